From an optimization exercise on the open Yosys and OpenROAD flow, aimed at small area, a short achievable clock period and few clock cycles; shortcuts taken in it are not production practice. RTL that was checked went through simulation tests only; none was proved equivalent to the original. Order is by start time. A run may have started before the one above it ended, and the first run may already hold edits. Some runs may be left out. An edit can pass the tests and still lose a function that they never use. No functional check of the RTL was part of runs 2 to 9, 23, 24 and 28.

==> design.v <==
module fmul_pipe #(
    parameter EXP_WIDTH    = 5,
    parameter FRAC_WIDTH   = 3,
    parameter CTRL_C_WIDTH = 16,
    parameter DEPTH_WARP   = 4
) (
    input  wire                              clk,
    input  wire                              rst_n,
    input  wire [EXP_WIDTH+FRAC_WIDTH:0]     a_i,
    input  wire [EXP_WIDTH+FRAC_WIDTH:0]     b_i,
    input  wire [2:0]                        rm_i,       
    input  wire [CTRL_C_WIDTH-1:0]           ctrl_c_i,   
    input  wire [2:0]                        ctrl_rm_i,  
    input  wire [7:0]                        ctrl_reg_idxw_i, 
    input  wire [DEPTH_WARP-1:0]             ctrl_warpid_i,   
    input  wire                              in_valid_i, 
    output reg                               in_ready_o, 
    output reg                               out_valid_o,
    input  wire                              out_ready_i, 
    output reg  [EXP_WIDTH+FRAC_WIDTH:0]     result_o,
    output reg  [4:0]                        fflags_o,
    output wire [CTRL_C_WIDTH-1:0]           ctrl_c_o,   
    output wire [2:0]                        ctrl_rm_o, 
    output wire [7:0]                        ctrl_reg_idxw_o, 
    output wire [DEPTH_WARP-1:0]             ctrl_warpid_o
);
    localparam integer MAN_WIDTH      = FRAC_WIDTH + 1;
    localparam integer PROD_WIDTH     = MAN_WIDTH * 2;
    localparam integer EXP_SUM_WIDTH  = EXP_WIDTH + 3;
    localparam integer BIAS           = (1 << (EXP_WIDTH - 1)) - 1;
    localparam signed [EXP_SUM_WIDTH:0] BIAS_VALUE = BIAS[EXP_SUM_WIDTH:0];
    localparam integer EXP_MAX        = (1 << EXP_WIDTH) - 1;
    localparam integer INDEX_MSB      = PROD_WIDTH - 3;
    localparam integer INDEX_LSB      = PROD_WIDTH - FRAC_WIDTH - 2;
    localparam integer GUARD_INDEX    = INDEX_LSB - 1;
    localparam integer ROUND_INDEX    = GUARD_INDEX - 1;
    assign ctrl_c_o        = ctrl_c_i;
    assign ctrl_rm_o       = ctrl_rm_i;
    assign ctrl_reg_idxw_o = ctrl_reg_idxw_i;
    assign ctrl_warpid_o   = ctrl_warpid_i;
    reg                               stage1_valid;
    reg                               stage1_sign_a;
    reg                               stage1_sign_b;
    reg  [EXP_WIDTH-1:0]              stage1_exp_a;
    reg  [EXP_WIDTH-1:0]              stage1_exp_b;
    reg  [MAN_WIDTH-1:0]              stage1_mant_a;
    reg  [MAN_WIDTH-1:0]              stage1_mant_b;
    reg  signed [EXP_SUM_WIDTH:0]     stage1_exp_a_eff;
    reg  signed [EXP_SUM_WIDTH:0]     stage1_exp_b_eff;
    reg                               stage1_is_zero_a;
    reg                               stage1_is_zero_b;
    reg                               stage1_is_inf_a;
    reg                               stage1_is_inf_b;
    reg                               stage1_is_nan_a;
    reg                               stage1_is_nan_b;
    reg                               stage2_valid;
    reg                               stage2_sign;
    reg  [PROD_WIDTH-1:0]             stage2_mant_product;
    reg  signed [EXP_SUM_WIDTH:0]     stage2_exp_sum;
    reg                               stage2_is_nan;
    reg                               stage2_is_inf;
    reg                               stage2_is_zero;
    reg                               stage2_invalid;
    reg                               stage3_valid;
    wire [PROD_WIDTH-1:0]             mant_product_w;
    wire signed [EXP_SUM_WIDTH:0]     exp_sum_w;
    wire                              invalid_w;
    wire                              nan_w;
    wire                              inf_w;
    wire                              zero_w;
    wire [EXP_WIDTH-1:0]              exp_a_w;
    wire [EXP_WIDTH-1:0]              exp_b_w;
    wire [FRAC_WIDTH-1:0]             frac_a_w;
    wire [FRAC_WIDTH-1:0]             frac_b_w;
    wire                              is_zero_a_w;
    wire                              is_zero_b_w;
    wire                              is_inf_a_w;
    wire                              is_inf_b_w;
    wire                              is_nan_a_w;
    wire                              is_nan_b_w;
    wire [MAN_WIDTH-1:0]              mant_a_w;
    wire [MAN_WIDTH-1:0]              mant_b_w;
    wire signed [EXP_SUM_WIDTH:0]     exp_a_eff_w;
    wire signed [EXP_SUM_WIDTH:0]     exp_b_eff_w;
    assign exp_a_w = a_i[EXP_WIDTH+FRAC_WIDTH-1:FRAC_WIDTH];
    assign exp_b_w = b_i[EXP_WIDTH+FRAC_WIDTH-1:FRAC_WIDTH];
    assign frac_a_w = a_i[FRAC_WIDTH-1:0];
    assign frac_b_w = b_i[FRAC_WIDTH-1:0];
    assign is_zero_a_w = (exp_a_w == {EXP_WIDTH{1'b0}}) && (frac_a_w == {FRAC_WIDTH{1'b0}});
    assign is_zero_b_w = (exp_b_w == {EXP_WIDTH{1'b0}}) && (frac_b_w == {FRAC_WIDTH{1'b0}});
    assign is_inf_a_w = (exp_a_w == {EXP_WIDTH{1'b1}}) && (frac_a_w == {FRAC_WIDTH{1'b0}});
    assign is_inf_b_w = (exp_b_w == {EXP_WIDTH{1'b1}}) && (frac_b_w == {FRAC_WIDTH{1'b0}});
    assign is_nan_a_w = (exp_a_w == {EXP_WIDTH{1'b1}}) && (frac_a_w != {FRAC_WIDTH{1'b0}});
    assign is_nan_b_w = (exp_b_w == {EXP_WIDTH{1'b1}}) && (frac_b_w != {FRAC_WIDTH{1'b0}});
    assign mant_a_w = (exp_a_w == {EXP_WIDTH{1'b0}}) ? {1'b0, frac_a_w} :
                                                       {1'b1, frac_a_w};
    assign mant_b_w = (exp_b_w == {EXP_WIDTH{1'b0}}) ? {1'b0, frac_b_w} :
                                                       {1'b1, frac_b_w};
    assign exp_a_eff_w = is_zero_a_w ? {EXP_SUM_WIDTH+1{1'b0}} :
                         ((exp_a_w == {EXP_WIDTH{1'b0}}) ?
                          {{EXP_SUM_WIDTH{1'b0}}, 1'b1} :
                          {{(EXP_SUM_WIDTH+1-EXP_WIDTH){1'b0}}, exp_a_w});
    assign exp_b_eff_w = is_zero_b_w ? {EXP_SUM_WIDTH+1{1'b0}} :
                         ((exp_b_w == {EXP_WIDTH{1'b0}}) ?
                          {{EXP_SUM_WIDTH{1'b0}}, 1'b1} :
                          {{(EXP_SUM_WIDTH+1-EXP_WIDTH){1'b0}}, exp_b_w});
    always @(posedge clk or negedge rst_n) begin
        if (!rst_n) begin
            stage1_valid     <= 1'b0;
            stage1_sign_a    <= 1'b0;
            stage1_sign_b    <= 1'b0;
            stage1_exp_a     <= {EXP_WIDTH{1'b0}};
            stage1_exp_b     <= {EXP_WIDTH{1'b0}};
            stage1_mant_a    <= {MAN_WIDTH{1'b0}};
            stage1_mant_b    <= {MAN_WIDTH{1'b0}};
            stage1_exp_a_eff <= {EXP_SUM_WIDTH+1{1'b0}};
            stage1_exp_b_eff <= {EXP_SUM_WIDTH+1{1'b0}};
            stage1_is_zero_a <= 1'b0;
            stage1_is_zero_b <= 1'b0;
            stage1_is_inf_a  <= 1'b0;
            stage1_is_inf_b  <= 1'b0;
            stage1_is_nan_a  <= 1'b0;
            stage1_is_nan_b  <= 1'b0;
        end else begin
            stage1_valid  <= in_valid_i && in_ready_o;
            if (in_valid_i && in_ready_o) begin
                stage1_sign_a <= a_i[EXP_WIDTH+FRAC_WIDTH];
                stage1_sign_b <= b_i[EXP_WIDTH+FRAC_WIDTH];
                stage1_exp_a  <= exp_a_w;
                stage1_exp_b  <= exp_b_w;
                stage1_mant_a <= mant_a_w;
                stage1_mant_b <= mant_b_w;
                stage1_is_zero_a <= is_zero_a_w;
                stage1_is_zero_b <= is_zero_b_w;
                stage1_is_inf_a  <= is_inf_a_w;
                stage1_is_inf_b  <= is_inf_b_w;
                stage1_is_nan_a  <= is_nan_a_w;
                stage1_is_nan_b  <= is_nan_b_w;
                stage1_exp_a_eff <= exp_a_eff_w;
                stage1_exp_b_eff <= exp_b_eff_w;
            end
        end
    end
    assign invalid_w = (stage1_is_inf_a && stage1_is_zero_b) ||
                       (stage1_is_inf_b && stage1_is_zero_a);
    assign nan_w = stage1_is_nan_a || stage1_is_nan_b || invalid_w;
    assign inf_w = (stage1_is_inf_a || stage1_is_inf_b) && !nan_w;
    assign zero_w = (stage1_is_zero_a || stage1_is_zero_b) && !inf_w && !nan_w;
    naiveMultiplier #(
        .WIDTH(MAN_WIDTH)
    ) mant_mul (
        .in_a(stage1_mant_a),
        .in_b(stage1_mant_b),
        .product(mant_product_w)
    );
    assign exp_sum_w = stage1_exp_a_eff + stage1_exp_b_eff - BIAS_VALUE;
    always @(posedge clk or negedge rst_n) begin
        if (!rst_n) begin
            stage2_valid        <= 1'b0;
            stage2_sign         <= 1'b0;
            stage2_mant_product <= {PROD_WIDTH{1'b0}};
            stage2_exp_sum      <= {EXP_SUM_WIDTH+1{1'b0}};
            stage2_is_nan       <= 1'b0;
            stage2_is_inf       <= 1'b0;
            stage2_is_zero      <= 1'b0;
            stage2_invalid      <= 1'b0;
        end else begin
            stage2_valid        <= stage1_valid;
            if (stage1_valid) begin
                stage2_sign         <= stage1_sign_a ^ stage1_sign_b;
                stage2_mant_product <= mant_product_w;
                stage2_exp_sum      <= exp_sum_w;
                stage2_is_nan       <= nan_w;
                stage2_is_inf       <= inf_w;
                stage2_is_zero      <= zero_w;
                stage2_invalid      <= invalid_w;
            end
        end
    end
    reg [EXP_WIDTH+FRAC_WIDTH:0] result_comb;
    reg                          overflow_comb;
    reg                          underflow_comb;
    reg                          invalid_comb;
    reg [PROD_WIDTH-1:0]         norm_mant;
    reg signed [EXP_SUM_WIDTH:0] norm_exp;
    reg signed [EXP_SUM_WIDTH:0] exp_after_round;
    reg [FRAC_WIDTH-1:0]         mantissa_field;
    reg                          guard_bit;
    reg                          round_bit;
    reg                          sticky_bit;
    reg                          round_up;
    reg [FRAC_WIDTH:0]           mantissa_rounded;
    reg                          found_one;
    integer                      i;
    always @(*) begin
        result_comb    = {EXP_WIDTH+FRAC_WIDTH+1{1'b0}};
        overflow_comb  = 1'b0;
        underflow_comb = 1'b0;
        invalid_comb   = 1'b0;
        norm_mant      = stage2_mant_product;
        norm_exp       = stage2_exp_sum;
        exp_after_round = stage2_exp_sum;
        mantissa_field = {FRAC_WIDTH{1'b0}};
        guard_bit      = 1'b0;
        round_bit      = 1'b0;
        sticky_bit     = 1'b0;
        round_up       = 1'b0;
        mantissa_rounded = {(FRAC_WIDTH+1){1'b0}};
        found_one      = 1'b0;
        if (stage2_is_nan) begin
            result_comb  = {1'b0, {EXP_WIDTH{1'b1}}, {FRAC_WIDTH{1'b0}}};
            if (FRAC_WIDTH > 0) begin
                result_comb[FRAC_WIDTH-1:0] = {1'b1, {FRAC_WIDTH-1{1'b0}}};
            end
            invalid_comb = 1'b1;
        end else if (stage2_is_inf) begin
            result_comb = {stage2_sign, {EXP_WIDTH{1'b1}}, {FRAC_WIDTH{1'b0}}};
        end else if (stage2_is_zero || (stage2_mant_product == {PROD_WIDTH{1'b0}})) begin
            result_comb = {stage2_sign, {EXP_WIDTH{1'b0}}, {FRAC_WIDTH{1'b0}}};
        end else begin
            norm_mant = stage2_mant_product;
            norm_exp  = stage2_exp_sum;
            if (norm_mant[PROD_WIDTH-1]) begin
                norm_mant = norm_mant >> 1;
                norm_exp  = norm_exp + 1'b1;
            end else begin
                found_one = 1'b0;
                for (i = 0; i < PROD_WIDTH-1; i = i + 1) begin
                    if (!found_one) begin
                        if (norm_mant[PROD_WIDTH-2]) begin
                            found_one = 1'b1;
                        end else begin
                            norm_mant = norm_mant << 1;
                            norm_exp  = norm_exp - 1'b1;
                        end
                    end
                end
            end
            mantissa_field = (INDEX_MSB >= INDEX_LSB) ?
                             norm_mant[INDEX_MSB:INDEX_LSB] :
                             {FRAC_WIDTH{1'b0}};
            guard_bit = (GUARD_INDEX >= 0) ? norm_mant[GUARD_INDEX] : 1'b0;
            round_bit = (ROUND_INDEX >= 0) ? norm_mant[ROUND_INDEX] : 1'b0;
            if (ROUND_INDEX > 0) begin
                sticky_bit = |norm_mant[ROUND_INDEX-1:0];
            end else begin
                sticky_bit = 1'b0;
            end
            if (FRAC_WIDTH > 0) begin
                round_up = guard_bit & (round_bit | sticky_bit | mantissa_field[0]);
            end else begin
                round_up = guard_bit & (round_bit | sticky_bit);
            end
            mantissa_rounded = {1'b0, mantissa_field} + { {FRAC_WIDTH{1'b0}}, round_up };
            exp_after_round = norm_exp;
            if (mantissa_rounded[FRAC_WIDTH]) begin
                mantissa_field   = mantissa_rounded[FRAC_WIDTH:1];
                exp_after_round  = norm_exp + 1'b1;
            end else begin
                mantissa_field = mantissa_rounded[FRAC_WIDTH-1:0];
            end
            if ($signed(exp_after_round) >= $signed(EXP_MAX[EXP_SUM_WIDTH:0])) begin
                result_comb   = {stage2_sign, {EXP_WIDTH{1'b1}}, {FRAC_WIDTH{1'b0}}};
                overflow_comb = 1'b1;
            end else if (exp_after_round <= 0) begin
                result_comb    = {stage2_sign, {EXP_WIDTH{1'b0}}, {FRAC_WIDTH{1'b0}}};
                underflow_comb = 1'b1;
            end else begin
                result_comb = {stage2_sign,
                               exp_after_round[EXP_WIDTH-1:0],
                               mantissa_field};
            end
        end
        if (stage2_invalid) begin
            invalid_comb = 1'b1;
        end
    end
    always @(posedge clk or negedge rst_n) begin
        if (!rst_n) begin
            stage3_valid<= 1'b0;
            result_o    <= {EXP_WIDTH+FRAC_WIDTH+1{1'b0}};
            fflags_o    <= 5'b0;
        end else begin
            stage3_valid <= stage2_valid;
            if (stage2_valid) begin
                result_o    <= result_comb;
                fflags_o    <= {1'b0, 1'b0, invalid_comb, underflow_comb, overflow_comb};
            end
        end
    end
    always @(posedge clk or negedge rst_n)begin
        if(!rst_n)
            in_ready_o <= 1'b0;
        else if(~in_ready_o && in_valid_i)
            in_ready_o <= 1'b1;
        else
            in_ready_o <= 1'b0;
    end
    always @(posedge clk or negedge rst_n)begin
        if(!rst_n)
            out_valid_o <= 1'b0;
        else if(stage3_valid)
            out_valid_o <= 1'b1;
        else if(out_ready_i)
            out_valid_o <= 1'b0;
        else
            out_valid_o <= out_valid_o;
    end
endmodule
module naiveMultiplier #(
    parameter WIDTH = 24
) (
    input  wire [WIDTH-1:0]  in_a,
    input  wire [WIDTH-1:0]  in_b,
    output wire [2*WIDTH-1:0] product
);
    assign product = in_a * in_b;
endmodule
module tc_mul #(
    parameter SHAPE_K       = 8,
    parameter ELEMENT_WIDTH = 9,
    parameter CTRL_C_WIDTH  = 16,
    parameter DEPTH_WARP    = 4
) (
    input  wire                              clk,
    input  wire                              rst_n,
    input  wire [SHAPE_K*ELEMENT_WIDTH-1:0]  a_i,
    input  wire [SHAPE_K*ELEMENT_WIDTH-1:0]  b_i,
    input  wire [2:0]                        rm_i,       
    input  wire [CTRL_C_WIDTH-1:0]           ctrl_c_i,   
    input  wire [2:0]                        ctrl_rm_i,  
    input  wire [7:0]                        ctrl_reg_idxw_i, 
    input  wire [DEPTH_WARP-1:0]             ctrl_warpid_i,   
    input  wire                              in_valid_i, 
    output reg                               in_ready_o, 
    output reg                               out_valid_o,
    input  wire                              out_ready_i, 
    output reg  [SHAPE_K*ELEMENT_WIDTH-1:0]  result_o,
    output reg  [4:0]                        fflags_o,
    output wire [CTRL_C_WIDTH-1:0]           ctrl_c_o,   
    output wire [2:0]                        ctrl_rm_o, 
    output wire [7:0]                        ctrl_reg_idxw_o, 
    output wire [DEPTH_WARP-1:0]             ctrl_warpid_o
);
assign ctrl_c_o        = ctrl_c_i;
assign ctrl_rm_o       = ctrl_rm_i;
assign ctrl_reg_idxw_o = ctrl_reg_idxw_i;
assign ctrl_warpid_o   = ctrl_warpid_i;
wire [ELEMENT_WIDTH-1:0] a_lane         [0:SHAPE_K-1];
wire [ELEMENT_WIDTH-1:0] b_lane         [0:SHAPE_K-1];
wire [ELEMENT_WIDTH-1:0] result_lane    [0:SHAPE_K-1];
wire [4:0]               fflags_lane    [0:SHAPE_K-1];
wire                     in_ready_lane  [0:SHAPE_K-1];
wire                     out_valid_lane [0:SHAPE_K-1];
genvar i;
generate
    for (i = 0; i < SHAPE_K; i = i + 1) begin : SPLIT
        assign a_lane[i] = a_i[(i+1)*ELEMENT_WIDTH-1 -: ELEMENT_WIDTH];
        assign b_lane[i] = b_i[(i+1)*ELEMENT_WIDTH-1 -: ELEMENT_WIDTH];
        assign result_o[(i+1)*ELEMENT_WIDTH-1 -: ELEMENT_WIDTH] = result_lane[i];
    end
endgenerate
integer j;
reg [4:0] fflags_r;
reg       in_ready_r;
reg       out_valid_r;
always @(*) begin
    fflags_r    = 5'b0;
    in_ready_r  = 1'b1;
    out_valid_r = 1'b1;
    for (j = 0; j < SHAPE_K; j = j + 1) begin
        fflags_r    = fflags_r    | fflags_lane[j];
        in_ready_r  = in_ready_r  & in_ready_lane[j];
        out_valid_r = out_valid_r & out_valid_lane[j];
    end
end
assign fflags_o    = fflags_r;
assign in_ready_o  = in_ready_r;
assign out_valid_o = out_valid_r;
generate
    for (i = 0; i < SHAPE_K; i = i + 1) begin : MUL_INST
        fmul_pipe u_fmul_pipe (
        .clk(clk),
        .rst_n(rst_n),
        .a_i(a_lane[i]),
        .b_i(b_lane[i]),
        .rm_i(3'b0),       
        .ctrl_c_i({CTRL_C_WIDTH{1'b0}}),   
        .ctrl_rm_i(3'b0),  
        .ctrl_reg_idxw_i(8'b0), 
        .ctrl_warpid_i({DEPTH_WARP{1'b0}}),   
        .in_valid_i(in_valid_i), 
        .in_ready_o(in_ready_lane[i]), 
        .out_valid_o(out_valid_lane[i]),
        .out_ready_i(out_ready_i), 
        .result_o(result_lane[i]),
        .fflags_o(fflags_lane[i]),
        .ctrl_c_o(),   
        .ctrl_rm_o(), 
        .ctrl_reg_idxw_o(), 
        .ctrl_warpid_o()
    );
    end
endgenerate
endmodule
module fadd_pipe #(
    parameter EXPWIDTH    = 5,
    parameter PRECISION   = 3,
    parameter CTRL_C_WIDTH = 16,
    parameter DEPTH_WARP   = 4
)(
    input  wire                              clk,
    input  wire                              rst_n,
    input  wire [EXPWIDTH+PRECISION:0]       a_i,
    input  wire [EXPWIDTH+PRECISION:0]       b_i,
    input  wire [2:0]                        rm_i,       
    input  wire [CTRL_C_WIDTH-1:0]           ctrl_c_i,   
    input  wire [2:0]                        ctrl_rm_i,  
    input  wire [7:0]                        ctrl_reg_idxw_i, 
    input  wire [DEPTH_WARP-1:0]             ctrl_warpid_i,   
    input  wire                              in_valid_i, 
    output reg                               in_ready_o, 
    output reg                               out_valid_o,
    input  wire                              out_ready_i, 
    output reg  [EXPWIDTH+PRECISION:0]       result_o,
    output reg  [4:0]                        fflags_o,
    output wire [CTRL_C_WIDTH-1:0]           ctrl_c_o,   
    output wire [2:0]                        ctrl_rm_o, 
    output wire [7:0]                        ctrl_reg_idxw_o, 
    output wire [DEPTH_WARP-1:0]             ctrl_warpid_o
);
    localparam TOTAL_WIDTH = EXPWIDTH + PRECISION + 1;
    localparam FRAC_WIDTH  = PRECISION + 3;
    localparam SUM_WIDTH   = FRAC_WIDTH + 2;
    assign ctrl_c_o        = ctrl_c_i;
    assign ctrl_rm_o       = ctrl_rm_i;
    assign ctrl_reg_idxw_o = ctrl_reg_idxw_i;
    assign ctrl_warpid_o   = ctrl_warpid_i;
    reg overflow;
    reg underflow;
    reg invalid;
    wire sign_a;
    wire [EXPWIDTH-1:0] E_a;
    wire [EXPWIDTH-1:0] exponent_a;
    wire hidden_a;
    wire [FRAC_WIDTH-1:0] fraction_a;
    wire sign_b;
    wire [EXPWIDTH-1:0] E_b;
    wire [EXPWIDTH-1:0] exponent_b;
    wire hidden_b;
    wire [FRAC_WIDTH-1:0] fraction_b;
    wire sign_large;
    wire [EXPWIDTH-1:0] exponent_large;
    wire [FRAC_WIDTH-1:0] fraction_large;
    wire [FRAC_WIDTH+2:0] FRACTION_LARGE;  
    wire sign_small;
    wire [EXPWIDTH-1:0] exponent_small;
    wire [FRAC_WIDTH-1:0] fraction_small;
    wire [FRAC_WIDTH+2:0] FRACTION_SMALL;  
    wire [FRAC_WIDTH:0] shifted_fraction_small;   
    wire [SUM_WIDTH:0] sum;
    wire [SUM_WIDTH:0] SUM;
    wire [SUM_WIDTH:0] normalizedSum;
    wire [SUM_WIDTH:0] NorSum;
    wire [SUM_WIDTH:0] NorSumm;
    wire [SUM_WIDTH:0] Sum;
    wire [SUM_WIDTH:0] SUMFINAL;
    wire [EXPWIDTH-1:0] Exponent;
    wire [EXPWIDTH-1:0] EXPONENT;
    wire [EXPWIDTH-1:0] EpreFinal;
    wire [EXPWIDTH-1:0] EFinal;
    wire [EXPWIDTH-1:0] EFINAL;
    wire [EXPWIDTH-1:0] subtraction;
    wire [EXPWIDTH-1:0] shift;
    wire [FRAC_WIDTH-1:0] lostBits;
    wire [SUM_WIDTH:0] sticky;
    wire [EXPWIDTH-1:0] k;
    wire carry;
    reg  [TOTAL_WIDTH-1:0] a_reg;
    reg  [TOTAL_WIDTH-1:0] b_reg;
    reg [FRAC_WIDTH+2:0]FRACTION_SMALL_stage2;
    reg [FRAC_WIDTH+2:0]FRACTION_LARGE_stage2;
    reg [EXPWIDTH-1:0] Exponent_stage2;
    reg [TOTAL_WIDTH-1:0] a_stage2;
    reg [TOTAL_WIDTH-1:0] b_stage2;
    reg [SUM_WIDTH:0] sum_stage2;
    reg stage1_valid;
    reg stage2_valid;
    wire[TOTAL_WIDTH-1:0] result;
    assign sign_a = a_i[EXPWIDTH+PRECISION];
    assign sign_b = b_i[EXPWIDTH+PRECISION];
    assign E_a = a_i[EXPWIDTH+PRECISION-1:PRECISION];
    assign E_b = b_i[EXPWIDTH+PRECISION-1:PRECISION];
    assign hidden_a = |E_a;
    assign hidden_b = |E_b;
    assign exponent_a = E_a > 0 ? E_a : {{EXPWIDTH-1{1'b0}}, 1'b1};
    assign exponent_b = E_b > 0 ? E_b : {{EXPWIDTH-1{1'b0}}, 1'b1};
    assign fraction_a = {hidden_a, a_i[PRECISION-1:0], 2'b00};
    assign fraction_b = {hidden_b, b_i[PRECISION-1:0], 2'b00};
    assign {carry, subtraction} = exponent_a - exponent_b;
    assign sign_small = carry == 0 ? sign_b : sign_a;
    assign sign_large = carry == 0 ? sign_a : sign_b;
    assign exponent_small = carry == 0 ? exponent_b : exponent_a;
    assign exponent_large = carry == 0 ? exponent_a : exponent_b;
    assign Exponent = exponent_large;
    assign fraction_small = carry == 0 ? fraction_b : fraction_a;  
    assign fraction_large = carry == 0 ? fraction_a : fraction_b;
    assign shift = carry == 0 ? subtraction : -subtraction;
    assign lostBits = shift <= FRAC_WIDTH ? fraction_small << (FRAC_WIDTH - shift) : fraction_small;
    assign shifted_fraction_small = {fraction_small >> shift, |lostBits};
    assign FRACTION_SMALL = sign_small ? {sign_small, sign_small, -shifted_fraction_small} : {sign_small, sign_small, shifted_fraction_small};
    assign FRACTION_LARGE = sign_large ? {sign_large, sign_large, -fraction_large, 1'b0} : {sign_large, sign_large, fraction_large, 1'b0};
    assign sum = FRACTION_LARGE + FRACTION_SMALL;    
    always @(posedge clk or negedge rst_n) begin
        if (!rst_n) begin
            stage1_valid <= 1'b0;
            FRACTION_LARGE_stage2 <= {FRAC_WIDTH+3{1'b0}};
            FRACTION_SMALL_stage2 <= {FRAC_WIDTH+3{1'b0}};
            Exponent_stage2 <= {EXPWIDTH{1'b0}};
            a_reg <= {TOTAL_WIDTH{1'b0}};
            b_reg <= {TOTAL_WIDTH{1'b0}};
            sum_stage2 <= {SUM_WIDTH+1{1'b0}};
        end else begin
            stage1_valid <= in_valid_i && in_ready_o;
            FRACTION_LARGE_stage2 <= FRACTION_LARGE;
            FRACTION_SMALL_stage2 <= FRACTION_SMALL;
            Exponent_stage2 <= Exponent;
            a_reg <= a_i;
            b_reg <= b_i;
            sum_stage2 <= sum;
        end
    end
    assign SUM = sum_stage2[SUM_WIDTH] ? -sum_stage2 : sum_stage2;
    reg [EXPWIDTH-1:0] k_reg;
    always @(*) begin
        k_reg = {EXPWIDTH{1'b0}};
        for (integer i = 0; i < SUM_WIDTH; i = i + 1) begin
            if (SUM[i]) begin
                k_reg = i[EXPWIDTH-1:0];   
            end
        end
    end
    assign k = k_reg;
    assign normalizedSum = k > (PRECISION + 2) ? SUM >> (k - FRAC_WIDTH) : SUM << (FRAC_WIDTH - k);
    assign EXPONENT      = k > (PRECISION + 2) ? (Exponent_stage2 + k - FRAC_WIDTH) : (Exponent_stage2 - FRAC_WIDTH + k);
    assign EpreFinal = Exponent_stage2 + k > FRAC_WIDTH ? EXPONENT : {EXPWIDTH{1'b0}}; 
    assign NorSum    = Exponent_stage2 + k > FRAC_WIDTH ? normalizedSum : SUM << (Exponent_stage2 - 1);
    assign sticky = (k > (FRAC_WIDTH-1)) ? SUM << (FRAC_WIDTH*2+2 - k) : SUM << SUM_WIDTH;
    assign NorSumm = {NorSum[SUM_WIDTH:1], |sticky};
    assign Sum = NorSumm[2] == 0 ? NorSumm :
                 NorSumm[1] == 1 ? (NorSumm + {{SUM_WIDTH-3{1'b0}}, 4'b1000}) :
                 NorSumm[0] == 1 ? (NorSumm + {{SUM_WIDTH-3{1'b0}}, 4'b1000}) :
                 NorSumm[3] == 0 ? NorSumm : (NorSumm + {{SUM_WIDTH-3{1'b0}}, 4'b1000});
    assign EFinal = |SUM ? EpreFinal : {EXPWIDTH{1'b0}};
    assign SUMFINAL = Sum[SUM_WIDTH-1] ? Sum >> 1 : Sum; 
    assign EFINAL =  Sum[SUM_WIDTH-1] ? EFinal + 1 : EFinal;
    assign result = (a_reg[EXPWIDTH+PRECISION-1:0] == 0) ? b_reg :
                      (b_reg[EXPWIDTH+PRECISION-1:0] == 0) ? a_reg : 
                      (a_reg[EXPWIDTH+PRECISION-1:PRECISION] == {EXPWIDTH{1'b1}}) && (a_reg[PRECISION-1:0] == 0) ? {1'b0, {EXPWIDTH{1'b1}}, {PRECISION{1'b0}}} :
                      (b_reg[EXPWIDTH+PRECISION-1:PRECISION] == {EXPWIDTH{1'b1}}) && (b_reg[PRECISION-1:0] == 0) ? {1'b0, {EXPWIDTH{1'b1}}, {PRECISION{1'b0}}} : 
                      (a_reg[EXPWIDTH+PRECISION-1:PRECISION] == {EXPWIDTH{1'b1}}) && (a_reg[PRECISION-1:0] != 0) ? {1'b0, {EXPWIDTH{1'b1}}, 1'b1, {PRECISION-1{1'b0}}} :
                      (b_reg[EXPWIDTH+PRECISION-1:PRECISION] == {EXPWIDTH{1'b1}}) && (b_reg[PRECISION-1:0] != 0) ? {1'b0, {EXPWIDTH{1'b1}}, 1'b1, {PRECISION-1{1'b0}}} : 
                      {sum_stage2[SUM_WIDTH], EFINAL, SUMFINAL[FRAC_WIDTH-1:3]};
    assign overflow = result[EXPWIDTH+PRECISION-1:PRECISION] == {EXPWIDTH{1'b1}};  
    assign underflow = 1'b0;  
    assign invalid  = (result[EXPWIDTH+PRECISION-1:PRECISION] == {EXPWIDTH{1'b1}}) && (result[PRECISION-1:0] != 0);
    always @(posedge clk or negedge rst_n) begin
        if (!rst_n) begin
            stage2_valid<= 1'b0;
            result_o    <= {EXPWIDTH+PRECISION+1{1'b0}};
            fflags_o    <= 5'b0;
        end else begin
            stage2_valid <= stage1_valid;
            if (stage1_valid) begin
                result_o    <= result;
                fflags_o    <= {1'b0, 1'b0, invalid, underflow, overflow};
            end
        end
    end
    always @(posedge clk or negedge rst_n)begin
        if(!rst_n)
            in_ready_o <= 1'b0;
        else if(~in_ready_o && in_valid_i)
            in_ready_o <= 1'b1;
        else
            in_ready_o <= 1'b0;
    end
    always @(posedge clk or negedge rst_n)begin
        if(!rst_n)
            out_valid_o <= 1'b0;
        else if(stage1_valid)
            out_valid_o <= 1'b1;
        else if(out_ready_i)
            out_valid_o <= 1'b0;
        else
            out_valid_o <= out_valid_o;
    end
endmodule
module fadd_tree #(
    parameter SHAPE_K       = 8,
    parameter ELEMENT_WIDTH = 9,
    parameter CTRL_C_WIDTH  = 16,
    parameter DEPTH_WARP    = 4
)(
    input  wire                              clk,
    input  wire                              rst_n,
    input  wire [SHAPE_K*ELEMENT_WIDTH-1:0]  data_i,
    input  wire [2:0]                        rm_i,       
    input  wire [CTRL_C_WIDTH-1:0]           ctrl_c_i,   
    input  wire [2:0]                        ctrl_rm_i,  
    input  wire [7:0]                        ctrl_reg_idxw_i, 
    input  wire [DEPTH_WARP-1:0]             ctrl_warpid_i,   
    input  wire                              in_valid_i, 
    output reg                               in_ready_o, 
    output reg                               out_valid_o,
    input  wire                              out_ready_i, 
    output reg  [ELEMENT_WIDTH-1:0]          result_o,
    output reg  [4:0]                        fflags_o,
    output wire [CTRL_C_WIDTH-1:0]           ctrl_c_o,   
    output wire [2:0]                        ctrl_rm_o, 
    output wire [7:0]                        ctrl_reg_idxw_o, 
    output wire [DEPTH_WARP-1:0]             ctrl_warpid_o
);
assign ctrl_c_o        = ctrl_c_i;
assign ctrl_rm_o       = ctrl_rm_i;
assign ctrl_reg_idxw_o = ctrl_reg_idxw_i;
assign ctrl_warpid_o   = ctrl_warpid_i;
wire [ELEMENT_WIDTH-1:0] data_lane         [0:SHAPE_K-1];
wire [ELEMENT_WIDTH-1:0] data_min          [0:SHAPE_K/2-1];
wire [ELEMENT_WIDTH-1:0] data_high         [0:SHAPE_K/4-1];
wire                     in_ready_lane_low [0:SHAPE_K/2-1];
wire                     out_valid_lane_low[0:SHAPE_K/2-1];
wire                     in_ready_lane_min [0:SHAPE_K/4-1];
wire                     out_valid_lane_min[0:SHAPE_K/4-1];
wire                     in_ready_high;
genvar i;
generate
    for (i = 0; i < SHAPE_K; i = i + 1) begin : SPLIT
        assign data_lane[i] = data_i[(i+1)*ELEMENT_WIDTH-1 -: ELEMENT_WIDTH];
    end
endgenerate
integer j;
reg       in_ready_r;
reg       out_valid_r;
always @(*) begin
    in_ready_r  = 1'b1;
    out_valid_r = 1'b1;
    for (j = 0; j < SHAPE_K/2; j = j + 1) begin
        in_ready_r  = in_ready_r  & in_ready_lane_low[j];
        out_valid_r = out_valid_r & out_valid_lane_low[j];
    end
end
assign in_ready_o  = in_ready_r;
wire   out_valid_low = out_valid_r;
integer k;
reg       in_ready_r_min;
reg       out_valid_r_min;
always @(*) begin
    in_ready_r_min  = 1'b1;
    out_valid_r_min = 1'b1;
    for (k = 0; k < SHAPE_K/4; k = k + 1) begin
        in_ready_r_min  = in_ready_r_min  & in_ready_lane_min[k];
        out_valid_r_min = out_valid_r_min & out_valid_lane_min[k];
    end
end
wire in_ready_min = in_ready_r_min;
wire out_valid_min = out_valid_r_min;
generate
    for (i = 0; i < SHAPE_K/2; i = i + 1) begin : ADD_INST_LOW
        fadd_pipe u_add_pipe_low(
            .clk(clk),
            .rst_n(rst_n),
            .a_i(data_lane[i]),
            .b_i(data_lane[i+4]),
            .rm_i(3'b0),       
            .ctrl_c_i({CTRL_C_WIDTH{1'b0}}),   
            .ctrl_rm_i(3'b0),  
            .ctrl_reg_idxw_i(8'b0), 
            .ctrl_warpid_i({DEPTH_WARP{1'b0}}),    
            .in_valid_i(in_valid_i), 
            .in_ready_o(in_ready_lane_low[i]), 
            .out_valid_o(out_valid_lane_low[i]),
            .out_ready_i(in_ready_min), 
            .result_o(data_min[i]),
            .fflags_o(),
            .ctrl_c_o(),   
            .ctrl_rm_o(), 
            .ctrl_reg_idxw_o(), 
            .ctrl_warpid_o()
        );
    end
endgenerate
generate
    for (i = 0; i < SHAPE_K/4; i = i + 1) begin : ADD_INST_MIN
        fadd_pipe u_add_pipe_min(
            .clk(clk),
            .rst_n(rst_n),
            .a_i(data_min[i]),
            .b_i(data_min[i+2]),
            .rm_i(3'b0),       
            .ctrl_c_i({CTRL_C_WIDTH{1'b0}}),   
            .ctrl_rm_i(3'b0),  
            .ctrl_reg_idxw_i(8'b0), 
            .ctrl_warpid_i({DEPTH_WARP{1'b0}}),    
            .in_valid_i(out_valid_low), 
            .in_ready_o(in_ready_lane_min[i]), 
            .out_valid_o(out_valid_lane_min[i]),
            .out_ready_i(in_ready_high), 
            .result_o(data_high[i]),
            .fflags_o(),
            .ctrl_c_o(),   
            .ctrl_rm_o(), 
            .ctrl_reg_idxw_o(), 
            .ctrl_warpid_o()
        );
    end
endgenerate
fadd_pipe u_add_pipe_high(
    .clk(clk),
    .rst_n(rst_n),
    .a_i(data_high[0]),
    .b_i(data_high[1]),
    .rm_i(3'b0),       
    .ctrl_c_i({CTRL_C_WIDTH{1'b0}}),   
    .ctrl_rm_i(3'b0),  
    .ctrl_reg_idxw_i(8'b0), 
    .ctrl_warpid_i({DEPTH_WARP{1'b0}}),    
    .in_valid_i(out_valid_min), 
    .in_ready_o(in_ready_high), 
    .out_valid_o(out_valid_o),
    .out_ready_i(out_ready_i), 
    .result_o(result_o),
    .fflags_o(fflags_o),
    .ctrl_c_o(),   
    .ctrl_rm_o(), 
    .ctrl_reg_idxw_o(), 
    .ctrl_warpid_o()
);
endmodule
module tc_add #(
    parameter SHAPE_N       = 8,
    parameter SHAPE_K       = 8,
    parameter ELEMENT_WIDTH = 9,
    parameter CTRL_C_WIDTH  = 16,
    parameter DEPTH_WARP    = 4
)(
    input  wire                              clk,
    input  wire                              rst_n,
    input  wire [SHAPE_N*SHAPE_K*ELEMENT_WIDTH-1:0]  r_v_i,
    input  wire [2:0]                        rm_i,       
    input  wire [CTRL_C_WIDTH-1:0]           ctrl_c_i,   
    input  wire [2:0]                        ctrl_rm_i,  
    input  wire [7:0]                        ctrl_reg_idxw_i, 
    input  wire [DEPTH_WARP-1:0]             ctrl_warpid_i,   
    input  wire                              in_valid_i, 
    output reg                               in_ready_o, 
    output reg                               out_valid_o,
    input  wire                              out_ready_i, 
    output reg  [SHAPE_K*ELEMENT_WIDTH-1:0]  result_o,
    output reg  [4:0]                        fflags_o,
    output wire [CTRL_C_WIDTH-1:0]           ctrl_c_o,   
    output wire [2:0]                        ctrl_rm_o, 
    output wire [7:0]                        ctrl_reg_idxw_o, 
    output wire [DEPTH_WARP-1:0]             ctrl_warpid_o
);
assign ctrl_c_o        = ctrl_c_i;
assign ctrl_rm_o       = ctrl_rm_i;
assign ctrl_reg_idxw_o = ctrl_reg_idxw_i;
assign ctrl_warpid_o   = ctrl_warpid_i;
wire [SHAPE_K*ELEMENT_WIDTH-1:0] data_lane      [0:SHAPE_N-1];
wire [ELEMENT_WIDTH-1:0]         result_lane    [0:SHAPE_N-1];
wire [4:0]                       fflags_lane    [0:SHAPE_N-1];
wire                             in_ready_lane  [0:SHAPE_N-1];
wire                             out_valid_lane [0:SHAPE_N-1];
genvar i;
generate
    for (i = 0; i < SHAPE_N; i = i + 1) begin : SPLIT
        assign data_lane[i] = r_v_i[(i+1)*SHAPE_K*ELEMENT_WIDTH-1 -: SHAPE_K*ELEMENT_WIDTH];
        assign result_o[(i+1)*ELEMENT_WIDTH-1 -: ELEMENT_WIDTH] = result_lane[i];
    end
endgenerate
integer j;
reg [4:0] fflags_r;
reg       in_ready_r;
reg       out_valid_r;
always @(*) begin
    fflags_r    = 5'b0;
    in_ready_r  = 1'b1;
    out_valid_r = 1'b1;
    for (j = 0; j < SHAPE_N; j = j + 1) begin
        fflags_r    = fflags_r    | fflags_lane[j];
        in_ready_r  = in_ready_r  & in_ready_lane[j];
        out_valid_r = out_valid_r & out_valid_lane[j];
    end
end
assign fflags_o    = fflags_r;
assign in_ready_o  = in_ready_r;
assign out_valid_o = out_valid_r;
generate
    for (i = 0; i < SHAPE_N; i = i + 1) begin : FADD_TREE_INST
        fadd_tree u_fadd_tree(
            .clk(clk),
            .rst_n(rst_n),
            .data_i(data_lane[i]),
            .rm_i(3'b0),       
            .ctrl_c_i({CTRL_C_WIDTH{1'b0}}),   
            .ctrl_rm_i(3'b0),  
            .ctrl_reg_idxw_i(8'b0), 
            .ctrl_warpid_i({DEPTH_WARP{1'b0}}),    
            .in_valid_i(in_valid_i), 
            .in_ready_o(in_ready_lane[i]), 
            .out_valid_o(out_valid_lane[i]),
            .out_ready_i(out_ready_i), 
            .result_o(result_lane[i]),
            .fflags_o(fflags_lane[i]),
            .ctrl_c_o(),   
            .ctrl_rm_o(), 
            .ctrl_reg_idxw_o(), 
            .ctrl_warpid_o()
        );
    end
endgenerate
endmodule
module mv_mul #(
    parameter SHAPE_M       = 2,
    parameter SHAPE_N       = 8,
    parameter ELEMENT_WIDTH = 9,
    parameter CTRL_C_WIDTH  = 16,
    parameter DEPTH_WARP    = 4
) (
    input  wire                              clk,
    input  wire                              rst_n,
    input  wire [SHAPE_M*SHAPE_N*ELEMENT_WIDTH-1:0]  a_i,
    input  wire [SHAPE_N*ELEMENT_WIDTH-1:0]  b_i,
    input  wire [2:0]                        rm_i,       
    input  wire [7:0]                        ctrl_reg_idxw_i, 
    input  wire [DEPTH_WARP-1:0]             ctrl_warpid_i,   
    input  wire                              in_valid_i, 
    output reg                               in_ready_o, 
    output reg                               out_valid_o,
    input  wire                              out_ready_i, 
    output reg  [SHAPE_M*ELEMENT_WIDTH-1:0]  result_o,
    output reg  [4:0]                        fflags_o
);
wire [SHAPE_M*SHAPE_N*ELEMENT_WIDTH-1:0] input_tc_add;
wire [SHAPE_N*ELEMENT_WIDTH-1:0] a_lane         [0:SHAPE_M-1];
wire [SHAPE_N*ELEMENT_WIDTH-1:0] result_lane    [0:SHAPE_M-1];
wire [4:0]                       fflags_lane    [0:SHAPE_M-1];
wire                             in_ready_lane  [0:SHAPE_M-1];
wire                             out_valid_lane [0:SHAPE_M-1];
genvar i;
generate
    for (i = 0; i < SHAPE_M; i = i + 1) begin : SPLIT
        assign a_lane[i] = a_i[(i+1)*SHAPE_N*ELEMENT_WIDTH-1 -: SHAPE_N*ELEMENT_WIDTH];
        assign input_tc_add[(i+1)*SHAPE_N*ELEMENT_WIDTH-1 -: SHAPE_N*ELEMENT_WIDTH] = result_lane[i];
    end
endgenerate
integer j;
reg       in_ready_r;
reg       out_valid_r;
always @(*) begin
    in_ready_r  = 1'b1;
    out_valid_r = 1'b1;
    for (j = 0; j < SHAPE_M; j = j + 1) begin
        in_ready_r  = in_ready_r  & in_ready_lane[j];
        out_valid_r = out_valid_r & out_valid_lane[j];
    end
end
assign in_ready_o  = in_ready_r;
wire   out_valid_mv_mul = out_valid_r;
wire   in_ready_tc_add;
generate
    for (i = 0; i < SHAPE_M; i = i + 1) begin : TC_MUL_INST
        tc_mul u_tc_mul (
        .clk(clk),
        .rst_n(rst_n),
        .a_i(a_lane[i]),
        .b_i(b_i),
        .rm_i(3'b0),       
        .ctrl_c_i({CTRL_C_WIDTH{1'b0}}),   
        .ctrl_rm_i(3'b0),  
        .ctrl_reg_idxw_i(8'b0), 
        .ctrl_warpid_i({DEPTH_WARP{1'b0}}),   
        .in_valid_i(in_valid_i), 
        .in_ready_o(in_ready_lane[i]), 
        .out_valid_o(out_valid_lane[i]),
        .out_ready_i(in_ready_tc_add), 
        .result_o(result_lane[i]),
        .fflags_o(fflags_lane[i]),
        .ctrl_c_o(),   
        .ctrl_rm_o(), 
        .ctrl_reg_idxw_o(), 
        .ctrl_warpid_o()
    );
    end
endgenerate
tc_add #(.SHAPE_N(SHAPE_M), .SHAPE_K(SHAPE_N)) u_tc_add(
    .clk(clk),
    .rst_n(rst_n),
    .r_v_i(input_tc_add),
    .rm_i(3'b0),       
    .ctrl_c_i({CTRL_C_WIDTH{1'b0}}),   
    .ctrl_rm_i(3'b0),  
    .ctrl_reg_idxw_i(8'b0), 
    .ctrl_warpid_i({DEPTH_WARP{1'b0}}), 
    .in_valid_i(out_valid_mv_mul), 
    .in_ready_o(in_ready_tc_add), 
    .out_valid_o(out_valid_o),
    .out_ready_i(out_ready_i), 
    .result_o(result_o),
    .fflags_o(fflags_o),
    .ctrl_c_o(),   
    .ctrl_rm_o(), 
    .ctrl_reg_idxw_o(), 
    .ctrl_warpid_o()
);
endmodule
==> run.sh <==
#!/bin/bash
# synth_recipe.tcl (not shown) runs the flow's synth.tcl, then flattens the netlist and writes it again
# the make line also repeats each setting of config.mk as NAME=value (left out here)
make -C /OpenROAD-flow-scripts/flow DESIGN_CONFIG=/design/flow/config.mk WORK_HOME=/design/flow/orfs CLKGATE_MAP_FILE= SYNTH_SCRIPT=/design/flow/synth_recipe.tcl finish
==> config.mk <==
export PLATFORM = sky130hd
export DESIGN_NAME = mv_mul
export DESIGN_NICKNAME = mv_mul
export VERILOG_FILES = /design/flow/design.v
export SDC_FILE = /design/flow/constraint.sdc
export NUM_CORES = 4
export LEC_CHECK = 0
export CAP_MARGIN = 20
export CORE_MARGIN = 2
export CORE_UTILIZATION = 40
export SLEW_MARGIN = 20
==> constraint.sdc <==
create_clock -name core_clock -period 10.0 [get_ports {clk}]
set_input_delay 2.0000 -clock core_clock [delete_from_list [all_inputs] [get_ports {clk}]]
set_output_delay 2.0000 -clock core_clock [all_outputs]
set_load 0.01 [all_outputs]
==> Implementation_results.wiki, run 1 <==
{| class="wikitable"
! Metric !! Value
|-
| Result of the run || timing/DRC/antenna clean
|-
| Finish-stage setup viols || 0
|-
| Detailed-route via count || roughly 120k
|-
| Buffer and inverter count on the worst path || 4
|-
| Global placer's final weighted congestion || just over 0.9
|-
| Number of buffers inserted during clock tree synthesis || around 190
|-
| Number of violations reported at the end of detailed-routing iteration 0 || 8,963
|-
| Post-CTS Hold Fix Bufs || 0
|-
| Max clock buf depth || 4
|-
| Synth area leaders || sky130_fd_sc_hd__dfrtp_1 28%, sky130_fd_sc_hd__ha_1 8.1%, sky130_fd_sc_hd__xnor2_1 6.6%
|-
| Cell with the most instances after synthesis || sky130_fd_sc_hd__nand2_1
|-
| Global-route wire length before repair || roughly 620,000 um
|-
| Area of the mapped netlist || around 140,000 sq um
|-
| Fraction of post-synthesis cell area in the top cell type by area || around 28%
|-
| Warning count from the yosys run || 46
|-
| Die area || about 360,000 sq um
|-
| DIE WIDTH || 603 um
|-
| Max capacitance violation total || 0
|-
| Tightest Pin Transition || around 1.1 ns
|-
| Dominant register cell in the synthesized netlist || sky130_fd_sc_hd__dfrtp_1
|-
| Clock Sink Count || between 1,500 and 2,000
|-
| Count of final max-slew check failures || 0
|-
| Avg Vias per Cell || approximately 5.6
|-
| Critical Path Start Type || register
|-
| Number of setup buffers added after CTS || 0
|-
| Number of unique standard cell types used by synthesis || ~130
|-
| Post-synth EDFFs || 0
|-
| Proportion of layout cells with a drive suffix above 1 || around 6.7%
|-
| Total wire length || between 300,000 and 400,000 um
|-
| Post-route antenna net violation count || 0
|-
| Wire length per cell || approximately 17 um
|-
| Most instantiated cells after synthesis || 1,706 x sky130_fd_sc_hd__nand2_1, 1,596 x sky130_fd_sc_hd__dfrtp_1, 1,475 x sky130_fd_sc_hd__nor2_1, 1,149 x sky130_fd_sc_hd__o21ai_0, 1,085 x sky130_fd_sc_hd__inv_1
|-
| Largest delay share family, worst path || simple AND/OR/NAND/NOR gates
|-
| Cell row count || around 220
|-
| Cts repair resizes || 0
|-
| Arrival time of the worst setup path || between 9 and 10 ns
|-
| Fmax || ~120 MHz
|-
| Worst rel slew slack || approximately a quarter
|-
| Class of the most critical setup path || reg2reg
|-
| Detailed placer's ending HPWL || between 200,000 and 300,000 um
|-
| Post-route fraction of the period consumed by the critical path || ~84%
|-
| Initial Util || between 40% and 50%
|-
| Worst-Skew Late Latency || ~0.9 ns
|-
| Worst-path cell with the longest stage delay || sky130_fd_sc_hd__or4b_2
|-
| I/O Buffers || approximately 240
|-
| Library cell occupying the most area in the post-synthesis netlist || sky130_fd_sc_hd__dfrtp_1
|-
| Via count of the first global-routing pass || 116,000
|-
| Peak fanout along the critical path || 12
|-
| Final Hold Fails || 0
|-
| Global-route usage over all layers || just over 20%
|-
| Post-synthesis sequential element count || ~1,600
|-
| Cell occurring most often along the worst timing path || sky130_fd_sc_hd__inv_1
|-
| Drt pass-1 iters || 8
|-
| Final clock skew || 0.0596 ns
|-
| Floorplan Core Area || ~360,000 sq um
|-
| Seq/Total Area, Yosys || between 20 and 30%
|-
| Residual overflow from global routing || 0
|-
| Die height || roughly 600 um
|-
| Deepest level of the CTS H-tree || 4
|-
| Async set-or-reset flop fraction in the synthesized netlist || 100%
|-
| Synthesized instance count || between 15,000 and 20,000
|-
| CP Capture Type || register
|-
| Setup total negative slack || 0 ns
|-
| Pin count of the biggest net entering global routing || 157
|-
| RSZ-0062 raised after global routing || no
|-
| Clock tree root driver cell || sky130_fd_sc_hd__clkbuf_16
|-
| Required time of the critical path || about 11 ns
|-
| TritonCTS clock tree || built
|-
| Worst Hold Class || reg2reg
|-
| Clock slew at the register clock pins of the worst setup and hold paths || 0.06 ns
|-
| Synth-to-layout area growth || 9.05%
|-
| Number of nets at the end of the flow || between 15,000 and 20,000
|-
| Initial antenna violation count || 30
|-
| Post-route DRC || 0
|-
| Crit path time final || about 8.4 ns
|-
| Synth Area per Inst || 8.24 sq um
|-
| Top-Level Pins || 260
|-
| Maximum cell stage delay along the critical path || between 0.6 and 0.7 ns
|}
## through the flow
step | cells | utilization [%] | worst slack, ns | hold WS (ns) | instance area, sq um
final | 22100 | 43.9 | 1.60 | 0.366 | 156000
after global routing | 22100 | 43.9 | 0.918 | 0.376 | 156000
after CTS | 22100 | 43.9 | 1.75 | 0.362 | 156000
after detailed placement | 21700 | 42.0 | 1.80 | 0.382 | 150000
after global placement | 21700 | 42.0 | 1.86 | 0.379 | 150000
after floorplan | 17400 | - | 2.84 | 0.352 | 143000
## final cells by class
cell class              count  area [sq um]
multi-input cells       13900         96300
diodes                     16          40.0
well taps                4751          5940
flip-flops and latches   1596         39900
fillers                 35400        200000
repair buffers            331          3200
clock inverters           111          1320
clock buffers             245          5360
inverters                1112          4170
## worst paths after layout
kind | startpoint | end | slack (ns) | cells past startpoint
min | register | register | 0.37 | 0
max reg2reg | register | register | 1.60 | 28
max in group asynchronous | rst_n | asynchronous set/reset pin | 6.91 | 3
max | register | register | 1.60 | 28
min in group asynchronous | rst_n | asynchronous set/reset pin | 1.07 | 1
min reg2reg | register | register | 0.37 | 0
## cell families (layout without fill, tap and decap cells)
| family | after synthesis | in the layout | share of synthesized area, % |
|---|---|---|---|
| buf+inv | 1869 | 1799 | 4.95 |
| compound gates | 4362 | 4362 | 19.6 |
| simple gates | 6096 | 6096 | 21.0 |
| fa+ha+maj | 1065 | 1065 | 10.0 |
| xor+xnor | 1579 | 1579 | 10.2 |
| flops | 1596 | 1596 | 27.9 |
| other cells | 1 | 19 | 0.00262 |
| mux | 826 | 826 | 6.43 |
## layout by cell type (no fill, tap or decap), drive strengths merged, types with 62 or more instances in the layout
| cell | n |
|---|---|
| a22oi | 95 |
| nor3b | 96 |
| nand3 | 497 |
| o21ai | 1175 |
| clkdlybuf4s50 | 239 |
| o2111ai | 64 |
| dfrtp | 1596 |
| nand2b | 168 |
| mux2 | 456 |
| a211oi | 173 |
| and2 | 352 |
| a21boi | 62 |
| and3 | 191 |
| a21o | 267 |
| ha | 928 |
| nand3b | 104 |
| o21a | 100 |
| a31oi | 216 |
| or4 | 120 |
| clkinv | 69 |
| or3 | 126 |
| clkbuf | 245 |
| nand2 | 1706 |
| mux2i | 340 |
| xnor2 | 1094 |
| nand4 | 128 |
| a21oi | 992 |
| or2 | 97 |
| nor2b | 172 |
| nor4 | 156 |
| buf | 92 |
| inv | 1108 |
| o211ai | 185 |
| nor2 | 1479 |
| nor3 | 494 |
| o22ai | 183 |
| fa | 136 |
| o31ai | 151 |
| xor2 | 438 |
## layer usage
layer	up-vias	GRT usage [%]	part of all wire (%)
li1	61900	-	-
met1	59200	28.7	48
met2	2651	32.9	45
met3	474	1.63	3.9
met4	0	6.20	3.0
met5	-	0	0
Testbench counts, summed over its fixed seeds: cycles 28,680.
Power of run 1 is left out: the tool's default activity adds up to more than one toggle a clock period on the data nets, which glitch-free logic cannot reach.
==> run 2: changes to the inputs <==
==> design.v (replaced) <==
module fp9_mul(input [8:0] a, input [8:0] b, output [8:0] y);
    wire [4:0] ea = a[7:3], eb = b[7:3];
    wire [2:0] fa = a[2:0], fb = b[2:0];
    wire s = a[8] ^ b[8];
    wire ea0 = (ea == 5'd0), eb0 = (eb == 5'd0);
    wire ea1 = &ea, eb1 = &eb;
    wire fa0 = (fa == 3'd0), fb0 = (fb == 3'd0);
    wire za = ea0 & fa0, zb = eb0 & fb0;
    wire ia = ea1 & fa0, ib = eb1 & fb0;
    wire na = ea1 & ~fa0, nb = eb1 & ~fb0;
    wire nan = na | nb | (ia & zb) | (ib & za);
    wire inf = ia | ib;
    wire zero = za | zb;
    wire [3:0] ma = {~ea0, fa}, mb = {~eb0, fb};
    wire [7:0] P = ma * mb;
    reg [2:0] L;
    always @(*) begin
        casez (P)
            8'b1???????: L = 3'd7;
            8'b01??????: L = 3'd6;
            8'b001?????: L = 3'd5;
            8'b0001????: L = 3'd4;
            8'b00001???: L = 3'd3;
            8'b000001??: L = 3'd2;
            8'b0000001?: L = 3'd1;
            default:     L = 3'd0;
        endcase
    end
    wire [7:0] N = P << (3'd7 - L);
    wire [2:0] fld = N[6:4];
    wire g = N[3], r = N[2], st = N[1] | (~P[7] & N[0]);
    wire rup = g & (r | st | fld[0]);
    wire cy = rup & (&fld);
    wire [2:0] fr = cy ? 3'b100 : fld + {2'b0, rup};
    wire [4:0] xa = ea0 ? 5'd1 : ea, xb = eb0 ? 5'd1 : eb;
    wire [6:0] T = xa + xb + L + cy;    
    wire ovf = (T >= 7'd52);
    wire unf = (T <= 7'd21);
    wire [4:0] ex = T[4:0] + 5'd11;
    assign y = nan  ? 9'b0_11111_100 :
               inf  ? {s, 5'b11111, 3'b000} :
               zero ? {s, 8'd0} :
               ovf  ? {s, 5'b11111, 3'b000} :
               unf  ? {s, 8'd0} :
                      {s, ex, fr};
endmodule
module fp9_add(input [8:0] a, input [8:0] b, output [8:0] y);
    wire [4:0] Ea = a[7:3], Eb = b[7:3];
    wire ha = |Ea, hb = |Eb;
    wire [4:0] xa = ha ? Ea : 5'd1, xb = hb ? Eb : 5'd1;
    wire [5:0] d = {1'b0, xa} - {1'b0, xb};
    wire swp = d[5];                        
    wire [4:0] sh = swp ? -d[4:0] : d[4:0];
    wire [3:0] fl = swp ? {hb, b[2:0]} : {ha, a[2:0]};
    wire [3:0] fs = swp ? {ha, a[2:0]} : {hb, b[2:0]};
    wire sl = swp ? b[8] : a[8];
    wire ss = swp ? a[8] : b[8];
    wire [4:0] E2 = swp ? xb : xa;
    wire [6:0] fs7 = {fs, 3'b000};
    wire [6:0] sa = fs7 >> sh;
    wire stk = (sh >= 5'd7) ? 1'b1 : |(fs7 & ~(7'h7f << sh));
    wire [6:0] S7 = {sa[6:1], sa[0] | stk};
    wire [6:0] L8 = {fl, 3'b000};
    wire [8:0] sum = (sl ? -{2'b0, L8} : {2'b0, L8}) + (ss ? -{2'b0, S7} : {2'b0, S7});
    wire [7:0] SUM = sum[8] ? -sum[7:0] : sum[7:0];
    reg [2:0] k;
    always @(*) begin
        casez (SUM)
            8'b1???????: k = 3'd7;
            8'b01??????: k = 3'd6;
            8'b001?????: k = 3'd5;
            8'b0001????: k = 3'd4;
            8'b00001???: k = 3'd3;
            8'b000001??: k = 3'd2;
            8'b0000001?: k = 3'd1;
            default:     k = 3'd0;
        endcase
    end
    wire [5:0] E2k = E2 + k;
    wire nrm = E2k > 6'd6;
    wire [7:0] NorSum = nrm ? ((k == 3'd7) ? {1'b0, SUM[7:1]} : SUM << (3'd6 - k)) : SUM << (E2 - 5'd1);
    wire stick = SUM[0] | ((k == 3'd7) & SUM[1]);
    wire [7:0] NS = {NorSum[7:1], stick};
    wire rup = NS[2] & (NS[1] | NS[0] | NS[3]);
    wire [7:0] Sm = NS + {4'b0, rup, 3'b000};
    wire [4:0] EF = (nrm && (SUM != 0)) ? (E2k[4:0] - 5'd6) : 5'd0;
    wire [4:0] EFIN = Sm[7] ? EF + 5'd1 : EF;
    wire [2:0] FF = Sm[7] ? Sm[6:4] : Sm[5:3];
    wire az = (a[7:0] == 0), bz = (b[7:0] == 0);
    wire ai = (&Ea) & (a[2:0] == 0), bi = (&Eb) & (b[2:0] == 0);
    wire an = (&Ea) & (a[2:0] != 0), bn = (&Eb) & (b[2:0] != 0);
    assign y = az ? b : bz ? a : (ai | bi) ? 9'b0_11111_000 : (an | bn) ? 9'b0_11111_100 :
               {sum[8], EFIN, FF};
endmodule
module mv_mul #(
    parameter SHAPE_M       = 2,
    parameter SHAPE_N       = 8,
    parameter ELEMENT_WIDTH = 9,
    parameter CTRL_C_WIDTH  = 16,
    parameter DEPTH_WARP    = 4
) (
    input  wire                              clk,
    input  wire                              rst_n,
    input  wire [SHAPE_M*SHAPE_N*ELEMENT_WIDTH-1:0]  a_i,
    input  wire [SHAPE_N*ELEMENT_WIDTH-1:0]  b_i,
    input  wire [2:0]                        rm_i,
    input  wire [7:0]                        ctrl_reg_idxw_i,
    input  wire [DEPTH_WARP-1:0]             ctrl_warpid_i,
    input  wire                              in_valid_i,
    output reg                               in_ready_o,
    output reg                               out_valid_o,
    input  wire                              out_ready_i,
    output reg  [SHAPE_M*ELEMENT_WIDTH-1:0]  result_o,
    output reg  [4:0]                        fflags_o
);
    reg  [3:0] cnt;
    wire       acc = in_valid_i & in_ready_o;
    always @(posedge clk or negedge rst_n) begin
        if (!rst_n) begin
            cnt        <= 4'd0;
            in_ready_o <= 1'b0;
        end else begin
            cnt        <= (in_valid_i && !in_ready_o) ? cnt + 4'd1 : 4'd0;
            in_ready_o <= in_valid_i && !in_ready_o && (cnt == 4'd9);
        end
    end
    always @(posedge clk or negedge rst_n) begin
        if (!rst_n)
            out_valid_o <= 1'b0;
        else if (acc)
            out_valid_o <= 1'b1;
        else if (out_ready_i)
            out_valid_o <= 1'b0;
    end
    wire [1:0] col = {cnt[0], cnt[1]};
    wire       row = cnt[2];
    wire [71:0] a_row = row ? a_i[143:72] : a_i[71:0];
    wire [8:0] ma0 = a_row[col*9 +: 9];
    wire [8:0] ma1 = a_row[(col+4)*9 +: 9];
    wire [8:0] mb0 = b_i[col*9 +: 9];
    wire [8:0] mb1 = b_i[(col+4)*9 +: 9];
    wire [8:0] p0, p1;
    fp9_mul u_mul0 (.a(ma0), .b(mb0), .y(p0));
    fp9_mul u_mul1 (.a(ma1), .b(mb1), .y(p1));
    reg [8:0] pa, pb;        
    reg [8:0] s0, s1;        
    reg [8:0] t0, t1;        
    always @(posedge clk) begin
        pa <= p0;
        pb <= p1;
    end
    wire [8:0] l1;
    fp9_add u_add1 (.a(pa), .b(pb), .y(l1));
    always @(posedge clk) begin
        s0 <= l1;
        s1 <= s0;
    end
    wire       top = (cnt == 4'd6) | (cnt == 4'd10);
    wire [8:0] l2;
    fp9_add u_add2 (.a(top ? t0 : s1), .b(top ? t1 : s0), .y(l2));
    always @(posedge clk) begin
        if (cnt == 4'd3 || cnt == 4'd7) t0 <= l2;
        if (cnt == 4'd5 || cnt == 4'd9) t1 <= l2;
        if (cnt == 4'd6)  result_o[8:0]  <= l2;
        if (cnt == 4'd10) result_o[17:9] <= l2;
    end
    wire ov0 = &result_o[7:3];
    wire ov1 = &result_o[16:12];
    always @(*) begin
        fflags_o = {2'b00, (ov0 & |result_o[2:0]) | (ov1 & |result_o[11:9]), 1'b0, ov0 | ov1};
    end
endmodule
==> run 2 against run 1 <==
Largest cell class unchanged. Flip-flop and latch count shrank 1518. Non-clock buffer count is 114 higher. Still clean on timing, DRC and antenna. Synthesized area fell by 90%. Highest routed layer unchanged.
==> Implementation_results.wiki, run 2 <==
{| class="wikitable"
! Metric !! Value
|-
| Buffer and inverter count on the worst path || 6 (was 4)
|-
| Final Hold Fails || 0 (unchanged)
|-
| Initial antenna violation count || 1 (was 30)
|-
| Placed cell area || 18,000 sq um (was 150,000 sq um)
|-
| Fin area || 19,100 sq um (was 156,000 sq um)
|-
| Pin count of the biggest net entering global routing || 64 (was 157)
|-
| Count of final max-slew check failures || 0 (unchanged)
|-
| Number of buffers inserted during clock tree synthesis || 9 (was 194)
|-
| WP depth || 47 (was 28)
|-
| Number of unique standard cell types used by synthesis || 112 (was 126)
|-
| Cell row count || 68 (was 219)
|-
| I/O Buffers || 241 (unchanged)
|-
| Residual overflow from global routing || 0 (unchanged)
|-
| Post-route antenna net violation count || 0 (unchanged)
|-
| Clock tree root driver cell || sky130_fd_sc_hd__clkbuf_16 (unchanged)
|-
| Synthesized instance count || 1,726 (was 17,400)
|-
| Most instantiated cells after synthesis || 163 x sky130_fd_sc_hd__nand2_1, 161 x sky130_fd_sc_hd__nor2_1, 120 x sky130_fd_sc_hd__a21oi_1, 110 x sky130_fd_sc_hd__inv_1, 93 x sky130_fd_sc_hd__ha_1 (was 1,706 x sky130_fd_sc_hd__nand2_1, 1,596 x sky130_fd_sc_hd__dfrtp_1, 1,475 x sky130_fd_sc_hd__nor2_1, 1,149 x sky130_fd_sc_hd__o21ai_0, 1,085 x sky130_fd_sc_hd__inv_1)
|-
| Post-CTS Hold Fix Bufs || 0 (unchanged)
|-
| Avg Vias per Cell || 5.72 (was 5.62)
|-
| Most frequent cells in the layout || 241 x sky130_fd_sc_hd__clkdlybuf4s50_1, 201 x sky130_fd_sc_hd__buf_4, 156 x sky130_fd_sc_hd__nand2_1 (was 1,706 x sky130_fd_sc_hd__nand2_1, 1,590 x sky130_fd_sc_hd__dfrtp_1, 1,475 x sky130_fd_sc_hd__nor2_1)
|-
| Library cell occupying the most area in the post-synthesis netlist || sky130_fd_sc_hd__mux4_2 (was sky130_fd_sc_hd__dfrtp_1)
|-
| Detailed placer's ending HPWL || 38,200 um (was 294,000 um)
|-
| Worst-path cell with the longest stage delay || sky130_fd_sc_hd__or4_4 (was sky130_fd_sc_hd__or4b_2)
|-
| Number of nets at the end of the flow || 2,457 (was 18,500)
|-
| Die area || 36,100 sq um (was 363,000 sq um)
|-
| Dominant register cell in the synthesized netlist || sky130_fd_sc_hd__edfxtp_1 (was sky130_fd_sc_hd__dfrtp_1)
|-
| Fraction of post-synthesis cell area in the top cell type by area || 9.28% (was 27.9%)
|-
| RSZ-0062 raised after global routing || yes (was no)
|-
| Initial Util || 40.3% (was 40.2%)
|-
| Finish-stage setup viols || 0 (unchanged)
|-
| Crit path time final || 9.86 ns (was 8.40 ns)
|-
| Met2 Resource Use GR || 43.8% (was 32.9%)
|-
| DIE WIDTH || 190 um (was 603 um)
|-
| Synth-to-layout area growth || 37.9% (was 9.05%)
|-
| Warning count from the yosys run || 3 (was 46)
|-
| Seq/Total Area, Yosys || 14.1% (was 27.9%)
|-
| Die height || 190 um (was 603 um)
|-
| Maximum cell stage delay along the critical path || 0.56 ns (was 0.65 ns)
|-
| Global-route wire length before repair || 73,600 um (was 622,000 um)
|-
| Result of the run || timing/DRC/antenna clean (unchanged)
|-
| Tightest Pin Transition || 1.06 ns (was 1.11 ns)
|-
| Class of the most critical setup path || reg2reg (unchanged)
|-
| Post-route DRC || 0 (unchanged)
|-
| Clock slew at the register clock pins of the worst setup and hold paths || 0.07 ns (was 0.06 ns)
|-
| Routing layer with the top usage in global route || met2 (unchanged)
|-
| Final clock skew || 0.0115 ns (was 0.0596 ns)
|-
| TritonCTS clock tree || built (unchanged)
|-
| Number of violations reported at the end of detailed-routing iteration 0 || 947 (was 8,963)
|-
| Drt pass-1 iters || 5 (was 8)
|-
| Post-route fraction of the period consumed by the critical path || 98.6% (was 84.0%)
|-
| Synth Area per Inst || 8.01 sq um (was 8.24 sq um)
|-
| Wire length per cell || 18.1 um (was 17.2 um)
|-
| Critical Path Start Type || register (unchanged)
|-
| Peak fanout along the critical path || 9 (was 12)
|-
| Logic depth of the worst register-to-register path || 47 (was 28)
|-
| Floorplan Core Area || 34,300 sq um (was 356,000 sq um)
|-
| Cell with the most instances after synthesis || sky130_fd_sc_hd__nand2_1 (unchanged)
|-
| Deepest level of the CTS H-tree || 3 (was 4)
|-
| Post-synthesis sequential element count || 78 (was 1,596)
|-
| Cell occurring most often along the worst timing path || sky130_fd_sc_hd__buf_4 (was sky130_fd_sc_hd__inv_1)
|-
| Async set-or-reset flop fraction in the synthesized netlist || 7.69% (was 100%)
|-
| CP Capture Type || register (unchanged)
|-
| Largest register FFs || 18
|-
| Clock Sink Count || 78 (was 1,596)
|-
| Hold Path Cell Cnt || 0 (unchanged)
|-
| Required time of the critical path || 10.05 ns (was 10.81 ns)
|-
| Max capacitance violation total || 0 (unchanged)
|-
| Max clock buf depth || 2 (was 4)
|-
| Met1 track utilization from global routing || 32.1% (was 28.7%)
|-
| Final core area utilization || 55.6% (was 43.9%)
|-
| Register name with the most flops || result_o
|-
| Top-Level Pins || 260 (unchanged)
|-
| Largest delay share family, worst path || simple AND/OR/NAND/NOR gates (unchanged)
|-
| Total wire length || 46,400 um (was 380,000 um)
|-
| Worst-Skew Late Latency || 0.35 ns (was 0.92 ns)
|-
| Global placer's final weighted congestion || 0.924 (was 0.914)
|-
| Post-synth EDFFs || 36 (was 0)
|-
| Number of antenna cells inserted || 0 (was 16)
|-
| Arrival time of the worst setup path || 9.91 ns (was 9.20 ns)
|-
| Met3 Resource Use GR || 4.10% (was 1.63%)
|-
| Detailed-route via count || 14,700 (was 124,000)
|-
| Via count of the first global-routing pass || 14,400 (was 116,000)
|-
| Global-route usage over all layers || 25.2% (was 20.3%)
|-
| Most common library cell in the layout ignoring fill and taps || sky130_fd_sc_hd__clkdlybuf4s50_1 (was sky130_fd_sc_hd__nand2_1)
|-
| Fmax || 101 MHz (was 119 MHz)
|-
| Synth area leaders || sky130_fd_sc_hd__mux4_2 9.3%, sky130_fd_sc_hd__ha_1 8.4%, sky130_fd_sc_hd__edfxtp_1 7.8% (was sky130_fd_sc_hd__dfrtp_1 28%, sky130_fd_sc_hd__ha_1 8.1%, sky130_fd_sc_hd__xnor2_1 6.6%)
|-
| Worst rel slew slack || 29.2% (was 25.0%)
|-
| Area of the mapped netlist || 13,800 sq um (was 143,000 sq um)
|-
| Proportion of layout cells with a drive suffix above 1 || 22.5% (was 6.67%)
|-
| Worst Hold Class || reg2reg (unchanged)
|}
run 2: changes by cell type after synthesis, sizes merged, moves of 436 or more:
cell	previous run	this run
dfrtp	1596	6
nand2	1706	166
nor2	1479	161
o21ai	1175	101
xnor2	1094	60
inv	1088	112
a21oi	992	122
ha	928	93
clkbuf	639	41
nor3	494	46
nand3	497	58
mux2	456	20
run 2: layout make-up:
cell class | instances | area [sq um]
clock inverters | 7 | 67.6
clock buffers | 9 | 225
well taps | 455 | 569
fillers | 3189 | 15200
flip-flops and latches | 78 | 1950
repair buffers | 445 | 3960
inverters | 113 | 424
multi-input cells | 1462 | 11900
run 2: final timing paths:
check	startpoint	endpoint	slack (ns)
setup / recovery	t1[6]	t1[0]	0.14
hold / removal	s0[8]	s1[8]	0.40
setup reg to reg	t1[6]	t1[0]	0.14
hold reg to reg	s0[8]	s1[8]	0.40
max in group asynchronous	rst_n	cnt[1]	7.80
min in group asynchronous	rst_n	out_valid_o	1.93
run 2: what timing repair did:
action	in CTS	in global routing
resized for setup	8	114
setup buffers	2	30
pin swaps	1	57
endpoints found under the setup margin	33	43
run 2: through the flow:
stage	worst slack, ns	hold WS, ns	std cells	TNS [ns]
floorplan	-0.398	0.343	1728	-9.89
global placement	-0.0272	0.386	2521	-0.0272
detailed placement	-0.161	0.385	2521	-3.23
CTS	0.00411	0.389	2539	0
global route	-0.220	0.403	2569	-4.52
finish	0.142	0.398	2569	0
run 2: logic make-up after synthesis:
| group | after synthesis | share of synthesized area (%) |
|---|---|---|
| AO/OA/AOI/OAI | 497 | 25.2 |
| flip-flops | 78 | 14.1 |
| XOR/XNOR | 102 | 6.62 |
| adder cells (fa/ha/maj) | 113 | 11.3 |
| other | 1 | 0.0271 |
| AND/OR/NAND/NOR | 595 | 20.9 |
| multiplexers | 152 | 16.4 |
| buffers and inverters | 188 | 5.44 |
run 2: routing by layer:
layer	vias to the layer above	part of all wire, %
met1	6990	44
met3	77	5.0
met5	-	0
met2	414	49
met4	0	2.6
li1	7219	-
Power of run 2 is left out for the same reason.
==> run 3: changes to the inputs <==
==> design.v (replaced) <==
module fp9_mul(input [8:0] a, input [8:0] b, output [8:0] y);
    wire [4:0] ea = a[7:3], eb = b[7:3];
    wire s = a[8] ^ b[8];
    wire ea0 = ~|ea, eb0 = ~|eb;
    wire ea1 = &ea, eb1 = &eb;
    wire fa0 = ~|a[2:0], fb0 = ~|b[2:0];
    wire za = ea0 & fa0, zb = eb0 & fb0;
    wire ia = ea1 & fa0, ib = eb1 & fb0;
    wire nan = (ea1 & ~fa0) | (eb1 & ~fb0) | (ia & zb) | (ib & za);
    wire inf = ia | ib;
    wire zero = za | zb;
    reg [2:0] na, nb; reg [1:0] la, lb;
    always @(*) begin
        casez (a[2:0])
            3'b1??: begin na = {a[1:0], 1'b0}; la = 2'd1; end
            3'b01?: begin na = {a[0], 2'b0};   la = 2'd2; end
            default: begin na = 3'b0;          la = 2'd3; end
        endcase
        casez (b[2:0])
            3'b1??: begin nb = {b[1:0], 1'b0}; lb = 2'd1; end
            3'b01?: begin nb = {b[0], 2'b0};   lb = 2'd2; end
            default: begin nb = 3'b0;          lb = 2'd3; end
        endcase
    end
    wire [2:0] ma = ea0 ? na : a[2:0];
    wire [2:0] mb = eb0 ? nb : b[2:0];
    reg [1:0] adj; reg [2:0] fr;
    always @(*) begin
        case ({ma, mb})
            6'd0: begin adj = 2'd0; fr = 3'd0; end
            6'd1: begin adj = 2'd0; fr = 3'd1; end
            6'd2: begin adj = 2'd0; fr = 3'd2; end
            6'd3: begin adj = 2'd0; fr = 3'd3; end
            6'd4: begin adj = 2'd0; fr = 3'd4; end
            6'd5: begin adj = 2'd0; fr = 3'd5; end
            6'd6: begin adj = 2'd0; fr = 3'd6; end
            6'd7: begin adj = 2'd0; fr = 3'd7; end
            6'd8: begin adj = 2'd0; fr = 3'd1; end
            6'd9: begin adj = 2'd0; fr = 3'd2; end
            6'd10: begin adj = 2'd0; fr = 3'd3; end
            6'd11: begin adj = 2'd0; fr = 3'd4; end
            6'd12: begin adj = 2'd0; fr = 3'd6; end
            6'd13: begin adj = 2'd0; fr = 3'd7; end
            6'd14: begin adj = 2'd1; fr = 3'd4; end
            6'd15: begin adj = 2'd1; fr = 3'd0; end
            6'd16: begin adj = 2'd0; fr = 3'd2; end
            6'd17: begin adj = 2'd0; fr = 3'd3; end
            6'd18: begin adj = 2'd0; fr = 3'd4; end
            6'd19: begin adj = 2'd0; fr = 3'd6; end
            6'd20: begin adj = 2'd0; fr = 3'd7; end
            6'd21: begin adj = 2'd1; fr = 3'd0; end
            6'd22: begin adj = 2'd1; fr = 3'd1; end
            6'd23: begin adj = 2'd1; fr = 3'd1; end
            6'd24: begin adj = 2'd0; fr = 3'd3; end
            6'd25: begin adj = 2'd0; fr = 3'd4; end
            6'd26: begin adj = 2'd0; fr = 3'd6; end
            6'd27: begin adj = 2'd0; fr = 3'd7; end
            6'd28: begin adj = 2'd1; fr = 3'd0; end
            6'd29: begin adj = 2'd1; fr = 3'd1; end
            6'd30: begin adj = 2'd1; fr = 3'd2; end
            6'd31: begin adj = 2'd1; fr = 3'd2; end
            6'd32: begin adj = 2'd0; fr = 3'd4; end
            6'd33: begin adj = 2'd0; fr = 3'd6; end
            6'd34: begin adj = 2'd0; fr = 3'd7; end
            6'd35: begin adj = 2'd1; fr = 3'd0; end
            6'd36: begin adj = 2'd1; fr = 3'd1; end
            6'd37: begin adj = 2'd1; fr = 3'd2; end
            6'd38: begin adj = 2'd1; fr = 3'd2; end
            6'd39: begin adj = 2'd1; fr = 3'd3; end
            6'd40: begin adj = 2'd0; fr = 3'd5; end
            6'd41: begin adj = 2'd0; fr = 3'd7; end
            6'd42: begin adj = 2'd1; fr = 3'd0; end
            6'd43: begin adj = 2'd1; fr = 3'd1; end
            6'd44: begin adj = 2'd1; fr = 3'd2; end
            6'd45: begin adj = 2'd1; fr = 3'd2; end
            6'd46: begin adj = 2'd1; fr = 3'd3; end
            6'd47: begin adj = 2'd1; fr = 3'd4; end
            6'd48: begin adj = 2'd0; fr = 3'd6; end
            6'd49: begin adj = 2'd1; fr = 3'd4; end
            6'd50: begin adj = 2'd1; fr = 3'd1; end
            6'd51: begin adj = 2'd1; fr = 3'd2; end
            6'd52: begin adj = 2'd1; fr = 3'd2; end
            6'd53: begin adj = 2'd1; fr = 3'd3; end
            6'd54: begin adj = 2'd1; fr = 3'd4; end
            6'd55: begin adj = 2'd1; fr = 3'd5; end
            6'd56: begin adj = 2'd0; fr = 3'd7; end
            6'd57: begin adj = 2'd1; fr = 3'd0; end
            6'd58: begin adj = 2'd1; fr = 3'd1; end
            6'd59: begin adj = 2'd1; fr = 3'd2; end
            6'd60: begin adj = 2'd1; fr = 3'd3; end
            6'd61: begin adj = 2'd1; fr = 3'd4; end
            6'd62: begin adj = 2'd1; fr = 3'd5; end
            6'd63: begin adj = 2'd1; fr = 3'd6; end
            default: begin adj = 2'd0; fr = 3'd0; end
        endcase
    end
    wire [6:0] xa = ea0 ? (7'd1 - {5'd0, la}) : {2'b0, ea};
    wire [6:0] xb = eb0 ? (7'd1 - {5'd0, lb}) : {2'b0, eb};
    wire [6:0] T = xa + xb + {5'd0, adj} - 7'd15;
    wire ovf = ~T[6] & (T[5:0] >= 6'd31);
    wire unf = T[6] | (T[5:0] == 6'd0);
    assign y = nan  ? 9'b0_11111_100 :
               (inf | ovf) ? {s, 5'b11111, 3'b000} :
               (zero | unf) ? {s, 8'd0} :
                      {s, T[4:0], fr};
endmodule
module fp9_add(input [8:0] a, input [8:0] b, output [8:0] y);
    wire [4:0] Ea = a[7:3], Eb = b[7:3];
    wire ha = |Ea, hb = |Eb;
    wire [4:0] xa = ha ? Ea : 5'd1, xb = hb ? Eb : 5'd1;
    wire [5:0] dab = {1'b0, xa} - {1'b0, xb};
    wire [5:0] dba = {1'b0, xb} - {1'b0, xa};
    wire [3:0] ma = {ha, a[2:0]}, mb = {hb, b[2:0]};
    wire swp = {xa, ma} < {xb, mb};           
    wire [4:0] sh = dab[5] ? dba[4:0] : dab[4:0];
    wire [3:0] fl = swp ? mb : ma;
    wire [3:0] fs = swp ? ma : mb;
    wire sl = swp ? b[8] : a[8];
    wire [4:0] E2 = swp ? xb : xa;
    wire sub = a[8] ^ b[8];
    wire [6:0] fs7 = {fs, 3'b000};
    wire [6:0] sa = fs7 >> sh;
    wire stk = (sh >= 5'd7) ? 1'b1 : |(fs7 & ~(7'h7f << sh));
    wire [6:0] S7 = {sa[6:1], sa[0] | stk};
    wire [6:0] L8 = {fl, 3'b000};
    wire [7:0] SUM = {1'b0, L8} + ({8{sub}} ^ {1'b0, S7}) + {7'd0, sub};
    wire sgn = sl;
    reg [3:0] adj; reg [2:0] FFn; reg [2:0] k;
    always @(*) begin
        case (SUM)
            8'd0: begin adj = 4'd10; FFn = 3'd0; k = 3'd0; end
            8'd1: begin adj = 4'd10; FFn = 3'd0; k = 3'd0; end
            8'd2: begin adj = 4'd11; FFn = 3'd0; k = 3'd1; end
            8'd3: begin adj = 4'd11; FFn = 3'd4; k = 3'd1; end
            8'd4: begin adj = 4'd12; FFn = 3'd0; k = 3'd2; end
            8'd5: begin adj = 4'd12; FFn = 3'd2; k = 3'd2; end
            8'd6: begin adj = 4'd12; FFn = 3'd4; k = 3'd2; end
            8'd7: begin adj = 4'd12; FFn = 3'd6; k = 3'd2; end
            8'd8: begin adj = 4'd13; FFn = 3'd0; k = 3'd3; end
            8'd9: begin adj = 4'd13; FFn = 3'd1; k = 3'd3; end
            8'd10: begin adj = 4'd13; FFn = 3'd2; k = 3'd3; end
            8'd11: begin adj = 4'd13; FFn = 3'd3; k = 3'd3; end
            8'd12: begin adj = 4'd13; FFn = 3'd4; k = 3'd3; end
            8'd13: begin adj = 4'd13; FFn = 3'd5; k = 3'd3; end
            8'd14: begin adj = 4'd13; FFn = 3'd6; k = 3'd3; end
            8'd15: begin adj = 4'd13; FFn = 3'd7; k = 3'd3; end
            8'd16: begin adj = 4'd14; FFn = 3'd0; k = 3'd4; end
            8'd17: begin adj = 4'd14; FFn = 3'd1; k = 3'd4; end
            8'd18: begin adj = 4'd14; FFn = 3'd1; k = 3'd4; end
            8'd19: begin adj = 4'd14; FFn = 3'd2; k = 3'd4; end
            8'd20: begin adj = 4'd14; FFn = 3'd2; k = 3'd4; end
            8'd21: begin adj = 4'd14; FFn = 3'd3; k = 3'd4; end
            8'd22: begin adj = 4'd14; FFn = 3'd3; k = 3'd4; end
            8'd23: begin adj = 4'd14; FFn = 3'd4; k = 3'd4; end
            8'd24: begin adj = 4'd14; FFn = 3'd4; k = 3'd4; end
            8'd25: begin adj = 4'd14; FFn = 3'd5; k = 3'd4; end
            8'd26: begin adj = 4'd14; FFn = 3'd5; k = 3'd4; end
            8'd27: begin adj = 4'd14; FFn = 3'd6; k = 3'd4; end
            8'd28: begin adj = 4'd14; FFn = 3'd6; k = 3'd4; end
            8'd29: begin adj = 4'd14; FFn = 3'd7; k = 3'd4; end
            8'd30: begin adj = 4'd14; FFn = 3'd7; k = 3'd4; end
            8'd31: begin adj = 4'd15; FFn = 3'd0; k = 3'd4; end
            8'd32: begin adj = 4'd15; FFn = 3'd0; k = 3'd5; end
            8'd33: begin adj = 4'd15; FFn = 3'd0; k = 3'd5; end
            8'd34: begin adj = 4'd15; FFn = 3'd0; k = 3'd5; end
            8'd35: begin adj = 4'd15; FFn = 3'd1; k = 3'd5; end
            8'd36: begin adj = 4'd15; FFn = 3'd1; k = 3'd5; end
            8'd37: begin adj = 4'd15; FFn = 3'd1; k = 3'd5; end
            8'd38: begin adj = 4'd15; FFn = 3'd2; k = 3'd5; end
            8'd39: begin adj = 4'd15; FFn = 3'd2; k = 3'd5; end
            8'd40: begin adj = 4'd15; FFn = 3'd2; k = 3'd5; end
            8'd41: begin adj = 4'd15; FFn = 3'd2; k = 3'd5; end
            8'd42: begin adj = 4'd15; FFn = 3'd2; k = 3'd5; end
            8'd43: begin adj = 4'd15; FFn = 3'd3; k = 3'd5; end
            8'd44: begin adj = 4'd15; FFn = 3'd3; k = 3'd5; end
            8'd45: begin adj = 4'd15; FFn = 3'd3; k = 3'd5; end
            8'd46: begin adj = 4'd15; FFn = 3'd4; k = 3'd5; end
            8'd47: begin adj = 4'd15; FFn = 3'd4; k = 3'd5; end
            8'd48: begin adj = 4'd15; FFn = 3'd4; k = 3'd5; end
            8'd49: begin adj = 4'd15; FFn = 3'd4; k = 3'd5; end
            8'd50: begin adj = 4'd15; FFn = 3'd4; k = 3'd5; end
            8'd51: begin adj = 4'd15; FFn = 3'd5; k = 3'd5; end
            8'd52: begin adj = 4'd15; FFn = 3'd5; k = 3'd5; end
            8'd53: begin adj = 4'd15; FFn = 3'd5; k = 3'd5; end
            8'd54: begin adj = 4'd15; FFn = 3'd6; k = 3'd5; end
            8'd55: begin adj = 4'd15; FFn = 3'd6; k = 3'd5; end
            8'd56: begin adj = 4'd15; FFn = 3'd6; k = 3'd5; end
            8'd57: begin adj = 4'd15; FFn = 3'd6; k = 3'd5; end
            8'd58: begin adj = 4'd15; FFn = 3'd6; k = 3'd5; end
            8'd59: begin adj = 4'd15; FFn = 3'd7; k = 3'd5; end
            8'd60: begin adj = 4'd15; FFn = 3'd7; k = 3'd5; end
            8'd61: begin adj = 4'd15; FFn = 3'd7; k = 3'd5; end
            8'd62: begin adj = 4'd0; FFn = 3'd0; k = 3'd5; end
            8'd63: begin adj = 4'd0; FFn = 3'd0; k = 3'd5; end
            8'd64: begin adj = 4'd0; FFn = 3'd0; k = 3'd6; end
            8'd65: begin adj = 4'd0; FFn = 3'd0; k = 3'd6; end
            8'd66: begin adj = 4'd0; FFn = 3'd0; k = 3'd6; end
            8'd67: begin adj = 4'd0; FFn = 3'd0; k = 3'd6; end
            8'd68: begin adj = 4'd0; FFn = 3'd0; k = 3'd6; end
            8'd69: begin adj = 4'd0; FFn = 3'd1; k = 3'd6; end
            8'd70: begin adj = 4'd0; FFn = 3'd1; k = 3'd6; end
            8'd71: begin adj = 4'd0; FFn = 3'd1; k = 3'd6; end
            8'd72: begin adj = 4'd0; FFn = 3'd1; k = 3'd6; end
            8'd73: begin adj = 4'd0; FFn = 3'd1; k = 3'd6; end
            8'd74: begin adj = 4'd0; FFn = 3'd1; k = 3'd6; end
            8'd75: begin adj = 4'd0; FFn = 3'd1; k = 3'd6; end
            8'd76: begin adj = 4'd0; FFn = 3'd2; k = 3'd6; end
            8'd77: begin adj = 4'd0; FFn = 3'd2; k = 3'd6; end
            8'd78: begin adj = 4'd0; FFn = 3'd2; k = 3'd6; end
            8'd79: begin adj = 4'd0; FFn = 3'd2; k = 3'd6; end
            8'd80: begin adj = 4'd0; FFn = 3'd2; k = 3'd6; end
            8'd81: begin adj = 4'd0; FFn = 3'd2; k = 3'd6; end
            8'd82: begin adj = 4'd0; FFn = 3'd2; k = 3'd6; end
            8'd83: begin adj = 4'd0; FFn = 3'd2; k = 3'd6; end
            8'd84: begin adj = 4'd0; FFn = 3'd2; k = 3'd6; end
            8'd85: begin adj = 4'd0; FFn = 3'd3; k = 3'd6; end
            8'd86: begin adj = 4'd0; FFn = 3'd3; k = 3'd6; end
            8'd87: begin adj = 4'd0; FFn = 3'd3; k = 3'd6; end
            8'd88: begin adj = 4'd0; FFn = 3'd3; k = 3'd6; end
            8'd89: begin adj = 4'd0; FFn = 3'd3; k = 3'd6; end
            8'd90: begin adj = 4'd0; FFn = 3'd3; k = 3'd6; end
            8'd91: begin adj = 4'd0; FFn = 3'd3; k = 3'd6; end
            8'd92: begin adj = 4'd0; FFn = 3'd4; k = 3'd6; end
            8'd93: begin adj = 4'd0; FFn = 3'd4; k = 3'd6; end
            8'd94: begin adj = 4'd0; FFn = 3'd4; k = 3'd6; end
            8'd95: begin adj = 4'd0; FFn = 3'd4; k = 3'd6; end
            8'd96: begin adj = 4'd0; FFn = 3'd4; k = 3'd6; end
            8'd97: begin adj = 4'd0; FFn = 3'd4; k = 3'd6; end
            8'd98: begin adj = 4'd0; FFn = 3'd4; k = 3'd6; end
            8'd99: begin adj = 4'd0; FFn = 3'd4; k = 3'd6; end
            8'd100: begin adj = 4'd0; FFn = 3'd4; k = 3'd6; end
            8'd101: begin adj = 4'd0; FFn = 3'd5; k = 3'd6; end
            8'd102: begin adj = 4'd0; FFn = 3'd5; k = 3'd6; end
            8'd103: begin adj = 4'd0; FFn = 3'd5; k = 3'd6; end
            8'd104: begin adj = 4'd0; FFn = 3'd5; k = 3'd6; end
            8'd105: begin adj = 4'd0; FFn = 3'd5; k = 3'd6; end
            8'd106: begin adj = 4'd0; FFn = 3'd5; k = 3'd6; end
            8'd107: begin adj = 4'd0; FFn = 3'd5; k = 3'd6; end
            8'd108: begin adj = 4'd0; FFn = 3'd6; k = 3'd6; end
            8'd109: begin adj = 4'd0; FFn = 3'd6; k = 3'd6; end
            8'd110: begin adj = 4'd0; FFn = 3'd6; k = 3'd6; end
            8'd111: begin adj = 4'd0; FFn = 3'd6; k = 3'd6; end
            8'd112: begin adj = 4'd0; FFn = 3'd6; k = 3'd6; end
            8'd113: begin adj = 4'd0; FFn = 3'd6; k = 3'd6; end
            8'd114: begin adj = 4'd0; FFn = 3'd6; k = 3'd6; end
            8'd115: begin adj = 4'd0; FFn = 3'd6; k = 3'd6; end
            8'd116: begin adj = 4'd0; FFn = 3'd6; k = 3'd6; end
            8'd117: begin adj = 4'd0; FFn = 3'd7; k = 3'd6; end
            8'd118: begin adj = 4'd0; FFn = 3'd7; k = 3'd6; end
            8'd119: begin adj = 4'd0; FFn = 3'd7; k = 3'd6; end
            8'd120: begin adj = 4'd0; FFn = 3'd7; k = 3'd6; end
            8'd121: begin adj = 4'd0; FFn = 3'd7; k = 3'd6; end
            8'd122: begin adj = 4'd0; FFn = 3'd7; k = 3'd6; end
            8'd123: begin adj = 4'd0; FFn = 3'd7; k = 3'd6; end
            8'd124: begin adj = 4'd1; FFn = 3'd0; k = 3'd6; end
            8'd125: begin adj = 4'd1; FFn = 3'd0; k = 3'd6; end
            8'd126: begin adj = 4'd1; FFn = 3'd0; k = 3'd6; end
            8'd127: begin adj = 4'd1; FFn = 3'd0; k = 3'd6; end
            8'd128: begin adj = 4'd1; FFn = 3'd0; k = 3'd7; end
            8'd129: begin adj = 4'd1; FFn = 3'd0; k = 3'd7; end
            8'd130: begin adj = 4'd1; FFn = 3'd0; k = 3'd7; end
            8'd131: begin adj = 4'd1; FFn = 3'd0; k = 3'd7; end
            8'd132: begin adj = 4'd1; FFn = 3'd0; k = 3'd7; end
            8'd133: begin adj = 4'd1; FFn = 3'd0; k = 3'd7; end
            8'd134: begin adj = 4'd1; FFn = 3'd0; k = 3'd7; end
            8'd135: begin adj = 4'd1; FFn = 3'd0; k = 3'd7; end
            8'd136: begin adj = 4'd1; FFn = 3'd0; k = 3'd7; end
            8'd137: begin adj = 4'd1; FFn = 3'd1; k = 3'd7; end
            8'd138: begin adj = 4'd1; FFn = 3'd1; k = 3'd7; end
            8'd139: begin adj = 4'd1; FFn = 3'd1; k = 3'd7; end
            8'd140: begin adj = 4'd1; FFn = 3'd1; k = 3'd7; end
            8'd141: begin adj = 4'd1; FFn = 3'd1; k = 3'd7; end
            8'd142: begin adj = 4'd1; FFn = 3'd1; k = 3'd7; end
            8'd143: begin adj = 4'd1; FFn = 3'd1; k = 3'd7; end
            8'd144: begin adj = 4'd1; FFn = 3'd1; k = 3'd7; end
            8'd145: begin adj = 4'd1; FFn = 3'd1; k = 3'd7; end
            8'd146: begin adj = 4'd1; FFn = 3'd1; k = 3'd7; end
            8'd147: begin adj = 4'd1; FFn = 3'd1; k = 3'd7; end
            8'd148: begin adj = 4'd1; FFn = 3'd1; k = 3'd7; end
            8'd149: begin adj = 4'd1; FFn = 3'd1; k = 3'd7; end
            8'd150: begin adj = 4'd1; FFn = 3'd1; k = 3'd7; end
            8'd151: begin adj = 4'd1; FFn = 3'd1; k = 3'd7; end
            8'd152: begin adj = 4'd1; FFn = 3'd2; k = 3'd7; end
            8'd153: begin adj = 4'd1; FFn = 3'd2; k = 3'd7; end
            8'd154: begin adj = 4'd1; FFn = 3'd2; k = 3'd7; end
            8'd155: begin adj = 4'd1; FFn = 3'd2; k = 3'd7; end
            8'd156: begin adj = 4'd1; FFn = 3'd2; k = 3'd7; end
            8'd157: begin adj = 4'd1; FFn = 3'd2; k = 3'd7; end
            8'd158: begin adj = 4'd1; FFn = 3'd2; k = 3'd7; end
            8'd159: begin adj = 4'd1; FFn = 3'd2; k = 3'd7; end
            8'd160: begin adj = 4'd1; FFn = 3'd2; k = 3'd7; end
            8'd161: begin adj = 4'd1; FFn = 3'd2; k = 3'd7; end
            8'd162: begin adj = 4'd1; FFn = 3'd2; k = 3'd7; end
            8'd163: begin adj = 4'd1; FFn = 3'd2; k = 3'd7; end
            8'd164: begin adj = 4'd1; FFn = 3'd2; k = 3'd7; end
            8'd165: begin adj = 4'd1; FFn = 3'd2; k = 3'd7; end
            8'd166: begin adj = 4'd1; FFn = 3'd2; k = 3'd7; end
            8'd167: begin adj = 4'd1; FFn = 3'd2; k = 3'd7; end
            8'd168: begin adj = 4'd1; FFn = 3'd2; k = 3'd7; end
            8'd169: begin adj = 4'd1; FFn = 3'd3; k = 3'd7; end
            8'd170: begin adj = 4'd1; FFn = 3'd3; k = 3'd7; end
            8'd171: begin adj = 4'd1; FFn = 3'd3; k = 3'd7; end
            8'd172: begin adj = 4'd1; FFn = 3'd3; k = 3'd7; end
            8'd173: begin adj = 4'd1; FFn = 3'd3; k = 3'd7; end
            8'd174: begin adj = 4'd1; FFn = 3'd3; k = 3'd7; end
            8'd175: begin adj = 4'd1; FFn = 3'd3; k = 3'd7; end
            8'd176: begin adj = 4'd1; FFn = 3'd3; k = 3'd7; end
            8'd177: begin adj = 4'd1; FFn = 3'd3; k = 3'd7; end
            8'd178: begin adj = 4'd1; FFn = 3'd3; k = 3'd7; end
            8'd179: begin adj = 4'd1; FFn = 3'd3; k = 3'd7; end
            8'd180: begin adj = 4'd1; FFn = 3'd3; k = 3'd7; end
            8'd181: begin adj = 4'd1; FFn = 3'd3; k = 3'd7; end
            8'd182: begin adj = 4'd1; FFn = 3'd3; k = 3'd7; end
            8'd183: begin adj = 4'd1; FFn = 3'd3; k = 3'd7; end
            8'd184: begin adj = 4'd1; FFn = 3'd4; k = 3'd7; end
            8'd185: begin adj = 4'd1; FFn = 3'd4; k = 3'd7; end
            8'd186: begin adj = 4'd1; FFn = 3'd4; k = 3'd7; end
            8'd187: begin adj = 4'd1; FFn = 3'd4; k = 3'd7; end
            8'd188: begin adj = 4'd1; FFn = 3'd4; k = 3'd7; end
            8'd189: begin adj = 4'd1; FFn = 3'd4; k = 3'd7; end
            8'd190: begin adj = 4'd1; FFn = 3'd4; k = 3'd7; end
            8'd191: begin adj = 4'd1; FFn = 3'd4; k = 3'd7; end
            8'd192: begin adj = 4'd1; FFn = 3'd4; k = 3'd7; end
            8'd193: begin adj = 4'd1; FFn = 3'd4; k = 3'd7; end
            8'd194: begin adj = 4'd1; FFn = 3'd4; k = 3'd7; end
            8'd195: begin adj = 4'd1; FFn = 3'd4; k = 3'd7; end
            8'd196: begin adj = 4'd1; FFn = 3'd4; k = 3'd7; end
            8'd197: begin adj = 4'd1; FFn = 3'd4; k = 3'd7; end
            8'd198: begin adj = 4'd1; FFn = 3'd4; k = 3'd7; end
            8'd199: begin adj = 4'd1; FFn = 3'd4; k = 3'd7; end
            8'd200: begin adj = 4'd1; FFn = 3'd4; k = 3'd7; end
            8'd201: begin adj = 4'd1; FFn = 3'd5; k = 3'd7; end
            8'd202: begin adj = 4'd1; FFn = 3'd5; k = 3'd7; end
            8'd203: begin adj = 4'd1; FFn = 3'd5; k = 3'd7; end
            8'd204: begin adj = 4'd1; FFn = 3'd5; k = 3'd7; end
            8'd205: begin adj = 4'd1; FFn = 3'd5; k = 3'd7; end
            8'd206: begin adj = 4'd1; FFn = 3'd5; k = 3'd7; end
            8'd207: begin adj = 4'd1; FFn = 3'd5; k = 3'd7; end
            8'd208: begin adj = 4'd1; FFn = 3'd5; k = 3'd7; end
            8'd209: begin adj = 4'd1; FFn = 3'd5; k = 3'd7; end
            8'd210: begin adj = 4'd1; FFn = 3'd5; k = 3'd7; end
            8'd211: begin adj = 4'd1; FFn = 3'd5; k = 3'd7; end
            8'd212: begin adj = 4'd1; FFn = 3'd5; k = 3'd7; end
            8'd213: begin adj = 4'd1; FFn = 3'd5; k = 3'd7; end
            8'd214: begin adj = 4'd1; FFn = 3'd5; k = 3'd7; end
            8'd215: begin adj = 4'd1; FFn = 3'd5; k = 3'd7; end
            8'd216: begin adj = 4'd1; FFn = 3'd6; k = 3'd7; end
            8'd217: begin adj = 4'd1; FFn = 3'd6; k = 3'd7; end
            8'd218: begin adj = 4'd1; FFn = 3'd6; k = 3'd7; end
            8'd219: begin adj = 4'd1; FFn = 3'd6; k = 3'd7; end
            8'd220: begin adj = 4'd1; FFn = 3'd6; k = 3'd7; end
            8'd221: begin adj = 4'd1; FFn = 3'd6; k = 3'd7; end
            8'd222: begin adj = 4'd1; FFn = 3'd6; k = 3'd7; end
            8'd223: begin adj = 4'd1; FFn = 3'd6; k = 3'd7; end
            8'd224: begin adj = 4'd1; FFn = 3'd6; k = 3'd7; end
            8'd225: begin adj = 4'd1; FFn = 3'd6; k = 3'd7; end
            8'd226: begin adj = 4'd1; FFn = 3'd6; k = 3'd7; end
            8'd227: begin adj = 4'd1; FFn = 3'd6; k = 3'd7; end
            8'd228: begin adj = 4'd1; FFn = 3'd6; k = 3'd7; end
            8'd229: begin adj = 4'd1; FFn = 3'd6; k = 3'd7; end
            8'd230: begin adj = 4'd1; FFn = 3'd6; k = 3'd7; end
            8'd231: begin adj = 4'd1; FFn = 3'd6; k = 3'd7; end
            8'd232: begin adj = 4'd1; FFn = 3'd6; k = 3'd7; end
            8'd233: begin adj = 4'd1; FFn = 3'd7; k = 3'd7; end
            8'd234: begin adj = 4'd1; FFn = 3'd7; k = 3'd7; end
            8'd235: begin adj = 4'd1; FFn = 3'd7; k = 3'd7; end
            8'd236: begin adj = 4'd1; FFn = 3'd7; k = 3'd7; end
            8'd237: begin adj = 4'd1; FFn = 3'd7; k = 3'd7; end
            8'd238: begin adj = 4'd1; FFn = 3'd7; k = 3'd7; end
            8'd239: begin adj = 4'd1; FFn = 3'd7; k = 3'd7; end
            8'd240: begin adj = 4'd1; FFn = 3'd7; k = 3'd7; end
            8'd241: begin adj = 4'd1; FFn = 3'd7; k = 3'd7; end
            8'd242: begin adj = 4'd1; FFn = 3'd7; k = 3'd7; end
            8'd243: begin adj = 4'd1; FFn = 3'd7; k = 3'd7; end
            8'd244: begin adj = 4'd1; FFn = 3'd7; k = 3'd7; end
            8'd245: begin adj = 4'd1; FFn = 3'd7; k = 3'd7; end
            8'd246: begin adj = 4'd1; FFn = 3'd7; k = 3'd7; end
            8'd247: begin adj = 4'd1; FFn = 3'd7; k = 3'd7; end
            8'd248: begin adj = 4'd2; FFn = 3'd0; k = 3'd7; end
            8'd249: begin adj = 4'd2; FFn = 3'd0; k = 3'd7; end
            8'd250: begin adj = 4'd2; FFn = 3'd0; k = 3'd7; end
            8'd251: begin adj = 4'd2; FFn = 3'd0; k = 3'd7; end
            8'd252: begin adj = 4'd2; FFn = 3'd0; k = 3'd7; end
            8'd253: begin adj = 4'd2; FFn = 3'd0; k = 3'd7; end
            8'd254: begin adj = 4'd2; FFn = 3'd0; k = 3'd7; end
            8'd255: begin adj = 4'd2; FFn = 3'd0; k = 3'd7; end
            default: begin adj = 4'd0; FFn = 3'd0; k = 3'd0; end
        endcase
    end
    wire nrm = ({1'b0, E2} + {3'b0, k}) > 6'd6;
    wire [7:0] NSd = (SUM << (E2 - 5'd1)) | {7'd0, SUM[0]};
    wire rupd = NSd[2] & (NSd[1] | NSd[0] | NSd[3]);
    wire [7:0] Smd = NSd + {4'b0, rupd, 3'b000};
    wire [4:0] EFIN = E2 + {adj[3], adj};
    wire az = (a[7:0] == 0), bz = (b[7:0] == 0);
    wire ai = (&Ea) & (a[2:0] == 0), bi = (&Eb) & (b[2:0] == 0);
    wire an = (&Ea) & (a[2:0] != 0), bn = (&Eb) & (b[2:0] != 0);
    assign y = az ? b : bz ? a : (ai | bi) ? 9'b0_11111_000 : (an | bn) ? 9'b0_11111_100 :
               (SUM == 8'd0) ? 9'd0 :
               nrm ? {sgn, EFIN, FFn} : {sgn, 5'd0, Smd[5:3]};
endmodule
module mv_mul #(
    parameter SHAPE_M       = 2,
    parameter SHAPE_N       = 8,
    parameter ELEMENT_WIDTH = 9,
    parameter CTRL_C_WIDTH  = 16,
    parameter DEPTH_WARP    = 4
) (
    input  wire                              clk,
    input  wire                              rst_n,
    input  wire [SHAPE_M*SHAPE_N*ELEMENT_WIDTH-1:0]  a_i,
    input  wire [SHAPE_N*ELEMENT_WIDTH-1:0]  b_i,
    input  wire [2:0]                        rm_i,
    input  wire [7:0]                        ctrl_reg_idxw_i,
    input  wire [DEPTH_WARP-1:0]             ctrl_warpid_i,
    input  wire                              in_valid_i,
    output reg                               in_ready_o,
    output reg                               out_valid_o,
    input  wire                              out_ready_i,
    output reg  [SHAPE_M*ELEMENT_WIDTH-1:0]  result_o,
    output reg  [4:0]                        fflags_o
);
    reg  [3:0] cnt;
    wire       acc = in_valid_i & in_ready_o;
    always @(posedge clk or negedge rst_n) begin
        if (!rst_n) begin
            cnt        <= 4'd0;
            in_ready_o <= 1'b0;
        end else begin
            cnt        <= (in_valid_i && !in_ready_o) ? cnt + 4'd1 : 4'd0;
            in_ready_o <= in_valid_i && !in_ready_o && (cnt == 4'd9);
        end
    end
    always @(posedge clk or negedge rst_n) begin
        if (!rst_n)
            out_valid_o <= 1'b0;
        else if (acc)
            out_valid_o <= 1'b1;
        else if (out_ready_i)
            out_valid_o <= 1'b0;
    end
    wire [1:0] col = {cnt[0], cnt[1]};
    wire       row = cnt[2];
    wire [71:0] a_row = row ? a_i[143:72] : a_i[71:0];
    wire [8:0] ma0 = a_row[col*9 +: 9];
    wire [8:0] ma1 = a_row[(col+4)*9 +: 9];
    wire [8:0] mb0 = b_i[col*9 +: 9];
    wire [8:0] mb1 = b_i[(col+4)*9 +: 9];
    wire [8:0] p0, p1;
    fp9_mul u_mul0 (.a(ma0), .b(mb0), .y(p0));
    fp9_mul u_mul1 (.a(ma1), .b(mb1), .y(p1));
    reg [8:0] pa, pb;        
    reg [8:0] s0, s1;        
    reg [8:0] t0, t1;        
    always @(posedge clk) begin
        pa <= p0;
        pb <= p1;
    end
    wire [8:0] l1;
    fp9_add u_add1 (.a(pa), .b(pb), .y(l1));
    always @(posedge clk) begin
        s0 <= l1;
        s1 <= s0;
    end
    wire       top = (cnt == 4'd6) | (cnt == 4'd10);
    wire [8:0] l2;
    fp9_add u_add2 (.a(top ? t0 : s1), .b(top ? t1 : s0), .y(l2));
    always @(posedge clk) begin
        if (cnt == 4'd3 || cnt == 4'd7) t0 <= l2;
        if (cnt == 4'd5 || cnt == 4'd9) t1 <= l2;
        if (cnt == 4'd6)  result_o[8:0]  <= l2;
        if (cnt == 4'd10) result_o[17:9] <= l2;
    end
    wire ov0 = &result_o[7:3];
    wire ov1 = &result_o[16:12];
    always @(*) begin
        fflags_o = {2'b00, (ov0 & |result_o[2:0]) | (ov1 & |result_o[11:9]), 1'b0, ov0 | ov1};
    end
endmodule
--- a/config.mk
+++ b/config.mk
@@ -5,6 +5,7 @@
 export SDC_FILE = /design/flow/constraint.sdc
 export NUM_CORES = 4
 export LEC_CHECK = 0
+export ABC_AREA = 1
 export CAP_MARGIN = 20
 export CORE_MARGIN = 2
 export CORE_UTILIZATION = 40
==> run 3 against run 2 <==
Still clean. Flip-flop and latch count stayed put. First-iteration DRC count shrank 0.42%. Critical path depth is 2 lower. Design area down 22%. Synthesized cell count increased by 14%. Register-to-register slack improved by 1.5 ns. Non-clock buffer count shrank 192. Via count fell by 8.5%. Core utilization down 5.2 points. Worst setup slack improved by 1.5 ns. Routed wire length down 16%. Hold slack got worse by 0.044 ns.
==> Implementation_results.wiki, run 3 <==
{| class="wikitable"
! Metric !! Value
|-
| Result of the run || timing/DRC/antenna clean (unchanged)
|-
| Clock tree root driver cell || sky130_fd_sc_hd__clkbuf_16 (unchanged)
|-
| Tightest Pin Transition || 1.02 ns (was 1.06 ns)
|-
| Most frequent cells in the layout || 475 x sky130_fd_sc_hd__nand2_1, 248 x sky130_fd_sc_hd__inv_1, 241 x sky130_fd_sc_hd__clkdlybuf4s50_1 (was 241 x sky130_fd_sc_hd__clkdlybuf4s50_1, 201 x sky130_fd_sc_hd__buf_4, 156 x sky130_fd_sc_hd__nand2_1)
|-
| Synth area leaders || sky130_fd_sc_hd__nand2_1 15%, sky130_fd_sc_hd__ha_1 11%, sky130_fd_sc_hd__edfxtp_1 9.0% (was sky130_fd_sc_hd__mux4_2 9.3%, sky130_fd_sc_hd__ha_1 8.4%, sky130_fd_sc_hd__edfxtp_1 7.8%)
|-
| Post-route antenna net violation count || 0 (unchanged)
|-
| Worst-path cell with the longest stage delay || sky130_fd_sc_hd__nor3_1 (was sky130_fd_sc_hd__or4_4)
|-
| Largest register FFs || 18 (unchanged)
|-
| Post-synth EDFFs || 36 (unchanged)
|-
| Finish-stage setup viols || 0 (unchanged)
|-
| Fmax || 119 MHz (was 101 MHz)
|-
| RSZ-0062 raised after global routing || no (was yes)
|-
| Pin count of the biggest net entering global routing || 76 (was 64)
|-
| Layout fillers || 3,061 (was 3,189)
|-
| Area of the multi-input gates || 8680 sq um (was 11,900 sq um)
|-
| Global-route usage over all layers || 24.6% (was 25.2%)
|-
| Class of the most critical setup path || reg2reg (unchanged)
|-
| I/O Buffers || 241 (unchanged)
|-
| Number of unique standard cell types used by synthesis || 66 (was 112)
|-
| Post-synthesis sequential element count || 78 (unchanged)
|-
| Post-route fraction of the period consumed by the critical path || 83.8% (was 98.6%)
|-
| TritonCTS clock tree || built (unchanged)
|-
| Worst-Skew Late Latency || 0.34 ns (was 0.35 ns)
|-
| End of the worst register-to-register path || t0[2] (was t1[0])
|-
| Fraction of post-synthesis cell area in the top cell type by area || 14.9% (was 9.28%)
|-
| Cell row count || 63 (was 68)
|-
| Fin area || 14,900 sq um (was 19,100 sq um)
|-
| Die height || 177 um (was 190 um)
|-
| Max capacitance violation total || 0 (unchanged)
|-
| Clock Sink Count || 78 (unchanged)
|-
| Synth-to-layout area growth || 24.6% (was 37.9%)
|-
| Synthesized instance count || 1,970 (was 1,726)
|-
| Most common library cell in the layout ignoring fill and taps || sky130_fd_sc_hd__nand2_1 (was sky130_fd_sc_hd__clkdlybuf4s50_1)
|-
| Number of nets at the end of the flow || 2,517 (was 2,457)
|-
| Floorplan Core Area || 29,600 sq um (was 34,300 sq um)
|-
| Post-route DRC || 0 (unchanged)
|-
| Crit path time final || 8.38 ns (was 9.86 ns)
|-
| Placed cell area || 14,600 sq um (was 18,000 sq um)
|-
| Deepest level of the CTS H-tree || 3 (unchanged)
|-
| Proportion of layout cells with a drive suffix above 1 || 5.48% (was 22.5%)
|-
| Hold Path Cell Cnt || 0 (unchanged)
|-
| Wire length per cell || 15.3 um (was 18.1 um)
|-
| Setup slack on the worst flop-to-flop path || 1.62 ns (was 0.14 ns)
|-
| Peak fanout along the critical path || 26 (was 9)
|-
| Final clock skew || 0.0123 ns (was 0.0115 ns)
|-
| Final Hold Fails || 0 (unchanged)
|-
| Synth Area per Inst || 6.07 sq um (was 8.01 sq um)
|-
| Max clock buf depth || 2 (unchanged)
|-
| Total area of sequential cells || 1950 sq um (unchanged)
|-
| Cts repair resizes || 0 (was 8)
|-
| Maximum cell stage delay along the critical path || 0.49 ns (was 0.56 ns)
|-
| Die area || 31,300 sq um (was 36,100 sq um)
|-
| Warning count from the yosys run || 3 (unchanged)
|-
| Number of buffers inserted during clock tree synthesis || 9 (unchanged)
|-
| Critical Path Start Type || register (unchanged)
|-
| Post-CTS Hold Fix Bufs || 0 (unchanged)
|-
| Dominant register cell in the synthesized netlist || sky130_fd_sc_hd__edfxtp_1 (unchanged)
|-
| Cell with the most instances after synthesis || sky130_fd_sc_hd__nand2_1 (unchanged)
|-
| Top-Level Pins || 260 (unchanged)
|-
| Global placer's final weighted congestion || 0.899 (was 0.924)
|-
| Drt pass-1 iters || 5 (unchanged)
|-
| Arrival time of the worst setup path || 8.46 ns (was 9.91 ns)
|-
| Global-route wire length before repair || 62,700 um (was 73,600 um)
|-
| Number of antenna cells inserted || 0 (unchanged)
|-
| Area of the mapped netlist || 12,000 sq um (was 13,800 sq um)
|-
| Residual overflow from global routing || 0 (unchanged)
|-
| Minimum hold slack || 0.354 ns (was 0.398 ns)
|-
| Register name with the most flops || result_o (unchanged)
|-
| Total wire length || 39,100 um (was 46,400 um)
|-
| Worst rel slew slack || 32.0% (was 29.2%)
|-
| Initial Util || 40.5% (was 40.3%)
|-
| CP Capture Type || register (unchanged)
|-
| Destination of the worst hold path || s1[5] (was s1[8])
|-
| Count of final max-slew check failures || 0 (unchanged)
|-
| Worst Hold Class || reg2reg (unchanged)
|-
| Initial antenna violation count || 0 (was 1)
|-
| Number of violations reported at the end of detailed-routing iteration 0 || 943 (was 947)
|-
| Setup total negative slack || 0 ns (unchanged)
|-
| Cell occurring most often along the worst timing path || sky130_fd_sc_hd__nand2_1 (was sky130_fd_sc_hd__buf_4)
|-
| Detailed-route via count || 13,500 (was 14,700)
|-
| Async set-or-reset flop fraction in the synthesized netlist || 7.69% (unchanged)
|-
| Most instantiated cells after synthesis || 475 x sky130_fd_sc_hd__nand2_1, 250 x sky130_fd_sc_hd__inv_1, 217 x sky130_fd_sc_hd__nor2_1, 178 x sky130_fd_sc_hd__o21ai_0, 133 x sky130_fd_sc_hd__nand3_1 (was 163 x sky130_fd_sc_hd__nand2_1, 161 x sky130_fd_sc_hd__nor2_1, 120 x sky130_fd_sc_hd__a21oi_1, 110 x sky130_fd_sc_hd__inv_1, 93 x sky130_fd_sc_hd__ha_1)
|-
| Worst hold start || s0[5] (was s0[8])
|-
| DIE WIDTH || 177 um (was 190 um)
|-
| Required time of the critical path || 10.08 ns (was 10.05 ns)
|-
| Library cell occupying the most area in the post-synthesis netlist || sky130_fd_sc_hd__nand2_1 (was sky130_fd_sc_hd__mux4_2)
|-
| Number of setup buffers added after CTS || 0 (was 2)
|-
| Logic depth of the worst register-to-register path || 45 (was 47)
|-
| Via count of the first global-routing pass || 12,700 (was 14,400)
|-
| Clock slew at the register clock pins of the worst setup and hold paths || 0.06 ns (was 0.07 ns)
|-
| Seq/Total Area, Yosys || 16.3% (was 14.1%)
|-
| Detailed placer's ending HPWL || 32,300 um (was 38,200 um)
|-
| Avg Vias per Cell || 5.26 (was 5.72)
|-
| Reg2reg start || cnt[0] (was t1[6])
|}
run 3: changes by cell type in the layout (fill, tap and decap cells not counted), sizes merged, moves of 27 or more:
| cell | previous run | this run |
|---|---|---|
| nand2b | 27 | 0 |
| xnor2 | 60 | 13 |
| mux4 | 57 | 0 |
| a21o | 36 | 3 |
| nand2 | 166 | 507 |
| o22ai | 6 | 44 |
| inv | 114 | 265 |
| nor2 | 161 | 225 |
| o21ai | 101 | 204 |
| buf | 204 | 12 |
| nand3 | 58 | 141 |
| mux2i | 75 | 1 |
run 3: layer usage:
metal	vias up	part of all wire [%]	GRT usage, %
li1	6952	-	-
met1	6087	42	28.5
met2	364	51	47.1
met3	50	4.4	2.49
met4	0	2.6	7.33
met5	-	0	0
run 3: logic make-up after synthesis:
logic type | after synthesis | share of synthesized area (%)
mux | 1 | 0.0837
flops | 78 | 16.3
buf+inv | 336 | 11.2
simple gates | 947 | 34.3
other cells | 1 | 0.0313
compound gates | 448 | 22.0
fa+ha+maj | 117 | 12.9
xor+xnor | 42 | 3.29
run 3: cell type report:
cell class | count | area share (%)
Multi-Input combinational cell | 1558 | 58.3
Timing Repair Buffer | 253 | 16.8
Sequential cell | 78 | 13.1
Inverter | 265 | 6.67
Tap cell | 390 | 3.27
Clock buffer | 9 | 1.51
Clock inverter | 7 | 0.386
run 3: critical path, delay by kind of cell (launching register included):
family                   cells  cell delay (ns)
AO/OA/AOI/OAI                8             1.85
XOR/XNOR                     2             0.34
adder cells (fa/ha/maj)      4             1.25
buffers and inverters        5             0.52
flip-flops                   1             0.38
AND/OR/NAND/NOR             26             3.76
run 3: how the worst max path moves through the flow:
stage	slack (ns)	to	from	cells past startpoint
3_5_place_dp	1.69	result_o[11]	cnt[0]	45
3_3_place_gp	1.82	result_o[2]	cnt[0]	45
4_1_cts	1.62	t0[2]	cnt[0]	45
6_report	1.62	t0[2]	cnt[0]	45
2_1_floorplan	2.50	result_o[11]	cnt[0]	53
5_1_grt	0.74	t0[2]	cnt[0]	45
run 3: through the flow:
stage          instances  util, %  worst slack, ns
2_1_floorplan       1972        -             2.50
3_3_place_gp        2544     49.5             1.82
3_5_place_dp        2544     49.5             1.69
4_1_cts             2560     50.4             1.62
5_1_grt             2560     50.4            0.741
6_report            2560     50.4             1.62
Power of run 3 is left out for the same reason.
==> run 4: changes to the inputs <==
--- a/design.v
+++ b/design.v
@@ -422,13 +422,23 @@
 );
     reg  [3:0] cnt;
     wire       acc = in_valid_i & in_ready_o;
+    reg        top, we_t0, we_t1, we_r0;
+    wire [3:0] cnt_n = (in_valid_i && !in_ready_o) ? cnt + 4'd1 : 4'd0;
     always @(posedge clk or negedge rst_n) begin
         if (!rst_n) begin
             cnt        <= 4'd0;
             in_ready_o <= 1'b0;
+            top        <= 1'b0;
+            we_t0      <= 1'b0;
+            we_t1      <= 1'b0;
+            we_r0      <= 1'b0;
         end else begin
-            cnt        <= (in_valid_i && !in_ready_o) ? cnt + 4'd1 : 4'd0;
+            cnt        <= cnt_n;
             in_ready_o <= in_valid_i && !in_ready_o && (cnt == 4'd9);
+            top        <= (cnt_n == 4'd6) | (cnt_n == 4'd10);
+            we_t0      <= (cnt_n == 4'd3) | (cnt_n == 4'd7);
+            we_t1      <= (cnt_n == 4'd5) | (cnt_n == 4'd9);
+            we_r0      <= (cnt_n == 4'd6);
         end
     end
     always @(posedge clk or negedge rst_n) begin
@@ -462,14 +472,13 @@
         s0 <= l1;
         s1 <= s0;
     end
-    wire       top = (cnt == 4'd6) | (cnt == 4'd10);
     wire [8:0] l2;
     fp9_add u_add2 (.a(top ? t0 : s1), .b(top ? t1 : s0), .y(l2));
     always @(posedge clk) begin
-        if (cnt == 4'd3 || cnt == 4'd7) t0 <= l2;
-        if (cnt == 4'd5 || cnt == 4'd9) t1 <= l2;
-        if (cnt == 4'd6)  result_o[8:0]  <= l2;
-        if (cnt == 4'd10) result_o[17:9] <= l2;
+        if (we_t0) t0 <= l2;
+        if (we_t1) t1 <= l2;
+        if (we_r0) result_o[8:0]  <= l2;
+        if (acc)   result_o[17:9] <= l2;
     end
     wire ov0 = &result_o[7:3];
     wire ov1 = &result_o[16:12];
==> run 4 against run 3 <==
Design area up 1.8%. Worst setup slack better by 0.41 ns. Non-clock buffer count down 2. Register-to-register slack better by 0.41 ns. Routed wire length up 1.7%. First-iteration DRC count down 6.9%. Sequential share of layout area up 0.43 points. Largest cell class unchanged. Highest routed layer unchanged.
==> Implementation_results.wiki, run 4 <==
{| class="wikitable"
! Metric !! Value
|-
| Result of the run || timing/DRC/antenna clean (unchanged)
|-
| Tightest Pin Transition || 0.968 ns (was 1.02 ns)
|-
| Warning count from the yosys run || 3 (unchanged)
|-
| Clock tree root driver cell || sky130_fd_sc_hd__clkbuf_16 (unchanged)
|-
| Max clock buf depth || 2 (unchanged)
|-
| Dominant register cell in the synthesized netlist || sky130_fd_sc_hd__edfxtp_1 (unchanged)
|-
| Clock slew at the register clock pins of the worst setup and hold paths || 0.06 ns (about the same)
|-
| Die area || 31,900 sq um (was 31,300 sq um)
|-
| Destination of the worst hold path || s1[0] (was s1[5])
|-
| M1 wire length || 18,100 um (was 16,300 um)
|-
| Hold Path Cell Cnt || 0 (unchanged)
|-
| Post-CTS Hold Fix Bufs || 0 (unchanged)
|-
| Area of the multi-input gates || 8750 sq um (was 8680 sq um)
|-
| Worst rel slew slack || 35.5% (was 32.0%)
|-
| Largest register FFs || 18 (unchanged)
|-
| Final clock skew || 0.00752 ns (was 0.0123 ns)
|-
| Number of unique standard cell types used by synthesis || 65 (was 66)
|-
| Library cell occupying the most area in the post-synthesis netlist || sky130_fd_sc_hd__nand2_1 (unchanged)
|-
| Max capacitance violation total || 0 (unchanged)
|-
| Count of final max-slew check failures || 0 (unchanged)
|-
| Finish-stage setup viols || 0 (unchanged)
|-
| Total area of sequential cells || 2050 sq um (was 1950 sq um)
|-
| Synth area leaders || sky130_fd_sc_hd__nand2_1 15%, sky130_fd_sc_hd__ha_1 11%, sky130_fd_sc_hd__edfxtp_1 8.9% (was sky130_fd_sc_hd__nand2_1 15%, sky130_fd_sc_hd__ha_1 11%, sky130_fd_sc_hd__edfxtp_1 9.0%)
|-
| Top routing layer in use || met4 (unchanged)
|-
| Most instantiated cells after synthesis || 480 x sky130_fd_sc_hd__nand2_1, 256 x sky130_fd_sc_hd__inv_1, 204 x sky130_fd_sc_hd__nor2_1, 149 x sky130_fd_sc_hd__o21ai_0, 135 x sky130_fd_sc_hd__nand3_1 (was 475 x sky130_fd_sc_hd__nand2_1, 250 x sky130_fd_sc_hd__inv_1, 217 x sky130_fd_sc_hd__nor2_1, 178 x sky130_fd_sc_hd__o21ai_0, 133 x sky130_fd_sc_hd__nand3_1)
|-
| Synthesized instance count || 1,993 (was 1,970)
|-
| Post-synthesis sequential element count || 82 (was 78)
|-
| Post-synth EDFFs || 36 (unchanged)
|-
| Global-route usage over all layers || 25.0% (was 24.6%)
|-
| Critical Path Start Type || register (unchanged)
|-
| Synth Area per Inst || 6.13 sq um (was 6.07 sq um)
|-
| Register name with the most flops || result_o (unchanged)
|-
| Post-route DRC || 0 (unchanged)
|-
| RSZ-0062 raised after global routing || no (unchanged)
|-
| Cts repair resizes || 0 (unchanged)
|-
| Number of nets at the end of the flow || 2,540 (was 2,517)
|-
| Drt pass-1 iters || 5 (unchanged)
|-
| Synth-to-layout area growth || 24.3% (was 24.6%)
|-
| Cell row count || 63 (unchanged)
|-
| DIE WIDTH || 179 um (was 177 um)
|-
| Seq/Total Area, Yosys || 16.8% (was 16.3%)
|-
| Avg Vias per Cell || 5.22 (was 5.26)
|-
| Fmax || 126 MHz (was 119 MHz)
|-
| Top-Level Pins || 260 (unchanged)
|-
| Die height || 179 um (was 177 um)
|-
| Deepest level of the CTS H-tree || 3 (unchanged)
|-
| Worst hold start || s0[0] (was s0[5])
|-
| End of the worst register-to-register path || t1[2] (was t0[2])
|-
| Peak fanout along the critical path || 27 (was 26)
|-
| Detailed-route via count || 13,500 (about the same)
|-
| Async set-or-reset flop fraction in the synthesized netlist || 12.2% (was 7.69%)
|-
| Crit path time final || 7.97 ns (was 8.38 ns)
|-
| Setup slack on the worst flop-to-flop path || 2.03 ns (was 1.62 ns)
|-
| Floorplan Core Area || 29,900 sq um (was 29,600 sq um)
|-
| Pin count of the biggest net entering global routing || 77 (was 76)
|-
| Met3 Routed Length || 1720 um (was 1710 um)
|-
| Maximum cell stage delay along the critical path || 0.59 ns (was 0.49 ns)
|-
| Most common library cell in the layout ignoring fill and taps || sky130_fd_sc_hd__nand2_1 (unchanged)
|-
| Cell occurring most often along the worst timing path || sky130_fd_sc_hd__nand2_1 (unchanged)
|-
| Number of buffers inserted during clock tree synthesis || 9 (unchanged)
|-
| Logic depth of the worst register-to-register path || 39 (was 45)
|-
| Reg2reg start || top (was cnt[0])
|-
| Most frequent cells in the layout || 480 x sky130_fd_sc_hd__nand2_1, 254 x sky130_fd_sc_hd__inv_1, 241 x sky130_fd_sc_hd__clkdlybuf4s50_1 (was 475 x sky130_fd_sc_hd__nand2_1, 248 x sky130_fd_sc_hd__inv_1, 241 x sky130_fd_sc_hd__clkdlybuf4s50_1)
|-
| Non-filler cells in the finished layout || 2,587 (was 2,560)
|-
| Fraction of post-synthesis cell area in the top cell type by area || 14.8% (was 14.9%)
|-
| Total wire length || 39,700 um (was 39,100 um)
|-
| Post-route fraction of the period consumed by the critical path || 79.7% (was 83.8%)
|-
| Class of the most critical setup path || reg2reg (unchanged)
|-
| I/O Buffers || 241 (unchanged)
|-
| Layout fillers || 3,004 (was 3,061)
|-
| Detailed placer's ending HPWL || 32,700 um (was 32,300 um)
|-
| Initial Util || 40.9% (was 40.5%)
|-
| Setup total negative slack || 0 ns (unchanged)
|-
| Residual overflow from global routing || 0 (unchanged)
|-
| Global placer's final weighted congestion || 0.944 (was 0.899)
|-
| Post-route antenna net violation count || 0 (unchanged)
|-
| Initial antenna violation count || 2 (was 0)
|-
| Wire length per cell || 15.4 um (was 15.3 um)
|-
| Via count of the first global-routing pass || 12,800 (was 12,700)
|-
| TritonCTS clock tree || built (unchanged)
|-
| Amount of wire on met2 after detailed routing || 19,000 um (was 20,100 um)
|-
| Worst-Skew Late Latency || 0.34 ns (about the same)
|-
| Number of setup buffers added after CTS || 0 (unchanged)
|-
| Area of the mapped netlist || 12,200 sq um (was 12,000 sq um)
|-
| Clock Sink Count || 82 (was 78)
|-
| Total placed cells including tap cells || 2,568 (was 2,544)
|-
| CP Capture Type || register (unchanged)
|-
| Cell with the most instances after synthesis || sky130_fd_sc_hd__nand2_1 (unchanged)
|-
| Arrival time of the worst setup path || 8.05 ns (was 8.46 ns)
|-
| Proportion of layout cells with a drive suffix above 1 || 6.79% (was 5.48%)
|-
| Worst-path cell with the longest stage delay || sky130_fd_sc_hd__dfrtp_1 (was sky130_fd_sc_hd__nor3_1)
|-
| Worst Hold Class || reg2reg (unchanged)
|-
| Final Hold Fails || 0 (unchanged)
|-
| Global-route wire length before repair || 64,500 um (was 62,700 um)
|-
| Number of violations reported at the end of detailed-routing iteration 0 || 878 (was 943)
|-
| Required time of the critical path || 10.09 ns (was 10.08 ns)
|}
-- run 4: area by class of cell --
class	count	share of cell area, %
clock inverters	7	0.544
well taps	390	3.22
diodes	3	0.0495
repair buffers	251	16.4
clock buffers	9	1.48
inverters	287	7.10
multi-input cells	1558	57.7
flip-flops and latches	82	13.5
-- run 4: layer usage --
metal  global-route usage [%]  vias up
li1                         -     7037
met1                     32.1     6094
met2                     43.4      330
met3                     3.84       54
met4                     6.74        0
met5                        0        -
-- run 4: how the worst max path moves through the flow --
stage	start	endpoint	slack [ns]
2_1_floorplan	top	result_o[16]	3.84
3_3_place_gp	top	result_o[11]	2.17
3_5_place_dp	top	result_o[11]	2.08
4_1_cts	top	t1[2]	2.04
5_1_grt	top	t1[2]	1.25
6_report	top	t1[2]	2.03
-- run 4: per-stage QoR --
step | instance area [sq um] | util (%) | worst slack, ns | hold WS [ns]
detailed placement | 14900 | 49.7 | 2.08 | 0.365
floorplan | 12200 | - | 3.84 | 0.331
CTS | 15200 | 50.8 | 2.04 | 0.374
global placement | 14900 | 49.7 | 2.17 | 0.368
global route | 15200 | 50.8 | 1.25 | 0.384
finish | 15200 | 50.8 | 2.03 | 0.369
-- run 4: critical path, delay by kind of cell (launching register included) --
kind	cells	cell delay, ns
XOR/XNOR	1	0.15
flip-flops	1	0.59
buffers and inverters	4	0.77
AND/OR/NAND/NOR	23	3.33
AO/OA/AOI/OAI	8	1.77
adder cells (fa/ha/maj)	3	1.08
-- run 4: kinds of logic (layout without fill, tap and decap cells) --
family / after synthesis / count (layout) / synth area share (%)
multiplexers: 1 / 1 / 0.184
other: 1 / 6 / 0.0307
AO/OA/AOI/OAI: 447 / 447 / 21.8
adder cells (fa/ha/maj): 116 / 116 / 12.5
AND/OR/NAND/NOR: 952 / 952 / 34.1
flip-flops: 82 / 82 / 16.8
XOR/XNOR: 39 / 39 / 3.01
buffers and inverters: 355 / 554 / 11.6
Power of run 4 is left out for the same reason.
==> run 5: changes to the inputs <==
--- a/config.mk
+++ b/config.mk
@@ -9,4 +9,5 @@
 export CAP_MARGIN = 20
 export CORE_MARGIN = 2
 export CORE_UTILIZATION = 40
+export SETUP_SLACK_MARGIN = 2.5
 export SLEW_MARGIN = 20
==> run 5 against run 4 <==
First-iteration DRC count fell by 3.6%. Design area increased by 1.2%. Maximum frequency rose by 14%. Final cell count rose by 0.27%. Critical path type is now in2reg. Highest routed layer unchanged.
==> Implementation_results.wiki, run 5 <==
{| class="wikitable"
! Metric !! Value
|-
| Critical Path Start Type || input pin (was register)
|-
| Via count of the first global-routing pass || 12,800 (unchanged)
|-
| Most instantiated cells after synthesis || 480 x sky130_fd_sc_hd__nand2_1, 256 x sky130_fd_sc_hd__inv_1, 204 x sky130_fd_sc_hd__nor2_1, 149 x sky130_fd_sc_hd__o21ai_0, 135 x sky130_fd_sc_hd__nand3_1 (unchanged)
|-
| Area of the mapped netlist || 12,200 sq um (unchanged)
|-
| Setup slack at placement || 2.08 ns (unchanged)
|-
| Proportion of layout cells with a drive suffix above 1 || 8.00% (was 6.79%)
|-
| Detailed placer's ending HPWL || 32,700 um (unchanged)
|-
| Peak fanout along the critical path || 14 (was 27)
|-
| Worst-path cell with the longest stage delay || sky130_fd_sc_hd__clkdlybuf4s50_1 (was sky130_fd_sc_hd__dfrtp_1)
|-
| RSZ-0062 raised after global routing || no (unchanged)
|-
| Dominant register cell in the synthesized netlist || sky130_fd_sc_hd__edfxtp_1 (unchanged)
|-
| Library cell occupying the most area in the post-synthesis netlist || sky130_fd_sc_hd__nand2_1 (unchanged)
|-
| Number of buffers inserted during clock tree synthesis || 9 (unchanged)
|-
| Worst-Skew Late Latency || 0.34 ns (about the same)
|-
| Initial antenna violation count || 2 (unchanged)
|-
| Synthesized instance count || 1,993 (unchanged)
|-
| Register name with the most flops || result_o (unchanged)
|-
| Fmax || 143 MHz (was 126 MHz)
|-
| Most common library cell in the layout ignoring fill and taps || sky130_fd_sc_hd__nand2_1 (unchanged)
|-
| CP Capture Type || register (unchanged)
|-
| Logic depth of the worst register-to-register path || 38 (was 39)
|-
| Deepest level of the CTS H-tree || 3 (unchanged)
|-
| Die height || 179 um (unchanged)
|-
| Max clock buf depth || 2 (unchanged)
|-
| Setup slack on the worst flop-to-flop path || 3.05 ns (was 2.03 ns)
|-
| Worst rel slew slack || 45.6% (was 35.5%)
|-
| Global placer's final weighted congestion || 0.944 (unchanged)
|-
| Launching instance or port of the critical path || b_i[49] (was top)
|-
| Clock slew at the register clock pins of the worst setup and hold paths || 0.07 ns (was 0.06 ns)
|-
| Maximum cell stage delay along the critical path || 0.45 ns (was 0.59 ns)
|-
| Synth Area per Inst || 6.13 sq um (unchanged)
|-
| Dominant combinational cell family by area after synthesis || simple AND/OR/NAND/NOR gates (unchanged)
|-
| Seq/Total Area, Yosys || 16.8% (unchanged)
|-
| Worst Hold Class || reg2reg (unchanged)
|-
| Top-Level Pins || 260 (unchanged)
|-
| I/O Buffers || 241 (unchanged)
|-
| Synth-to-layout area growth || 25.8% (was 24.3%)
|-
| Synth Area in Simple Gates || 34.1% (unchanged)
|-
| Reg2reg start || top (unchanged)
|-
| End of the worst register-to-register path || t0[1] (was t1[2])
|-
| Post-Synth Adder-Cell Area || 12.5% (unchanged)
|-
| Global-route usage over all layers || 25.0% (about the same)
|-
| DIE WIDTH || 179 um (unchanged)
|-
| Setup slack of the critical path after layout || 2.99 ns (was 2.03 ns)
|-
| Async set-or-reset flop fraction in the synthesized netlist || 12.2% (unchanged)
|-
| Warning count from the yosys run || 3 (unchanged)
|-
| Avg Vias per Cell || 5.25 (was 5.22)
|-
| Class of the most critical setup path || in2reg (was reg2reg)
|-
| Final Hold Fails || 0 (unchanged)
|-
| Result of the run || timing/DRC/antenna clean (unchanged)
|-
| Post-route fraction of the period consumed by the critical path || 70.1% (was 79.7%)
|-
| Total wire length || 40,200 um (was 39,700 um)
|-
| Finish-stage setup viols || 0 (unchanged)
|-
| Most frequent cells in the layout || 477 x sky130_fd_sc_hd__nand2_1, 254 x sky130_fd_sc_hd__inv_1, 241 x sky130_fd_sc_hd__clkdlybuf4s50_1 (was 480 x sky130_fd_sc_hd__nand2_1, 254 x sky130_fd_sc_hd__inv_1, 241 x sky130_fd_sc_hd__clkdlybuf4s50_1)
|-
| Compound-gate portion of the synthesized area || 21.8% (unchanged)
|-
| Post-CTS Hold Fix Bufs || 0 (unchanged)
|-
| Synth Area in XOR/XNOR || 3.01% (unchanged)
|-
| Pin count of the biggest net entering global routing || 77 (unchanged)
|-
| Largest register FFs || 18 (unchanged)
|-
| Max capacitance violation total || 0 (unchanged)
|-
| Wire length per cell || 15.5 um (was 15.4 um)
|-
| Setup total negative slack || 0 ns (unchanged)
|-
| Cell occurring most often along the worst timing path || sky130_fd_sc_hd__nand2_1 (unchanged)
|-
| Crit path time final || 7.01 ns (was 7.97 ns)
|-
| Number of nets at the end of the flow || 2,547 (was 2,540)
|-
| Post-route DRC || 0 (unchanged)
|-
| Number of violations reported at the end of detailed-routing iteration 0 || 846 (was 878)
|-
| Arrival time of the worst setup path || 7.27 ns (was 8.05 ns)
|-
| Fraction of post-synthesis cell area in the top cell type by area || 14.8% (unchanged)
|-
| Clock tree root driver cell || sky130_fd_sc_hd__clkbuf_16 (unchanged)
|-
| Synth area leaders || sky130_fd_sc_hd__nand2_1 15%, sky130_fd_sc_hd__ha_1 11%, sky130_fd_sc_hd__edfxtp_1 8.9% (unchanged)
|-
| Tightest Pin Transition || 0.807 ns (was 0.968 ns)
|-
| Cell with the most instances after synthesis || sky130_fd_sc_hd__nand2_1 (unchanged)
|-
| Number of unique standard cell types used by synthesis || 65 (unchanged)
|-
| Final clock skew || 0.00732 ns (was 0.00752 ns)
|-
| Die area || 31,900 sq um (unchanged)
|-
| Required time of the critical path || 10.25 ns (was 10.09 ns)
|-
| Drt pass-1 iters || 5 (unchanged)
|-
| Cell row count || 63 (unchanged)
|-
| TritonCTS clock tree || built (unchanged)
|-
| Fraction of synthesized area in multiplexers || 0.184% (unchanged)
|-
| Clock Sink Count || 82 (unchanged)
|-
| Initial Util || 40.9% (unchanged)
|-
| Worst Setup EP || pb[1] (was t1[2])
|-
| Post-synthesis sequential element count || 82 (unchanged)
|-
| Global-route wire length before repair || 64,500 um (about the same)
|-
| Count of final max-slew check failures || 0 (unchanged)
|-
| Floorplan Core Area || 29,900 sq um (unchanged)
|-
| Detailed-route via count || 13,600 (was 13,500)
|-
| Post-route antenna net violation count || 0 (unchanged)
|-
| Post-synth EDFFs || 36 (unchanged)
|-
| Residual overflow from global routing || 0 (unchanged)
|}
-- run 5: cell type report --
class	count	area, sq um
Clock inverter	7	82.6
Inverter	287	1080
Clock buffer	9	225
Fill cell	2987	14500
Sequential cell	82	2060
Multi-Input combinational cell	1560	8890
Tap cell	390	488
Antenna cell	3	7.51
Timing Repair Buffer	256	2530
-- run 5: critical path, delay by kind of cell --
family	cells	cell delay, ns
adder cells (fa/ha/maj)	4	1.21
XOR/XNOR	1	0.23
AO/OA/AOI/OAI	7	1.66
buffers and inverters	5	0.97
AND/OR/NAND/NOR	12	1.16
-- run 5: kinds of logic after synthesis --
family                   count (synthesis)
adder cells (fa/ha/maj)                116
buffers and inverters                  355
XOR/XNOR                                39
multiplexers                             1
AND/OR/NAND/NOR                        952
AO/OA/AOI/OAI                          447
other                                    1
flip-flops                              82
-- run 5: stage by stage --
step / hold WS, ns / util, % / std cells / cell area (sq um)
floorplan: 0.331 / - / 1995 / 12200
global placement: 0.368 / 49.7 / 2568 / 14900
detailed placement: 0.365 / 49.7 / 2568 / 14900
CTS: 0.374 / 50.8 / 2584 / 15200
global route: 0.384 / 51.4 / 2594 / 15400
finish: 0.369 / 51.4 / 2594 / 15400
-- run 5: timing repair --
item / in CTS / in global routing
cloned: 0 / 2
resized for setup: 4 / 24
setup endpoints to repair: 32 / 51
setup buffers: 0 / 5
pin swaps: 0 / 3
-- run 5: worst min path at each step --
stage,cells after the start,startpoint,slack (ns),end
2_1_floorplan,0,s0[0],0.33,s1[0]
3_3_place_gp,0,s0[0],0.37,s1[0]
3_5_place_dp,0,s0[0],0.37,s1[0]
4_1_cts,0,s0[0],0.37,s1[0]
5_1_grt,0,s0[0],0.38,s1[0]
6_report,0,s0[0],0.37,s1[0]
-- run 5: metal layers --
metal / track usage, % / up-vias / wire length, um
li1: - / 7054 / -
met1: 32.1 / 6181 / 18400
met2: 43.4 / 320 / 19200
met3: 3.84 / 51 / 1740
met4: 6.74 / 0 / 882
met5: 0 / - / 0
Power of run 5 is left out for the same reason.
==> run 6: changes to the inputs <==
--- a/design.v
+++ b/design.v
@@ -420,25 +420,21 @@
     output reg  [SHAPE_M*ELEMENT_WIDTH-1:0]  result_o,
     output reg  [4:0]                        fflags_o
 );
-    reg  [3:0] cnt;
+    reg [9:0]  ph;           
+    reg        ph0;
+    reg        top;          
     wire       acc = in_valid_i & in_ready_o;
-    reg        top, we_t0, we_t1, we_r0;
-    wire [3:0] cnt_n = (in_valid_i && !in_ready_o) ? cnt + 4'd1 : 4'd0;
     always @(posedge clk or negedge rst_n) begin
         if (!rst_n) begin
-            cnt        <= 4'd0;
+            ph0        <= 1'b1;
+            ph         <= 10'd0;
             in_ready_o <= 1'b0;
             top        <= 1'b0;
-            we_t0      <= 1'b0;
-            we_t1      <= 1'b0;
-            we_r0      <= 1'b0;
         end else begin
-            cnt        <= cnt_n;
-            in_ready_o <= in_valid_i && !in_ready_o && (cnt == 4'd9);
-            top        <= (cnt_n == 4'd6) | (cnt_n == 4'd10);
-            we_t0      <= (cnt_n == 4'd3) | (cnt_n == 4'd7);
-            we_t1      <= (cnt_n == 4'd5) | (cnt_n == 4'd9);
-            we_r0      <= (cnt_n == 4'd6);
+            ph0        <= !in_valid_i | ph[9];
+            ph         <= in_valid_i ? {ph[8:0], ph0} : 10'd0;
+            in_ready_o <= in_valid_i & ph[8];
+            top        <= in_valid_i & (ph[4] | ph[8]);
         end
     end
     always @(posedge clk or negedge rst_n) begin
@@ -449,13 +445,21 @@
         else if (out_ready_i)
             out_valid_o <= 1'b0;
     end
-    wire [1:0] col = {cnt[0], cnt[1]};
-    wire       row = cnt[2];
-    wire [71:0] a_row = row ? a_i[143:72] : a_i[71:0];
-    wire [8:0] ma0 = a_row[col*9 +: 9];
-    wire [8:0] ma1 = a_row[(col+4)*9 +: 9];
-    wire [8:0] mb0 = b_i[col*9 +: 9];
-    wire [8:0] mb1 = b_i[(col+4)*9 +: 9];
+    wire [7:0] slot = {ph[6:0], ph0};
+    wire [3:0] csel = slot[3:0] | slot[7:4];
+    reg  [8:0] ma0, ma1, mb0, mb1;
+    integer t;
+    always @(*) begin
+        ma0 = 9'd0; ma1 = 9'd0; mb0 = 9'd0; mb1 = 9'd0;
+        for (t = 0; t < 8; t = t + 1) begin
+            ma0 = ma0 | ({9{slot[t]}} & a_i[(t[2]*8 + {t[0], t[1]})*9 +: 9]);
+            ma1 = ma1 | ({9{slot[t]}} & a_i[(t[2]*8 + {t[0], t[1]} + 4)*9 +: 9]);
+        end
+        for (t = 0; t < 4; t = t + 1) begin
+            mb0 = mb0 | ({9{csel[t]}} & b_i[{t[0], t[1]}*9 +: 9]);
+            mb1 = mb1 | ({9{csel[t]}} & b_i[({t[0], t[1]} + 4)*9 +: 9]);
+        end
+    end
     wire [8:0] p0, p1;
     fp9_mul u_mul0 (.a(ma0), .b(mb0), .y(p0));
     fp9_mul u_mul1 (.a(ma1), .b(mb1), .y(p1));
@@ -475,10 +479,10 @@
     wire [8:0] l2;
     fp9_add u_add2 (.a(top ? t0 : s1), .b(top ? t1 : s0), .y(l2));
     always @(posedge clk) begin
-        if (we_t0) t0 <= l2;
-        if (we_t1) t1 <= l2;
-        if (we_r0) result_o[8:0]  <= l2;
-        if (acc)   result_o[17:9] <= l2;
+        if (ph[2] | ph[6]) t0 <= l2;
+        if (ph[4] | ph[8]) t1 <= l2;
+        if (ph[5])         result_o[8:0]  <= l2;
+        if (ph[9])         result_o[17:9] <= l2;
     end
     wire ov0 = &result_o[7:3];
     wire ov1 = &result_o[16:12];
--- a/config.mk
+++ b/config.mk
@@ -9,5 +9,5 @@
 export CAP_MARGIN = 20
 export CORE_MARGIN = 2
 export CORE_UTILIZATION = 40
-export SETUP_SLACK_MARGIN = 2.5
+export SETUP_SLACK_MARGIN = 3.5
 export SLEW_MARGIN = 20
==> run 6 against run 5 <==
Count of clock-buffer cells in the layout did not move. Clock skew increased by 0.0033 ns. Global-route usage down 0.51 points. Synthesized area decreased by 3.6%. Sequential share of layout area fell by 0.82 points. Maximum frequency increased by 9.0%. Critical path type is now reg2reg. Largest cell class unchanged.
==> Implementation_results.wiki, run 6 <==
{| class="wikitable"
! Metric !! Value
|-
| Result of the run || timing/DRC/antenna clean (unchanged)
|-
| Setup total negative slack || 0 ns (unchanged)
|-
| Finish-stage setup viols || 0 (unchanged)
|-
| Critical Path Start Type || register (was input pin)
|-
| Cell with the most instances after synthesis || sky130_fd_sc_hd__nand2_1 (unchanged)
|-
| Global placer's final weighted congestion || 0.908 (was 0.944)
|-
| Residual overflow from global routing || 0 (unchanged)
|-
| Number of buffers inserted during clock tree synthesis || 9 (unchanged)
|-
| Register name with the most flops || result_o (unchanged)
|-
| Post-CTS Hold Fix Bufs || 0 (unchanged)
|-
| Clock tree root driver cell || sky130_fd_sc_hd__clkbuf_16 (unchanged)
|-
| Floorplan Core Area || 28,900 sq um (was 29,900 sq um)
|-
| Post-synthesis sequential element count || 85 (was 82)
|-
| Library cell occupying the most area in the post-synthesis netlist || sky130_fd_sc_hd__nand2_1 (unchanged)
|-
| Worst rel slew slack || 41.1% (was 45.6%)
|-
| Buffer and inverter count on the worst path || 6 (was 5)
|-
| Count of final max-slew check failures || 0 (unchanged)
|-
| Async set-or-reset flop fraction in the synthesized netlist || 15.3% (was 12.2%)
|-
| Post-route fraction of the period consumed by the critical path || 64.4% (was 70.1%)
|-
| Post-route antenna net violation count || 0 (unchanged)
|-
| Warning count from the yosys run || 3 (unchanged)
|-
| Reg2reg start || top (unchanged)
|-
| Detailed-route via count || 13,600 (about the same)
|-
| Met3 Routed Length || 1780 um (was 1740 um)
|-
| Wire length per cell || 15.7 um (was 15.5 um)
|-
| Worst Hold Class || reg2reg (unchanged)
|-
| Initial Util || 40.8% (was 40.9%)
|-
| Total wire length || 40,900 um (was 40,200 um)
|-
| Area of the mapped netlist || 11,800 sq um (was 12,200 sq um)
|-
| Worst-Skew Late Latency || 0.34 ns (about the same)
|-
| Die height || 176 um (was 179 um)
|-
| Fraction of synthesized area in multiplexers || 0.213% (was 0.184%)
|-
| Final Hold Fails || 0 (unchanged)
|-
| Launching instance or port of the critical path || top (was b_i[49])
|-
| Global-route wire length before repair || 61,800 um (was 64,500 um)
|-
| Setup slack at placement || 1.66 ns (was 2.08 ns)
|-
| Tightest Pin Transition || 0.876 ns (was 0.807 ns)
|-
| Class of the most critical setup path || reg2reg (was in2reg)
|-
| DIE WIDTH || 176 um (was 179 um)
|-
| Destination of the worst hold path || s1[5] (was s1[0])
|-
| Post-synth EDFFs || 36 (unchanged)
|-
| Via count of the first global-routing pass || 12,500 (was 12,800)
|-
| Number of unique standard cell types used by synthesis || 63 (was 65)
|-
| Die area || 30,800 sq um (was 31,900 sq um)
|-
| Logic depth of the worst register-to-register path || 41 (was 38)
|-
| Largest register FFs || 18 (unchanged)
|-
| Final clock skew || 0.0107 ns (was 0.00732 ns)
|-
| Compound-gate portion of the synthesized area || 18.9% (was 21.8%)
|-
| Max clock buf depth || 2 (unchanged)
|-
| Global-route usage over all layers || 24.5% (was 25.0%)
|-
| Amount of wire on met2 after detailed routing || 21,000 um (was 19,200 um)
|-
| Dominant register cell in the synthesized netlist || sky130_fd_sc_hd__edfxtp_1 (unchanged)
|-
| Arrival time of the worst setup path || 6.48 ns (was 7.27 ns)
|-
| Number of violations reported at the end of detailed-routing iteration 0 || 1,089 (was 846)
|-
| Hold Path Cell Cnt || 0 (unchanged)
|-
| Fmax || 155 MHz (was 143 MHz)
|-
| Most instantiated cells after synthesis || 504 x sky130_fd_sc_hd__nand2_1, 287 x sky130_fd_sc_hd__inv_1, 138 x sky130_fd_sc_hd__nand3_1, 125 x sky130_fd_sc_hd__nor2_1, 102 x sky130_fd_sc_hd__ha_1 (was 480 x sky130_fd_sc_hd__nand2_1, 256 x sky130_fd_sc_hd__inv_1, 204 x sky130_fd_sc_hd__nor2_1, 149 x sky130_fd_sc_hd__o21ai_0, 135 x sky130_fd_sc_hd__nand3_1)
|-
| Dominant combinational cell family by area after synthesis || simple AND/OR/NAND/NOR gates (unchanged)
|-
| Peak fanout along the critical path || 8 (was 14)
|-
| Cell row count || 62 (was 63)
|-
| Crit path time final || 6.44 ns (was 7.01 ns)
|-
| Clock slew at the register clock pins of the worst setup and hold paths || 0.07 ns (about the same)
|-
| Largest delay share family, worst path || simple AND/OR/NAND/NOR gates (was compound AO/OA/AOI/OAI gates)
|-
| Top routing layer in use || met4 (unchanged)
|-
| End of the worst register-to-register path || t0[7] (was t0[1])
|-
| Required time of the critical path || 10.05 ns (was 10.25 ns)
|-
| Most common library cell in the layout ignoring fill and taps || sky130_fd_sc_hd__nand2_1 (unchanged)
|-
| Synth area leaders || sky130_fd_sc_hd__nand2_1 16%, sky130_fd_sc_hd__ha_1 11%, sky130_fd_sc_hd__edfxtp_1 9.2% (was sky130_fd_sc_hd__nand2_1 15%, sky130_fd_sc_hd__ha_1 11%, sky130_fd_sc_hd__edfxtp_1 8.9%)
|-
| I/O Buffers || 241 (unchanged)
|-
| Initial antenna violation count || 0 (was 2)
|-
| Most frequent cells in the layout || 463 x sky130_fd_sc_hd__nand2_1, 252 x sky130_fd_sc_hd__inv_1, 234 x sky130_fd_sc_hd__clkdlybuf4s50_1 (was 477 x sky130_fd_sc_hd__nand2_1, 254 x sky130_fd_sc_hd__inv_1, 241 x sky130_fd_sc_hd__clkdlybuf4s50_1)
|-
| Top-Level Pins || 260 (unchanged)
|-
| Synth Area in Simple Gates || 35.1% (was 34.1%)
|-
| M1 wire length || 17,000 um (was 18,400 um)
|-
| Detailed placer's ending HPWL || 31,300 um (was 32,700 um)
|-
| Clock Sink Count || 85 (was 82)
|-
| RSZ-0062 raised after global routing || yes (was no)
|-
| CP Capture Type || register (unchanged)
|-
| Number of antenna cells inserted || 0 (was 3)
|-
| Synthesized instance count || 1,876 (was 1,993)
|-
| Setup slack on the worst flop-to-flop path || 3.56 ns (was 3.05 ns)
|-
| Max capacitance violation total || 0 (unchanged)
|-
| Proportion of layout cells with a drive suffix above 1 || 20.7% (was 8.00%)
|-
| Number of nets at the end of the flow || 2,556 (was 2,547)
|-
| Avg Vias per Cell || 5.25 (about the same)
|-
| Layout fillers || 2,760 (was 2,987)
|-
| Fraction of post-synthesis cell area in the top cell type by area || 16.1% (was 14.8%)
|-
| TritonCTS clock tree || built (unchanged)
|-
| Post-Synth Adder-Cell Area || 12.5% (about the same)
|-
| Deepest level of the CTS H-tree || 3 (unchanged)
|-
| Synth Area in XOR/XNOR || 2.94% (was 3.01%)
|-
| Maximum cell stage delay along the critical path || 0.45 ns (about the same)
|-
| Synth Area per Inst || 6.27 sq um (was 6.13 sq um)
|-
| Worst hold start || s0[5] (was s0[0])
|-
| Post-route DRC || 0 (unchanged)
|-
| Pin count of the biggest net entering global routing || 29 (was 77)
|-
| Seq/Total Area, Yosys || 18.1% (was 16.8%)
|-
| Final core area utilization || 58.9% (was 51.4%)
|-
| Setup slack of the critical path after layout || 3.56 ns (was 2.99 ns)
|-
| Worst-path cell with the longest stage delay || sky130_fd_sc_hd__dfrtp_2 (was sky130_fd_sc_hd__clkdlybuf4s50_1)
|-
| Drt pass-1 iters || 7 (was 5)
|-
| Synth-to-layout area growth || 44.3% (was 25.8%)
|}
==> run 6: cell types whose count changed after synthesis, moves of 17 or more <==
cell,previous run,this run
sky130_fd_sc_hd__nor2_1,204,125
sky130_fd_sc_hd__o21ai_0,149,85
sky130_fd_sc_hd__o22ai_1,45,6
sky130_fd_sc_hd__a22o_1,1,33
sky130_fd_sc_hd__inv_1,256,287
sky130_fd_sc_hd__nand2_1,480,504
sky130_fd_sc_hd__nand4_1,27,46
sky130_fd_sc_hd__a21oi_1,98,80
sky130_fd_sc_hd__buf_2,27,10
==> run 6: what timing repair did <==
| action | in CTS | in global routing |
|---|---|---|
| pin swaps | 39 | 124 |
| endpoints found under the hold margin | 0 | 0 |
| resized for setup | 119 | 211 |
| buffers inserted | 44 | 78 |
| gates cloned | 3 | 2 |
| setup endpoints to repair | 56 | 56 |
==> run 6: stage by stage <==
step | hold WS [ns] | cell area [sq um] | std cells
global route | 0.396 | 17000 | 2598
finish | 0.390 | 17000 | 2598
floorplan | 0.330 | 11800 | 1878
CTS | 0.393 | 15600 | 2518
detailed placement | 0.356 | 14400 | 2455
global placement | 0.359 | 14400 | 2455
==> run 6: logic make-up after synthesis <==
kind of cell             count (synthesis)
AND/OR/NAND/NOR                        929
buffers and inverters                  359
AO/OA/AOI/OAI                          351
adder cells (fa/ha/maj)                112
flip-flops                              85
XOR/XNOR                                37
multiplexers                             2
other                                    1
==> run 6: routing by layer <==
metal	up-vias	GRT usage (%)
met1	6215	29.7
met2	424	46.0
met4	0	6.58
met3	78	2.23
li1	6920	-
met5	-	0
==> run 6: area by class of cell <==
cell class | count | area [sq um] | area share, %
well taps | 384 | 480 | 2.83
flip-flops and latches | 85 | 2130 | 12.6
repair buffers | 372 | 3530 | 20.8
inverters | 305 | 1180 | 6.94
clock inverters | 7 | 83.8 | 0.494
multi-input cells | 1436 | 9350 | 55.1
clock buffers | 9 | 225 | 1.33
==> run 6: worst max-delay path by stage <==
stage                   endpoint  slack, ns  cells after the start
finish                     t0[7]       3.56                     41
floorplan                  pa[2]       3.60                     28
CTS                        pa[2]       3.45                     28
detailed placement         pa[2]       1.66                     26
global placement           pa[2]       1.75                     26
global route        result_o[16]       3.19                     43
Power of run 6 is left out for the same reason.
==> run 7: changes to the inputs <==
--- a/config.mk
+++ b/config.mk
@@ -9,5 +9,5 @@
 export CAP_MARGIN = 20
 export CORE_MARGIN = 2
 export CORE_UTILIZATION = 40
-export SETUP_SLACK_MARGIN = 3.5
+export SETUP_SLACK_MARGIN = 5
 export SLEW_MARGIN = 20
==> run 7 against run 6 <==
Die area did not move. Sequential share of layout area fell by 0.98 points. Worst setup slack improved by 0.034 ns. Critical path type unchanged. Register-to-register slack improved by 0.03 ns. Count of clock-buffer cells in the layout did not move. Largest cell class unchanged.
==> Implementation_results.wiki, run 7 <==
{| class="wikitable"
! Metric !! Value
|-
| Global-route usage over all layers || 27.0% (was 24.5%)
|-
| Drt pass-1 iters || 5 (was 7)
|-
| Async set-or-reset flop fraction in the synthesized netlist || 15.3% (unchanged)
|-
| Hold Path Cell Cnt || 0 (unchanged)
|-
| Pin count of the biggest net entering global routing || 28 (was 29)
|-
| Via count of the first global-routing pass || 14,000 (was 12,500)
|-
| Floorplan Core Area || 28,900 sq um (unchanged)
|-
| Total area of sequential cells || 2150 sq um (was 2130 sq um)
|-
| Post-route fraction of the period consumed by the critical path || 64.0% (was 64.4%)
|-
| Seq/Total Area, Yosys || 18.1% (unchanged)
|-
| End of the worst register-to-register path || result_o[7] (was t0[7])
|-
| Post-synthesis sequential element count || 85 (unchanged)
|-
| Worst rel slew slack || 38.3% (was 41.1%)
|-
| Synth-to-layout area growth || 57.6% (was 44.3%)
|-
| Synth Area per Inst || 6.27 sq um (unchanged)
|-
| Result of the run || timing/DRC/antenna clean (unchanged)
|-
| Setup slack on the worst flop-to-flop path || 3.60 ns (was 3.56 ns)
|-
| Clock slew at the register clock pins of the worst setup and hold paths || 0.07 ns (about the same)
|-
| Fraction of post-synthesis cell area in the top cell type by area || 16.1% (unchanged)
|-
| Reg2reg start || top (unchanged)
|-
| Most common library cell in the layout ignoring fill and taps || sky130_fd_sc_hd__nand2_1 (unchanged)
|-
| Die height || 176 um (unchanged)
|-
| Library cell occupying the most area in the post-synthesis netlist || sky130_fd_sc_hd__nand2_1 (unchanged)
|-
| Most instantiated cells after synthesis || 504 x sky130_fd_sc_hd__nand2_1, 287 x sky130_fd_sc_hd__inv_1, 138 x sky130_fd_sc_hd__nand3_1, 125 x sky130_fd_sc_hd__nor2_1, 102 x sky130_fd_sc_hd__ha_1 (unchanged)
|-
| Total placed cells including tap cells || 2,456 (was 2,455)
|-
| Worst-Skew Late Latency || 0.33 ns (was 0.34 ns)
|-
| Initial antenna violation count || 1 (was 0)
|-
| Critical Path Start Type || register (unchanged)
|-
| Register name with the most flops || result_o (unchanged)
|-
| TritonCTS clock tree || built (unchanged)
|-
| Required time of the critical path || 10.04 ns (was 10.05 ns)
|-
| Cell with the most instances after synthesis || sky130_fd_sc_hd__nand2_1 (unchanged)
|-
| Clock Sink Count || 85 (unchanged)
|-
| Peak fanout along the critical path || 6 (was 8)
|-
| Destination of the worst hold path || s1[3] (was s1[5])
|-
| Logic depth of the worst register-to-register path || 44 (was 41)
|-
| Area of the mapped netlist || 11,800 sq um (unchanged)
|-
| Synthesized instance count || 1,876 (unchanged)
|-
| Number of unique standard cell types used by synthesis || 63 (unchanged)
|-
| DIE WIDTH || 176 um (unchanged)
|-
| Clock tree root driver cell || sky130_fd_sc_hd__clkbuf_16 (unchanged)
|-
| Worst hold start || s0[3] (was s0[5])
|-
| Maximum cell stage delay along the critical path || 0.56 ns (was 0.45 ns)
|-
| Non-filler cells in the finished layout || 2,711 (was 2,598)
|-
| Finish-stage setup viols || 0 (unchanged)
|-
| Setup total negative slack || 0 ns (unchanged)
|-
| Proportion of layout cells with a drive suffix above 1 || 31.9% (was 20.7%)
|-
| RSZ-0062 raised after global routing || yes (unchanged)
|-
| Number of buffers inserted during clock tree synthesis || 9 (unchanged)
|-
| Detailed-route via count || 14,400 (was 13,600)
|-
| Layout fillers || 2,583 (was 2,760)
|-
| Avg Vias per Cell || 5.29 (was 5.25)
|-
| Area of the multi-input gates || 10,100 sq um (was 9350 sq um)
|-
| Global placer's final weighted congestion || 0.936 (was 0.908)
|-
| Tightest Pin Transition || 0.917 ns (was 0.876 ns)
|-
| Number of violations reported at the end of detailed-routing iteration 0 || 834 (was 1,089)
|-
| Crit path time final || 6.40 ns (was 6.44 ns)
|-
| Class of the most critical setup path || reg2reg (unchanged)
|-
| Wire length per cell || 16.1 um (was 15.7 um)
|-
| Post-synth EDFFs || 36 (unchanged)
|-
| Synth area leaders || sky130_fd_sc_hd__nand2_1 16%, sky130_fd_sc_hd__ha_1 11%, sky130_fd_sc_hd__edfxtp_1 9.2% (unchanged)
|-
| Largest register FFs || 18 (unchanged)
|-
| Max capacitance violation total || 0 (unchanged)
|-
| Warning count from the yosys run || 3 (unchanged)
|-
| Minimum hold slack || 0.364 ns (was 0.390 ns)
|-
| Cell row count || 62 (unchanged)
|-
| Residual overflow from global routing || 0 (unchanged)
|-
| Post-route antenna net violation count || 0 (unchanged)
|-
| Most frequent cells in the layout || 436 x sky130_fd_sc_hd__nand2_1, 220 x sky130_fd_sc_hd__inv_1, 215 x sky130_fd_sc_hd__buf_4 (was 463 x sky130_fd_sc_hd__nand2_1, 252 x sky130_fd_sc_hd__inv_1, 234 x sky130_fd_sc_hd__clkdlybuf4s50_1)
|-
| I/O Buffers || 241 (unchanged)
|-
| Count of final max-slew check failures || 0 (unchanged)
|-
| Dominant register cell in the synthesized netlist || sky130_fd_sc_hd__edfxtp_1 (unchanged)
|-
| Number of nets at the end of the flow || 2,668 (was 2,556)
|-
| Post-route DRC || 0 (unchanged)
|-
| Top-Level Pins || 260 (unchanged)
|-
| Total wire length || 43,700 um (was 40,900 um)
|-
| Detailed placer's ending HPWL || 31,700 um (was 31,300 um)
|-
| Final clock skew || 0.00646 ns (was 0.0107 ns)
|-
| Initial Util || 40.8% (unchanged)
|-
| Worst Hold Class || reg2reg (unchanged)
|-
| Max clock buf depth || 2 (unchanged)
|-
| Post-CTS Hold Fix Bufs || 0 (unchanged)
|-
| Global-route wire length before repair || 68,100 um (was 61,800 um)
|-
| Fmax || 156 MHz (was 155 MHz)
|-
| Arrival time of the worst setup path || 6.44 ns (was 6.48 ns)
|-
| Final Hold Fails || 0 (unchanged)
|-
| CP Capture Type || register (unchanged)
|-
| Die area || 30,800 sq um (unchanged)
|-
| Deepest level of the CTS H-tree || 3 (unchanged)
|-
| Worst-path cell with the longest stage delay || sky130_fd_sc_hd__dfrtp_4 (was sky130_fd_sc_hd__dfrtp_2)
|}
==> run 7: cell counts after synthesis <==
No cell type changed its count.
==> run 7: kinds of logic after synthesis <==
kind of cell    after synthesis  share of synthesized area, %
xor+xnor                     37                          2.94
mux                           2                         0.213
simple gates                929                          35.1
fa+ha+maj                   112                          12.5
flops                        85                          18.1
other cells                   1                        0.0319
compound gates              351                          18.9
buf+inv                     359                          12.2
==> run 7: how the worst max path moves through the flow <==
stage / slack, ns / to / startpoint / cells after the start
after floorplan: 4.07 / result_o[16] / top / 48
after global placement: 2.13 / t0[7] / top / 39
after detailed placement: 2.10 / t1[7] / top / 37
after CTS: 3.77 / result_o[7] / top / 46
after global routing: 3.29 / result_o[7] / top / 44
final: 3.60 / result_o[7] / top / 44
==> run 7: metrics by stage <==
step	setup slack (ns)	util [%]	instance area, sq um
2_1_floorplan	4.07	-	12100
3_3_place_gp	2.13	51.2	14800
3_5_place_dp	2.10	51.2	14800
4_1_cts	3.77	61.0	17600
5_1_grt	3.29	64.3	18600
6_report	3.60	64.3	18600
==> run 7: cell type report <==
class / count / area share (%)
Timing Repair Buffer: 482 / 23.2
Inverter: 305 / 6.49
Clock buffer: 9 / 1.21
Tap cell: 384 / 2.59
Antenna cell: 1 / 0.0135
Sequential cell: 85 / 11.6
Multi-Input combinational cell: 1438 / 54.5
Clock inverter: 7 / 0.445
==> run 7: metal layers <==
metal / vias to the layer above / track usage (%) / wire [um] / part of all wire (%)
met2: 453 / 50.7 / 22700 / 52
met4: 0 / 11.0 / 1800 / 4.1
met3: 85 / 3.01 / 2020 / 4.6
met1: 6642 / 30.9 / 17200 / 39
met5: - / 0 / 0 / 0
li1: 7173 / - / - / -
==> run 7: critical path: cells and delay by family (launching register included) <==
family	cells	cell delay, ns
AND/OR/NAND/NOR	22	2.17
adder cells (fa/ha/maj)	5	1.39
AO/OA/AOI/OAI	8	1.00
buffers and inverters	7	0.62
flip-flops	1	0.56
XOR/XNOR	2	0.37
==> run 7: repair_timing <==
action | in CTS | in global routing
gates resized for setup | 438 | 163
pin swaps | 198 | 138
endpoints found under the setup margin | 61 | 61
buffers inserted | 180 | 53
gates cloned | 5 | 0
Power of run 7 is left out for the same reason.
==> run 8: changes to the inputs <==
--- a/config.mk
+++ b/config.mk
@@ -9,5 +9,5 @@
 export CAP_MARGIN = 20
 export CORE_MARGIN = 2
 export CORE_UTILIZATION = 40
-export SETUP_SLACK_MARGIN = 5
+export SETUP_SLACK_MARGIN = 3
 export SLEW_MARGIN = 20
==> run 8 against run 7 <==
Die area unchanged. Synthesized cell count unchanged. Register-to-register slack got worse by 0.24 ns. Via count decreased by 7.7%. Critical path type is now in2reg. Critical endpoint is now pa[2]. Largest cell class unchanged.
==> Implementation_results.wiki, run 8 <==
{| class="wikitable"
! Metric !! Value
|-
| Drt pass-1 iters || 6 (was 5)
|-
| Avg Vias per Cell || 5.21 (was 5.29)
|-
| Met3 Routed Length || 1780 um (was 2020 um)
|-
| Residual overflow from global routing || 0 (unchanged)
|-
| Class of the most critical setup path || in2reg (was reg2reg)
|-
| Final clock skew || 0.0116 ns (was 0.00646 ns)
|-
| Die height || 176 um (unchanged)
|-
| Setup slack on the worst flop-to-flop path || 3.36 ns (was 3.60 ns)
|-
| Library cell occupying the most area in the post-synthesis netlist || sky130_fd_sc_hd__nand2_1 (unchanged)
|-
| Area of the multi-input gates || 8750 sq um (was 10,100 sq um)
|-
| Register name with the most flops || result_o (unchanged)
|-
| Synth-to-layout area growth || 34.7% (was 57.6%)
|-
| Most instantiated cells after synthesis || 504 x sky130_fd_sc_hd__nand2_1, 287 x sky130_fd_sc_hd__inv_1, 138 x sky130_fd_sc_hd__nand3_1, 125 x sky130_fd_sc_hd__nor2_1, 102 x sky130_fd_sc_hd__ha_1 (unchanged)
|-
| Total placed cells including tap cells || 2,455 (was 2,456)
|-
| Number of unique standard cell types used by synthesis || 63 (unchanged)
|-
| Finish-stage setup viols || 0 (unchanged)
|-
| Required time of the critical path || 10.24 ns (was 10.04 ns)
|-
| Number of violations reported at the end of detailed-routing iteration 0 || 800 (was 834)
|-
| Total wire length || 39,000 um (was 43,700 um)
|-
| Post-synth EDFFs || 36 (unchanged)
|-
| Initial Util || 40.8% (unchanged)
|-
| Async set-or-reset flop fraction in the synthesized netlist || 15.3% (unchanged)
|-
| Number of buffers inserted during clock tree synthesis || 9 (unchanged)
|-
| Final core area utilization || 54.9% (was 64.3%)
|-
| Fraction of post-synthesis cell area in the top cell type by area || 16.1% (unchanged)
|-
| Worst rel slew slack || 38.3% (about the same)
|-
| Top-Level Pins || 260 (unchanged)
|-
| Reg2reg start || top (unchanged)
|-
| CP Capture Type || register (unchanged)
|-
| Clock Sink Count || 85 (unchanged)
|-
| Peak fanout along the critical path || 7 (was 6)
|-
| Setup slack of the critical path after layout || 3.35 ns (was 3.60 ns)
|-
| DIE WIDTH || 176 um (unchanged)
|-
| Floorplan Core Area || 28,900 sq um (unchanged)
|-
| Result of the run || timing/DRC/antenna clean (unchanged)
|-
| Worst-Skew Late Latency || 0.34 ns (was 0.33 ns)
|-
| Logic depth of the worst register-to-register path || 40 (was 44)
|-
| Proportion of layout cells with a drive suffix above 1 || 13.1% (was 31.9%)
|-
| Warning count from the yosys run || 3 (unchanged)
|-
| Deepest level of the CTS H-tree || 3 (unchanged)
|-
| Top routing layer in use || met4 (unchanged)
|-
| Arrival time of the worst setup path || 6.89 ns (was 6.44 ns)
|-
| Post-route DRC || 0 (unchanged)
|-
| Synth Area per Inst || 6.27 sq um (unchanged)
|-
| Global placer's final weighted congestion || 0.908 (was 0.936)
|-
| Clock tree root driver cell || sky130_fd_sc_hd__clkbuf_16 (unchanged)
|-
| Detailed placer's ending HPWL || 31,300 um (was 31,700 um)
|-
| M1 wire length || 16,600 um (was 17,200 um)
|-
| Area of the mapped netlist || 11,800 sq um (unchanged)
|-
| Setup total negative slack || 0 ns (unchanged)
|-
| Final Hold Fails || 0 (unchanged)
|-
| Non-filler cells in the finished layout || 2,543 (was 2,711)
|-
| Post-route antenna net violation count || 0 (unchanged)
|-
| Setup slack at placement || 1.66 ns (was 2.10 ns)
|-
| Dominant register cell in the synthesized netlist || sky130_fd_sc_hd__edfxtp_1 (unchanged)
|-
| Count of final max-slew check failures || 0 (unchanged)
|-
| Worst Hold Class || reg2reg (unchanged)
|-
| Post-CTS Hold Fix Bufs || 0 (unchanged)
|-
| Global-route usage over all layers || 23.8% (was 27.0%)
|-
| End of the worst register-to-register path || t1[4] (was result_o[7])
|-
| Tightest Pin Transition || 0.916 ns (was 0.917 ns)
|-
| Global-route wire length before repair || 59,900 um (was 68,100 um)
|-
| Initial antenna violation count || 0 (was 1)
|-
| Detailed-route via count || 13,300 (was 14,400)
|-
| Max capacitance violation total || 0 (unchanged)
|-
| Amount of wire on met2 after detailed routing || 19,900 um (was 22,700 um)
|-
| Most frequent cells in the layout || 492 x sky130_fd_sc_hd__nand2_1, 272 x sky130_fd_sc_hd__inv_1, 241 x sky130_fd_sc_hd__clkdlybuf4s50_1 (was 436 x sky130_fd_sc_hd__nand2_1, 220 x sky130_fd_sc_hd__inv_1, 215 x sky130_fd_sc_hd__buf_4)
|-
| TritonCTS clock tree || built (unchanged)
|-
| Worst Setup EP || pa[2] (was result_o[7])
|-
| I/O Buffers || 241 (unchanged)
|-
| Wire length per cell || 15.3 um (was 16.1 um)
|-
| Number of antenna cells inserted || 0 (was 1)
|-
| Die area || 30,800 sq um (unchanged)
|-
| Clock slew at the register clock pins of the worst setup and hold paths || 0.06 ns (was 0.07 ns)
|-
| Launching instance or port of the critical path || a_i[4] (was top)
|-
| Post-synthesis sequential element count || 85 (unchanged)
|-
| Total area of sequential cells || 2130 sq um (was 2150 sq um)
|-
| Critical Path Start Type || input pin (was register)
|-
| Cell row count || 62 (unchanged)
|-
| Post-route fraction of the period consumed by the critical path || 66.5% (was 64.0%)
|-
| Synthesized instance count || 1,876 (unchanged)
|-
| Hold Path Cell Cnt || 0 (unchanged)
|-
| Layout fillers || 2,880 (was 2,583)
|-
| Seq/Total Area, Yosys || 18.1% (unchanged)
|-
| Pin count of the biggest net entering global routing || 29 (was 28)
|-
| Largest register FFs || 18 (unchanged)
|-
| Via count of the first global-routing pass || 12,100 (was 14,000)
|-
| Cell with the most instances after synthesis || sky130_fd_sc_hd__nand2_1 (unchanged)
|-
| Max clock buf depth || 2 (unchanged)
|-
| Fmax || 150 MHz (was 156 MHz)
|-
| Crit path time final || 6.65 ns (was 6.40 ns)
|-
| Number of nets at the end of the flow || 2,501 (was 2,668)
|-
| Most common library cell in the layout ignoring fill and taps || sky130_fd_sc_hd__nand2_1 (unchanged)
|-
| RSZ-0062 raised after global routing || no (was yes)
|-
| Synth area leaders || sky130_fd_sc_hd__nand2_1 16%, sky130_fd_sc_hd__ha_1 11%, sky130_fd_sc_hd__edfxtp_1 9.2% (unchanged)
|}
run 8: changes by cell type in the layout (fill, tap and decap cells not counted), moves of 28 or more:
cell,change
sky130_fd_sc_hd__nand3_1,+29
sky130_fd_sc_hd__nand2_1,+56
sky130_fd_sc_hd__nand2_2,-32
sky130_fd_sc_hd__nand3_2,-28
sky130_fd_sc_hd__dlygate4sd2_1,-40
sky130_fd_sc_hd__clkdlybuf4s50_1,+96
sky130_fd_sc_hd__inv_2,-39
sky130_fd_sc_hd__buf_4,-144
sky130_fd_sc_hd__inv_1,+52
run 8: stage by stage:
step	hold WS, ns	cell area (sq um)
2_1_floorplan	0.330	11800
3_3_place_gp	0.359	14400
3_5_place_dp	0.356	14400
4_1_cts	0.389	15000
5_1_grt	0.393	15900
6_report	0.390	15900
run 8: worst min-delay path by stage:
stage | slack (ns) | end | startpoint
6_report | 0.39 | s1[5] | s0[5]
4_1_cts | 0.39 | s1[5] | s0[5]
3_3_place_gp | 0.36 | s1[5] | s0[5]
5_1_grt | 0.39 | s1[1] | s0[1]
2_1_floorplan | 0.33 | s1[8] | s0[8]
3_5_place_dp | 0.36 | s1[5] | s0[5]
run 8: timing repair:
| item | in CTS | in global routing |
|---|---|---|
| setup buffers | 4 | 62 |
| endpoints found under the setup margin | 51 | 56 |
| pin swaps | 3 | 42 |
| cloned | 1 | 5 |
| hold endpoints to repair | 0 | 0 |
| gates resized for setup | 38 | 96 |
run 8: cell type report:
cell class                      instances  area share (%)
Clock buffer                            9            1.42
Clock inverter                          7           0.529
Inverter                              305            7.30
Multi-Input combinational cell       1436            55.2
Sequential cell                        85            13.4
Tap cell                              384            3.03
Timing Repair Buffer                  316            19.1
Timing Repair inverter                  1          0.0316
run 8: routing by layer:
| metal | up-vias | GRT usage (%) |
|---|---|---|
| met3 | 48 | 2.12 |
| li1 | 6796 | - |
| met1 | 6016 | 29.1 |
| met2 | 394 | 44.7 |
| met4 | 0 | 5.58 |
| met5 | - | 0 |
run 8: critical path, stage by stage:
cell,delay (ns)
sky130_fd_sc_hd__clkdlybuf4s50_1,0.41
sky130_fd_sc_hd__a22o_1,0.23
sky130_fd_sc_hd__a221oi_1,0.23
sky130_fd_sc_hd__nand4_1,0.21
sky130_fd_sc_hd__a21oi_4,0.23
sky130_fd_sc_hd__nand3b_1,0.12
sky130_fd_sc_hd__or2_4,0.29
sky130_fd_sc_hd__nor2_1,0.12
sky130_fd_sc_hd__o21ai_2,0.12
sky130_fd_sc_hd__inv_2,0.10
sky130_fd_sc_hd__buf_4,0.12
sky130_fd_sc_hd__nor2_1,0.03
sky130_fd_sc_hd__o21ai_0,0.19
sky130_fd_sc_hd__nand2_1,0.11
sky130_fd_sc_hd__ha_1,0.28
sky130_fd_sc_hd__inv_1,0.04
sky130_fd_sc_hd__ha_1,0.21
sky130_fd_sc_hd__fa_1,0.40
sky130_fd_sc_hd__a21oi_1,0.15
sky130_fd_sc_hd__o21bai_1,0.10
sky130_fd_sc_hd__a21oi_1,0.14
sky130_fd_sc_hd__o21bai_1,0.09
sky130_fd_sc_hd__xor2_1,0.20
sky130_fd_sc_hd__o21a_1,0.15
sky130_fd_sc_hd__nand3_1,0.10
sky130_fd_sc_hd__inv_1,0.12
sky130_fd_sc_hd__nand2_1,0.12
sky130_fd_sc_hd__o311ai_1,0.28
run 8: kinds of logic (layout without fill, tap and decap cells):
logic type | count (synthesis) | in the layout | synth area share, %
multiplexers | 2 | 2 | 0.213
flip-flops | 85 | 85 | 18.1
XOR/XNOR | 37 | 37 | 2.94
adder cells (fa/ha/maj) | 112 | 112 | 12.5
AO/OA/AOI/OAI | 351 | 351 | 18.9
AND/OR/NAND/NOR | 929 | 931 | 35.1
buffers and inverters | 359 | 638 | 12.2
other | 1 | 3 | 0.0319
Power of run 8 is left out for the same reason.
==> run 9: changes to the inputs <==
--- a/config.mk
+++ b/config.mk
@@ -9,5 +9,5 @@
 export CAP_MARGIN = 20
 export CORE_MARGIN = 2
 export CORE_UTILIZATION = 40
-export SETUP_SLACK_MARGIN = 3
+export SETUP_SLACK_MARGIN = 2.5
 export SLEW_MARGIN = 20
==> run 9 against run 8 <==
Worst setup slack lost 0.42 ns. Maximum frequency decreased by 5.9%. Die area did not move. Flip-flop and latch count stayed put. Critical path type unchanged. Still clean. Hold slack worse by 0.0036 ns. Clock skew is essentially flat.
==> Implementation_results.wiki, run 9 <==
{| class="wikitable"
! Metric !! Value
|-
| Result of the run || timing/DRC/antenna clean (unchanged)
|-
| TritonCTS clock tree || built (unchanged)
|-
| Total wire length || 37,800 um (was 39,000 um)
|-
| Cell row count || 62 (unchanged)
|-
| Post-route DRC || 0 (unchanged)
|-
| Global-route usage over all layers || 23.6% (was 23.8%)
|-
| Fraction of post-synthesis cell area in the top cell type by area || 16.1% (unchanged)
|-
| Via count of the first global-routing pass || 12,000 (was 12,100)
|-
| Warning count from the yosys run || 3 (unchanged)
|-
| Detailed placer's ending HPWL || 31,300 um (unchanged)
|-
| Most frequent cells in the layout || 503 x sky130_fd_sc_hd__nand2_1, 286 x sky130_fd_sc_hd__inv_1, 241 x sky130_fd_sc_hd__clkdlybuf4s50_1 (was 492 x sky130_fd_sc_hd__nand2_1, 272 x sky130_fd_sc_hd__inv_1, 241 x sky130_fd_sc_hd__clkdlybuf4s50_1)
|-
| Fmax || 141 MHz (was 150 MHz)
|-
| Number of antenna cells inserted || 0 (unchanged)
|-
| RSZ-0062 raised after global routing || no (unchanged)
|-
| Worst-Skew Late Latency || 0.34 ns (about the same)
|-
| Area of the mapped netlist || 11,800 sq um (unchanged)
|-
| Clock slew at the register clock pins of the worst setup and hold paths || 0.06 ns (about the same)
|-
| Register name with the most flops || result_o (unchanged)
|-
| Critical Path Start Type || input pin (unchanged)
|-
| Floorplan Core Area || 28,900 sq um (unchanged)
|-
| Synth-to-layout area growth || 28.4% (was 34.7%)
|-
| Pin count of the biggest net entering global routing || 35 (was 29)
|-
| Number of unique standard cell types used by synthesis || 63 (unchanged)
|-
| Clock Sink Count || 85 (unchanged)
|-
| Deepest level of the CTS H-tree || 3 (unchanged)
|-
| Total area of sequential cells || 2130 sq um (unchanged)
|-
| Number of buffers inserted during clock tree synthesis || 9 (unchanged)
|-
| Async set-or-reset flop fraction in the synthesized netlist || 15.3% (unchanged)
|-
| Post-route antenna net violation count || 0 (unchanged)
|-
| DIE WIDTH || 176 um (unchanged)
|-
| Initial Util || 40.8% (unchanged)
|-
| Finish-stage setup viols || 0 (unchanged)
|-
| Cell with the most instances after synthesis || sky130_fd_sc_hd__nand2_1 (unchanged)
|-
| Wire length per cell || 15.2 um (was 15.3 um)
|-
| Required time of the critical path || 10.26 ns (was 10.24 ns)
|-
| Library cell occupying the most area in the post-synthesis netlist || sky130_fd_sc_hd__nand2_1 (unchanged)
|-
| Die area || 30,800 sq um (unchanged)
|-
| Die height || 176 um (unchanged)
|-
| Final Hold Fails || 0 (unchanged)
|-
| Synthesized instance count || 1,876 (unchanged)
|-
| Seq/Total Area, Yosys || 18.1% (unchanged)
|-
| Area of the multi-input gates || 8470 sq um (was 8750 sq um)
|-
| Synth Area per Inst || 6.27 sq um (unchanged)
|-
| Most instantiated cells after synthesis || 504 x sky130_fd_sc_hd__nand2_1, 287 x sky130_fd_sc_hd__inv_1, 138 x sky130_fd_sc_hd__nand3_1, 125 x sky130_fd_sc_hd__nor2_1, 102 x sky130_fd_sc_hd__ha_1 (unchanged)
|-
| Most common library cell in the layout ignoring fill and taps || sky130_fd_sc_hd__nand2_1 (unchanged)
|-
| Crit path time final || 7.07 ns (was 6.65 ns)
|-
| Tightest Pin Transition || 0.823 ns (was 0.916 ns)
|-
| Post-synthesis sequential element count || 85 (unchanged)
|-
| Worst rel slew slack || 45.1% (was 38.3%)
|-
| Setup total negative slack || 0 ns (unchanged)
|-
| Number of nets at the end of the flow || 2,442 (was 2,501)
|-
| Global-route wire length before repair || 59,500 um (was 59,900 um)
|-
| Global placer's final weighted congestion || 0.908 (unchanged)
|-
| Initial antenna violation count || 0 (unchanged)
|-
| Proportion of layout cells with a drive suffix above 1 || 8.14% (was 13.1%)
|-
| Dominant register cell in the synthesized netlist || sky130_fd_sc_hd__edfxtp_1 (unchanged)
|-
| Residual overflow from global routing || 0 (unchanged)
|-
| Post-route fraction of the period consumed by the critical path || 70.7% (was 66.5%)
|-
| Number of violations reported at the end of detailed-routing iteration 0 || 948 (was 800)
|-
| Worst Hold Class || reg2reg (unchanged)
|-
| Final clock skew || 0.0119 ns (was 0.0116 ns)
|-
| Count of final max-slew check failures || 0 (unchanged)
|-
| Setup slack at placement || 1.66 ns (unchanged)
|-
| Clock tree root driver cell || sky130_fd_sc_hd__clkbuf_16 (unchanged)
|-
| Setup slack of the critical path after layout || 2.93 ns (was 3.35 ns)
|-
| Avg Vias per Cell || 5.22 (was 5.21)
|-
| Max clock buf depth || 2 (unchanged)
|-
| Top-Level Pins || 260 (unchanged)
|-
| Drt pass-1 iters || 5 (was 6)
|-
| Largest register FFs || 18 (unchanged)
|-
| Detailed-route via count || 13,000 (was 13,300)
|-
| Layout fillers || 2,974 (was 2,880)
|-
| I/O Buffers || 241 (unchanged)
|-
| Peak fanout along the critical path || 7 (unchanged)
|-
| CP Capture Type || register (unchanged)
|-
| Arrival time of the worst setup path || 7.34 ns (was 6.89 ns)
|-
| Synth area leaders || sky130_fd_sc_hd__nand2_1 16%, sky130_fd_sc_hd__ha_1 11%, sky130_fd_sc_hd__edfxtp_1 9.2% (unchanged)
|-
| Max capacitance violation total || 0 (unchanged)
|-
| Post-synth EDFFs || 36 (unchanged)
|-
| Class of the most critical setup path || in2reg (unchanged)
|}
## run 9: worst paths after layout
path | from | to | slack, ns | cells after the start
setup reg to reg | top | t0[7] | 3.05 | 45
min in group asynchronous | rst_n | ph[1] | 2.03 | 1
max in group asynchronous | rst_n | top | 7.55 | 1
hold / removal | s0[5] | s1[5] | 0.39 | 0
setup / recovery | b_i[42] | pb[1] | 2.93 | 27
hold reg to reg | s0[5] | s1[5] | 0.39 | 0
## run 9: layout make-up
class | instances | area share [%]
Clock buffer | 9 | 1.49
Sequential cell | 85 | 14.1
Inverter | 305 | 7.59
Clock inverter | 7 | 0.554
Multi-Input combinational cell | 1435 | 56.1
Tap cell | 384 | 3.18
Timing Repair Buffer | 259 | 17.0
## run 9: logic make-up after synthesis
logic type	Yosys count	share of synthesized area, %
and+or+nand+nor	929	35.1
adders and majority gates	112	12.5
xor gates and xnor gates	37	2.94
buffers and inverters	359	12.2
AOI/OAI and AO/OA	351	18.9
muxes	2	0.213
DFF	85	18.1
other	1	0.0319
## run 9: worst max-delay path, stage by stage
cell	delay, ns
sky130_fd_sc_hd__clkdlybuf4s50_1	0.40
sky130_fd_sc_hd__a22o_1	0.24
sky130_fd_sc_hd__a221oi_2	0.33
sky130_fd_sc_hd__nand4_1	0.32
sky130_fd_sc_hd__inv_1	0.22
sky130_fd_sc_hd__nor2_1	0.07
sky130_fd_sc_hd__a31oi_2	0.37
sky130_fd_sc_hd__inv_1	0.24
sky130_fd_sc_hd__ha_1	0.25
sky130_fd_sc_hd__or2_2	0.31
sky130_fd_sc_hd__a21oi_1	0.19
sky130_fd_sc_hd__o21ai_0	0.12
sky130_fd_sc_hd__a31oi_1	0.17
sky130_fd_sc_hd__ha_1	0.14
sky130_fd_sc_hd__inv_1	0.04
sky130_fd_sc_hd__ha_1	0.22
sky130_fd_sc_hd__fa_1	0.40
sky130_fd_sc_hd__a21oi_1	0.15
sky130_fd_sc_hd__o21bai_1	0.10
sky130_fd_sc_hd__xor2_1	0.15
sky130_fd_sc_hd__inv_1	0.10
sky130_fd_sc_hd__nor3_1	0.05
sky130_fd_sc_hd__o21ai_0	0.19
sky130_fd_sc_hd__nand3_1	0.12
sky130_fd_sc_hd__nor2_2	0.21
sky130_fd_sc_hd__nand2_1	0.11
sky130_fd_sc_hd__a21oi_1	0.14
## run 9: metal layers
metal / vias to the layer above / part of all wire [%] / global-route usage, % / routed length [um]
li1: 6673 / - / - / -
met4: 0 / 1.7 / 5.37 / 637
met2: 361 / 51 / 44.4 / 19300
met5: - / 0 / 0 / 0
met3: 41 / 3.9 / 2.12 / 1480
met1: 5903 / 43 / 28.9 / 16400
## run 9: timing repair
item                       in CTS  in global routing
gates resized for setup         6                 49
pin swaps                       0                  8
buffers inserted                0                 11
setup endpoints to repair      33                 56
cloned                          0                  2
hold buffers                    0                  0
## run 9: metrics by stage
step / hold slack (ns) / std cells / instance area [sq um] / utilization [%]
after floorplan: 0.330 / 1878 / 11800 / -
after global placement: 0.359 / 2455 / 14400 / 50.0
after detailed placement: 0.356 / 2455 / 14400 / 50.0
after CTS: 0.368 / 2471 / 14800 / 51.2
after global routing: 0.390 / 2484 / 15100 / 52.4
final: 0.386 / 2484 / 15100 / 52.4
Power of run 9 is left out for the same reason.
--- run 10: outline of the changes from run 9 ---
design.v: 492 -> 2028 lines; modules unchanged: 0
  fp9_mul: edited, 106 -> 435 lines, not shown
  fp9_add: edited, 295 -> 777 lines, shown in part
  fp9_add_ns: new, 725 lines, not shown
  mv_mul: edited, 91 -> 91 lines
==> module fp9_add as of run 10, first 126 of 777 lines <==
module fp9_add(a, b, y);
  input [8:0] a;
  wire [8:0] a;
  input [8:0] b;
  wire [8:0] b;
  output [8:0] y;
  wire [8:0] y;
  wire _000_;
  wire _001_;
  wire _002_;
  wire _003_;
  wire _004_;
  wire _005_;
  wire _006_;
  wire _007_;
  wire _008_;
  wire _009_;
  wire _010_;
  wire _011_;
  wire _012_;
  wire _013_;
  wire _014_;
  wire _015_;
  wire _016_;
  wire _017_;
  wire _018_;
  wire _019_;
  wire _020_;
  wire _021_;
  wire _022_;
  wire _023_;
  wire _024_;
  wire _025_;
  wire _026_;
  wire _027_;
  wire _028_;
  wire _029_;
  wire _030_;
  wire _031_;
  wire _032_;
  wire _033_;
  wire _034_;
  wire _035_;
  wire _036_;
  wire _037_;
  wire _038_;
  wire _039_;
  wire _040_;
  wire _041_;
  wire _042_;
  wire _043_;
  wire _044_;
  wire _045_;
  wire _046_;
  wire _047_;
  wire _048_;
  wire _049_;
  wire _050_;
  wire _051_;
  wire _052_;
  wire _053_;
  wire _054_;
  wire _055_;
  wire _056_;
  wire _057_;
  wire _058_;
  wire _059_;
  wire _060_;
  wire _061_;
  wire _062_;
  wire _063_;
  wire _064_;
  wire _065_;
  wire _066_;
  wire _067_;
  wire _068_;
  wire _069_;
  wire _070_;
  wire _071_;
  wire _072_;
  wire _073_;
  wire _074_;
  wire _075_;
  wire _076_;
  wire _077_;
  wire _078_;
  wire _079_;
  wire _080_;
  wire _081_;
  wire _082_;
  wire _083_;
  wire _084_;
  wire _085_;
  wire _086_;
  wire _087_;
  wire _088_;
  wire _089_;
  wire _090_;
  wire _091_;
  wire _092_;
  wire _093_;
  wire _094_;
  wire _095_;
  wire _096_;
  wire _097_;
  wire _098_;
  wire _099_;
  wire _100_;
  wire _101_;
  wire _102_;
  wire _103_;
  wire _104_;
  wire _105_;
  wire _106_;
  wire _107_;
  wire _108_;
  wire _109_;
  wire _110_;
  wire _111_;
  wire _112_;
  wire _113_;
  wire _114_;
  wire _115_;
  wire _116_;
  wire _117_;
  wire _118_;
==> module mv_mul, changes in run 10 <==
@@ -70,7 +70,7 @@
         pb <= p1;
     end
     wire [8:0] l1;
-    fp9_add u_add1 (.a(pa), .b(pb), .y(l1));
+    fp9_add_ns u_add1 (.a(pa), .b(pb), .y(l1));
     always @(posedge clk) begin
         s0 <= l1;
         s1 <= s0;
--- a/config.mk
+++ b/config.mk
@@ -9,5 +9,5 @@
 export CAP_MARGIN = 20
 export CORE_MARGIN = 2
 export CORE_UTILIZATION = 40
-export SETUP_SLACK_MARGIN = 2.5
+export SETUP_SLACK_MARGIN = 2
 export SLEW_MARGIN = 20
==> run 10 against run 9 <==
Non-clock buffer count is 8 lower. Register-to-register slack worse by 0.38 ns. Sequential share of layout area rose by 3.8 points. Clock skew fell by 0.0041 ns. Design area down 21%. First-iteration DRC count fell by 42%. Core utilization is 2.1 points higher. Hold slack lost 0.035 ns. Die area is 24% lower. Synthesized cell count shrank 28%. Count of clock-buffer cells in the layout is 1 higher. Largest cell class unchanged. Highest routed layer unchanged.
==> Implementation_results.wiki, run 10 <==
{| class="wikitable"
! Metric !! Value
|-
| Clock slew at the register clock pins of the worst setup and hold paths || 0.06 ns (about the same)
|-
| Max clock buf depth || 2 (unchanged)
|-
| Seq/Total Area, Yosys || 23.9% (was 18.1%)
|-
| Tightest Pin Transition || 0.857 ns (was 0.823 ns)
|-
| Post-route fraction of the period consumed by the critical path || 73.3% (was 70.7%)
|-
| Max capacitance violation total || 0 (unchanged)
|-
| Residual overflow from global routing || 0 (unchanged)
|-
| Crit path time final || 7.33 ns (was 7.07 ns)
|-
| Global placer's final weighted congestion || 0.897 (was 0.908)
|-
| Clock Sink Count || 85 (unchanged)
|-
| Count of final max-slew check failures || 0 (unchanged)
|-
| Area of the multi-input gates || 5770 sq um (was 8470 sq um)
|-
| Peak fanout along the critical path || 22 (was 7)
|-
| Pin count of the biggest net entering global routing || 29 (was 35)
|-
| Die area || 23,500 sq um (was 30,800 sq um)
|-
| Final Hold Fails || 0 (unchanged)
|-
| Finish-stage setup viols || 0 (unchanged)
|-
| Cell with the most instances after synthesis || sky130_fd_sc_hd__nand2_1 (unchanged)
|-
| Dominant register cell in the synthesized netlist || sky130_fd_sc_hd__edfxtp_1 (unchanged)
|-
| Library cell occupying the most area in the post-synthesis netlist || sky130_fd_sc_hd__nand2_1 (unchanged)
|-
| Via count of the first global-routing pass || 9,440 (was 12,000)
|-
| Required time of the critical path || 10.02 ns (was 10.26 ns)
|-
| Clock tree root driver cell || sky130_fd_sc_hd__clkbuf_16 (unchanged)
|-
| Worst Hold Class || reg2reg (unchanged)
|-
| Number of violations reported at the end of detailed-routing iteration 0 || 553 (was 948)
|-
| Detailed placer's ending HPWL || 25,000 um (was 31,300 um)
|-
| Top-Level Pins || 260 (unchanged)
|-
| Drt pass-1 iters || 5 (unchanged)
|-
| Initial Util || 40.8% (about the same)
|-
| Setup total negative slack || 0 ns (unchanged)
|-
| Total wire length || 29,800 um (was 37,800 um)
|-
| Initial antenna violation count || 0 (unchanged)
|-
| Most common library cell in the layout ignoring fill and taps || sky130_fd_sc_hd__nand2_1 (unchanged)
|-
| RSZ-0062 raised after global routing || no (unchanged)
|-
| Deepest level of the CTS H-tree || 3 (unchanged)
|-
| Post-route antenna net violation count || 0 (unchanged)
|-
| Synth Area per Inst || 6.60 sq um (was 6.27 sq um)
|-
| Cell row count || 54 (was 62)
|-
| Number of antenna cells inserted || 0 (unchanged)
|-
| Global-route wire length before repair || 47,400 um (was 59,500 um)
|-
| Worst rel slew slack || 42.4% (was 45.1%)
|-
| Fraction of post-synthesis cell area in the top cell type by area || 15.1% (was 16.1%)
|-
| Worst-path cell with the longest stage delay || sky130_fd_sc_hd__fa_1 (was sky130_fd_sc_hd__clkdlybuf4s50_1)
|-
| Most frequent cells in the layout || 359 x sky130_fd_sc_hd__nand2_1, 241 x sky130_fd_sc_hd__clkdlybuf4s50_1, 199 x sky130_fd_sc_hd__inv_1 (was 503 x sky130_fd_sc_hd__nand2_1, 286 x sky130_fd_sc_hd__inv_1, 241 x sky130_fd_sc_hd__clkdlybuf4s50_1)
|-
| Final core area utilization || 54.5% (was 52.4%)
|-
| Result of the run || timing/DRC/antenna clean (unchanged)
|-
| Area of the mapped netlist || 8900 sq um (was 11,800 sq um)
|-
| Arrival time of the worst setup path || 7.35 ns (was 7.34 ns)
|-
| Number of setup buffers added after CTS || 0 (unchanged)
|-
| Worst-Skew Late Latency || 0.33 ns (was 0.34 ns)
|-
| Layout fillers || 2,188 (was 2,974)
|-
| Async set-or-reset flop fraction in the synthesized netlist || 15.3% (unchanged)
|-
| DIE WIDTH || 153 um (was 176 um)
|-
| Detailed-route via count || 9,696 (was 13,000)
|-
| I/O Buffers || 241 (unchanged)
|-
| Global-route usage over all layers || 24.9% (was 23.6%)
|-
| Largest register FFs || 18 (unchanged)
|-
| TritonCTS clock tree || built (unchanged)
|-
| Critical Path Start Type || register (was input pin)
|-
| Synthesized instance count || 1,348 (was 1,876)
|-
| Post-synthesis sequential element count || 85 (unchanged)
|-
| Number of buffers inserted during clock tree synthesis || 9 (unchanged)
|-
| Cell occurring most often along the worst timing path || sky130_fd_sc_hd__inv_1 (unchanged)
|-
| Post-synth EDFFs || 36 (unchanged)
|-
| Number of nets at the end of the flow || 1,877 (was 2,442)
|-
| Synth area leaders || sky130_fd_sc_hd__nand2_1 15%, sky130_fd_sc_hd__edfxtp_1 12%, sky130_fd_sc_hd__inv_1 8.4% (was sky130_fd_sc_hd__nand2_1 16%, sky130_fd_sc_hd__ha_1 11%, sky130_fd_sc_hd__edfxtp_1 9.2%)
|-
| Avg Vias per Cell || 5.20 (was 5.22)
|-
| Final clock skew || 0.00785 ns (was 0.0119 ns)
|-
| Number of unique standard cell types used by synthesis || 65 (was 63)
|-
| Wire length per cell || 16.0 um (was 15.2 um)
|-
| Maximum cell stage delay along the critical path || 0.39 ns (was 0.40 ns)
|-
| CP Capture Type || register (unchanged)
|-
| Most instantiated cells after synthesis || 359 x sky130_fd_sc_hd__nand2_1, 199 x sky130_fd_sc_hd__inv_1, 99 x sky130_fd_sc_hd__nor2_1, 80 x sky130_fd_sc_hd__nand3_1, 74 x sky130_fd_sc_hd__o21ai_0 (was 504 x sky130_fd_sc_hd__nand2_1, 287 x sky130_fd_sc_hd__inv_1, 138 x sky130_fd_sc_hd__nand3_1, 125 x sky130_fd_sc_hd__nor2_1, 102 x sky130_fd_sc_hd__ha_1)
|-
| Synth-to-layout area growth || 33.7% (was 28.4%)
|-
| Total area of sequential cells || 2130 sq um (about the same)
|-
| Die height || 153 um (was 176 um)
|-
| Class of the most critical setup path || reg2reg (was in2reg)
|-
| Floorplan Core Area || 21,800 sq um (was 28,900 sq um)
|-
| Proportion of layout cells with a drive suffix above 1 || 7.14% (was 8.14%)
|-
| Warning count from the yosys run || 1 (was 3)
|-
| Placed cell area || 11,600 sq um (was 14,400 sq um)
|-
| Register name with the most flops || result_o (unchanged)
|-
| Fin area || 11,900 sq um (was 15,100 sq um)
|-
| Post-CTS Hold Fix Bufs || 0 (unchanged)
|-
| Fmax || 136 MHz (was 141 MHz)
|-
| Post-route DRC || 0 (unchanged)
|}
[run 10: cell count changes after synthesis, sizes merged, moves of 25 or more]
cell / before / now
nand2: 535 / 376
inv: 301 / 223
nand3: 145 / 87
ha: 102 / 50
a21oi: 81 / 43
nor2: 135 / 110
[run 10: kinds of logic (layout without fill, tap and decap cells)]
kind of cell / Yosys count / in the layout / synth area share (%)
AND/OR/NAND/NOR: 653 / 653 / 32.9
buffers and inverters: 262 / 495 / 11.6
AO/OA/AOI/OAI: 258 / 258 / 18.8
flip-flops: 85 / 85 / 23.9
adder cells (fa/ha/maj): 64 / 64 / 10.2
XOR/XNOR: 22 / 22 / 2.17
multiplexers: 3 / 3 / 0.337
other: 1 / 3 / 0.0421
[run 10: final timing paths]
| path | startpoint | endpoint | slack (ns) | cells past startpoint |
|---|---|---|---|---|
| setup / recovery | top | t0[5] | 2.67 | 38 |
| hold / removal | s0[2] | s1[2] | 0.35 | 0 |
| setup reg to reg | top | t0[5] | 2.67 | 38 |
| hold reg to reg | s0[2] | s1[2] | 0.35 | 0 |
| max in group asynchronous | rst_n | ph[3] | 7.58 | 1 |
| min in group asynchronous | rst_n | ph[7] | 2.04 | 1 |
[run 10: stage by stage]
step / setup WS [ns] / std cells / hold slack [ns]
floorplan: 3.33 / 1350 / 0.326
global placement: 2.07 / 1847 / 0.344
detailed placement: 1.98 / 1847 / 0.342
CTS: 2.21 / 1863 / 0.354
global route: 2.04 / 1863 / 0.359
finish: 2.67 / 1863 / 0.351
[run 10: worst max-delay path, delay by kind of cell (launching register included)]
| kind | cells | cell delay [ns] |
|---|---|---|
| AO/OA/AOI/OAI | 5 | 0.92 |
| XOR/XNOR | 1 | 0.11 |
| adder cells (fa/ha/maj) | 7 | 2.12 |
| buffers and inverters | 10 | 1.03 |
| flip-flops | 1 | 0.32 |
| AND/OR/NAND/NOR | 15 | 2.53 |
[run 10: what timing repair did]
item,4_1_cts,5_1_grt
pin swaps,0,1
endpoints found under the setup margin,28,32
resized for setup,1,3
[run 10: area by class of cell]
| class | instances | share of cell area, % |
|---|---|---|
| Clock buffer | 10 | 2.01 |
| Clock inverter | 6 | 0.526 |
| Inverter | 228 | 7.20 |
| Multi-Input combinational cell | 1003 | 48.5 |
| Sequential cell | 85 | 17.9 |
| Tap cell | 280 | 2.95 |
| Timing Repair Buffer | 251 | 20.9 |
[run 10: layer usage]
metal / wire [um] / up-vias / track usage, %
li1: - / 4923 / -
met1: 12200 / 4427 / 29.2
met2: 15300 / 298 / 46.0
met3: 1390 / 48 / 3.18
met4: 916 / 0 / 9.39
met5: 0 / - / 0
Testbench counts for the RTL of run 10, summed over its fixed seeds: cycles 22,536.
Power of run 10 is left out for the same reason.
==> run 11: changes to the inputs <==
--- a/config.mk
+++ b/config.mk
@@ -9,5 +9,5 @@
 export CAP_MARGIN = 20
 export CORE_MARGIN = 2
 export CORE_UTILIZATION = 40
-export SETUP_SLACK_MARGIN = 2
+export SETUP_SLACK_MARGIN = 3
 export SLEW_MARGIN = 20
==> run 11 against run 10 <==
Count of clock-buffer cells in the layout is the same. Sequential share of layout area shrank 0.33 points. Global-route usage rose by 0.083 points. Maximum frequency up 11%. Flip-flop and latch count unchanged. Core utilization increased by 1.1 points. Highest routed layer unchanged.
==> Implementation_results.wiki, run 11 <==
{| class="wikitable"
! Metric !! Value
|-
| Result of the run || timing/DRC/antenna clean (unchanged)
|-
| Detailed-route via count || 9,779 (was 9,696)
|-
| TritonCTS clock tree || built (unchanged)
|-
| Number of buffers inserted during clock tree synthesis || 9 (unchanged)
|-
| Number of unique standard cell types used by synthesis || 65 (unchanged)
|-
| Required time of the critical path || 10.26 ns (was 10.02 ns)
|-
| Fin area || 12,100 sq um (was 11,900 sq um)
|-
| Post-synthesis sequential element count || 85 (unchanged)
|-
| Count of final max-slew check failures || 0 (unchanged)
|-
| Seq/Total Area, Yosys || 23.9% (unchanged)
|-
| DIE WIDTH || 153 um (unchanged)
|-
| Final clock skew || 0.00741 ns (was 0.00785 ns)
|-
| Global-route wire length before repair || 47,500 um (was 47,400 um)
|-
| Synthesized instance count || 1,348 (unchanged)
|-
| Layout fillers || 2,170 (was 2,188)
|-
| Floorplan Core Area || 21,800 sq um (unchanged)
|-
| Post-route fraction of the period consumed by the critical path || 66.3% (was 73.3%)
|-
| Fraction of post-synthesis cell area in the top cell type by area || 15.1% (unchanged)
|-
| Placed cell area || 11,600 sq um (unchanged)
|-
| Most common library cell in the layout ignoring fill and taps || sky130_fd_sc_hd__nand2_1 (unchanged)
|-
| Dominant register cell in the synthesized netlist || sky130_fd_sc_hd__edfxtp_1 (unchanged)
|-
| Die height || 153 um (unchanged)
|-
| Peak fanout along the critical path || 7 (was 22)
|-
| Synth-to-layout area growth || 36.3% (was 33.7%)
|-
| Tightest Pin Transition || 0.866 ns (was 0.857 ns)
|-
| Worst Setup EP || pa[2] (was t0[5])
|-
| Top-Level Pins || 260 (unchanged)
|-
| Minimum hold slack || 0.351 ns (about the same)
|-
| Library cell occupying the most area in the post-synthesis netlist || sky130_fd_sc_hd__nand2_1 (unchanged)
|-
| Post-synth EDFFs || 36 (unchanged)
|-
| Ordered list of cells on the worst path || clkdlybuf4s50_1 > a22o_1 > nor4_1 > inv_1 > nor2_1 > nand3_1 > inv_1 > nand2_1 > o21ai_0 > ha_1 > fa_1 > inv_1 > fa_1 > inv_1 > fa_1 > fa_1 > inv_1 > a21oi_1 > nor3_1 > nand2_1 > inv_1 > o21ai_0 > o21bai_1
|-
| Class of the most critical setup path || in2reg (was reg2reg)
|-
| Cell occurring most often along the worst timing path || sky130_fd_sc_hd__inv_1 (unchanged)
|-
| Number of nets at the end of the flow || 1,892 (was 1,877)
|-
| Worst-Skew Late Latency || 0.33 ns (about the same)
|-
| RSZ-0062 raised after global routing || no (unchanged)
|-
| End of the worst register-to-register path || result_o[7] (was t0[5])
|-
| Worst Hold Class || reg2reg (unchanged)
|-
| Area of the mapped netlist || 8900 sq um (unchanged)
|-
| Avg Vias per Cell || 5.21 (was 5.20)
|-
| Initial Util || 40.8% (unchanged)
|-
| I/O Buffers || 241 (unchanged)
|-
| Final Hold Fails || 0 (unchanged)
|-
| Async set-or-reset flop fraction in the synthesized netlist || 15.3% (unchanged)
|-
| CP Capture Type || register (unchanged)
|-
| Max capacitance violation total || 0 (unchanged)
|-
| Total wire length || 30,200 um (was 29,800 um)
|-
| Logic depth of the worst register-to-register path || 40 (was 38)
|-
| Max clock buf depth || 2 (unchanged)
|-
| Register name with the most flops || result_o (unchanged)
|-
| Largest register FFs || 18 (unchanged)
|-
| Post-route DRC || 0 (unchanged)
|-
| Area of the multi-input gates || 5860 sq um (was 5770 sq um)
|-
| Global placer's final weighted congestion || 0.897 (unchanged)
|-
| Total placed cells including tap cells || 1,847 (unchanged)
|-
| Total area of sequential cells || 2130 sq um (about the same)
|-
| Crit path time final || 6.63 ns (was 7.33 ns)
|-
| Launching instance or port of the critical path || a_i[103] (was top)
|-
| Worst-path cell with the longest stage delay || sky130_fd_sc_hd__nor4_1 (was sky130_fd_sc_hd__fa_1)
|-
| Most frequent cells in the layout || 355 x sky130_fd_sc_hd__nand2_1, 241 x sky130_fd_sc_hd__clkdlybuf4s50_1, 195 x sky130_fd_sc_hd__inv_1 (was 359 x sky130_fd_sc_hd__nand2_1, 241 x sky130_fd_sc_hd__clkdlybuf4s50_1, 199 x sky130_fd_sc_hd__inv_1)
|-
| Post-route antenna net violation count || 0 (unchanged)
|-
| Proportion of layout cells with a drive suffix above 1 || 9.57% (was 7.14%)
|-
| Via count of the first global-routing pass || 9,479 (was 9,440)
|-
| Clock tree root driver cell || sky130_fd_sc_hd__clkbuf_16 (unchanged)
|-
| Global-route usage over all layers || 25.0% (was 24.9%)
|-
| Initial antenna violation count || 0 (unchanged)
|-
| Synth Area per Inst || 6.60 sq um (unchanged)
|-
| Deepest level of the CTS H-tree || 3 (unchanged)
|-
| Number of violations reported at the end of detailed-routing iteration 0 || 590 (was 553)
|-
| Clock slew at the register clock pins of the worst setup and hold paths || 0.06 ns (about the same)
|-
| Warning count from the yosys run || 1 (unchanged)
|-
| Number of antenna cells inserted || 0 (unchanged)
|-
| Arrival time of the worst setup path || 6.89 ns (was 7.35 ns)
|-
| Worst rel slew slack || 41.8% (was 42.4%)
|-
| Wire length per cell || 16.1 um (was 16.0 um)
|-
| Fmax || 151 MHz (was 136 MHz)
|-
| Drt pass-1 iters || 5 (unchanged)
|-
| Die area || 23,500 sq um (unchanged)
|-
| Post-CTS Hold Fix Bufs || 0 (unchanged)
|-
| Finish-stage setup viols || 0 (unchanged)
|-
| Residual overflow from global routing || 0 (unchanged)
|-
| Cell row count || 54 (unchanged)
|-
| Synth area leaders || sky130_fd_sc_hd__nand2_1 15%, sky130_fd_sc_hd__edfxtp_1 12%, sky130_fd_sc_hd__inv_1 8.4% (unchanged)
|-
| Reg2reg start || top (unchanged)
|-
| Setup slack on the worst flop-to-flop path || 3.40 ns (was 2.67 ns)
|-
| Maximum cell stage delay along the critical path || 0.54 ns (was 0.39 ns)
|-
| Detailed placer's ending HPWL || 25,000 um (unchanged)
|-
| Critical Path Start Type || input pin (was register)
|-
| Setup total negative slack || 0 ns (unchanged)
|-
| Non-filler cells in the finished layout || 1,878 (was 1,863)
|-
| Clock Sink Count || 85 (unchanged)
|-
| Most instantiated cells after synthesis || 359 x sky130_fd_sc_hd__nand2_1, 199 x sky130_fd_sc_hd__inv_1, 99 x sky130_fd_sc_hd__nor2_1, 80 x sky130_fd_sc_hd__nand3_1, 74 x sky130_fd_sc_hd__o21ai_0 (unchanged)
|-
| Cell with the most instances after synthesis || sky130_fd_sc_hd__nand2_1 (unchanged)
|-
| Pin count of the biggest net entering global routing || 29 (unchanged)
|}
==> run 11: cell counts after synthesis <==
Identical to the previous run, type by type.
==> run 11: cell type report <==
| class | count | area share [%] |
|---|---|---|
| clock inverter | 6 | 0.516 |
| clock buffer | 10 | 1.97 |
| sequential | 85 | 17.6 |
| timing repair buffer | 266 | 21.7 |
| tap | 280 | 2.89 |
| multi-input combinational | 1003 | 48.3 |
| inverter | 228 | 7.08 |
==> run 11: worst min path at each step <==
stage,startpoint,to,slack (ns),cells past startpoint
floorplan,s0[0],s1[0],0.33,0
global placement,s0[2],s1[2],0.34,0
detailed placement,s0[2],s1[2],0.34,0
CTS,s0[2],s1[2],0.35,0
global route,s0[2],s1[2],0.36,0
finish,s0[2],s1[2],0.35,0
==> run 11: logic make-up after synthesis <==
family,count (synthesis),synth area share (%)
AND/OR/NAND/NOR,653,32.9
buffers and inverters,262,11.6
AO/OA/AOI/OAI,258,18.8
flip-flops,85,23.9
adder cells (fa/ha/maj),64,10.2
XOR/XNOR,22,2.17
multiplexers,3,0.337
other,1,0.0421
==> run 11: critical path, delay by kind of cell <==
family | cells | cell delay [ns]
adder cells (fa/ha/maj) | 5 | 1.41
AND/OR/NAND/NOR | 6 | 1.61
AO/OA/AOI/OAI | 5 | 0.78
buffers and inverters | 7 | 1.09
==> run 11: stage by stage <==
stage	setup slack, ns	utilization [%]
after floorplan	3.33	-
after global placement	2.07	53.0
after detailed placement	1.98	53.0
after CTS	2.97	54.7
after global routing	2.98	55.6
final	3.37	55.6
==> run 11: per-layer routing <==
layer / track usage, % / part of all wire, % / vias to the layer above
met5: 0 / 0 / -
met4: 9.39 / 3.1 / 0
met3: 3.18 / 4.5 / 50
met2: 46.3 / 51 / 309
met1: 29.1 / 41 / 4463
li1: - / - / 4957
==> run 11: what timing repair did <==
action / 4_1_cts / 5_1_grt
setup endpoints to repair: 36 / 36
gates cloned: 0 / 1
buffers inserted: 2 / 12
pin swaps: 3 / 8
gates resized for setup: 12 / 28
Power of run 11 is left out for the same reason.
==> run 12: changes to the inputs <==
--- a/config.mk
+++ b/config.mk
@@ -9,5 +9,5 @@
 export CAP_MARGIN = 20
 export CORE_MARGIN = 2
 export CORE_UTILIZATION = 40
-export SETUP_SLACK_MARGIN = 3
+export SETUP_SLACK_MARGIN = 4
 export SLEW_MARGIN = 20
==> run 12 against run 11 <==
Clock skew grew 0.0025 ns. Die area unchanged. Register-to-register slack better by 0.26 ns. Via count is 3.0% higher. Highest routed layer unchanged. Critical path depth increased by 16. Design area is 10% higher. Synthesized cell count unchanged. Core utilization increased by 5.6 points. Final cell count is 4.3% higher.
==> Implementation_results.wiki, run 12 <==
{| class="wikitable"
! Metric !! Value
|-
| Synth-to-layout area growth || 50.0% (was 36.3%)
|-
| Synth Area per Inst || 6.60 sq um (unchanged)
|-
| Async set-or-reset flop fraction in the synthesized netlist || 15.3% (unchanged)
|-
| Library cell occupying the most area in the post-synthesis netlist || sky130_fd_sc_hd__nand2_1 (unchanged)
|-
| Peak fanout along the critical path || 7 (unchanged)
|-
| Avg Vias per Cell || 5.14 (was 5.21)
|-
| Clock slew at the register clock pins of the worst setup and hold paths || 0.06 ns (about the same)
|-
| Floorplan Core Area || 21,800 sq um (unchanged)
|-
| Post-route DRC || 0 (unchanged)
|-
| TritonCTS clock tree || built (unchanged)
|-
| CP Capture Type || register (unchanged)
|-
| Number of antenna cells inserted || 0 (unchanged)
|-
| Arrival time of the worst setup path || 6.39 ns (was 6.89 ns)
|-
| Fraction of post-synthesis cell area in the top cell type by area || 15.1% (unchanged)
|-
| Setup total negative slack || 0 ns (unchanged)
|-
| Max capacitance violation total || 0 (unchanged)
|-
| Final Hold Fails || 0 (unchanged)
|-
| Maximum cell stage delay along the critical path || 0.42 ns (was 0.54 ns)
|-
| Reg2reg start || top (unchanged)
|-
| Warning count from the yosys run || 1 (unchanged)
|-
| Worst Hold Class || reg2reg (unchanged)
|-
| Area of the mapped netlist || 8900 sq um (unchanged)
|-
| Total area of sequential cells || 2140 sq um (was 2130 sq um)
|-
| Finish-stage setup viols || 0 (unchanged)
|-
| Die height || 153 um (unchanged)
|-
| Most instantiated cells after synthesis || 359 x sky130_fd_sc_hd__nand2_1, 199 x sky130_fd_sc_hd__inv_1, 99 x sky130_fd_sc_hd__nor2_1, 80 x sky130_fd_sc_hd__nand3_1, 74 x sky130_fd_sc_hd__o21ai_0 (unchanged)
|-
| Register name with the most flops || result_o (unchanged)
|-
| Area of the multi-input gates || 6450 sq um (was 5860 sq um)
|-
| Global-route usage over all layers || 25.9% (was 25.0%)
|-
| Via count of the first global-routing pass || 9,760 (was 9,479)
|-
| Drt pass-1 iters || 5 (unchanged)
|-
| Critical Path Start Type || register (was input pin)
|-
| End of the worst register-to-register path || t0[7] (was result_o[7])
|-
| Crit path time final || 6.34 ns (was 6.63 ns)
|-
| Worst Setup EP || t0[7] (was pa[2])
|-
| Global-route wire length before repair || 49,200 um (was 47,500 um)
|-
| Number of violations reported at the end of detailed-routing iteration 0 || 482 (was 590)
|-
| Setup slack on the worst flop-to-flop path || 3.66 ns (was 3.40 ns)
|-
| Cell with the most instances after synthesis || sky130_fd_sc_hd__nand2_1 (unchanged)
|-
| Launching instance or port of the critical path || top (was a_i[103])
|-
| Count of final max-slew check failures || 0 (unchanged)
|-
| Proportion of layout cells with a drive suffix above 1 || 20.1% (was 9.57%)
|-
| RSZ-0062 raised after global routing || yes (was no)
|-
| Required time of the critical path || 10.05 ns (was 10.26 ns)
|-
| Cell row count || 54 (unchanged)
|-
| Top-Level Pins || 260 (unchanged)
|-
| Die area || 23,500 sq um (unchanged)
|-
| Deepest level of the CTS H-tree || 3 (unchanged)
|-
| Synth area leaders || sky130_fd_sc_hd__nand2_1 15%, sky130_fd_sc_hd__edfxtp_1 12%, sky130_fd_sc_hd__inv_1 8.4% (unchanged)
|-
| Seq/Total Area, Yosys || 23.9% (unchanged)
|-
| I/O Buffers || 241 (unchanged)
|-
| Logic depth of the worst register-to-register path || 39 (was 40)
|-
| Pin count of the biggest net entering global routing || 28 (was 29)
|-
| Residual overflow from global routing || 0 (unchanged)
|-
| Layout fillers || 2,028 (was 2,170)
|-
| Post-synth EDFFs || 36 (unchanged)
|-
| Dominant register cell in the synthesized netlist || sky130_fd_sc_hd__edfxtp_1 (unchanged)
|-
| Initial Util || 40.8% (unchanged)
|-
| Post-route antenna net violation count || 0 (unchanged)
|-
| Worst rel slew slack || 30.5% (was 41.8%)
|-
| Wire length per cell || 16.3 um (was 16.1 um)
|-
| Final clock skew || 0.00993 ns (was 0.00741 ns)
|-
| Fmax || 158 MHz (was 151 MHz)
|-
| Number of nets at the end of the flow || 1,973 (was 1,892)
|-
| Most common library cell in the layout ignoring fill and taps || sky130_fd_sc_hd__nand2_1 (unchanged)
|-
| Synthesized instance count || 1,348 (unchanged)
|-
| Result of the run || timing/DRC/antenna clean (unchanged)
|-
| Post-synthesis sequential element count || 85 (unchanged)
|-
| Most frequent cells in the layout || 337 x sky130_fd_sc_hd__nand2_1, 241 x sky130_fd_sc_hd__clkdlybuf4s50_1, 183 x sky130_fd_sc_hd__inv_1 (was 355 x sky130_fd_sc_hd__nand2_1, 241 x sky130_fd_sc_hd__clkdlybuf4s50_1, 195 x sky130_fd_sc_hd__inv_1)
|-
| Clock tree root driver cell || sky130_fd_sc_hd__clkbuf_16 (unchanged)
|-
| Largest register FFs || 18 (unchanged)
|-
| Worst-path cell with the longest stage delay || sky130_fd_sc_hd__dfrtp_1 (was sky130_fd_sc_hd__nor4_1)
|-
| Class of the most critical setup path || reg2reg (was in2reg)
|-
| Total wire length || 31,900 um (was 30,200 um)
|-
| Worst-Skew Late Latency || 0.34 ns (was 0.33 ns)
|-
| Global placer's final weighted congestion || 0.952 (was 0.897)
|-
| Number of buffers inserted during clock tree synthesis || 9 (unchanged)
|-
| DIE WIDTH || 153 um (unchanged)
|-
| Detailed-route via count || 10,100 (was 9,779)
|-
| Max clock buf depth || 2 (unchanged)
|-
| Cell occurring most often along the worst timing path || sky130_fd_sc_hd__inv_2 (was sky130_fd_sc_hd__inv_1)
|-
| Post-route fraction of the period consumed by the critical path || 63.4% (was 66.3%)
|-
| Detailed placer's ending HPWL || 25,000 um (about the same)
|-
| Post-CTS Hold Fix Bufs || 0 (unchanged)
|-
| Number of unique standard cell types used by synthesis || 65 (unchanged)
|-
| Initial antenna violation count || 0 (unchanged)
|-
| Tightest Pin Transition || 1.04 ns (was 0.866 ns)
|-
| Clock Sink Count || 85 (unchanged)
|}
run 12: cell counts after synthesis:
Identical to the previous run, type by type.
run 12: area by class of cell:
class                   count  share of cell area, %
flip-flops and latches     85                   16.0
well taps                 280                   2.62
clock inverters             4                  0.225
inverters                 228                   6.53
multi-input cells        1004                   48.3
repair buffers            346                   24.4
clock buffers              12                   1.92
run 12: logic make-up after synthesis:
kind of cell	after synthesis	synth area share, %
and+or+nand+nor	653	32.9
buffers and inverters	262	11.6
AOI/OAI and AO/OA	258	18.8
DFF	85	23.9
adders and majority gates	64	10.2
xor gates and xnor gates	22	2.17
muxes	3	0.337
other	1	0.0421
run 12: worst max-delay path: cells and delay by family, from the launching register on:
| family | cells | cell delay [ns] |
|---|---|---|
| XOR/XNOR | 3 | 0.53 |
| buffers and inverters | 10 | 0.65 |
| AND/OR/NAND/NOR | 12 | 1.64 |
| flip-flops | 1 | 0.42 |
| AO/OA/AOI/OAI | 7 | 0.96 |
| adder cells (fa/ha/maj) | 7 | 1.82 |
run 12: worst min-delay path by stage:
stage,slack [ns],cells past startpoint,end,from
CTS,0.36,0,s1[0],s0[0]
global placement,0.34,0,s1[0],s0[0]
detailed placement,0.35,0,s1[0],s0[0]
floorplan,0.33,0,s1[0],s0[0]
finish,0.36,0,s1[0],s0[0]
global route,0.37,0,s1[0],s0[0]
run 12: metrics by stage:
stage / setup slack (ns) / hold slack [ns] / cells / cell area [sq um] / util, %
finish: 3.66 / 0.358 / 1959 / 13300 / 61.2
CTS: 3.83 / 0.362 / 1912 / 12600 / 57.7
global route: 3.36 / 0.372 / 1959 / 13300 / 61.2
global placement: 2.80 / 0.340 / 1841 / 11600 / 53.2
detailed placement: 2.72 / 0.354 / 1841 / 11600 / 53.2
floorplan: 3.89 / 0.326 / 1350 / 9000 / -
run 12: metal layers:
metal	global-route usage, %	wire length, um	up-vias	share of wire, %
met5	0	0	-	0
met4	9.48	1090	0	3.4
met3	3.63	1340	78	4.2
met2	48.6	16700	296	52
met1	29.6	12800	4575	40
li1	-	-	5121	-
run 12: what timing repair did:
action                                  in CTS  in global routing
pin swaps                                   40                 63
gates resized for setup                     71                107
cloned                                       1                  1
endpoints found under the setup margin      52                 60
setup buffers                               54                 46
Power of run 12 is left out for the same reason.
==> run 13: changes to the inputs <==
--- a/config.mk
+++ b/config.mk
@@ -8,6 +8,6 @@
 export ABC_AREA = 1
 export CAP_MARGIN = 20
 export CORE_MARGIN = 2
-export CORE_UTILIZATION = 40
-export SETUP_SLACK_MARGIN = 4
+export CORE_UTILIZATION = 65
+export SETUP_SLACK_MARGIN = 3
 export SLEW_MARGIN = 20
==> run 13 against run 12 <==
The flow now stops in 5_1_grt. Synthesized area unchanged. Synthesized cell count stayed put.
==> Implementation_results.wiki, run 13 <==
{| class="wikitable"
! Metric !! Value
|-
| Dominant register cell in the synthesized netlist || sky130_fd_sc_hd__edfxtp_1 (unchanged)
|-
| Deepest level of the CTS H-tree || 3 (unchanged)
|-
| Seq/Total Area, Yosys || 23.9% (unchanged)
|-
| Post-CTS Hold Fix Bufs || 0 (unchanged)
|-
| Area of the mapped netlist || 8900 sq um (unchanged)
|-
| Clock tree root driver cell || sky130_fd_sc_hd__clkbuf_16 (unchanged)
|-
| Post-synthesis sequential element count || 85 (unchanged)
|-
| Result of the run || did not finish (was timing/DRC/antenna clean)
|-
| Initial Util || 66.9% (was 40.8%)
|-
| DIE WIDTH || 121 um (was 153 um)
|-
| Warning count from the yosys run || 1 (unchanged)
|-
| Residual overflow from global routing || 16
|-
| Clock Sink Count || 85 (unchanged)
|-
| Top-Level Pins || 260 (unchanged)
|-
| Cell row count || 42 (was 54)
|-
| Number of buffers inserted during clock tree synthesis || 9 (unchanged)
|-
| Most instantiated cells after synthesis || 359 x sky130_fd_sc_hd__nand2_1, 199 x sky130_fd_sc_hd__inv_1, 99 x sky130_fd_sc_hd__nor2_1, 80 x sky130_fd_sc_hd__nand3_1, 74 x sky130_fd_sc_hd__o21ai_0 (unchanged)
|-
| Error message || [ERROR GRT-0232] Routing congestion too high. Check the congestion heatmap in the GUI.
|-
| Die height || 121 um (was 153 um)
|-
| I/O Buffers || 241 (unchanged)
|-
| Stage where the run ended || 5_1_grt
|-
| Synth Area per Inst || 6.60 sq um (unchanged)
|-
| Detailed placer's ending HPWL || 25,200 um (was 25,000 um)
|-
| Final worst endpoint reported by repair_timing after global routing || result_o[2]$_DFFE_PP_/D
|-
| Global placer's final weighted congestion || 1.02 (was 0.952)
|-
| Max clock buf depth || 2 (unchanged)
|-
| Cell with the most instances after synthesis || sky130_fd_sc_hd__nand2_1 (unchanged)
|-
| Library cell occupying the most area in the post-synthesis netlist || sky130_fd_sc_hd__nand2_1 (unchanged)
|-
| Async set-or-reset flop fraction in the synthesized netlist || 15.3% (unchanged)
|-
| Fraction of post-synthesis cell area in the top cell type by area || 15.1% (unchanged)
|-
| Post-synth EDFFs || 36 (unchanged)
|-
| Synthesized instance count || 1,348 (unchanged)
|-
| WEP type || sequential cell input
|-
| Pin count of the biggest net entering global routing || 30
|-
| Number of unique standard cell types used by synthesis || 65 (unchanged)
|-
| Synth area leaders || sky130_fd_sc_hd__nand2_1 15%, sky130_fd_sc_hd__edfxtp_1 12%, sky130_fd_sc_hd__inv_1 8.4% (unchanged)
|-
| Global-route usage over all layers || between 70% and 80%
|}
run 13: cell counts after synthesis:
No cell type changed its count.
run 13: repair_timing:
action,CTS
pin swaps,9
setup endpoints to repair,36
buffers inserted,8
resized for setup,22
run 13: per-stage QoR:
step / hold WS, ns / utilization (%) / cells / cell area [sq um] / setup slack (ns)
after floorplan: 0.326 / - / 1350 / 8910 / 3.33
after global placement: 0.365 / 85.6 / 1735 / 11400 / 1.83
after detailed placement: 0.361 / 85.6 / 1735 / 11400 / 1.35
after CTS: 0.369 / 89.2 / 1759 / 11900 / 3.02
run 13: cell families after synthesis:
family / Yosys count / synth area share (%)
simple gates: 653 / 32.9
buf+inv: 262 / 11.6
compound gates: 258 / 18.8
flops: 85 / 23.9
fa+ha+maj: 64 / 10.2
xor+xnor: 22 / 2.17
mux: 3 / 0.337
other cells: 1 / 0.0421
run 13: worst max-delay path by stage:
stage	from	endpoint	depth (start not counted)
CTS	top	t0[7]	38
global placement	top	result_o[2]	38
detailed placement	top	result_o[14]	37
floorplan	top	result_o[11]	37
run 13: per-layer routing:
layer / overflow / global-route usage (%)
met2: 8 / 92.2
met5: 0 / 22.1
met3: 0 / 57.0
met1: 1 / 66.6
met4: 7 / 62.6
==> run 14: changes to the inputs <==
--- a/config.mk
+++ b/config.mk
@@ -8,6 +8,6 @@
 export ABC_AREA = 1
 export CAP_MARGIN = 20
 export CORE_MARGIN = 2
-export CORE_UTILIZATION = 65
+export CORE_UTILIZATION = 50
 export SETUP_SLACK_MARGIN = 3
 export SLEW_MARGIN = 20
==> run 14 against run 13 <==
Now clean on timing, DRC and antenna. Synthesized area did not move. Synthesized cell count did not move.
==> Implementation_results.wiki, run 14 <==
{| class="wikitable"
! Metric !! Value
|-
| Global-route wire length before repair || roughly 46,000 um
|-
| Warning count from the yosys run || 1 (unchanged)
|-
| Pin count of the biggest net entering global routing || 30
|-
| CP Capture Type || register
|-
| Placed cell area || 11,400 sq um (about the same)
|-
| Crit path time final || approximately 6.7 ns
|-
| Finish-stage setup viols || 0
|-
| Tightest Pin Transition || ~1.0 ns
|-
| Post-route DRC || 0
|-
| Non-filler cells in the finished layout || approximately 1,800
|-
| DIE WIDTH || 137 um (was 121 um)
|-
| Die height || 137 um (was 121 um)
|-
| Seq/Total Area, Yosys || 23.9% (unchanged)
|-
| Post-CTS Hold Fix Bufs || 0 (unchanged)
|-
| Fin area || ~12,000 sq um
|-
| Fmax || roughly 150 MHz
|-
| Arrival time of the worst setup path || just under 7 ns
|-
| Post-synthesis sequential element count || 85 (unchanged)
|-
| Largest delay share family, worst path || simple AND/OR/NAND/NOR gates
|-
| Max clock buf depth || 2 (unchanged)
|-
| Dominant register cell in the synthesized netlist || sky130_fd_sc_hd__edfxtp_1 (unchanged)
|-
| Class of the most critical setup path || reg2reg
|-
| Buffer and inverter count on the worst path || 11
|-
| Most frequent cells in the layout || 357 x sky130_fd_sc_hd__nand2_1, 241 x sky130_fd_sc_hd__clkdlybuf4s50_1, 195 x sky130_fd_sc_hd__inv_1
|-
| Async set-or-reset flop fraction in the synthesized netlist || 15.3% (unchanged)
|-
| Post-route fraction of the period consumed by the critical path || 67.1%
|-
| Synth Area per Inst || 6.60 sq um (unchanged)
|-
| Critical Path Start Type || register
|-
| Count of final max-slew check failures || 0
|-
| Maximum cell stage delay along the critical path || around 0.64 ns
|-
| Final core area utilization || approximately 69%
|-
| Synthesized instance count || 1,348 (unchanged)
|-
| Initial antenna violation count || 0
|-
| Global-route usage over all layers || between 30% and 40%
|-
| Synth-to-layout area growth || 34.3%
|-
| Layout fillers || between 1,500 and 2,000
|-
| Most common library cell in the layout ignoring fill and taps || sky130_fd_sc_hd__nand2_1
|-
| Reg2reg start || top
|-
| Synth area leaders || sky130_fd_sc_hd__nand2_1 15%, sky130_fd_sc_hd__edfxtp_1 12%, sky130_fd_sc_hd__inv_1 8.4% (unchanged)
|-
| Final Hold Fails || 0
|-
| Library cell occupying the most area in the post-synthesis netlist || sky130_fd_sc_hd__nand2_1 (unchanged)
|-
| Destination of the worst hold path || s1[2]
|-
| Fraction of post-synthesis cell area in the top cell type by area || 15.1% (unchanged)
|-
| Via count of the first global-routing pass || about 9,300
|-
| Clock slew at the register clock pins of the worst setup and hold paths || roughly 0.060 ns
|-
| Worst rel slew slack || between 30% and 40%
|-
| Number of buffers inserted during clock tree synthesis || 9 (unchanged)
|-
| Clock tree root driver cell || sky130_fd_sc_hd__clkbuf_16 (unchanged)
|-
| Floorplan Core Area || roughly 17,000 sq um
|-
| I/O Buffers || 241 (unchanged)
|-
| Number of nets at the end of the flow || 1,878
|-
| Largest register FFs || 18
|-
| Avg Vias per Cell || ~5.4
|-
| Hold Path Cell Cnt || 0
|-
| Top-Level Pins || 260 (unchanged)
|-
| Cell occurring most often along the worst timing path || sky130_fd_sc_hd__inv_2
|-
| Die area || about 19,000 sq um
|-
| Global placer's final weighted congestion || 0.945 (was 1.02)
|-
| Drt pass-1 iters || 6
|-
| Final clock skew || just over 0.007 ns
|-
| Setup total negative slack || 0 ns
|-
| Worst Hold Class || reg2reg
|-
| TritonCTS clock tree || built
|-
| Worst-path cell with the longest stage delay || sky130_fd_sc_hd__fa_2
|-
| Cell with the most instances after synthesis || sky130_fd_sc_hd__nand2_1 (unchanged)
|-
| Detailed-route via count || ~9,800
|-
| Area of the mapped netlist || 8900 sq um (unchanged)
|-
| Wire length per cell || between 15 and 20 um
|-
| Residual overflow from global routing || 0
|-
| Peak fanout along the critical path || 13
|-
| Cell row count || 48 (was 42)
|-
| Result of the run || timing/DRC/antenna clean (was did not finish)
|-
| Total placed cells including tap cells || 1,784 (was 1,735)
|-
| Worst-Skew Late Latency || 0.33 ns
|-
| Number of unique standard cell types used by synthesis || 65 (unchanged)
|-
| RSZ-0062 raised after global routing || no
|-
| Number of antenna cells inserted || 0
|-
| Clock Sink Count || 85 (unchanged)
|-
| Setup slack on the worst flop-to-flop path || 3.29 ns
|-
| Total wire length || ~30,000 um
|-
| Most instantiated cells after synthesis || 359 x sky130_fd_sc_hd__nand2_1, 199 x sky130_fd_sc_hd__inv_1, 99 x sky130_fd_sc_hd__nor2_1, 80 x sky130_fd_sc_hd__nand3_1, 74 x sky130_fd_sc_hd__o21ai_0 (unchanged)
|-
| Logic depth of the worst register-to-register path || 40
|-
| Proportion of layout cells with a drive suffix above 1 || roughly 8.5%
|-
| Post-route antenna net violation count || 0
|-
| Required time of the critical path || a little over 10 ns
|-
| Deepest level of the CTS H-tree || 3 (unchanged)
|-
| Max capacitance violation total || 0
|-
| Register name with the most flops || result_o
|-
| Number of violations reported at the end of detailed-routing iteration 0 || around 630
|-
| Post-synth EDFFs || 36 (unchanged)
|-
| End of the worst register-to-register path || t1[2]
|-
| Detailed placer's ending HPWL || 24,600 um (was 25,200 um)
|-
| Initial Util || 51.3% (was 66.9%)
|-
| Worst hold start || s0[2]
|}
## run 14: cell counts after synthesis
No cell type changed its count.
## run 14: through the flow
stage / hold slack, ns / setup WS, ns
detailed placement: 0.343 / 1.54
global placement: 0.345 / 1.72
global route: 0.369 / 2.93
floorplan: 0.326 / 3.33
finish: 0.357 / 3.29
CTS: 0.361 / 3.01
## run 14: worst register-to-register path: cells and delay by family, from the launching register on
| family | cells | cell delay, ns |
|---|---|---|
| AO/OA/AOI/OAI | 3 | 0.56 |
| XOR/XNOR | 1 | 0.10 |
| adder cells (fa/ha/maj) | 6 | 2.05 |
| buffers and inverters | 11 | 1.04 |
| flip-flops | 1 | 0.51 |
| AND/OR/NAND/NOR | 19 | 2.21 |
## run 14: worst max path at each step
stage | from | end | slack [ns] | cells after the start
floorplan | top | result_o[11] | 3.33 | 37
global placement | top | result_o[11] | 1.72 | 38
detailed placement | top | t1[0] | 1.54 | 36
CTS | top | result_o[16] | 3.01 | 37
global route | top | t0[2] | 2.93 | 39
finish | top | t1[2] | 3.29 | 40
## run 14: metal layers
layer,wire (um),vias to the layer above,GRT usage [%]
li1,-,4910,-
met1,11700,4436,36.4
met2,15300,373,57.9
met3,1520,81,3.97
met4,1270,0,13.8
met5,0,-,0
## run 14: repair_timing
item / CTS / global route
gates resized for setup: 9 / 29
gates cloned: 0 / 0
setup buffers: 3 / 6
pin swaps: 2 / 9
setup endpoints to repair: 36 / 41
## run 14: cell type report
cell class	count	area (sq um)	area share (%)
flip-flops and latches	85	2130	17.8
clock inverters	3	43.8	0.366
multi-input cells	1003	5870	49.1
inverters	228	861	7.20
well taps	225	282	2.36
repair buffers	252	2500	20.9
clock buffers	13	262	2.19
## run 14: logic make-up after synthesis
family | count (synthesis) | share of synthesized area (%)
compound gates | 258 | 18.8
mux | 3 | 0.337
xor+xnor | 22 | 2.17
simple gates | 653 | 32.9
buf+inv | 262 | 11.6
other cells | 1 | 0.0421
fa+ha+maj | 64 | 10.2
flops | 85 | 23.9
Power of run 14 is left out for the same reason.
==> run 15: changes to the inputs <==
==> flow/run.sh (new file) <==
#!/bin/bash
# The standard layout (standard.sh: standard synthesis, floorplan, power
# grid, placement, CTS, routing), with one change: the buffers that placement
# puts on every input and output port are the plain sky130 buf_1 instead of the
# tool's default pick (a clkdlybuf4s50 delay cell).
set -euo pipefail
bash standard.sh 'BUFFER_PORTS_ARGS=-buffer_cell sky130_fd_sc_hd__buf_1' finish > standard_flow.log 2>&1
==> standard.sh (new file) <==
#!/bin/bash
# synth_recipe.tcl (not shown) runs the flow's synth.tcl, then flattens the netlist and writes it again
# the make line also repeats each setting of config.mk as NAME=value (left out here)
make -C /OpenROAD-flow-scripts/flow DESIGN_CONFIG=/design/flow/config.mk WORK_HOME=/design/flow/orfs CLKGATE_MAP_FILE= SYNTH_SCRIPT=/design/flow/synth_recipe.tcl "${@:-finish}"
--- a/config.mk
+++ b/config.mk
@@ -8,6 +8,6 @@
 export ABC_AREA = 1
 export CAP_MARGIN = 20
 export CORE_MARGIN = 2
-export CORE_UTILIZATION = 50
+export CORE_UTILIZATION = 40
 export SETUP_SLACK_MARGIN = 3
 export SLEW_MARGIN = 20
removed: run.sh
==> run 15 against run 14 <==
Die area grew 24%. Core utilization shrank 20 points. Final cell count grew 3.5%. Design area shrank 12%. Synthesized cell count is the same. First-iteration DRC count shrank 8.3%. Maximum frequency grew 1.5%. Routed wire length shrank 5.0%. Still clean on timing, DRC and antenna. Sequential share of layout area grew 2.3 points.
==> Implementation_results.wiki, run 15 <==
{| class="wikitable"
! Metric !! Value
|-
| Final core area utilization || 48.4% (was 68.9%)
|-
| Compound-gate portion of the synthesized area || 18.8% (unchanged)
|-
| CP Capture Type || register (unchanged)
|-
| Warning count from the yosys run || 1 (unchanged)
|-
| Dominant register cell in the synthesized netlist || sky130_fd_sc_hd__edfxtp_1 (unchanged)
|-
| Detailed placer's ending HPWL || 23,500 um (was 24,600 um)
|-
| Result of the run || timing/DRC/antenna clean (unchanged)
|-
| Number of violations reported at the end of detailed-routing iteration 0 || 576 (was 628)
|-
| Largest delay share family, worst path || simple AND/OR/NAND/NOR gates (unchanged)
|-
| Cell row count || 54 (was 48)
|-
| TritonCTS clock tree || built (unchanged)
|-
| Pin count of the biggest net entering global routing || 29 (was 30)
|-
| Clock Sink Count || 85 (unchanged)
|-
| Most instantiated cells after synthesis || 359 x sky130_fd_sc_hd__nand2_1, 199 x sky130_fd_sc_hd__inv_1, 99 x sky130_fd_sc_hd__nor2_1, 80 x sky130_fd_sc_hd__nand3_1, 74 x sky130_fd_sc_hd__o21ai_0 (unchanged)
|-
| Required time of the critical path || 10.05 ns (was 10.08 ns)
|-
| Synth-to-layout area growth || 18.7% (was 34.3%)
|-
| Maximum cell stage delay along the critical path || 0.60 ns (was 0.64 ns)
|-
| Post-route DRC || 0 (unchanged)
|-
| Buffer and inverter count on the worst path || 10 (was 11)
|-
| Final Hold Fails || 0 (unchanged)
|-
| Post-route fraction of the period consumed by the critical path || 66.1% (was 67.1%)
|-
| Worst hold start || s0[8] (was s0[2])
|-
| Worst rel slew slack || 36.3% (was 31.5%)
|-
| Setup total negative slack || 0 ns (unchanged)
|-
| Area of the mapped netlist || 8900 sq um (unchanged)
|-
| Post-Synth Adder-Cell Area || 10.2% (unchanged)
|-
| Dominant combinational cell family by area after synthesis || simple AND/OR/NAND/NOR gates (unchanged)
|-
| Fraction of post-synthesis cell area in the top cell type by area || 15.1% (unchanged)
|-
| Global placer's final weighted congestion || 0.910 (was 0.945)
|-
| Initial antenna violation count || 0 (unchanged)
|-
| Synth Area in XOR/XNOR || 2.17% (unchanged)
|-
| Drt pass-1 iters || 5 (was 6)
|-
| Deepest level of the CTS H-tree || 3 (unchanged)
|-
| Synth area leaders || sky130_fd_sc_hd__nand2_1 15%, sky130_fd_sc_hd__edfxtp_1 12%, sky130_fd_sc_hd__inv_1 8.4% (unchanged)
|-
| Post-synth EDFFs || 36 (unchanged)
|-
| Minimum hold slack || 0.354 ns (was 0.357 ns)
|-
| Finish-stage setup viols || 0 (unchanged)
|-
| Count of final max-slew check failures || 0 (unchanged)
|-
| Number of antenna cells inserted || 0 (unchanged)
|-
| RSZ-0062 raised after global routing || no (unchanged)
|-
| Clock tree root driver cell || sky130_fd_sc_hd__clkbuf_16 (unchanged)
|-
| Final clock skew || 0.00556 ns (was 0.00714 ns)
|-
| Largest register FFs || 18 (unchanged)
|-
| Cell with the most instances after synthesis || sky130_fd_sc_hd__nand2_1 (unchanged)
|-
| Critical Path Start Type || register (unchanged)
|-
| DIE WIDTH || 153 um (was 137 um)
|-
| Global-route usage over all layers || 23.0% (was 31.5%)
|-
| Max capacitance violation total || 0 (unchanged)
|-
| Post-CTS Hold Fix Bufs || 0 (unchanged)
|-
| Peak fanout along the critical path || 13 (unchanged)
|-
| Detailed-route via count || 9,701 (was 9,800)
|-
| Die area || 23,500 sq um (was 18,900 sq um)
|-
| Most frequent cells in the layout || 358 x sky130_fd_sc_hd__nand2_1, 241 x sky130_fd_sc_hd__buf_1, 196 x sky130_fd_sc_hd__inv_1 (was 357 x sky130_fd_sc_hd__nand2_1, 241 x sky130_fd_sc_hd__clkdlybuf4s50_1, 195 x sky130_fd_sc_hd__inv_1)
|-
| Wire length per cell || 15.1 um (was 16.5 um)
|-
| Post-route antenna net violation count || 0 (unchanged)
|-
| Total wire length || 28,300 um (was 29,800 um)
|-
| Seq/Total Area, Yosys || 23.9% (unchanged)
|-
| Floorplan Core Area || 21,800 sq um (was 17,400 sq um)
|-
| Tightest Pin Transition || 0.947 ns (was 1.02 ns)
|-
| Proportion of layout cells with a drive suffix above 1 || 9.04% (was 8.52%)
|-
| Synthesized instance count || 1,348 (unchanged)
|-
| Register name with the most flops || result_o (unchanged)
|-
| Worst-Skew Late Latency || 0.33 ns (about the same)
|-
| Die height || 153 um (was 137 um)
|-
| Launching instance or port of the critical path || top (unchanged)
|-
| Number of nets at the end of the flow || 1,887 (was 1,878)
|-
| Most common library cell in the layout ignoring fill and taps || sky130_fd_sc_hd__nand2_1 (unchanged)
|-
| Initial Util || 40.8% (was 51.3%)
|-
| Reg2reg start || top (unchanged)
|-
| Global-route wire length before repair || 44,200 um (was 46,300 um)
|-
| Synth Area per Inst || 6.60 sq um (unchanged)
|-
| Fraction of synthesized area in multiplexers || 0.337% (unchanged)
|-
| Arrival time of the worst setup path || 6.66 ns (was 6.78 ns)
|-
| Top-Level Pins || 260 (unchanged)
|-
| I/O Buffers || 241 (unchanged)
|-
| Fmax || 151 MHz (was 149 MHz)
|-
| Synth Area in Simple Gates || 32.9% (unchanged)
|-
| Worst Hold Class || reg2reg (unchanged)
|-
| Post-synthesis sequential element count || 85 (unchanged)
|-
| Clock slew at the register clock pins of the worst setup and hold paths || 0.07 ns (was 0.06 ns)
|-
| Max clock buf depth || 2 (unchanged)
|-
| Crit path time final || 6.61 ns (was 6.71 ns)
|-
| Residual overflow from global routing || 0 (unchanged)
|-
| Cell occurring most often along the worst timing path || sky130_fd_sc_hd__inv_1 (was sky130_fd_sc_hd__inv_2)
|-
| Avg Vias per Cell || 5.18 (was 5.42)
|-
| Worst-path cell with the longest stage delay || sky130_fd_sc_hd__fa_2 (unchanged)
|-
| Number of unique standard cell types used by synthesis || 65 (unchanged)
|-
| Number of buffers inserted during clock tree synthesis || 9 (unchanged)
|-
| Library cell occupying the most area in the post-synthesis netlist || sky130_fd_sc_hd__nand2_1 (unchanged)
|-
| Class of the most critical setup path || reg2reg (unchanged)
|-
| Via count of the first global-routing pass || 9,165 (was 9,337)
|-
| Async set-or-reset flop fraction in the synthesized netlist || 15.3% (unchanged)
|}
-- run 15: stage by stage --
step | worst slack, ns | area [sq um] | instances
final | 3.39 | 10600 | 1873
after global routing | 2.99 | 10600 | 1873
after CTS | 3.03 | 10400 | 1866
after detailed placement | 1.59 | 10000 | 1845
after global placement | 1.69 | 10000 | 1845
after floorplan | 3.33 | 8910 | 1350
-- run 15: area by class of cell --
| cell class | count | area [sq um] |
|---|---|---|
| tap | 280 | 350 |
| sequential | 85 | 2130 |
| fill | 2322 | 11300 |
| inverter | 228 | 861 |
| clock buffer | 9 | 225 |
| multi-input combinational | 1003 | 5840 |
| timing repair buffer | 261 | 1060 |
| clock inverter | 7 | 91.3 |
-- run 15: final timing paths --
path / end / slack [ns] / cells past startpoint
max: t0[1] / 3.39 / 36
min: s1[8] / 0.35 / 0
max reg2reg: t0[1] / 3.39 / 36
min reg2reg: s1[8] / 0.35 / 0
max in group asynchronous: top / 7.74 / 1
min in group asynchronous: out_valid_o / 1.71 / 1
-- run 15: metal layers --
layer  up-vias  share of wire [%]  global-route usage [%]  wire length (um)
met5         -                  0                       0                 0
met4         0                3.6                    9.35              1030
met3        47                3.3                    1.39               925
met2       275                 52                    43.6             14700
met1      4421                 41                    26.7             11600
li1       4958                  -                       -                 -
-- run 15: what timing repair did --
action	in CTS	in global routing
buffers inserted	5	7
resized for setup	7	27
pin swaps	2	7
endpoints found under the setup margin	36	36
-- run 15: kinds of logic after synthesis --
logic type,after synthesis
simple gates,653
buf+inv,262
compound gates,258
flops,85
fa+ha+maj,64
xor+xnor,22
mux,3
other cells,1
-- run 15: worst register-to-register path, delay by kind of cell (launching register included) --
family	cells	cell delay (ns)
compound gates	3	0.52
xor+xnor	1	0.10
fa+ha+maj	6	1.95
buf+inv	10	0.89
flops	1	0.45
simple gates	16	2.41
Power of run 15 is left out for the same reason.
==> run 16: changes to the inputs <==
==> flow/run.sh (replaced) <==
#!/bin/bash
# The standard layout (standard.sh: floorplan, power grid, placement,
# CTS, routing) with two changes:
# - synthesis is the standard one (synth_recipe.tcl, same registers and names)
#   except for the combinational mapping: no full-adder extraction, no
#   Kogge-Stone adder map, and ABC's default liberty-mapping script
#   (flow/my_synth.tcl);
# - the buffers that placement puts on every input and output port are the
#   plain sky130 buf_1 instead of the default clkdlybuf4s50 delay cell.
set -euo pipefail
W=$PWD
FLOW_SYNTH_TCL=$W/synth_recipe.tcl bash standard.sh \
  SYNTH_SCRIPT=$W/flow/my_synth.tcl ADDER_MAP_FILE= SYNTH_OPERATIONS_ARGS=-nofsm \
  'BUFFER_PORTS_ARGS=-buffer_cell sky130_fd_sc_hd__buf_1' finish > standard_flow.log 2>&1
==> flow/my_synth.tcl (new file) <==
# Synthesis script for flow/run.sh: synth_recipe.tcl (the standard synthesis,
# named by FLOW_SYNTH_TCL) with the technology mapping done by ABC's own
# default script for a liberty library.
proc abc {args} {
  set i [lsearch -exact $args -script]
  if {$i >= 0} { set args [lreplace $args $i [expr {$i + 1}]] }
  yosys abc {*}$args
}
source $::env(FLOW_SYNTH_TCL)
==> run 16 against run 15 <==
Global-route usage increased by 2.3 points. Register-to-register slack gained 0.10 ns. Core utilization grew 0.62 points. Synthesized cell count shrank 21%. Via count down 4.6%. Synthesized area decreased by 7.9%. Clock skew is 0.0047 ns higher. Sequential share of layout area up 1.3 points.
==> Implementation_results.wiki, run 16 <==
{| class="wikitable"
! Metric !! Value
|-
| Deepest level of the CTS H-tree || 3 (unchanged)
|-
| Number of unique standard cell types used by synthesis || 96 (was 65)
|-
| Drt pass-1 iters || 9 (was 5)
|-
| Crit path time final || 6.65 ns (was 6.61 ns)
|-
| Detailed placer's ending HPWL || 22,900 um (was 23,500 um)
|-
| Number of violations reported at the end of detailed-routing iteration 0 || 878 (was 576)
|-
| Synth Area per Inst || 7.74 sq um (was 6.60 sq um)
|-
| Result of the run || timing/DRC/antenna clean (unchanged)
|-
| Synth-to-layout area growth || 20.6% (was 18.7%)
|-
| Initial Util || 40.7% (was 40.8%)
|-
| Global placer's final weighted congestion || 0.924 (was 0.910)
|-
| Setup total negative slack || 0 ns (unchanged)
|-
| Clock tree root driver cell || sky130_fd_sc_hd__clkbuf_16 (unchanged)
|-
| Worst rel slew slack || 41.4% (was 36.3%)
|-
| Fraction of post-synthesis cell area in the top cell type by area || 13.2% (was 15.1%)
|-
| RSZ-0062 raised after global routing || no (unchanged)
|-
| Arrival time of the worst setup path || 6.89 ns (was 6.66 ns)
|-
| CP Capture Type || register (unchanged)
|-
| Max clock buf depth || 2 (unchanged)
|-
| I/O Buffers || 241 (unchanged)
|-
| Critical Path Start Type || input pin (was register)
|-
| Cell with the most instances after synthesis || sky130_fd_sc_hd__nand2_1 (unchanged)
|-
| Post-synth EDFFs || 36 (unchanged)
|-
| Area of the multi-input gates || 5940 sq um (was 5840 sq um)
|-
| Most common library cell in the layout ignoring fill and taps || sky130_fd_sc_hd__buf_1 (was sky130_fd_sc_hd__nand2_1)
|-
| Register name with the most flops || result_o (unchanged)
|-
| Required time of the critical path || 10.25 ns (was 10.05 ns)
|-
| Final Hold Fails || 0 (unchanged)
|-
| Count of final max-slew check failures || 0 (unchanged)
|-
| Max capacitance violation total || 0 (unchanged)
|-
| Post-route DRC || 0 (unchanged)
|-
| Fmax || 150 MHz (was 151 MHz)
|-
| Die area || 21,700 sq um (was 23,500 sq um)
|-
| Total area of sequential cells || 2130 sq um (about the same)
|-
| Detailed-route via count || 9,252 (was 9,701)
|-
| Synth area leaders || sky130_fd_sc_hd__edfxtp_1 13%, sky130_fd_sc_hd__dfxtp_1 8.8%, sky130_fd_sc_hd__nand2_1 6.5% (was sky130_fd_sc_hd__nand2_1 15%, sky130_fd_sc_hd__edfxtp_1 12%, sky130_fd_sc_hd__inv_1 8.4%)
|-
| Clock slew at the register clock pins of the worst setup and hold paths || 0.07 ns (about the same)
|-
| Most instantiated cells after synthesis || 141 x sky130_fd_sc_hd__nand2_1, 108 x sky130_fd_sc_hd__nor2_1, 68 x sky130_fd_sc_hd__o21ai_0, 51 x sky130_fd_sc_hd__a21oi_1, 47 x sky130_fd_sc_hd__a222oi_1 (was 359 x sky130_fd_sc_hd__nand2_1, 199 x sky130_fd_sc_hd__inv_1, 99 x sky130_fd_sc_hd__nor2_1, 80 x sky130_fd_sc_hd__nand3_1, 74 x sky130_fd_sc_hd__o21ai_0)
|-
| Number of antenna cells inserted || 0 (unchanged)
|-
| Residual overflow from global routing || 0 (unchanged)
|-
| Number of nets at the end of the flow || 1,527 (was 1,887)
|-
| Dominant register cell in the synthesized netlist || sky130_fd_sc_hd__edfxtp_1 (unchanged)
|-
| Warning count from the yosys run || 1 (unchanged)
|-
| Layout fillers || 2,060 (was 2,322)
|-
| Async set-or-reset flop fraction in the synthesized netlist || 15.3% (unchanged)
|-
| Peak fanout along the critical path || 8 (was 13)
|-
| Via count of the first global-routing pass || 8,497 (was 9,165)
|-
| Total wire length || 28,600 um (was 28,300 um)
|-
| Worst-Skew Late Latency || 0.35 ns (was 0.33 ns)
|-
| Final clock skew || 0.0103 ns (was 0.00556 ns)
|-
| Class of the most critical setup path || in2reg (was reg2reg)
|-
| Finish-stage setup viols || 0 (unchanged)
|-
| Minimum hold slack || 0.351 ns (was 0.354 ns)
|-
| Clock Sink Count || 85 (unchanged)
|-
| Largest register FFs || 18 (unchanged)
|-
| Wire length per cell || 18.3 um (was 15.1 um)
|-
| Post-route fraction of the period consumed by the critical path || 66.5% (was 66.1%)
|-
| Worst Hold Class || reg2reg (unchanged)
|-
| Post-route antenna net violation count || 0 (unchanged)
|-
| Global-route usage over all layers || 25.3% (was 23.0%)
|-
| Avg Vias per Cell || 5.90 (was 5.18)
|-
| Pin count of the biggest net entering global routing || 32 (was 29)
|-
| Global-route wire length before repair || 44,100 um (was 44,200 um)
|-
| Seq/Total Area, Yosys || 26.0% (was 23.9%)
|-
| Floorplan Core Area || 20,200 sq um (was 21,800 sq um)
|-
| Top-Level Pins || 260 (unchanged)
|-
| Number of buffers inserted during clock tree synthesis || 9 (unchanged)
|-
| Initial antenna violation count || 0 (unchanged)
|-
| DIE WIDTH || 147 um (was 153 um)
|-
| Proportion of layout cells with a drive suffix above 1 || 9.10% (was 9.04%)
|-
| Die height || 147 um (was 153 um)
|-
| Library cell occupying the most area in the post-synthesis netlist || sky130_fd_sc_hd__edfxtp_1 (was sky130_fd_sc_hd__nand2_1)
|-
| Post-synthesis sequential element count || 85 (unchanged)
|-
| Synthesized instance count || 1,059 (was 1,348)
|-
| Cell row count || 52 (was 54)
|-
| Area of the mapped netlist || 8200 sq um (was 8900 sq um)
|-
| Most frequent cells in the layout || 241 x sky130_fd_sc_hd__buf_1, 141 x sky130_fd_sc_hd__nand2_1, 107 x sky130_fd_sc_hd__nor2_1 (was 358 x sky130_fd_sc_hd__nand2_1, 241 x sky130_fd_sc_hd__buf_1, 196 x sky130_fd_sc_hd__inv_1)
|-
| Final core area utilization || 49.0% (was 48.4%)
|-
| Tightest Pin Transition || 0.879 ns (was 0.947 ns)
|-
| TritonCTS clock tree || built (unchanged)
|}
==> run 16: cell types whose count changed in the layout (fill, tap and decap cells not counted), sizes merged, moves of 30 or more <==
cell,change
o21ai,-30
nand3,-47
xnor2,+37
inv,-189
ha,-50
a222oi,+47
nand2,-235
==> run 16: critical path, stage by stage <==
cell and delay (ns):
sky130_fd_sc_hd__buf_1 0.08, sky130_fd_sc_hd__a222oi_1 0.43, sky130_fd_sc_hd__nand3_1 0.21, sky130_fd_sc_hd__or4_1 0.56, sky130_fd_sc_hd__nor2_1 0.27, sky130_fd_sc_hd__and2_1 0.33
sky130_fd_sc_hd__nor2_1 0.12, sky130_fd_sc_hd__xor2_1 0.28, sky130_fd_sc_hd__a21oi_1 0.16, sky130_fd_sc_hd__maj3_1 0.40, sky130_fd_sc_hd__maj3_1 0.39, sky130_fd_sc_hd__xnor2_1 0.25
sky130_fd_sc_hd__xnor2_1 0.23, sky130_fd_sc_hd__o21ai_0 0.15, sky130_fd_sc_hd__o21a_1 0.20, sky130_fd_sc_hd__nor3_2 0.34, sky130_fd_sc_hd__nand2_1 0.18, sky130_fd_sc_hd__o21ai_0 0.28
==> run 16: repair_timing <==
action,CTS,global route
pin swaps,0,4
setup buffers,0,9
setup endpoints to repair,8,50
cloned,0,0
hold buffers,0,0
gates resized for setup,1,28
==> run 16: layout make-up <==
class | instances | area share [%]
Multi-Input combinational cell | 903 | 60.0
Sequential cell | 85 | 21.5
Timing Repair Buffer | 260 | 10.6
Tap cell | 270 | 3.42
Clock buffer | 9 | 2.28
Inverter | 33 | 1.25
Clock inverter | 7 | 0.848
==> run 16: cell families (layout without fill, tap and decap cells) <==
group / Yosys count / after routing / share of synthesized area [%]
multiplexers: 39 / 39 / 5.23
XOR/XNOR: 71 / 71 / 8.03
flip-flops: 85 / 85 / 26.0
other: 1 / 3 / 0.0457
AO/OA/AOI/OAI: 335 / 335 / 29.8
adder cells (fa/ha/maj): 9 / 9 / 1.11
AND/OR/NAND/NOR: 446 / 446 / 26.2
buffers and inverters: 73 / 309 / 3.62
==> run 16: per-layer routing <==
layer / vias up / routed length (um) / global-route usage (%)
li1: 4491 / - / -
met1: 4304 / 12600 / 34.9
met2: 412 / 13200 / 40.5
met3: 45 / 1920 / 3.66
met4: 0 / 905 / 9.09
met5: - / 0 / 0
==> run 16: worst paths after layout <==
check	start	endpoint	slack, ns	cells past startpoint
worst max-delay path	a_i[23]	pa[2]	3.35	18
worst min-delay path	s0[3]	s1[3]	0.35	0
worst max register to register	top	t0[5]	3.49	24
worst min register to register	s0[3]	s1[3]	0.35	0
max in group asynchronous	rst_n	ph[1]	7.85	1
min in group asynchronous	rst_n	out_valid_o	1.68	1
==> run 16: stage by stage <==
step           setup WS [ns]  cells  area, sq um
4_1_cts                 3.06   1558         9670
3_5_place_dp            2.69   1542         9360
5_1_grt                 3.01   1567         9890
2_1_floorplan           3.60   1061         8210
6_report                3.35   1567         9890
3_3_place_gp            2.80   1542         9350
Power of run 16 is left out for the same reason.
==> run 17: changes to the inputs <==
--- a/flow/run.sh
+++ b/flow/run.sh
@@ -3,7 +3,7 @@
 # CTS, routing) with two changes:
 # - synthesis is the standard one (synth_recipe.tcl, same registers and names)
 #   except for the combinational mapping: no full-adder extraction, no
-#   Kogge-Stone adder map, and ABC's default liberty-mapping script
+#   Kogge-Stone adder map, and ABC script flow/map.abc (logic rewriting, then area-oriented mapping with upsizing)
 #   (flow/my_synth.tcl);
 # - the buffers that placement puts on every input and output port are the
 #   plain sky130 buf_1 instead of the default clkdlybuf4s50 delay cell.
==> flow/map.abc (new file) <==
strash
dc2
balance
rewrite
refactor
balance
rewrite
rewrite -z
balance
refactor -z
rewrite -z
balance
dc2
balance
rewrite
refactor
balance
rewrite
rewrite -z
balance
refactor -z
rewrite -z
balance
dch -f
map -a {D}
topo
buffer
upsize {D}
dnsize {D}
==> flow/my_synth.tcl (replaced) <==
# Synthesis script for flow/run.sh: synth_recipe.tcl (the standard synthesis,
# named by FLOW_SYNTH_TCL) with the technology mapping done by flow/map.abc
# instead of ORFS's abc_area/abc_speed script. Registers are untouched: ABC
# only maps the combinational logic.
set map_script [file join [file dirname [file normalize [info script]]] map.abc]
proc abc {args} {
  set i [lsearch -exact $args -script]
  if {$i >= 0} { set args [lreplace $args $i [expr {$i + 1}]] }
  yosys abc -script $::map_script {*}$args
}
source $::env(FLOW_SYNTH_TCL)
--- a/config.mk
+++ b/config.mk
@@ -9,5 +9,5 @@
 export CAP_MARGIN = 20
 export CORE_MARGIN = 2
 export CORE_UTILIZATION = 40
-export SETUP_SLACK_MARGIN = 3
+export SETUP_SLACK_MARGIN = 4.5
 export SLEW_MARGIN = 20
==> run 17 against run 16 <==
Synthesized area down 0.43%. Final cell count up 29%. Non-clock buffer count up 182. Global-route usage up 3.0 points.
==> Implementation_results.wiki, run 17 <==
{| class="wikitable"
! Metric !! Value
|-
| Die height || 147 um (about the same)
|-
| Max clock buf depth || 2 (unchanged)
|-
| Number of violations reported at the end of detailed-routing iteration 0 || 1,043 (was 878)
|-
| Detailed-route via count || 11,300 (was 9,252)
|-
| Synth area leaders || sky130_fd_sc_hd__edfxtp_1 13%, sky130_fd_sc_hd__nand2_1 12%, sky130_fd_sc_hd__nor2_1 10% (was sky130_fd_sc_hd__edfxtp_1 13%, sky130_fd_sc_hd__dfxtp_1 8.8%, sky130_fd_sc_hd__nand2_1 6.5%)
|-
| Wire length per cell || 17.6 um (was 18.3 um)
|-
| Fmax || 160 MHz (was 150 MHz)
|-
| Library cell occupying the most area in the post-synthesis netlist || sky130_fd_sc_hd__edfxtp_1 (unchanged)
|-
| Proportion of layout cells with a drive suffix above 1 || 28.3% (was 9.10%)
|-
| Final clock skew || 0.00808 ns (was 0.0103 ns)
|-
| Synth Area per Inst || 6.18 sq um (was 7.74 sq um)
|-
| Cell with the most instances after synthesis || sky130_fd_sc_hd__nand2_1 (unchanged)
|-
| Maximum cell stage delay along the critical path || 0.46 ns (was 0.56 ns)
|-
| Number of unique standard cell types used by synthesis || 60 (was 96)
|-
| Pin count of the biggest net entering global routing || 28 (was 32)
|-
| Worst rel slew slack || 22.9% (was 41.4%)
|-
| I/O Buffers || 241 (unchanged)
|-
| Most common library cell in the layout ignoring fill and taps || sky130_fd_sc_hd__buf_1 (unchanged)
|-
| RSZ-0062 raised after global routing || yes (was no)
|-
| Reg2reg start || pa[5] (was top)
|-
| Arrival time of the worst setup path || 6.51 ns (was 6.89 ns)
|-
| Finish-stage setup viols || 0 (unchanged)
|-
| Post-CTS Hold Fix Bufs || 0 (unchanged)
|-
| Worst-Skew Late Latency || 0.34 ns (was 0.35 ns)
|-
| Via count of the first global-routing pass || 10,200 (was 8,497)
|-
| Residual overflow from global routing || 0 (unchanged)
|-
| Number of buffers inserted during clock tree synthesis || 9 (unchanged)
|-
| DIE WIDTH || 147 um (about the same)
|-
| Register name with the most flops || result_o (unchanged)
|-
| Avg Vias per Cell || 5.59 (was 5.90)
|-
| Area of the multi-input gates || 6360 sq um (was 5940 sq um)
|-
| Hold Path Cell Cnt || 0 (unchanged)
|-
| Cell row count || 52 (unchanged)
|-
| Async set-or-reset flop fraction in the synthesized netlist || 15.3% (unchanged)
|-
| Post-synth EDFFs || 36 (unchanged)
|-
| Global placer's final weighted congestion || 0.970 (was 0.924)
|-
| Synth-to-layout area growth || 54.7% (was 20.6%)
|-
| Floorplan Core Area || 20,100 sq um (was 20,200 sq um)
|-
| Dominant register cell in the synthesized netlist || sky130_fd_sc_hd__edfxtp_1 (unchanged)
|-
| Warning count from the yosys run || 1 (unchanged)
|-
| Worst-path cell with the longest stage delay || sky130_fd_sc_hd__dfxtp_1 (was sky130_fd_sc_hd__or4_1)
|-
| Required time of the critical path || 10.25 ns (about the same)
|-
| CP Capture Type || register (unchanged)
|-
| Global-route usage over all layers || 28.3% (was 25.3%)
|-
| Initial antenna violation count || 1 (was 0)
|-
| Die area || 21,600 sq um (was 21,700 sq um)
|-
| Area of the mapped netlist || 8160 sq um (was 8200 sq um)
|-
| Most frequent cells in the layout || 241 x sky130_fd_sc_hd__buf_1, 224 x sky130_fd_sc_hd__nand2_1, 169 x sky130_fd_sc_hd__inv_1 (was 241 x sky130_fd_sc_hd__buf_1, 141 x sky130_fd_sc_hd__nand2_1, 107 x sky130_fd_sc_hd__nor2_1)
|-
| Fraction of post-synthesis cell area in the top cell type by area || 13.2% (about the same)
|-
| Initial Util || 40.6% (was 40.7%)
|-
| Deepest level of the CTS H-tree || 3 (unchanged)
|-
| Clock tree root driver cell || sky130_fd_sc_hd__clkbuf_16 (unchanged)
|-
| Total area of sequential cells || 2150 sq um (was 2130 sq um)
|-
| Post-route DRC || 0 (unchanged)
|-
| Layout fillers || 1,743 (was 2,060)
|-
| Count of final max-slew check failures || 0 (unchanged)
|-
| Setup total negative slack || 0 ns (unchanged)
|-
| Number of nets at the end of the flow || 1,980 (was 1,527)
|-
| Peak fanout along the critical path || 4 (was 8)
|-
| Clock slew at the register clock pins of the worst setup and hold paths || 0.06 ns (was 0.07 ns)
|-
| Synthesized instance count || 1,320 (was 1,059)
|-
| Post-route antenna net violation count || 0 (unchanged)
|-
| Drt pass-1 iters || 7 (was 9)
|-
| Setup slack on the worst flop-to-flop path || 3.74 ns (was 3.49 ns)
|-
| Worst Hold Class || reg2reg (unchanged)
|-
| Worst hold start || s0[6] (was s0[3])
|-
| Largest register FFs || 18 (unchanged)
|-
| Result of the run || timing/DRC/antenna clean (unchanged)
|-
| Clock Sink Count || 85 (unchanged)
|-
| Post-synthesis sequential element count || 85 (unchanged)
|-
| Max capacitance violation total || 0 (unchanged)
|-
| Top-Level Pins || 260 (unchanged)
|-
| Destination of the worst hold path || s1[6] (was s1[3])
|-
| Crit path time final || 6.26 ns (was 6.65 ns)
|-
| Most instantiated cells after synthesis || 261 x sky130_fd_sc_hd__nand2_1, 222 x sky130_fd_sc_hd__nor2_1, 207 x sky130_fd_sc_hd__inv_1, 92 x sky130_fd_sc_hd__a22oi_1, 77 x sky130_fd_sc_hd__o21ai_0 (was 141 x sky130_fd_sc_hd__nand2_1, 108 x sky130_fd_sc_hd__nor2_1, 68 x sky130_fd_sc_hd__o21ai_0, 51 x sky130_fd_sc_hd__a21oi_1, 47 x sky130_fd_sc_hd__a222oi_1)
|-
| Final Hold Fails || 0 (unchanged)
|-
| End of the worst register-to-register path || s0[7] (was t0[5])
|-
| Logic depth of the worst register-to-register path || 51 (was 24)
|-
| Post-route fraction of the period consumed by the critical path || 62.6% (was 66.5%)
|-
| Global-route wire length before repair || 49,300 um (was 44,100 um)
|-
| Tightest Pin Transition || 1.14 ns (was 0.879 ns)
|-
| Detailed placer's ending HPWL || 22,500 um (was 22,900 um)
|-
| Class of the most critical setup path || reg2reg (was in2reg)
|-
| Seq/Total Area, Yosys || 26.1% (was 26.0%)
|-
| Total wire length || 35,500 um (was 28,600 um)
|-
| TritonCTS clock tree || built (unchanged)
|-
| Critical Path Start Type || register (was input pin)
|}
## run 17: cell types whose count changed after synthesis, moves of 12 or more
| cell | delta |
|---|---|
| sky130_fd_sc_hd__and2_1 | -23 |
| sky130_fd_sc_hd__a22oi_1 | +66 |
| sky130_fd_sc_hd__mux2i_1 | -28 |
| sky130_fd_sc_hd__a222oi_1 | -47 |
| sky130_fd_sc_hd__nor2_1 | +114 |
| sky130_fd_sc_hd__xnor2_1 | -25 |
| sky130_fd_sc_hd__and3_1 | -12 |
| sky130_fd_sc_hd__a21oi_1 | +13 |
| sky130_fd_sc_hd__nand2_1 | +120 |
| sky130_fd_sc_hd__nand2b_1 | -22 |
| sky130_fd_sc_hd__inv_1 | +176 |
## run 17: per-stage QoR
stage / utilization, % / hold slack (ns) / cells / worst slack [ns] / instance area [sq um]
global placement: 46.5 / 0.336 / 1809 / 2.67 / 9350
detailed placement: 46.5 / 0.338 / 1809 / 2.67 / 9350
finish: 62.8 / 0.348 / 2021 / 3.74 / 12600
global route: 62.8 / 0.351 / 2021 / 3.51 / 12600
CTS: 56.9 / 0.351 / 1968 / 4.13 / 11400
floorplan: - / 0.327 / 1322 / 4.50 / 8190
## run 17: logic make-up after synthesis
logic type	Yosys count	synth area share, %
adder cells (fa/ha/maj)	4	0.490
buffers and inverters	248	11.6
AO/OA/AOI/OAI	337	26.7
other	1	0.0459
flip-flops	85	26.1
XOR/XNOR	44	4.72
multiplexers	1	0.138
AND/OR/NAND/NOR	600	30.3
## run 17: worst max-delay path by stage
stage	from	to	cells after the start
detailed placement	top	t1[2]	40
global placement	top	t0[2]	40
CTS	pa[3]	s0[2]	48
floorplan	a_i[50]	pb[2]	21
global route	pa[5]	s0[7]	51
finish	pa[5]	s0[7]	51
## run 17: repair_timing
action	4_1_cts	5_1_grt
hold endpoints to repair	0	0
pin swaps	64	104
cloned	2	1
gates resized for setup	202	208
setup endpoints to repair	61	61
setup buffers	141	51
## run 17: area by class of cell
type / count / share of cell area (%)
diodes: 1 / 0.0198
well taps: 270 / 2.67
inverters: 218 / 6.60
flip-flops and latches: 85 / 17.0
multi-input cells: 989 / 50.4
repair buffers: 442 / 20.7
clock buffers: 9 / 1.78
clock inverters: 7 / 0.773
## run 17: critical path: cells and delay by family, from the launching register on
family | cells | cell delay (ns)
AND/OR/NAND/NOR | 25 | 2.90
buffers and inverters | 17 | 1.79
flip-flops | 1 | 0.46
AO/OA/AOI/OAI | 9 | 1.05
## run 17: per-layer routing
layer / track usage, % / up-vias / routed length, um
li1: - / 5311 / -
met1: 30.6 / 5159 / 12700
met2: 51.0 / 650 / 17900
met3: 2.83 / 183 / 2190
met4: 21.5 / 0 / 2730
met5: 0 / - / 0
Power of run 17 is left out for the same reason.
==> run 18: changes to the inputs <==
--- a/config.mk
+++ b/config.mk
@@ -9,5 +9,5 @@
 export CAP_MARGIN = 20
 export CORE_MARGIN = 2
 export CORE_UTILIZATION = 40
-export SETUP_SLACK_MARGIN = 4.5
+export SETUP_SLACK_MARGIN = 4
 export SLEW_MARGIN = 20
==> run 18 against run 17 <==
Via count decreased by 11%. Count of clock-buffer cells in the layout increased by 1. Register-to-register slack improved by 0.37 ns. Critical path depth unchanged. Final cell count decreased by 5.4%. Worst setup slack improved by 0.37 ns. Non-clock buffer count decreased by 110. Design area decreased by 12%. Critical path type unchanged. Largest cell class unchanged.
==> Implementation_results.wiki, run 18 <==
{| class="wikitable"
! Metric !! Value
|-
| Floorplan Core Area || 20,100 sq um (unchanged)
|-
| Async set-or-reset flop fraction in the synthesized netlist || 15.3% (unchanged)
|-
| Most frequent cells in the layout || 242 x sky130_fd_sc_hd__nand2_1, 241 x sky130_fd_sc_hd__buf_1, 182 x sky130_fd_sc_hd__nor2_1, 182 x sky130_fd_sc_hd__inv_1, 90 x sky130_fd_sc_hd__a22oi_1 (was 241 x sky130_fd_sc_hd__buf_1, 224 x sky130_fd_sc_hd__nand2_1, 169 x sky130_fd_sc_hd__inv_1)
|-
| Deepest level of the CTS H-tree || 3 (unchanged)
|-
| Setup slack at placement || 2.54 ns (was 2.67 ns)
|-
| Drt pass-1 iters || 5 (was 7)
|-
| Amount of wire on met2 after detailed routing || 14,600 um (was 17,900 um)
|-
| Total wire length || 28,700 um (was 35,500 um)
|-
| Post-route fraction of the period consumed by the critical path || 58.9% (was 62.6%)
|-
| Dominant register cell in the synthesized netlist || sky130_fd_sc_hd__edfxtp_1 (unchanged)
|-
| Number of nets at the end of the flow || 1,870 (was 1,980)
|-
| Count of final max-slew check failures || 0 (unchanged)
|-
| Top-Level Pins || 260 (unchanged)
|-
| Residual overflow from global routing || 0 (unchanged)
|-
| Cell row count || 52 (unchanged)
|-
| Detailed-route via count || 10,000 (was 11,300)
|-
| I/O Buffers || 241 (unchanged)
|-
| Top routing layer in use || met4 (unchanged)
|-
| Number of unique standard cell types used by synthesis || 60 (unchanged)
|-
| Final Hold Fails || 0 (unchanged)
|-
| Clock Sink Count || 85 (unchanged)
|-
| Post-route DRC || 0 (unchanged)
|-
| Wire length per cell || 15.0 um (was 17.6 um)
|-
| Post-synthesis sequential element count || 85 (unchanged)
|-
| Met3 Routed Length || 1250 um (was 2190 um)
|-
| Seq/Total Area, Yosys || 26.1% (unchanged)
|-
| Die area || 21,600 sq um (unchanged)
|-
| Post-CTS Hold Fix Bufs || 0 (unchanged)
|-
| Most instantiated cells after synthesis || 261 x sky130_fd_sc_hd__nand2_1, 222 x sky130_fd_sc_hd__nor2_1, 207 x sky130_fd_sc_hd__inv_1, 92 x sky130_fd_sc_hd__a22oi_1, 77 x sky130_fd_sc_hd__o21ai_0 (unchanged)
|-
| Library cell occupying the most area in the post-synthesis netlist || sky130_fd_sc_hd__edfxtp_1 (unchanged)
|-
| Critical Path Start Type || register (unchanged)
|-
| Global-route usage over all layers || 24.4% (was 28.3%)
|-
| Area of the mapped netlist || 8160 sq um (unchanged)
|-
| Clock tree root driver cell || sky130_fd_sc_hd__clkbuf_16 (unchanged)
|-
| Initial Util || 40.6% (unchanged)
|-
| DIE WIDTH || 147 um (unchanged)
|-
| Fmax || 170 MHz (was 160 MHz)
|-
| Arrival time of the worst setup path || 6.14 ns (was 6.51 ns)
|-
| Finish-stage setup viols || 0 (unchanged)
|-
| M1 wire length || 11,600 um (was 12,700 um)
|-
| Worst-Skew Late Latency || 0.34 ns (about the same)
|-
| Max clock buf depth || 2 (unchanged)
|-
| Worst Hold Class || reg2reg (unchanged)
|-
| Required time of the critical path || 10.26 ns (was 10.25 ns)
|-
| Final clock skew || 0.00752 ns (was 0.00808 ns)
|-
| Setup slack of the critical path after layout || 4.11 ns (was 3.74 ns)
|-
| Via count of the first global-routing pass || 8,939 (was 10,200)
|-
| Cell with the most instances after synthesis || sky130_fd_sc_hd__nand2_1 (unchanged)
|-
| Detailed placer's ending HPWL || 21,700 um (was 22,500 um)
|-
| Die height || 147 um (unchanged)
|-
| Post-route antenna net violation count || 0 (unchanged)
|-
| Avg Vias per Cell || 5.25 (was 5.59)
|-
| Worst rel slew slack || 47.2% (was 22.9%)
|-
| Synthesized instance count || 1,320 (unchanged)
|-
| Peak fanout along the critical path || 8 (was 4)
|-
| TritonCTS clock tree || built (unchanged)
|-
| Fraction of post-synthesis cell area in the top cell type by area || 13.2% (unchanged)
|-
| Synth area leaders || sky130_fd_sc_hd__edfxtp_1 13%, sky130_fd_sc_hd__nand2_1 12%, sky130_fd_sc_hd__nor2_1 10% (unchanged)
|-
| Area of the multi-input gates || 5850 sq um (was 6360 sq um)
|-
| Synth Area per Inst || 6.18 sq um (unchanged)
|-
| Post-synth EDFFs || 36 (unchanged)
|-
| Maximum cell stage delay along the critical path || 0.36 ns (was 0.46 ns)
|-
| Warning count from the yosys run || 1 (unchanged)
|-
| Global-route wire length before repair || 42,800 um (was 49,300 um)
|-
| Worst-path cell with the longest stage delay || sky130_fd_sc_hd__dfxtp_4 (was sky130_fd_sc_hd__dfxtp_1)
|-
| Setup total negative slack || 0 ns (unchanged)
|-
| Clock slew at the register clock pins of the worst setup and hold paths || 0.06 ns (about the same)
|-
| Pin count of the biggest net entering global routing || 28 (unchanged)
|-
| Tightest Pin Transition || 0.784 ns (was 1.14 ns)
|-
| Most common library cell in the layout ignoring fill and taps || sky130_fd_sc_hd__nand2_1 (was sky130_fd_sc_hd__buf_1)
|-
| CP Capture Type || register (unchanged)
|-
| Total area of sequential cells || 2150 sq um (about the same)
|-
| Number of violations reported at the end of detailed-routing iteration 0 || 605 (was 1,043)
|-
| Global placer's final weighted congestion || 0.931 (was 0.970)
|-
| Synth-to-layout area growth || 36.8% (was 54.7%)
|-
| Max capacitance violation total || 0 (unchanged)
|-
| Class of the most critical setup path || reg2reg (unchanged)
|-
| Initial antenna violation count || 2 (was 1)
|-
| Layout fillers || 1,931 (was 1,743)
|-
| Result of the run || timing/DRC/antenna clean (unchanged)
|-
| Register name with the most flops || result_o (unchanged)
|-
| Number of buffers inserted during clock tree synthesis || 9 (unchanged)
|-
| Crit path time final || 5.89 ns (was 6.26 ns)
|-
| Proportion of layout cells with a drive suffix above 1 || 18.2% (was 28.3%)
|-
| RSZ-0062 raised after global routing || yes (unchanged)
|-
| Largest register FFs || 18 (unchanged)
|}
## run 18: cell type report
class	count	area share (%)
clock buffer	10	2.24
antenna	2	0.0448
sequential	85	19.2
clock inverter	6	0.840
tap	270	3.02
multi-input combinational	989	52.4
timing repair buffer	332	14.8
inverter	218	7.43
## run 18: timing repair
| item | 4_1_cts | 5_1_grt |
|---|---|---|
| cloned | 0 | 2 |
| endpoints found under the setup margin | 51 | 60 |
| gates resized for setup | 94 | 162 |
| pin swaps | 28 | 78 |
| setup buffers | 30 | 54 |
## run 18: cells by family (layout without fill, tap and decap cells)
family | count (synthesis) | count (layout) | share of synthesized area, %
buf+inv | 248 | 566 | 11.6
simple gates | 600 | 600 | 30.3
mux | 1 | 1 | 0.138
xor+xnor | 44 | 44 | 4.72
other cells | 1 | 5 | 0.0459
compound gates | 337 | 337 | 26.7
fa+ha+maj | 4 | 4 | 0.490
flops | 85 | 85 | 26.1
## run 18: final timing paths
path                            depth (start not counted)  startpoint    endpoint  slack [ns]
worst max-delay path                                   51       pa[4]       s0[7]        4.11
worst min-delay path                                    0       s0[2]       s1[2]        0.35
worst max register to register                         51       pa[4]       s0[7]        4.11
worst min register to register                          0       s0[2]       s1[2]        0.35
max in group asynchronous                               1       rst_n         top        7.84
min in group asynchronous                               1       rst_n  in_ready_o        1.67
## run 18: layer usage
metal / GRT usage, % / vias to the layer above
li1: - / 5084
met1: 28.8 / 4479
met2: 44.3 / 389
met3: 2.86 / 81
met4: 11.2 / 0
met5: 0 / -
## run 18: worst max-delay path, delay by kind of cell (launching register included)
family          cells  cell delay, ns
compound gates     13            1.54
buf+inv             9            0.68
flops               1            0.36
simple gates       29            3.21
## run 18: metrics by stage
| stage | util (%) | instances | cell area, sq um | hold WS (ns) |
|---|---|---|---|---|
| 4_1_cts | 50.6 | 1854 | 10200 | 0.353 |
| 3_3_place_gp | 46.4 | 1808 | 9330 | 0.339 |
| 2_1_floorplan | - | 1322 | 8170 | 0.327 |
| 6_report | 55.6 | 1912 | 11200 | 0.351 |
| 5_1_grt | 55.6 | 1912 | 11200 | 0.364 |
| 3_5_place_dp | 46.4 | 1808 | 9330 | 0.341 |
Power of run 18 is left out for the same reason.
==> run 19: changes to the inputs <==
--- a/config.mk
+++ b/config.mk
@@ -9,5 +9,5 @@
 export CAP_MARGIN = 20
 export CORE_MARGIN = 2
 export CORE_UTILIZATION = 40
-export SETUP_SLACK_MARGIN = 4
+export SETUP_SLACK_MARGIN = 2.5
 export SLEW_MARGIN = 20
==> run 19 against run 18 <==
Register-to-register slack got worse by 0.79 ns. Via count down 5.8%. Final cell count shrank 4.4%. Highest routed layer unchanged. Hold slack about the same. Critical path type unchanged. Critical path depth fell by 8. Routed wire length shrank 8.1%. Core utilization shrank 7.1 points. Flip-flop and latch count unchanged.
==> Implementation_results.wiki, run 19 <==
{| class="wikitable"
! Metric !! Value
|-
| Clock tree root driver cell || sky130_fd_sc_hd__clkbuf_16 (unchanged)
|-
| Global placer's final weighted congestion || 0.931 (unchanged)
|-
| Global-route wire length before repair || 41,400 um (was 42,800 um)
|-
| Pin count of the biggest net entering global routing || 36 (was 28)
|-
| Count of final max-slew check failures || 0 (unchanged)
|-
| Worst hold start || s0[2] (unchanged)
|-
| RSZ-0062 raised after global routing || no (was yes)
|-
| Detailed placer's ending HPWL || 21,700 um (unchanged)
|-
| Cell with the most instances after synthesis || sky130_fd_sc_hd__nand2_1 (unchanged)
|-
| Setup total negative slack || 0 ns (unchanged)
|-
| Most frequent cells in the layout || 259 x sky130_fd_sc_hd__nand2_1, 241 x sky130_fd_sc_hd__buf_1, 218 x sky130_fd_sc_hd__nor2_1 (was 242 x sky130_fd_sc_hd__nand2_1, 241 x sky130_fd_sc_hd__buf_1, 182 x sky130_fd_sc_hd__nor2_1, 182 x sky130_fd_sc_hd__inv_1, 90 x sky130_fd_sc_hd__a22oi_1)
|-
| Via count of the first global-routing pass || 8,739 (was 8,939)
|-
| I/O Buffers || 241 (unchanged)
|-
| Total wire length || 26,400 um (was 28,700 um)
|-
| Number of nets at the end of the flow || 1,785 (was 1,870)
|-
| Seq/Total Area, Yosys || 26.1% (unchanged)
|-
| Layout fillers || 2,116 (was 1,931)
|-
| Most common library cell in the layout ignoring fill and taps || sky130_fd_sc_hd__nand2_1 (unchanged)
|-
| Initial antenna violation count || 2 (unchanged)
|-
| Finish-stage setup viols || 0 (unchanged)
|-
| Cell occurring most often along the worst timing path || sky130_fd_sc_hd__nor2_1
|-
| Launching instance or port of the critical path || top (was pa[4])
|-
| Worst-path cell with the longest stage delay || sky130_fd_sc_hd__dfrtp_4 (was sky130_fd_sc_hd__dfxtp_4)
|-
| Max clock buf depth || 2 (unchanged)
|-
| Global-route usage over all layers || 23.7% (was 24.4%)
|-
| Peak fanout along the critical path || 19 (was 8)
|-
| Destination of the worst hold path || s1[2] (unchanged)
|-
| Final Hold Fails || 0 (unchanged)
|-
| Number of buffers inserted during clock tree synthesis || 9 (unchanged)
|-
| Dominant register cell in the synthesized netlist || sky130_fd_sc_hd__edfxtp_1 (unchanged)
|-
| Die area || 21,600 sq um (unchanged)
|-
| Warning count from the yosys run || 1 (unchanged)
|-
| Arrival time of the worst setup path || 6.73 ns (was 6.14 ns)
|-
| End of the worst register-to-register path || t0[4] (was s0[7])
|-
| Tightest Pin Transition || 0.773 ns (was 0.784 ns)
|-
| Library cell occupying the most area in the post-synthesis netlist || sky130_fd_sc_hd__edfxtp_1 (unchanged)
|-
| Crit path time final || 6.67 ns (was 5.89 ns)
|-
| TritonCTS clock tree || built (unchanged)
|-
| Floorplan Core Area || 20,100 sq um (unchanged)
|-
| Logic depth of the worst register-to-register path || 43 (was 51)
|-
| Area of the multi-input gates || 5160 sq um (was 5850 sq um)
|-
| Number of unique standard cell types used by synthesis || 60 (unchanged)
|-
| Async set-or-reset flop fraction in the synthesized netlist || 15.3% (unchanged)
|-
| Wire length per cell || 14.4 um (was 15.0 um)
|-
| Critical Path Start Type || register (unchanged)
|-
| Maximum cell stage delay along the critical path || 0.58 ns (was 0.36 ns)
|-
| Synthesized instance count || 1,320 (unchanged)
|-
| Total area of sequential cells || 2130 sq um (was 2150 sq um)
|-
| Die height || 147 um (unchanged)
|-
| Fraction of post-synthesis cell area in the top cell type by area || 13.2% (unchanged)
|-
| CP Capture Type || register (unchanged)
|-
| Result of the run || timing/DRC/antenna clean (unchanged)
|-
| Register name with the most flops || result_o (unchanged)
|-
| Post-route antenna net violation count || 0 (unchanged)
|-
| Residual overflow from global routing || 0 (unchanged)
|-
| Hold Path Cell Cnt || 0 (unchanged)
|-
| Deepest level of the CTS H-tree || 3 (unchanged)
|-
| Final core area utilization || 48.5% (was 55.6%)
|-
| Synth-to-layout area growth || 19.4% (was 36.8%)
|-
| Top-Level Pins || 260 (unchanged)
|-
| Synth Area per Inst || 6.18 sq um (unchanged)
|-
| Post-CTS Hold Fix Bufs || 0 (unchanged)
|-
| Max capacitance violation total || 0 (unchanged)
|-
| Reg2reg start || top (was pa[4])
|-
| Fmax || 150 MHz (was 170 MHz)
|-
| Final clock skew || 0.00822 ns (was 0.00752 ns)
|-
| Proportion of layout cells with a drive suffix above 1 || 4.50% (was 18.2%)
|-
| DIE WIDTH || 147 um (unchanged)
|-
| Initial Util || 40.6% (unchanged)
|-
| Clock Sink Count || 85 (unchanged)
|-
| Area of the mapped netlist || 8160 sq um (unchanged)
|-
| Required time of the critical path || 10.05 ns (was 10.26 ns)
|-
| Post-route fraction of the period consumed by the critical path || 66.7% (was 58.9%)
|-
| Drt pass-1 iters || 6 (was 5)
|-
| Cell row count || 52 (unchanged)
|-
| Most instantiated cells after synthesis || 261 x sky130_fd_sc_hd__nand2_1, 222 x sky130_fd_sc_hd__nor2_1, 207 x sky130_fd_sc_hd__inv_1, 92 x sky130_fd_sc_hd__a22oi_1, 77 x sky130_fd_sc_hd__o21ai_0 (unchanged)
|-
| Avg Vias per Cell || 5.18 (was 5.25)
|-
| Clock slew at the register clock pins of the worst setup and hold paths || 0.06 ns (about the same)
|-
| Worst-Skew Late Latency || 0.35 ns (was 0.34 ns)
|-
| Post-synth EDFFs || 36 (unchanged)
|-
| Post-route DRC || 0 (unchanged)
|-
| Worst rel slew slack || 48.5% (was 47.2%)
|-
| Number of violations reported at the end of detailed-routing iteration 0 || 527 (was 605)
|-
| Setup slack on the worst flop-to-flop path || 3.33 ns (was 4.11 ns)
|-
| Synth area leaders || sky130_fd_sc_hd__edfxtp_1 13%, sky130_fd_sc_hd__nand2_1 12%, sky130_fd_sc_hd__nor2_1 10% (unchanged)
|-
| Post-synthesis sequential element count || 85 (unchanged)
|-
| Class of the most critical setup path || reg2reg (unchanged)
|-
| Largest register FFs || 18 (unchanged)
|-
| Worst Hold Class || reg2reg (unchanged)
|-
| Detailed-route via count || 9,455 (was 10,000)
|}
==> run 19: cell type report <==
| cell class | count | share of cell area, % |
|---|---|---|
| Tap cell | 270 | 3.47 |
| Clock inverter | 6 | 0.963 |
| Multi-Input combinational cell | 989 | 52.9 |
| Clock buffer | 10 | 2.57 |
| Inverter | 218 | 8.39 |
| Timing Repair Buffer | 247 | 9.78 |
| Antenna cell | 2 | 0.0513 |
| Sequential cell | 85 | 21.9 |
==> run 19: how the worst max path moves through the flow <==
stage,end,depth (start not counted)
after floorplan,result_o[16],43
after global placement,t0[2],40
after detailed placement,t0[2],40
after CTS,result_o[11],40
after global routing,s0[7],49
final,t0[4],43
==> run 19: stage by stage <==
step	instances	instance area, sq um	hold slack [ns]	worst slack (ns)
2_1_floorplan	1322	8170	0.327	4.39
3_3_place_gp	1808	9330	0.339	2.62
3_5_place_dp	1808	9330	0.341	2.54
4_1_cts	1824	9670	0.353	2.53
5_1_grt	1827	9750	0.364	2.51
6_report	1827	9750	0.351	3.33
==> run 19: repair_timing <==
| item | 4_1_cts | 5_1_grt |
|---|---|---|
| endpoints found under the setup margin | 0 | 39 |
| setup buffers | 0 | 1 |
| gates resized for setup | 0 | 25 |
==> run 19: cells by family (layout without fill, tap and decap cells) <==
| kind of cell | Yosys count | after routing | share of synthesized area [%] |
|---|---|---|---|
| compound gates | 337 | 337 | 26.7 |
| xor+xnor | 44 | 44 | 4.72 |
| fa+ha+maj | 4 | 4 | 0.490 |
| buf+inv | 248 | 481 | 11.6 |
| flops | 85 | 85 | 26.1 |
| mux | 1 | 1 | 0.138 |
| other cells | 1 | 5 | 0.0459 |
| simple gates | 600 | 600 | 30.3 |
==> run 19: critical path, delay by kind of cell (launching register included) <==
family	cells	cell delay, ns
compound gates	7	1.51
buf+inv	11	1.07
flops	1	0.58
xor+xnor	2	0.51
simple gates	23	2.69
==> run 19: layer usage <==
metal / global-route usage (%) / wire length (um)
met5: 0 / 0
met4: 11.4 / 1140
met3: 2.76 / 1160
met2: 42.6 / 13000
met1: 28.0 / 11100
Power of run 19 is left out for the same reason.
==> run 20: changes to the inputs <==
--- a/config.mk
+++ b/config.mk
@@ -9,5 +9,6 @@
 export CAP_MARGIN = 20
 export CORE_MARGIN = 2
 export CORE_UTILIZATION = 40
-export SETUP_SLACK_MARGIN = 2.5
+export PLACE_DENSITY = 0.8
+export SETUP_SLACK_MARGIN = 3
 export SLEW_MARGIN = 20
==> run 20 against run 19 <==
Core utilization rose by 0.52 points. Maximum frequency rose by 2.5%. Final cell count grew 0.44%. Sequential share of layout area fell by 0.22 points. Worst setup slack gained 0.16 ns. Critical path depth increased by 6. Synthesized cell count did not move.
==> Implementation_results.wiki, run 20 <==
{| class="wikitable"
! Metric !! Value
|-
| Launching instance or port of the critical path || pb[5] (was top)
|-
| Number of buffers inserted during clock tree synthesis || 9 (unchanged)
|-
| Required time of the critical path || 10.25 ns (was 10.05 ns)
|-
| Largest register FFs || 18 (unchanged)
|-
| Logic depth of the worst register-to-register path || 49 (was 43)
|-
| Synth area leaders || sky130_fd_sc_hd__edfxtp_1 13%, sky130_fd_sc_hd__nand2_1 12%, sky130_fd_sc_hd__nor2_1 10% (unchanged)
|-
| Worst Setup EP || s0[7] (was t0[4])
|-
| Total wire length || 28,000 um (was 26,400 um)
|-
| Deepest level of the CTS H-tree || 3 (unchanged)
|-
| Warning count from the yosys run || 1 (unchanged)
|-
| Post-synth EDFFs || 36 (unchanged)
|-
| Critical Path Start Type || register (unchanged)
|-
| Max clock buf depth || 2 (unchanged)
|-
| Seq/Total Area, Yosys || 26.1% (unchanged)
|-
| End of the worst register-to-register path || s0[7] (was t0[4])
|-
| Most common library cell in the layout ignoring fill and taps || sky130_fd_sc_hd__nand2_1 (unchanged)
|-
| Minimum hold slack || 0.352 ns (was 0.351 ns)
|-
| Clock Sink Count || 85 (unchanged)
|-
| Worst rel slew slack || 41.8% (was 48.5%)
|-
| Final Hold Fails || 0 (unchanged)
|-
| Synth-to-layout area growth || 20.7% (was 19.4%)
|-
| Crit path time final || 6.51 ns (was 6.67 ns)
|-
| Die height || 147 um (unchanged)
|-
| Maximum cell stage delay along the critical path || 0.44 ns (was 0.58 ns)
|-
| Clock tree root driver cell || sky130_fd_sc_hd__clkbuf_16 (unchanged)
|-
| Arrival time of the worst setup path || 6.76 ns (was 6.73 ns)
|-
| Result of the run || timing/DRC/antenna clean (unchanged)
|-
| Post-route DRC || 0 (unchanged)
|-
| Drt pass-1 iters || 6 (unchanged)
|-
| Final clock skew || 0.0110 ns (was 0.00822 ns)
|-
| Peak fanout along the critical path || 10 (was 19)
|-
| Cell occurring most often along the worst timing path || sky130_fd_sc_hd__nand2_1 (was sky130_fd_sc_hd__nor2_1)
|-
| Layout fillers || 2,037 (was 2,116)
|-
| Cell row count || 52 (unchanged)
|-
| I/O Buffers || 241 (unchanged)
|-
| Class of the most critical setup path || reg2reg (unchanged)
|-
| RSZ-0062 raised after global routing || no (unchanged)
|-
| Residual overflow from global routing || 0 (unchanged)
|-
| Avg Vias per Cell || 5.50 (was 5.18)
|-
| Cell with the most instances after synthesis || sky130_fd_sc_hd__nand2_1 (unchanged)
|-
| Die area || 21,600 sq um (unchanged)
|-
| Worst Hold Class || reg2reg (unchanged)
|-
| Post-route fraction of the period consumed by the critical path || 65.1% (was 66.7%)
|-
| Worst-path cell with the longest stage delay || sky130_fd_sc_hd__dfxtp_1 (was sky130_fd_sc_hd__dfrtp_4)
|-
| Fraction of post-synthesis cell area in the top cell type by area || 13.2% (unchanged)
|-
| Setup slack on the worst flop-to-flop path || 3.49 ns (was 3.33 ns)
|-
| Register name with the most flops || result_o (unchanged)
|-
| Post-synthesis sequential element count || 85 (unchanged)
|-
| Worst-Skew Late Latency || 0.34 ns (was 0.35 ns)
|-
| Async set-or-reset flop fraction in the synthesized netlist || 15.3% (unchanged)
|-
| Synth Area per Inst || 6.18 sq um (unchanged)
|-
| Dominant register cell in the synthesized netlist || sky130_fd_sc_hd__edfxtp_1 (unchanged)
|-
| Setup total negative slack || 0 ns (unchanged)
|-
| Synthesized instance count || 1,320 (unchanged)
|-
| Finish-stage setup viols || 0 (unchanged)
|-
| Most frequent cells in the layout || 259 x sky130_fd_sc_hd__nand2_1, 241 x sky130_fd_sc_hd__buf_1, 216 x sky130_fd_sc_hd__nor2_1 (was 259 x sky130_fd_sc_hd__nand2_1, 241 x sky130_fd_sc_hd__buf_1, 218 x sky130_fd_sc_hd__nor2_1)
|-
| Number of violations reported at the end of detailed-routing iteration 0 || 885 (was 527)
|-
| Area of the multi-input gates || 5240 sq um (was 5160 sq um)
|-
| Top-Level Pins || 260 (unchanged)
|-
| Floorplan Core Area || 20,100 sq um (unchanged)
|-
| Wire length per cell || 15.2 um (was 14.4 um)
|-
| Area of the mapped netlist || 8160 sq um (unchanged)
|-
| Final core area utilization || 49.0% (was 48.5%)
|-
| Fmax || 154 MHz (was 150 MHz)
|-
| Pin count of the biggest net entering global routing || 36 (unchanged)
|-
| Most instantiated cells after synthesis || 261 x sky130_fd_sc_hd__nand2_1, 222 x sky130_fd_sc_hd__nor2_1, 207 x sky130_fd_sc_hd__inv_1, 92 x sky130_fd_sc_hd__a22oi_1, 77 x sky130_fd_sc_hd__o21ai_0 (unchanged)
|-
| Tightest Pin Transition || 0.871 ns (was 0.773 ns)
|-
| Detailed-route via count || 10,100 (was 9,455)
|-
| Global-route wire length before repair || 43,200 um (was 41,400 um)
|-
| Reg2reg start || pb[5] (was top)
|-
| Initial Util || 40.6% (unchanged)
|-
| Initial antenna violation count || 6 (was 2)
|-
| Clock slew at the register clock pins of the worst setup and hold paths || 0.07 ns (was 0.06 ns)
|-
| Count of final max-slew check failures || 0 (unchanged)
|-
| Total area of sequential cells || 2130 sq um (about the same)
|-
| CP Capture Type || register (unchanged)
|-
| Post-route antenna net violation count || 0 (unchanged)
|-
| Detailed placer's ending HPWL || 22,700 um (was 21,700 um)
|-
| Proportion of layout cells with a drive suffix above 1 || 5.58% (was 4.50%)
|-
| Number of nets at the end of the flow || 1,789 (was 1,785)
|-
| TritonCTS clock tree || built (unchanged)
|-
| Global placer's final weighted congestion || 0.982 (was 0.931)
|-
| Max capacitance violation total || 0 (unchanged)
|-
| Number of unique standard cell types used by synthesis || 60 (unchanged)
|-
| DIE WIDTH || 147 um (unchanged)
|-
| Via count of the first global-routing pass || 9,224 (was 8,739)
|-
| Library cell occupying the most area in the post-synthesis netlist || sky130_fd_sc_hd__edfxtp_1 (unchanged)
|-
| Global-route usage over all layers || 24.5% (was 23.7%)
|}
==> run 20: area by class of cell <==
class / instances / area share [%]
clock inverter: 7 / 0.851
timing repair buffer: 251 / 10.2
sequential: 85 / 21.7
clock buffer: 9 / 2.29
tap: 270 / 3.43
inverter: 218 / 8.30
multi-input combinational: 989 / 53.1
antenna: 6 / 0.152
==> run 20: kinds of logic after synthesis <==
logic type | count (synthesis) | synth area share [%]
muxes | 1 | 0.138
xor gates and xnor gates | 44 | 4.72
AOI/OAI and AO/OA | 337 | 26.7
buffers and inverters | 248 | 11.6
other | 1 | 0.0459
adders and majority gates | 4 | 0.490
DFF | 85 | 26.1
and+or+nand+nor | 600 | 30.3
==> run 20: layer usage <==
layer  GRT usage (%)  share of wire [%]  up-vias
li1                -                  -     4922
met1            27.4                 37     4514
met2            44.3                 50      535
met3            1.77                6.2      113
met4            16.8                7.2        0
met5               0                  0        -
==> run 20: worst min path at each step <==
stage	startpoint	end	cells past startpoint
after CTS	s0[7]	s1[7]	0
after global routing	s0[7]	s1[7]	0
after global placement	s0[3]	s1[3]	0
final	s0[7]	s1[7]	0
after detailed placement	s0[1]	s1[1]	0
after floorplan	s0[7]	s1[7]	0
==> run 20: timing repair <==
item | in CTS | in global routing
setup buffers | 0 | 6
hold buffers | 0 | 0
gates resized for setup | 2 | 50
setup endpoints to repair | 32 | 44
pin swaps | 0 | 4
cloned | 0 | 0
==> run 20: critical path, delay by kind of cell (launching register included) <==
family	cells	cell delay (ns)
simple gates	29	3.65
buf+inv	8	0.59
compound gates	12	1.72
flops	1	0.44
==> run 20: through the flow <==
step,cells,cell area [sq um],setup slack (ns)
6_report,1835,9850,3.49
5_1_grt,1835,9850,2.94
4_1_cts,1822,9620,3.06
3_5_place_dp,1806,9310,2.74
3_3_place_gp,1806,9310,2.85
2_1_floorplan,1322,8170,4.39
Power of run 20 is left out for the same reason.
==> run 21: changes to the inputs <==
--- a/config.mk
+++ b/config.mk
@@ -9,6 +9,5 @@
 export CAP_MARGIN = 20
 export CORE_MARGIN = 2
 export CORE_UTILIZATION = 40
-export PLACE_DENSITY = 0.8
 export SETUP_SLACK_MARGIN = 3
 export SLEW_MARGIN = 20
==> run 21 against run 20 <==
Still clean on timing, DRC and antenna. Synthesized area unchanged. Maximum frequency increased by 2.0%. Critical path depth unchanged. Hold slack got worse by 0.00066 ns. Core utilization increased by 0.41 points. Routed wire length decreased by 5.1%. Synthesized cell count unchanged. Register-to-register slack improved by 0.13 ns. Die area unchanged. Global-route usage decreased by 0.81 points. Final cell count decreased by 0.16%. Via count decreased by 5.8%. Critical path type unchanged.
==> Implementation_results.wiki, run 21 <==
{| class="wikitable"
! Metric !! Value
|-
| Result of the run || timing/DRC/antenna clean (unchanged)
|-
| Die height || 147 um (unchanged)
|-
| Seq/Total Area, Yosys || 26.1% (unchanged)
|-
| Max capacitance violation total || 0 (unchanged)
|-
| Proportion of layout cells with a drive suffix above 1 || 6.47% (was 5.58%)
|-
| Setup slack at placement || 2.54 ns (was 2.74 ns)
|-
| Post-CTS Hold Fix Bufs || 0 (unchanged)
|-
| Deepest level of the CTS H-tree || 3 (unchanged)
|-
| Area of the mapped netlist || 8160 sq um (unchanged)
|-
| Worst rel slew slack || 47.2% (was 41.8%)
|-
| Worst-path cell with the longest stage delay || sky130_fd_sc_hd__dfxtp_2 (was sky130_fd_sc_hd__dfxtp_1)
|-
| Fmax || 157 MHz (was 154 MHz)
|-
| DIE WIDTH || 147 um (unchanged)
|-
| Final clock skew || 0.00775 ns (was 0.0110 ns)
|-
| Final Hold Fails || 0 (unchanged)
|-
| Total wire length || 26,500 um (was 28,000 um)
|-
| Number of nets at the end of the flow || 1,790 (was 1,789)
|-
| Cell row count || 52 (unchanged)
|-
| Buffer and inverter count on the worst path || 9 (was 8)
|-
| Class of the most critical setup path || reg2reg (unchanged)
|-
| Synth Area per Inst || 6.18 sq um (unchanged)
|-
| Via count of the first global-routing pass || 8,733 (was 9,224)
|-
| Detailed-route via count || 9,497 (was 10,100)
|-
| Register name with the most flops || result_o (unchanged)
|-
| Detailed placer's ending HPWL || 21,700 um (was 22,700 um)
|-
| Count of final max-slew check failures || 0 (unchanged)
|-
| Die area || 21,600 sq um (unchanged)
|-
| Worst Hold Class || reg2reg (unchanged)
|-
| Largest register FFs || 18 (unchanged)
|-
| Max clock buf depth || 2 (unchanged)
|-
| Launching instance or port of the critical path || pb[3] (was pb[5])
|-
| Post-route fraction of the period consumed by the critical path || 63.8% (was 65.1%)
|-
| Post-route antenna net violation count || 0 (unchanged)
|-
| Global placer's final weighted congestion || 0.931 (was 0.982)
|-
| Global-route usage over all layers || 23.7% (was 24.5%)
|-
| Floorplan Core Area || 20,100 sq um (unchanged)
|-
| I/O Buffers || 241 (unchanged)
|-
| Post-route DRC || 0 (unchanged)
|-
| Fraction of post-synthesis cell area in the top cell type by area || 13.2% (unchanged)
|-
| TritonCTS clock tree || built (unchanged)
|-
| Residual overflow from global routing || 0 (unchanged)
|-
| Tightest Pin Transition || 0.792 ns (was 0.871 ns)
|-
| Critical Path Start Type || register (unchanged)
|-
| Top-Level Pins || 260 (unchanged)
|-
| Global-route wire length before repair || 41,500 um (was 43,200 um)
|-
| Clock Sink Count || 85 (unchanged)
|-
| Worst hold start || s0[2] (was s0[7])
|-
| Async set-or-reset flop fraction in the synthesized netlist || 15.3% (unchanged)
|-
| Placed cell area || 9330 sq um (was 9310 sq um)
|-
| Wire length per cell || 14.5 um (was 15.2 um)
|-
| Avg Vias per Cell || 5.18 (was 5.50)
|-
| Arrival time of the worst setup path || 6.64 ns (was 6.76 ns)
|-
| Synth-to-layout area growth || 21.7% (was 20.7%)
|-
| Number of unique standard cell types used by synthesis || 60 (unchanged)
|-
| Clock tree root driver cell || sky130_fd_sc_hd__clkbuf_16 (unchanged)
|-
| RSZ-0062 raised after global routing || no (unchanged)
|-
| Most common library cell in the layout ignoring fill and taps || sky130_fd_sc_hd__nand2_1 (unchanged)
|-
| Post-synth EDFFs || 36 (unchanged)
|-
| Cell with the most instances after synthesis || sky130_fd_sc_hd__nand2_1 (unchanged)
|-
| Dominant register cell in the synthesized netlist || sky130_fd_sc_hd__edfxtp_1 (unchanged)
|-
| Setup total negative slack || 0 ns (unchanged)
|-
| Crit path time final || 6.38 ns (was 6.51 ns)
|-
| Peak fanout along the critical path || 9 (was 10)
|-
| Synth area leaders || sky130_fd_sc_hd__edfxtp_1 13%, sky130_fd_sc_hd__nand2_1 12%, sky130_fd_sc_hd__nor2_1 10% (unchanged)
|-
| Maximum cell stage delay along the critical path || 0.37 ns (was 0.44 ns)
|-
| Cell occurring most often along the worst timing path || sky130_fd_sc_hd__nand2_1 (unchanged)
|-
| Pin count of the biggest net entering global routing || 36 (unchanged)
|-
| Initial Util || 40.6% (unchanged)
|-
| Fin area || 9940 sq um (was 9850 sq um)
|-
| Required time of the critical path || 10.25 ns (about the same)
|-
| Initial antenna violation count || 2 (was 6)
|-
| Setup slack on the worst flop-to-flop path || 3.62 ns (was 3.49 ns)
|-
| Drt pass-1 iters || 5 (was 6)
|-
| Most frequent cells in the layout || 259 x sky130_fd_sc_hd__nand2_1, 241 x sky130_fd_sc_hd__buf_1, 212 x sky130_fd_sc_hd__nor2_1 (was 259 x sky130_fd_sc_hd__nand2_1, 241 x sky130_fd_sc_hd__buf_1, 216 x sky130_fd_sc_hd__nor2_1)
|-
| Setup slack of the critical path after layout || 3.62 ns (was 3.49 ns)
|-
| Reg2reg start || pb[3] (was pb[5])
|-
| Number of buffers inserted during clock tree synthesis || 9 (unchanged)
|-
| Number of violations reported at the end of detailed-routing iteration 0 || 517 (was 885)
|-
| CP Capture Type || register (unchanged)
|-
| Post-synthesis sequential element count || 85 (unchanged)
|-
| Largest delay share family, worst path || simple AND/OR/NAND/NOR gates (unchanged)
|-
| Finish-stage setup viols || 0 (unchanged)
|-
| Clock slew at the register clock pins of the worst setup and hold paths || 0.06 ns (was 0.07 ns)
|-
| Layout fillers || 2,098 (was 2,037)
|-
| Synthesized instance count || 1,320 (unchanged)
|-
| Library cell occupying the most area in the post-synthesis netlist || sky130_fd_sc_hd__edfxtp_1 (unchanged)
|-
| Worst-Skew Late Latency || 0.35 ns (was 0.34 ns)
|-
| Warning count from the yosys run || 1 (unchanged)
|-
| Most instantiated cells after synthesis || 261 x sky130_fd_sc_hd__nand2_1, 222 x sky130_fd_sc_hd__nor2_1, 207 x sky130_fd_sc_hd__inv_1, 92 x sky130_fd_sc_hd__a22oi_1, 77 x sky130_fd_sc_hd__o21ai_0 (unchanged)
|}
==> run 21: stage by stage <==
step	util [%]	hold slack (ns)	instances
after floorplan	-	0.327	1322
after global placement	46.4	0.339	1808
after detailed placement	46.4	0.341	1808
after CTS	48.2	0.353	1824
after global routing	49.4	0.364	1832
final	49.4	0.351	1832
==> run 21: kinds of logic (layout without fill, tap and decap cells) <==
family,after synthesis,in the layout,synth area share (%)
compound gates,337,337,26.7
xor+xnor,44,44,4.72
fa+ha+maj,4,4,0.490
buf+inv,248,486,11.6
flops,85,85,26.1
mux,1,1,0.138
other cells,1,5,0.0459
simple gates,600,600,30.3
==> run 21: timing repair <==
action                                  CTS  global route
resized for setup                         5            61
pin swaps                                 0             5
endpoints found under the setup margin   32            44
setup buffers                             0             6
==> run 21: final timing paths <==
check | endpoint | cells after the start
worst max-delay path | s0[7] | 49
worst min-delay path | s1[2] | 0
worst max register to register | s0[7] | 49
worst min register to register | s1[2] | 0
max in group asynchronous | top | 1
min in group asynchronous | out_valid_o | 1
==> run 21: cell type report <==
class,count,area (sq um),area share (%)
multi-input combinational,989,5310,53.4
sequential,85,2130,21.5
tap,270,338,3.40
antenna,2,5.00,0.0504
clock inverter,6,93.8,0.944
timing repair buffer,252,991,9.97
inverter,218,818,8.24
clock buffer,10,250,2.52
==> run 21: metal layers <==
metal / global-route usage, % / vias up / wire length, um
met1: 28.1 / 4239 / 11100
met4: 11.4 / 0 / 1160
met5: 0 / - / 0
met2: 42.5 / 289 / 13200
li1: - / 4905 / -
met3: 2.76 / 64 / 1080
Power of run 21 is left out for the same reason.
==> run 22: changes to the inputs <==
--- a/flow/run.sh
+++ b/flow/run.sh
@@ -3,7 +3,7 @@
 # CTS, routing) with two changes:
 # - synthesis is the standard one (synth_recipe.tcl, same registers and names)
 #   except for the combinational mapping: no full-adder extraction, no
-#   Kogge-Stone adder map, and ABC script flow/map.abc (logic rewriting, then area-oriented mapping with upsizing)
+#   Kogge-Stone adder map, and ABC script flow/map.abc (logic rewriting, then mapping with &nf and gate sizing)
 #   (flow/my_synth.tcl);
 # - the buffers that placement puts on every input and output port are the
 #   plain sky130 buf_1 instead of the default clkdlybuf4s50 delay cell.
--- a/flow/map.abc
+++ b/flow/map.abc
@@ -21,9 +21,10 @@
 refactor -z
 rewrite -z
 balance
-dch -f
-map -a {D}
-topo
+&get -n
+&dch -f
+&nf -R 1000 {D}
+&put
 buffer
 upsize {D}
 dnsize {D}
==> run 22 against run 21 <==
Worst setup slack lost 0.40 ns. Final cell count shrank 14%. Via count shrank 6.1%. Highest routed layer unchanged.
==> Implementation_results.wiki, run 22 <==
{| class="wikitable"
! Metric !! Value
|-
| Result of the run || timing/DRC/antenna clean (unchanged)
|-
| Async set-or-reset flop fraction in the synthesized netlist || 15.3% (unchanged)
|-
| Clock slew at the register clock pins of the worst setup and hold paths || 0.06 ns (about the same)
|-
| Cell occurring most often along the worst timing path || sky130_fd_sc_hd__nor2_1 (was sky130_fd_sc_hd__nand2_1)
|-
| Peak fanout along the critical path || 7 (was 9)
|-
| Dominant register cell in the synthesized netlist || sky130_fd_sc_hd__edfxtp_1 (unchanged)
|-
| Setup slack of the critical path after layout || 3.21 ns (was 3.62 ns)
|-
| TritonCTS clock tree || built (unchanged)
|-
| Post-synthesis sequential element count || 85 (unchanged)
|-
| Proportion of layout cells with a drive suffix above 1 || 12.7% (was 6.47%)
|-
| Logic depth of the worst register-to-register path || 31 (was 49)
|-
| Post-synth EDFFs || 36 (unchanged)
|-
| Total wire length || 27,300 um (was 26,500 um)
|-
| Fraction of post-synthesis cell area in the top cell type by area || 13.6% (was 13.2%)
|-
| Die area || 21,000 sq um (was 21,600 sq um)
|-
| RSZ-0062 raised after global routing || no (unchanged)
|-
| Synth-to-layout area growth || 27.1% (was 21.7%)
|-
| Library cell occupying the most area in the post-synthesis netlist || sky130_fd_sc_hd__edfxtp_1 (unchanged)
|-
| End of the worst register-to-register path || result_o[6] (was s0[7])
|-
| Worst-Skew Late Latency || 0.34 ns (was 0.35 ns)
|-
| Critical Path Start Type || register (unchanged)
|-
| Most common library cell in the layout ignoring fill and taps || sky130_fd_sc_hd__buf_1 (was sky130_fd_sc_hd__nand2_1)
|-
| Residual overflow from global routing || 0 (unchanged)
|-
| Warning count from the yosys run || 1 (unchanged)
|-
| Wire length per cell || 17.4 um (was 14.5 um)
|-
| Post-route antenna net violation count || 0 (unchanged)
|-
| Seq/Total Area, Yosys || 26.8% (was 26.1%)
|-
| Number of unique standard cell types used by synthesis || 85 (was 60)
|-
| Drt pass-1 iters || 6 (was 5)
|-
| Max capacitance violation total || 0 (unchanged)
|-
| Global-route usage over all layers || 24.8% (was 23.7%)
|-
| Synthesized instance count || 1,035 (was 1,320)
|-
| Via count of the first global-routing pass || 8,117 (was 8,733)
|-
| Pin count of the biggest net entering global routing || 29 (was 36)
|-
| Final Hold Fails || 0 (unchanged)
|-
| Finish-stage setup viols || 0 (unchanged)
|-
| Global-route wire length before repair || 40,900 um (was 41,500 um)
|-
| Detailed placer's ending HPWL || 21,400 um (was 21,700 um)
|-
| Synth Area per Inst || 7.66 sq um (was 6.18 sq um)
|-
| Max clock buf depth || 2 (unchanged)
|-
| Class of the most critical setup path || reg2reg (unchanged)
|-
| Most instantiated cells after synthesis || 137 x sky130_fd_sc_hd__nor2_1, 136 x sky130_fd_sc_hd__nand2_1, 58 x sky130_fd_sc_hd__a21oi_1, 52 x sky130_fd_sc_hd__o21ai_0, 48 x sky130_fd_sc_hd__a222oi_1 (was 261 x sky130_fd_sc_hd__nand2_1, 222 x sky130_fd_sc_hd__nor2_1, 207 x sky130_fd_sc_hd__inv_1, 92 x sky130_fd_sc_hd__a22oi_1, 77 x sky130_fd_sc_hd__o21ai_0)
|-
| Number of nets at the end of the flow || 1,531 (was 1,790)
|-
| Largest register FFs || 18 (unchanged)
|-
| I/O Buffers || 241 (unchanged)
|-
| Floorplan Core Area || 19,500 sq um (was 20,100 sq um)
|-
| Cell with the most instances after synthesis || sky130_fd_sc_hd__nor2_1 (was sky130_fd_sc_hd__nand2_1)
|-
| Setup slack at placement || 1.90 ns (was 2.54 ns)
|-
| Crit path time final || 6.79 ns (was 6.38 ns)
|-
| CP Capture Type || register (unchanged)
|-
| Worst Setup EP || result_o[6] (was s0[7])
|-
| Launching instance or port of the critical path || top (was pb[3])
|-
| Global placer's final weighted congestion || 0.925 (was 0.931)
|-
| Setup total negative slack || 0 ns (unchanged)
|-
| Number of violations reported at the end of detailed-routing iteration 0 || 677 (was 517)
|-
| Die height || 145 um (was 147 um)
|-
| Required time of the critical path || 10.07 ns (was 10.25 ns)
|-
| Buffer and inverter count on the worst path || 4 (was 9)
|-
| Clock tree root driver cell || sky130_fd_sc_hd__clkbuf_16 (unchanged)
|-
| Number of buffers inserted during clock tree synthesis || 9 (unchanged)
|-
| Largest delay share family, worst path || compound AO/OA/AOI/OAI gates (was simple AND/OR/NAND/NOR gates)
|-
| Initial Util || 40.8% (was 40.6%)
|-
| Setup slack on the worst flop-to-flop path || 3.21 ns (was 3.62 ns)
|-
| Cell row count || 51 (was 52)
|-
| Maximum cell stage delay along the critical path || 0.55 ns (was 0.37 ns)
|-
| Post-CTS Hold Fix Bufs || 0 (unchanged)
|-
| Deepest level of the CTS H-tree || 3 (unchanged)
|-
| DIE WIDTH || 145 um (was 147 um)
|-
| Worst hold start || s0[8] (was s0[2])
|-
| Tightest Pin Transition || 1.10 ns (was 0.792 ns)
|-
| Synth area leaders || sky130_fd_sc_hd__edfxtp_1 14%, sky130_fd_sc_hd__dfxtp_1 9.1%, sky130_fd_sc_hd__nor2_1 6.5% (was sky130_fd_sc_hd__edfxtp_1 13%, sky130_fd_sc_hd__nand2_1 12%, sky130_fd_sc_hd__nor2_1 10%)
|-
| Arrival time of the worst setup path || 6.85 ns (was 6.64 ns)
|-
| Count of final max-slew check failures || 0 (unchanged)
|-
| Worst rel slew slack || 26.7% (was 47.2%)
|-
| Area of the mapped netlist || 7930 sq um (was 8160 sq um)
|-
| Clock Sink Count || 85 (unchanged)
|-
| Avg Vias per Cell || 5.68 (was 5.18)
|-
| Initial antenna violation count || 3 (was 2)
|-
| WP depth || 31 (was 49)
|-
| Post-route fraction of the period consumed by the critical path || 67.9% (was 63.8%)
|-
| Post-route DRC || 0 (unchanged)
|-
| Fmax || 147 MHz (was 157 MHz)
|-
| Worst Hold Class || reg2reg (unchanged)
|-
| Worst-path cell with the longest stage delay || sky130_fd_sc_hd__a2111oi_4 (was sky130_fd_sc_hd__dfxtp_2)
|-
| Register name with the most flops || result_o (unchanged)
|-
| Most frequent cells in the layout || 241 x sky130_fd_sc_hd__buf_1, 135 x sky130_fd_sc_hd__nor2_1, 131 x sky130_fd_sc_hd__nand2_1 (was 259 x sky130_fd_sc_hd__nand2_1, 241 x sky130_fd_sc_hd__buf_1, 212 x sky130_fd_sc_hd__nor2_1)
|-
| Final clock skew || 0.00837 ns (was 0.00775 ns)
|-
| Reg2reg start || top (was pb[3])
|-
| Top-Level Pins || 260 (unchanged)
|-
| Detailed-route via count || 8,913 (was 9,497)
|}
run 22: cell count changes after synthesis, moves of 23 or more:
cell                       previous run  this run
sky130_fd_sc_hd__nand2b_1             0        24
sky130_fd_sc_hd__nor2_1             222       137
sky130_fd_sc_hd__o21ai_0             77        52
sky130_fd_sc_hd__xnor2_1             16        39
sky130_fd_sc_hd__nand2_1            261       136
sky130_fd_sc_hd__inv_1              207        27
sky130_fd_sc_hd__mux2i_1              0        29
sky130_fd_sc_hd__a222oi_1             0        48
sky130_fd_sc_hd__a22oi_1             92        23
run 22: worst min-delay path by stage:
| stage | end | cells past startpoint |
|---|---|---|
| 2_1_floorplan | s1[1] | 0 |
| 3_3_place_gp | s1[8] | 0 |
| 3_5_place_dp | s1[8] | 0 |
| 4_1_cts | s1[8] | 0 |
| 5_1_grt | s1[8] | 0 |
| 6_report | s1[8] | 0 |
run 22: final cells by class:
cell class	count	area, sq um
Timing Repair Buffer	287	1280
Clock inverter	6	87.6
Antenna cell	3	7.51
Fill cell	1889	9380
Tap cell	265	332
Sequential cell	85	2130
Inverter	32	120
Clock buffer	10	229
Multi-Input combinational cell	881	5890
run 22: worst register-to-register path, delay by kind of cell, from the launching register on:
kind / cells / cell delay [ns]
DFF: 1 / 0.51
AOI/OAI and AO/OA: 12 / 2.53
adders and majority gates: 2 / 0.75
muxes: 1 / 0.35
and+or+nand+nor: 9 / 1.15
xor gates and xnor gates: 3 / 0.69
buffers and inverters: 4 / 0.57
run 22: per-stage QoR:
stage / instances / hold slack, ns / utilization, % / instance area [sq um]
after CTS: 1537 / 0.354 / 49.0 / 9530
after global placement: 1510 / 0.341 / 46.5 / 9040
after detailed placement: 1510 / 0.346 / 46.5 / 9040
after floorplan: 1037 / 0.330 / - / 7940
after global routing: 1569 / 0.358 / 51.8 / 10100
final: 1569 / 0.351 / 51.8 / 10100
run 22: logic make-up (layout without fill, tap and decap cells):
kind of cell	count (synthesis)	after routing	synth area share, %
mux	39	39	5.32
fa+ha+maj	10	10	1.34
buf+inv	71	335	3.77
flops	85	85	26.8
xor+xnor	70	70	8.44
compound gates	305	305	27.5
other cells	1	6	0.0473
simple gates	454	454	26.8
run 22: routing by layer:
metal  track usage [%]  up-vias  wire [um]
met3              2.14       63       1260
met4              15.5        0       1560
met5                 0        -          0
met2              43.5      337      13700
li1                  -     4369          -
met1              29.3     4144      10800
run 22: what timing repair did:
action                                  CTS  global route
gates resized for setup                  11            58
endpoints found under the setup margin   37            48
pin swaps                                 3            20
setup buffers                            11            29
Power of run 22 is left out for the same reason.
==> run 23: changes to the inputs <==
--- a/design.v
+++ b/design.v
@@ -1571,369 +1571,429 @@
   wire _351_;
   wire _352_;
   wire _353_;
-  assign _178_ = 4'h8 >> { b[5], b[3] };
-  assign _188_ = 4'h8 >> { b[7], b[4] };
-  assign _197_ = 4'h8 >> { _188_, b[6] };
-  assign _208_ = 4'h8 >> { _197_, _178_ };
-  assign _219_ = 4'h8 >> a[7:6];
-  assign _229_ = 4'h8 >> a[4:3];
-  assign _240_ = 4'h8 >> { _229_, a[5] };
-  assign _251_ = 4'h8 >> { _240_, _219_ };
-  assign _261_ = 4'h1 >> { _251_, _208_ };
-  assign _272_ = 4'h1 >> { b[7], a[7] };
-  assign _282_ = 4'h1 >> { b[8], a[8] };
-  assign _293_ = 4'h8 >> { b[8], a[8] };
-  assign _294_ = 4'h1 >> { _293_, _282_ };
-  assign _295_ = 4'h4 >> { a[4], b[4] };
-  assign _296_ = 4'h2 >> { a[4], b[4] };
-  assign _297_ = 4'h1 >> { _296_, _295_ };
-  assign _298_ = 4'h2 >> { a[3], b[3] };
-  assign _299_ = 4'h4 >> { a[5], b[5] };
-  assign _300_ = 4'h2 >> { a[5], b[5] };
-  assign _301_ = 4'h1 >> { _298_, _296_ };
-  assign _302_ = 4'h1 >> { _301_, _295_ };
-  assign _303_ = 4'h1 >> { _302_, _300_ };
-  assign _304_ = 4'h1 >> { _303_, _299_ };
-  assign _305_ = 4'h2 >> { b[7], a[7] };
-  assign _306_ = 4'h2 >> { b[6], a[6] };
-  assign _307_ = 4'h1 >> { _306_, _305_ };
-  assign _308_ = 4'h8 >> { _307_, _304_ };
-  assign _309_ = 4'h4 >> { b[7], a[7] };
-  assign _310_ = 4'h4 >> { b[6], a[6] };
-  assign _311_ = 4'h1 >> { _310_, _309_ };
-  assign _312_ = 4'h1 >> { _311_, _305_ };
-  assign _313_ = 4'h1 >> { _312_, _308_ };
-  assign _314_ = 4'h4 >> { _313_, _298_ };
-  assign _315_ = 4'h4 >> { a[3], b[3] };
-  assign _316_ = 4'h1 >> { _315_, _313_ };
-  assign _317_ = 4'h1 >> { _316_, _314_ };
-  assign _318_ = 4'h2 >> { _317_, _297_ };
-  assign _319_ = 4'h4 >> { _317_, _297_ };
-  assign _320_ = 4'h1 >> { _319_, _318_ };
-  assign _321_ = 4'h1 >> { _300_, _299_ };
-  assign _322_ = 4'h1 >> { _309_, _307_ };
-  assign _323_ = 4'h4 >> { _322_, _304_ };
-  assign _324_ = 4'h8 >> { _312_, _304_ };
-  assign _325_ = 4'h1 >> { _324_, _323_ };
-  assign _326_ = 4'h4 >> { _325_, _321_ };
-  assign _327_ = 4'h8 >> { _313_, _302_ };
-  assign _328_ = 4'h1 >> { _313_, _296_ };
-  assign _329_ = 4'h4 >> { _328_, _318_ };
-  assign _330_ = 4'h1 >> { _329_, _327_ };
-  assign _331_ = 4'h8 >> { _330_, _326_ };
-  assign _332_ = 4'h1 >> { _310_, _306_ };
-  assign _333_ = 4'h1 >> { _332_, _326_ };
-  assign _334_ = 4'h1 >> { _306_, a[7] };
-  assign _335_ = 4'h1 >> { _310_, b[7] };
-  assign _336_ = 4'h1 >> { _335_, _334_ };
-  assign _337_ = 4'h1 >> { _336_, _272_ };
-  assign _338_ = 4'h1 >> { _337_, _333_ };
-  assign _339_ = 4'h4 >> { _338_, _331_ };
-  assign _340_ = 4'h4 >> { _339_, _320_ };
-  assign _341_ = 4'h1 >> { _315_, _298_ };
-  assign _342_ = 4'h8 >> { _341_, _340_ };
-  assign _343_ = 4'h4 >> { a[2], b[2] };
-  assign _344_ = 4'h2 >> { a[2], b[2] };
-  assign _345_ = 4'h8 >> { a[0], a[1] };
-  assign _346_ = 4'h1 >> { a[0], a[1] };
-  assign _347_ = 4'h1 >> { _346_, b[1] };
-  assign _348_ = 4'h1 >> { _347_, _345_ };
-  assign _349_ = 4'h1 >> { _348_, _344_ };
-  assign _350_ = 4'h1 >> { _349_, _343_ };
-  assign _351_ = 4'h8 >> { _350_, _342_ };
-  assign _352_ = 4'h2 >> { _351_, _313_ };
-  assign _353_ = 4'h2 >> { _352_, a[2] };
-  assign _000_ = 4'h8 >> { _352_, b[2] };
-  assign _001_ = 4'h1 >> { _000_, _353_ };
-  assign _002_ = 4'h8 >> { _001_, _341_ };
-  assign _003_ = 4'h2 >> { _002_, _340_ };
-  assign _004_ = 4'h4 >> { _003_, _294_ };
-  assign _005_ = 4'h2 >> { _003_, _294_ };
-  assign _006_ = 4'h1 >> { _005_, _004_ };
-  assign _007_ = 4'h2 >> { _352_, b[2] };
-  assign _008_ = 4'h8 >> { _352_, a[2] };
-  assign _009_ = 4'h1 >> { _008_, _007_ };
-  assign _010_ = 4'h1 >> { _009_, _006_ };
-  assign _011_ = 4'h8 >> { _009_, _006_ };
-  assign _012_ = 4'h1 >> { _011_, _010_ };
-  assign _013_ = 4'h8 >> { _339_, _320_ };
-  assign _014_ = 4'h8 >> { _013_, _341_ };
-  assign _015_ = 4'h2 >> { _352_, a[1] };
-  assign _016_ = 4'h8 >> { _352_, b[1] };
+  wire _354_;
+  wire _355_;
+  wire _356_;
+  wire _357_;
+  wire _358_;
+  wire _359_;
+  wire _360_;
+  wire _361_;
+  wire _362_;
+  wire _363_;
+  wire _364_;
+  wire _365_;
+  wire _366_;
+  wire _367_;
+  wire _368_;
+  wire _369_;
+  wire _370_;
+  wire _371_;
+  wire _372_;
+  wire _373_;
+  wire _374_;
+  wire _375_;
+  wire _376_;
+  wire _377_;
+  wire _378_;
+  wire _379_;
+  wire _380_;
+  wire _381_;
+  wire _382_;
+  wire _383_;
+  assign _180_ = 4'h8 >> { a[4], a[5] };
+  assign _190_ = 4'h8 >> a[7:6];
+  assign _201_ = 4'h8 >> { _190_, a[3] };
+  assign _212_ = 4'h8 >> { _201_, _180_ };
+  assign _222_ = 4'h8 >> b[4:3];
+  assign _231_ = 4'h8 >> { b[7], b[5] };
+  assign _241_ = 4'h8 >> { _231_, b[6] };
+  assign _252_ = 4'h8 >> { _241_, _222_ };
+  assign _263_ = 4'h1 >> { _252_, _212_ };
+  assign _273_ = 4'h2 >> { b[8], a[8] };
+  assign _284_ = 4'h4 >> { b[8], a[8] };
+  assign _294_ = 4'h1 >> { _284_, _273_ };
+  assign _305_ = 4'h2 >> { b[4], a[4] };
+  assign _316_ = 4'h4 >> { b[4], a[4] };
+  assign _326_ = 4'h2 >> { a[3], b[3] };
+  assign _327_ = 4'h1 >> { _326_, _316_ };
+  assign _328_ = 4'h1 >> { _327_, _305_ };
+  assign _329_ = 4'h1 >> { b[5], a[5] };
+  assign _330_ = 4'h8 >> { b[5], a[5] };
+  assign _331_ = 4'h1 >> { _330_, _329_ };
+  assign _332_ = 4'h2 >> { _331_, _328_ };
+  assign _333_ = 4'h4 >> { _331_, _328_ };
+  assign _334_ = 4'h1 >> { _333_, _332_ };
+  assign _335_ = 4'h4 >> { b[7], a[7] };
+  assign _336_ = 4'h2 >> { b[7], a[7] };
+  assign _337_ = 4'h2 >> { b[6], a[6] };
+  assign _338_ = 4'h1 >> { _337_, _336_ };
+  assign _339_ = 4'h1 >> { _316_, _305_ };
+  assign _340_ = 4'h4 >> { a[3], b[3] };
+  assign _341_ = 4'h1 >> { _340_, _326_ };
+  assign _342_ = 4'h8 >> { _341_, _334_ };
+  assign _343_ = 4'h8 >> { _342_, _339_ };
+  assign _344_ = 4'h4 >> { a[2], b[2] };
+  assign _345_ = 4'h2 >> { a[2], b[2] };
+  assign _346_ = 4'h8 >> { a[0], a[1] };
+  assign _347_ = 4'h1 >> { a[0], a[1] };
+  assign _348_ = 4'h1 >> { _347_, b[1] };
+  assign _349_ = 4'h1 >> { _348_, _346_ };
+  assign _350_ = 4'h1 >> { _349_, _345_ };
+  assign _351_ = 4'h1 >> { _350_, _344_ };
+  assign _352_ = 4'h8 >> { _351_, _343_ };
+  assign _353_ = 4'h4 >> { b[6], a[6] };
+  assign _354_ = 4'h4 >> { b[5], a[5] };
+  assign _355_ = 4'h1 >> { _354_, _332_ };
+  assign _356_ = 4'h4 >> { _355_, _353_ };
+  assign _357_ = 4'h4 >> { _356_, _352_ };
+  assign _358_ = 4'h2 >> { _357_, _338_ };
+  assign _359_ = 4'h1 >> { _358_, _335_ };
+  assign _360_ = 4'h2 >> { _353_, _336_ };
+  assign _361_ = 4'h4 >> { _355_, _338_ };
+  assign _362_ = 4'h1 >> { _361_, _360_ };
+  assign _363_ = 4'h8 >> { _362_, _359_ };
+  assign _364_ = 4'h8 >> { _363_, _334_ };
+  assign _365_ = 4'h1 >> { _339_, _326_ };
+  assign _366_ = 4'h2 >> { _340_, _339_ };
+  assign _367_ = 4'h1 >> { _366_, _365_ };
+  assign _368_ = 4'h8 >> { _367_, b[2] };
+  assign _369_ = 4'h4 >> { _341_, _339_ };
+  assign _370_ = 4'h8 >> { _341_, b[1] };
+  assign _371_ = 4'h1 >> { _370_, _369_ };
+  assign _372_ = 4'h4 >> { _371_, _368_ };
+  assign _373_ = 4'h2 >> { _372_, _364_ };
+  assign _374_ = 4'h1 >> { _336_, _335_ };
+  assign _375_ = 4'h1 >> { _374_, _337_ };
+  assign _376_ = 4'h1 >> b[4:3];
+  assign _377_ = 4'h2 >> { _354_, a[3] };
+  assign _378_ = 4'h8 >> { _377_, _376_ };
+  assign _379_ = 4'h2 >> { b[5], a[5] };
+  assign _380_ = 4'h1 >> { _353_, _337_ };
+  assign _381_ = 4'h1 >> { _380_, _379_ };
+  assign _382_ = 4'h4 >> { _381_, _378_ };
+  assign _383_ = 4'h1 >> { _382_, _375_ };
+  assign _000_ = 4'h4 >> { _383_, _359_ };
+  assign _001_ = 4'h8 >> { _341_, _339_ };
+  assign _002_ = 4'h1 >> { _001_, _334_ };
+  assign _003_ = 4'h1 >> { _002_, _343_ };
+  assign _004_ = 4'h2 >> { _003_, _000_ };
+  assign _005_ = 4'h4 >> { _339_, _326_ };
+  assign _006_ = 4'h4 >> { _005_, a[1] };
+  assign _007_ = 4'h1 >> { _341_, a[2] };
+  assign _008_ = 4'h1 >> { _007_, _367_ };
+  assign _009_ = 4'h4 >> { _008_, _006_ };
+  assign _010_ = 4'h8 >> { _009_, _004_ };
+  assign _011_ = 4'h1 >> { _010_, _373_ };
+  assign _012_ = 4'h8 >> { _011_, _294_ };
+  assign _013_ = 4'h1 >> { _011_, _294_ };
+  assign _014_ = 4'h1 >> { _013_, _012_ };
+  assign _015_ = 4'h2 >> { _359_, b[1] };
+  assign _016_ = 4'h8 >> { _359_, a[1] };
   assign _017_ = 4'h1 >> { _016_, _015_ };
-  assign _018_ = 4'h2 >> { _017_, _341_ };
-  assign _019_ = 4'h1 >> { _001_, _341_ };
+  assign _018_ = 4'h4 >> { _017_, _014_ };
+  assign _019_ = 4'h2 >> { _017_, _014_ };
   assign _020_ = 4'h1 >> { _019_, _018_ };
-  assign _021_ = 4'h2 >> { _020_, _340_ };
-  assign _022_ = 4'h1 >> { _021_, _014_ };
-  assign _023_ = 4'h4 >> { _022_, _294_ };
-  assign _024_ = 4'h2 >> { _022_, _294_ };
-  assign _025_ = 4'h1 >> { _024_, _023_ };
-  assign _026_ = 4'h2 >> { _352_, b[1] };
-  assign _027_ = 4'h8 >> { _352_, a[1] };
-  assign _028_ = 4'h1 >> { _027_, _026_ };
-  assign _029_ = 4'h2 >> { _028_, _025_ };
-  assign _030_ = 4'h4 >> { _028_, _025_ };
+  assign _021_ = 4'h4 >> { _367_, b[1] };
+  assign _022_ = 4'h4 >> { _001_, b[0] };
+  assign _023_ = 4'h4 >> { _369_, b[2] };
+  assign _024_ = 4'h1 >> { _023_, _022_ };
+  assign _025_ = 4'h4 >> { _024_, _021_ };
+  assign _026_ = 4'h8 >> { _025_, _364_ };
+  assign _027_ = 4'h1 >> { _367_, _341_ };
+  assign _028_ = 4'h4 >> { _027_, a[1] };
+  assign _029_ = 4'h4 >> { _001_, a[0] };
+  assign _030_ = 4'h4 >> { _369_, a[2] };
   assign _031_ = 4'h1 >> { _030_, _029_ };
-  assign _032_ = 4'h4 >> { _013_, _002_ };
-  assign _033_ = 4'h1 >> { _017_, _341_ };
-  assign _034_ = 4'h2 >> { _352_, a[0] };
-  assign _035_ = 4'h8 >> { _352_, b[0] };
-  assign _036_ = 4'h1 >> { _035_, _034_ };
-  assign _037_ = 4'h2 >> { _036_, _341_ };
-  assign _038_ = 4'h1 >> { _037_, _033_ };
-  assign _039_ = 4'h2 >> { _038_, _340_ };
-  assign _040_ = 4'h1 >> { _039_, _032_ };
-  assign _041_ = 4'h4 >> { _040_, _294_ };
-  assign _042_ = 4'h2 >> { _352_, b[0] };
-  assign _043_ = 4'h8 >> { _352_, a[0] };
-  assign _044_ = 4'h1 >> { _043_, _042_ };
-  assign _045_ = 4'h2 >> { _044_, _040_ };
-  assign _046_ = 4'h2 >> { _038_, _013_ };
-  assign _047_ = 4'h1 >> { _002_, _321_ };
-  assign _048_ = 4'h2 >> { _047_, _330_ };
-  assign _049_ = 4'h1 >> { _330_, _321_ };
-  assign _050_ = 4'h1 >> { _337_, _320_ };
-  assign _051_ = 4'h4 >> { _050_, _049_ };
-  assign _052_ = 4'h4 >> { _051_, _048_ };
-  assign _053_ = 4'h1 >> { _052_, _046_ };
-  assign _054_ = 4'h1 >> { _036_, _341_ };
-  assign _055_ = 4'h4 >> { _054_, _340_ };
-  assign _056_ = 4'h1 >> { a[0], b[0] };
-  assign _057_ = 4'h8 >> { _056_, _001_ };
-  assign _058_ = 4'h8 >> { _057_, _017_ };
-  assign _059_ = 4'h1 >> { _058_, _339_ };
-  assign _060_ = 4'h1 >> { _059_, _055_ };
-  assign _061_ = 4'h8 >> { _060_, _053_ };
-  assign _062_ = 4'h2 >> { _020_, _013_ };
-  assign _063_ = 4'h8 >> { _054_, _340_ };
-  assign _064_ = 4'h8 >> { _341_, _326_ };
-  assign _065_ = 4'h8 >> { _064_, _050_ };
-  assign _066_ = 4'h1 >> { _065_, _063_ };
-  assign _067_ = 4'h4 >> { _066_, _062_ };
-  assign _068_ = 4'h8 >> { _067_, _061_ };
-  assign _069_ = 4'h2 >> { _068_, _294_ };
-  assign _070_ = 4'h4 >> { _044_, _040_ };
-  assign _071_ = 4'h1 >> { _070_, _045_ };
-  assign _072_ = 4'h4 >> { _071_, _069_ };
-  assign _073_ = 4'h1 >> { _072_, _045_ };
-  assign _074_ = 4'h1 >> { _073_, _041_ };
-  assign _075_ = 4'h8 >> { _074_, _031_ };
-  assign _076_ = 4'h1 >> { _075_, _029_ };
-  assign _077_ = 4'h2 >> { _076_, _012_ };
-  assign _078_ = 4'h1 >> { _077_, _010_ };
-  assign _079_ = 4'h8 >> { _078_, _342_ };
-  assign _080_ = 4'h1 >> { _078_, _342_ };
-  assign _081_ = 4'h1 >> { _080_, _079_ };
-  assign _082_ = 4'h8 >> { _081_, _294_ };
-  assign _083_ = 4'h1 >> { _060_, _053_ };
-  assign _084_ = 4'h2 >> { _083_, _067_ };
-  assign _085_ = 4'h2 >> { _084_, _325_ };
-  assign _086_ = 4'h1 >> { _085_, _061_ };
-  assign _087_ = 4'h1 >> { _074_, _031_ };
-  assign _088_ = 4'h1 >> { _087_, _075_ };
-  assign _089_ = 4'h2 >> { _071_, _069_ };
-  assign _090_ = 4'h1 >> { _089_, _072_ };
-  assign _091_ = 4'h8 >> { _090_, _088_ };
-  assign _092_ = 4'h8 >> { _091_, _086_ };
-  assign _093_ = 4'h2 >> { _092_, _082_ };
-  assign _094_ = 4'h1 >> { a[3], b[3] };
-  assign _095_ = 4'h1 >> { _094_, _317_ };
-  assign _096_ = 4'h4 >> { _076_, _012_ };
-  assign _097_ = 4'h1 >> { _096_, _077_ };
-  assign _098_ = 4'h1 >> { _067_, _061_ };
-  assign _099_ = 4'h2 >> { _098_, _071_ };
-  assign _100_ = 4'h1 >> { _071_, _067_ };
-  assign _101_ = 4'h1 >> { _100_, _099_ };
-  assign _102_ = 4'h2 >> { _101_, _090_ };
-  assign _103_ = 4'h8 >> { _102_, _088_ };
-  assign _104_ = 4'h2 >> { _103_, _097_ };
-  assign _105_ = 4'h4 >> { _090_, _088_ };
+  assign _032_ = 4'h4 >> { _031_, _028_ };
+  assign _033_ = 4'h8 >> { _032_, _004_ };
+  assign _034_ = 4'h1 >> { _033_, _026_ };
+  assign _035_ = 4'h2 >> { _359_, b[0] };
+  assign _036_ = 4'h8 >> { _359_, a[0] };
+  assign _037_ = 4'h1 >> { _036_, _035_ };
+  assign _038_ = 4'h4 >> { _037_, _034_ };
+  assign _039_ = 4'h2 >> { _037_, _034_ };
+  assign _040_ = 4'h1 >> { _039_, _038_ };
+  assign _041_ = 4'h8 >> { _369_, b[0] };
+  assign _042_ = 4'h8 >> { _027_, b[1] };
+  assign _043_ = 4'h1 >> { _042_, _041_ };
+  assign _044_ = 4'h2 >> { _043_, _334_ };
+  assign _045_ = 4'h1 >> { _044_, _004_ };
+  assign _046_ = 4'h8 >> { _005_, b[2] };
+  assign _047_ = 4'h1 >> { _046_, _367_ };
+  assign _048_ = 4'h1 >> { _047_, _334_ };
+  assign _049_ = 4'h8 >> { _048_, _363_ };
+  assign _050_ = 4'h8 >> { _366_, a[2] };
+  assign _051_ = 4'h1 >> { _050_, _027_ };
+  assign _052_ = 4'h2 >> { _051_, _000_ };
+  assign _053_ = 4'h1 >> { _052_, _049_ };
+  assign _054_ = 4'h8 >> { _053_, _045_ };
+  assign _055_ = 4'h8 >> { _369_, a[0] };
+  assign _056_ = 4'h8 >> { _367_, a[1] };
+  assign _057_ = 4'h1 >> { _056_, _055_ };
+  assign _058_ = 4'h8 >> { _057_, _004_ };
+  assign _059_ = 4'h1 >> { _058_, _054_ };
+  assign _060_ = 4'h4 >> { _347_, a[2] };
+  assign _061_ = 4'h8 >> { _367_, a[0] };
+  assign _062_ = 4'h1 >> { _061_, _003_ };
+  assign _063_ = 4'h1 >> { _062_, _060_ };
+  assign _064_ = 4'h4 >> { _063_, _363_ };
+  assign _065_ = 4'h1 >> b[1:0];
+  assign _066_ = 4'h4 >> { _065_, b[2] };
+  assign _067_ = 4'h8 >> { _027_, b[0] };
+  assign _068_ = 4'h2 >> { _067_, _334_ };
+  assign _069_ = 4'h1 >> { _068_, _066_ };
+  assign _070_ = 4'h8 >> { _069_, _363_ };
+  assign _071_ = 4'h1 >> { _070_, _064_ };
+  assign _072_ = 4'h4 >> { _071_, _059_ };
+  assign _073_ = 4'h8 >> { _027_, b[2] };
+  assign _074_ = 4'h8 >> { _367_, b[0] };
+  assign _075_ = 4'h1 >> { _074_, _073_ };
+  assign _076_ = 4'h2 >> { _075_, _364_ };
+  assign _077_ = 4'h4 >> { _027_, a[0] };
+  assign _078_ = 4'h4 >> { _367_, a[2] };
+  assign _079_ = 4'h4 >> { _369_, a[1] };
+  assign _080_ = 4'h1 >> { _079_, _334_ };
+  assign _081_ = 4'h4 >> { _080_, _078_ };
+  assign _082_ = 4'h4 >> { _081_, _077_ };
+  assign _083_ = 4'h8 >> { _082_, _000_ };
+  assign _084_ = 4'h1 >> { _370_, _333_ };
+  assign _085_ = 4'h2 >> { _084_, _003_ };
+  assign _086_ = 4'h8 >> { _085_, _363_ };
+  assign _087_ = 4'h1 >> { _086_, _083_ };
+  assign _088_ = 4'h4 >> { _087_, _076_ };
+  assign _089_ = 4'h8 >> { _088_, _072_ };
+  assign _090_ = 4'h1 >> { _089_, _294_ };
+  assign _091_ = 4'h8 >> { _090_, _040_ };
+  assign _092_ = 4'h8 >> { _034_, _294_ };
+  assign _093_ = 4'h1 >> { _092_, _038_ };
+  assign _094_ = 4'h4 >> { _093_, _091_ };
+  assign _095_ = 4'h2 >> { _094_, _020_ };
+  assign _096_ = 4'h4 >> { _094_, _020_ };
+  assign _097_ = 4'h1 >> { _096_, _095_ };
+  assign _098_ = 4'h1 >> { _095_, _018_ };
+  assign _099_ = 4'h2 >> { _047_, _364_ };
+  assign _100_ = 4'h1 >> { _341_, _334_ };
+  assign _101_ = 4'h1 >> { _100_, _342_ };
+  assign _102_ = 4'h2 >> { _101_, _052_ };
+  assign _103_ = 4'h1 >> { _102_, _099_ };
+  assign _104_ = 4'h8 >> { _103_, _294_ };
+  assign _105_ = 4'h1 >> { _103_, _294_ };
   assign _106_ = 4'h1 >> { _105_, _104_ };
-  assign _107_ = 4'h1 >> { _078_, _294_ };
-  assign _108_ = 4'h1 >> { _107_, _079_ };
-  assign _109_ = 4'h4 >> { _108_, _082_ };
+  assign _107_ = 4'h2 >> { _359_, b[2] };
+  assign _108_ = 4'h8 >> { _359_, a[2] };
+  assign _109_ = 4'h1 >> { _108_, _107_ };
   assign _110_ = 4'h4 >> { _109_, _106_ };
-  assign _111_ = 4'h8 >> { _097_, _085_ };
-  assign _112_ = 4'h2 >> { _111_, _106_ };
-  assign _113_ = 4'h8 >> { _112_, _108_ };
-  assign _114_ = 4'h1 >> { _113_, _110_ };
-  assign _115_ = 4'h8 >> { _114_, _095_ };
-  assign _116_ = 4'h2 >> { _352_, b[4] };
-  assign _117_ = 4'h8 >> { _352_, a[4] };
-  assign _118_ = 4'h1 >> { _117_, _116_ };
-  assign _119_ = 4'h2 >> { _118_, _115_ };
-  assign _120_ = 4'h4 >> { _119_, _093_ };
-  assign _121_ = 4'h2 >> { _313_, b[5] };
-  assign _122_ = 4'h8 >> { _313_, a[5] };
-  assign _123_ = 4'h1 >> { _122_, _121_ };
-  assign _124_ = 4'h2 >> { _123_, _120_ };
-  assign _125_ = 4'h2 >> { _352_, b[6] };
-  assign _126_ = 4'h8 >> { _352_, a[6] };
-  assign _127_ = 4'h1 >> { _126_, _125_ };
-  assign _128_ = 4'h2 >> { _127_, _124_ };
-  assign _129_ = 4'h1 >> { _097_, _088_ };
-  assign _130_ = 4'h2 >> { _129_, _093_ };
-  assign _131_ = 4'h4 >> { _118_, _115_ };
-  assign _132_ = 4'h1 >> { _131_, _119_ };
-  assign _133_ = 4'h8 >> { _132_, _130_ };
-  assign _134_ = 4'h2 >> { _119_, _093_ };
-  assign _135_ = 4'h4 >> { _134_, _133_ };
-  assign _136_ = 4'h8 >> { _135_, _123_ };
-  assign _137_ = 4'h8 >> { _136_, _127_ };
-  assign _138_ = 4'h1 >> { _137_, _128_ };
-  assign _139_ = 4'h8 >> { _138_, _272_ };
-  assign _140_ = 4'h1 >> { _138_, _272_ };
-  assign _141_ = 4'h1 >> { _097_, _095_ };
-  assign _142_ = 4'h1 >> { _129_, _118_ };
-  assign _143_ = 4'h4 >> { _142_, _141_ };
-  assign _144_ = 4'h4 >> { _129_, _090_ };
-  assign _145_ = 4'h2 >> { _144_, _326_ };
-  assign _146_ = 4'h8 >> { a[5], b[5] };
-  assign _147_ = 4'h1 >> { b[6], b[7] };
-  assign _148_ = 4'h4 >> { _147_, a[6] };
-  assign _149_ = 4'h4 >> { _148_, _146_ };
-  assign _150_ = 4'h4 >> { _149_, _145_ };
-  assign _151_ = 4'h4 >> { _150_, _143_ };
-  assign _152_ = 4'h8 >> { _151_, _093_ };
-  assign _153_ = 4'h8 >> { _144_, _067_ };
-  assign _154_ = 4'h8 >> { _153_, _082_ };
-  assign _155_ = 4'h1 >> { _154_, _152_ };
-  assign _156_ = 4'h4 >> { _155_, _140_ };
-  assign _157_ = 4'h4 >> { _156_, _139_ };
-  assign y[7] = 4'hd >> { _157_, _261_ };
-  assign _158_ = 4'h1 >> { _136_, _124_ };
-  assign _159_ = 4'h1 >> { _158_, _127_ };
-  assign _160_ = 4'h8 >> { _158_, _127_ };
-  assign _161_ = 4'h2 >> { _160_, _155_ };
-  assign _162_ = 4'h4 >> { _161_, _159_ };
-  assign y[6] = 4'hd >> { _162_, _261_ };
-  assign _163_ = 4'h4 >> { _346_, a[2] };
-  assign _164_ = 4'h1 >> a[7:6];
-  assign _165_ = 4'h1 >> a[4:3];
-  assign _166_ = 4'h4 >> { _165_, a[5] };
-  assign _167_ = 4'h8 >> { _166_, _164_ };
-  assign _168_ = 4'h8 >> { _167_, _163_ };
-  assign _169_ = 4'h1 >> b[1:0];
-  assign _170_ = 4'h4 >> { _169_, b[2] };
-  assign _171_ = 4'h1 >> { b[5], b[3] };
-  assign _172_ = 4'h4 >> { _171_, b[4] };
-  assign _173_ = 4'h8 >> { _172_, _147_ };
-  assign _174_ = 4'h8 >> { _173_, _170_ };
-  assign _175_ = 4'h1 >> { _174_, _168_ };
-  assign _176_ = 4'h8 >> { _175_, _261_ };
-  assign _177_ = 4'h1 >> { _135_, _120_ };
-  assign _179_ = 4'h2 >> { _177_, _176_ };
-  assign _180_ = 4'h8 >> { _179_, _155_ };
-  assign _181_ = 4'h2 >> { _180_, _123_ };
-  assign _182_ = 4'h4 >> { _179_, _123_ };
-  assign y[5] = 4'h1 >> { _182_, _181_ };
-  assign _183_ = 4'h2 >> { _176_, _118_ };
-  assign _184_ = 4'h1 >> { _132_, _130_ };
-  assign _185_ = 4'h4 >> { _155_, _133_ };
-  assign _186_ = 4'h4 >> { _185_, _184_ };
-  assign _187_ = 4'h2 >> { _186_, _176_ };
-  assign y[4] = 4'h1 >> { _187_, _183_ };
-  assign _189_ = 4'h8 >> { _176_, _114_ };
-  assign _190_ = 4'h1 >> { _189_, _095_ };
-  assign _191_ = 4'h4 >> { _155_, _115_ };
-  assign _192_ = 4'h2 >> { _191_, _176_ };
-  assign y[3] = 4'h1 >> { _192_, _190_ };
-  assign _193_ = 4'h1 >> { a[2], b[2] };
-  assign _194_ = 4'h1 >> { _193_, _175_ };
-  assign _195_ = 4'h1 >> { _136_, _103_ };
-  assign _196_ = 4'h2 >> { _115_, _103_ };
-  assign _198_ = 4'h2 >> { _196_, _151_ };
-  assign _199_ = 4'h4 >> { _198_, _195_ };
-  assign _200_ = 4'h8 >> { _086_, _071_ };
-  assign _201_ = 4'h1 >> { _081_, _294_ };
-  assign _202_ = 4'h1 >> { _201_, _082_ };
-  assign _203_ = 4'h1 >> { _202_, _200_ };
-  assign _204_ = 4'h4 >> { _102_, _097_ };
-  assign _205_ = 4'h8 >> { _204_, _088_ };
-  assign _206_ = 4'h1 >> { _104_, _342_ };
-  assign _207_ = 4'h4 >> { _206_, _205_ };
-  assign _209_ = 4'h4 >> { _207_, _203_ };
-  assign _210_ = 4'h8 >> { _097_, _091_ };
-  assign _211_ = 4'h1 >> { _097_, _091_ };
-  assign _212_ = 4'h2 >> { _211_, _088_ };
-  assign _213_ = 4'h1 >> { _212_, _204_ };
-  assign _214_ = 4'h2 >> { _213_, _108_ };
-  assign _215_ = 4'h1 >> { _214_, _210_ };
-  assign _216_ = 4'h8 >> { _215_, _203_ };
-  assign _217_ = 4'h1 >> { _216_, _209_ };
-  assign _218_ = 4'h2 >> { _152_, _261_ };
-  assign _220_ = 4'h4 >> { _218_, _217_ };
-  assign _221_ = 4'h8 >> { _163_, _251_ };
-  assign _222_ = 4'h8 >> { _170_, _208_ };
-  assign _223_ = 4'h1 >> { _222_, _221_ };
-  assign _224_ = 4'h8 >> { _223_, _175_ };
-  assign _225_ = 4'h4 >> { _224_, _220_ };
-  assign _226_ = 4'h4 >> { _225_, _199_ };
-  assign y[2] = 4'he >> { _226_, _194_ };
-  assign _227_ = 4'h1 >> { a[1], b[1] };
-  assign _228_ = 4'h1 >> { _227_, _175_ };
-  assign _230_ = 4'h1 >> { _102_, _088_ };
-  assign _231_ = 4'h1 >> { _230_, _103_ };
-  assign _232_ = 4'h2 >> { _231_, _109_ };
-  assign _233_ = 4'h1 >> { _211_, _210_ };
-  assign _234_ = 4'h1 >> { _233_, _108_ };
-  assign _235_ = 4'h8 >> { _088_, _054_ };
-  assign _236_ = 4'h4 >> { _235_, _097_ };
-  assign _237_ = 4'h4 >> { _090_, _086_ };
-  assign _238_ = 4'h2 >> { _090_, _086_ };
-  assign _239_ = 4'h1 >> { _238_, _237_ };
-  assign _241_ = 4'h2 >> { _239_, _097_ };
-  assign _242_ = 4'h1 >> { _241_, _236_ };
-  assign _243_ = 4'h8 >> { _242_, _082_ };
-  assign _244_ = 4'h1 >> { _243_, _234_ };
-  assign _245_ = 4'h4 >> { _244_, _232_ };
-  assign _246_ = 4'h1 >> { _245_, _152_ };
-  assign _247_ = 4'h1 >> { _118_, _095_ };
-  assign _248_ = 4'h8 >> { _247_, _090_ };
-  assign _249_ = 4'h4 >> { _118_, _090_ };
-  assign _250_ = 4'h1 >> { _249_, _067_ };
-  assign _252_ = 4'h8 >> { _250_, _088_ };
-  assign _253_ = 4'h1 >> { _250_, _088_ };
-  assign _254_ = 4'h2 >> { _253_, _095_ };
-  assign _255_ = 4'h4 >> { _254_, _252_ };
-  assign _256_ = 4'h1 >> { _255_, _248_ };
-  assign _257_ = 4'h8 >> { _256_, _152_ };
-  assign _258_ = 4'h2 >> { _257_, _176_ };
-  assign _259_ = 4'h4 >> { _258_, _246_ };
-  assign y[1] = 4'he >> { _259_, _228_ };
-  assign _260_ = 4'h1 >> { _175_, _056_ };
-  assign _262_ = 4'h8 >> { _118_, _095_ };
-  assign _263_ = 4'h8 >> { _262_, _101_ };
-  assign _264_ = 4'h4 >> { _247_, _067_ };
-  assign _265_ = 4'h1 >> { _264_, _263_ };
-  assign _266_ = 4'h8 >> { _265_, _152_ };
-  assign _267_ = 4'h4 >> { _109_, _101_ };
-  assign _268_ = 4'h1 >> { _067_, _053_ };
-  assign _269_ = 4'h2 >> { _268_, _111_ };
-  assign _270_ = 4'h2 >> { _269_, _082_ };
-  assign _271_ = 4'h1 >> { _071_, _068_ };
-  assign _273_ = 4'h4 >> { _271_, _088_ };
-  assign _274_ = 4'h8 >> { _088_, _071_ };
-  assign _275_ = 4'h1 >> { _274_, _273_ };
-  assign _276_ = 4'h4 >> { _275_, _108_ };
-  assign _277_ = 4'h1 >> { _276_, _270_ };
-  assign _278_ = 4'h4 >> { _277_, _267_ };
-  assign _279_ = 4'h1 >> { _278_, _152_ };
-  assign _280_ = 4'h2 >> { _279_, _176_ };
-  assign _281_ = 4'h4 >> { _280_, _266_ };
-  assign y[0] = 4'he >> { _281_, _260_ };
-  assign _283_ = 4'h4 >> { _352_, a[8] };
-  assign _284_ = 4'h1 >> { _352_, b[8] };
-  assign _285_ = 4'h2 >> { _284_, _261_ };
-  assign _286_ = 4'h4 >> { _285_, _283_ };
-  assign _287_ = 4'h4 >> { _286_, _154_ };
-  assign _288_ = 4'h8 >> { _174_, a[8] };
-  assign _289_ = 4'h4 >> { _288_, _168_ };
-  assign _290_ = 4'h8 >> { _168_, b[8] };
-  assign _291_ = 4'h4 >> { _290_, _288_ };
-  assign _292_ = 4'h1 >> { _291_, _289_ };
-  assign y[8] = 4'hb >> { _292_, _287_ };
+  assign _111_ = 4'h2 >> { _109_, _106_ };
+  assign _112_ = 4'h1 >> { _111_, _110_ };
+  assign _113_ = 4'h4 >> { _112_, _098_ };
+  assign _114_ = 4'h2 >> { _112_, _098_ };
+  assign _115_ = 4'h1 >> { _114_, _113_ };
+  assign _116_ = 4'h8 >> { _115_, _097_ };
+  assign _117_ = 4'h1 >> { _000_, _363_ };
+  assign _118_ = 4'h2 >> { _117_, _343_ };
+  assign _119_ = 4'h4 >> { _118_, _294_ };
+  assign _120_ = 4'h8 >> { _119_, _040_ };
+  assign _121_ = 4'h8 >> { _120_, _116_ };
+  assign _122_ = 4'h8 >> { _121_, _263_ };
+  assign _123_ = 4'h1 >> { _113_, _110_ };
+  assign _124_ = 4'h8 >> { _123_, _118_ };
+  assign _125_ = 4'h1 >> { _123_, _118_ };
+  assign _126_ = 4'h1 >> { _125_, _124_ };
+  assign _127_ = 4'h1 >> { _126_, _294_ };
+  assign _128_ = 4'h2 >> { _071_, _059_ };
+  assign _129_ = 4'h1 >> { _072_, _294_ };
+  assign _130_ = 4'h4 >> { _129_, _088_ };
+  assign _131_ = 4'h2 >> { _129_, _088_ };
+  assign _132_ = 4'h1 >> { _131_, _130_ };
+  assign _133_ = 4'h4 >> { _132_, _072_ };
+  assign _134_ = 4'h4 >> { _133_, _128_ };
+  assign _135_ = 4'h1 >> { _090_, _040_ };
+  assign _136_ = 4'h1 >> { _135_, _091_ };
+  assign _137_ = 4'h2 >> { _136_, _134_ };
+  assign _138_ = 4'h4 >> { _137_, _097_ };
+  assign _139_ = 4'h2 >> { _138_, _127_ };
+  assign _140_ = 4'h4 >> { _139_, _116_ };
+  assign _141_ = 4'h2 >> { _359_, b[4] };
+  assign _142_ = 4'h8 >> { _359_, a[4] };
+  assign _143_ = 4'h1 >> { _142_, _141_ };
+  assign _144_ = 4'h2 >> { _143_, _140_ };
+  assign _145_ = 4'h8 >> { _126_, _294_ };
+  assign _146_ = 4'h1 >> { _145_, _127_ };
+  assign _147_ = 4'h1 >> { _136_, _097_ };
+  assign _148_ = 4'h8 >> { _147_, _132_ };
+  assign _149_ = 4'h4 >> { _148_, _115_ };
+  assign _150_ = 4'h8 >> { _149_, _146_ };
+  assign _151_ = 4'h2 >> { _136_, _097_ };
+  assign _152_ = 4'h1 >> { _137_, _115_ };
+  assign _153_ = 4'h1 >> { _152_, _151_ };
+  assign _154_ = 4'h1 >> { _153_, _146_ };
+  assign _155_ = 4'h4 >> { _123_, _294_ };
+  assign _156_ = 4'h1 >> { _155_, _125_ };
+  assign _157_ = 4'h1 >> { _156_, _154_ };
+  assign _158_ = 4'h4 >> { _157_, _150_ };
+  assign _159_ = 4'h2 >> { _359_, b[3] };
+  assign _160_ = 4'h8 >> { _359_, a[3] };
+  assign _161_ = 4'h1 >> { _160_, _159_ };
+  assign _162_ = 4'h1 >> { _161_, _158_ };
+  assign _163_ = 4'h4 >> { _143_, _140_ };
+  assign _164_ = 4'h1 >> { _163_, _144_ };
+  assign _165_ = 4'h8 >> { _164_, _162_ };
+  assign _166_ = 4'h1 >> { _165_, _144_ };
+  assign _167_ = 4'h2 >> { _359_, b[5] };
+  assign _168_ = 4'h8 >> { _359_, a[5] };
+  assign _169_ = 4'h1 >> { _168_, _167_ };
+  assign _170_ = 4'h8 >> { _169_, _139_ };
+  assign _171_ = 4'h1 >> { _170_, _122_ };
+  assign _172_ = 4'h2 >> { _171_, _166_ };
+  assign _173_ = 4'h2 >> { _359_, b[6] };
+  assign _174_ = 4'h8 >> { _359_, a[6] };
+  assign _175_ = 4'h1 >> { _174_, _173_ };
+  assign _176_ = 4'h8 >> { _175_, _172_ };
+  assign _177_ = 4'h1 >> { _176_, _122_ };
+  assign _178_ = 4'h1 >> { b[7], a[7] };
+  assign _179_ = 4'h1 >> { _169_, _139_ };
+  assign _181_ = 4'h4 >> { _179_, _166_ };
+  assign _182_ = 4'h4 >> { _181_, _175_ };
+  assign _183_ = 4'h2 >> { _182_, _178_ };
+  assign y[7] = 4'h2 >> { _183_, _177_ };
+  assign _184_ = 4'h1 >> { a[4], a[5] };
+  assign _185_ = 4'h1 >> a[7:6];
+  assign _186_ = 4'h4 >> { _185_, a[3] };
+  assign _187_ = 4'h8 >> { _186_, _184_ };
+  assign _188_ = 4'h8 >> { _187_, _060_ };
+  assign _189_ = 4'h1 >> { b[7], b[5] };
+  assign _191_ = 4'h4 >> { _189_, b[6] };
+  assign _192_ = 4'h8 >> { _191_, _376_ };
+  assign _193_ = 4'h8 >> { _192_, _066_ };
+  assign _194_ = 4'h1 >> { _193_, _188_ };
+  assign _195_ = 4'h8 >> { _194_, _263_ };
+  assign _196_ = 4'h4 >> { _195_, _121_ };
+  assign _197_ = 4'h1 >> { b[4], a[4] };
+  assign _198_ = 4'h1 >> { _197_, _115_ };
+  assign _199_ = 4'h8 >> { _136_, _097_ };
+  assign _200_ = 4'h1 >> { _199_, _329_ };
+  assign _202_ = 4'h2 >> { _161_, b[4] };
+  assign _203_ = 4'h4 >> { _202_, _097_ };
+  assign _204_ = 4'h4 >> { _178_, _330_ };
+  assign _205_ = 4'h8 >> { _204_, _175_ };
+  assign _206_ = 4'h4 >> { _205_, _203_ };
+  assign _207_ = 4'h4 >> { _206_, _200_ };
+  assign _208_ = 4'h4 >> { _207_, _198_ };
+  assign _209_ = 4'h8 >> { _208_, _127_ };
+  assign _210_ = 4'h2 >> { _209_, _196_ };
+  assign _211_ = 4'h8 >> { _210_, _176_ };
+  assign _213_ = 4'h8 >> { _210_, _182_ };
+  assign _214_ = 4'h2 >> { _181_, _175_ };
+  assign _215_ = 4'h1 >> { _214_, _172_ };
+  assign _216_ = 4'h4 >> { _215_, _213_ };
+  assign y[6] = 4'he >> { _216_, _211_ };
+  assign _217_ = 4'h1 >> { _195_, _329_ };
+  assign _218_ = 4'h1 >> { _179_, _170_ };
+  assign _219_ = 4'h1 >> { _218_, _166_ };
+  assign _220_ = 4'h8 >> { _218_, _166_ };
+  assign _221_ = 4'h2 >> { _220_, _210_ };
+  assign _223_ = 4'h4 >> { _221_, _219_ };
+  assign y[5] = 4'he >> { _223_, _217_ };
+  assign _224_ = 4'h1 >> { _197_, _195_ };
+  assign _225_ = 4'h1 >> { _164_, _162_ };
+  assign _226_ = 4'h4 >> { _210_, _165_ };
+  assign _227_ = 4'h4 >> { _226_, _225_ };
+  assign y[4] = 4'he >> { _227_, _224_ };
+  assign _228_ = 4'h1 >> { _195_, _161_ };
+  assign _229_ = 4'h8 >> { _161_, _158_ };
+  assign _230_ = 4'h4 >> { _210_, _162_ };
+  assign _232_ = 4'h4 >> { _230_, _229_ };
+  assign y[3] = 4'he >> { _232_, _228_ };
+  assign _233_ = 4'h4 >> { _209_, _148_ };
+  assign _234_ = 4'h8 >> { _233_, _177_ };
+  assign _235_ = 4'h2 >> { _136_, _132_ };
+  assign _236_ = 4'h4 >> { _136_, _134_ };
+  assign _237_ = 4'h2 >> { _236_, _152_ };
+  assign _238_ = 4'h4 >> { _237_, _235_ };
+  assign _239_ = 4'h1 >> { _238_, _139_ };
+  assign _240_ = 4'h1 >> { _115_, _097_ };
+  assign _242_ = 4'h1 >> { _235_, _147_ };
+  assign _243_ = 4'h1 >> { _242_, _237_ };
+  assign _244_ = 4'h1 >> { _243_, _240_ };
+  assign _245_ = 4'h1 >> { _244_, _209_ };
+  assign _246_ = 4'h4 >> { _132_, _097_ };
+  assign _247_ = 4'h8 >> { _246_, _115_ };
+  assign _248_ = 4'h4 >> { _247_, _136_ };
+  assign _249_ = 4'h1 >> { _248_, _245_ };
+  assign _250_ = 4'h1 >> { _249_, _239_ };
+  assign _251_ = 4'h2 >> { _148_, _115_ };
+  assign _253_ = 4'h1 >> { _251_, _149_ };
+  assign _254_ = 4'h1 >> { _253_, _156_ };
+  assign _255_ = 4'h2 >> { _254_, _146_ };
+  assign _256_ = 4'h2 >> { _255_, _195_ };
+  assign _257_ = 4'h4 >> { _256_, _250_ };
+  assign _258_ = 4'h4 >> { _257_, _234_ };
+  assign _259_ = 4'h1 >> { a[2], b[2] };
+  assign _260_ = 4'h4 >> { _259_, _194_ };
+  assign _261_ = 4'h8 >> { _066_, _252_ };
+  assign _262_ = 4'h8 >> { _060_, _212_ };
+  assign _264_ = 4'h1 >> { _262_, _261_ };
+  assign _265_ = 4'h4 >> { _264_, _260_ };
+  assign y[2] = 4'h4 >> { _265_, _258_ };
+  assign _266_ = 4'h1 >> { a[1], b[1] };
+  assign _267_ = 4'h1 >> { _266_, _194_ };
+  assign _268_ = 4'h1 >> { _247_, _208_ };
+  assign _269_ = 4'h4 >> { _268_, _237_ };
+  assign _270_ = 4'h2 >> { _269_, _127_ };
+  assign _271_ = 4'h2 >> { _235_, _097_ };
+  assign _272_ = 4'h1 >> { _271_, _148_ };
+  assign _274_ = 4'h1 >> { _156_, _127_ };
+  assign _275_ = 4'h8 >> { _274_, _272_ };
+  assign _276_ = 4'h2 >> { _147_, _115_ };
+  assign _277_ = 4'h4 >> { _147_, _115_ };
+  assign _278_ = 4'h1 >> { _277_, _276_ };
+  assign _279_ = 4'h8 >> { _278_, _156_ };
+  assign _280_ = 4'h1 >> { _279_, _275_ };
+  assign _281_ = 4'h4 >> { _280_, _270_ };
+  assign _282_ = 4'h1 >> { _197_, _136_ };
+  assign _283_ = 4'h2 >> { _282_, _161_ };
+  assign _285_ = 4'h2 >> { _197_, _136_ };
+  assign _286_ = 4'h1 >> { _285_, _161_ };
+  assign _287_ = 4'h4 >> { _286_, _272_ };
+  assign _288_ = 4'h1 >> { _287_, _283_ };
+  assign _289_ = 4'h2 >> { _288_, _209_ };
+  assign _290_ = 4'h2 >> { _289_, _196_ };
+  assign _291_ = 4'h4 >> { _290_, _281_ };
+  assign y[1] = 4'he >> { _291_, _267_ };
+  assign _292_ = 4'h4 >> { _136_, _133_ };
+  assign _293_ = 4'h1 >> { _292_, _235_ };
+  assign _295_ = 4'h2 >> { _293_, _274_ };
+  assign _296_ = 4'h1 >> { _088_, _059_ };
+  assign _297_ = 4'h4 >> { _296_, _115_ };
+  assign _298_ = 4'h8 >> { _128_, _088_ };
+  assign _299_ = 4'h1 >> { _298_, _297_ };
+  assign _300_ = 4'h8 >> { _299_, _127_ };
+  assign _301_ = 4'h1 >> { _089_, _040_ };
+  assign _302_ = 4'h8 >> { _301_, _097_ };
+  assign _303_ = 4'h2 >> { _097_, _040_ };
+  assign _304_ = 4'h1 >> { _303_, _302_ };
+  assign _306_ = 4'h8 >> { _304_, _156_ };
+  assign _307_ = 4'h1 >> { _306_, _300_ };
+  assign _308_ = 4'h8 >> { _307_, _210_ };
+  assign _309_ = 4'h4 >> { _308_, _295_ };
+  assign _310_ = 4'h8 >> { _087_, b[4] };
+  assign _311_ = 4'h4 >> { _075_, b[4] };
+  assign _312_ = 4'h2 >> { _311_, _161_ };
+  assign _313_ = 4'h4 >> { _312_, _310_ };
+  assign _314_ = 4'h1 >> { _161_, b[4] };
+  assign _315_ = 4'h8 >> { _314_, _293_ };
+  assign _317_ = 4'h1 >> { _315_, _313_ };
+  assign _318_ = 4'h2 >> { _317_, _209_ };
+  assign _319_ = 4'h1 >> { a[0], b[0] };
+  assign _320_ = 4'h1 >> { _319_, _194_ };
+  assign _321_ = 4'h1 >> { _320_, _318_ };
+  assign y[0] = 4'hb >> { _321_, _309_ };
+  assign _322_ = 4'h2 >> { _196_, _194_ };
+  assign _323_ = 4'h4 >> { _359_, a[8] };
+  assign _324_ = 4'h1 >> { _359_, b[8] };
+  assign _325_ = 4'h1 >> { _324_, _323_ };
+  assign y[8] = 4'h4 >> { _325_, _322_ };
 endmodule
 module mv_mul #(
     parameter SHAPE_M       = 2,
--- a/flow/run.sh
+++ b/flow/run.sh
@@ -3,7 +3,7 @@
 # CTS, routing) with two changes:
 # - synthesis is the standard one (synth_recipe.tcl, same registers and names)
 #   except for the combinational mapping: no full-adder extraction, no
-#   Kogge-Stone adder map, and ABC script flow/map.abc (logic rewriting, then mapping with &nf and gate sizing)
+#   Kogge-Stone adder map, and ABC script flow/map.abc (logic rewriting, then area-oriented mapping with upsizing)
 #   (flow/my_synth.tcl);
 # - the buffers that placement puts on every input and output port are the
 #   plain sky130 buf_1 instead of the default clkdlybuf4s50 delay cell.
--- a/flow/map.abc
+++ b/flow/map.abc
@@ -21,10 +21,9 @@
 refactor -z
 rewrite -z
 balance
-&get -n
-&dch -f
-&nf -R 1000 {D}
-&put
+dch -f
+map -a {D}
+topo
 buffer
 upsize {D}
 dnsize {D}
==> run 23 against run 22 <==
Synthesized area rose by 4.4%. Routed wire length rose by 2.3%. Count of clock-buffer cells in the layout fell by 1. Synthesized cell count rose by 28%. Critical path depth rose by 8. Via count rose by 9.8%.
==> Implementation_results.wiki, run 23 <==
{| class="wikitable"
! Metric !! Value
|-
| Worst Setup EP || t0[1] (was result_o[6])
|-
| Async set-or-reset flop fraction in the synthesized netlist || 15.3% (unchanged)
|-
| Deepest level of the CTS H-tree || 3 (unchanged)
|-
| Floorplan Core Area || 20,300 sq um (was 19,500 sq um)
|-
| Post-route fraction of the period consumed by the critical path || 63.4% (was 67.9%)
|-
| Synthesized instance count || 1,325 (was 1,035)
|-
| Worst-Skew Late Latency || 0.33 ns (was 0.34 ns)
|-
| Required time of the critical path || 10.09 ns (was 10.07 ns)
|-
| Top-Level Pins || 260 (unchanged)
|-
| Peak fanout along the critical path || 35 (was 7)
|-
| Worst Hold Class || reg2reg (unchanged)
|-
| Most common library cell in the layout ignoring fill and taps || sky130_fd_sc_hd__nand2_1 (was sky130_fd_sc_hd__buf_1)
|-
| Cts repair resizes || 0 (was 11)
|-
| Post-route antenna net violation count || 0 (unchanged)
|-
| Critical Path Start Type || register (unchanged)
|-
| Residual overflow from global routing || 0 (unchanged)
|-
| Seq/Total Area, Yosys || 25.7% (was 26.8%)
|-
| Launching instance or port of the critical path || top (unchanged)
|-
| Cell row count || 52 (was 51)
|-
| Count of final max-slew check failures || 0 (unchanged)
|-
| Pin count of the biggest net entering global routing || 36 (was 29)
|-
| Dominant register cell in the synthesized netlist || sky130_fd_sc_hd__edfxtp_1 (unchanged)
|-
| Clock Sink Count || 85 (unchanged)
|-
| Number of setup buffers added after CTS || 0 (was 11)
|-
| Post-synthesis sequential element count || 85 (unchanged)
|-
| Detailed-route via count || 9,789 (was 8,913)
|-
| Reg2reg start || top (unchanged)
|-
| Cell occurring most often along the worst timing path || sky130_fd_sc_hd__inv_2 (was sky130_fd_sc_hd__nor2_1)
|-
| Result of the run || timing/DRC/antenna clean (unchanged)
|-
| Worst rel slew slack || 32.7% (was 26.7%)
|-
| Number of unique standard cell types used by synthesis || 64 (was 85)
|-
| Arrival time of the worst setup path || 6.43 ns (was 6.85 ns)
|-
| Total wire length || 28,000 um (was 27,300 um)
|-
| Final core area utilization || 48.0% (was 51.8%)
|-
| Setup total negative slack || 0 ns (unchanged)
|-
| Fmax || 158 MHz (was 147 MHz)
|-
| Setup slack on the worst flop-to-flop path || 3.66 ns (was 3.21 ns)
|-
| Max capacitance violation total || 0 (unchanged)
|-
| Fin area || 9750 sq um (was 10,100 sq um)
|-
| Tightest Pin Transition || 1.00 ns (was 1.10 ns)
|-
| Largest delay share family, worst path || simple AND/OR/NAND/NOR gates (was compound AO/OA/AOI/OAI gates)
|-
| Avg Vias per Cell || 5.34 (was 5.68)
|-
| Fraction of post-synthesis cell area in the top cell type by area || 13.1% (was 13.6%)
|-
| Finish-stage setup viols || 0 (unchanged)
|-
| Most instantiated cells after synthesis || 268 x sky130_fd_sc_hd__nand2_1, 210 x sky130_fd_sc_hd__nor2_1, 193 x sky130_fd_sc_hd__inv_1, 92 x sky130_fd_sc_hd__a22oi_1, 84 x sky130_fd_sc_hd__o21ai_0 (was 137 x sky130_fd_sc_hd__nor2_1, 136 x sky130_fd_sc_hd__nand2_1, 58 x sky130_fd_sc_hd__a21oi_1, 52 x sky130_fd_sc_hd__o21ai_0, 48 x sky130_fd_sc_hd__a222oi_1)
|-
| Post-route DRC || 0 (unchanged)
|-
| Die height || 148 um (was 145 um)
|-
| Synth-to-layout area growth || 17.7% (was 27.1%)
|-
| Area of the mapped netlist || 8280 sq um (was 7930 sq um)
|-
| Proportion of layout cells with a drive suffix above 1 || 4.81% (was 12.7%)
|-
| Logic depth of the worst register-to-register path || 39 (was 31)
|-
| DIE WIDTH || 148 um (was 145 um)
|-
| Synth Area per Inst || 6.25 sq um (was 7.66 sq um)
|-
| Number of nets at the end of the flow || 1,790 (was 1,531)
|-
| Global-route usage over all layers || 24.8% (about the same)
|-
| End of the worst register-to-register path || t0[1] (was result_o[6])
|-
| Largest register FFs || 18 (unchanged)
|-
| Placed cell area || 9440 sq um (was 9040 sq um)
|-
| Post-synth EDFFs || 36 (unchanged)
|-
| Via count of the first global-routing pass || 9,038 (was 8,117)
|-
| Initial antenna violation count || 2 (was 3)
|-
| Post-CTS Hold Fix Bufs || 0 (unchanged)
|-
| Number of violations reported at the end of detailed-routing iteration 0 || 744 (was 677)
|-
| Final Hold Fails || 0 (unchanged)
|-
| Buffer and inverter count on the worst path || 9 (was 4)
|-
| Clock slew at the register clock pins of the worst setup and hold paths || 0.06 ns (about the same)
|-
| Worst-path cell with the longest stage delay || sky130_fd_sc_hd__dfrtp_4 (was sky130_fd_sc_hd__a2111oi_4)
|-
| Class of the most critical setup path || reg2reg (unchanged)
|-
| Number of buffers inserted during clock tree synthesis || 9 (unchanged)
|-
| Warning count from the yosys run || 1 (unchanged)
|-
| TritonCTS clock tree || built (unchanged)
|-
| Setup slack at placement || 3.24 ns (was 1.90 ns)
|-
| Library cell occupying the most area in the post-synthesis netlist || sky130_fd_sc_hd__edfxtp_1 (unchanged)
|-
| I/O Buffers || 241 (unchanged)
|-
| Maximum cell stage delay along the critical path || 0.64 ns (was 0.55 ns)
|-
| Detailed placer's ending HPWL || 23,200 um (was 21,400 um)
|-
| Wire length per cell || 15.3 um (was 17.4 um)
|-
| Final clock skew || 0.00954 ns (was 0.00837 ns)
|-
| WP depth || 39 (was 31)
|-
| Die area || 21,900 sq um (was 21,000 sq um)
|-
| Synth area leaders || sky130_fd_sc_hd__edfxtp_1 13%, sky130_fd_sc_hd__nand2_1 12%, sky130_fd_sc_hd__nor2_1 9.5% (was sky130_fd_sc_hd__edfxtp_1 14%, sky130_fd_sc_hd__dfxtp_1 9.1%, sky130_fd_sc_hd__nor2_1 6.5%)
|-
| Clock tree root driver cell || sky130_fd_sc_hd__clkbuf_16 (unchanged)
|-
| Drt pass-1 iters || 6 (unchanged)
|-
| RSZ-0062 raised after global routing || no (unchanged)
|-
| Crit path time final || 6.34 ns (was 6.79 ns)
|-
| Most frequent cells in the layout || 268 x sky130_fd_sc_hd__nand2_1, 241 x sky130_fd_sc_hd__buf_1, 209 x sky130_fd_sc_hd__nor2_1 (was 241 x sky130_fd_sc_hd__buf_1, 135 x sky130_fd_sc_hd__nor2_1, 131 x sky130_fd_sc_hd__nand2_1)
|-
| Cell with the most instances after synthesis || sky130_fd_sc_hd__nand2_1 (was sky130_fd_sc_hd__nor2_1)
|-
| Global-route wire length before repair || 44,200 um (was 40,900 um)
|-
| CP Capture Type || register (unchanged)
|-
| Global placer's final weighted congestion || 0.942 (was 0.925)
|-
| Initial Util || 40.8% (about the same)
|-
| Register name with the most flops || result_o (unchanged)
|-
| Setup slack of the critical path after layout || 3.66 ns (was 3.21 ns)
|-
| Max clock buf depth || 2 (unchanged)
|}
[run 23: cell count changes in the layout (fill, tap and decap cells not counted), moves of 23 or more]
cell                       previous run  this run
sky130_fd_sc_hd__inv_1               27       193
sky130_fd_sc_hd__nand2_1            131       268
sky130_fd_sc_hd__nor2_1             135       209
sky130_fd_sc_hd__a22oi_1             23        92
sky130_fd_sc_hd__a222oi_1            48         0
sky130_fd_sc_hd__buf_4               43         6
sky130_fd_sc_hd__o21ai_0             52        83
sky130_fd_sc_hd__xnor2_1             37        12
sky130_fd_sc_hd__nand2b_1            24         0
sky130_fd_sc_hd__and2_1              25         2
[run 23: kinds of logic after synthesis]
group           after synthesis  share of synthesized area (%)
compound gates              350                           27.8
xor+xnor                     45                           4.94
simple gates                594                           29.6
buf+inv                     246                           11.4
flops                        85                           25.7
other cells                   1                         0.0453
mux                           1                          0.136
fa+ha+maj                     3                          0.363
[run 23: final cells by class]
cell class	count	area, sq um
diodes	2	5.00
clock buffers	9	225
clock inverters	7	73.8
fillers	2188	10500
inverters	216	811
multi-input cells	996	5220
flip-flops and latches	85	2130
well taps	270	338
repair buffers	247	950
[run 23: per-stage QoR]
stage	cells	hold WS (ns)
after global placement	1814	0.341
after global routing	1832	0.358
final	1832	0.354
after floorplan	1327	0.327
after CTS	1830	0.353
after detailed placement	1814	0.341
[run 23: worst min-delay path by stage]
stage,start,endpoint,depth (start not counted)
2_1_floorplan,s0[7],s1[7],0
3_3_place_gp,s0[3],s1[3],0
3_5_place_dp,s0[3],s1[3],0
4_1_cts,s0[6],s1[6],0
5_1_grt,s0[6],s1[6],0
6_report,s0[7],s1[7],0
[run 23: layer usage]
| metal | GRT usage [%] | part of all wire (%) | vias to the layer above |
|---|---|---|---|
| li1 | - | - | 4948 |
| met5 | 0 | 0 | - |
| met2 | 42.6 | 48 | 335 |
| met1 | 31.1 | 43 | 4455 |
| met3 | 3.06 | 5.0 | 51 |
| met4 | 11.1 | 4.2 | 0 |
Power of run 23 is not shown: the default activity estimate is doubtful for this run.
--- run 24: outline of the changes from run 23 ---
design.v: 2088 -> 2027 lines; modules unchanged: 2
  fp9_add_ns: edited, 785 -> 725 lines, shown in part
  mv_mul: edited, 91 -> 90 lines
==> module fp9_add_ns as of run 24, first 116 of 725 lines <==
module fp9_add_ns(a, b, y);
  input [8:0] a;
  wire [8:0] a;
  input [8:0] b;
  wire [8:0] b;
  output [8:0] y;
  wire [8:0] y;
  wire _000_;
  wire _001_;
  wire _002_;
  wire _003_;
  wire _004_;
  wire _005_;
  wire _006_;
  wire _007_;
  wire _008_;
  wire _009_;
  wire _010_;
  wire _011_;
  wire _012_;
  wire _013_;
  wire _014_;
  wire _015_;
  wire _016_;
  wire _017_;
  wire _018_;
  wire _019_;
  wire _020_;
  wire _021_;
  wire _022_;
  wire _023_;
  wire _024_;
  wire _025_;
  wire _026_;
  wire _027_;
  wire _028_;
  wire _029_;
  wire _030_;
  wire _031_;
  wire _032_;
  wire _033_;
  wire _034_;
  wire _035_;
  wire _036_;
  wire _037_;
  wire _038_;
  wire _039_;
  wire _040_;
  wire _041_;
  wire _042_;
  wire _043_;
  wire _044_;
  wire _045_;
  wire _046_;
  wire _047_;
  wire _048_;
  wire _049_;
  wire _050_;
  wire _051_;
  wire _052_;
  wire _053_;
  wire _054_;
  wire _055_;
  wire _056_;
  wire _057_;
  wire _058_;
  wire _059_;
  wire _060_;
  wire _061_;
  wire _062_;
  wire _063_;
  wire _064_;
  wire _065_;
  wire _066_;
  wire _067_;
  wire _068_;
  wire _069_;
  wire _070_;
  wire _071_;
  wire _072_;
  wire _073_;
  wire _074_;
  wire _075_;
  wire _076_;
  wire _077_;
  wire _078_;
  wire _079_;
  wire _080_;
  wire _081_;
  wire _082_;
  wire _083_;
  wire _084_;
  wire _085_;
  wire _086_;
  wire _087_;
  wire _088_;
  wire _089_;
  wire _090_;
  wire _091_;
  wire _092_;
  wire _093_;
  wire _094_;
  wire _095_;
  wire _096_;
  wire _097_;
  wire _098_;
  wire _099_;
  wire _100_;
  wire _101_;
  wire _102_;
  wire _103_;
  wire _104_;
  wire _105_;
  wire _106_;
  wire _107_;
  wire _108_;
==> module mv_mul, changes in run 24 <==
@@ -64,22 +64,21 @@
     fp9_mul u_mul1 (.a(ma1), .b(mb1), .y(p1));
     reg [8:0] pa, pb;        
     reg [8:0] s0, s1;        
-    reg [8:0] t0, t1;        
+    reg [8:0] t0;            
     always @(posedge clk) begin
         pa <= p0;
         pb <= p1;
     end
     wire [8:0] l1;
     fp9_add_ns u_add1 (.a(pa), .b(pb), .y(l1));
+    wire [8:0] l2;
     always @(posedge clk) begin
         s0 <= l1;
-        s1 <= s0;
+        s1 <= (ph[4] | ph[8]) ? l2 : s0;
     end
-    wire [8:0] l2;
-    fp9_add u_add2 (.a(top ? t0 : s1), .b(top ? t1 : s0), .y(l2));
+    fp9_add u_add2 (.a(top ? t0 : s1), .b(top ? s1 : s0), .y(l2));
     always @(posedge clk) begin
         if (ph[2] | ph[6]) t0 <= l2;
-        if (ph[4] | ph[8]) t1 <= l2;
         if (ph[5])         result_o[8:0]  <= l2;
         if (ph[9])         result_o[17:9] <= l2;
     end
==> run 24 against run 23 <==
Clock skew rose by 0.00089 ns. Register-to-register slack worse by 0.02 ns. Final cell count rose by 0.55%. Synthesized cell count up 0.83%. Routed wire length increased by 0.42%. Global-route usage up 0.98 points. Sequential share of layout area shrank 2.6 points. Count of clock-buffer cells in the layout unchanged. Highest routed layer unchanged.
==> Implementation_results.wiki, run 24 <==
{| class="wikitable"
! Metric !! Value
|-
| Avg Vias per Cell || 5.32 (was 5.34)
|-
| Setup total negative slack || 0 ns (unchanged)
|-
| Result of the run || timing/DRC/antenna clean (unchanged)
|-
| Library cell occupying the most area in the post-synthesis netlist || sky130_fd_sc_hd__nand2_1 (was sky130_fd_sc_hd__edfxtp_1)
|-
| Count of final max-slew check failures || 0 (unchanged)
|-
| Global-route wire length before repair || 45,000 um (was 44,200 um)
|-
| Worst-Skew Late Latency || 0.34 ns (was 0.33 ns)
|-
| Top-Level Pins || 260 (unchanged)
|-
| Reg2reg start || pb[6] (was top)
|-
| Total area of sequential cells || 1860 sq um (was 2130 sq um)
|-
| Post-synth EDFFs || 27 (was 36)
|-
| Fraction of post-synthesis cell area in the top cell type by area || 11.4% (was 13.1%)
|-
| Required time of the critical path || 10.23 ns (was 10.09 ns)
|-
| Number of buffers inserted during clock tree synthesis || 9 (unchanged)
|-
| I/O Buffers || 241 (unchanged)
|-
| Worst-path cell with the longest stage delay || sky130_fd_sc_hd__dfxtp_1 (was sky130_fd_sc_hd__dfrtp_4)
|-
| Proportion of layout cells with a drive suffix above 1 || 6.91% (was 4.81%)
|-
| Initial antenna violation count || 0 (was 2)
|-
| Final clock skew || 0.0104 ns (was 0.00954 ns)
|-
| Most common library cell in the layout ignoring fill and taps || sky130_fd_sc_hd__nand2_1 (unchanged)
|-
| Most instantiated cells after synthesis || 245 x sky130_fd_sc_hd__nand2_1, 231 x sky130_fd_sc_hd__nor2_1, 214 x sky130_fd_sc_hd__inv_1, 95 x sky130_fd_sc_hd__a22oi_1, 86 x sky130_fd_sc_hd__o21ai_0 (was 268 x sky130_fd_sc_hd__nand2_1, 210 x sky130_fd_sc_hd__nor2_1, 193 x sky130_fd_sc_hd__inv_1, 92 x sky130_fd_sc_hd__a22oi_1, 84 x sky130_fd_sc_hd__o21ai_0)
|-
| Post-route antenna net violation count || 0 (unchanged)
|-
| Die area || 21,300 sq um (was 21,900 sq um)
|-
| Seq/Total Area, Yosys || 23.1% (was 25.7%)
|-
| Async set-or-reset flop fraction in the synthesized netlist || 17.1% (was 15.3%)
|-
| Worst Hold Class || reg2reg (unchanged)
|-
| Largest register FFs || 18 (unchanged)
|-
| Via count of the first global-routing pass || 9,389 (was 9,038)
|-
| Fmax || 157 MHz (was 158 MHz)
|-
| Clock slew at the register clock pins of the worst setup and hold paths || 0.07 ns (was 0.06 ns)
|-
| Residual overflow from global routing || 0 (unchanged)
|-
| End of the worst register-to-register path || s0[7] (was t0[1])
|-
| Synthesized instance count || 1,336 (was 1,325)
|-
| Peak fanout along the critical path || 13 (was 35)
|-
| Class of the most critical setup path || reg2reg (unchanged)
|-
| Drt pass-1 iters || 5 (was 6)
|-
| Cell with the most instances after synthesis || sky130_fd_sc_hd__nand2_1 (unchanged)
|-
| Crit path time final || 6.36 ns (was 6.34 ns)
|-
| Clock tree root driver cell || sky130_fd_sc_hd__clkbuf_16 (unchanged)
|-
| Die height || 146 um (was 148 um)
|-
| Layout fillers || 2,110 (was 2,188)
|-
| Detailed-route via count || 9,800 (was 9,789)
|-
| Hold Path Cell Cnt || 2 (was 0)
|-
| Finish-stage setup viols || 0 (unchanged)
|-
| Register name with the most flops || result_o (unchanged)
|-
| TritonCTS clock tree || built (unchanged)
|-
| DIE WIDTH || 146 um (was 148 um)
|-
| Initial Util || 41.1% (was 40.8%)
|-
| Area of the mapped netlist || 8050 sq um (was 8280 sq um)
|-
| Synth Area per Inst || 6.03 sq um (was 6.25 sq um)
|-
| Number of nets at the end of the flow || 1,807 (was 1,790)
|-
| Maximum cell stage delay along the critical path || 0.39 ns (was 0.64 ns)
|-
| Most frequent cells in the layout || 243 x sky130_fd_sc_hd__nand2_1, 241 x sky130_fd_sc_hd__buf_1, 225 x sky130_fd_sc_hd__nor2_1 (was 268 x sky130_fd_sc_hd__nand2_1, 241 x sky130_fd_sc_hd__buf_1, 209 x sky130_fd_sc_hd__nor2_1)
|-
| Global-route usage over all layers || 25.7% (was 24.8%)
|-
| Largest delay share family, worst path || simple AND/OR/NAND/NOR gates (unchanged)
|-
| Post-route fraction of the period consumed by the critical path || 63.6% (was 63.4%)
|-
| Arrival time of the worst setup path || 6.59 ns (was 6.43 ns)
|-
| Number of violations reported at the end of detailed-routing iteration 0 || 549 (was 744)
|-
| Detailed placer's ending HPWL || 23,100 um (was 23,200 um)
|-
| Total wire length || 28,100 um (was 28,000 um)
|-
| Cell occurring most often along the worst timing path || sky130_fd_sc_hd__nor2_1 (was sky130_fd_sc_hd__inv_2)
|-
| Critical Path Start Type || register (unchanged)
|-
| Synth-to-layout area growth || 20.0% (was 17.7%)
|-
| Pin count of the biggest net entering global routing || 36 (unchanged)
|-
| Post-synthesis sequential element count || 76 (was 85)
|-
| Area of the multi-input gates || 5320 sq um (was 5220 sq um)
|-
| Wire length per cell || 15.2 um (was 15.3 um)
|-
| Max clock buf depth || 2 (unchanged)
|-
| Post-route DRC || 0 (unchanged)
|-
| Final Hold Fails || 0 (unchanged)
|-
| Clock Sink Count || 76 (was 85)
|-
| Number of unique standard cell types used by synthesis || 64 (unchanged)
|-
| Max capacitance violation total || 0 (unchanged)
|-
| Number of antenna cells inserted || 0 (was 2)
|-
| Global placer's final weighted congestion || 0.942 (about the same)
|-
| Destination of the worst hold path || s1[1] (was s1[7])
|-
| Setup slack on the worst flop-to-flop path || 3.64 ns (was 3.66 ns)
|-
| Launching instance or port of the critical path || pb[6] (was top)
|-
| Dominant register cell in the synthesized netlist || sky130_fd_sc_hd__dfxtp_1 (was sky130_fd_sc_hd__edfxtp_1)
|-
| Warning count from the yosys run || 1 (unchanged)
|-
| Buffer and inverter count on the worst path || 8 (was 9)
|-
| Synth area leaders || sky130_fd_sc_hd__nand2_1 11%, sky130_fd_sc_hd__nor2_1 11%, sky130_fd_sc_hd__edfxtp_1 10% (was sky130_fd_sc_hd__edfxtp_1 13%, sky130_fd_sc_hd__nand2_1 12%, sky130_fd_sc_hd__nor2_1 9.5%)
|-
| Cell row count || 51 (was 52)
|-
| Floorplan Core Area || 19,600 sq um (was 20,300 sq um)
|-
| Worst rel slew slack || 44.3% (was 32.7%)
|-
| Logic depth of the worst register-to-register path || 47 (was 39)
|-
| Deepest level of the CTS H-tree || 3 (unchanged)
|-
| Worst hold start || s0[1] (was s0[7])
|-
| CP Capture Type || register (unchanged)
|-
| Tightest Pin Transition || 0.814 ns (was 1.00 ns)
|-
| RSZ-0062 raised after global routing || no (unchanged)
|}
[run 24: changes by cell type in the layout (fill, tap and decap cells not counted), sizes merged, moves of 7 or more]
cell / before / now
nand3: 51 / 44
edfxtp: 36 / 27
a21oi: 52 / 79
nand2: 270 / 252
inv: 214 / 226
o21ai: 106 / 99
nor2: 219 / 246
[run 24: per-stage QoR]
stage,instance area [sq um],hold slack [ns],worst slack [ns],instances,utilization [%]
after detailed placement,9210,0.458,2.87,1819,47.0
after global placement,9210,0.444,2.99,1819,47.0
after CTS,9510,0.464,3.11,1835,48.5
after global routing,9660,0.504,2.98,1842,49.3
after floorplan,8060,0.428,4.47,1338,-
final,9660,0.473,3.64,1842,49.3
[run 24: worst register-to-register path, delay by kind of cell, from the launching register on]
family	cells	cell delay, ns
buffers and inverters	8	0.56
AO/OA/AOI/OAI	14	2.34
flip-flops	1	0.39
AND/OR/NAND/NOR	25	2.95
[run 24: repair_timing]
action	in CTS	in global routing
pin swaps	0	4
hold buffers	0	0
setup buffers	0	7
hold endpoints to repair	0	0
endpoints found under the setup margin	22	37
gates resized for setup	1	39
[run 24: how the worst max path moves through the flow]
stage | to | slack (ns) | cells after the start
6_report | s0[7] | 3.64 | 47
5_1_grt | s0[7] | 2.98 | 47
4_1_cts | t0[1] | 3.11 | 37
3_5_place_dp | t0[2] | 2.87 | 39
3_3_place_gp | t0[1] | 2.99 | 37
2_1_floorplan | pa[3] | 4.47 | 20
[run 24: kinds of logic (layout without fill, tap and decap cells)]
| kind of cell | count (synthesis) | count (layout) | share of synthesized area, % |
|---|---|---|---|
| and+or+nand+nor | 602 | 602 | 31.3 |
| AOI/OAI and AO/OA | 355 | 355 | 28.4 |
| other | 1 | 3 | 0.0466 |
| adders and majority gates | 4 | 4 | 0.497 |
| xor gates and xnor gates | 39 | 39 | 4.34 |
| buffers and inverters | 258 | 497 | 12.2 |
| DFF | 76 | 76 | 23.1 |
| muxes | 1 | 1 | 0.140 |
[run 24: layout make-up]
class                           count  area share, %
Multi-Input combinational cell   1004           55.0
Sequential cell                    76           19.3
Timing Repair Buffer              253           10.3
Inverter                          228           8.86
Tap cell                          265           3.43
Clock buffer                        9           2.33
Clock inverter                      7          0.777
[run 24: layer usage]
| layer | share of wire, % | global-route usage [%] |
|---|---|---|
| met3 | 4.6 | 3.39 |
| met1 | 40 | 29.0 |
| met4 | 5.0 | 13.7 |
| met5 | 0 | 0 |
| met2 | 50 | 47.1 |
Power of run 24 is not shown: default switching activity piles up to over one toggle a cycle in this logic, so the estimate is an artifact.
==> run 25: changes to the inputs <==
--- a/design.v
+++ b/design.v
@@ -1571,369 +1571,429 @@
   wire _351_;
   wire _352_;
   wire _353_;
-  assign _178_ = 4'h8 >> { b[5], b[3] };
-  assign _188_ = 4'h8 >> { b[7], b[4] };
-  assign _197_ = 4'h8 >> { _188_, b[6] };
-  assign _208_ = 4'h8 >> { _197_, _178_ };
-  assign _219_ = 4'h8 >> a[7:6];
-  assign _229_ = 4'h8 >> a[4:3];
-  assign _240_ = 4'h8 >> { _229_, a[5] };
-  assign _251_ = 4'h8 >> { _240_, _219_ };
-  assign _261_ = 4'h1 >> { _251_, _208_ };
-  assign _272_ = 4'h1 >> { b[7], a[7] };
-  assign _282_ = 4'h1 >> { b[8], a[8] };
-  assign _293_ = 4'h8 >> { b[8], a[8] };
-  assign _294_ = 4'h1 >> { _293_, _282_ };
-  assign _295_ = 4'h4 >> { a[4], b[4] };
-  assign _296_ = 4'h2 >> { a[4], b[4] };
-  assign _297_ = 4'h1 >> { _296_, _295_ };
-  assign _298_ = 4'h2 >> { a[3], b[3] };
-  assign _299_ = 4'h4 >> { a[5], b[5] };
-  assign _300_ = 4'h2 >> { a[5], b[5] };
-  assign _301_ = 4'h1 >> { _298_, _296_ };
-  assign _302_ = 4'h1 >> { _301_, _295_ };
-  assign _303_ = 4'h1 >> { _302_, _300_ };
-  assign _304_ = 4'h1 >> { _303_, _299_ };
-  assign _305_ = 4'h2 >> { b[7], a[7] };
-  assign _306_ = 4'h2 >> { b[6], a[6] };
-  assign _307_ = 4'h1 >> { _306_, _305_ };
-  assign _308_ = 4'h8 >> { _307_, _304_ };
-  assign _309_ = 4'h4 >> { b[7], a[7] };
-  assign _310_ = 4'h4 >> { b[6], a[6] };
-  assign _311_ = 4'h1 >> { _310_, _309_ };
-  assign _312_ = 4'h1 >> { _311_, _305_ };
-  assign _313_ = 4'h1 >> { _312_, _308_ };
-  assign _314_ = 4'h4 >> { _313_, _298_ };
-  assign _315_ = 4'h4 >> { a[3], b[3] };
-  assign _316_ = 4'h1 >> { _315_, _313_ };
-  assign _317_ = 4'h1 >> { _316_, _314_ };
-  assign _318_ = 4'h2 >> { _317_, _297_ };
-  assign _319_ = 4'h4 >> { _317_, _297_ };
-  assign _320_ = 4'h1 >> { _319_, _318_ };
-  assign _321_ = 4'h1 >> { _300_, _299_ };
-  assign _322_ = 4'h1 >> { _309_, _307_ };
-  assign _323_ = 4'h4 >> { _322_, _304_ };
-  assign _324_ = 4'h8 >> { _312_, _304_ };
-  assign _325_ = 4'h1 >> { _324_, _323_ };
-  assign _326_ = 4'h4 >> { _325_, _321_ };
-  assign _327_ = 4'h8 >> { _313_, _302_ };
-  assign _328_ = 4'h1 >> { _313_, _296_ };
-  assign _329_ = 4'h4 >> { _328_, _318_ };
-  assign _330_ = 4'h1 >> { _329_, _327_ };
-  assign _331_ = 4'h8 >> { _330_, _326_ };
-  assign _332_ = 4'h1 >> { _310_, _306_ };
-  assign _333_ = 4'h1 >> { _332_, _326_ };
-  assign _334_ = 4'h1 >> { _306_, a[7] };
-  assign _335_ = 4'h1 >> { _310_, b[7] };
-  assign _336_ = 4'h1 >> { _335_, _334_ };
-  assign _337_ = 4'h1 >> { _336_, _272_ };
-  assign _338_ = 4'h1 >> { _337_, _333_ };
-  assign _339_ = 4'h4 >> { _338_, _331_ };
-  assign _340_ = 4'h4 >> { _339_, _320_ };
-  assign _341_ = 4'h1 >> { _315_, _298_ };
-  assign _342_ = 4'h8 >> { _341_, _340_ };
-  assign _343_ = 4'h4 >> { a[2], b[2] };
-  assign _344_ = 4'h2 >> { a[2], b[2] };
-  assign _345_ = 4'h8 >> { a[0], a[1] };
-  assign _346_ = 4'h1 >> { a[0], a[1] };
-  assign _347_ = 4'h1 >> { _346_, b[1] };
-  assign _348_ = 4'h1 >> { _347_, _345_ };
-  assign _349_ = 4'h1 >> { _348_, _344_ };
-  assign _350_ = 4'h1 >> { _349_, _343_ };
-  assign _351_ = 4'h8 >> { _350_, _342_ };
-  assign _352_ = 4'h2 >> { _351_, _313_ };
-  assign _353_ = 4'h2 >> { _352_, a[2] };
-  assign _000_ = 4'h8 >> { _352_, b[2] };
-  assign _001_ = 4'h1 >> { _000_, _353_ };
-  assign _002_ = 4'h8 >> { _001_, _341_ };
-  assign _003_ = 4'h2 >> { _002_, _340_ };
-  assign _004_ = 4'h4 >> { _003_, _294_ };
-  assign _005_ = 4'h2 >> { _003_, _294_ };
-  assign _006_ = 4'h1 >> { _005_, _004_ };
-  assign _007_ = 4'h2 >> { _352_, b[2] };
-  assign _008_ = 4'h8 >> { _352_, a[2] };
-  assign _009_ = 4'h1 >> { _008_, _007_ };
-  assign _010_ = 4'h1 >> { _009_, _006_ };
-  assign _011_ = 4'h8 >> { _009_, _006_ };
-  assign _012_ = 4'h1 >> { _011_, _010_ };
-  assign _013_ = 4'h8 >> { _339_, _320_ };
-  assign _014_ = 4'h8 >> { _013_, _341_ };
-  assign _015_ = 4'h2 >> { _352_, a[1] };
-  assign _016_ = 4'h8 >> { _352_, b[1] };
+  wire _354_;
+  wire _355_;
+  wire _356_;
+  wire _357_;
+  wire _358_;
+  wire _359_;
+  wire _360_;
+  wire _361_;
+  wire _362_;
+  wire _363_;
+  wire _364_;
+  wire _365_;
+  wire _366_;
+  wire _367_;
+  wire _368_;
+  wire _369_;
+  wire _370_;
+  wire _371_;
+  wire _372_;
+  wire _373_;
+  wire _374_;
+  wire _375_;
+  wire _376_;
+  wire _377_;
+  wire _378_;
+  wire _379_;
+  wire _380_;
+  wire _381_;
+  wire _382_;
+  wire _383_;
+  assign _180_ = 4'h8 >> { a[4], a[5] };
+  assign _190_ = 4'h8 >> a[7:6];
+  assign _201_ = 4'h8 >> { _190_, a[3] };
+  assign _212_ = 4'h8 >> { _201_, _180_ };
+  assign _222_ = 4'h8 >> b[4:3];
+  assign _231_ = 4'h8 >> { b[7], b[5] };
+  assign _241_ = 4'h8 >> { _231_, b[6] };
+  assign _252_ = 4'h8 >> { _241_, _222_ };
+  assign _263_ = 4'h1 >> { _252_, _212_ };
+  assign _273_ = 4'h2 >> { b[8], a[8] };
+  assign _284_ = 4'h4 >> { b[8], a[8] };
+  assign _294_ = 4'h1 >> { _284_, _273_ };
+  assign _305_ = 4'h2 >> { b[4], a[4] };
+  assign _316_ = 4'h4 >> { b[4], a[4] };
+  assign _326_ = 4'h2 >> { a[3], b[3] };
+  assign _327_ = 4'h1 >> { _326_, _316_ };
+  assign _328_ = 4'h1 >> { _327_, _305_ };
+  assign _329_ = 4'h1 >> { b[5], a[5] };
+  assign _330_ = 4'h8 >> { b[5], a[5] };
+  assign _331_ = 4'h1 >> { _330_, _329_ };
+  assign _332_ = 4'h2 >> { _331_, _328_ };
+  assign _333_ = 4'h4 >> { _331_, _328_ };
+  assign _334_ = 4'h1 >> { _333_, _332_ };
+  assign _335_ = 4'h4 >> { b[7], a[7] };
+  assign _336_ = 4'h2 >> { b[7], a[7] };
+  assign _337_ = 4'h2 >> { b[6], a[6] };
+  assign _338_ = 4'h1 >> { _337_, _336_ };
+  assign _339_ = 4'h1 >> { _316_, _305_ };
+  assign _340_ = 4'h4 >> { a[3], b[3] };
+  assign _341_ = 4'h1 >> { _340_, _326_ };
+  assign _342_ = 4'h8 >> { _341_, _334_ };
+  assign _343_ = 4'h8 >> { _342_, _339_ };
+  assign _344_ = 4'h4 >> { a[2], b[2] };
+  assign _345_ = 4'h2 >> { a[2], b[2] };
+  assign _346_ = 4'h8 >> { a[0], a[1] };
+  assign _347_ = 4'h1 >> { a[0], a[1] };
+  assign _348_ = 4'h1 >> { _347_, b[1] };
+  assign _349_ = 4'h1 >> { _348_, _346_ };
+  assign _350_ = 4'h1 >> { _349_, _345_ };
+  assign _351_ = 4'h1 >> { _350_, _344_ };
+  assign _352_ = 4'h8 >> { _351_, _343_ };
+  assign _353_ = 4'h4 >> { b[6], a[6] };
+  assign _354_ = 4'h4 >> { b[5], a[5] };
+  assign _355_ = 4'h1 >> { _354_, _332_ };
+  assign _356_ = 4'h4 >> { _355_, _353_ };
+  assign _357_ = 4'h4 >> { _356_, _352_ };
+  assign _358_ = 4'h2 >> { _357_, _338_ };
+  assign _359_ = 4'h1 >> { _358_, _335_ };
+  assign _360_ = 4'h2 >> { _353_, _336_ };
+  assign _361_ = 4'h4 >> { _355_, _338_ };
+  assign _362_ = 4'h1 >> { _361_, _360_ };
+  assign _363_ = 4'h8 >> { _362_, _359_ };
+  assign _364_ = 4'h8 >> { _363_, _334_ };
+  assign _365_ = 4'h1 >> { _339_, _326_ };
+  assign _366_ = 4'h2 >> { _340_, _339_ };
+  assign _367_ = 4'h1 >> { _366_, _365_ };
+  assign _368_ = 4'h8 >> { _367_, b[2] };
+  assign _369_ = 4'h4 >> { _341_, _339_ };
+  assign _370_ = 4'h8 >> { _341_, b[1] };
+  assign _371_ = 4'h1 >> { _370_, _369_ };
+  assign _372_ = 4'h4 >> { _371_, _368_ };
+  assign _373_ = 4'h2 >> { _372_, _364_ };
+  assign _374_ = 4'h1 >> { _336_, _335_ };
+  assign _375_ = 4'h1 >> { _374_, _337_ };
+  assign _376_ = 4'h1 >> b[4:3];
+  assign _377_ = 4'h2 >> { _354_, a[3] };
+  assign _378_ = 4'h8 >> { _377_, _376_ };
+  assign _379_ = 4'h2 >> { b[5], a[5] };
+  assign _380_ = 4'h1 >> { _353_, _337_ };
+  assign _381_ = 4'h1 >> { _380_, _379_ };
+  assign _382_ = 4'h4 >> { _381_, _378_ };
+  assign _383_ = 4'h1 >> { _382_, _375_ };
+  assign _000_ = 4'h4 >> { _383_, _359_ };
+  assign _001_ = 4'h8 >> { _341_, _339_ };
+  assign _002_ = 4'h1 >> { _001_, _334_ };
+  assign _003_ = 4'h1 >> { _002_, _343_ };
+  assign _004_ = 4'h2 >> { _003_, _000_ };
+  assign _005_ = 4'h4 >> { _339_, _326_ };
+  assign _006_ = 4'h4 >> { _005_, a[1] };
+  assign _007_ = 4'h1 >> { _341_, a[2] };
+  assign _008_ = 4'h1 >> { _007_, _367_ };
+  assign _009_ = 4'h4 >> { _008_, _006_ };
+  assign _010_ = 4'h8 >> { _009_, _004_ };
+  assign _011_ = 4'h1 >> { _010_, _373_ };
+  assign _012_ = 4'h8 >> { _011_, _294_ };
+  assign _013_ = 4'h1 >> { _011_, _294_ };
+  assign _014_ = 4'h1 >> { _013_, _012_ };
+  assign _015_ = 4'h2 >> { _359_, b[1] };
+  assign _016_ = 4'h8 >> { _359_, a[1] };
   assign _017_ = 4'h1 >> { _016_, _015_ };
-  assign _018_ = 4'h2 >> { _017_, _341_ };
-  assign _019_ = 4'h1 >> { _001_, _341_ };
+  assign _018_ = 4'h4 >> { _017_, _014_ };
+  assign _019_ = 4'h2 >> { _017_, _014_ };
   assign _020_ = 4'h1 >> { _019_, _018_ };
-  assign _021_ = 4'h2 >> { _020_, _340_ };
-  assign _022_ = 4'h1 >> { _021_, _014_ };
-  assign _023_ = 4'h4 >> { _022_, _294_ };
-  assign _024_ = 4'h2 >> { _022_, _294_ };
-  assign _025_ = 4'h1 >> { _024_, _023_ };
-  assign _026_ = 4'h2 >> { _352_, b[1] };
-  assign _027_ = 4'h8 >> { _352_, a[1] };
-  assign _028_ = 4'h1 >> { _027_, _026_ };
-  assign _029_ = 4'h2 >> { _028_, _025_ };
-  assign _030_ = 4'h4 >> { _028_, _025_ };
+  assign _021_ = 4'h4 >> { _367_, b[1] };
+  assign _022_ = 4'h4 >> { _001_, b[0] };
+  assign _023_ = 4'h4 >> { _369_, b[2] };
+  assign _024_ = 4'h1 >> { _023_, _022_ };
+  assign _025_ = 4'h4 >> { _024_, _021_ };
+  assign _026_ = 4'h8 >> { _025_, _364_ };
+  assign _027_ = 4'h1 >> { _367_, _341_ };
+  assign _028_ = 4'h4 >> { _027_, a[1] };
+  assign _029_ = 4'h4 >> { _001_, a[0] };
+  assign _030_ = 4'h4 >> { _369_, a[2] };
   assign _031_ = 4'h1 >> { _030_, _029_ };
-  assign _032_ = 4'h4 >> { _013_, _002_ };
-  assign _033_ = 4'h1 >> { _017_, _341_ };
-  assign _034_ = 4'h2 >> { _352_, a[0] };
-  assign _035_ = 4'h8 >> { _352_, b[0] };
-  assign _036_ = 4'h1 >> { _035_, _034_ };
-  assign _037_ = 4'h2 >> { _036_, _341_ };
-  assign _038_ = 4'h1 >> { _037_, _033_ };
-  assign _039_ = 4'h2 >> { _038_, _340_ };
-  assign _040_ = 4'h1 >> { _039_, _032_ };
-  assign _041_ = 4'h4 >> { _040_, _294_ };
-  assign _042_ = 4'h2 >> { _352_, b[0] };
-  assign _043_ = 4'h8 >> { _352_, a[0] };
-  assign _044_ = 4'h1 >> { _043_, _042_ };
-  assign _045_ = 4'h2 >> { _044_, _040_ };
-  assign _046_ = 4'h2 >> { _038_, _013_ };
-  assign _047_ = 4'h1 >> { _002_, _321_ };
-  assign _048_ = 4'h2 >> { _047_, _330_ };
-  assign _049_ = 4'h1 >> { _330_, _321_ };
-  assign _050_ = 4'h1 >> { _337_, _320_ };
-  assign _051_ = 4'h4 >> { _050_, _049_ };
-  assign _052_ = 4'h4 >> { _051_, _048_ };
-  assign _053_ = 4'h1 >> { _052_, _046_ };
-  assign _054_ = 4'h1 >> { _036_, _341_ };
-  assign _055_ = 4'h4 >> { _054_, _340_ };
-  assign _056_ = 4'h1 >> { a[0], b[0] };
-  assign _057_ = 4'h8 >> { _056_, _001_ };
-  assign _058_ = 4'h8 >> { _057_, _017_ };
-  assign _059_ = 4'h1 >> { _058_, _339_ };
-  assign _060_ = 4'h1 >> { _059_, _055_ };
-  assign _061_ = 4'h8 >> { _060_, _053_ };
-  assign _062_ = 4'h2 >> { _020_, _013_ };
-  assign _063_ = 4'h8 >> { _054_, _340_ };
-  assign _064_ = 4'h8 >> { _341_, _326_ };
-  assign _065_ = 4'h8 >> { _064_, _050_ };
-  assign _066_ = 4'h1 >> { _065_, _063_ };
-  assign _067_ = 4'h4 >> { _066_, _062_ };
-  assign _068_ = 4'h8 >> { _067_, _061_ };
-  assign _069_ = 4'h2 >> { _068_, _294_ };
-  assign _070_ = 4'h4 >> { _044_, _040_ };
-  assign _071_ = 4'h1 >> { _070_, _045_ };
-  assign _072_ = 4'h4 >> { _071_, _069_ };
-  assign _073_ = 4'h1 >> { _072_, _045_ };
-  assign _074_ = 4'h1 >> { _073_, _041_ };
-  assign _075_ = 4'h8 >> { _074_, _031_ };
-  assign _076_ = 4'h1 >> { _075_, _029_ };
-  assign _077_ = 4'h2 >> { _076_, _012_ };
-  assign _078_ = 4'h1 >> { _077_, _010_ };
-  assign _079_ = 4'h8 >> { _078_, _342_ };
-  assign _080_ = 4'h1 >> { _078_, _342_ };
-  assign _081_ = 4'h1 >> { _080_, _079_ };
-  assign _082_ = 4'h8 >> { _081_, _294_ };
-  assign _083_ = 4'h1 >> { _060_, _053_ };
-  assign _084_ = 4'h2 >> { _083_, _067_ };
-  assign _085_ = 4'h2 >> { _084_, _325_ };
-  assign _086_ = 4'h1 >> { _085_, _061_ };
-  assign _087_ = 4'h1 >> { _074_, _031_ };
-  assign _088_ = 4'h1 >> { _087_, _075_ };
-  assign _089_ = 4'h2 >> { _071_, _069_ };
-  assign _090_ = 4'h1 >> { _089_, _072_ };
-  assign _091_ = 4'h8 >> { _090_, _088_ };
-  assign _092_ = 4'h8 >> { _091_, _086_ };
-  assign _093_ = 4'h2 >> { _092_, _082_ };
-  assign _094_ = 4'h1 >> { a[3], b[3] };
-  assign _095_ = 4'h1 >> { _094_, _317_ };
-  assign _096_ = 4'h4 >> { _076_, _012_ };
-  assign _097_ = 4'h1 >> { _096_, _077_ };
-  assign _098_ = 4'h1 >> { _067_, _061_ };
-  assign _099_ = 4'h2 >> { _098_, _071_ };
-  assign _100_ = 4'h1 >> { _071_, _067_ };
-  assign _101_ = 4'h1 >> { _100_, _099_ };
-  assign _102_ = 4'h2 >> { _101_, _090_ };
-  assign _103_ = 4'h8 >> { _102_, _088_ };
-  assign _104_ = 4'h2 >> { _103_, _097_ };
-  assign _105_ = 4'h4 >> { _090_, _088_ };
+  assign _032_ = 4'h4 >> { _031_, _028_ };
+  assign _033_ = 4'h8 >> { _032_, _004_ };
+  assign _034_ = 4'h1 >> { _033_, _026_ };
+  assign _035_ = 4'h2 >> { _359_, b[0] };
+  assign _036_ = 4'h8 >> { _359_, a[0] };
+  assign _037_ = 4'h1 >> { _036_, _035_ };
+  assign _038_ = 4'h4 >> { _037_, _034_ };
+  assign _039_ = 4'h2 >> { _037_, _034_ };
+  assign _040_ = 4'h1 >> { _039_, _038_ };
+  assign _041_ = 4'h8 >> { _369_, b[0] };
+  assign _042_ = 4'h8 >> { _027_, b[1] };
+  assign _043_ = 4'h1 >> { _042_, _041_ };
+  assign _044_ = 4'h2 >> { _043_, _334_ };
+  assign _045_ = 4'h1 >> { _044_, _004_ };
+  assign _046_ = 4'h8 >> { _005_, b[2] };
+  assign _047_ = 4'h1 >> { _046_, _367_ };
+  assign _048_ = 4'h1 >> { _047_, _334_ };
+  assign _049_ = 4'h8 >> { _048_, _363_ };
+  assign _050_ = 4'h8 >> { _366_, a[2] };
+  assign _051_ = 4'h1 >> { _050_, _027_ };
+  assign _052_ = 4'h2 >> { _051_, _000_ };
+  assign _053_ = 4'h1 >> { _052_, _049_ };
+  assign _054_ = 4'h8 >> { _053_, _045_ };
+  assign _055_ = 4'h8 >> { _369_, a[0] };
+  assign _056_ = 4'h8 >> { _367_, a[1] };
+  assign _057_ = 4'h1 >> { _056_, _055_ };
+  assign _058_ = 4'h8 >> { _057_, _004_ };
+  assign _059_ = 4'h1 >> { _058_, _054_ };
+  assign _060_ = 4'h4 >> { _347_, a[2] };
+  assign _061_ = 4'h8 >> { _367_, a[0] };
+  assign _062_ = 4'h1 >> { _061_, _003_ };
+  assign _063_ = 4'h1 >> { _062_, _060_ };
+  assign _064_ = 4'h4 >> { _063_, _363_ };
+  assign _065_ = 4'h1 >> b[1:0];
+  assign _066_ = 4'h4 >> { _065_, b[2] };
+  assign _067_ = 4'h8 >> { _027_, b[0] };
+  assign _068_ = 4'h2 >> { _067_, _334_ };
+  assign _069_ = 4'h1 >> { _068_, _066_ };
+  assign _070_ = 4'h8 >> { _069_, _363_ };
+  assign _071_ = 4'h1 >> { _070_, _064_ };
+  assign _072_ = 4'h4 >> { _071_, _059_ };
+  assign _073_ = 4'h8 >> { _027_, b[2] };
+  assign _074_ = 4'h8 >> { _367_, b[0] };
+  assign _075_ = 4'h1 >> { _074_, _073_ };
+  assign _076_ = 4'h2 >> { _075_, _364_ };
+  assign _077_ = 4'h4 >> { _027_, a[0] };
+  assign _078_ = 4'h4 >> { _367_, a[2] };
+  assign _079_ = 4'h4 >> { _369_, a[1] };
+  assign _080_ = 4'h1 >> { _079_, _334_ };
+  assign _081_ = 4'h4 >> { _080_, _078_ };
+  assign _082_ = 4'h4 >> { _081_, _077_ };
+  assign _083_ = 4'h8 >> { _082_, _000_ };
+  assign _084_ = 4'h1 >> { _370_, _333_ };
+  assign _085_ = 4'h2 >> { _084_, _003_ };
+  assign _086_ = 4'h8 >> { _085_, _363_ };
+  assign _087_ = 4'h1 >> { _086_, _083_ };
+  assign _088_ = 4'h4 >> { _087_, _076_ };
+  assign _089_ = 4'h8 >> { _088_, _072_ };
+  assign _090_ = 4'h1 >> { _089_, _294_ };
+  assign _091_ = 4'h8 >> { _090_, _040_ };
+  assign _092_ = 4'h8 >> { _034_, _294_ };
+  assign _093_ = 4'h1 >> { _092_, _038_ };
+  assign _094_ = 4'h4 >> { _093_, _091_ };
+  assign _095_ = 4'h2 >> { _094_, _020_ };
+  assign _096_ = 4'h4 >> { _094_, _020_ };
+  assign _097_ = 4'h1 >> { _096_, _095_ };
+  assign _098_ = 4'h1 >> { _095_, _018_ };
+  assign _099_ = 4'h2 >> { _047_, _364_ };
+  assign _100_ = 4'h1 >> { _341_, _334_ };
+  assign _101_ = 4'h1 >> { _100_, _342_ };
+  assign _102_ = 4'h2 >> { _101_, _052_ };
+  assign _103_ = 4'h1 >> { _102_, _099_ };
+  assign _104_ = 4'h8 >> { _103_, _294_ };
+  assign _105_ = 4'h1 >> { _103_, _294_ };
   assign _106_ = 4'h1 >> { _105_, _104_ };
-  assign _107_ = 4'h1 >> { _078_, _294_ };
-  assign _108_ = 4'h1 >> { _107_, _079_ };
-  assign _109_ = 4'h4 >> { _108_, _082_ };
+  assign _107_ = 4'h2 >> { _359_, b[2] };
+  assign _108_ = 4'h8 >> { _359_, a[2] };
+  assign _109_ = 4'h1 >> { _108_, _107_ };
   assign _110_ = 4'h4 >> { _109_, _106_ };
-  assign _111_ = 4'h8 >> { _097_, _085_ };
-  assign _112_ = 4'h2 >> { _111_, _106_ };
-  assign _113_ = 4'h8 >> { _112_, _108_ };
-  assign _114_ = 4'h1 >> { _113_, _110_ };
-  assign _115_ = 4'h8 >> { _114_, _095_ };
-  assign _116_ = 4'h2 >> { _352_, b[4] };
-  assign _117_ = 4'h8 >> { _352_, a[4] };
-  assign _118_ = 4'h1 >> { _117_, _116_ };
-  assign _119_ = 4'h2 >> { _118_, _115_ };
-  assign _120_ = 4'h4 >> { _119_, _093_ };
-  assign _121_ = 4'h2 >> { _313_, b[5] };
-  assign _122_ = 4'h8 >> { _313_, a[5] };
-  assign _123_ = 4'h1 >> { _122_, _121_ };
-  assign _124_ = 4'h2 >> { _123_, _120_ };
-  assign _125_ = 4'h2 >> { _352_, b[6] };
-  assign _126_ = 4'h8 >> { _352_, a[6] };
-  assign _127_ = 4'h1 >> { _126_, _125_ };
-  assign _128_ = 4'h2 >> { _127_, _124_ };
-  assign _129_ = 4'h1 >> { _097_, _088_ };
-  assign _130_ = 4'h2 >> { _129_, _093_ };
-  assign _131_ = 4'h4 >> { _118_, _115_ };
-  assign _132_ = 4'h1 >> { _131_, _119_ };
-  assign _133_ = 4'h8 >> { _132_, _130_ };
-  assign _134_ = 4'h2 >> { _119_, _093_ };
-  assign _135_ = 4'h4 >> { _134_, _133_ };
-  assign _136_ = 4'h8 >> { _135_, _123_ };
-  assign _137_ = 4'h8 >> { _136_, _127_ };
-  assign _138_ = 4'h1 >> { _137_, _128_ };
-  assign _139_ = 4'h8 >> { _138_, _272_ };
-  assign _140_ = 4'h1 >> { _138_, _272_ };
-  assign _141_ = 4'h1 >> { _097_, _095_ };
-  assign _142_ = 4'h1 >> { _129_, _118_ };
-  assign _143_ = 4'h4 >> { _142_, _141_ };
-  assign _144_ = 4'h4 >> { _129_, _090_ };
-  assign _145_ = 4'h2 >> { _144_, _326_ };
-  assign _146_ = 4'h8 >> { a[5], b[5] };
-  assign _147_ = 4'h1 >> { b[6], b[7] };
-  assign _148_ = 4'h4 >> { _147_, a[6] };
-  assign _149_ = 4'h4 >> { _148_, _146_ };
-  assign _150_ = 4'h4 >> { _149_, _145_ };
-  assign _151_ = 4'h4 >> { _150_, _143_ };
-  assign _152_ = 4'h8 >> { _151_, _093_ };
-  assign _153_ = 4'h8 >> { _144_, _067_ };
-  assign _154_ = 4'h8 >> { _153_, _082_ };
-  assign _155_ = 4'h1 >> { _154_, _152_ };
-  assign _156_ = 4'h4 >> { _155_, _140_ };
-  assign _157_ = 4'h4 >> { _156_, _139_ };
-  assign y[7] = 4'hd >> { _157_, _261_ };
-  assign _158_ = 4'h1 >> { _136_, _124_ };
-  assign _159_ = 4'h1 >> { _158_, _127_ };
-  assign _160_ = 4'h8 >> { _158_, _127_ };
-  assign _161_ = 4'h2 >> { _160_, _155_ };
-  assign _162_ = 4'h4 >> { _161_, _159_ };
-  assign y[6] = 4'hd >> { _162_, _261_ };
-  assign _163_ = 4'h4 >> { _346_, a[2] };
-  assign _164_ = 4'h1 >> a[7:6];
-  assign _165_ = 4'h1 >> a[4:3];
-  assign _166_ = 4'h4 >> { _165_, a[5] };
-  assign _167_ = 4'h8 >> { _166_, _164_ };
-  assign _168_ = 4'h8 >> { _167_, _163_ };
-  assign _169_ = 4'h1 >> b[1:0];
-  assign _170_ = 4'h4 >> { _169_, b[2] };
-  assign _171_ = 4'h1 >> { b[5], b[3] };
-  assign _172_ = 4'h4 >> { _171_, b[4] };
-  assign _173_ = 4'h8 >> { _172_, _147_ };
-  assign _174_ = 4'h8 >> { _173_, _170_ };
-  assign _175_ = 4'h1 >> { _174_, _168_ };
-  assign _176_ = 4'h8 >> { _175_, _261_ };
-  assign _177_ = 4'h1 >> { _135_, _120_ };
-  assign _179_ = 4'h2 >> { _177_, _176_ };
-  assign _180_ = 4'h8 >> { _179_, _155_ };
-  assign _181_ = 4'h2 >> { _180_, _123_ };
-  assign _182_ = 4'h4 >> { _179_, _123_ };
-  assign y[5] = 4'h1 >> { _182_, _181_ };
-  assign _183_ = 4'h2 >> { _176_, _118_ };
-  assign _184_ = 4'h1 >> { _132_, _130_ };
-  assign _185_ = 4'h4 >> { _155_, _133_ };
-  assign _186_ = 4'h4 >> { _185_, _184_ };
-  assign _187_ = 4'h2 >> { _186_, _176_ };
-  assign y[4] = 4'h1 >> { _187_, _183_ };
-  assign _189_ = 4'h8 >> { _176_, _114_ };
-  assign _190_ = 4'h1 >> { _189_, _095_ };
-  assign _191_ = 4'h4 >> { _155_, _115_ };
-  assign _192_ = 4'h2 >> { _191_, _176_ };
-  assign y[3] = 4'h1 >> { _192_, _190_ };
-  assign _193_ = 4'h1 >> { a[2], b[2] };
-  assign _194_ = 4'h1 >> { _193_, _175_ };
-  assign _195_ = 4'h1 >> { _136_, _103_ };
-  assign _196_ = 4'h2 >> { _115_, _103_ };
-  assign _198_ = 4'h2 >> { _196_, _151_ };
-  assign _199_ = 4'h4 >> { _198_, _195_ };
-  assign _200_ = 4'h8 >> { _086_, _071_ };
-  assign _201_ = 4'h1 >> { _081_, _294_ };
-  assign _202_ = 4'h1 >> { _201_, _082_ };
-  assign _203_ = 4'h1 >> { _202_, _200_ };
-  assign _204_ = 4'h4 >> { _102_, _097_ };
-  assign _205_ = 4'h8 >> { _204_, _088_ };
-  assign _206_ = 4'h1 >> { _104_, _342_ };
-  assign _207_ = 4'h4 >> { _206_, _205_ };
-  assign _209_ = 4'h4 >> { _207_, _203_ };
-  assign _210_ = 4'h8 >> { _097_, _091_ };
-  assign _211_ = 4'h1 >> { _097_, _091_ };
-  assign _212_ = 4'h2 >> { _211_, _088_ };
-  assign _213_ = 4'h1 >> { _212_, _204_ };
-  assign _214_ = 4'h2 >> { _213_, _108_ };
-  assign _215_ = 4'h1 >> { _214_, _210_ };
-  assign _216_ = 4'h8 >> { _215_, _203_ };
-  assign _217_ = 4'h1 >> { _216_, _209_ };
-  assign _218_ = 4'h2 >> { _152_, _261_ };
-  assign _220_ = 4'h4 >> { _218_, _217_ };
-  assign _221_ = 4'h8 >> { _163_, _251_ };
-  assign _222_ = 4'h8 >> { _170_, _208_ };
-  assign _223_ = 4'h1 >> { _222_, _221_ };
-  assign _224_ = 4'h8 >> { _223_, _175_ };
-  assign _225_ = 4'h4 >> { _224_, _220_ };
-  assign _226_ = 4'h4 >> { _225_, _199_ };
-  assign y[2] = 4'he >> { _226_, _194_ };
-  assign _227_ = 4'h1 >> { a[1], b[1] };
-  assign _228_ = 4'h1 >> { _227_, _175_ };
-  assign _230_ = 4'h1 >> { _102_, _088_ };
-  assign _231_ = 4'h1 >> { _230_, _103_ };
-  assign _232_ = 4'h2 >> { _231_, _109_ };
-  assign _233_ = 4'h1 >> { _211_, _210_ };
-  assign _234_ = 4'h1 >> { _233_, _108_ };
-  assign _235_ = 4'h8 >> { _088_, _054_ };
-  assign _236_ = 4'h4 >> { _235_, _097_ };
-  assign _237_ = 4'h4 >> { _090_, _086_ };
-  assign _238_ = 4'h2 >> { _090_, _086_ };
-  assign _239_ = 4'h1 >> { _238_, _237_ };
-  assign _241_ = 4'h2 >> { _239_, _097_ };
-  assign _242_ = 4'h1 >> { _241_, _236_ };
-  assign _243_ = 4'h8 >> { _242_, _082_ };
-  assign _244_ = 4'h1 >> { _243_, _234_ };
-  assign _245_ = 4'h4 >> { _244_, _232_ };
-  assign _246_ = 4'h1 >> { _245_, _152_ };
-  assign _247_ = 4'h1 >> { _118_, _095_ };
-  assign _248_ = 4'h8 >> { _247_, _090_ };
-  assign _249_ = 4'h4 >> { _118_, _090_ };
-  assign _250_ = 4'h1 >> { _249_, _067_ };
-  assign _252_ = 4'h8 >> { _250_, _088_ };
-  assign _253_ = 4'h1 >> { _250_, _088_ };
-  assign _254_ = 4'h2 >> { _253_, _095_ };
-  assign _255_ = 4'h4 >> { _254_, _252_ };
-  assign _256_ = 4'h1 >> { _255_, _248_ };
-  assign _257_ = 4'h8 >> { _256_, _152_ };
-  assign _258_ = 4'h2 >> { _257_, _176_ };
-  assign _259_ = 4'h4 >> { _258_, _246_ };
-  assign y[1] = 4'he >> { _259_, _228_ };
-  assign _260_ = 4'h1 >> { _175_, _056_ };
-  assign _262_ = 4'h8 >> { _118_, _095_ };
-  assign _263_ = 4'h8 >> { _262_, _101_ };
-  assign _264_ = 4'h4 >> { _247_, _067_ };
-  assign _265_ = 4'h1 >> { _264_, _263_ };
-  assign _266_ = 4'h8 >> { _265_, _152_ };
-  assign _267_ = 4'h4 >> { _109_, _101_ };
-  assign _268_ = 4'h1 >> { _067_, _053_ };
-  assign _269_ = 4'h2 >> { _268_, _111_ };
-  assign _270_ = 4'h2 >> { _269_, _082_ };
-  assign _271_ = 4'h1 >> { _071_, _068_ };
-  assign _273_ = 4'h4 >> { _271_, _088_ };
-  assign _274_ = 4'h8 >> { _088_, _071_ };
-  assign _275_ = 4'h1 >> { _274_, _273_ };
-  assign _276_ = 4'h4 >> { _275_, _108_ };
-  assign _277_ = 4'h1 >> { _276_, _270_ };
-  assign _278_ = 4'h4 >> { _277_, _267_ };
-  assign _279_ = 4'h1 >> { _278_, _152_ };
-  assign _280_ = 4'h2 >> { _279_, _176_ };
-  assign _281_ = 4'h4 >> { _280_, _266_ };
-  assign y[0] = 4'he >> { _281_, _260_ };
-  assign _283_ = 4'h4 >> { _352_, a[8] };
-  assign _284_ = 4'h1 >> { _352_, b[8] };
-  assign _285_ = 4'h2 >> { _284_, _261_ };
-  assign _286_ = 4'h4 >> { _285_, _283_ };
-  assign _287_ = 4'h4 >> { _286_, _154_ };
-  assign _288_ = 4'h8 >> { _174_, a[8] };
-  assign _289_ = 4'h4 >> { _288_, _168_ };
-  assign _290_ = 4'h8 >> { _168_, b[8] };
-  assign _291_ = 4'h4 >> { _290_, _288_ };
-  assign _292_ = 4'h1 >> { _291_, _289_ };
-  assign y[8] = 4'hb >> { _292_, _287_ };
+  assign _111_ = 4'h2 >> { _109_, _106_ };
+  assign _112_ = 4'h1 >> { _111_, _110_ };
+  assign _113_ = 4'h4 >> { _112_, _098_ };
+  assign _114_ = 4'h2 >> { _112_, _098_ };
+  assign _115_ = 4'h1 >> { _114_, _113_ };
+  assign _116_ = 4'h8 >> { _115_, _097_ };
+  assign _117_ = 4'h1 >> { _000_, _363_ };
+  assign _118_ = 4'h2 >> { _117_, _343_ };
+  assign _119_ = 4'h4 >> { _118_, _294_ };
+  assign _120_ = 4'h8 >> { _119_, _040_ };
+  assign _121_ = 4'h8 >> { _120_, _116_ };
+  assign _122_ = 4'h8 >> { _121_, _263_ };
+  assign _123_ = 4'h1 >> { _113_, _110_ };
+  assign _124_ = 4'h8 >> { _123_, _118_ };
+  assign _125_ = 4'h1 >> { _123_, _118_ };
+  assign _126_ = 4'h1 >> { _125_, _124_ };
+  assign _127_ = 4'h1 >> { _126_, _294_ };
+  assign _128_ = 4'h2 >> { _071_, _059_ };
+  assign _129_ = 4'h1 >> { _072_, _294_ };
+  assign _130_ = 4'h4 >> { _129_, _088_ };
+  assign _131_ = 4'h2 >> { _129_, _088_ };
+  assign _132_ = 4'h1 >> { _131_, _130_ };
+  assign _133_ = 4'h4 >> { _132_, _072_ };
+  assign _134_ = 4'h4 >> { _133_, _128_ };
+  assign _135_ = 4'h1 >> { _090_, _040_ };
+  assign _136_ = 4'h1 >> { _135_, _091_ };
+  assign _137_ = 4'h2 >> { _136_, _134_ };
+  assign _138_ = 4'h4 >> { _137_, _097_ };
+  assign _139_ = 4'h2 >> { _138_, _127_ };
+  assign _140_ = 4'h4 >> { _139_, _116_ };
+  assign _141_ = 4'h2 >> { _359_, b[4] };
+  assign _142_ = 4'h8 >> { _359_, a[4] };
+  assign _143_ = 4'h1 >> { _142_, _141_ };
+  assign _144_ = 4'h2 >> { _143_, _140_ };
+  assign _145_ = 4'h8 >> { _126_, _294_ };
+  assign _146_ = 4'h1 >> { _145_, _127_ };
+  assign _147_ = 4'h1 >> { _136_, _097_ };
+  assign _148_ = 4'h8 >> { _147_, _132_ };
+  assign _149_ = 4'h4 >> { _148_, _115_ };
+  assign _150_ = 4'h8 >> { _149_, _146_ };
+  assign _151_ = 4'h2 >> { _136_, _097_ };
+  assign _152_ = 4'h1 >> { _137_, _115_ };
+  assign _153_ = 4'h1 >> { _152_, _151_ };
+  assign _154_ = 4'h1 >> { _153_, _146_ };
+  assign _155_ = 4'h4 >> { _123_, _294_ };
+  assign _156_ = 4'h1 >> { _155_, _125_ };
+  assign _157_ = 4'h1 >> { _156_, _154_ };
+  assign _158_ = 4'h4 >> { _157_, _150_ };
+  assign _159_ = 4'h2 >> { _359_, b[3] };
+  assign _160_ = 4'h8 >> { _359_, a[3] };
+  assign _161_ = 4'h1 >> { _160_, _159_ };
+  assign _162_ = 4'h1 >> { _161_, _158_ };
+  assign _163_ = 4'h4 >> { _143_, _140_ };
+  assign _164_ = 4'h1 >> { _163_, _144_ };
+  assign _165_ = 4'h8 >> { _164_, _162_ };
+  assign _166_ = 4'h1 >> { _165_, _144_ };
+  assign _167_ = 4'h2 >> { _359_, b[5] };
+  assign _168_ = 4'h8 >> { _359_, a[5] };
+  assign _169_ = 4'h1 >> { _168_, _167_ };
+  assign _170_ = 4'h8 >> { _169_, _139_ };
+  assign _171_ = 4'h1 >> { _170_, _122_ };
+  assign _172_ = 4'h2 >> { _171_, _166_ };
+  assign _173_ = 4'h2 >> { _359_, b[6] };
+  assign _174_ = 4'h8 >> { _359_, a[6] };
+  assign _175_ = 4'h1 >> { _174_, _173_ };
+  assign _176_ = 4'h8 >> { _175_, _172_ };
+  assign _177_ = 4'h1 >> { _176_, _122_ };
+  assign _178_ = 4'h1 >> { b[7], a[7] };
+  assign _179_ = 4'h1 >> { _169_, _139_ };
+  assign _181_ = 4'h4 >> { _179_, _166_ };
+  assign _182_ = 4'h4 >> { _181_, _175_ };
+  assign _183_ = 4'h2 >> { _182_, _178_ };
+  assign y[7] = 4'h2 >> { _183_, _177_ };
+  assign _184_ = 4'h1 >> { a[4], a[5] };
+  assign _185_ = 4'h1 >> a[7:6];
+  assign _186_ = 4'h4 >> { _185_, a[3] };
+  assign _187_ = 4'h8 >> { _186_, _184_ };
+  assign _188_ = 4'h8 >> { _187_, _060_ };
+  assign _189_ = 4'h1 >> { b[7], b[5] };
+  assign _191_ = 4'h4 >> { _189_, b[6] };
+  assign _192_ = 4'h8 >> { _191_, _376_ };
+  assign _193_ = 4'h8 >> { _192_, _066_ };
+  assign _194_ = 4'h1 >> { _193_, _188_ };
+  assign _195_ = 4'h8 >> { _194_, _263_ };
+  assign _196_ = 4'h4 >> { _195_, _121_ };
+  assign _197_ = 4'h1 >> { b[4], a[4] };
+  assign _198_ = 4'h1 >> { _197_, _115_ };
+  assign _199_ = 4'h8 >> { _136_, _097_ };
+  assign _200_ = 4'h1 >> { _199_, _329_ };
+  assign _202_ = 4'h2 >> { _161_, b[4] };
+  assign _203_ = 4'h4 >> { _202_, _097_ };
+  assign _204_ = 4'h4 >> { _178_, _330_ };
+  assign _205_ = 4'h8 >> { _204_, _175_ };
+  assign _206_ = 4'h4 >> { _205_, _203_ };
+  assign _207_ = 4'h4 >> { _206_, _200_ };
+  assign _208_ = 4'h4 >> { _207_, _198_ };
+  assign _209_ = 4'h8 >> { _208_, _127_ };
+  assign _210_ = 4'h2 >> { _209_, _196_ };
+  assign _211_ = 4'h8 >> { _210_, _176_ };
+  assign _213_ = 4'h8 >> { _210_, _182_ };
+  assign _214_ = 4'h2 >> { _181_, _175_ };
+  assign _215_ = 4'h1 >> { _214_, _172_ };
+  assign _216_ = 4'h4 >> { _215_, _213_ };
+  assign y[6] = 4'he >> { _216_, _211_ };
+  assign _217_ = 4'h1 >> { _195_, _329_ };
+  assign _218_ = 4'h1 >> { _179_, _170_ };
+  assign _219_ = 4'h1 >> { _218_, _166_ };
+  assign _220_ = 4'h8 >> { _218_, _166_ };
+  assign _221_ = 4'h2 >> { _220_, _210_ };
+  assign _223_ = 4'h4 >> { _221_, _219_ };
+  assign y[5] = 4'he >> { _223_, _217_ };
+  assign _224_ = 4'h1 >> { _197_, _195_ };
+  assign _225_ = 4'h1 >> { _164_, _162_ };
+  assign _226_ = 4'h4 >> { _210_, _165_ };
+  assign _227_ = 4'h4 >> { _226_, _225_ };
+  assign y[4] = 4'he >> { _227_, _224_ };
+  assign _228_ = 4'h1 >> { _195_, _161_ };
+  assign _229_ = 4'h8 >> { _161_, _158_ };
+  assign _230_ = 4'h4 >> { _210_, _162_ };
+  assign _232_ = 4'h4 >> { _230_, _229_ };
+  assign y[3] = 4'he >> { _232_, _228_ };
+  assign _233_ = 4'h4 >> { _209_, _148_ };
+  assign _234_ = 4'h8 >> { _233_, _177_ };
+  assign _235_ = 4'h2 >> { _136_, _132_ };
+  assign _236_ = 4'h4 >> { _136_, _134_ };
+  assign _237_ = 4'h2 >> { _236_, _152_ };
+  assign _238_ = 4'h4 >> { _237_, _235_ };
+  assign _239_ = 4'h1 >> { _238_, _139_ };
+  assign _240_ = 4'h1 >> { _115_, _097_ };
+  assign _242_ = 4'h1 >> { _235_, _147_ };
+  assign _243_ = 4'h1 >> { _242_, _237_ };
+  assign _244_ = 4'h1 >> { _243_, _240_ };
+  assign _245_ = 4'h1 >> { _244_, _209_ };
+  assign _246_ = 4'h4 >> { _132_, _097_ };
+  assign _247_ = 4'h8 >> { _246_, _115_ };
+  assign _248_ = 4'h4 >> { _247_, _136_ };
+  assign _249_ = 4'h1 >> { _248_, _245_ };
+  assign _250_ = 4'h1 >> { _249_, _239_ };
+  assign _251_ = 4'h2 >> { _148_, _115_ };
+  assign _253_ = 4'h1 >> { _251_, _149_ };
+  assign _254_ = 4'h1 >> { _253_, _156_ };
+  assign _255_ = 4'h2 >> { _254_, _146_ };
+  assign _256_ = 4'h2 >> { _255_, _195_ };
+  assign _257_ = 4'h4 >> { _256_, _250_ };
+  assign _258_ = 4'h4 >> { _257_, _234_ };
+  assign _259_ = 4'h1 >> { a[2], b[2] };
+  assign _260_ = 4'h4 >> { _259_, _194_ };
+  assign _261_ = 4'h8 >> { _066_, _252_ };
+  assign _262_ = 4'h8 >> { _060_, _212_ };
+  assign _264_ = 4'h1 >> { _262_, _261_ };
+  assign _265_ = 4'h4 >> { _264_, _260_ };
+  assign y[2] = 4'h4 >> { _265_, _258_ };
+  assign _266_ = 4'h1 >> { a[1], b[1] };
+  assign _267_ = 4'h1 >> { _266_, _194_ };
+  assign _268_ = 4'h1 >> { _247_, _208_ };
+  assign _269_ = 4'h4 >> { _268_, _237_ };
+  assign _270_ = 4'h2 >> { _269_, _127_ };
+  assign _271_ = 4'h2 >> { _235_, _097_ };
+  assign _272_ = 4'h1 >> { _271_, _148_ };
+  assign _274_ = 4'h1 >> { _156_, _127_ };
+  assign _275_ = 4'h8 >> { _274_, _272_ };
+  assign _276_ = 4'h2 >> { _147_, _115_ };
+  assign _277_ = 4'h4 >> { _147_, _115_ };
+  assign _278_ = 4'h1 >> { _277_, _276_ };
+  assign _279_ = 4'h8 >> { _278_, _156_ };
+  assign _280_ = 4'h1 >> { _279_, _275_ };
+  assign _281_ = 4'h4 >> { _280_, _270_ };
+  assign _282_ = 4'h1 >> { _197_, _136_ };
+  assign _283_ = 4'h2 >> { _282_, _161_ };
+  assign _285_ = 4'h2 >> { _197_, _136_ };
+  assign _286_ = 4'h1 >> { _285_, _161_ };
+  assign _287_ = 4'h4 >> { _286_, _272_ };
+  assign _288_ = 4'h1 >> { _287_, _283_ };
+  assign _289_ = 4'h2 >> { _288_, _209_ };
+  assign _290_ = 4'h2 >> { _289_, _196_ };
+  assign _291_ = 4'h4 >> { _290_, _281_ };
+  assign y[1] = 4'he >> { _291_, _267_ };
+  assign _292_ = 4'h4 >> { _136_, _133_ };
+  assign _293_ = 4'h1 >> { _292_, _235_ };
+  assign _295_ = 4'h2 >> { _293_, _274_ };
+  assign _296_ = 4'h1 >> { _088_, _059_ };
+  assign _297_ = 4'h4 >> { _296_, _115_ };
+  assign _298_ = 4'h8 >> { _128_, _088_ };
+  assign _299_ = 4'h1 >> { _298_, _297_ };
+  assign _300_ = 4'h8 >> { _299_, _127_ };
+  assign _301_ = 4'h1 >> { _089_, _040_ };
+  assign _302_ = 4'h8 >> { _301_, _097_ };
+  assign _303_ = 4'h2 >> { _097_, _040_ };
+  assign _304_ = 4'h1 >> { _303_, _302_ };
+  assign _306_ = 4'h8 >> { _304_, _156_ };
+  assign _307_ = 4'h1 >> { _306_, _300_ };
+  assign _308_ = 4'h8 >> { _307_, _210_ };
+  assign _309_ = 4'h4 >> { _308_, _295_ };
+  assign _310_ = 4'h8 >> { _087_, b[4] };
+  assign _311_ = 4'h4 >> { _075_, b[4] };
+  assign _312_ = 4'h2 >> { _311_, _161_ };
+  assign _313_ = 4'h4 >> { _312_, _310_ };
+  assign _314_ = 4'h1 >> { _161_, b[4] };
+  assign _315_ = 4'h8 >> { _314_, _293_ };
+  assign _317_ = 4'h1 >> { _315_, _313_ };
+  assign _318_ = 4'h2 >> { _317_, _209_ };
+  assign _319_ = 4'h1 >> { a[0], b[0] };
+  assign _320_ = 4'h1 >> { _319_, _194_ };
+  assign _321_ = 4'h1 >> { _320_, _318_ };
+  assign y[0] = 4'hb >> { _321_, _309_ };
+  assign _322_ = 4'h2 >> { _196_, _194_ };
+  assign _323_ = 4'h4 >> { _359_, a[8] };
+  assign _324_ = 4'h1 >> { _359_, b[8] };
+  assign _325_ = 4'h1 >> { _324_, _323_ };
+  assign y[8] = 4'h4 >> { _325_, _322_ };
 endmodule
 module mv_mul #(
     parameter SHAPE_M       = 2,
==> run 25 against run 24 <==
Global-route usage increased by 0.97 points. Clock skew decreased by 0.0060 ns. Maximum frequency is 0.90% higher. First-iteration DRC count is 35% higher. Core utilization decreased by 1.4 points. Still clean. Hold slack lost 0.016 ns. Critical path type unchanged. Synthesized area up 1.5%.
==> Implementation_results.wiki, run 25 <==
{| class="wikitable"
! Metric !! Value
|-
| Detailed placer's ending HPWL || 24,300 um (was 23,100 um)
|-
| Cell occurring most often along the worst timing path || sky130_fd_sc_hd__nand2_1 (was sky130_fd_sc_hd__nor2_1)
|-
| Pin count of the biggest net entering global routing || 35 (was 36)
|-
| Global placer's final weighted congestion || 0.957 (was 0.942)
|-
| Register name with the most flops || result_o (unchanged)
|-
| Drt pass-1 iters || 6 (was 5)
|-
| Fmax || 159 MHz (was 157 MHz)
|-
| Most instantiated cells after synthesis || 262 x sky130_fd_sc_hd__nand2_1, 203 x sky130_fd_sc_hd__nor2_1, 197 x sky130_fd_sc_hd__inv_1, 107 x sky130_fd_sc_hd__a22oi_1, 83 x sky130_fd_sc_hd__o21ai_0 (was 245 x sky130_fd_sc_hd__nand2_1, 231 x sky130_fd_sc_hd__nor2_1, 214 x sky130_fd_sc_hd__inv_1, 95 x sky130_fd_sc_hd__a22oi_1, 86 x sky130_fd_sc_hd__o21ai_0)
|-
| Dominant register cell in the synthesized netlist || sky130_fd_sc_hd__dfxtp_1 (unchanged)
|-
| Peak fanout along the critical path || 34 (was 13)
|-
| Max clock buf depth || 2 (unchanged)
|-
| Post-route antenna net violation count || 0 (unchanged)
|-
| Number of nets at the end of the flow || 1,801 (was 1,807)
|-
| Dominant combinational cell family by area after synthesis || simple AND/OR/NAND/NOR gates (unchanged)
|-
| Number of buffers inserted during clock tree synthesis || 9 (unchanged)
|-
| Setup total negative slack || 0 ns (unchanged)
|-
| TritonCTS clock tree || built (unchanged)
|-
| Synth-to-layout area growth || 18.4% (was 20.0%)
|-
| Residual overflow from global routing || 0 (unchanged)
|-
| Library cell occupying the most area in the post-synthesis netlist || sky130_fd_sc_hd__nand2_1 (unchanged)
|-
| Clock slew at the register clock pins of the worst setup and hold paths || 0.06 ns (was 0.07 ns)
|-
| Count of final max-slew check failures || 0 (unchanged)
|-
| Synth Area in Simple Gates || 31.1% (was 31.3%)
|-
| Top-Level Pins || 260 (unchanged)
|-
| Proportion of layout cells with a drive suffix above 1 || 5.47% (was 6.91%)
|-
| Result of the run || timing/DRC/antenna clean (unchanged)
|-
| Compound-gate portion of the synthesized area || 28.5% (was 28.4%)
|-
| Max capacitance violation total || 0 (unchanged)
|-
| Via count of the first global-routing pass || 9,467 (was 9,389)
|-
| Fraction of post-synthesis cell area in the top cell type by area || 12.0% (was 11.4%)
|-
| Deepest level of the CTS H-tree || 3 (unchanged)
|-
| Most common library cell in the layout ignoring fill and taps || sky130_fd_sc_hd__nand2_1 (unchanged)
|-
| Crit path time final || 6.30 ns (was 6.36 ns)
|-
| Arrival time of the worst setup path || 6.36 ns (was 6.59 ns)
|-
| Tightest Pin Transition || 0.912 ns (was 0.814 ns)
|-
| Final clock skew || 0.00444 ns (was 0.0104 ns)
|-
| Die height || 147 um (was 146 um)
|-
| Most frequent cells in the layout || 261 x sky130_fd_sc_hd__nand2_1, 241 x sky130_fd_sc_hd__buf_1, 203 x sky130_fd_sc_hd__nor2_1 (was 243 x sky130_fd_sc_hd__nand2_1, 241 x sky130_fd_sc_hd__buf_1, 225 x sky130_fd_sc_hd__nor2_1)
|-
| Number of violations reported at the end of detailed-routing iteration 0 || 743 (was 549)
|-
| Initial antenna violation count || 1 (was 0)
|-
| Post-synth EDFFs || 27 (unchanged)
|-
| Clock Sink Count || 76 (unchanged)
|-
| Largest register FFs || 18 (unchanged)
|-
| I/O Buffers || 241 (unchanged)
|-
| DIE WIDTH || 147 um (was 146 um)
|-
| Warning count from the yosys run || 1 (unchanged)
|-
| Seq/Total Area, Yosys || 22.7% (was 23.1%)
|-
| Initial Util || 40.5% (was 41.1%)
|-
| Synth Area per Inst || 6.11 sq um (was 6.03 sq um)
|-
| Critical Path Start Type || register (unchanged)
|-
| RSZ-0062 raised after global routing || no (unchanged)
|-
| Die area || 21,600 sq um (was 21,300 sq um)
|-
| Post-synthesis sequential element count || 76 (unchanged)
|-
| Cell with the most instances after synthesis || sky130_fd_sc_hd__nand2_1 (unchanged)
|-
| Finish-stage setup viols || 0 (unchanged)
|-
| Avg Vias per Cell || 5.39 (was 5.32)
|-
| CP Capture Type || register (unchanged)
|-
| Worst-Skew Late Latency || 0.34 ns (about the same)
|-
| Worst Hold Class || reg2reg (unchanged)
|-
| Floorplan Core Area || 20,200 sq um (was 19,600 sq um)
|-
| Cell row count || 52 (was 51)
|-
| Class of the most critical setup path || reg2reg (unchanged)
|-
| Number of unique standard cell types used by synthesis || 62 (was 64)
|-
| Post-route fraction of the period consumed by the critical path || 63.0% (was 63.6%)
|-
| Global-route usage over all layers || 26.7% (was 25.7%)
|-
| Synth area leaders || sky130_fd_sc_hd__nand2_1 12%, sky130_fd_sc_hd__edfxtp_1 9.9%, sky130_fd_sc_hd__a22oi_1 9.8% (was sky130_fd_sc_hd__nand2_1 11%, sky130_fd_sc_hd__nor2_1 11%, sky130_fd_sc_hd__edfxtp_1 10%)
|-
| Async set-or-reset flop fraction in the synthesized netlist || 17.1% (unchanged)
|-
| Area of the mapped netlist || 8170 sq um (was 8050 sq um)
|-
| Post-route DRC || 0 (unchanged)
|-
| Worst rel slew slack || 39.2% (was 44.3%)
|-
| Final Hold Fails || 0 (unchanged)
|-
| Worst-path cell with the longest stage delay || sky130_fd_sc_hd__dfrtp_2 (was sky130_fd_sc_hd__dfxtp_1)
|-
| Wire length per cell || 16.1 um (was 15.2 um)
|-
| Clock tree root driver cell || sky130_fd_sc_hd__clkbuf_16 (unchanged)
|-
| Global-route wire length before repair || 46,700 um (was 45,000 um)
|-
| Synthesized instance count || 1,337 (was 1,336)
|-
| Total wire length || 29,700 um (was 28,100 um)
|-
| Maximum cell stage delay along the critical path || 0.72 ns (was 0.39 ns)
|-
| Required time of the critical path || 10.06 ns (was 10.23 ns)
|-
| Fraction of synthesized area in multiplexers || 0.276% (was 0.140%)
|-
| Detailed-route via count || 9,924 (was 9,800)
|-
| Post-Synth Adder-Cell Area || 0.490% (was 0.497%)
|-
| Synth Area in XOR/XNOR || 5.04% (was 4.34%)
|}
==> run 25: cell count changes after synthesis, moves of 5 or more <==
cell / delta
sky130_fd_sc_hd__a21oi_1: -20
sky130_fd_sc_hd__a21oi_2: -5
sky130_fd_sc_hd__a22oi_1: +12
sky130_fd_sc_hd__a31oi_1: +7
sky130_fd_sc_hd__inv_1: -17
sky130_fd_sc_hd__inv_2: +10
sky130_fd_sc_hd__nand2_1: +17
sky130_fd_sc_hd__nand3_1: +11
sky130_fd_sc_hd__nor2_1: -28
sky130_fd_sc_hd__nor4_1: +5
sky130_fd_sc_hd__o21ai_1: +9
sky130_fd_sc_hd__o22ai_1: +6
sky130_fd_sc_hd__xnor2_1: +5
==> run 25: repair_timing <==
action	4_1_cts	5_1_grt
gates resized for setup	0	2
hold buffers	0	0
endpoints found under the hold margin	0	0
buffers inserted	0	0
setup endpoints to repair	0	36
==> run 25: final timing paths <==
kind / start / to / slack [ns] / cells after the start
min: s0[0] / s1[0] / 0.46 / 2
max reg2reg: top / t0[2] / 3.70 / 43
min reg2reg: s0[0] / s1[0] / 0.46 / 2
max: top / t0[2] / 3.70 / 43
min in group asynchronous: rst_n / out_valid_o / 1.69 / 1
max in group asynchronous: rst_n / top / 7.81 / 1
==> run 25: kinds of logic (layout without fill, tap and decap cells) <==
family                   Yosys count  count (layout)
multiplexers                       2               2
AND/OR/NAND/NOR                  600             600
other                              1               4
buffers and inverters            252             484
AO/OA/AOI/OAI                    358             358
flip-flops                        76              76
XOR/XNOR                          44              44
adder cells (fa/ha/maj)            4               4
==> run 25: area by class of cell <==
| class | count | area, sq um |
|---|---|---|
| inverters | 222 | 836 |
| flip-flops and latches | 76 | 1860 |
| well taps | 270 | 338 |
| fillers | 2220 | 10500 |
| diodes | 1 | 2.50 |
| multi-input cells | 1011 | 5360 |
| clock inverters | 5 | 98.8 |
| clock buffers | 11 | 243 |
| repair buffers | 246 | 942 |
==> run 25: layer usage <==
layer | vias up | part of all wire, % | track usage, %
li1 | 4991 | - | -
met1 | 4434 | 39 | 29.7
met2 | 416 | 50 | 49.6
met3 | 83 | 6.0 | 3.98
met4 | 0 | 4.9 | 13.1
met5 | - | 0 | 0
==> run 25: critical path, delay by kind of cell, from the launching register on <==
kind / cells / cell delay [ns]
multiplexers: 1 / 0.48
buffers and inverters: 9 / 0.75
AO/OA/AOI/OAI: 10 / 1.49
flip-flops: 1 / 0.72
AND/OR/NAND/NOR: 23 / 2.58
==> run 25: metrics by stage <==
stage | hold slack, ns | utilization, % | setup slack [ns] | area, sq um | instances
global route | 0.481 | 48.0 | 3.00 | 9670 | 1842
finish | 0.457 | 48.0 | 3.70 | 9670 | 1842
detailed placement | 0.450 | 46.2 | 3.37 | 9330 | 1825
CTS | 0.462 | 47.9 | 3.34 | 9670 | 1841
global placement | 0.437 | 46.2 | 3.35 | 9330 | 1825
floorplan | 0.428 | - | 4.61 | 8180 | 1339
Testbench counts for the RTL of run 25, summed over its fixed seeds: cycles 22,536.
Power of run 25 is left out for the same reason.
==> run 26: changes to the inputs <==
--- a/config.mk
+++ b/config.mk
@@ -9,5 +9,6 @@
 export CAP_MARGIN = 20
 export CORE_MARGIN = 2
 export CORE_UTILIZATION = 40
+export CTS_BUF_LIST = sky130_fd_sc_hd__clkbuf_4 sky130_fd_sc_hd__clkbuf_8
 export SETUP_SLACK_MARGIN = 3
 export SLEW_MARGIN = 20
==> run 26 against run 25 <==
Synthesized area did not move. Design area fell by 1.0%. Highest routed layer unchanged. First-iteration DRC count fell by 12%. Worst setup slack got worse by 0.027 ns. Largest cell class unchanged. Critical path depth did not move. Final cell count did not move. Register-to-register slack got worse by 0.03 ns. Clock skew rose by 0.0025 ns.
==> Implementation_results.wiki, run 26 <==
{| class="wikitable"
! Metric !! Value
|-
| Die area || 21,600 sq um (unchanged)
|-
| Avg Vias per Cell || 5.37 (was 5.39)
|-
| Total wire length || 29,600 um (was 29,700 um)
|-
| Initial antenna violation count || 1 (unchanged)
|-
| Detailed placer's ending HPWL || 24,300 um (unchanged)
|-
| Cell with the most instances after synthesis || sky130_fd_sc_hd__nand2_1 (unchanged)
|-
| Tightest Pin Transition || 0.923 ns (was 0.912 ns)
|-
| Most frequent cells in the layout || 261 x sky130_fd_sc_hd__nand2_1, 241 x sky130_fd_sc_hd__buf_1, 203 x sky130_fd_sc_hd__nor2_1 (unchanged)
|-
| Cell row count || 52 (unchanged)
|-
| Register name with the most flops || result_o (unchanged)
|-
| Global placer's final weighted congestion || 0.957 (unchanged)
|-
| Worst-Skew Late Latency || 0.35 ns (was 0.34 ns)
|-
| Post-synthesis sequential element count || 76 (unchanged)
|-
| Number of setup buffers added after CTS || 0 (unchanged)
|-
| Crit path time final || 6.33 ns (was 6.30 ns)
|-
| Die height || 147 um (unchanged)
|-
| Clock tree root driver cell || sky130_fd_sc_hd__clkbuf_8 (was sky130_fd_sc_hd__clkbuf_16)
|-
| Worst-path cell with the longest stage delay || sky130_fd_sc_hd__dfrtp_2 (unchanged)
|-
| Dominant register cell in the synthesized netlist || sky130_fd_sc_hd__dfxtp_1 (unchanged)
|-
| Number of unique standard cell types used by synthesis || 62 (unchanged)
|-
| Post-synth EDFFs || 27 (unchanged)
|-
| Floorplan Core Area || 20,200 sq um (unchanged)
|-
| Result of the run || timing/DRC/antenna clean (unchanged)
|-
| Drt pass-1 iters || 6 (unchanged)
|-
| Post-route DRC || 0 (unchanged)
|-
| Max capacitance violation total || 0 (unchanged)
|-
| Worst Hold Class || reg2reg (unchanged)
|-
| Synth area leaders || sky130_fd_sc_hd__nand2_1 12%, sky130_fd_sc_hd__edfxtp_1 9.9%, sky130_fd_sc_hd__a22oi_1 9.8% (unchanged)
|-
| Residual overflow from global routing || 0 (unchanged)
|-
| Finish-stage setup viols || 0 (unchanged)
|-
| Worst rel slew slack || 38.5% (was 39.2%)
|-
| Most common library cell in the layout ignoring fill and taps || sky130_fd_sc_hd__nand2_1 (unchanged)
|-
| Initial Util || 40.5% (unchanged)
|-
| Fmax || 158 MHz (was 159 MHz)
|-
| Cell occurring most often along the worst timing path || sky130_fd_sc_hd__nand2_1 (unchanged)
|-
| Required time of the critical path || 10.07 ns (was 10.06 ns)
|-
| Global-route wire length before repair || 46,700 um (about the same)
|-
| Setup total negative slack || 0 ns (unchanged)
|-
| Number of buffers inserted during clock tree synthesis || 9 (unchanged)
|-
| Final core area utilization || 47.5% (was 48.0%)
|-
| Most instantiated cells after synthesis || 262 x sky130_fd_sc_hd__nand2_1, 203 x sky130_fd_sc_hd__nor2_1, 197 x sky130_fd_sc_hd__inv_1, 107 x sky130_fd_sc_hd__a22oi_1, 83 x sky130_fd_sc_hd__o21ai_0 (unchanged)
|-
| Max clock buf depth || 2 (unchanged)
|-
| Clock slew at the register clock pins of the worst setup and hold paths || 0.07 ns (was 0.06 ns)
|-
| Number of violations reported at the end of detailed-routing iteration 0 || 655 (was 743)
|-
| Proportion of layout cells with a drive suffix above 1 || 5.54% (was 5.47%)
|-
| RSZ-0062 raised after global routing || yes (was no)
|-
| Area of the mapped netlist || 8170 sq um (unchanged)
|-
| Global-route usage over all layers || 26.7% (about the same)
|-
| Deepest level of the CTS H-tree || 3 (unchanged)
|-
| Library cell occupying the most area in the post-synthesis netlist || sky130_fd_sc_hd__nand2_1 (unchanged)
|-
| Final Hold Fails || 0 (unchanged)
|-
| Warning count from the yosys run || 1 (unchanged)
|-
| Detailed-route via count || 9,893 (was 9,924)
|-
| Final clock skew || 0.00695 ns (was 0.00444 ns)
|-
| Top-Level Pins || 260 (unchanged)
|-
| Post-route antenna net violation count || 0 (unchanged)
|-
| Async set-or-reset flop fraction in the synthesized netlist || 17.1% (unchanged)
|-
| Class of the most critical setup path || reg2reg (unchanged)
|-
| Peak fanout along the critical path || 34 (unchanged)
|-
| Synthesized instance count || 1,337 (unchanged)
|-
| Synth Area per Inst || 6.11 sq um (unchanged)
|-
| Wire length per cell || 16.1 um (about the same)
|-
| Critical Path Start Type || register (unchanged)
|-
| I/O Buffers || 241 (unchanged)
|-
| Synth-to-layout area growth || 17.2% (was 18.4%)
|-
| Largest register FFs || 18 (unchanged)
|-
| Seq/Total Area, Yosys || 22.7% (unchanged)
|-
| TritonCTS clock tree || built (unchanged)
|-
| CP Capture Type || register (unchanged)
|-
| Maximum cell stage delay along the critical path || 0.72 ns (about the same)
|-
| Arrival time of the worst setup path || 6.40 ns (was 6.36 ns)
|-
| Fraction of post-synthesis cell area in the top cell type by area || 12.0% (unchanged)
|-
| Post-route fraction of the period consumed by the critical path || 63.3% (was 63.0%)
|-
| Number of nets at the end of the flow || 1,801 (unchanged)
|-
| Setup slack on the worst flop-to-flop path || 3.67 ns (was 3.70 ns)
|-
| Count of final max-slew check failures || 0 (unchanged)
|-
| Clock Sink Count || 76 (unchanged)
|-
| Via count of the first global-routing pass || 9,445 (was 9,467)
|-
| Pin count of the biggest net entering global routing || 35 (unchanged)
|-
| DIE WIDTH || 147 um (unchanged)
|}
## run 26: kinds of logic (layout without fill, tap and decap cells)
family | Yosys count | in the layout | share of synthesized area [%]
muxes | 2 | 2 | 0.276
DFF | 76 | 76 | 22.7
and+or+nand+nor | 600 | 600 | 31.1
buffers and inverters | 252 | 484 | 11.8
adders and majority gates | 4 | 4 | 0.490
xor gates and xnor gates | 44 | 44 | 5.04
AOI/OAI and AO/OA | 358 | 358 | 28.5
other | 1 | 4 | 0.0459
## run 26: metrics by stage
step	hold WS [ns]	std cells	setup slack, ns	area [sq um]
after floorplan	0.428	1339	4.61	8180
after global placement	0.437	1825	3.35	9330
after detailed placement	0.450	1825	3.37	9330
after CTS	0.465	1841	3.34	9570
after global routing	0.486	1842	3.00	9580
final	0.460	1842	3.67	9580
## run 26: path summary, 6_finish.rpt
check / from / endpoint / cells after the start
setup / recovery: top / t0[2] / 43
hold / removal: s0[0] / s1[0] / 2
setup reg to reg: top / t0[2] / 43
hold reg to reg: s0[0] / s1[0] / 2
max in group asynchronous: rst_n / top / 1
min in group asynchronous: rst_n / out_valid_o / 1
## run 26: timing repair
item | 4_1_cts | 5_1_grt
hold buffers | 0 | 0
setup endpoints to repair | 0 | 36
resized for setup | 0 | 2
## run 26: area by class of cell
class	instances	area [sq um]
antenna	1	2.50
clock buffer	11	145
clock inverter	5	98.8
fill	2230	10600
inverter	222	836
multi-input combinational	1011	5360
sequential	76	1860
tap	270	338
timing repair buffer	246	942
## run 26: critical path, delay by kind of cell, from the launching register on
kind / cells / cell delay [ns]
muxes: 1 / 0.48
and+or+nand+nor: 23 / 2.58
DFF: 1 / 0.72
buffers and inverters: 9 / 0.75
AOI/OAI and AO/OA: 10 / 1.50
## run 26: routing by layer
| layer | wire (um) | part of all wire (%) | GRT usage [%] | up-vias |
|---|---|---|---|---|
| li1 | - | - | - | 4987 |
| met1 | 11500 | 39 | 29.8 | 4455 |
| met2 | 15000 | 51 | 49.8 | 382 |
| met3 | 1710 | 5.8 | 3.91 | 69 |
| met4 | 1320 | 4.5 | 12.5 | 0 |
| met5 | 0 | 0 | 0 | - |
Power of run 26 is left out for the same reason.
==> run 27: changes to the inputs <==
--- a/config.mk
+++ b/config.mk
@@ -10,5 +10,6 @@
 export CORE_MARGIN = 2
 export CORE_UTILIZATION = 40
 export CTS_BUF_LIST = sky130_fd_sc_hd__clkbuf_4 sky130_fd_sc_hd__clkbuf_8
+export GPL_ROUTABILITY_DRIVEN = 0
 export SETUP_SLACK_MARGIN = 3
 export SLEW_MARGIN = 20
==> run 27 against run 26 <==
First-iteration DRC count shrank 13%. Routed wire length shrank 1.8%. Critical path depth is the same. Synthesized cell count is the same. Flip-flop and latch count is the same. Die area is the same. Synthesized area is the same. Design area grew 0.27%. Non-clock buffer count is the same. Sequential share of layout area shrank 0.053 points. Global-route usage shrank 0.49 points.
==> Implementation_results.wiki, run 27 <==
{| class="wikitable"
! Metric !! Value
|-
| Initial Util || 40.5% (unchanged)
|-
| Largest register FFs || 18 (unchanged)
|-
| Most common library cell in the layout ignoring fill and taps || sky130_fd_sc_hd__nand2_1 (unchanged)
|-
| Detailed-route via count || 10,000 (was 9,893)
|-
| Setup slack of the critical path after layout || 3.62 ns (was 3.67 ns)
|-
| Post-CTS Hold Fix Bufs || 0 (unchanged)
|-
| Worst Hold Class || reg2reg (unchanged)
|-
| TritonCTS clock tree || built (unchanged)
|-
| Class of the most critical setup path || reg2reg (unchanged)
|-
| CP Capture Type || register (unchanged)
|-
| Minimum hold slack || 0.466 ns (was 0.460 ns)
|-
| Most frequent cells in the layout || 262 x sky130_fd_sc_hd__nand2_1, 241 x sky130_fd_sc_hd__buf_1, 203 x sky130_fd_sc_hd__nor2_1 (was 261 x sky130_fd_sc_hd__nand2_1, 241 x sky130_fd_sc_hd__buf_1, 203 x sky130_fd_sc_hd__nor2_1)
|-
| Setup slack at placement || 3.34 ns (was 3.37 ns)
|-
| Arrival time of the worst setup path || 6.44 ns (was 6.40 ns)
|-
| DIE WIDTH || 147 um (unchanged)
|-
| Peak fanout along the critical path || 34 (unchanged)
|-
| Post-route fraction of the period consumed by the critical path || 63.8% (was 63.3%)
|-
| Global-route usage over all layers || 26.2% (was 26.7%)
|-
| Cell with the most instances after synthesis || sky130_fd_sc_hd__nand2_1 (unchanged)
|-
| Total wire length || 29,000 um (was 29,600 um)
|-
| Final clock skew || 0.00862 ns (was 0.00695 ns)
|-
| Number of violations reported at the end of detailed-routing iteration 0 || 571 (was 655)
|-
| Clock Sink Count || 76 (unchanged)
|-
| Proportion of layout cells with a drive suffix above 1 || 5.54% (unchanged)
|-
| Most instantiated cells after synthesis || 262 x sky130_fd_sc_hd__nand2_1, 203 x sky130_fd_sc_hd__nor2_1, 197 x sky130_fd_sc_hd__inv_1, 107 x sky130_fd_sc_hd__a22oi_1, 83 x sky130_fd_sc_hd__o21ai_0 (unchanged)
|-
| Detailed placer's ending HPWL || 23,800 um (was 24,300 um)
|-
| Cts repair resizes || 0 (unchanged)
|-
| Number of buffers inserted during clock tree synthesis || 9 (unchanged)
|-
| Clock tree root driver cell || sky130_fd_sc_hd__clkbuf_8 (unchanged)
|-
| Crit path time final || 6.38 ns (was 6.33 ns)
|-
| Dominant register cell in the synthesized netlist || sky130_fd_sc_hd__dfxtp_1 (unchanged)
|-
| Worst-path cell with the longest stage delay || sky130_fd_sc_hd__dfrtp_2 (unchanged)
|-
| Die area || 21,600 sq um (unchanged)
|-
| Number of setup buffers added after CTS || 0 (unchanged)
|-
| Seq/Total Area, Yosys || 22.7% (unchanged)
|-
| Final Hold Fails || 0 (unchanged)
|-
| Global-route wire length before repair || 46,100 um (was 46,700 um)
|-
| Warning count from the yosys run || 1 (unchanged)
|-
| Residual overflow from global routing || 0 (unchanged)
|-
| Die height || 147 um (unchanged)
|-
| Count of final max-slew check failures || 0 (unchanged)
|-
| Max capacitance violation total || 0 (unchanged)
|-
| RSZ-0062 raised after global routing || no (was yes)
|-
| Setup total negative slack || 0 ns (unchanged)
|-
| Drt pass-1 iters || 7 (was 6)
|-
| Async set-or-reset flop fraction in the synthesized netlist || 17.1% (unchanged)
|-
| Maximum cell stage delay along the critical path || 0.73 ns (was 0.72 ns)
|-
| Fraction of post-synthesis cell area in the top cell type by area || 12.0% (unchanged)
|-
| Max clock buf depth || 2 (unchanged)
|-
| Library cell occupying the most area in the post-synthesis netlist || sky130_fd_sc_hd__nand2_1 (unchanged)
|-
| Critical Path Start Type || register (unchanged)
|-
| Number of nets at the end of the flow || 1,801 (unchanged)
|-
| Result of the run || timing/DRC/antenna clean (unchanged)
|-
| Floorplan Core Area || 20,200 sq um (unchanged)
|-
| Synth-to-layout area growth || 17.5% (was 17.2%)
|-
| Worst-Skew Late Latency || 0.34 ns (was 0.35 ns)
|-
| I/O Buffers || 241 (unchanged)
|-
| Deepest level of the CTS H-tree || 3 (unchanged)
|-
| Register name with the most flops || result_o (unchanged)
|-
| Post-synthesis sequential element count || 76 (unchanged)
|-
| Cell occurring most often along the worst timing path || sky130_fd_sc_hd__nand2_1 (unchanged)
|-
| Wire length per cell || 15.8 um (was 16.1 um)
|-
| Pin count of the biggest net entering global routing || 35 (unchanged)
|-
| Cell row count || 52 (unchanged)
|-
| Required time of the critical path || 10.06 ns (was 10.07 ns)
|-
| Post-route antenna net violation count || 0 (unchanged)
|-
| Clock slew at the register clock pins of the worst setup and hold paths || 0.07 ns (about the same)
|-
| Synthesized instance count || 1,337 (unchanged)
|-
| Worst rel slew slack || 35.5% (was 38.5%)
|-
| Area of the mapped netlist || 8170 sq um (unchanged)
|-
| Via count of the first global-routing pass || 9,441 (was 9,445)
|-
| Tightest Pin Transition || 0.968 ns (was 0.923 ns)
|-
| Post-synth EDFFs || 27 (unchanged)
|-
| Post-route DRC || 0 (unchanged)
|-
| Initial antenna violation count || 1 (unchanged)
|-
| Synth area leaders || sky130_fd_sc_hd__nand2_1 12%, sky130_fd_sc_hd__edfxtp_1 9.9%, sky130_fd_sc_hd__a22oi_1 9.8% (unchanged)
|-
| Synth Area per Inst || 6.11 sq um (unchanged)
|-
| Top-Level Pins || 260 (unchanged)
|-
| Avg Vias per Cell || 5.43 (was 5.37)
|-
| Number of unique standard cell types used by synthesis || 62 (unchanged)
|-
| Finish-stage setup viols || 0 (unchanged)
|-
| Final core area utilization || 47.6% (was 47.5%)
|-
| Fmax || 157 MHz (was 158 MHz)
|}
-- run 27: final cells by class --
type / count / area (sq um)
antenna: 1 / 2.50
clock buffer: 12 / 153
sequential: 76 / 1860
inverter: 222 / 836
fill: 2221 / 10600
tap: 270 / 338
clock inverter: 4 / 120
multi-input combinational: 1011 / 5350
timing repair buffer: 246 / 942
-- run 27: kinds of logic (layout without fill, tap and decap cells) --
| family | after synthesis | count (layout) | synth area share (%) |
|---|---|---|---|
| flip-flops | 76 | 76 | 22.7 |
| other | 1 | 4 | 0.0459 |
| XOR/XNOR | 44 | 44 | 5.04 |
| AO/OA/AOI/OAI | 358 | 358 | 28.5 |
| buffers and inverters | 252 | 484 | 11.8 |
| AND/OR/NAND/NOR | 600 | 600 | 31.1 |
| adder cells (fa/ha/maj) | 4 | 4 | 0.490 |
| multiplexers | 2 | 2 | 0.276 |
-- run 27: through the flow --
stage	std cells	cell area [sq um]
floorplan	1339	8180
global placement	1825	9330
detailed placement	1825	9330
CTS	1841	9600
global route	1842	9600
finish	1842	9600
-- run 27: final timing paths --
path / start / to / slack [ns] / cells after the start
worst max register to register: top / t0[2] / 3.62 / 43
min in group asynchronous: rst_n / ph[2] / 1.67 / 1
worst max-delay path: top / t0[2] / 3.62 / 43
max in group asynchronous: rst_n / top / 7.85 / 1
worst min register to register: s0[1] / s1[1] / 0.47 / 2
worst min-delay path: s0[1] / s1[1] / 0.47 / 2
-- run 27: layer usage --
metal	share of wire (%)	vias to the layer above	wire length [um]	global-route usage [%]
li1	-	4980	-	-
met1	39	4503	11400	30.1
met2	50	451	14400	47.4
met3	6.1	72	1780	3.60
met4	5.0	0	1460	13.8
met5	0	-	0	0
-- run 27: critical path, delay by kind of cell, from the launching register on --
family | cells | cell delay [ns]
flops | 1 | 0.73
buf+inv | 9 | 0.79
compound gates | 10 | 1.57
mux | 1 | 0.47
simple gates | 23 | 2.53
Power of run 27 is not shown: the default activity estimate is doubtful for this run.
==> run 28: changes to the inputs <==
--- a/design.v
+++ b/design.v
@@ -775,440 +775,350 @@
   wire _332_;
   wire _333_;
   wire _334_;
-  wire _335_;
-  wire _336_;
-  wire _337_;
-  wire _338_;
-  wire _339_;
-  wire _340_;
-  wire _341_;
-  wire _342_;
-  wire _343_;
-  wire _344_;
-  wire _345_;
-  wire _346_;
-  wire _347_;
-  wire _348_;
-  wire _349_;
-  wire _350_;
-  wire _351_;
-  wire _352_;
-  wire _353_;
-  wire _354_;
-  wire _355_;
-  wire _356_;
-  wire _357_;
-  wire _358_;
-  wire _359_;
-  wire _360_;
-  wire _361_;
-  wire _362_;
-  wire _363_;
-  wire _364_;
-  wire _365_;
-  wire _366_;
-  wire _367_;
-  wire _368_;
-  wire _369_;
-  wire _370_;
-  wire _371_;
-  wire _372_;
-  wire _373_;
-  wire _374_;
-  wire _375_;
-  wire _376_;
-  wire _377_;
-  wire _378_;
-  wire _379_;
-  assign _180_ = 4'h8 >> a[5:4];
-  assign _191_ = 4'h8 >> a[7:6];
-  assign _202_ = 4'h8 >> { _191_, a[3] };
-  assign _213_ = 4'h8 >> { _202_, _180_ };
-  assign _222_ = 4'h8 >> b[4:3];
-  assign _231_ = 4'h8 >> b[6:5];
-  assign _241_ = 4'h8 >> { _231_, b[7] };
-  assign _252_ = 4'h8 >> { _241_, _222_ };
-  assign _263_ = 4'h1 >> { _252_, _213_ };
-  assign _273_ = 4'h4 >> { b[7], a[7] };
-  assign _284_ = 4'h1 >> { a[0], a[1] };
-  assign _295_ = 4'h1 >> { _284_, b[1] };
-  assign _305_ = 4'h4 >> { a[2], b[2] };
-  assign _316_ = 4'h8 >> { a[0], a[1] };
-  assign _322_ = 4'h1 >> { _316_, _305_ };
-  assign _323_ = 4'h4 >> { _322_, _295_ };
-  assign _324_ = 4'h2 >> { a[3], b[3] };
-  assign _325_ = 4'h2 >> { a[2], b[2] };
-  assign _326_ = 4'h1 >> { _325_, _324_ };
-  assign _327_ = 4'h4 >> { _326_, _323_ };
-  assign _328_ = 4'h4 >> { a[3], b[3] };
-  assign _329_ = 4'h2 >> { b[5], a[5] };
-  assign _330_ = 4'h2 >> { b[4], a[4] };
-  assign _331_ = 4'h4 >> { b[5], a[5] };
-  assign _332_ = 4'h2 >> { _331_, _330_ };
-  assign _333_ = 4'h1 >> { _332_, _329_ };
-  assign _334_ = 4'h4 >> { _333_, _328_ };
-  assign _335_ = 4'h4 >> { _334_, _327_ };
-  assign _336_ = 4'h4 >> { b[6], a[6] };
-  assign _337_ = 4'h4 >> { b[4], a[4] };
-  assign _338_ = 4'h4 >> { _337_, _329_ };
-  assign _339_ = 4'h1 >> { _338_, _331_ };
-  assign _340_ = 4'h4 >> { _339_, _336_ };
-  assign _341_ = 4'h4 >> { _340_, _335_ };
-  assign _342_ = 4'h2 >> { b[6], a[6] };
-  assign _343_ = 4'h2 >> { b[7], a[7] };
-  assign _344_ = 4'h1 >> { _343_, _342_ };
-  assign _345_ = 4'h4 >> { _344_, _341_ };
-  assign _346_ = 4'h1 >> { _345_, _273_ };
-  assign _347_ = 4'h1 >> { _342_, _336_ };
-  assign _348_ = 4'h2 >> { _347_, _339_ };
-  assign _349_ = 4'h4 >> { _347_, _339_ };
-  assign _350_ = 4'h1 >> { _349_, _348_ };
-  assign _351_ = 4'h8 >> { _350_, _346_ };
-  assign _352_ = 4'h1 >> a[7:6];
-  assign _353_ = 4'h1 >> a[5:4];
-  assign _354_ = 4'h4 >> { _353_, a[3] };
-  assign _355_ = 4'h8 >> { _354_, _352_ };
-  assign _356_ = 4'h1 >> { _355_, a[3] };
-  assign _357_ = 4'h1 >> b[7:6];
-  assign _358_ = 4'h1 >> b[4:3];
-  assign _359_ = 4'h4 >> { _358_, b[5] };
-  assign _360_ = 4'h8 >> { _359_, _357_ };
-  assign _361_ = 4'h1 >> { _360_, b[3] };
-  assign _362_ = 4'h4 >> { _361_, _356_ };
-  assign _363_ = 4'h1 >> { _337_, _330_ };
-  assign _364_ = 4'h8 >> { _363_, _362_ };
-  assign _365_ = 4'h1 >> { _364_, _330_ };
-  assign _366_ = 4'h1 >> { _331_, _329_ };
-  assign _367_ = 4'h8 >> { _366_, _365_ };
-  assign _368_ = 4'h1 >> { _366_, _365_ };
-  assign _369_ = 4'h1 >> { _368_, _367_ };
-  assign _370_ = 4'h2 >> { _361_, _356_ };
-  assign _371_ = 4'h1 >> { _370_, _362_ };
-  assign _372_ = 4'h8 >> { _371_, _363_ };
-  assign _373_ = 4'h1 >> { _372_, _369_ };
-  assign _374_ = 4'h8 >> { _372_, _369_ };
-  assign _375_ = 4'h1 >> { _374_, _373_ };
-  assign _376_ = 4'h8 >> { _375_, _351_ };
-  assign _377_ = 4'h1 >> { _363_, _362_ };
-  assign _378_ = 4'h1 >> { _377_, _364_ };
-  assign _379_ = 4'h4 >> { _378_, _371_ };
-  assign _000_ = 4'h1 >> { _343_, _273_ };
-  assign _001_ = 4'h1 >> { _000_, _336_ };
-  assign _002_ = 4'h2 >> { _001_, b[0] };
-  assign _003_ = 4'h8 >> { _002_, _379_ };
-  assign _004_ = 4'h2 >> { _003_, _376_ };
-  assign _005_ = 4'h2 >> { _371_, a[2] };
-  assign _006_ = 4'h2 >> { _005_, _284_ };
-  assign _007_ = 4'h2 >> { _006_, _369_ };
-  assign _008_ = 4'h1 >> { _378_, _371_ };
-  assign _009_ = 4'h8 >> { _008_, a[0] };
-  assign _010_ = 4'h1 >> { _009_, _346_ };
-  assign _011_ = 4'h4 >> { _010_, _007_ };
-  assign _012_ = 4'h2 >> { _371_, b[2] };
-  assign _013_ = 4'h1 >> b[1:0];
-  assign _014_ = 4'h4 >> { _013_, _012_ };
-  assign _015_ = 4'h8 >> { _014_, _346_ };
-  assign _016_ = 4'h1 >> { _015_, _011_ };
-  assign _017_ = 4'h4 >> { _016_, _004_ };
-  assign _018_ = 4'h1 >> { _008_, _372_ };
-  assign _019_ = 4'h8 >> { _018_, _376_ };
-  assign _020_ = 4'h1 >> { _371_, b[1] };
-  assign _021_ = 4'h4 >> { _371_, b[0] };
-  assign _022_ = 4'h1 >> { _021_, _020_ };
-  assign _023_ = 4'h8 >> { _022_, _019_ };
-  assign _024_ = 4'h2 >> { _347_, _333_ };
-  assign _025_ = 4'h1 >> { _000_, _342_ };
+  assign _180_ = 4'h2 >> { a[7], b[7] };
+  assign _191_ = 4'h2 >> { a[4], b[4] };
+  assign _202_ = 4'h2 >> { a[3], b[3] };
+  assign _213_ = 4'h1 >> { _202_, _191_ };
+  assign _222_ = 4'h4 >> { a[4], b[4] };
+  assign _232_ = 4'h4 >> { a[5], b[5] };
+  assign _241_ = 4'h1 >> { _232_, _222_ };
+  assign _250_ = 4'h4 >> { _241_, _213_ };
+  assign _260_ = 4'h2 >> { a[5], b[5] };
+  assign _271_ = 4'h2 >> { a[6], b[6] };
+  assign _273_ = 4'h1 >> { _271_, _260_ };
+  assign _274_ = 4'h4 >> { _273_, _250_ };
+  assign _275_ = 4'h4 >> { a[7], b[7] };
+  assign _276_ = 4'h4 >> { a[6], b[6] };
+  assign _277_ = 4'h1 >> { _276_, _275_ };
+  assign _278_ = 4'h4 >> { _277_, _274_ };
+  assign _279_ = 4'h1 >> { _278_, _180_ };
+  assign _280_ = 4'h2 >> { _279_, b[5] };
+  assign _281_ = 4'h8 >> { _279_, a[5] };
+  assign _282_ = 4'h1 >> { _281_, _280_ };
+  assign _283_ = 4'h1 >> { _222_, _191_ };
+  assign _284_ = 4'h2 >> { _276_, _180_ };
+  assign _285_ = 4'h4 >> { _275_, _271_ };
+  assign _286_ = 4'h1 >> { _285_, _284_ };
+  assign _287_ = 4'h1 >> a[4:3];
+  assign _288_ = 4'h1 >> a[6:5];
+  assign _289_ = 4'h4 >> { _288_, a[7] };
+  assign _290_ = 4'h8 >> { _289_, _287_ };
+  assign _291_ = 4'h1 >> { _290_, a[3] };
+  assign _292_ = 4'h1 >> b[4:3];
+  assign _293_ = 4'h1 >> b[6:5];
+  assign _294_ = 4'h4 >> { _293_, b[7] };
+  assign _295_ = 4'h8 >> { _294_, _292_ };
+  assign _296_ = 4'h1 >> { _295_, b[3] };
+  assign _297_ = 4'h2 >> { _296_, _291_ };
+  assign _298_ = 4'h4 >> { _296_, _291_ };
+  assign _299_ = 4'h1 >> { _298_, _297_ };
+  assign _300_ = 4'h8 >> { _299_, _286_ };
+  assign _301_ = 4'h1 >> { _295_, _290_ };
+  assign _302_ = 4'h8 >> { _301_, _300_ };
+  assign _303_ = 4'h8 >> { _302_, _283_ };
+  assign _304_ = 4'h1 >> { _260_, _232_ };
+  assign _305_ = 4'h2 >> { _279_, b[4] };
+  assign _306_ = 4'h8 >> { _279_, a[4] };
+  assign _307_ = 4'h1 >> { _306_, _305_ };
+  assign _308_ = 4'h1 >> { _307_, _283_ };
+  assign _309_ = 4'h1 >> { _291_, _279_ };
+  assign _310_ = 4'h8 >> { _291_, _279_ };
+  assign _311_ = 4'h1 >> { _310_, _309_ };
+  assign _312_ = 4'h1 >> { _311_, _300_ };
+  assign _313_ = 4'h2 >> { _312_, _283_ };
+  assign _314_ = 4'h1 >> { _313_, _308_ };
+  assign _315_ = 4'h8 >> { _314_, _304_ };
+  assign _316_ = 4'h1 >> { _314_, _304_ };
+  assign _317_ = 4'h1 >> { _316_, _315_ };
+  assign _318_ = 4'h1 >> { _276_, _271_ };
+  assign _319_ = 4'h2 >> { _304_, _282_ };
+  assign _320_ = 4'h1 >> { _319_, _318_ };
+  assign _321_ = 4'h2 >> { _320_, _317_ };
+  assign _322_ = 4'h8 >> { _321_, _303_ };
+  assign _323_ = 4'h8 >> { _290_, _279_ };
+  assign _324_ = 4'h1 >> { _323_, _322_ };
+  assign _325_ = 4'h2 >> { b[8], a[8] };
+  assign _326_ = 4'h4 >> { b[8], a[8] };
+  assign _327_ = 4'h1 >> { _326_, _325_ };
+  assign _328_ = 4'h1 >> { _327_, _324_ };
+  assign _329_ = 4'h4 >> { _327_, _323_ };
+  assign _330_ = 4'h2 >> { _279_, b[2] };
+  assign _331_ = 4'h8 >> { _279_, a[2] };
+  assign _332_ = 4'h1 >> { _331_, _330_ };
+  assign _333_ = 4'h4 >> { _312_, _283_ };
+  assign _334_ = 4'h1 >> { _333_, _313_ };
+  assign _000_ = 4'h2 >> { _279_, a[2] };
+  assign _001_ = 4'h8 >> { _279_, b[2] };
+  assign _002_ = 4'h1 >> { _001_, _000_ };
+  assign _003_ = 4'h2 >> { _002_, _300_ };
+  assign _004_ = 4'h2 >> { _299_, _286_ };
+  assign _005_ = 4'h8 >> { _004_, _301_ };
+  assign _006_ = 4'h1 >> { _005_, _003_ };
+  assign _007_ = 4'h1 >> { _006_, _334_ };
+  assign _008_ = 4'h8 >> { _327_, _321_ };
+  assign _009_ = 4'h1 >> { _327_, _321_ };
+  assign _010_ = 4'h1 >> { _009_, _008_ };
+  assign _011_ = 4'h2 >> { _010_, _007_ };
+  assign _012_ = 4'h1 >> { _007_, _327_ };
+  assign _013_ = 4'h1 >> { _012_, _011_ };
+  assign _014_ = 4'h1 >> { _013_, _332_ };
+  assign _015_ = 4'h4 >> { _004_, _002_ };
+  assign _016_ = 4'h2 >> { _279_, a[1] };
+  assign _017_ = 4'h8 >> { _279_, b[1] };
+  assign _018_ = 4'h1 >> { _017_, _016_ };
+  assign _019_ = 4'h2 >> { _018_, _300_ };
+  assign _020_ = 4'h1 >> { _019_, _015_ };
+  assign _021_ = 4'h1 >> { _020_, _334_ };
+  assign _022_ = 4'h4 >> { _302_, _283_ };
+  assign _023_ = 4'h1 >> { _022_, _021_ };
+  assign _024_ = 4'h8 >> { _023_, _327_ };
+  assign _025_ = 4'h2 >> { _023_, _010_ };
   assign _026_ = 4'h1 >> { _025_, _024_ };
-  assign _027_ = 4'h4 >> { _026_, _346_ };
-  assign _028_ = 4'h4 >> { _027_, _369_ };
-  assign _029_ = 4'h4 >> { _028_, _378_ };
-  assign _030_ = 4'h1 >> { _371_, a[1] };
-  assign _031_ = 4'h4 >> { _371_, a[0] };
-  assign _032_ = 4'h1 >> { _031_, _030_ };
-  assign _033_ = 4'h8 >> { _032_, _029_ };
-  assign _034_ = 4'h4 >> { _371_, b[2] };
-  assign _035_ = 4'h8 >> { _360_, _356_ };
-  assign _036_ = 4'h1 >> { _035_, _001_ };
-  assign _037_ = 4'h4 >> { _036_, _034_ };
-  assign _038_ = 4'h8 >> { _037_, _351_ };
-  assign _039_ = 4'h4 >> { _038_, _018_ };
-  assign _040_ = 4'h4 >> { _039_, _375_ };
-  assign _041_ = 4'h4 >> { _371_, a[2] };
-  assign _042_ = 4'h8 >> { _361_, _355_ };
-  assign _043_ = 4'h1 >> { _042_, _041_ };
-  assign _044_ = 4'h8 >> { _378_, _369_ };
-  assign _045_ = 4'h8 >> { _044_, _027_ };
-  assign _046_ = 4'h8 >> { _045_, _043_ };
-  assign _047_ = 4'h1 >> { _046_, _040_ };
-  assign _048_ = 4'h4 >> { _047_, _033_ };
-  assign _049_ = 4'h4 >> { _048_, _023_ };
-  assign _050_ = 4'h4 >> { _049_, _017_ };
-  assign _051_ = 4'h2 >> { _001_, _376_ };
-  assign _052_ = 4'h8 >> { _371_, b[1] };
-  assign _053_ = 4'h1 >> { _052_, _012_ };
-  assign _054_ = 4'h2 >> { _053_, _018_ };
-  assign _055_ = 4'h8 >> { _008_, b[0] };
-  assign _056_ = 4'h1 >> { _055_, _054_ };
-  assign _057_ = 4'h2 >> { _056_, _051_ };
-  assign _058_ = 4'h8 >> { _371_, a[1] };
-  assign _059_ = 4'h1 >> { _058_, _005_ };
-  assign _060_ = 4'h2 >> { _059_, _029_ };
-  assign _061_ = 4'h4 >> { _371_, _355_ };
-  assign _062_ = 4'h8 >> { _061_, _045_ };
-  assign _063_ = 4'h1 >> { _001_, _360_ };
-  assign _064_ = 4'h8 >> { _063_, _372_ };
-  assign _065_ = 4'h4 >> { _064_, _366_ };
-  assign _066_ = 4'h8 >> { _065_, _351_ };
-  assign _067_ = 4'h8 >> { _379_, a[0] };
-  assign _068_ = 4'h8 >> { _067_, _028_ };
-  assign _069_ = 4'h1 >> { _068_, _066_ };
-  assign _070_ = 4'h4 >> { _069_, _062_ };
-  assign _071_ = 4'h4 >> { _070_, _060_ };
-  assign _072_ = 4'h4 >> { _071_, _057_ };
-  assign _073_ = 4'h4 >> { _051_, _018_ };
-  assign _074_ = 4'h8 >> { _073_, _022_ };
-  assign _075_ = 4'h8 >> { _037_, _019_ };
-  assign _076_ = 4'h8 >> { _043_, _029_ };
-  assign _077_ = 4'h8 >> { _028_, _378_ };
-  assign _078_ = 4'h8 >> { _077_, _032_ };
-  assign _079_ = 4'h1 >> { _078_, _076_ };
-  assign _080_ = 4'h4 >> { _079_, _075_ };
-  assign _081_ = 4'h4 >> { _080_, _074_ };
-  assign _082_ = 4'h1 >> { _346_, b[0] };
-  assign _083_ = 4'h4 >> { _346_, a[0] };
-  assign _084_ = 4'h1 >> { _083_, _082_ };
+  assign _027_ = 4'h2 >> { _279_, b[1] };
+  assign _028_ = 4'h8 >> { _279_, a[1] };
+  assign _029_ = 4'h1 >> { _028_, _027_ };
+  assign _030_ = 4'h4 >> { _029_, _026_ };
+  assign _031_ = 4'h2 >> { _006_, _334_ };
+  assign _032_ = 4'h2 >> { _279_, a[0] };
+  assign _033_ = 4'h8 >> { _279_, b[0] };
+  assign _034_ = 4'h1 >> { _033_, _032_ };
+  assign _035_ = 4'h2 >> { _034_, _300_ };
+  assign _036_ = 4'h2 >> { _018_, _004_ };
+  assign _037_ = 4'h1 >> { _036_, _035_ };
+  assign _038_ = 4'h1 >> { _037_, _334_ };
+  assign _039_ = 4'h1 >> { _038_, _031_ };
+  assign _040_ = 4'h8 >> { _039_, _327_ };
+  assign _041_ = 4'h2 >> { _039_, _010_ };
+  assign _042_ = 4'h1 >> { _041_, _040_ };
+  assign _043_ = 4'h2 >> { _279_, b[0] };
+  assign _044_ = 4'h8 >> { _279_, a[0] };
+  assign _045_ = 4'h1 >> { _044_, _043_ };
+  assign _046_ = 4'h2 >> { _045_, _042_ };
+  assign _047_ = 4'h2 >> { _334_, _317_ };
+  assign _048_ = 4'h2 >> { _037_, _317_ };
+  assign _049_ = 4'h1 >> { _048_, _007_ };
+  assign _050_ = 4'h8 >> { _020_, _334_ };
+  assign _051_ = 4'h1 >> { _050_, _037_ };
+  assign _052_ = 4'h2 >> { _034_, _004_ };
+  assign _053_ = 4'h1 >> { _052_, _021_ };
+  assign _054_ = 4'h4 >> { _053_, _051_ };
+  assign _055_ = 4'h8 >> { _054_, _049_ };
+  assign _056_ = 4'h1 >> { _055_, _047_ };
+  assign _057_ = 4'h4 >> { _056_, _327_ };
+  assign _058_ = 4'h2 >> { _052_, _047_ };
+  assign _059_ = 4'h1 >> { _317_, _303_ };
+  assign _060_ = 4'h4 >> { _320_, _315_ };
+  assign _061_ = 4'h1 >> { _060_, _050_ };
+  assign _062_ = 4'h4 >> { _061_, _059_ };
+  assign _063_ = 4'h4 >> { _062_, _058_ };
+  assign _064_ = 4'h1 >> { _063_, _057_ };
+  assign _065_ = 4'h4 >> { _064_, _327_ };
+  assign _066_ = 4'h4 >> { _045_, _042_ };
+  assign _067_ = 4'h1 >> { _066_, _046_ };
+  assign _068_ = 4'h8 >> { _067_, _065_ };
+  assign _069_ = 4'h1 >> { _068_, _046_ };
+  assign _070_ = 4'h2 >> { _029_, _026_ };
+  assign _071_ = 4'h1 >> { _070_, _030_ };
+  assign _072_ = 4'h8 >> { _071_, _069_ };
+  assign _073_ = 4'h1 >> { _072_, _030_ };
+  assign _074_ = 4'h8 >> { _013_, _332_ };
+  assign _075_ = 4'h2 >> { _074_, _073_ };
+  assign _076_ = 4'h1 >> { _075_, _014_ };
+  assign _077_ = 4'h4 >> { _076_, _329_ };
+  assign _078_ = 4'h1 >> { _077_, _328_ };
+  assign _079_ = 4'h8 >> { _076_, _328_ };
+  assign _080_ = 4'h1 >> { _071_, _069_ };
+  assign _081_ = 4'h1 >> { _080_, _072_ };
+  assign _082_ = 4'h1 >> { _067_, _065_ };
+  assign _083_ = 4'h1 >> { _082_, _068_ };
+  assign _084_ = 4'h8 >> { _083_, _079_ };
   assign _085_ = 4'h2 >> { _084_, _081_ };
-  assign _086_ = 4'h4 >> { _084_, _081_ };
-  assign _087_ = 4'h1 >> { _086_, _085_ };
-  assign _088_ = 4'h2 >> { _087_, _072_ };
-  assign _089_ = 4'h8 >> { _088_, _050_ };
-  assign _090_ = 4'h1 >> { b[8], a[8] };
-  assign _091_ = 4'h8 >> { b[8], a[8] };
-  assign _092_ = 4'h1 >> { _091_, _090_ };
-  assign _093_ = 4'h4 >> { _028_, _355_ };
-  assign _094_ = 4'h1 >> { _093_, _376_ };
-  assign _095_ = 4'h2 >> { _094_, _064_ };
-  assign _096_ = 4'h8 >> { _077_, _043_ };
-  assign _097_ = 4'h8 >> { _039_, _375_ };
-  assign _098_ = 4'h1 >> { _097_, _096_ };
-  assign _099_ = 4'h8 >> { _098_, _092_ };
-  assign _100_ = 4'h1 >> { _098_, _092_ };
-  assign _101_ = 4'h1 >> { _100_, _099_ };
-  assign _102_ = 4'h1 >> { _346_, b[2] };
-  assign _103_ = 4'h4 >> { _346_, a[2] };
-  assign _104_ = 4'h1 >> { _103_, _102_ };
-  assign _105_ = 4'h4 >> { _104_, _101_ };
-  assign _106_ = 4'h4 >> { _073_, _053_ };
-  assign _107_ = 4'h8 >> { _063_, _371_ };
-  assign _108_ = 4'h8 >> { _107_, _019_ };
-  assign _109_ = 4'h8 >> { _061_, _029_ };
-  assign _110_ = 4'h4 >> { _077_, _059_ };
-  assign _111_ = 4'h1 >> { _110_, _109_ };
-  assign _112_ = 4'h4 >> { _111_, _108_ };
-  assign _113_ = 4'h4 >> { _112_, _106_ };
-  assign _114_ = 4'h2 >> { _113_, _092_ };
-  assign _115_ = 4'h4 >> { _113_, _092_ };
-  assign _116_ = 4'h1 >> { _115_, _114_ };
-  assign _117_ = 4'h1 >> { _346_, b[1] };
-  assign _118_ = 4'h4 >> { _346_, a[1] };
-  assign _119_ = 4'h1 >> { _118_, _117_ };
-  assign _120_ = 4'h8 >> { _119_, _116_ };
-  assign _121_ = 4'h2 >> { _092_, _087_ };
-  assign _122_ = 4'h4 >> { _092_, _087_ };
-  assign _123_ = 4'h1 >> { _122_, _121_ };
-  assign _124_ = 4'h8 >> { _123_, _084_ };
-  assign _125_ = 4'h8 >> { _092_, _089_ };
-  assign _126_ = 4'h1 >> { _125_, _124_ };
-  assign _127_ = 4'h1 >> { _119_, _116_ };
-  assign _128_ = 4'h1 >> { _127_, _120_ };
-  assign _129_ = 4'h4 >> { _128_, _126_ };
-  assign _130_ = 4'h1 >> { _129_, _120_ };
-  assign _131_ = 4'h2 >> { _104_, _101_ };
-  assign _132_ = 4'h1 >> { _131_, _105_ };
-  assign _133_ = 4'h4 >> { _132_, _130_ };
-  assign _134_ = 4'h1 >> { _133_, _105_ };
-  assign _135_ = 4'h8 >> { _360_, _355_ };
-  assign _136_ = 4'h1 >> { _135_, _095_ };
-  assign _137_ = 4'h8 >> { _136_, _092_ };
-  assign _138_ = 4'h1 >> { _136_, _092_ };
-  assign _139_ = 4'h1 >> { _138_, _137_ };
-  assign _140_ = 4'h4 >> { _139_, _134_ };
-  assign _141_ = 4'h1 >> { _140_, _095_ };
-  assign _142_ = 4'h1 >> { _141_, _092_ };
-  assign _143_ = 4'h2 >> { _139_, _134_ };
-  assign _144_ = 4'h1 >> { _143_, _140_ };
-  assign _145_ = 4'h2 >> { _128_, _126_ };
-  assign _146_ = 4'h1 >> { _145_, _129_ };
-  assign _147_ = 4'h4 >> { _092_, _050_ };
-  assign _148_ = 4'h8 >> { _147_, _072_ };
-  assign _149_ = 4'h1 >> { _147_, _072_ };
-  assign _150_ = 4'h1 >> { _149_, _148_ };
-  assign _151_ = 4'h1 >> { _150_, _123_ };
-  assign _152_ = 4'h8 >> { _151_, _146_ };
-  assign _153_ = 4'h8 >> { _049_, _017_ };
-  assign _154_ = 4'h1 >> { _049_, _017_ };
-  assign _155_ = 4'h1 >> { _154_, _153_ };
-  assign _156_ = 4'h2 >> { _155_, _152_ };
-  assign _157_ = 4'h1 >> { _156_, _144_ };
-  assign _158_ = 4'h4 >> { _157_, _142_ };
-  assign _159_ = 4'h2 >> { _132_, _130_ };
-  assign _160_ = 4'h1 >> { _159_, _133_ };
-  assign _161_ = 4'h1 >> { _160_, _146_ };
-  assign _162_ = 4'h8 >> { _161_, _158_ };
-  assign _163_ = 4'h8 >> { _162_, _089_ };
-  assign _164_ = 4'h1 >> { _346_, b[4] };
-  assign _165_ = 4'h4 >> { _346_, a[4] };
-  assign _166_ = 4'h1 >> { _165_, _164_ };
-  assign _167_ = 4'h4 >> { _166_, _161_ };
-  assign _168_ = 4'h2 >> { _167_, _158_ };
-  assign _169_ = 4'h1 >> { _346_, b[5] };
-  assign _170_ = 4'h4 >> { _346_, a[5] };
-  assign _171_ = 4'h1 >> { _170_, _169_ };
-  assign _172_ = 4'h2 >> { _171_, _168_ };
-  assign _173_ = 4'h2 >> { _161_, _158_ };
-  assign _174_ = 4'h4 >> { _173_, _166_ };
-  assign _175_ = 4'h2 >> { _173_, _166_ };
+  assign _086_ = 4'h2 >> { _085_, _079_ };
+  assign _087_ = 4'h1 >> { _074_, _014_ };
+  assign _088_ = 4'h2 >> { _087_, _073_ };
+  assign _089_ = 4'h4 >> { _087_, _073_ };
+  assign _090_ = 4'h1 >> { _089_, _088_ };
+  assign _091_ = 4'h8 >> { _090_, _086_ };
+  assign _092_ = 4'h1 >> { _090_, _086_ };
+  assign _093_ = 4'h1 >> { _092_, _091_ };
+  assign _094_ = 4'h1 >> { _093_, _078_ };
+  assign _095_ = 4'h4 >> { _084_, _081_ };
+  assign _096_ = 4'h1 >> { _095_, _085_ };
+  assign _097_ = 4'h4 >> { _096_, _078_ };
+  assign _098_ = 4'h1 >> { _097_, _094_ };
+  assign _099_ = 4'h1 >> { _098_, _307_ };
+  assign _100_ = 4'h1 >> { _099_, _078_ };
+  assign _101_ = 4'h8 >> { _100_, _282_ };
+  assign _102_ = 4'h1 >> { _100_, _282_ };
+  assign _103_ = 4'h1 >> { _102_, _101_ };
+  assign _104_ = 4'h8 >> { _098_, _307_ };
+  assign _105_ = 4'h1 >> { _104_, _099_ };
+  assign _106_ = 4'h2 >> { _105_, _103_ };
+  assign _107_ = 4'h1 >> { _106_, _101_ };
+  assign _108_ = 4'h1 >> { _279_, b[3] };
+  assign _109_ = 4'h1 >> { _108_, _310_ };
+  assign _110_ = 4'h4 >> { _076_, _322_ };
+  assign _111_ = 4'h2 >> { _110_, _329_ };
+  assign _112_ = 4'h1 >> { _111_, _094_ };
+  assign _113_ = 4'h1 >> { _096_, _078_ };
+  assign _114_ = 4'h8 >> { _113_, _083_ };
+  assign _115_ = 4'h2 >> { _114_, _112_ };
+  assign _116_ = 4'h4 >> { _115_, _109_ };
+  assign _117_ = 4'h2 >> { _116_, _103_ };
+  assign _118_ = 4'h1 >> { a[7], b[7] };
+  assign _119_ = 4'h1 >> { a[6], b[6] };
+  assign _120_ = 4'h8 >> { _119_, _118_ };
+  assign _121_ = 4'h4 >> { _120_, _117_ };
+  assign _122_ = 4'h4 >> { _121_, _107_ };
+  assign _123_ = 4'h8 >> { _052_, _308_ };
+  assign _124_ = 4'h1 >> { a[4], b[4] };
+  assign _125_ = 4'h8 >> { _124_, _083_ };
+  assign _126_ = 4'h1 >> { _125_, _123_ };
+  assign _127_ = 4'h2 >> { _126_, _122_ };
+  assign _128_ = 4'h4 >> { _112_, _083_ };
+  assign _129_ = 4'h8 >> { _063_, _057_ };
+  assign _130_ = 4'h1 >> { _129_, _064_ };
+  assign _131_ = 4'h1 >> { _130_, _078_ };
+  assign _132_ = 4'h8 >> { _096_, _093_ };
+  assign _133_ = 4'h2 >> { _132_, _131_ };
+  assign _134_ = 4'h1 >> { _133_, _128_ };
+  assign _135_ = 4'h4 >> { _093_, _078_ };
+  assign _136_ = 4'h8 >> { _111_, _081_ };
+  assign _137_ = 4'h1 >> { _136_, _135_ };
+  assign _138_ = 4'h8 >> { _137_, _134_ };
+  assign _139_ = 4'h1 >> { _138_, _127_ };
+  assign _140_ = 4'h2 >> { _130_, _112_ };
+  assign _141_ = 4'h4 >> { _111_, _067_ };
+  assign _142_ = 4'h1 >> { _054_, _049_ };
+  assign _143_ = 4'h2 >> { _142_, _056_ };
+  assign _144_ = 4'h1 >> { _143_, _060_ };
+  assign _145_ = 4'h4 >> { _144_, _078_ };
+  assign _146_ = 4'h1 >> { _145_, _141_ };
+  assign _147_ = 4'h4 >> { _146_, _140_ };
+  assign _148_ = 4'h4 >> { _147_, _139_ };
+  assign _149_ = 4'h2 >> { _131_, _096_ };
+  assign _150_ = 4'h8 >> { _149_, _112_ };
+  assign _151_ = 4'h4 >> { _083_, _078_ };
+  assign _152_ = 4'h1 >> { _151_, _111_ };
+  assign _153_ = 4'h1 >> { _152_, _093_ };
+  assign _154_ = 4'h1 >> { _153_, _150_ };
+  assign _155_ = 4'h4 >> { _154_, _122_ };
+  assign _156_ = 4'h1 >> { _096_, _052_ };
+  assign _157_ = 4'h2 >> { _156_, _109_ };
+  assign _158_ = 4'h2 >> { _109_, _083_ };
+  assign _159_ = 4'h1 >> { _158_, _157_ };
+  assign _160_ = 4'h8 >> { _159_, _122_ };
+  assign _161_ = 4'h1 >> { _160_, _155_ };
+  assign _162_ = 4'h8 >> { _161_, _148_ };
+  assign _163_ = 4'h1 >> { _111_, _093_ };
+  assign _164_ = 4'h8 >> { _329_, _303_ };
+  assign _165_ = 4'h4 >> { _164_, _076_ };
+  assign _166_ = 4'h1 >> { _165_, _163_ };
+  assign _167_ = 4'h1 >> { _166_, _113_ };
+  assign _168_ = 4'h8 >> { _135_, _134_ };
+  assign _169_ = 4'h1 >> { _168_, _167_ };
+  assign _170_ = 4'h1 >> { _169_, _122_ };
+  assign _171_ = 4'h8 >> { _133_, _128_ };
+  assign _172_ = 4'h2 >> { _115_, _109_ };
+  assign _173_ = 4'h8 >> { _172_, _105_ };
+  assign _174_ = 4'h2 >> { _173_, _101_ };
+  assign _175_ = 4'h8 >> { _173_, _102_ };
   assign _176_ = 4'h1 >> { _175_, _174_ };
-  assign _177_ = 4'h4 >> { _361_, _346_ };
-  assign _178_ = 4'h8 >> { _356_, _346_ };
-  assign _179_ = 4'h1 >> { _178_, _177_ };
-  assign _181_ = 4'h8 >> { _072_, _050_ };
-  assign _182_ = 4'h2 >> { _181_, _123_ };
-  assign _183_ = 4'h1 >> { _182_, _089_ };
-  assign _184_ = 4'h4 >> { _183_, _146_ };
-  assign _185_ = 4'h1 >> { _184_, _160_ };
-  assign _186_ = 4'h4 >> { _185_, _179_ };
-  assign _187_ = 4'h8 >> { _186_, _176_ };
-  assign _188_ = 4'h1 >> { _187_, _172_ };
-  assign _189_ = 4'h4 >> { _171_, _168_ };
-  assign _190_ = 4'h8 >> { _357_, _352_ };
-  assign _192_ = 4'h4 >> { _190_, _189_ };
-  assign _193_ = 4'h4 >> { _192_, _188_ };
-  assign _194_ = 4'h1 >> { _193_, _163_ };
-  assign _195_ = 4'h1 >> { b[7], a[7] };
-  assign _196_ = 4'h8 >> { _152_, _144_ };
-  assign _197_ = 4'h1 >> { _196_, _157_ };
-  assign _198_ = 4'h1 >> { _197_, _185_ };
-  assign _199_ = 4'h1 >> { _198_, _142_ };
-  assign _200_ = 4'h2 >> { _199_, _179_ };
-  assign _201_ = 4'h4 >> { _200_, _176_ };
-  assign _203_ = 4'h8 >> { _201_, _189_ };
-  assign _204_ = 4'h1 >> { _346_, b[6] };
-  assign _205_ = 4'h4 >> { _346_, a[6] };
-  assign _206_ = 4'h1 >> { _205_, _204_ };
-  assign _207_ = 4'h4 >> { _206_, _203_ };
-  assign _208_ = 4'h2 >> { _201_, _172_ };
-  assign _209_ = 4'h1 >> { _208_, _206_ };
-  assign _210_ = 4'h1 >> { _209_, _207_ };
-  assign _211_ = 4'h8 >> { _210_, _195_ };
-  assign _212_ = 4'h1 >> { _210_, _195_ };
-  assign _214_ = 4'h1 >> { _212_, _211_ };
-  assign _215_ = 4'h2 >> { _214_, _194_ };
-  assign y[7] = 4'hd >> { _215_, _263_ };
-  assign _216_ = 4'h1 >> { _208_, _203_ };
-  assign _217_ = 4'h2 >> { _216_, _206_ };
-  assign _218_ = 4'h4 >> { _216_, _206_ };
-  assign _219_ = 4'h2 >> { _218_, _194_ };
-  assign _220_ = 4'h4 >> { _219_, _217_ };
-  assign y[6] = 4'hd >> { _220_, _263_ };
-  assign _221_ = 4'h1 >> { _189_, _172_ };
-  assign _223_ = 4'h8 >> { _221_, _201_ };
-  assign _224_ = 4'h1 >> { _221_, _201_ };
-  assign _225_ = 4'h1 >> { _224_, _223_ };
-  assign _226_ = 4'h2 >> { _225_, _194_ };
-  assign y[5] = 4'hd >> { _226_, _263_ };
-  assign _227_ = 4'h2 >> { _200_, _176_ };
-  assign _228_ = 4'h1 >> { _227_, _201_ };
-  assign _229_ = 4'h8 >> { _228_, _194_ };
-  assign y[4] = 4'hd >> { _229_, _263_ };
-  assign _230_ = 4'h4 >> { _199_, _179_ };
-  assign _232_ = 4'h1 >> { _230_, _200_ };
-  assign _233_ = 4'h8 >> { _232_, _194_ };
-  assign y[3] = 4'hd >> { _233_, _263_ };
-  assign _234_ = 4'h2 >> { _167_, _366_ };
-  assign _235_ = 4'h4 >> { _234_, _201_ };
-  assign _236_ = 4'h2 >> { _235_, _193_ };
-  assign _237_ = 4'h1 >> { _181_, _123_ };
-  assign _238_ = 4'h8 >> { _237_, _162_ };
-  assign _239_ = 4'h8 >> { _183_, _146_ };
-  assign _240_ = 4'h8 >> { _239_, _160_ };
-  assign _242_ = 4'h1 >> { _240_, _144_ };
-  assign _243_ = 4'h2 >> { _160_, _152_ };
-  assign _244_ = 4'h4 >> { _160_, _152_ };
-  assign _245_ = 4'h1 >> { _244_, _243_ };
-  assign _246_ = 4'h4 >> { _245_, _142_ };
-  assign _247_ = 4'h1 >> { _246_, _242_ };
-  assign _248_ = 4'h1 >> { _239_, _160_ };
-  assign _249_ = 4'h1 >> { _155_, _150_ };
-  assign _250_ = 4'h8 >> { _249_, _183_ };
-  assign _251_ = 4'h1 >> { _250_, _146_ };
-  assign _253_ = 4'h1 >> { _251_, _248_ };
-  assign _254_ = 4'h8 >> { _253_, _158_ };
-  assign _255_ = 4'h1 >> { _254_, _247_ };
-  assign _256_ = 4'h4 >> { _255_, _238_ };
-  assign _257_ = 4'h1 >> { _256_, _193_ };
-  assign _258_ = 4'h4 >> { _013_, b[2] };
-  assign _259_ = 4'h8 >> { _258_, _360_ };
-  assign _260_ = 4'h4 >> { _284_, a[2] };
-  assign _261_ = 4'h8 >> { _260_, _355_ };
-  assign _262_ = 4'h1 >> { _261_, _259_ };
-  assign _264_ = 4'h4 >> { _262_, _263_ };
-  assign _265_ = 4'h1 >> { _264_, _257_ };
-  assign _266_ = 4'h4 >> { _265_, _236_ };
-  assign _267_ = 4'h8 >> { _258_, _252_ };
-  assign _268_ = 4'h8 >> { _260_, _213_ };
-  assign _269_ = 4'h1 >> { _268_, _267_ };
-  assign y[2] = 4'h4 >> { _269_, _266_ };
-  assign _270_ = 4'h1 >> { _151_, _146_ };
-  assign _271_ = 4'h1 >> { _270_, _152_ };
-  assign _272_ = 4'h8 >> { _271_, _144_ };
-  assign _274_ = 4'h4 >> { _146_, _072_ };
-  assign _275_ = 4'h4 >> { _274_, _160_ };
-  assign _276_ = 4'h1 >> { _249_, _183_ };
-  assign _277_ = 4'h1 >> { _276_, _250_ };
-  assign _278_ = 4'h8 >> { _277_, _160_ };
-  assign _279_ = 4'h1 >> { _278_, _275_ };
-  assign _280_ = 4'h1 >> { _279_, _144_ };
-  assign _281_ = 4'h1 >> { _280_, _142_ };
-  assign _282_ = 4'h4 >> { _281_, _272_ };
-  assign _283_ = 4'h1 >> { _248_, _240_ };
-  assign _285_ = 4'h2 >> { _283_, _142_ };
-  assign _286_ = 4'h1 >> { _285_, _282_ };
-  assign _287_ = 4'h1 >> { _286_, _193_ };
-  assign _288_ = 4'h8 >> { _262_, _163_ };
-  assign _289_ = 4'h1 >> { _288_, _264_ };
-  assign _290_ = 4'h8 >> { _179_, _150_ };
-  assign _291_ = 4'h4 >> { _290_, _146_ };
-  assign _292_ = 4'h1 >> { _183_, _179_ };
-  assign _293_ = 4'h1 >> { _292_, _291_ };
-  assign _294_ = 4'h2 >> { _293_, _193_ };
-  assign _296_ = 4'h2 >> { _294_, _289_ };
-  assign y[1] = 4'h4 >> { _296_, _287_ };
-  assign _297_ = 4'h4 >> { _183_, _166_ };
-  assign _298_ = 4'h2 >> { _179_, _166_ };
-  assign _299_ = 4'h4 >> { _298_, _150_ };
-  assign _300_ = 4'h1 >> { _299_, _297_ };
-  assign _301_ = 4'h2 >> { _300_, _193_ };
-  assign _302_ = 4'h1 >> { _237_, _146_ };
-  assign _303_ = 4'h1 >> { _302_, _239_ };
-  assign _304_ = 4'h8 >> { _303_, _142_ };
-  assign _306_ = 4'h1 >> { _087_, _050_ };
-  assign _307_ = 4'h1 >> { _306_, _072_ };
-  assign _308_ = 4'h1 >> { _307_, _088_ };
-  assign _309_ = 4'h2 >> { _308_, _144_ };
-  assign _310_ = 4'h2 >> { _153_, _150_ };
-  assign _311_ = 4'h1 >> { _310_, _249_ };
-  assign _312_ = 4'h8 >> { _311_, _160_ };
-  assign _313_ = 4'h1 >> { _312_, _144_ };
-  assign _314_ = 4'h1 >> { _313_, _142_ };
-  assign _315_ = 4'h4 >> { _314_, _309_ };
-  assign _317_ = 4'h1 >> { _315_, _304_ };
-  assign _318_ = 4'h4 >> { _317_, _301_ };
-  assign y[0] = 4'h2 >> { _318_, _289_ };
-  assign _319_ = 4'h4 >> { _346_, a[8] };
-  assign _320_ = 4'h1 >> { _346_, b[8] };
-  assign _321_ = 4'h1 >> { _320_, _319_ };
-  assign y[8] = 4'h8 >> { _321_, _289_ };
+  assign _177_ = 4'h4 >> { _176_, _171_ };
+  assign _178_ = 4'h8 >> { _177_, _122_ };
+  assign _179_ = 4'h1 >> { _178_, _170_ };
+  assign _181_ = 4'h2 >> { _179_, _162_ };
+  assign _182_ = 4'h1 >> { _172_, _116_ };
+  assign _183_ = 4'h8 >> { _182_, _181_ };
+  assign _184_ = 4'h1 >> { _183_, _172_ };
+  assign _185_ = 4'h2 >> { _184_, _105_ };
+  assign _186_ = 4'h4 >> { _185_, _103_ };
+  assign _187_ = 4'h1 >> { _186_, _106_ };
+  assign _188_ = 4'h4 >> { _279_, a[6] };
+  assign _189_ = 4'h1 >> { _279_, b[6] };
+  assign _190_ = 4'h1 >> { _189_, _188_ };
+  assign _192_ = 4'h2 >> { _190_, _107_ };
+  assign _193_ = 4'h4 >> { _190_, _107_ };
+  assign _194_ = 4'h1 >> { _193_, _192_ };
+  assign _195_ = 4'h4 >> { _194_, _187_ };
+  assign _196_ = 4'h8 >> { _195_, _183_ };
+  assign _197_ = 4'h8 >> b[4:3];
+  assign _198_ = 4'h8 >> b[6:5];
+  assign _199_ = 4'h8 >> { _198_, b[7] };
+  assign _200_ = 4'h8 >> { _199_, _197_ };
+  assign _201_ = 4'h8 >> a[4:3];
+  assign _203_ = 4'h8 >> a[6:5];
+  assign _204_ = 4'h8 >> { _203_, a[7] };
+  assign _205_ = 4'h8 >> { _204_, _201_ };
+  assign _206_ = 4'h1 >> { _205_, _200_ };
+  assign _207_ = 4'h4 >> { _194_, _176_ };
+  assign _208_ = 4'h2 >> { _207_, _118_ };
+  assign _209_ = 4'h4 >> { _207_, _118_ };
+  assign _210_ = 4'h1 >> { _171_, _122_ };
+  assign _211_ = 4'h4 >> { _210_, _209_ };
+  assign _212_ = 4'h4 >> { _211_, _208_ };
+  assign _214_ = 4'h2 >> { _212_, _206_ };
+  assign y[7] = 4'hb >> { _214_, _196_ };
+  assign _215_ = 4'h4 >> { _210_, _195_ };
+  assign _216_ = 4'h2 >> { _215_, _206_ };
+  assign _217_ = 4'h2 >> { _194_, _187_ };
+  assign y[6] = 4'h1 >> { _217_, _216_ };
+  assign _218_ = 4'h1 >> b[1:0];
+  assign _219_ = 4'h4 >> { _218_, b[2] };
+  assign _220_ = 4'h8 >> { _219_, _295_ };
+  assign _221_ = 4'h1 >> { _220_, _206_ };
+  assign _223_ = 4'h4 >> { _210_, _103_ };
+  assign _224_ = 4'h1 >> { _223_, _185_ };
+  assign _225_ = 4'h1 >> { _224_, _186_ };
+  assign y[5] = 4'he >> { _225_, _221_ };
+  assign _226_ = 4'h1 >> { _172_, _105_ };
+  assign _227_ = 4'h1 >> { _226_, _173_ };
+  assign _228_ = 4'h8 >> { _227_, _210_ };
+  assign _229_ = 4'h4 >> { _228_, _183_ };
+  assign _230_ = 4'h2 >> { _228_, _183_ };
+  assign _231_ = 4'h2 >> { _230_, _206_ };
+  assign y[4] = 4'hb >> { _231_, _229_ };
+  assign _233_ = 4'h8 >> { _210_, _182_ };
+  assign _234_ = 4'h1 >> { _233_, _181_ };
+  assign _235_ = 4'h1 >> { _234_, _183_ };
+  assign y[3] = 4'he >> { _235_, _221_ };
+  assign _236_ = 4'h1 >> { a[1], a[2] };
+  assign _237_ = 4'h4 >> { _236_, a[0] };
+  assign _238_ = 4'h8 >> { _237_, _290_ };
+  assign _239_ = 4'h2 >> { _238_, _221_ };
+  assign _240_ = 4'h8 >> { _219_, _200_ };
+  assign _242_ = 4'h8 >> { _237_, _205_ };
+  assign _243_ = 4'h1 >> { _242_, _240_ };
+  assign _244_ = 4'h8 >> { _243_, _239_ };
+  assign _245_ = 4'h4 >> { _179_, _162_ };
+  assign _246_ = 4'h1 >> { _239_, _181_ };
+  assign _247_ = 4'h4 >> { _246_, _245_ };
+  assign y[2] = 4'he >> { _247_, _244_ };
+  assign _248_ = 4'h1 >> { _161_, _148_ };
+  assign _249_ = 4'h1 >> { _239_, _162_ };
+  assign y[1] = 4'h4 >> { _249_, _248_ };
+  assign _251_ = 4'h2 >> { _115_, _063_ };
+  assign _252_ = 4'h8 >> { _056_, _054_ };
+  assign _253_ = 4'h8 >> { _252_, _251_ };
+  assign _254_ = 4'h1 >> { _251_, _056_ };
+  assign _255_ = 4'h2 >> { _254_, _147_ };
+  assign _256_ = 4'h4 >> { _255_, _253_ };
+  assign _257_ = 4'h2 >> { _256_, _139_ };
+  assign _258_ = 4'h1 >> { _239_, _148_ };
+  assign y[0] = 4'h4 >> { _258_, _257_ };
+  assign _259_ = 4'h4 >> { _279_, a[8] };
+  assign _261_ = 4'h1 >> { _259_, _079_ };
+  assign _262_ = 4'h8 >> { _259_, _079_ };
+  assign _263_ = 4'h1 >> { _262_, _261_ };
+  assign _264_ = 4'h1 >> { _279_, b[8] };
+  assign _265_ = 4'h2 >> { _264_, _206_ };
+  assign _266_ = 4'h4 >> { _265_, _263_ };
+  assign _267_ = 4'h4 >> { _266_, _171_ };
+  assign _268_ = 4'h8 >> { _238_, b[8] };
+  assign _269_ = 4'h8 >> { _220_, a[8] };
+  assign _270_ = 4'h4 >> { _269_, _238_ };
+  assign _272_ = 4'h1 >> { _270_, _268_ };
+  assign y[8] = 4'hb >> { _272_, _267_ };
 endmodule
 module fp9_add_ns(a, b, y);
   input [8:0] a;
--- a/config.mk
+++ b/config.mk
@@ -10,6 +10,5 @@
 export CORE_MARGIN = 2
 export CORE_UTILIZATION = 40
 export CTS_BUF_LIST = sky130_fd_sc_hd__clkbuf_4 sky130_fd_sc_hd__clkbuf_8
-export GPL_ROUTABILITY_DRIVEN = 0
 export SETUP_SLACK_MARGIN = 3
 export SLEW_MARGIN = 20
==> run 28 against run 27 <==
Global-route usage down 1.5 points. Critical path depth grew 11. Worst setup slack worse by 0.58 ns. Clock skew is 0.0056 ns higher. Synthesized area shrank 1.8%. Largest cell class unchanged.
==> Implementation_results.wiki, run 28 <==
{| class="wikitable"
! Metric !! Value
|-
| Result of the run || timing/DRC/antenna clean (unchanged)
|-
| Critical Path Start Type || register (unchanged)
|-
| Total wire length || 27,700 um (was 29,000 um)
|-
| Worst-path cell with the longest stage delay || sky130_fd_sc_hd__dfrtp_4 (was sky130_fd_sc_hd__dfrtp_2)
|-
| CP Capture Type || register (unchanged)
|-
| Initial Util || 41.0% (was 40.5%)
|-
| RSZ-0062 raised after global routing || yes (was no)
|-
| Global-route wire length before repair || 43,400 um (was 46,100 um)
|-
| Required time of the critical path || 10.21 ns (was 10.06 ns)
|-
| Number of violations reported at the end of detailed-routing iteration 0 || 520 (was 571)
|-
| Crit path time final || 6.96 ns (was 6.38 ns)
|-
| Seq/Total Area, Yosys || 23.2% (was 22.7%)
|-
| Post-route antenna net violation count || 0 (unchanged)
|-
| Launching instance or port of the critical path || top (unchanged)
|-
| Deepest level of the CTS H-tree || 3 (unchanged)
|-
| Residual overflow from global routing || 0 (unchanged)
|-
| Number of nets at the end of the flow || 1,795 (was 1,801)
|-
| Number of buffers inserted during clock tree synthesis || 9 (unchanged)
|-
| DIE WIDTH || 146 um (was 147 um)
|-
| Die area || 21,200 sq um (was 21,600 sq um)
|-
| Global placer's final weighted congestion || about 0.94
|-
| Proportion of layout cells with a drive suffix above 1 || 9.97% (was 5.54%)
|-
| Max clock buf depth || 2 (unchanged)
|-
| Floorplan Core Area || 19,600 sq um (was 20,200 sq um)
|-
| Most frequent cells in the layout || 241 x sky130_fd_sc_hd__buf_1, 240 x sky130_fd_sc_hd__nand2_1, 199 x sky130_fd_sc_hd__nor2_1 (was 262 x sky130_fd_sc_hd__nand2_1, 241 x sky130_fd_sc_hd__buf_1, 203 x sky130_fd_sc_hd__nor2_1)
|-
| Async set-or-reset flop fraction in the synthesized netlist || 17.1% (unchanged)
|-
| TritonCTS clock tree || built (unchanged)
|-
| Number of antenna cells inserted || 0 (was 1)
|-
| Largest register FFs || 18 (unchanged)
|-
| Class of the most critical setup path || reg2reg (unchanged)
|-
| Warning count from the yosys run || 1 (unchanged)
|-
| Initial antenna violation count || 0 (was 1)
|-
| Worst hold start || ph[7] (was s0[1])
|-
| Synth Area per Inst || 6.17 sq um (was 6.11 sq um)
|-
| Synth-to-layout area growth || 23.5% (was 17.5%)
|-
| Peak fanout along the critical path || 8 (was 34)
|-
| Detailed-route via count || 9,665 (was 10,000)
|-
| Clock slew at the register clock pins of the worst setup and hold paths || 0.08 ns (was 0.07 ns)
|-
| Worst-Skew Late Latency || 0.34 ns (about the same)
|-
| Via count of the first global-routing pass || 9,084 (was 9,441)
|-
| Most instantiated cells after synthesis || 252 x sky130_fd_sc_hd__nand2_1, 209 x sky130_fd_sc_hd__nor2_1, 183 x sky130_fd_sc_hd__inv_1, 101 x sky130_fd_sc_hd__a22oi_1, 90 x sky130_fd_sc_hd__o21ai_0 (was 262 x sky130_fd_sc_hd__nand2_1, 203 x sky130_fd_sc_hd__nor2_1, 197 x sky130_fd_sc_hd__inv_1, 107 x sky130_fd_sc_hd__a22oi_1, 83 x sky130_fd_sc_hd__o21ai_0)
|-
| Post-route DRC || 0 (unchanged)
|-
| Maximum cell stage delay along the critical path || 0.50 ns (was 0.73 ns)
|-
| Total area of sequential cells || 1860 sq um (about the same)
|-
| Global-route usage over all layers || 24.7% (was 26.2%)
|-
| Synthesized instance count || 1,301 (was 1,337)
|-
| Setup total negative slack || 0 ns (unchanged)
|-
| Register name with the most flops || result_o (unchanged)
|-
| Clock tree root driver cell || sky130_fd_sc_hd__clkbuf_8 (unchanged)
|-
| Pin count of the biggest net entering global routing || 29 (was 35)
|-
| Routing layer with the top usage in global route || met2 (unchanged)
|-
| Number of unique standard cell types used by synthesis || 65 (was 62)
|-
| Met2 Resource Use GR || 48.1% (was 47.4%)
|-
| Detailed placer's ending HPWL || 22,400 um (was 23,800 um)
|-
| Worst Hold Class || reg2reg (unchanged)
|-
| Layout fillers || 2,126 (was 2,221)
|-
| Post-synth EDFFs || 27 (unchanged)
|-
| Wire length per cell || 15.2 um (was 15.8 um)
|-
| I/O Buffers || 241 (unchanged)
|-
| Arrival time of the worst setup path || 7.18 ns (was 6.44 ns)
|-
| Final clock skew || 0.0142 ns (was 0.00862 ns)
|-
| Finish-stage setup viols || 0 (unchanged)
|-
| Synth area leaders || sky130_fd_sc_hd__nand2_1 12%, sky130_fd_sc_hd__edfxtp_1 10%, sky130_fd_sc_hd__nor2_1 9.8% (was sky130_fd_sc_hd__nand2_1 12%, sky130_fd_sc_hd__edfxtp_1 9.9%, sky130_fd_sc_hd__a22oi_1 9.8%)
|-
| Worst rel slew slack || 27.8% (was 35.5%)
|-
| Post-synthesis sequential element count || 76 (unchanged)
|-
| Library cell occupying the most area in the post-synthesis netlist || sky130_fd_sc_hd__nand2_1 (unchanged)
|-
| Most common library cell in the layout ignoring fill and taps || sky130_fd_sc_hd__buf_1 (was sky130_fd_sc_hd__nand2_1)
|-
| Post-CTS Hold Fix Bufs || 0 (unchanged)
|-
| Reg2reg start || top (unchanged)
|-
| Fraction of post-synthesis cell area in the top cell type by area || 11.8% (was 12.0%)
|-
| Max capacitance violation total || 0 (unchanged)
|-
| Area of the mapped netlist || 8020 sq um (was 8170 sq um)
|-
| Top-Level Pins || 260 (unchanged)
|-
| Avg Vias per Cell || 5.28 (was 5.43)
|-
| Final Hold Fails || 0 (unchanged)
|-
| Cell row count || 51 (was 52)
|-
| Clock Sink Count || 76 (unchanged)
|-
| Post-route fraction of the period consumed by the critical path || 69.6% (was 63.8%)
|-
| Area of the multi-input gates || 5590 sq um (was 5350 sq um)
|-
| Tightest Pin Transition || 1.08 ns (was 0.968 ns)
|-
| Met3 Resource Use GR || 1.57% (was 3.60%)
|-
| Drt pass-1 iters || 6 (was 7)
|-
| Die height || 146 um (was 147 um)
|-
| Count of final max-slew check failures || 0 (unchanged)
|-
| Dominant register cell in the synthesized netlist || sky130_fd_sc_hd__dfxtp_1 (unchanged)
|-
| Fmax || 144 MHz (was 157 MHz)
|-
| Met1 track utilization from global routing || 28.2% (was 30.1%)
|-
| Cell with the most instances after synthesis || sky130_fd_sc_hd__nand2_1 (unchanged)
|}
[run 28: cell count changes in the layout (fill, tap and decap cells not counted), moves of 9 or more]
| cell | change |
|---|---|
| sky130_fd_sc_hd__nand2_1 | -22 |
| sky130_fd_sc_hd__a31oi_1 | -12 |
| sky130_fd_sc_hd__o21ai_1 | -11 |
| sky130_fd_sc_hd__nand2_4 | +9 |
| sky130_fd_sc_hd__nand3_1 | -17 |
| sky130_fd_sc_hd__inv_1 | -15 |
| sky130_fd_sc_hd__buf_4 | +27 |
| sky130_fd_sc_hd__nand2_2 | +13 |
[run 28: critical path, delay by kind of cell (launching register included)]
kind	cells	cell delay, ns
AOI/OAI and AO/OA	11	1.56
buffers and inverters	9	0.82
xor gates and xnor gates	2	0.46
muxes	1	0.34
and+or+nand+nor	31	3.14
DFF	1	0.50
[run 28: final timing paths]
check | to | slack (ns) | cells after the start
max | s1[6] | 3.04 | 54
min | ph[8] | 0.47 | 2
max reg2reg | s1[6] | 3.04 | 54
min reg2reg | ph[8] | 0.47 | 2
max in group asynchronous | top | 7.82 | 1
min in group asynchronous | out_valid_o | 1.67 | 1
[run 28: per-stage QoR]
stage | util [%] | hold WS [ns] | setup slack [ns] | instances | area, sq um
6_report | 50.6 | 0.471 | 3.04 | 1830 | 9910
5_1_grt | 50.6 | 0.501 | 2.51 | 1830 | 9910
4_1_cts | 48.1 | 0.473 | 3.00 | 1805 | 9420
3_5_place_dp | 46.8 | 0.463 | 2.06 | 1784 | 9160
3_3_place_gp | 46.8 | 0.442 | 2.19 | 1784 | 9160
2_1_floorplan | - | 0.434 | 3.98 | 1303 | 8030
[run 28: final cells by class]
cell class	count	share of cell area, %
clock buffers	9	1.25
inverters	202	7.70
clock inverters	7	0.505
well taps	265	3.35
flip-flops and latches	76	18.8
repair buffers	276	12.0
multi-input cells	995	56.4
[run 28: routing by layer]
layer | up-vias | part of all wire [%]
li1 | 4931 | -
met1 | 4360 | 40
met2 | 320 | 53
met3 | 54 | 4.0
met4 | 0 | 3.1
met5 | - | 0
[run 28: timing repair]
item                       4_1_cts  5_1_grt
pin swaps                        2       33
setup buffers                    4       25
gates resized for setup         10       66
setup endpoints to repair       32       33
gates cloned                     1        0
[run 28: kinds of logic after synthesis]
family	count (synthesis)	synth area share [%]
adders and majority gates	5	0.624
DFF	76	23.2
and+or+nand+nor	588	30.9
xor gates and xnor gates	44	4.90
AOI/OAI and AO/OA	352	28.7
buffers and inverters	233	11.3
other	1	0.0467
muxes	2	0.281
Power of run 28 is not shown: default switching activity piles up to over one toggle a cycle in this logic, so the estimate is an artifact.
==> run 29: changes to the inputs <==
==> design.v: back to that of run 25 <==
--- a/config.mk
+++ b/config.mk
@@ -8,7 +8,7 @@
 export ABC_AREA = 1
 export CAP_MARGIN = 20
 export CORE_MARGIN = 2
-export CORE_UTILIZATION = 40
+export CORE_UTILIZATION = 45
 export CTS_BUF_LIST = sky130_fd_sc_hd__clkbuf_4 sky130_fd_sc_hd__clkbuf_8
 export SETUP_SLACK_MARGIN = 3
 export SLEW_MARGIN = 20
==> run 29 against run 28 <==
Still clean on timing, DRC and antenna. Register-to-register slack better by 0.66 ns. Routed wire length is 0.49% lower. First-iteration DRC count is 42% higher. Count of clock-buffer cells in the layout is 1 higher. Critical path depth is 9 lower. Critical path type unchanged.
==> Implementation_results.wiki, run 29 <==
{| class="wikitable"
! Metric !! Value
|-
| Reg2reg start || top (unchanged)
|-
| Post-route antenna net violation count || 0 (unchanged)
|-
| Global-route wire length before repair || 44,500 um (was 43,400 um)
|-
| Detailed-route via count || 9,769 (was 9,665)
|-
| Top-Level Pins || 260 (unchanged)
|-
| Fraction of post-synthesis cell area in the top cell type by area || 12.0% (was 11.8%)
|-
| Crit path time final || 6.30 ns (was 6.96 ns)
|-
| Avg Vias per Cell || 5.43 (was 5.28)
|-
| Drt pass-1 iters || 7 (was 6)
|-
| Number of buffers inserted during clock tree synthesis || 9 (unchanged)
|-
| End of the worst register-to-register path || s1[2] (was s1[6])
|-
| Max clock buf depth || 2 (unchanged)
|-
| Critical Path Start Type || register (unchanged)
|-
| Most frequent cells in the layout || 262 x sky130_fd_sc_hd__nand2_1, 241 x sky130_fd_sc_hd__buf_1, 203 x sky130_fd_sc_hd__nor2_1 (was 241 x sky130_fd_sc_hd__buf_1, 240 x sky130_fd_sc_hd__nand2_1, 199 x sky130_fd_sc_hd__nor2_1)
|-
| DIE WIDTH || 139 um (was 146 um)
|-
| Most instantiated cells after synthesis || 262 x sky130_fd_sc_hd__nand2_1, 203 x sky130_fd_sc_hd__nor2_1, 197 x sky130_fd_sc_hd__inv_1, 107 x sky130_fd_sc_hd__a22oi_1, 83 x sky130_fd_sc_hd__o21ai_0 (was 252 x sky130_fd_sc_hd__nand2_1, 209 x sky130_fd_sc_hd__nor2_1, 183 x sky130_fd_sc_hd__inv_1, 101 x sky130_fd_sc_hd__a22oi_1, 90 x sky130_fd_sc_hd__o21ai_0)
|-
| Post-synthesis sequential element count || 76 (unchanged)
|-
| Clock Sink Count || 76 (unchanged)
|-
| Setup total negative slack || 0 ns (unchanged)
|-
| Die area || 19,300 sq um (was 21,200 sq um)
|-
| Clock slew at the register clock pins of the worst setup and hold paths || 0.08 ns (about the same)
|-
| Wire length per cell || 15.3 um (was 15.2 um)
|-
| Number of nets at the end of the flow || 1,798 (was 1,795)
|-
| Hold Path Cell Cnt || 2 (unchanged)
|-
| Initial Util || 45.6% (was 41.0%)
|-
| RSZ-0062 raised after global routing || no (was yes)
|-
| Tightest Pin Transition || 0.984 ns (was 1.08 ns)
|-
| Detailed placer's ending HPWL || 23,000 um (was 22,400 um)
|-
| Post-synth EDFFs || 27 (unchanged)
|-
| Warning count from the yosys run || 1 (unchanged)
|-
| Async set-or-reset flop fraction in the synthesized netlist || 17.1% (unchanged)
|-
| Residual overflow from global routing || 0 (unchanged)
|-
| Proportion of layout cells with a drive suffix above 1 || 5.36% (was 9.97%)
|-
| Arrival time of the worst setup path || 6.57 ns (was 7.18 ns)
|-
| Count of final max-slew check failures || 0 (unchanged)
|-
| Clock tree root driver cell || sky130_fd_sc_hd__clkbuf_8 (unchanged)
|-
| Destination of the worst hold path || ph[8] (unchanged)
|-
| Finish-stage setup viols || 0 (unchanged)
|-
| Dominant register cell in the synthesized netlist || sky130_fd_sc_hd__dfxtp_1 (unchanged)
|-
| Cts repair resizes || 0 (was 10)
|-
| Required time of the critical path || 10.27 ns (was 10.21 ns)
|-
| Post-route fraction of the period consumed by the critical path || 63.0% (was 69.6%)
|-
| Cell row count || 49 (was 51)
|-
| Seq/Total Area, Yosys || 22.7% (was 23.2%)
|-
| Area of the mapped netlist || 8170 sq um (was 8020 sq um)
|-
| Worst hold start || ph[7] (unchanged)
|-
| Worst-Skew Late Latency || 0.34 ns (about the same)
|-
| Total wire length || 27,600 um (was 27,700 um)
|-
| Most common library cell in the layout ignoring fill and taps || sky130_fd_sc_hd__nand2_1 (was sky130_fd_sc_hd__buf_1)
|-
| Class of the most critical setup path || reg2reg (unchanged)
|-
| Pin count of the biggest net entering global routing || 35 (was 29)
|-
| Result of the run || timing/DRC/antenna clean (unchanged)
|-
| Cell with the most instances after synthesis || sky130_fd_sc_hd__nand2_1 (unchanged)
|-
| Synth-to-layout area growth || 16.0% (was 23.5%)
|-
| CP Capture Type || register (unchanged)
|-
| Worst-path cell with the longest stage delay || sky130_fd_sc_hd__dfrtp_2 (was sky130_fd_sc_hd__dfrtp_4)
|-
| Setup slack on the worst flop-to-flop path || 3.70 ns (was 3.04 ns)
|-
| Fmax || 159 MHz (was 144 MHz)
|-
| TritonCTS clock tree || built (unchanged)
|-
| Number of unique standard cell types used by synthesis || 62 (was 65)
|-
| Synth Area per Inst || 6.11 sq um (was 6.17 sq um)
|-
| Synth area leaders || sky130_fd_sc_hd__nand2_1 12%, sky130_fd_sc_hd__edfxtp_1 9.9%, sky130_fd_sc_hd__a22oi_1 9.8% (was sky130_fd_sc_hd__nand2_1 12%, sky130_fd_sc_hd__edfxtp_1 10%, sky130_fd_sc_hd__nor2_1 9.8%)
|-
| Number of violations reported at the end of detailed-routing iteration 0 || 737 (was 520)
|-
| Layout fillers || 1,938 (was 2,126)
|-
| Register name with the most flops || result_o (unchanged)
|-
| Worst rel slew slack || 34.0% (was 27.8%)
|-
| Global-route usage over all layers || 27.8% (was 24.7%)
|-
| Synthesized instance count || 1,337 (was 1,301)
|-
| Number of setup buffers added after CTS || 0 (was 4)
|-
| Cell occurring most often along the worst timing path || sky130_fd_sc_hd__nand2_1
|-
| Peak fanout along the critical path || 34 (was 8)
|-
| Initial antenna violation count || 3 (was 0)
|-
| Largest register FFs || 18 (unchanged)
|-
| I/O Buffers || 241 (unchanged)
|-
| Max capacitance violation total || 0 (unchanged)
|-
| Maximum cell stage delay along the critical path || 0.71 ns (was 0.50 ns)
|-
| Logic depth of the worst register-to-register path || 45 (was 54)
|-
| Floorplan Core Area || 17,900 sq um (was 19,600 sq um)
|-
| Global placer's final weighted congestion || 0.913 (was 0.945)
|-
| Die height || 139 um (was 146 um)
|-
| Final clock skew || 0.0116 ns (was 0.0142 ns)
|-
| Post-route DRC || 0 (unchanged)
|-
| Deepest level of the CTS H-tree || 3 (unchanged)
|-
| Library cell occupying the most area in the post-synthesis netlist || sky130_fd_sc_hd__nand2_1 (unchanged)
|-
| Final Hold Fails || 0 (unchanged)
|-
| Worst Hold Class || reg2reg (unchanged)
|-
| Via count of the first global-routing pass || 9,114 (was 9,084)
|-
| Post-CTS Hold Fix Bufs || 0 (unchanged)
|}
==> run 29: cell count changes after synthesis, moves of 7 or more <==
cell	delta
sky130_fd_sc_hd__o21ai_1	+7
sky130_fd_sc_hd__nand2_1	+10
sky130_fd_sc_hd__a31oi_1	+11
sky130_fd_sc_hd__nand2_2	-11
sky130_fd_sc_hd__o21ai_0	-7
sky130_fd_sc_hd__inv_1	+14
sky130_fd_sc_hd__nand3_1	+17
==> run 29: kinds of logic (layout without fill, tap and decap cells) <==
group                      count (synthesis)  count (layout)  synth area share, %
buffers and inverters                    252             481                 11.8
adders and majority gates                  4               4                0.490
other                                      1               6               0.0459
DFF                                       76              76                 22.7
muxes                                      2               2                0.276
xor gates and xnor gates                  44              44                 5.04
AOI/OAI and AO/OA                        358             358                 28.5
and+or+nand+nor                          600             600                 31.1
==> run 29: metal layers <==
| layer | wire length, um | track usage [%] | vias to the layer above |
|---|---|---|---|
| met1 | 11900 | 35.3 | 4406 |
| met3 | 1210 | 1.90 | 44 |
| li1 | - | - | 4982 |
| met2 | 13700 | 50.0 | 337 |
| met4 | 751 | 9.73 | 0 |
| met5 | 0 | 0 | - |
==> run 29: worst max-delay path: cells and delay by family (launching register included) <==
family          cells  cell delay, ns
compound gates     11            1.60
flops               1            0.71
buf+inv             9            0.78
mux                 1            0.47
simple gates       24            2.67
==> run 29: area by class of cell <==
| type | count | area [sq um] | area share (%) |
|---|---|---|---|
| repair buffers | 243 | 920 | 9.70 |
| diodes | 3 | 7.51 | 0.0792 |
| clock buffers | 10 | 131 | 1.39 |
| clock inverters | 6 | 88.8 | 0.937 |
| inverters | 222 | 836 | 8.81 |
| multi-input cells | 1011 | 5350 | 56.5 |
| flip-flops and latches | 76 | 1860 | 19.6 |
| well taps | 229 | 287 | 3.02 |
==> run 29: worst max path at each step <==
stage / startpoint / end / cells after the start
3_5_place_dp: top / s1[2] / 40
2_1_floorplan: a_i[97] / pa[0] / 18
3_3_place_gp: top / t0[2] / 38
5_1_grt: top / t0[7] / 46
4_1_cts: top / s1[2] / 45
6_report: top / s1[2] / 45
==> run 29: through the flow <==
step	instances	instance area, sq um	setup slack (ns)	utilization (%)	hold WS [ns]
detailed placement	1781	9250	3.41	51.7	0.449
CTS	1797	9470	3.38	52.9	0.467
finish	1800	9480	3.70	53.0	0.464
global route	1800	9480	3.02	53.0	0.491
global placement	1781	9250	3.44	51.7	0.441
floorplan	1339	8180	4.61	-	0.428
Testbench counts for the RTL of run 29, summed over its fixed seeds: cycles 22,536.
Power of run 29 is left out for the same reason.
==> run 30: changes to the inputs <==
--- a/config.mk
+++ b/config.mk
@@ -8,7 +8,7 @@
 export ABC_AREA = 1
 export CAP_MARGIN = 20
 export CORE_MARGIN = 2
-export CORE_UTILIZATION = 45
+export CORE_UTILIZATION = 40
 export CTS_BUF_LIST = sky130_fd_sc_hd__clkbuf_4 sky130_fd_sc_hd__clkbuf_8
-export SETUP_SLACK_MARGIN = 3
+export SETUP_SLACK_MARGIN = 3.25
 export SLEW_MARGIN = 20
==> run 30 against run 29 <==
Still clean on timing, DRC and antenna. Non-clock buffer count rose by 4. Maximum frequency rose by 2.5%. Sequential share of layout area fell by 0.29 points. Critical path depth fell by 25. Register-to-register slack improved by 0.19 ns. Routed wire length rose by 7.9%. Hold slack got worse by 0.0042 ns. Global-route usage fell by 1.1 points. Design area rose by 1.6%. Flip-flop and latch count did not move. Largest cell class unchanged.
==> Implementation_results.wiki, run 30 <==
{| class="wikitable"
! Metric !! Value
|-
| Result of the run || timing/DRC/antenna clean (unchanged)
|-
| Layout fillers || 2,220 (was 1,938)
|-
| Ordered list of cells on the worst path || buf_1 > a22oi_1 > nand2_1 > nor4_1 > inv_1 > nor2_1 > nand3_1 > nor2_1 > inv_1 > o21ai_0 > a31oi_1 > maj3_1 > maj3_1 > xor2_1 > nand2_1 > nand2_1 > nor2_1 > a211oi_1 > nand2_1 > nor3_1
|-
| Post-route antenna net violation count || 0 (unchanged)
|-
| Final Hold Fails || 0 (unchanged)
|-
| Post-route DRC || 0 (unchanged)
|-
| Worst-Skew Late Latency || 0.35 ns (was 0.34 ns)
|-
| Required time of the critical path || 10.26 ns (was 10.27 ns)
|-
| Clock tree root driver cell || sky130_fd_sc_hd__clkbuf_8 (unchanged)
|-
| Proportion of layout cells with a drive suffix above 1 || 6.04% (was 5.36%)
|-
| Clock slew at the register clock pins of the worst setup and hold paths || 0.08 ns (about the same)
|-
| Largest delay share family, worst path || simple AND/OR/NAND/NOR gates (unchanged)
|-
| Post-synth EDFFs || 27 (unchanged)
|-
| Worst rel slew slack || 39.0% (was 34.0%)
|-
| RSZ-0062 raised after global routing || no (unchanged)
|-
| Area of the multi-input gates || 5400 sq um (was 5350 sq um)
|-
| Placed cell area || 9330 sq um (was 9250 sq um)
|-
| Buffer and inverter count on the worst path || 3 (was 9)
|-
| Deepest level of the CTS H-tree || 3 (unchanged)
|-
| Critical Path Start Type || input pin (was register)
|-
| Setup total negative slack || 0 ns (unchanged)
|-
| Crit path time final || 6.15 ns (was 6.30 ns)
|-
| Wire length per cell || 16.2 um (was 15.3 um)
|-
| Worst Hold Class || reg2reg (unchanged)
|-
| Synth Area per Inst || 6.11 sq um (unchanged)
|-
| Reg2reg start || top (unchanged)
|-
| Post-route fraction of the period consumed by the critical path || 61.5% (was 63.0%)
|-
| Max capacitance violation total || 0 (unchanged)
|-
| Peak fanout along the critical path || 6 (was 34)
|-
| WP depth || 20 (was 45)
|-
| Finish-stage setup viols || 0 (unchanged)
|-
| TritonCTS clock tree || built (unchanged)
|-
| Area of the mapped netlist || 8170 sq um (unchanged)
|-
| Most frequent cells in the layout || 261 x sky130_fd_sc_hd__nand2_1, 241 x sky130_fd_sc_hd__buf_1, 201 x sky130_fd_sc_hd__nor2_1 (was 262 x sky130_fd_sc_hd__nand2_1, 241 x sky130_fd_sc_hd__buf_1, 203 x sky130_fd_sc_hd__nor2_1)
|-
| Initial Util || 40.5% (was 45.6%)
|-
| Synthesized instance count || 1,337 (unchanged)
|-
| Pin count of the biggest net entering global routing || 35 (unchanged)
|-
| Synth area leaders || sky130_fd_sc_hd__nand2_1 12%, sky130_fd_sc_hd__edfxtp_1 9.9%, sky130_fd_sc_hd__a22oi_1 9.8% (unchanged)
|-
| Residual overflow from global routing || 0 (unchanged)
|-
| Fin area || 9640 sq um (was 9480 sq um)
|-
| Setup slack on the worst flop-to-flop path || 3.89 ns (was 3.70 ns)
|-
| Detailed placer's ending HPWL || 24,300 um (was 23,000 um)
|-
| Post-CTS Hold Fix Bufs || 0 (unchanged)
|-
| Fraction of post-synthesis cell area in the top cell type by area || 12.0% (unchanged)
|-
| Die height || 147 um (was 139 um)
|-
| Worst hold start || s0[0] (was ph[7])
|-
| Clock Sink Count || 76 (unchanged)
|-
| Drt pass-1 iters || 5 (was 7)
|-
| Number of buffers inserted during clock tree synthesis || 9 (unchanged)
|-
| Maximum cell stage delay along the critical path || 0.57 ns (was 0.71 ns)
|-
| Hold Path Cell Cnt || 2 (unchanged)
|-
| Most common library cell in the layout ignoring fill and taps || sky130_fd_sc_hd__nand2_1 (unchanged)
|-
| DIE WIDTH || 147 um (was 139 um)
|-
| Arrival time of the worst setup path || 6.41 ns (was 6.57 ns)
|-
| Fmax || 163 MHz (was 159 MHz)
|-
| Largest register FFs || 18 (unchanged)
|-
| Tightest Pin Transition || 0.915 ns (was 0.984 ns)
|-
| Worst-path cell with the longest stage delay || sky130_fd_sc_hd__a211oi_1 (was sky130_fd_sc_hd__dfrtp_2)
|-
| Cell occurring most often along the worst timing path || sky130_fd_sc_hd__nand2_1 (unchanged)
|-
| Launching instance or port of the critical path || a_i[7] (was top)
|-
| Warning count from the yosys run || 1 (unchanged)
|-
| Max clock buf depth || 2 (unchanged)
|-
| Dominant register cell in the synthesized netlist || sky130_fd_sc_hd__dfxtp_1 (unchanged)
|-
| Async set-or-reset flop fraction in the synthesized netlist || 17.1% (unchanged)
|-
| Synth-to-layout area growth || 18.0% (was 16.0%)
|-
| Top-Level Pins || 260 (unchanged)
|-
| Count of final max-slew check failures || 0 (unchanged)
|-
| Register name with the most flops || result_o (unchanged)
|-
| Number of nets at the end of the flow || 1,802 (was 1,798)
|-
| Detailed-route via count || 9,939 (was 9,769)
|-
| Global placer's final weighted congestion || 0.957 (was 0.913)
|-
| Class of the most critical setup path || in2reg (was reg2reg)
|-
| I/O Buffers || 241 (unchanged)
|-
| Total wire length || 29,800 um (was 27,600 um)
|-
| Avg Vias per Cell || 5.39 (was 5.43)
|-
| Most instantiated cells after synthesis || 262 x sky130_fd_sc_hd__nand2_1, 203 x sky130_fd_sc_hd__nor2_1, 197 x sky130_fd_sc_hd__inv_1, 107 x sky130_fd_sc_hd__a22oi_1, 83 x sky130_fd_sc_hd__o21ai_0 (unchanged)
|-
| Library cell occupying the most area in the post-synthesis netlist || sky130_fd_sc_hd__nand2_1 (unchanged)
|-
| Floorplan Core Area || 20,200 sq um (was 17,900 sq um)
|-
| Die area || 21,600 sq um (was 19,300 sq um)
|-
| Initial antenna violation count || 1 (was 3)
|-
| Post-synthesis sequential element count || 76 (unchanged)
|-
| Cell with the most instances after synthesis || sky130_fd_sc_hd__nand2_1 (unchanged)
|-
| Seq/Total Area, Yosys || 22.7% (unchanged)
|-
| Logic depth of the worst register-to-register path || 46 (was 45)
|-
| Total area of sequential cells || 1860 sq um (about the same)
|-
| Cell row count || 52 (was 49)
|-
| Global-route wire length before repair || 46,700 um (was 44,500 um)
|-
| Number of violations reported at the end of detailed-routing iteration 0 || 705 (was 737)
|-
| Final clock skew || 0.00801 ns (was 0.0116 ns)
|-
| Global-route usage over all layers || 26.7% (was 27.8%)
|-
| Number of unique standard cell types used by synthesis || 62 (unchanged)
|-
| CP Capture Type || register (unchanged)
|-
| Via count of the first global-routing pass || 9,445 (was 9,114)
|}
==> run 30: cell counts after synthesis <==
Identical to the previous run, type by type.
==> run 30: cell families (layout without fill, tap and decap cells) <==
family	count (synthesis)	after routing	synth area share, %
muxes	2	2	0.276
buffers and inverters	252	485	11.8
xor gates and xnor gates	44	44	5.04
and+or+nand+nor	600	600	31.1
adders and majority gates	4	4	0.490
AOI/OAI and AO/OA	358	358	28.5
other	1	4	0.0459
DFF	76	76	22.7
==> run 30: layout make-up <==
| cell class | count | area share, % |
|---|---|---|
| flip-flops and latches | 76 | 19.3 |
| clock inverters | 5 | 1.03 |
| clock buffers | 11 | 1.51 |
| diodes | 1 | 0.0260 |
| inverters | 222 | 8.67 |
| well taps | 270 | 3.51 |
| repair buffers | 247 | 9.89 |
| multi-input cells | 1011 | 56.1 |
==> run 30: worst paths after layout <==
kind | endpoint
worst max-delay path | pa[0]
worst min-delay path | s1[0]
worst max register to register | t0[7]
worst min register to register | s1[0]
max in group asynchronous | top
min in group asynchronous | out_valid_o
==> run 30: what timing repair did <==
item / in CTS / in global routing
gates resized for setup: 0 / 12
buffers inserted: 0 / 1
setup endpoints to repair: 0 / 38
==> run 30: routing by layer <==
metal / wire (um) / vias to the layer above / part of all wire (%) / GRT usage (%)
li1: - / 4989 / - / -
met1: 11700 / 4497 / 39 / 29.8
met2: 15200 / 383 / 51 / 49.8
met3: 1670 / 70 / 5.6 / 3.91
met4: 1300 / 0 / 4.4 / 12.5
met5: 0 / - / 0 / 0
==> run 30: metrics by stage <==
stage	hold slack [ns]	cells	setup WS (ns)	util (%)
finish	0.460	1843	3.85	47.8
global route	0.486	1843	3.25	47.8
CTS	0.465	1841	3.34	47.5
detailed placement	0.450	1825	3.37	46.2
global placement	0.437	1825	3.35	46.2
floorplan	0.428	1339	4.61	-
==> run 30: worst min-delay path, cell delays in order, from the launching register on <==
cell,delay (ns)
sky130_fd_sc_hd__dfxtp_1,0.30
sky130_fd_sc_hd__inv_1,0.05
sky130_fd_sc_hd__o21ai_1,0.06
Power of run 30 is left out for the same reason.
==> run 31: changes to the inputs <==
--- a/config.mk
+++ b/config.mk
@@ -8,7 +8,7 @@
 export ABC_AREA = 1
 export CAP_MARGIN = 20
 export CORE_MARGIN = 2
-export CORE_UTILIZATION = 40
+export CORE_UTILIZATION = 45
 export CTS_BUF_LIST = sky130_fd_sc_hd__clkbuf_4 sky130_fd_sc_hd__clkbuf_8
-export SETUP_SLACK_MARGIN = 3.25
+export SETUP_SLACK_MARGIN = 3.5
 export SLEW_MARGIN = 20
==> run 31 against run 30 <==
Still clean. Design area about the same. Global-route usage increased by 1.1 points. Hold slack better by 0.0042 ns. Die area is 11% lower. Worst setup slack improved by 0.079 ns. Via count is 0.71% lower. Synthesized cell count unchanged. Sequential share of layout area about the same. Core utilization is 6.0 points higher. Largest cell class unchanged.
==> Implementation_results.wiki, run 31 <==
{| class="wikitable"
! Metric !! Value
|-
| Arrival time of the worst setup path || 6.13 ns (was 6.41 ns)
|-
| Post-route antenna net violation count || 0 (unchanged)
|-
| Warning count from the yosys run || 1 (unchanged)
|-
| Max capacitance violation total || 0 (unchanged)
|-
| Library cell occupying the most area in the post-synthesis netlist || sky130_fd_sc_hd__nand2_1 (unchanged)
|-
| Setup total negative slack || 0 ns (unchanged)
|-
| Post-route fraction of the period consumed by the critical path || 60.7% (was 61.5%)
|-
| Synth Area per Inst || 6.11 sq um (unchanged)
|-
| Synth area leaders || sky130_fd_sc_hd__nand2_1 12%, sky130_fd_sc_hd__edfxtp_1 9.9%, sky130_fd_sc_hd__a22oi_1 9.8% (unchanged)
|-
| Max clock buf depth || 2 (unchanged)
|-
| Required time of the critical path || 10.06 ns (was 10.26 ns)
|-
| Fmax || 165 MHz (was 163 MHz)
|-
| Number of unique standard cell types used by synthesis || 62 (unchanged)
|-
| Async set-or-reset flop fraction in the synthesized netlist || 17.1% (unchanged)
|-
| Detailed-route via count || 9,868 (was 9,939)
|-
| Maximum cell stage delay along the critical path || 0.52 ns (was 0.57 ns)
|-
| Number of buffers inserted during clock tree synthesis || 9 (unchanged)
|-
| Seq/Total Area, Yosys || 22.7% (unchanged)
|-
| Critical Path Start Type || register (was input pin)
|-
| Worst rel slew slack || 34.1% (was 39.0%)
|-
| Peak fanout along the critical path || 17 (was 6)
|-
| Launching instance or port of the critical path || top (was a_i[7])
|-
| Worst-Skew Late Latency || 0.34 ns (was 0.35 ns)
|-
| TritonCTS clock tree || built (unchanged)
|-
| Setup slack at placement || 3.41 ns (was 3.37 ns)
|-
| Global-route usage over all layers || 27.8% (was 26.7%)
|-
| M1 wire length || 12,100 um (was 11,700 um)
|-
| Result of the run || timing/DRC/antenna clean (unchanged)
|-
| Dominant register cell in the synthesized netlist || sky130_fd_sc_hd__dfxtp_1 (unchanged)
|-
| Worst Hold Class || reg2reg (unchanged)
|-
| Synthesized instance count || 1,337 (unchanged)
|-
| Clock tree root driver cell || sky130_fd_sc_hd__clkbuf_8 (unchanged)
|-
| Initial Util || 45.6% (was 40.5%)
|-
| Floorplan Core Area || 17,900 sq um (was 20,200 sq um)
|-
| Amount of wire on met2 after detailed routing || 14,000 um (was 15,200 um)
|-
| Buffer and inverter count on the worst path || 11 (was 3)
|-
| Wire length per cell || 15.5 um (was 16.2 um)
|-
| Largest delay share family, worst path || simple AND/OR/NAND/NOR gates (unchanged)
|-
| Avg Vias per Cell || 5.46 (was 5.39)
|-
| Global placer's final weighted congestion || 0.913 (was 0.957)
|-
| DIE WIDTH || 139 um (was 147 um)
|-
| Total wire length || 28,000 um (was 29,800 um)
|-
| Clock Sink Count || 76 (unchanged)
|-
| Register name with the most flops || result_o (unchanged)
|-
| Worst hold start || ph[7] (was s0[0])
|-
| Most frequent cells in the layout || 261 x sky130_fd_sc_hd__nand2_1, 241 x sky130_fd_sc_hd__buf_1, 197 x sky130_fd_sc_hd__inv_1, 197 x sky130_fd_sc_hd__nor2_1, 107 x sky130_fd_sc_hd__a22oi_1 (was 261 x sky130_fd_sc_hd__nand2_1, 241 x sky130_fd_sc_hd__buf_1, 201 x sky130_fd_sc_hd__nor2_1)
|-
| Post-synth EDFFs || 27 (unchanged)
|-
| Final core area utilization || 53.8% (was 47.8%)
|-
| Reg2reg start || top (unchanged)
|-
| Number of violations reported at the end of detailed-routing iteration 0 || 749 (was 705)
|-
| Global-route wire length before repair || 44,500 um (was 46,700 um)
|-
| Final clock skew || 0.0116 ns (was 0.00801 ns)
|-
| I/O Buffers || 241 (unchanged)
|-
| Residual overflow from global routing || 0 (unchanged)
|-
| Most common library cell in the layout ignoring fill and taps || sky130_fd_sc_hd__nand2_1 (unchanged)
|-
| Cell row count || 49 (was 52)
|-
| Crit path time final || 6.07 ns (was 6.15 ns)
|-
| Most instantiated cells after synthesis || 262 x sky130_fd_sc_hd__nand2_1, 203 x sky130_fd_sc_hd__nor2_1, 197 x sky130_fd_sc_hd__inv_1, 107 x sky130_fd_sc_hd__a22oi_1, 83 x sky130_fd_sc_hd__o21ai_0 (unchanged)
|-
| RSZ-0062 raised after global routing || yes (was no)
|-
| Clock slew at the register clock pins of the worst setup and hold paths || 0.08 ns (about the same)
|-
| Tightest Pin Transition || 0.983 ns (was 0.915 ns)
|-
| Proportion of layout cells with a drive suffix above 1 || 6.93% (was 6.04%)
|-
| Pin count of the biggest net entering global routing || 35 (unchanged)
|-
| Detailed placer's ending HPWL || 23,000 um (was 24,300 um)
|-
| CP Capture Type || register (unchanged)
|-
| Finish-stage setup viols || 0 (unchanged)
|-
| Die height || 139 um (was 147 um)
|-
| Layout fillers || 1,918 (was 2,220)
|-
| Final Hold Fails || 0 (unchanged)
|-
| Deepest level of the CTS H-tree || 3 (unchanged)
|-
| Setup slack of the critical path after layout || 3.93 ns (was 3.85 ns)
|-
| Fraction of post-synthesis cell area in the top cell type by area || 12.0% (unchanged)
|-
| Drt pass-1 iters || 5 (unchanged)
|-
| Post-route DRC || 0 (unchanged)
|-
| Post-synthesis sequential element count || 76 (unchanged)
|-
| Largest register FFs || 18 (unchanged)
|-
| Cell with the most instances after synthesis || sky130_fd_sc_hd__nand2_1 (unchanged)
|-
| Count of final max-slew check failures || 0 (unchanged)
|-
| Top-Level Pins || 260 (unchanged)
|-
| Worst-path cell with the longest stage delay || sky130_fd_sc_hd__dfrtp_4 (was sky130_fd_sc_hd__a211oi_1)
|-
| Number of nets at the end of the flow || 1,804 (was 1,802)
|-
| Synth-to-layout area growth || 17.9% (was 18.0%)
|-
| Top routing layer in use || met4 (unchanged)
|-
| Class of the most critical setup path || reg2reg (was in2reg)
|-
| Met3 Routed Length || 1160 um (was 1670 um)
|-
| Via count of the first global-routing pass || 9,114 (was 9,445)
|-
| Die area || 19,300 sq um (was 21,600 sq um)
|-
| Initial antenna violation count || 3 (was 1)
|-
| Post-CTS Hold Fix Bufs || 0 (unchanged)
|-
| Area of the mapped netlist || 8170 sq um (unchanged)
|}
## run 31: worst paths after layout
check                                    to  slack [ns]  cells after the start
worst max-delay path                  t0[0]        3.93                     39
worst min-delay path                  ph[8]        0.46                      2
worst max register to register        t0[0]        3.93                     39
worst min register to register        ph[8]        0.46                      2
max in group asynchronous               top        7.81                      1
min in group asynchronous       out_valid_o        1.67                      1
## run 31: repair_timing
action | 4_1_cts | 5_1_grt
setup endpoints to repair | 12 | 40
pin swaps | 0 | 2
setup buffers | 0 | 6
resized for setup | 1 | 27
## run 31: metal layers
metal	vias up	global-route usage (%)
met1	4498	35.3
met3	40	1.90
met2	327	50.0
met5	-	0
met4	0	9.73
li1	5003	-
## run 31: through the flow
step                      std cells  hold WS (ns)  instance area [sq um]
final                          1806         0.464                   9630
after CTS                      1797         0.467                   9470
after global routing           1806         0.491                   9630
after detailed placement       1781         0.449                   9250
after global placement         1781         0.441                   9250
after floorplan                1339         0.428                   8180
## run 31: final cells by class
class                           instances  area (sq um)  share of cell area (%)
Clock inverter                          6          88.8                   0.922
Antenna cell                            3          7.51                  0.0779
Clock buffer                           10           131                    1.36
Sequential cell                        76          1860                    19.3
Inverter                              222           838                    8.70
Tap cell                              229           287                    2.97
Timing Repair Buffer                  249           968                    10.1
Multi-Input combinational cell       1011          5450                    56.6
## run 31: kinds of logic (layout without fill, tap and decap cells)
group	count (synthesis)	in the layout	share of synthesized area [%]
AO/OA/AOI/OAI	358	358	28.5
flip-flops	76	76	22.7
multiplexers	2	2	0.276
AND/OR/NAND/NOR	600	600	31.1
XOR/XNOR	44	44	5.04
other	1	6	0.0459
buffers and inverters	252	487	11.8
adder cells (fa/ha/maj)	4	4	0.490
## run 31: worst min-delay path, stage by stage (launching register included)
cell	delay (ns)
sky130_fd_sc_hd__dfrtp_1	0.33
sky130_fd_sc_hd__inv_1	0.03
sky130_fd_sc_hd__nor2_1	0.07
Power of run 31 is left out for the same reason.
==> run 32: changes to the inputs <==
--- a/config.mk
+++ b/config.mk
@@ -10,5 +10,5 @@
 export CORE_MARGIN = 2
 export CORE_UTILIZATION = 45
 export CTS_BUF_LIST = sky130_fd_sc_hd__clkbuf_4 sky130_fd_sc_hd__clkbuf_8
-export SETUP_SLACK_MARGIN = 3.5
+export SETUP_SLACK_MARGIN = 3.25
 export SLEW_MARGIN = 20
==> run 32 against run 31 <==
Synthesized cell count is the same. Hold slack is essentially flat. Critical endpoint is now pa[2]. Non-clock buffer count shrank 5. Critical path depth shrank 20. Via count shrank 0.56%. Clock skew is essentially flat. Design area shrank 0.96%. Core utilization shrank 0.52 points. Flip-flop and latch count is the same. First-iteration DRC count shrank 11%. Die area is the same.
==> Implementation_results.wiki, run 32 <==
{| class="wikitable"
! Metric !! Value
|-
| Largest register FFs || 18 (unchanged)
|-
| Hold Path Cell Cnt || 2 (unchanged)
|-
| Logic depth of the worst register-to-register path || 42 (was 39)
|-
| Die height || 139 um (unchanged)
|-
| Crit path time final || 6.28 ns (was 6.07 ns)
|-
| Pin count of the biggest net entering global routing || 35 (unchanged)
|-
| Met3 Resource Use GR || 1.90% (unchanged)
|-
| Met1 track utilization from global routing || 35.3% (unchanged)
|-
| Initial Util || 45.6% (unchanged)
|-
| Detailed-route via count || 9,813 (was 9,868)
|-
| Fraction of post-synthesis cell area in the top cell type by area || 12.0% (unchanged)
|-
| Fmax || 159 MHz (was 165 MHz)
|-
| TritonCTS clock tree || built (unchanged)
|-
| Reg2reg start || top (unchanged)
|-
| Clock slew at the register clock pins of the worst setup and hold paths || 0.08 ns (about the same)
|-
| Global-route usage over all layers || 27.8% (unchanged)
|-
| Die area || 19,300 sq um (unchanged)
|-
| Clock Sink Count || 76 (unchanged)
|-
| Floorplan Core Area || 17,900 sq um (unchanged)
|-
| Destination of the worst hold path || ph[8] (unchanged)
|-
| Worst-Skew Late Latency || 0.34 ns (about the same)
|-
| Total placed cells including tap cells || 1,781 (unchanged)
|-
| Drt pass-1 iters || 7 (was 5)
|-
| Class of the most critical setup path || in2reg (was reg2reg)
|-
| Dominant register cell in the synthesized netlist || sky130_fd_sc_hd__dfxtp_1 (unchanged)
|-
| Arrival time of the worst setup path || 6.55 ns (was 6.13 ns)
|-
| Max clock buf depth || 2 (unchanged)
|-
| Worst Hold Class || reg2reg (unchanged)
|-
| Most frequent cells in the layout || 261 x sky130_fd_sc_hd__nand2_1, 241 x sky130_fd_sc_hd__buf_1, 201 x sky130_fd_sc_hd__nor2_1 (was 261 x sky130_fd_sc_hd__nand2_1, 241 x sky130_fd_sc_hd__buf_1, 197 x sky130_fd_sc_hd__inv_1, 197 x sky130_fd_sc_hd__nor2_1, 107 x sky130_fd_sc_hd__a22oi_1)
|-
| Max capacitance violation total || 0 (unchanged)
|-
| Cell row count || 49 (unchanged)
|-
| Post-synth EDFFs || 27 (unchanged)
|-
| Result of the run || timing/DRC/antenna clean (unchanged)
|-
| Final clock skew || 0.0115 ns (was 0.0116 ns)
|}
[run 32: kinds of logic (layout without fill, tap and decap cells)]
group / after synthesis / after routing / share of synthesized area, %
compound gates: 358 / 358 / 28.5
buf+inv: 252 / 482 / 11.8
fa+ha+maj: 4 / 4 / 0.490
other cells: 1 / 6 / 0.0459
simple gates: 600 / 600 / 31.1
mux: 2 / 2 / 0.276
xor+xnor: 44 / 44 / 5.04
flops: 76 / 76 / 22.7
[run 32: cell type report]
class / count / area share (%)
inverters: 222 / 8.76
flip-flops and latches: 76 / 19.5
clock buffers: 10 / 1.38
diodes: 3 / 0.0787
clock inverters: 6 / 0.931
multi-input cells: 1011 / 56.6
repair buffers: 244 / 9.76
well taps: 229 / 3.00
[run 32: metal layers]
layer,vias to the layer above,part of all wire (%)
met5,-,0
met4,0,2.8
li1,4989,-
met3,44,4.2
met2,329,50
met1,4451,43
[run 32: worst max path at each step]
stage / from / to / slack, ns / cells after the start
2_1_floorplan: a_i[97] / pa[0] / 4.61 / 18
6_report: a_i[97] / pa[2] / 3.72 / 19
3_3_place_gp: top / t0[2] / 3.44 / 38
3_5_place_dp: top / s1[2] / 3.41 / 40
4_1_cts: top / s1[2] / 3.38 / 45
5_1_grt: pb[4] / s0[2] / 3.24 / 46
[run 32: critical path: stages]
cell and delay [ns]:
sky130_fd_sc_hd__buf_1 0.08, sky130_fd_sc_hd__a22o_1 0.22, sky130_fd_sc_hd__nor4_1 0.63, sky130_fd_sc_hd__inv_1 0.19
sky130_fd_sc_hd__nor2_1 0.14, sky130_fd_sc_hd__nand3_1 0.12, sky130_fd_sc_hd__nor2_1 0.33, sky130_fd_sc_hd__inv_1 0.15
sky130_fd_sc_hd__o21ai_0 0.35, sky130_fd_sc_hd__a31oi_1 0.18, sky130_fd_sc_hd__maj3_1 0.39, sky130_fd_sc_hd__maj3_1 0.37
sky130_fd_sc_hd__xor2_1 0.16, sky130_fd_sc_hd__nand2_1 0.11, sky130_fd_sc_hd__nand2_1 0.11, sky130_fd_sc_hd__nor2_1 0.05
sky130_fd_sc_hd__a211oi_1 0.57, sky130_fd_sc_hd__nand2_1 0.21, sky130_fd_sc_hd__o21bai_1 0.18
[run 32: what timing repair did]
action                     4_1_cts  5_1_grt
buffers inserted                 0        1
setup endpoints to repair        0       38
gates resized for setup          0       13
[run 32: metrics by stage]
| step | instance area (sq um) | setup slack (ns) | util (%) |
|---|---|---|---|
| 2_1_floorplan | 8180 | 4.61 | - |
| 3_3_place_gp | 9250 | 3.44 | 51.7 |
| 3_5_place_dp | 9250 | 3.41 | 51.7 |
| 4_1_cts | 9470 | 3.38 | 52.9 |
| 5_1_grt | 9540 | 3.24 | 53.3 |
| 6_report | 9540 | 3.72 | 53.3 |
Power of run 32 is left out for the same reason.

static timing again, ports no longer ideal:
In the flow no input, the clock included, has a driving cell. The finished layouts below were timed again as built, in two steps. Step 1 sets driving cells, clkbuf_16 on the clock port and buf_2 on the other inputs (assumed; they add their load-dependent delay and slew). Step 2 times the ports against the registers' clock, not the clock port: input delays grow and output delays shrink by t, the midpoint of the rising clock arrivals with the driver on. Slacks: ideal ports / drivers / drivers and shift; pairs: ideal ports / drivers.
| run | shift t [ns] | setup slack, ns | worst data-port slew with drivers (ns) |
|---|---|---|---|
| run 1 | 1.006 | 1.605 / 1.605 / 1.605 | 0.26 |
| run 2 | 0.393 | 0.142 / 0.142 / 0.142 | 0.11 |
| run 3 | 0.373 | 1.621 / 1.621 / 1.621 | 0.07 |
| run 4 | 0.381 | 2.034 / 2.034 / 2.034 | 0.10 |
| run 5 | 0.382 | 2.987 / 2.999 / 2.617 | 0.10 |
| run 6 | 0.374 | 3.563 / 3.563 / 3.370 | 0.09 |
| run 7 | 0.372 | 3.597 / 3.597 / 3.597 | 0.12 |
| run 8 | 0.376 | 3.346 / 3.358 / 2.991 | 0.08 |
| run 9 | 0.376 | 2.926 / 2.947 / 2.572 | 0.09 |
| run 10 | 0.363 | 2.668 / 2.668 / 2.668 | 0.06 |
| run 11 | 0.361 | 3.373 / 3.385 / 3.024 | 0.07 |
| run 12 | 0.376 | 3.663 / 3.663 / 3.663 | 0.07 |
| run 14 | 0.366 | 3.293 / 3.293 / 3.098 | 0.07 |
| run 15 | 0.362 | 3.389 / 3.389 / 3.321 | 0.06 |
| run 16 | 0.393 | 3.355 / 3.379 / 2.986 | 0.07 |
| run 17 | 0.367 | 3.742 / 3.742 / 3.742 | 0.09 |
| run 18 | 0.376 | 4.114 / 4.114 / 4.019 | 0.09 |
| run 19 | 0.379 | 3.327 / 3.327 / 3.327 | 0.09 |
| run 20 | 0.365 | 3.490 / 3.490 / 3.246 | 0.10 |
| run 21 | 0.378 | 3.616 / 3.616 / 3.616 | 0.09 |
| run 22 | 0.371 | 3.213 / 3.213 / 3.202 | 0.09 |
| run 23 | 0.367 | 3.659 / 3.659 / 3.392 | 0.10 |
| run 24 | 0.381 | 3.642 / 3.642 / 3.571 | 0.08 |
| run 25 | 0.367 | 3.699 / 3.699 / 3.535 | 0.09 |
| run 26 | 0.378 | 3.672 / 3.672 / 3.513 | 0.09 |
| run 27 | 0.370 | 3.615 / 3.615 / 3.584 | 0.08 |
| run 28 | 0.358 | 3.038 / 3.038 / 3.038 | 0.11 |
| run 29 | 0.366 | 3.699 / 3.699 / 3.402 | 0.10 |
| run 30 | 0.379 | 3.851 / 3.863 / 3.484 | 0.10 |
| run 31 | 0.366 | 3.930 / 3.930 / 3.580 | 0.10 |
| run 32 | 0.367 | 3.724 / 3.734 / 3.367 | 0.10 |
After both steps setup and hold are still met in every run listed. The setup slack of run 5, which loses most, moves by +0.012 ns with the drivers and by -0.370 ns with both steps.
